Source: an optimization exercise on an open RTL-to-GDS flow (aim: small area and a short achievable clock period). Production flows keep margins and buffers that such runs may drop. Where RTL was checked, it was by simulation tests only, not by an equivalence proof against the original. The runs stand in the order in which they began. Some may have run side by side, so a run need not build on the results above it, and the first need not be the original design. Not every run is shown, and edits may drop behaviour that the tests do not exercise. Function not checked in runs 2, 5 to 17, 25, 26, 38 and 39: the RTL went through the layout flow alone.

### design.v
module Cordic #(parameter MODE = 0, STAGES = 8, WIDTH = 16, PHASE_WIDTH = 19)(
input wire                        in_clk,
input wire                        in_rst,
input wire                        in_enable,
input wire    [WIDTH-1:0]         in_x,
input wire    [WIDTH-1:0]         in_y,
input wire    [PHASE_WIDTH-1:0]   in_phase,
output wire                       out_valid,
output wire   [PHASE_WIDTH-1:0]   out_phase,
output wire   [WIDTH-1:0]         out_x,
output wire   [WIDTH-1:0]         out_y
);
localparam	ROTATIONAL = 0, 
			VECTORING  = 1;
wire signed   [WIDTH:0]         xn [STAGES:0];
wire signed   [WIDTH:0]         yn [STAGES:0];
wire signed   [PHASE_WIDTH-1:0]   zn [STAGES:0];
reg signed  [WIDTH:0]         xn_reg [STAGES:0];
reg signed  [WIDTH:0]         yn_reg [STAGES:0];
reg signed  [PHASE_WIDTH-1:0]   zn_reg [STAGES:0];
reg start;
generate
	if(MODE == ROTATIONAL) begin
reg [WIDTH-1:0] temp_x, temp_y;
reg [PHASE_WIDTH-1:0] temp_z;
always @ (posedge in_clk or negedge in_rst) 
begin
 if(!in_rst) begin
	temp_x <= 'b0;
	temp_y <= 'b0;
	temp_z <= 'b0; 
 end else if (start) begin
	temp_x <= in_x;
	temp_y <= in_y;
	temp_z <= in_phase;
	end
end
wire [PHASE_WIDTH-1:0] half_pi = 19'h19220;
wire [PHASE_WIDTH-1:0] z_limit = 19'h1b333;
reg [WIDTH-1:0] adjusted_x, adjusted_y;
reg [PHASE_WIDTH-1:0] adjusted_z;
always @ (*) 
begin
	if(temp_z[PHASE_WIDTH-1] == 1'b0 && temp_z > z_limit) begin
		adjusted_x = ~temp_y + 'b1;
		adjusted_y = temp_x;
		adjusted_z = temp_z - half_pi;
	end 
	else if(temp_z[PHASE_WIDTH-1] == 1'b1 && (~temp_z+19'b1) > z_limit) begin
		adjusted_x = temp_y;
		adjusted_y = ~temp_x + 'b1;
		adjusted_z = temp_z + half_pi;
	end 
	else begin
		adjusted_x = temp_x;
		adjusted_y = temp_y;
		adjusted_z = temp_z;
	end
end
assign xn[0] = {adjusted_x[WIDTH-1], adjusted_x};
assign yn[0] = {adjusted_y[WIDTH-1], adjusted_y};
assign zn[0] = adjusted_z;
end else if(MODE == VECTORING) begin
assign xn[0] = {in_x[WIDTH-1], in_x};
assign yn[0] = {in_y[WIDTH-1], in_y};
assign zn[0] = 'b0;
end
endgenerate
generate 
genvar i;
	if(MODE == ROTATIONAL) begin
for(i=0; i<STAGES; i=i+1) begin
  assign xn[i+1] = (zn_reg[i][PHASE_WIDTH-1] == 1'b0) ? xn_reg[i]-(yn_reg[i]>>>i)   : xn_reg[i]+(yn_reg[i]>>>i);
  assign yn[i+1] = (zn_reg[i][PHASE_WIDTH-1] == 1'b0) ? yn_reg[i]+(xn_reg[i]>>>i)   : yn_reg[i]-(xn_reg[i]>>>i);
  assign zn[i+1] = (zn_reg[i][PHASE_WIDTH-1] == 1'b0) ? zn_reg[i]-arctangent(i) : zn_reg[i]+arctangent(i);
end
end else if(MODE == VECTORING) begin
for(i=0; i<STAGES; i=i+1) begin
  assign xn[i+1] = (yn_reg[i][WIDTH] == 1'b1) ? xn_reg[i]-(yn_reg[i]>>>i)   : xn_reg[i]+(yn_reg[i]>>>i);
  assign yn[i+1] = (yn_reg[i][WIDTH] == 1'b1) ? yn_reg[i]+(xn_reg[i]>>>i)   : yn_reg[i]-(xn_reg[i]>>>i);
  assign zn[i+1] = (yn_reg[i][WIDTH] == 1'b1) ? zn_reg[i]-arctangent(i) : zn_reg[i]+arctangent(i);
end
end
endgenerate
always @ (posedge in_clk or negedge in_rst)
	if(!in_rst)
		start <= 1'b0;
	else
		start <= in_enable;
reg [STAGES+2:0] valid_reg;	
for(i=0; i<=STAGES; i=i+1) begin
  always @ (posedge in_clk or negedge in_rst)
    if(!in_rst)begin
      xn_reg[i] <= 'b0;
      yn_reg[i] <= 'b0;
      zn_reg[i] <= 'b0;    
    end
    else if(valid_reg[i+1]) begin
      xn_reg[i] <= xn[i];
      yn_reg[i] <= yn[i];
      zn_reg[i] <= zn[i];
    end
end
wire signed [15:0] k = 18'h009B7;
wire signed [31:0] scaled_x = xn_reg[STAGES] * k;
wire signed [31:0] scaled_y = yn_reg[STAGES] * k;
assign out_x = scaled_x[27:12];
assign out_y = scaled_y[27:12];
assign out_phase = zn_reg[STAGES];
always@(posedge in_clk or negedge in_rst)
begin
  if(!in_rst)
    valid_reg <= 'b0;
  else
    valid_reg <= {valid_reg[STAGES+1:0], in_enable};
end
assign out_valid = valid_reg[STAGES+2];
function [18:0] arctangent;
  input [3:0] i;
  begin
    case (i)
    0 : arctangent = 19'b000_1100100100001111;  
    1 : arctangent = 19'b000_0111011010110001;  
    2 : arctangent = 19'b000_0011111010110110;  
    3 : arctangent = 19'b000_0001111111010101;  
    4 : arctangent = 19'b000_0000111111111010;  
    5 : arctangent = 19'b000_0000011111111111;  
    6 : arctangent = 19'b000_0000001111111111;  
    7 : arctangent = 19'b000_0000000111111111;  
    8 : arctangent = 19'b000_0000000011111111;  
    9 : arctangent = 19'b000_0000000001111111;  
    10: arctangent = 19'b000_0000000000111111;  
    11: arctangent = 19'b000_0000000000011111;  
    12: arctangent = 19'b000_0000000000001111;  
    13: arctangent = 19'b000_0000000000000111;  
    14: arctangent = 19'b000_0000000000000011;  
    15: arctangent = 19'b000_0000000000000001;  
    default: arctangent = 19'b000_0000000000000000;  
    endcase
  end
endfunction
endmodule
module CordicVectoring (
  input  wire        in_clk,
  input  wire        in_rst,
  input  wire        in_enable,
  input  wire [15:0] in_x,
  input  wire [15:0] in_y,
  output wire        out_valid,
  output wire [18:0] out_phase,
  output wire [15:0] out_x,
  output wire [15:0] out_y
);
  Cordic #(.MODE(1), .STAGES(8), .WIDTH(16), .PHASE_WIDTH(19)) u_cordic (
    .in_clk    (in_clk),
    .in_rst    (in_rst),
    .in_enable (in_enable),
    .in_x      (in_x),
    .in_y      (in_y),
    .in_phase  (19'd0),
    .out_valid (out_valid),
    .out_phase (out_phase),
    .out_x     (out_x),
    .out_y     (out_y)
  );
endmodule
### run.sh
#!/bin/bash
# synth_recipe.tcl (not shown) runs the flow's synth.tcl, then flattens the netlist and writes it again
# the make line also repeats each setting of config.mk as NAME=value (left out here)
make -C /OpenROAD-flow-scripts/flow DESIGN_CONFIG=/design/flow/config.mk WORK_HOME=/design/flow/orfs CLKGATE_MAP_FILE= SYNTH_SCRIPT=/design/flow/synth_recipe.tcl finish
### config.mk
export PLATFORM = sky130hd
export DESIGN_NAME = CordicVectoring
export DESIGN_NICKNAME = CordicVectoring
export VERILOG_FILES = /design/flow/design.v
export SDC_FILE = /design/flow/constraint.sdc
export NUM_CORES = 4
export LEC_CHECK = 0
export CAP_MARGIN = 20
export CORE_MARGIN = 2
export CORE_UTILIZATION = 40
export SLEW_MARGIN = 20
### constraint.sdc
create_clock -name core_clock -period 9.0 [get_ports {in_clk}]
set_input_delay 1.8000 -clock core_clock [delete_from_list [all_inputs] [get_ports {in_clk}]]
set_output_delay 1.8000 -clock core_clock [all_outputs]
set_load 0.01 [all_outputs]
==> run summary, run 1 <==
run status timing/DRC/antenna clean; minimum setup slack after placement about 1.2 ns; overall fraction of global-route tracks in use around 18%; proportion of synthesized area in mux cells 5.93%; tightest slew margin relative to the limit between 30% and 40%; metal3 WL 2320 um; H-Tree Depth 2; wire length on met1 45600 um; detailed-route wire length per cell 15.6 um; GRT Residual Overflow 0; Crit-path slowest cell sky130_fd_sc_hd__clkdlybuf4s50_1; total length of routed met2 wires 51400 um; count of final max-slew check failures 0; vias after detailed routing 34300; Finished Core Util 44.1%; first-pass GRT wire length 174000 um; number of primary I/O pins 87; Fmax achieved 117 MHz; Inserted Diodes 0; starting DRC count in detailed routing 1520; number of port buffers 86; post-synth net total around 6000; synthesized-area fraction occupied by xor and xnor cells about a tenth; via count of the first global-routing pass 34900; biggest fanout along the worst timing path 5; largest stage delay on the critical path between 0.5 and 0.6 ns; max reg flops 152; largest family of logic cells by synthesized area adder cells; basic-gate share of the synthesized area counting and, or, nand and nor cells 11.6%; cell-by-cell trace of the critical path ha_1, inv_1, fa_1, inv_1, fa_1, fa_1, inv_1, fa_1, inv_1, ha_1, a21o_1, a221oi_1, o22ai_1, a41oi_1, nor2b_1, o221ai_1, a21oi_1, xnor2_1, clkdlybuf4s50_1; Core Region 113000 um^2; share of final-layout standard cells stronger than drive strength 1 a little over 7%; initial core utilization 40.3%; width of the die 341 um; number of antenna violations at the first check in global routing 0; source-to-sink clock delay at the later pin of the worst-skew pair 0.67 ns; maximum count of clock buffers along a single path 3; count of filler cells inserted in the layout 11100; reported max-cap violation count 0; most frequently used flop master after synthesis sky130_fd_sc_hd__dfrtp_1; classification of the worst-slack hold path flop to flop; post-route setup slack 0.483 ns; Clock Sink Count 450; number of antenna-violating nets in the routed design 0; first drt pass iteration count 7; number of instances in the synthesized netlist 5054; clock transition at the register clock pins on the worst setup and hold paths after CTS 0.07 ns; final critical-path required period 8.52 ns; max layer used met4; hold bufs inserted after CTS 0; DRC viols 0; fraction of the mapped netlist area in compound gates 17.7%; category of the most critical setup path flop to primary output; clock tree root buffer cell sky130_fd_sc_hd__clkbuf_16; required time at the worst-slack endpoint 7.20 ns; adder-cell area share of the yosys netlist 24.3%; TritonCTS clock tree built; Cell variety after synth between 70 and 80; detailed placer's ending HPWL 82500 um; FF-to-FF setup slack about 4.7 ns; number of nets in the final layout 5854; total number of yosys warnings 4; final period utilization between 90% and 100%; routability congestion estimate from global placement roughly 0.9; kind of start point of the critical path flop; sequential element share of the synthesized area about 25%; area growth from synthesis to layout 9.43%; number of synthesized flops with an enable pin 0; DIE AREA 116000 um^2; mean number of vias per cell 5.19; synthesis-stage register bit count 450; number of setup violations in the final report 0; Mean Syn Cell Area 8.99 um^2; clock skew after layout 0.0497 ns; number of placement rows 123; maximum number of pins on one net before global-route repair 138; transition at the pin with the smallest max-transition slack 1.02 ns; cell area after synthesis 45400 um^2; Gates resized, CTS repair 0; number of instances in the placed design 6499; Synth async-reset ratio 100%; final non-filler cell total ~6600; capturing element type of the critical path primary output; Setup Buffers After CTS 0; unrepaired setup endpoints after global routing false; arrival time of data at the critical path endpoint 6.72 ns; sum of negative setup slack 0 ns; die height between 300 and 400 um; Post-Route WL 103000 um; number of endpoints with negative hold slack in the final report 0; number of buffers created by CTS 56
critical path: cells and delay by family, from the launching register on:
kind                       cells  cell delay, ns
AOI/OAI and AO/OA              6            1.68
xor gates and xnor gates       1            0.13
and+or+nand+nor                1            0.35
DFF                            1            0.45
adders and majority gates      6            2.66
buffers and inverters          5            0.79
cells in the mapped netlist, drive strengths merged (34+ instances only):
cell,number,area [um^2]
clkbuf,104,392
nand2,235,885
dfrtp,450,11300
nor2,394,1480
a21oi,408,2040
buf,60,345
o21a,76,571
a31oi,57,357
o21ai,271,1360
o21bai,50,375
nor3,108,541
a211oi,39,293
a21o,157,1180
mux2i,42,420
ha,559,6990
mux2,202,2270
xnor2,325,2850
inv,565,2120
and3,34,213
nand3,53,265
nor2b,55,344
fa,203,4060
nand2b,62,388
xor2,158,1380
final timing paths:
check                                         endpoint  cells past startpoint                   from
worst max-delay path                         out_y[10]                     19  u_cordic.yn_reg[8][8]
worst max register to register  u_cordic.yn_reg[6][15]                     14  u_cordic.xn_reg[5][5]
worst min register to register   u_cordic.valid_reg[1]                      0  u_cordic.valid_reg[0]
max in group asynchronous        u_cordic.valid_reg[3]                      3                 in_rst
worst min-delay path             u_cordic.valid_reg[1]                      0  u_cordic.valid_reg[0]
min in group asynchronous       u_cordic.xn_reg[8][16]                      1                 in_rst
layout by cell type (no fill, tap or decap), types with 12 or more instances in the layout:
master / count
sky130_fd_sc_hd__a21o_1: 157
sky130_fd_sc_hd__a41oi_1: 15
sky130_fd_sc_hd__mux2_2: 202
sky130_fd_sc_hd__a21oi_1: 408
sky130_fd_sc_hd__o21ai_0: 271
sky130_fd_sc_hd__clkdlybuf4s50_1: 85
sky130_fd_sc_hd__and3_1: 34
sky130_fd_sc_hd__or3_1: 23
sky130_fd_sc_hd__ha_1: 559
sky130_fd_sc_hd__nor2_1: 394
sky130_fd_sc_hd__dfrtp_1: 441
sky130_fd_sc_hd__a2111oi_0: 15
sky130_fd_sc_hd__nor3_1: 108
sky130_fd_sc_hd__o31ai_1: 25
sky130_fd_sc_hd__nand2b_1: 62
sky130_fd_sc_hd__nor3b_1: 17
sky130_fd_sc_hd__mux2i_1: 42
sky130_fd_sc_hd__nand4_1: 21
sky130_fd_sc_hd__a31oi_1: 57
sky130_fd_sc_hd__o21a_1: 76
sky130_fd_sc_hd__o22ai_1: 12
sky130_fd_sc_hd__o211ai_1: 22
sky130_fd_sc_hd__xnor2_1: 325
sky130_fd_sc_hd__a211oi_1: 39
sky130_fd_sc_hd__nand2_1: 234
sky130_fd_sc_hd__clkbuf_16: 56
sky130_fd_sc_hd__buf_4: 22
sky130_fd_sc_hd__and2_1: 13
sky130_fd_sc_hd__nor4_1: 28
sky130_fd_sc_hd__nor2b_1: 55
sky130_fd_sc_hd__fa_1: 203
sky130_fd_sc_hd__a211o_1: 16
sky130_fd_sc_hd__or2_2: 15
sky130_fd_sc_hd__o21bai_1: 50
sky130_fd_sc_hd__nand3_1: 53
sky130_fd_sc_hd__clkbuf_8: 16
sky130_fd_sc_hd__inv_1: 565
sky130_fd_sc_hd__xor2_1: 158
sky130_fd_sc_hd__a21boi_0: 12
per-layer routing:
metal  vias to the layer above  global-route usage (%)
met4                         0                    6.36
met3                       180                    1.81
met2                       386                    32.5
li1                      17600                       -
met5                         -                       0
met1                     16100                    21.5
area by class of cell:
class                           count  area (um^2)  area share (%)
Inverter                          567         2130            4.28
Sequential cell                   450        11300            22.7
Clock buffer                       82         1660            3.34
Clock inverter                     23          423           0.850
Timing Repair Buffer              109         1050            2.11
Tap cell                         1500         1880            3.77
Multi-Input combinational cell   3873        31300            63.0
logic make-up after synthesis:
| logic type | Yosys count |
|---|---|
| AO/OA/AOI/OAI | 1279 |
| XOR/XNOR | 483 |
| adder cells (fa/ha/maj) | 762 |
| buffers and inverters | 731 |
| flip-flops | 450 |
| multiplexers | 244 |
| AND/OR/NAND/NOR | 1105 |
metrics by stage:
step | hold slack, ns | instance area [um^2]
CTS | 0.342 | 49700
floorplan | 0.331 | 45400
detailed placement | 0.335 | 47600
global placement | 0.332 | 47600
finish | 0.340 | 49700
global route | 0.359 | 49700
Power of run 1 is not shown: default switching activity piles up to over one toggle a cycle in this logic, so the estimate is an artifact.
==> inputs of run 2 (changes only) <==
==> design.v (replaced) <==
module Cordic (
  input  wire        in_clk,
  input  wire        in_rst,
  input  wire        in_enable,
  input  wire [15:0] in_x,
  input  wire [15:0] in_y,
  output wire        out_valid,
  output wire [18:0] out_phase,
  output wire [15:0] out_x,
  output wire [15:0] out_y
);
  function [18:0] atan;
    input integer i;
    begin
      case (i)
        0: atan = 19'h0c90f;
        1: atan = 19'h076b1;
        2: atan = 19'h03eb6;
        3: atan = 19'h01fd5;
        4: atan = 19'h00ffa;
        5: atan = 19'h007ff;
        6: atan = 19'h003ff;
        default: atan = 19'h001ff;
      endcase
    end
  endfunction
  reg [11:0] vld;
  always @(posedge in_clk or negedge in_rst)
    if (!in_rst) vld <= 12'b0;
    else         vld <= {vld[10:0], in_enable};
  assign out_valid = vld[11];
  reg signed [16:0] xr [0:8];
  reg signed [16:0] yr [0:8];
  reg        [7:0]  dr [1:8];    
  always @(posedge in_clk) begin
    xr[0] <= {in_x[15], in_x};
    yr[0] <= {in_y[15], in_y};
  end
  genvar i;
  generate
    for (i = 0; i < 8; i = i + 1) begin : g_stage
      wire               d  = yr[i][16];
      wire signed [16:0] xs = xr[i] >>> i;
      wire signed [16:0] ys = yr[i] >>> i;
      wire signed [16:0] xn = xr[i] + (ys ^ {17{d}}) + d;
      wire signed [16:0] yn = yr[i] + (xs ^ {17{~d}}) + !d;
      always @(posedge in_clk) begin
        xr[i+1] <= xn;
        yr[i+1] <= yn;
      end
      if (i == 0) begin : g_d0
        always @(posedge in_clk) dr[1] <= {7'b0, d};
      end else begin : g_dn
        always @(posedge in_clk) dr[i+1] <= (dr[i] & ((8'd1 << i) - 8'd1)) | ({7'b0, d} << i);
      end
    end
  endgenerate
  wire signed [31:0] ex = xr[8];
  wire signed [31:0] ey = yr[8];
  wire signed [31:0] px = (ex <<< 11) + (ex <<< 9) - (ex <<< 6) - (ex <<< 3) - ex;
  wire signed [31:0] py = (ey <<< 11) + (ey <<< 9) - (ey <<< 6) - (ey <<< 3) - ey;
  function [18:0] zsum;
    input [3:0] dirs;
    input integer base;
    integer k;
    begin
      zsum = 19'd0;
      for (k = 0; k < 4; k = k + 1)
        zsum = dirs[k] ? zsum - atan(base + k) : zsum + atan(base + k);
    end
  endfunction
  wire [18:0] zlo [0:15];
  wire [18:0] zhi [0:15];
  genvar j;
  generate
    for (j = 0; j < 16; j = j + 1) begin : g_ztab
      assign zlo[j] = zsum(j, 0);
      assign zhi[j] = zsum(j, 4);
    end
  endgenerate
  wire [18:0] z = zlo[dr[8][3:0]] + zhi[dr[8][7:4]];
  reg [15:0] ox, oy;
  reg [18:0] oz;
  always @(posedge in_clk) begin
    ox <= px[27:12];
    oy <= py[27:12];
    oz <= z;
  end
  assign out_x = ox;
  assign out_y = oy;
  assign out_phase = oz;
endmodule
module CordicVectoring (
  input  wire        in_clk,
  input  wire        in_rst,
  input  wire        in_enable,
  input  wire [15:0] in_x,
  input  wire [15:0] in_y,
  output wire        out_valid,
  output wire [18:0] out_phase,
  output wire [15:0] out_x,
  output wire [15:0] out_y
);
  Cordic u_cordic (
    .in_clk    (in_clk),
    .in_rst    (in_rst),
    .in_enable (in_enable),
    .in_x      (in_x),
    .in_y      (in_y),
    .out_valid (out_valid),
    .out_phase (out_phase),
    .out_x     (out_x),
    .out_y     (out_y)
  );
endmodule
==> run summary, run 2 <==
run status timing/DRC/antenna clean; Clock Sink Count 401; Core Region 62700 um^2; detailed placer's ending HPWL between 40000 and 50000 um; crit-path most repeated cell sky130_fd_sc_hd__a21o_1; unrepaired setup endpoints after global routing false; first-pass GRT wire length 86400 um; mean number of vias per cell roughly 5; commonest non-fill, non-tap cells in the layout sky130_fd_sc_hd__dfxtp_1, sky130_fd_sc_hd__ha_1, sky130_fd_sc_hd__xnor2_1, sky130_fd_sc_hd__inv_1, sky130_fd_sc_hd__xor2_1; routability congestion estimate from global placement 0.853; GRT Residual Overflow 0; hold_sp u_cordic.dr[3][2]; Crit-path slowest cell sky130_fd_sc_hd__dfxtp_1; Synth async-reset ratio 2.99%; number of setup violations in the final report 0; hold bufs inserted after CTS 0; number of endpoints with negative hold slack in the final report 0; final period utilization 50.9%; overall fraction of global-route tracks in use 15.6%; TritonCTS clock tree built; clock tree root buffer cell sky130_fd_sc_hd__clkbuf_16; max reg flops 152; capturing element type of the critical path flop; kind of start point of the critical path flop; number of antenna violations at the first check in global routing 0; Mean Syn Cell Area slightly below 10 um^2; sum of negative setup slack 0 ns; synthesis-stage register bit count 401; family with the most delay on the worst path adder cells; number of antenna-violating nets in the routed design 0; reported max-cap violation count 0; via count of the first global-routing pass around 18000; arrival time of data at the critical path endpoint about 5.1 ns; clock transition at the register clock pins on the worst setup and hold paths after CTS 0.06 ns; sequential element share of the synthesized area 32.0%; number of port buffers 85; Fmax achieved 218 MHz; DIE AREA between 60000 and 70000 um^2; Reg2Reg Capture Point u_cordic.ox[15]; Setup Buffers After CTS 0; die height roughly 260 um; detailed-route wire length per cell approximately 14 um; worst min-delay path endpoint u_cordic.dr[4][2]; final critical-path required period 4.58 ns; cell area after synthesis 25300 um^2; share of the synthesized area in the top cell type a little under a third; Post-Route WL about 50000 um; maximum count of clock buffers along a single path 3; startpoint of the worst-slack reg-to-reg timing path u_cordic.xr[8][16]; transition at the pin with the smallest max-transition slack 0.946 ns; FF-to-FF setup slack roughly 4.4 ns; classification of the worst-slack hold path flop to flop; category of the most critical setup path flop to flop; width of the die 255 um; total number of yosys warnings 4; Inserted Diodes 0; share of final-layout standard cells stronger than drive strength 1 5.33%; post-synth net total around 3000; number of placement rows 92; leading post-synthesis cells by cell area sky130_fd_sc_hd__dfxtp_1, sky130_fd_sc_hd__ha_1, sky130_fd_sc_hd__xnor2_1, sky130_fd_sc_hd__fa_1, sky130_fd_sc_hd__xor2_1; R2R depth 13; initial core utilization approximately two fifths; maximum number of pins on one net before global-route repair 33; largest stage delay on the critical path 0.55 ns; source-to-sink clock delay at the later pin of the worst-skew pair 0.61 ns; number of synthesized flops with an enable pin 0; number of nets in the final layout ~3100; biggest fanout along the worst timing path 9; Area after DPL around 27000 um^2; first drt pass iteration count 5; worst hold path cell count 0; tightest slew margin relative to the limit 36.1%; post-route standard cell area excluding fillers 28800 um^2; area growth from synthesis to layout 14.0%; count of final max-slew check failures 0; most common library cell in the layout ignoring fill and taps sky130_fd_sc_hd__dfxtp_1; vias after detailed routing between 15000 and 20000; number of primary I/O pins 87; most numerous cell types in the synthesized netlist sky130_fd_sc_hd__dfxtp_1, sky130_fd_sc_hd__ha_1, sky130_fd_sc_hd__xnor2_1; number of buffers created by CTS 48; worst path buffer plus inverter count 1; most repeated cell in the gate-level netlist after synthesis sky130_fd_sc_hd__dfxtp_1; library cell with the largest summed area after synthesis sky130_fd_sc_hd__dfxtp_1; cell-by-cell trace of the critical path inv_1, fa_1, fa_1, fa_1, ha_1, a21o_1, a21o_1, a21o_1, a21o_1, a221oi_2, o2111ai_1, a21oi_1, xor2_1; most frequently used flop master after synthesis sky130_fd_sc_hd__dfxtp_1; H-Tree Depth 2; Gates resized, CTS repair 0; required time at the worst-slack endpoint 9.53 ns; number of instances in the synthesized netlist 2574; starting DRC count in detailed routing 731; Cell variety after synth 71; DRC viols 0; clock skew after layout ~0.05 ns
==> run 2: cell types whose count changed in the layout (fill, tap and decap cells not counted), sizes merged, moves of 236 or more <==
cell | before | now
inv | 567 | 207
nor2 | 394 | 116
dfrtp | 450 | 12
ha | 559 | 323
a21oi | 408 | 162
dfxtp | 0 | 389
==> run 2: cell families after synthesis <==
group	share of synthesized area, %
xor gates and xnor gates	16.7
AOI/OAI and AO/OA	13.9
other	0.0148
and+or+nand+nor	9.47
muxes	0.396
adders and majority gates	23.8
buffers and inverters	3.62
DFF	32.0
==> run 2: per-stage QoR <==
step / utilization, % / hold slack (ns) / setup slack, ns / cells
CTS: 45.9 / 0.321 / 4.40 / 3566
floorplan: - / 0.310 / 4.80 / 2574
global route: 45.9 / 0.328 / 4.12 / 3566
global placement: 43.2 / 0.310 / 4.50 / 3477
finish: 45.9 / 0.323 / 4.42 / 3566
detailed placement: 43.2 / 0.312 / 4.41 / 3477
==> run 2: how the worst max path moves through the flow <==
| stage | startpoint | endpoint | slack, ns | cells after the start |
|---|---|---|---|---|
| floorplan | u_cordic.xr[8][16] | u_cordic.ox[15] | 4.80 | 13 |
| global placement | u_cordic.xr[8][5] | u_cordic.ox[15] | 4.50 | 16 |
| detailed placement | u_cordic.xr[8][6] | u_cordic.ox[15] | 4.41 | 16 |
| CTS | u_cordic.xr[8][6] | u_cordic.ox[15] | 4.40 | 16 |
| global route | u_cordic.xr[8][5] | u_cordic.ox[15] | 4.12 | 16 |
| finish | u_cordic.xr[8][16] | u_cordic.ox[15] | 4.42 | 13 |
==> run 2: routing by layer <==
layer	part of all wire [%]	routed length, um	vias to the layer above	GRT usage (%)
li1	-	-	9033	-
met1	46	22900	8165	19.3
met3	2.8	1370	72	2.19
met5	0	0	-	0
met2	49	24200	188	28.3
met4	2.0	998	0	4.07
==> run 2: final cells by class <==
cell class / count / area [um^2]
flip-flops and latches: 401 / 8090
clock inverters: 25 / 322
clock buffers: 64 / 1380
inverters: 205 / 769
fillers: 5900 / 33900
multi-input cells: 1932 / 16300
well taps: 846 / 1060
repair buffers: 93 / 911
Power of run 2 is left out for the same reason.
==> inputs of run 3 (changes only) <==
--- a/design.v
+++ b/design.v
@@ -24,14 +24,14 @@
       endcase
     end
   endfunction
-  reg [11:0] vld;
+  reg [12:0] vld;
   always @(posedge in_clk or negedge in_rst)
-    if (!in_rst) vld <= 12'b0;
-    else         vld <= {vld[10:0], in_enable};
-  assign out_valid = vld[11];
+    if (!in_rst) vld <= 13'b0;
+    else         vld <= {vld[11:0], in_enable};
+  assign out_valid = vld[12];
   reg signed [16:0] xr [0:8];
   reg signed [16:0] yr [0:8];
-  reg        [7:0]  dr [1:8];    
+  reg        [7:0]  dr [1:9];    
   always @(posedge in_clk) begin
     xr[0] <= {in_x[15], in_x};
     yr[0] <= {in_y[15], in_y};
@@ -42,11 +42,9 @@
       wire               d  = yr[i][16];
       wire signed [16:0] xs = xr[i] >>> i;
       wire signed [16:0] ys = yr[i] >>> i;
-      wire signed [16:0] xn = xr[i] + (ys ^ {17{d}}) + d;
-      wire signed [16:0] yn = yr[i] + (xs ^ {17{~d}}) + !d;
       always @(posedge in_clk) begin
-        xr[i+1] <= xn;
-        yr[i+1] <= yn;
+        xr[i+1] <= xr[i] + (ys ^ {17{d}}) + d;
+        yr[i+1] <= yr[i] + (xs ^ {17{~d}}) + !d;
       end
       if (i == 0) begin : g_d0
         always @(posedge in_clk) dr[1] <= {7'b0, d};
@@ -55,10 +53,28 @@
       end
     end
   endgenerate
-  wire signed [31:0] ex = xr[8];
-  wire signed [31:0] ey = yr[8];
-  wire signed [31:0] px = (ex <<< 11) + (ex <<< 9) - (ex <<< 6) - (ex <<< 3) - ex;
-  wire signed [31:0] py = (ey <<< 11) + (ey <<< 9) - (ey <<< 6) - (ey <<< 3) - ey;
+  reg [15:0] xa, ya;      
+  reg [11:0] xb, yb;      
+  reg        xc, yc;      
+  function [28:0] gain1;   
+    input signed [16:0] v;
+    reg signed [18:0] a;
+    reg signed [23:0] b;
+    reg        [3:0]  lo;
+    begin
+      a  = (v <<< 2) + v;
+      b  = (v <<< 6) + (v <<< 3) + v;
+      lo = {1'b0, a[2:0]} - {1'b0, b[11:9]} - {3'b0, |v[8:0]};
+      gain1 = {lo[3], a[18:3], b[23:12]};
+    end
+  endfunction
+  wire [28:0] gx = gain1(xr[8]);
+  wire [28:0] gy = gain1(yr[8]);
+  always @(posedge in_clk) begin
+    {xc, xa, xb} <= gx;
+    {yc, ya, yb} <= gy;
+    dr[9]        <= dr[8];
+  end
   function [18:0] zsum;
     input [3:0] dirs;
     input integer base;
@@ -78,13 +94,12 @@
       assign zhi[j] = zsum(j, 4);
     end
   endgenerate
-  wire [18:0] z = zlo[dr[8][3:0]] + zhi[dr[8][7:4]];
   reg [15:0] ox, oy;
   reg [18:0] oz;
   always @(posedge in_clk) begin
-    ox <= px[27:12];
-    oy <= py[27:12];
-    oz <= z;
+    ox <= xa - {{4{xb[11]}}, xb} - xc;
+    oy <= ya - {{4{yb[11]}}, yb} - yc;
+    oz <= zlo[dr[9][3:0]] + zhi[dr[9][7:4]];
   end
   assign out_x = ox;
   assign out_y = oy;
==> run summary, run 3 <==
first-pass GRT wire length around 95000 um; routability congestion estimate from global placement 0.850; clock skew after layout 0.0306 ns; number of instances in the synthesized netlist 3051; vias after detailed routing 20600; die height 271 um; Crit-path slowest cell sky130_fd_sc_hd__a2111oi_0; fraction of the mapped netlist area in compound gates 15.5%; clock tree root buffer cell sky130_fd_sc_hd__clkbuf_16; post-route setup slack ~5.6 ns; cell-by-cell trace of the critical path buf_4, nand2b_1, and2_1, fa_1, a21o_1, a21oi_1, o21ai_0, a31oi_1, o21ai_0, a2111oi_0, nor3_1, xor2_1; unrepaired setup endpoints after global routing false; tightest slew margin relative to the limit between 30% and 40%; biggest fanout along the worst timing path 32; maximum count of clock buffers along a single path 3; sequential element share of the synthesized area approximately a third; final critical-path required period 3.42 ns; synthesis-stage register bit count 469; category of the most critical setup path flop to flop; R2R depth 12; total number of yosys warnings 4; Core Region 71100 um^2; detailed-route wire length per cell 13.5 um; maximum number of pins on one net before global-route repair 33; number of antenna-violating nets in the routed design 0; library cell with the largest summed area after synthesis sky130_fd_sc_hd__dfxtp_1; classification of the worst-slack hold path flop to flop; leading post-synthesis cells by cell area sky130_fd_sc_hd__dfxtp_1, sky130_fd_sc_hd__ha_1, sky130_fd_sc_hd__xnor2_1, sky130_fd_sc_hd__xor2_1, sky130_fd_sc_hd__fa_1; Inserted Diodes 0; total number of cells along the worst setup path 12; number of endpoints with negative hold slack in the final report 0; starting DRC count in detailed routing 861; sum of negative setup slack 0 ns; detailed placer's ending HPWL between 40000 and 50000 um; capturing element type of the critical path flop; largest stage delay on the critical path 0.47 ns; proportion of synthesized area in mux cells 0.670%; reported max-cap violation count 0; overall fraction of global-route tracks in use 15.1%; DIE AREA about 74000 um^2; count of final max-slew check failures 0; source-to-sink clock delay at the later pin of the worst-skew pair between 0.6 and 0.7 ns; Cell variety after synth 77; Post-Route WL between 50000 and 60000 um; first drt pass iteration count 5; mean number of vias per cell 4.97; number of placement rows 98; number of buffers created by CTS between 50 and 60; transition at the pin with the smallest max-transition slack 0.957 ns; number of nets in the final layout 3597; family with the most delay on the worst path compound AO/OA/AOI/OAI gates; number of antenna violations at the first check in global routing 0; most frequently used flop master after synthesis sky130_fd_sc_hd__dfxtp_1; required time at the worst-slack endpoint 9.50 ns; synthesized-area fraction occupied by xor and xnor cells 15.3%; kind of start point of the critical path flop; area growth from synthesis to layout 13.3%; Synth async-reset ratio 2.77%; number of synthesized flops with an enable pin 0; TritonCTS clock tree built; width of the die roughly 270 um; most repeated cell in the gate-level netlist after synthesis sky130_fd_sc_hd__dfxtp_1; number of primary I/O pins 87; basic-gate share of the synthesized area counting and, or, nand and nor cells 12.6%; Gates resized, CTS repair 0; worst hold slack ~0.32 ns; crit-path most repeated cell sky130_fd_sc_hd__o21ai_0; count of filler cells inserted in the layout 6882; DRC viols 0; most common library cell in the layout ignoring fill and taps sky130_fd_sc_hd__dfxtp_1; hold bufs inserted after CTS 0; arrival time of data at the critical path endpoint 3.92 ns; most numerous cell types in the synthesized netlist sky130_fd_sc_hd__dfxtp_1, sky130_fd_sc_hd__ha_1, sky130_fd_sc_hd__xnor2_1; via count of the first global-routing pass 19800; Mean Syn Cell Area ~9.4 um^2; share of final-layout standard cells stronger than drive strength 1 4.64%; clock transition at the register clock pins on the worst setup and hold paths after CTS 0.06 ns; GRT Residual Overflow 0; number of setup violations in the final report 0; run status timing/DRC/antenna clean; Fmax achieved 293 MHz; number of port buffers 85; H-Tree Depth 2; Clock Sink Count 469; worst hold path cell count 0; adder-cell area share of the yosys netlist 19.3%; initial core utilization 40.2%; largest family of logic cells by synthesized area adder cells; share of the synthesized area in the top cell type 31.9%; Setup Buffers After CTS 0; Finished Core Util 45.5%; worst path buffer plus inverter count 1; commonest non-fill, non-tap cells in the layout sky130_fd_sc_hd__dfxtp_1, sky130_fd_sc_hd__ha_1, sky130_fd_sc_hd__xnor2_1, sky130_fd_sc_hd__inv_1, sky130_fd_sc_hd__a21oi_1; minimum setup slack after placement 5.58 ns; post-synth net total 3496; final period utilization 38.0%; cell area after synthesis 28600 um^2
[run 3: cell types whose count changed in the layout (fill, tap and decap cells not counted), moves of 15 or more]
| cell | previous run | this run |
|---|---|---|
| sky130_fd_sc_hd__xnor2_1 | 287 | 304 |
| sky130_fd_sc_hd__nand2b_1 | 30 | 56 |
| sky130_fd_sc_hd__o21ai_0 | 76 | 110 |
| sky130_fd_sc_hd__a21oi_1 | 161 | 196 |
| sky130_fd_sc_hd__ha_1 | 323 | 359 |
| sky130_fd_sc_hd__a31oi_1 | 23 | 38 |
| sky130_fd_sc_hd__nand2_1 | 94 | 123 |
| sky130_fd_sc_hd__nor3_1 | 49 | 91 |
| sky130_fd_sc_hd__nor2_1 | 116 | 178 |
| sky130_fd_sc_hd__dfxtp_1 | 389 | 456 |
| sky130_fd_sc_hd__fa_1 | 99 | 51 |
[run 3: final timing paths]
kind                                         start            endpoint  slack (ns)
worst min-delay path             u_cordic.dr[3][0]   u_cordic.dr[4][0]        0.32
worst min register to register   u_cordic.dr[3][0]   u_cordic.dr[4][0]        0.32
worst max register to register  u_cordic.yr[1][16]  u_cordic.yr[2][12]        5.58
max in group asynchronous                   in_rst     u_cordic.vld[3]        7.07
worst max-delay path            u_cordic.yr[1][16]  u_cordic.yr[2][12]        5.58
min in group asynchronous                   in_rst     u_cordic.vld[5]        1.56
[run 3: final cells by class]
cell class / count / area [um^2] / area share (%)
multi-input combinational: 2314 / 18100 / 55.9
sequential: 469 / 9450 / 29.2
clock buffer: 73 / 1510 / 4.68
tap: 950 / 1190 / 3.67
timing repair buffer: 93 / 911 / 2.81
inverter: 219 / 822 / 2.54
clock inverter: 25 / 394 / 1.22
[run 3: cells by family after synthesis]
kind of cell,Yosys count
DFF,469
muxes,18
buffers and inverters,268
other,1
and+or+nand+nor,716
xor gates and xnor gates,498
AOI/OAI and AO/OA,671
adders and majority gates,410
[run 3: through the flow]
stage	instances	area, um^2
2_1_floorplan	3051	28600
3_3_place_gp	4045	30500
3_5_place_dp	4045	30500
4_1_cts	4143	32400
5_1_grt	4143	32400
6_report	4143	32400
[run 3: routing by layer]
metal | vias up | part of all wire [%] | track usage (%)
met1 | 9365 | 46 | 18.7
li1 | 10900 | - | -
met4 | 0 | 3.2 | 5.62
met2 | 237 | 48 | 26.8
met5 | - | 0 | 0
met3 | 99 | 2.5 | 1.87
Power of run 3 is left out for the same reason.
==> inputs of run 4 (changes only) <==
==> flow/run.sh (new file) <==
#!/bin/bash
set -euo pipefail
bash standard.sh \
  SETUP_SLACK_MARGIN=${MARGIN:-6.4} \
  "BUFFER_PORTS_ARGS=-buffer_cell sky130_fd_sc_hd__buf_2" \
  finish > standard.log 2>&1
==> standard.sh (new file) <==
#!/bin/bash
# synth_recipe.tcl (not shown) runs the flow's synth.tcl, then flattens the netlist and writes it again
# the make line also repeats each setting of config.mk as NAME=value (left out here)
make -C /OpenROAD-flow-scripts/flow DESIGN_CONFIG=/design/flow/config.mk WORK_HOME=/design/flow/orfs CLKGATE_MAP_FILE= SYNTH_SCRIPT=/design/flow/synth_recipe.tcl "${@:-finish}"
removed: run.sh
==> run summary, run 4 <==
source-to-sink clock delay at the later pin of the worst-skew pair 0.61 ns; first drt pass iteration count 5; run status timing/DRC/antenna clean; area growth from synthesis to layout 28.0%; Core Region 71100 um^2; H-Tree Depth 2; number of instances in the synthesized netlist 3051; leading post-synthesis cells by cell area sky130_fd_sc_hd__dfxtp_1, sky130_fd_sc_hd__ha_1, sky130_fd_sc_hd__xnor2_1, sky130_fd_sc_hd__xor2_1, sky130_fd_sc_hd__fa_1; Cell variety after synth between 70 and 80; clock skew after layout about 0.028 ns; most common library cell in the layout ignoring fill and taps sky130_fd_sc_hd__dfxtp_1; final period utilization between 30 and 40%; sum of negative setup slack 0 ns; GRT Residual Overflow 0; maximum count of clock buffers along a single path 3; overall fraction of global-route tracks in use between 15 and 20%; DIE AREA 73600 um^2; required time at the worst-slack endpoint 9.50 ns; vias after detailed routing roughly 22000; arrival time of data at the critical path endpoint 3.39 ns; number of port buffers 85; number of instances in the placed design 4045; detailed placer's ending HPWL 43900 um; Clock Sink Count around 470; number of endpoints with negative hold slack in the final report 0; die height 271 um; share of final-layout standard cells stronger than drive strength 1 26.0%; share of the synthesized area in the top cell type between 30% and 40%; first-pass GRT wire length roughly 100000 um; post-route setup slack approximately 6 ns; multi-input logic area 20300 um^2; most repeated cell in the gate-level netlist after synthesis sky130_fd_sc_hd__dfxtp_1; synthesis-stage register bit count between 400 and 500; final non-filler cell total 4371; number of setup violations in the final report 0; number of antenna-violating nets in the routed design 0; count of filler cells inserted in the layout 6452; initial core utilization 40.2%; post-synth net total 3496; reported max-cap violation count 0; DRC viols 0; category of the most critical setup path flop to flop; most numerous cell types in the synthesized netlist sky130_fd_sc_hd__dfxtp_1, sky130_fd_sc_hd__ha_1, sky130_fd_sc_hd__xnor2_1; Post-Route WL 64000 um; final critical-path required period between 2 and 3 ns; clock transition at the register clock pins on the worst setup and hold paths after CTS 0.06 ns; detailed-route wire length per cell 14.6 um; maximum number of pins on one net before global-route repair 17; number of placement rows between 90 and 100; transition at the pin with the smallest max-transition slack 0.528 ns; Fmax achieved 346 MHz; cell area after synthesis 28600 um^2; classification of the worst-slack hold path flop to flop; unrepaired setup endpoints after global routing true; clock tree root buffer cell sky130_fd_sc_hd__clkbuf_16; number of synthesized flops with an enable pin 0; minimum setup slack after placement 5.74 ns; mean number of vias per cell 5.05; kind of start point of the critical path flop; number of buffers created by CTS 53; number of primary I/O pins 87; total number of yosys warnings 4; via count of the first global-routing pass 21400; most frequently used flop master after synthesis sky130_fd_sc_hd__dfxtp_1; capturing element type of the critical path flop; number of antenna violations at the first check in global routing 0; sequential element share of the synthesized area between 30% and 40%; library cell with the largest summed area after synthesis sky130_fd_sc_hd__dfxtp_1; width of the die 271 um; starting DRC count in detailed routing 786; commonest non-fill, non-tap cells in the layout sky130_fd_sc_hd__dfxtp_1, sky130_fd_sc_hd__ha_1, sky130_fd_sc_hd__xnor2_1, sky130_fd_sc_hd__inv_1, sky130_fd_sc_hd__xor2_1; count of final max-slew check failures 0; tightest slew margin relative to the limit roughly 65%; number of nets in the final layout about 3800; Inserted Diodes 0; TritonCTS clock tree built; Mean Syn Cell Area 9.37 um^2; area taken by flip-flops and latches 9640 um^2; routability congestion estimate from global placement between 0.8 and 0.9; biggest fanout along the worst timing path 3; Synth async-reset ratio 2.77%
-- run 4: cell types whose count changed in the layout (fill, tap and decap cells not counted), moves of 28 or more --
cell and change:
sky130_fd_sc_hd__buf_4 +171, sky130_fd_sc_hd__clkdlybuf4s50_1 -85, sky130_fd_sc_hd__dfxtp_1 -72, sky130_fd_sc_hd__buf_2 +69, sky130_fd_sc_hd__a21oi_1 -68, sky130_fd_sc_hd__a21oi_2 +58
sky130_fd_sc_hd__o21ai_0 -54, sky130_fd_sc_hd__buf_6 +50, sky130_fd_sc_hd__dfxtp_4 +37, sky130_fd_sc_hd__o21ai_2 +37, sky130_fd_sc_hd__dfxtp_2 +35, sky130_fd_sc_hd__xnor2_1 -31
sky130_fd_sc_hd__ha_1 -29, sky130_fd_sc_hd__xnor2_2 +28
-- run 4: per-stage QoR --
stage	util [%]	area (um^2)	hold WS [ns]
floorplan	-	28800	0.310
global placement	42.4	30200	0.310
detailed placement	42.4	30200	0.312
CTS	48.2	34300	0.321
global route	51.4	36600	0.328
finish	51.4	36600	0.321
-- run 4: logic make-up (layout without fill, tap and decap cells) --
logic type	after synthesis	in the layout	share of synthesized area, %
buffers and inverters	268	638	3.58
AND/OR/NAND/NOR	716	716	12.6
AO/OA/AOI/OAI	671	671	15.5
XOR/XNOR	498	498	15.3
multiplexers	18	18	0.670
flip-flops	469	469	33.1
other	1	1	0.0131
adder cells (fa/ha/maj)	410	410	19.3
-- run 4: layer usage --
layer | global-route usage [%] | vias up | wire (um)
li1 | - | 11300 | -
met1 | 19.5 | 10300 | 27900
met2 | 29.9 | 246 | 32200
met3 | 2.19 | 132 | 1470
met4 | 6.35 | 0 | 2420
met5 | 0 | - | 0
-- run 4: final timing paths --
check | start | to | slack, ns | depth (start not counted)
max | u_cordic.yr[8][3] | u_cordic.yc | 6.11 | 12
min | u_cordic.dr[4][0] | u_cordic.dr[5][0] | 0.32 | 0
max reg2reg | u_cordic.yr[8][3] | u_cordic.yc | 6.11 | 12
min reg2reg | u_cordic.dr[4][0] | u_cordic.dr[5][0] | 0.32 | 0
max in group asynchronous | in_rst | u_cordic.vld[6] | 7.70 | 1
min in group asynchronous | in_rst | u_cordic.vld[5] | 1.08 | 1
-- run 4: cell type report --
cell class | count | share of cell area (%)
multi-input combinational | 2314 | 55.5
sequential | 469 | 26.3
timing repair buffer | 319 | 7.50
inverter | 219 | 2.25
clock inverter | 33 | 1.16
tap | 950 | 3.25
clock buffer | 67 | 4.04
-- run 4: timing repair --
| action | CTS | global route |
|---|---|---|
| setup buffers | 113 | 104 |
| endpoints found under the setup margin | 212 | 186 |
| gates cloned | 7 | 2 |
| pin swaps | 144 | 257 |
| resized for setup | 323 | 315 |
| hold buffers | 0 | 0 |
-- run 4: worst max-delay path, stage by stage, from the launching register on --
cell and delay [ns]:
sky130_fd_sc_hd__dfxtp_4 0.36, sky130_fd_sc_hd__fa_2 0.57, sky130_fd_sc_hd__ha_4 0.21, sky130_fd_sc_hd__nand4_1 0.15, sky130_fd_sc_hd__a21boi_1 0.09, sky130_fd_sc_hd__o21a_1 0.22
sky130_fd_sc_hd__o31ai_4 0.22, sky130_fd_sc_hd__ha_1 0.27, sky130_fd_sc_hd__a21o_1 0.16, sky130_fd_sc_hd__ha_1 0.26, sky130_fd_sc_hd__nand2_1 0.06, sky130_fd_sc_hd__nand3b_1 0.08
sky130_fd_sc_hd__xnor2_1 0.12
Power of run 4 is left out for the same reason.
==> inputs of run 5 (changes only) <==
--- a/design.v
+++ b/design.v
@@ -42,9 +42,12 @@
       wire               d  = yr[i][16];
       wire signed [16:0] xs = xr[i] >>> i;
       wire signed [16:0] ys = yr[i] >>> i;
+      wire        [16:0] xn, yn;
+      padd #(.N(17), .ARCH(1)) u_xadd (.a(xr[i]), .b(ys ^ {17{d}}),  .cin(d),  .s(xn));
+      padd #(.N(17), .ARCH(1)) u_yadd (.a(yr[i]), .b(xs ^ {17{~d}}), .cin(~d), .s(yn));
       always @(posedge in_clk) begin
-        xr[i+1] <= xr[i] + (ys ^ {17{d}}) + d;
-        yr[i+1] <= yr[i] + (xs ^ {17{~d}}) + !d;
+        xr[i+1] <= xn;
+        yr[i+1] <= yn;
       end
       if (i == 0) begin : g_d0
         always @(posedge in_clk) dr[1] <= {7'b0, d};
@@ -105,6 +108,40 @@
   assign out_y = oy;
   assign out_phase = oz;
 endmodule
+module padd #(parameter N = 17, ARCH = 0) (
+  input  wire [N-1:0] a,
+  input  wire [N-1:0] b,
+  input  wire         cin,
+  output wire [N-1:0] s
+);
+  localparam W = N + 1;              
+  localparam L = $clog2(W);
+  localparam D = 2 * L;              
+  wire [W*(D+1)-1:0] g, p;           
+  assign g[W-1:0] = {a & b, cin};
+  assign p[W-1:0] = {a ^ b, 1'b0};
+  genvar l, k;
+  generate
+    for (l = 0; l < D; l = l + 1) begin : lv
+      for (k = 0; k < W; k = k + 1) begin : bt
+        localparam integer J =
+          (ARCH == 0) ? ((l < L && ((k >> l) & 1)) ? ((k >> l) << l) - 1 : -1) :
+          (ARCH == 2) ? ((l < L && k >= (1 << l)) ? k - (1 << l) : -1) :
+          (l < L) ? ((((k + 1) % (2 << l)) == 0) ? k - (1 << l) : -1) :
+          (l < 2 * L - 1) ? (((((k + 1) % (2 << (2 * L - 2 - l))) == (1 << (2 * L - 2 - l))) &&
+                              k >= (2 << (2 * L - 2 - l))) ? k - (1 << (2 * L - 2 - l)) : -1) : -1;
+        if (J >= 0) begin : c
+          assign g[(l+1)*W+k] = g[l*W+k] | (p[l*W+k] & g[l*W+J]);
+          assign p[(l+1)*W+k] = p[l*W+k] & p[l*W+J];
+        end else begin : n
+          assign g[(l+1)*W+k] = g[l*W+k];
+          assign p[(l+1)*W+k] = p[l*W+k];
+        end
+      end
+    end
+  endgenerate
+  assign s = p[W-1:1] ^ g[D*W+N-1:D*W];
+endmodule
 module CordicVectoring (
   input  wire        in_clk,
   input  wire        in_rst,
==> run summary, run 5 <==
Inserted Diodes 0; DIE AREA 71700 um^2; detailed placer's ending HPWL 41400 um; category of the most critical setup path flop to flop; most repeated cell in the gate-level netlist after synthesis sky130_fd_sc_hd__dfxtp_1; sum of negative setup slack 0 ns; clock tree root buffer cell sky130_fd_sc_hd__clkbuf_16; share of final-layout standard cells stronger than drive strength 1 29.2%; library cell with the largest summed area after synthesis sky130_fd_sc_hd__dfxtp_1; count of filler cells inserted in the layout around 5700; commonest non-fill, non-tap cells in the layout sky130_fd_sc_hd__inv_1, sky130_fd_sc_hd__dfxtp_1, sky130_fd_sc_hd__ha_1, sky130_fd_sc_hd__xnor2_1, sky130_fd_sc_hd__buf_4; Synth async-reset ratio 2.77%; detailed-route wire length per cell 14.8 um; H-Tree Depth 2; post-synth net total 3328; starting DRC count in detailed routing 537; most frequently used flop master after synthesis sky130_fd_sc_hd__dfxtp_1; maximum number of pins on one net before global-route repair 17; number of synthesized flops with an enable pin 0; final critical-path required period between 2 and 3 ns; required time at the worst-slack endpoint 9.55 ns; number of instances in the synthesized netlist around 2800; overall fraction of global-route tracks in use 16.7%; count of final max-slew check failures 0; most numerous cell types in the synthesized netlist sky130_fd_sc_hd__dfxtp_1, sky130_fd_sc_hd__inv_1, sky130_fd_sc_hd__ha_1; clock transition at the register clock pins on the worst setup and hold paths after CTS 0.06 ns; synthesis-stage register bit count 469; area growth from synthesis to layout 34.0%; width of the die 268 um; cell area after synthesis 27800 um^2; kind of start point of the critical path flop; number of placement rows 96; sequential element share of the synthesized area 34.0%; maximum count of clock buffers along a single path 3; biggest fanout along the worst timing path 5; routability congestion estimate from global placement between 0.8 and 0.9; first-pass GRT wire length 98300 um; mean number of vias per cell 4.83; classification of the worst-slack hold path flop to flop; share of the synthesized area in the top cell type about a third; Core Region around 69000 um^2; number of setup violations in the final report 0; arrival time of data at the critical path endpoint about 3.5 ns; via count of the first global-routing pass 21200; Clock Sink Count ~470; die height 268 um; source-to-sink clock delay at the later pin of the worst-skew pair 0.61 ns; leading post-synthesis cells by cell area sky130_fd_sc_hd__dfxtp_1, sky130_fd_sc_hd__ha_1, sky130_fd_sc_hd__fa_1, sky130_fd_sc_hd__xnor2_1, sky130_fd_sc_hd__xor2_1; number of endpoints with negative hold slack in the final report 0; clock skew after layout between 0.02 and 0.03 ns; most common library cell in the layout ignoring fill and taps sky130_fd_sc_hd__inv_1; TritonCTS clock tree built; number of antenna-violating nets in the routed design 0; vias after detailed routing 20000; hold_sp u_cordic.dr[6][5]; Reg2Reg Capture Point u_cordic.yr[8][15]; Fmax achieved 336 MHz; R2R depth 11; Post-Route WL 61200 um; unrepaired setup endpoints after global routing true; FF-to-FF setup slack 6.02 ns; first drt pass iteration count 5; number of port buffers 85; worst hold path cell count 0; final period utilization about a third; initial core utilization 40.5%; total number of yosys warnings 7; startpoint of the worst-slack reg-to-reg timing path u_cordic.yr[7][16]; number of primary I/O pins between 80 and 90; number of nets in the final layout 3709; run status timing/DRC/antenna clean; number of antenna violations at the first check in global routing 0; number of buffers created by CTS 55; DRC viols 0; capturing element type of the critical path flop; worst min-delay path endpoint u_cordic.dr[7][5]; reported max-cap violation count 0; Cell variety after synth 73; Mean Syn Cell Area 10.0 um^2; GRT Residual Overflow 0
## run 5: cell count changes after synthesis, moves of 18 or more
cell / delta
sky130_fd_sc_hd__nor3_1: -62
sky130_fd_sc_hd__xnor2_1: -56
sky130_fd_sc_hd__fa_1: +94
sky130_fd_sc_hd__a21o_1: -21
sky130_fd_sc_hd__inv_1: +206
sky130_fd_sc_hd__nor2_1: -69
sky130_fd_sc_hd__o21ai_0: -37
sky130_fd_sc_hd__a21oi_1: -32
sky130_fd_sc_hd__nand3_1: -49
sky130_fd_sc_hd__nand2_1: -37
sky130_fd_sc_hd__nand2b_1: -18
## run 5: worst max path at each step
| stage | from | end | slack (ns) | depth (start not counted) |
|---|---|---|---|---|
| floorplan | u_cordic.yr[7][16] | u_cordic.yr[8][15] | 6.07 | 12 |
| CTS | u_cordic.yr[7][16] | u_cordic.yr[8][15] | 6.01 | 11 |
| finish | u_cordic.yr[7][16] | u_cordic.yr[8][15] | 6.02 | 11 |
| global route | u_cordic.yr[7][16] | u_cordic.yr[8][15] | 5.94 | 11 |
| detailed placement | u_cordic.yr[2][16] | u_cordic.yr[3][15] | 5.34 | 11 |
| global placement | u_cordic.yr[2][16] | u_cordic.yr[3][15] | 5.43 | 11 |
## run 5: per-stage QoR
step	setup WS [ns]	utilization, %	hold slack [ns]	instance area, um^2	std cells
floorplan	6.07	-	0.310	28600	2779
global placement	5.43	43.4	0.313	29800	3763
detailed placement	5.34	43.4	0.314	29800	3763
CTS	6.01	50.8	0.324	34900	4032
global route	5.94	54.3	0.327	37300	4132
finish	6.02	54.3	0.311	37300	4132
## run 5: repair_timing
action,CTS,global route
gates cloned,2,1
hold buffers,0,0
gates resized for setup,342,330
setup buffers,169,99
pin swaps,189,188
endpoints found under the setup margin,265,214
## run 5: worst max-delay path, stage by stage (launching register included)
cell and delay, ns:
sky130_fd_sc_hd__dfxtp_4 0.36, sky130_fd_sc_hd__buf_12 0.15, sky130_fd_sc_hd__xnor2_4 0.19, sky130_fd_sc_hd__ha_4 0.22, sky130_fd_sc_hd__and3_4 0.16, sky130_fd_sc_hd__a221o_1 0.33
sky130_fd_sc_hd__o31a_1 0.28, sky130_fd_sc_hd__o41a_1 0.35, sky130_fd_sc_hd__a41o_1 0.23, sky130_fd_sc_hd__o22ai_2 0.16, sky130_fd_sc_hd__fa_1 0.42, sky130_fd_sc_hd__inv_1 0.06
## run 5: routing by layer
layer,GRT usage [%],routed length [um]
met4,7.34,2440
met3,2.11,1410
met2,34.3,34700
met5,0,0
met1,16.4,22700
## run 5: area by class of cell
type / instances / area [um^2] / area share (%)
Clock inverter: 22 / 275 / 0.738
Multi-Input combinational cell: 1851 / 19800 / 53.2
Inverter: 425 / 1600 / 4.30
Clock buffer: 76 / 1640 / 4.39
Sequential cell: 469 / 9630 / 25.8
Tap cell: 931 / 1160 / 3.12
Timing Repair Buffer: 358 / 3150 / 8.46
## run 5: cell families (layout without fill, tap and decap cells)
| kind of cell | count (synthesis) | count (layout) | share of synthesized area [%] |
|---|---|---|---|
| AO/OA/AOI/OAI | 484 | 484 | 11.3 |
| flip-flops | 469 | 469 | 34.0 |
| adder cells (fa/ha/maj) | 514 | 514 | 27.0 |
| buffers and inverters | 459 | 881 | 6.25 |
| other | 1 | 1 | 0.0135 |
| multiplexers | 9 | 9 | 0.342 |
| AND/OR/NAND/NOR | 403 | 403 | 7.29 |
| XOR/XNOR | 440 | 440 | 13.8 |
Power of run 5 is left out for the same reason.
==> inputs of run 6 (changes only) <==
--- a/design.v
+++ b/design.v
@@ -43,8 +43,8 @@
       wire signed [16:0] xs = xr[i] >>> i;
       wire signed [16:0] ys = yr[i] >>> i;
       wire        [16:0] xn, yn;
-      padd #(.N(17), .ARCH(1)) u_xadd (.a(xr[i]), .b(ys ^ {17{d}}),  .cin(d),  .s(xn));
-      padd #(.N(17), .ARCH(1)) u_yadd (.a(yr[i]), .b(xs ^ {17{~d}}), .cin(~d), .s(yn));
+      padd #(.N(17), .ARCH(0)) u_xadd (.a(xr[i]), .b(ys ^ {17{d}}),  .cin(d),  .s(xn));
+      padd #(.N(17), .ARCH(0)) u_yadd (.a(yr[i]), .b(xs ^ {17{~d}}), .cin(~d), .s(yn));
       always @(posedge in_clk) begin
         xr[i+1] <= xn;
         yr[i+1] <= yn;
==> run summary, run 6 <==
worst path buffer plus inverter count 1; unrepaired setup endpoints after global routing true; required time at the worst-slack endpoint 7.20 ns; width of the die approximately 270 um; leading post-synthesis cells by cell area sky130_fd_sc_hd__dfxtp_1, sky130_fd_sc_hd__ha_1, sky130_fd_sc_hd__xnor2_1, sky130_fd_sc_hd__xor2_1, sky130_fd_sc_hd__fa_1; number of instances in the synthesized netlist 2837; synthesis-stage register bit count 469; DIE AREA 70700 um^2; sum of negative setup slack 0 ns; tightest slew margin relative to the limit 63.4%; library cell with the largest summed area after synthesis sky130_fd_sc_hd__dfxtp_1; post-synth net total 3322; number of antenna violations at the first check in global routing 0; overall fraction of global-route tracks in use 16.6%; final critical-path required period 2.89 ns; multi-input logic area 18800 um^2; first drt pass iteration count 5; kind of start point of the critical path flop; Cell variety after synth 76; family with the most delay on the worst path flip-flops; clock tree root buffer cell sky130_fd_sc_hd__clkbuf_16; vias after detailed routing 20300; run status timing/DRC/antenna clean; number of placement rows 96; TritonCTS clock tree built; detailed placer's ending HPWL 42700 um; transition at the pin with the smallest max-transition slack about 0.55 ns; minimum setup slack after placement 5.47 ns; biggest fanout along the worst timing path 1; Inserted Diodes 0; number of port buffers 85; area taken by flip-flops and latches 9610 um^2; source-to-sink clock delay at the later pin of the worst-skew pair 0.62 ns; cell-by-cell trace of the critical path buf_2; GRT Residual Overflow 0; starting DRC count in detailed routing between 600 and 700; number of primary I/O pins 87; initial core utilization 40.2%; detailed-route wire length per cell 14.7 um; maximum count of clock buffers along a single path 3; Core Region 68200 um^2; number of instances in the placed design ~3800; number of setup violations in the final report 0; Mean Syn Cell Area 9.67 um^2; area growth from synthesis to layout 30.1%; via count of the first global-routing pass 20900; post-route setup slack 6.11 ns; category of the most critical setup path flop to primary output; largest stage delay on the critical path 0.35 ns; most frequently used flop master after synthesis sky130_fd_sc_hd__dfxtp_1; Crit-path slowest cell sky130_fd_sc_hd__dfrtp_1; maximum number of pins on one net before global-route repair 17; sequential element share of the synthesized area 34.5%; count of filler cells inserted in the layout 5961; number of nets in the final layout 3688; most numerous cell types in the synthesized netlist sky130_fd_sc_hd__dfxtp_1, sky130_fd_sc_hd__inv_1, sky130_fd_sc_hd__ha_1; final non-filler cell total 4128; Synth async-reset ratio 2.77%; routability congestion estimate from global placement ~0.88; die height 266 um; hold bufs inserted after CTS 0; Fmax achieved 346 MHz; cell area after synthesis roughly 27000 um^2; share of final-layout standard cells stronger than drive strength 1 26.6%; reported max-cap violation count 0; H-Tree Depth 2; final period utilization 32.1%; total number of yosys warnings 7; most repeated cell in the gate-level netlist after synthesis sky130_fd_sc_hd__dfxtp_1; first-pass GRT wire length approximately 98000 um; commonest non-fill, non-tap cells in the layout sky130_fd_sc_hd__dfxtp_1, sky130_fd_sc_hd__inv_1, sky130_fd_sc_hd__ha_1, sky130_fd_sc_hd__xnor2_1, sky130_fd_sc_hd__buf_4; classification of the worst-slack hold path flop to flop; number of synthesized flops with an enable pin 0; clock skew after layout roughly 0.027 ns; capturing element type of the critical path primary output; share of the synthesized area in the top cell type 33.3%; DRC viols 0; clock transition at the register clock pins on the worst setup and hold paths after CTS ~0.060 ns; number of endpoints with negative hold slack in the final report 0; most common library cell in the layout ignoring fill and taps sky130_fd_sc_hd__dfxtp_1; number of antenna-violating nets in the routed design 0; count of final max-slew check failures 0; arrival time of data at the critical path endpoint between 1 and 1.5 ns; Clock Sink Count 469; number of buffers created by CTS 52; Post-Route WL 60900 um; mean number of vias per cell 4.93
## run 6: changes by cell type in the layout (fill, tap and decap cells not counted), moves of 22 or more
cell                      change
sky130_fd_sc_hd__o21ai_0     +22
sky130_fd_sc_hd__buf_4       +28
sky130_fd_sc_hd__nor2_1      +44
sky130_fd_sc_hd__fa_1        -36
sky130_fd_sc_hd__xnor2_1     +30
sky130_fd_sc_hd__xor2_1      +23
sky130_fd_sc_hd__inv_1       -48
sky130_fd_sc_hd__buf_6       -47
## run 6: per-layer routing
metal	vias to the layer above	global-route usage [%]	part of all wire (%)
li1	10300	-	-
met1	9683	19.1	42
met2	253	31.3	52
met4	0	5.98	3.3
met5	-	0	0
met3	130	2.13	2.7
## run 6: cell type report
type	instances	share of cell area, %
timing repair buffer	348	8.06
multi-input combinational	1959	52.7
sequential	469	26.9
tap	882	3.09
clock inverter	31	1.18
clock buffer	66	4.07
inverter	373	3.92
## run 6: metrics by stage
| step | hold WS, ns | area, um^2 | util, % |
|---|---|---|---|
| after CTS | 0.326 | 33400 | 49.0 |
| after global routing | 0.330 | 35700 | 52.3 |
| final | 0.314 | 35700 | 52.3 |
| after floorplan | 0.310 | 28000 | - |
| after global placement | 0.311 | 29100 | 42.7 |
| after detailed placement | 0.312 | 29100 | 42.7 |
## run 6: repair_timing
| action | 4_1_cts | 5_1_grt |
|---|---|---|
| pin swaps | 145 | 222 |
| setup endpoints to repair | 210 | 168 |
| buffers inserted | 142 | 109 |
| gates resized for setup | 235 | 289 |
| cloned | 7 | 1 |
## run 6: cells by family after synthesis
group,Yosys count,synth area share [%]
adder cells (fa/ha/maj),450,23.0
buffers and inverters,409,5.64
XOR/XNOR,472,15.1
AO/OA/AOI/OAI,538,12.8
AND/OR/NAND/NOR,487,8.64
flip-flops,469,34.5
multiplexers,11,0.438
other,1,0.0137
## run 6: final timing paths
check                                   from           endpoint  slack (ns)  cells after the start
max                         u_cordic.vld[12]          out_valid        6.11                      1
min                        u_cordic.dr[6][3]  u_cordic.dr[7][3]        0.31                      0
max reg2reg                u_cordic.xr[8][6]        u_cordic.xc        6.12                     12
min reg2reg                u_cordic.dr[6][3]  u_cordic.dr[7][3]        0.31                      0
max in group asynchronous             in_rst    u_cordic.vld[2]        7.73                      1
min in group asynchronous             in_rst   u_cordic.vld[12]        1.06                      1
Power of run 6 is left out for the same reason.
==> inputs of run 7 (changes only) <==
==> flow/run.sh (replaced) <==
#!/bin/bash
set -euo pipefail
bash standard.sh \
  SETUP_SLACK_MARGIN=${MARGIN:-6.1} \
  "BUFFER_PORTS_ARGS=-buffer_cell sky130_fd_sc_hd__buf_2" \
  finish > standard.log 2>&1
==> run summary, run 7 <==
launch point of the critical path u_cordic.yr[1][16]; number of instances in the synthesized netlist 2837; number of nets in the final layout 3526; category of the most critical setup path flop to flop; via count of the first global-routing pass 18800; number of setup violations in the final report 0; Synth async-reset ratio about 2.8%; Fmax achieved 338 MHz; total number of yosys warnings 7; number of synthesized flops with an enable pin 0; cell-by-cell trace of the critical path buf_8, xnor2_2, ha_1, nand3_1, o211ai_1, a211oi_2, o31a_1, a221oi_2, nor2_1, fa_1, xor2_1; detailed placer's ending HPWL 39500 um; starting DRC count in detailed routing 574; most numerous cell types in the synthesized netlist sky130_fd_sc_hd__dfxtp_1, sky130_fd_sc_hd__inv_1, sky130_fd_sc_hd__ha_1; clock tree root buffer cell sky130_fd_sc_hd__clkbuf_16; maximum number of pins on one net before global-route repair 31; count of filler cells inserted in the layout 6369; number of port buffers 85; Core Region 68200 um^2; initial core utilization 40.2%; sum of negative setup slack 0 ns; classification of the worst-slack hold path flop to flop; kind of start point of the critical path flop; multi-input logic area 17300 um^2; capturing element type of the critical path flop; number of antenna violations at the first check in global routing 0; Clock Sink Count approximately 470; Post-Route WL 53400 um; Crit-path slowest cell sky130_fd_sc_hd__fa_1; DIE AREA 70700 um^2; H-Tree Depth 2; most repeated cell in the gate-level netlist after synthesis sky130_fd_sc_hd__dfxtp_1; final critical-path required period 2.96 ns; clock transition at the register clock pins on the worst setup and hold paths after CTS 0.06 ns; width of the die 266 um; first-pass GRT wire length 86900 um; synthesis-stage register bit count 469; area taken by flip-flops and latches about 9600 um^2; number of placement rows between 90 and 100; TritonCTS clock tree built; largest stage delay on the critical path ~0.41 ns; count of final max-slew check failures 0; library cell with the largest summed area after synthesis sky130_fd_sc_hd__dfxtp_1; biggest fanout along the worst timing path 7; arrival time of data at the critical path endpoint 3.44 ns; family with the most delay on the worst path compound AO/OA/AOI/OAI gates; number of antenna-violating nets in the routed design 0; leading post-synthesis cells by cell area sky130_fd_sc_hd__dfxtp_1, sky130_fd_sc_hd__ha_1, sky130_fd_sc_hd__xnor2_1, sky130_fd_sc_hd__xor2_1, sky130_fd_sc_hd__fa_1; share of final-layout standard cells stronger than drive strength 1 14.9%; commonest non-fill, non-tap cells in the layout sky130_fd_sc_hd__dfxtp_1, sky130_fd_sc_hd__inv_1, sky130_fd_sc_hd__ha_1, sky130_fd_sc_hd__xnor2_1, sky130_fd_sc_hd__xor2_1; post-synth net total 3322; overall fraction of global-route tracks in use between 10% and 20%; mean number of vias per cell roughly 4.8; startpoint of the worst-slack reg-to-reg timing path u_cordic.yr[1][16]; number of primary I/O pins a little under 90; unrepaired setup endpoints after global routing true; first drt pass iteration count 5; Mean Syn Cell Area 9.67 um^2; Cell variety after synth 76; hold bufs inserted after CTS 0; worst hold slack 0.301 ns; required time at the worst-slack endpoint approximately 9.5 ns; final period utilization 32.9%; number of buffers created by CTS 55; routability congestion estimate from global placement 0.837; run status timing/DRC/antenna clean; vias after detailed routing around 19000; worst path buffer plus inverter count 1; cell area after synthesis 27400 um^2; Inserted Diodes 0; share of the synthesized area in the top cell type 33.3%; die height 266 um; number of endpoints with negative hold slack in the final report 0; detailed-route wire length per cell 13.5 um; source-to-sink clock delay at the later pin of the worst-skew pair 0.62 ns; DRC viols 0; Most Used Layer, Global Route met2; most frequently used flop master after synthesis sky130_fd_sc_hd__dfxtp_1; area growth from synthesis to layout 18.5%; clock skew after layout 0.0323 ns; most common library cell in the layout ignoring fill and taps sky130_fd_sc_hd__dfxtp_1; maximum count of clock buffers along a single path 3; reported max-cap violation count 0; GRT Residual Overflow 0; hold_sp u_cordic.dr[7][3]; global-route track usage on met1 15.9%; sequential element share of the synthesized area 34.5%; global routing usage on met3 2.35%; met2 track demand over resource in global routing 28.6%
## run 7: cell counts after synthesis
No cell type changed its count.
## run 7: final cells by class
type	count	share of cell area (%)
Clock buffer	80	5.08
Tap cell	882	3.39
Multi-Input combinational cell	1959	53.2
Sequential cell	469	29.4
Timing Repair Buffer	183	4.26
Clock inverter	12	0.331
Inverter	373	4.31
## run 7: timing repair
action,4_1_cts,5_1_grt
setup buffers,36,51
endpoints found under the setup margin,81,54
pin swaps,29,92
resized for setup,106,137
cloned,3,3
## run 7: final timing paths
kind / end / slack, ns / depth (start not counted)
max in group asynchronous: u_cordic.vld[0] / 7.71 / 1
max reg2reg: u_cordic.yr[2][16] / 6.04 / 11
min: u_cordic.dr[8][3] / 0.30 / 0
min in group asynchronous: u_cordic.vld[12] / 1.06 / 1
max: u_cordic.yr[2][16] / 6.04 / 11
min reg2reg: u_cordic.dr[8][3] / 0.30 / 0
## run 7: per-layer routing
layer  share of wire, %  wire length [um]
met5                  0                 0
met4                3.3              1770
met3                2.9              1570
met2                 53             28000
met1                 41             22000
## run 7: cell families after synthesis
kind of cell             after synthesis  synth area share (%)
AO/OA/AOI/OAI                        538                  12.8
XOR/XNOR                             472                  15.1
adder cells (fa/ha/maj)              450                  23.0
buffers and inverters                409                  5.64
flip-flops                           469                  34.5
multiplexers                          11                 0.438
other                                  1                0.0137
AND/OR/NAND/NOR                      487                  8.64
## run 7: stage by stage
stage          utilization, %  cells  instance area, um^2  setup WS [ns]
5_1_grt                  47.7   3958                32500           5.98
2_1_floorplan               -   2837                27600           6.06
6_report                 47.7   3958                32500           6.04
3_5_place_dp             42.4   3773                28900           5.38
4_1_cts                  46.1   3904                31500           6.05
3_3_place_gp             42.4   3773                28900           5.43
## run 7: worst register-to-register path, cell delays in order (launching register included)
cell,delay [ns]
sky130_fd_sc_hd__dfxtp_4,0.39
sky130_fd_sc_hd__buf_8,0.16
sky130_fd_sc_hd__xnor2_2,0.14
sky130_fd_sc_hd__ha_1,0.34
sky130_fd_sc_hd__nand3_1,0.09
sky130_fd_sc_hd__o211ai_1,0.32
sky130_fd_sc_hd__a211oi_2,0.15
sky130_fd_sc_hd__o31a_1,0.32
sky130_fd_sc_hd__a221oi_2,0.28
sky130_fd_sc_hd__nor2_1,0.11
sky130_fd_sc_hd__fa_1,0.41
sky130_fd_sc_hd__xor2_1,0.14
Power of run 7 is left out for the same reason.
==> inputs of run 8 (changes only) <==
--- a/design.v
+++ b/design.v
@@ -30,32 +30,38 @@
     else         vld <= {vld[11:0], in_enable};
   assign out_valid = vld[12];
   reg signed [16:0] xr [0:8];
-  reg signed [16:0] yr [0:8];
+  reg        [16:0] mr [0:8];
   reg        [7:0]  dr [1:9];    
   always @(posedge in_clk) begin
     xr[0] <= {in_x[15], in_x};
-    yr[0] <= {in_y[15], in_y};
+    mr[0] <= {in_y[15], in_y};
   end
   genvar i;
   generate
     for (i = 0; i < 8; i = i + 1) begin : g_stage
-      wire               d  = yr[i][16];
+      wire        e;             
+      wire        s  = mr[i][16];
+      wire        d  = s ^ e;
+      wire [16:0] ym = mr[i] ^ {17{s}};
       wire signed [16:0] xs = xr[i] >>> i;
-      wire signed [16:0] ys = yr[i] >>> i;
-      wire        [16:0] xn, yn;
-      padd #(.N(17), .ARCH(0)) u_xadd (.a(xr[i]), .b(ys ^ {17{d}}),  .cin(d),  .s(xn));
-      padd #(.N(17), .ARCH(0)) u_yadd (.a(yr[i]), .b(xs ^ {17{~d}}), .cin(~d), .s(yn));
+      wire [16:0] xn, mn;
+      padd #(.N(17), .ARCH(0)) u_xadd (.a(xr[i]), .b(ym >> i), .cin(d),    .s(xn));
+      padd #(.N(17), .ARCH(0)) u_madd (.a(ym),    .b(~xs),    .cin(1'b1), .s(mn));
       always @(posedge in_clk) begin
         xr[i+1] <= xn;
-        yr[i+1] <= yn;
+        mr[i+1] <= mn;
       end
       if (i == 0) begin : g_d0
+        assign e = 1'b0;
         always @(posedge in_clk) dr[1] <= {7'b0, d};
       end else begin : g_dn
+        assign e = dr[i][i-1];
         always @(posedge in_clk) dr[i+1] <= (dr[i] & ((8'd1 << i) - 8'd1)) | ({7'b0, d} << i);
       end
     end
   endgenerate
+  wire signed [16:0] x8 = xr[8];
+  wire signed [16:0] y8 = mr[8] ^ {17{dr[8][7]}};
   reg [15:0] xa, ya;      
   reg [11:0] xb, yb;      
   reg        xc, yc;      
@@ -71,8 +77,8 @@
       gain1 = {lo[3], a[18:3], b[23:12]};
     end
   endfunction
-  wire [28:0] gx = gain1(xr[8]);
-  wire [28:0] gy = gain1(yr[8]);
+  wire [28:0] gx = gain1(x8);
+  wire [28:0] gy = gain1(y8);
   always @(posedge in_clk) begin
     {xc, xa, xb} <= gx;
     {yc, ya, yb} <= gy;
@@ -116,31 +122,42 @@
 );
   localparam W = N + 1;              
   localparam L = $clog2(W);
-  localparam D = 2 * L;              
-  wire [W*(D+1)-1:0] g, p;           
-  assign g[W-1:0] = {a & b, cin};
-  assign p[W-1:0] = {a ^ b, 1'b0};
-  genvar l, k;
-  generate
-    for (l = 0; l < D; l = l + 1) begin : lv
-      for (k = 0; k < W; k = k + 1) begin : bt
-        localparam integer J =
-          (ARCH == 0) ? ((l < L && ((k >> l) & 1)) ? ((k >> l) << l) - 1 : -1) :
-          (ARCH == 2) ? ((l < L && k >= (1 << l)) ? k - (1 << l) : -1) :
-          (l < L) ? ((((k + 1) % (2 << l)) == 0) ? k - (1 << l) : -1) :
-          (l < 2 * L - 1) ? (((((k + 1) % (2 << (2 * L - 2 - l))) == (1 << (2 * L - 2 - l))) &&
-                              k >= (2 << (2 * L - 2 - l))) ? k - (1 << (2 * L - 2 - l)) : -1) : -1;
-        if (J >= 0) begin : c
-          assign g[(l+1)*W+k] = g[l*W+k] | (p[l*W+k] & g[l*W+J]);
-          assign p[(l+1)*W+k] = p[l*W+k] & p[l*W+J];
-        end else begin : n
-          assign g[(l+1)*W+k] = g[l*W+k];
-          assign p[(l+1)*W+k] = p[l*W+k];
-        end
+  localparam D = 2 * L - 1;          
+  function integer src;
+    input integer l, k;
+    integer m;
+    begin
+      src = -1;
+      if (ARCH == 0) begin
+        if (l < L && ((k >> l) & 1)) src = ((k >> l) << l) - 1;
+      end else if (ARCH == 2) begin
+        if (l < L && k >= (1 << l)) src = k - (1 << l);
+      end else if (l < L) begin
+        if (((k + 1) % (2 << l)) == 0) src = k - (1 << l);
+      end else begin
+        m = 2 * L - 2 - l;
+        if (((k + 1) % (2 << m)) == (1 << m) && k >= (2 << m)) src = k - (1 << m);
       end
     end
-  endgenerate
-  assign s = p[W-1:1] ^ g[D*W+N-1:D*W];
+  endfunction
+  reg [W-1:0] g, p, gn, pn;
+  integer l, k;
+  always @(*) begin
+    g = {a & b, cin};
+    p = {a ^ b, 1'b0};
+    for (l = 0; l < D; l = l + 1) begin
+      gn = g;
+      pn = p;
+      for (k = 0; k < W; k = k + 1)
+        if (src(l, k) >= 0) begin
+          gn[k] = g[k] | (p[k] & g[src(l, k)]);
+          pn[k] = p[k] & p[src(l, k)];
+        end
+      g = gn;
+      p = pn;
+    end
+  end
+  assign s = (a ^ b) ^ g[N-1:0];
 endmodule
 module CordicVectoring (
   input  wire        in_clk,
--- a/config.mk
+++ b/config.mk
@@ -8,4 +8,6 @@
 export CAP_MARGIN = 20
 export CORE_MARGIN = 2
 export CORE_UTILIZATION = 40
+export CTS_CLUSTER_DIAMETER = 100
+export CTS_CLUSTER_SIZE = 30
 export SLEW_MARGIN = 20
==> run summary, run 8 <==
leading post-synthesis cells by cell area sky130_fd_sc_hd__dfxtp_1, sky130_fd_sc_hd__ha_1, sky130_fd_sc_hd__xor2_1, sky130_fd_sc_hd__fa_1, sky130_fd_sc_hd__xnor2_1; arrival time of data at the critical path endpoint 3.76 ns; number of antenna violations at the first check in global routing 0; transition at the pin with the smallest max-transition slack 0.613 ns; clock transition at the register clock pins on the worst setup and hold paths after CTS about 0.11 ns; most repeated cell in the gate-level netlist after synthesis sky130_fd_sc_hd__dfxtp_1; biggest fanout along the worst timing path 12; source-to-sink clock delay at the later pin of the worst-skew pair 0.62 ns; tightest slew margin relative to the limit between 50% and 60%; Fmax achieved 310 MHz; area growth from synthesis to layout 29.4%; FF-to-FF setup slack 5.78 ns; detailed-route wire length per cell about 14 um; run status timing/DRC/antenna clean; sequential element share of the synthesized area 35.0%; post-route standard cell area excluding fillers 34900 um^2; detailed placer's ending HPWL 41000 um; DIE AREA 69500 um^2; worst min-delay path endpoint u_cordic.dr[9][0]; number of instances in the synthesized netlist ~2800; initial core utilization 40.3%; family with the most delay on the worst path simple AND/OR/NAND/NOR gates; die height around 260 um; final period utilization between 30% and 40%; worst hold slack 0.315 ns; R2R depth 14; share of the synthesized area in the top cell type about a third; number of port buffers between 80 and 90; required time at the worst-slack endpoint 9.54 ns; number of antenna-violating nets in the routed design 0; Mean Syn Cell Area 9.66 um^2; kind of start point of the critical path flop; maximum count of clock buffers along a single path 3; most frequently used flop master after synthesis sky130_fd_sc_hd__dfxtp_1; hold_sp u_cordic.dr[8][0]; most common library cell in the layout ignoring fill and taps sky130_fd_sc_hd__dfxtp_1; Synth async-reset ratio 2.77%; Reg2Reg Capture Point u_cordic.yc; vias after detailed routing roughly 19000; share of final-layout standard cells stronger than drive strength 1 27.4%; first-pass GRT wire length just over 90000 um; Cell variety after synth 73; category of the most critical setup path flop to flop; Inserted Diodes 0; clock tree root buffer cell sky130_fd_sc_hd__clkbuf_16; number of placement rows between 90 and 100; via count of the first global-routing pass 20000; first drt pass iteration count 5; DRC viols 0; largest stage delay on the critical path 0.42 ns; total number of yosys warnings 8; clock skew after layout ~0.036 ns; cell area after synthesis 27000 um^2; most numerous cell types in the synthesized netlist sky130_fd_sc_hd__dfxtp_1, sky130_fd_sc_hd__inv_1, sky130_fd_sc_hd__ha_1; Clock Sink Count 469; library cell with the largest summed area after synthesis sky130_fd_sc_hd__dfxtp_1; H-Tree Depth 1; commonest non-fill, non-tap cells in the layout sky130_fd_sc_hd__dfxtp_1, sky130_fd_sc_hd__inv_1, sky130_fd_sc_hd__ha_1, sky130_fd_sc_hd__buf_4, sky130_fd_sc_hd__xor2_1; Crit-path slowest cell sky130_fd_sc_hd__dfxtp_4; number of buffers created by CTS 26; post-route setup slack 5.78 ns; Post-Route WL 57600 um; synthesis-stage register bit count 469; Core Region 66900 um^2; unrepaired setup endpoints after global routing true; width of the die 264 um; cell-by-cell trace of the critical path bufbuf_16, and3b_1, or3_4, ha_4, a21boi_2, o21ai_1, nor2b_2, xor2_1, ha_1, a21o_1, ha_4, nand2b_4, a21oi_2, xor2_1; number of setup violations in the final report 0; sum of negative setup slack 0 ns; GRT Residual Overflow 0; Area after DPL approximately 29000 um^2; starting DRC count in detailed routing 513; maximum number of pins on one net before global-route repair 33; worst hold path cell count 0; post-synth net total 3285; number of endpoints with negative hold slack in the final report 0; hold bufs inserted after CTS 0; minimum setup slack after placement 4.94 ns; worst path buffer plus inverter count 1; number of primary I/O pins 87; number of nets in the final layout 3620; startpoint of the worst-slack reg-to-reg timing path u_cordic.dr[8][7]; classification of the worst-slack hold path flop to flop; final critical-path required period 3.22 ns; count of final max-slew check failures 0; overall fraction of global-route tracks in use 16.0%; mean number of vias per cell 4.78; TritonCTS clock tree built; number of synthesized flops with an enable pin 0; capturing element type of the critical path flop; routability congestion estimate from global placement about 0.85; reported max-cap violation count 0
[run 8: cell count changes in the layout (fill, tap and decap cells not counted), moves of 23 or more]
cell | before | now
sky130_fd_sc_hd__buf_4 | 82 | 195
sky130_fd_sc_hd__o21ai_0 | 80 | 44
sky130_fd_sc_hd__clkbuf_16 | 60 | 27
sky130_fd_sc_hd__a21oi_1 | 137 | 77
sky130_fd_sc_hd__buf_6 | 1 | 53
sky130_fd_sc_hd__ha_1 | 346 | 314
sky130_fd_sc_hd__xor2_4 | 0 | 37
sky130_fd_sc_hd__a21o_1 | 64 | 34
sky130_fd_sc_hd__o21ai_2 | 6 | 35
sky130_fd_sc_hd__xor2_2 | 5 | 30
sky130_fd_sc_hd__ha_2 | 2 | 25
sky130_fd_sc_hd__xnor2_1 | 247 | 165
[run 8: area by class of cell]
| type | count | area [um^2] |
|---|---|---|
| Clock buffer | 28 | 668 |
| Sequential cell | 469 | 9580 |
| Inverter | 392 | 1470 |
| Clock inverter | 19 | 320 |
| Multi-Input combinational cell | 1885 | 18700 |
| Fill cell | 5810 | 32000 |
| Timing Repair Buffer | 353 | 3050 |
| Tap cell | 873 | 1090 |
[run 8: timing repair]
action                                 CTS  global route
setup endpoints to repair              191           155
buffers inserted                       175            80
pin swaps                              201           189
cloned                                   4             1
endpoints found under the hold margin    0             0
gates resized for setup                325           281
[run 8: worst max path at each step]
stage,startpoint,cells past startpoint,slack [ns],endpoint
3_5_place_dp,u_cordic.mr[2][16],13,4.94,u_cordic.xr[3][16]
6_report,u_cordic.dr[8][7],14,5.78,u_cordic.yc
4_1_cts,u_cordic.dr[8][7],16,5.80,u_cordic.yc
3_3_place_gp,u_cordic.mr[2][16],13,5.00,u_cordic.xr[3][16]
2_1_floorplan,u_cordic.dr[8][7],18,5.61,u_cordic.yc
5_1_grt,u_cordic.dr[8][7],16,5.63,u_cordic.yb[11]
[run 8: kinds of logic after synthesis]
group	count (synthesis)	synth area share, %
other	1	0.0139
adders and majority gates	462	23.9
AOI/OAI and AO/OA	454	11.2
DFF	469	35.0
buffers and inverters	438	6.20
and+or+nand+nor	527	9.35
xor gates and xnor gates	438	14.2
muxes	3	0.116
[run 8: routing by layer]
metal	vias to the layer above	global-route usage [%]	share of wire [%]
met4	0	5.61	3.3
met1	9110	17.1	39
li1	9813	-	-
met3	107	1.57	2.2
met5	-	0	0
met2	198	32.1	56
[run 8: per-stage QoR]
| stage | std cells | util [%] |
|---|---|---|
| 3_5_place_dp | 3712 | 43.2 |
| 4_1_cts | 3938 | 49.1 |
| 2_1_floorplan | 2792 | - |
| 5_1_grt | 4019 | 52.2 |
| 6_report | 4019 | 52.2 |
| 3_3_place_gp | 3712 | 43.2 |
Power of run 8 is left out for the same reason.
==> inputs of run 9 (changes only) <==
==> flow/run.sh (replaced) <==
#!/bin/bash
set -euo pipefail
bash standard.sh \
  SETUP_SLACK_MARGIN=${MARGIN:-5.9} \
  "BUFFER_PORTS_ARGS=-buffer_cell sky130_fd_sc_hd__buf_2" \
  finish > standard.log 2>&1
==> run summary, run 9 <==
run status timing/DRC/antenna clean; first-pass GRT wire length roughly 91000 um; mean number of vias per cell 4.82; number of port buffers 85; Fmax achieved about 310 MHz; cell area after synthesis 27000 um^2; final period utilization 35.7%; sequential element share of the synthesized area 35.0%; number of placement rows 95; H-Tree Depth 1; most frequently used flop master after synthesis sky130_fd_sc_hd__dfxtp_1; required time at the worst-slack endpoint 9.53 ns; share of the synthesized area in the top cell type 33.8%; transition at the pin with the smallest max-transition slack 0.661 ns; Cell variety after synth 73; sum of negative setup slack 0 ns; leading post-synthesis cells by cell area sky130_fd_sc_hd__dfxtp_1, sky130_fd_sc_hd__ha_1, sky130_fd_sc_hd__xor2_1, sky130_fd_sc_hd__fa_1, sky130_fd_sc_hd__xnor2_1; startpoint of the worst-slack reg-to-reg timing path u_cordic.dr[8][7]; number of setup violations in the final report 0; die height 264 um; reported max-cap violation count 0; number of primary I/O pins between 80 and 90; final critical-path required period 3.21 ns; source-to-sink clock delay at the later pin of the worst-skew pair 0.59 ns; number of synthesized flops with an enable pin 0; Inserted Diodes 0; tightest slew margin relative to the limit 55.3%; capturing element type of the critical path flop; arrival time of data at the critical path endpoint 3.74 ns; DRC viols 0; Reg2Reg Capture Point u_cordic.yc; TritonCTS clock tree built; number of endpoints with negative hold slack in the final report 0; FF-to-FF setup slack 5.79 ns; number of nets in the final layout 3553; initial core utilization 40.3%; maximum number of pins on one net before global-route repair 33; Mean Syn Cell Area 9.66 um^2; kind of start point of the critical path flop; worst min-delay path endpoint u_cordic.dr[9][3]; count of final max-slew check failures 0; library cell with the largest summed area after synthesis sky130_fd_sc_hd__dfxtp_1; most numerous cell types in the synthesized netlist sky130_fd_sc_hd__dfxtp_1, sky130_fd_sc_hd__inv_1, sky130_fd_sc_hd__ha_1; number of instances in the synthesized netlist 2792; GRT Residual Overflow 0; maximum count of clock buffers along a single path 3; synthesis-stage register bit count 469; worst hold path cell count 0; Clock Sink Count 469; clock transition at the register clock pins on the worst setup and hold paths after CTS 0.11 ns; routability congestion estimate from global placement 0.850; R2R depth 16; DIE AREA between 60000 and 70000 um^2; launch point of the critical path u_cordic.dr[8][7]; width of the die 264 um; post-route standard cell area excluding fillers roughly 33000 um^2; clock skew after layout 0.0229 ns; most common library cell in the layout ignoring fill and taps sky130_fd_sc_hd__dfxtp_1; vias after detailed routing 19000; Post-Route WL 56700 um; starting DRC count in detailed routing 605; via count of the first global-routing pass 19300; number of buffers created by CTS 24; unrepaired setup endpoints after global routing true; Synth async-reset ratio 2.77%; number of antenna violations at the first check in global routing 0; classification of the worst-slack hold path flop to flop; Core Region 66900 um^2; overall fraction of global-route tracks in use 15.7%; detailed-route wire length per cell 14.3 um; most repeated cell in the gate-level netlist after synthesis sky130_fd_sc_hd__dfxtp_1; number of antenna-violating nets in the routed design 0; share of final-layout standard cells stronger than drive strength 1 21.3%; first drt pass iteration count 5; hold_sp u_cordic.dr[8][3]; commonest non-fill, non-tap cells in the layout sky130_fd_sc_hd__dfxtp_1, sky130_fd_sc_hd__inv_1, sky130_fd_sc_hd__ha_1, sky130_fd_sc_hd__xor2_1, sky130_fd_sc_hd__xnor2_1; total number of yosys warnings 8; biggest fanout along the worst timing path 6; post-synth net total 3285; clock tree root buffer cell sky130_fd_sc_hd__clkbuf_16; Area after DPL 28700 um^2; detailed placer's ending HPWL ~42000 um; area growth from synthesis to layout 22.7%; worst hold slack between 0.3 and 0.4 ns; category of the most critical setup path flop to flop
run 9: cell count changes in the layout (fill, tap and decap cells not counted), moves of 11 or more:
| cell | previous run | this run |
|---|---|---|
| sky130_fd_sc_hd__buf_12 | 20 | 9 |
| sky130_fd_sc_hd__a21oi_2 | 39 | 27 |
| sky130_fd_sc_hd__ha_4 | 29 | 17 |
| sky130_fd_sc_hd__o21ai_0 | 44 | 58 |
| sky130_fd_sc_hd__a21oi_1 | 77 | 94 |
| sky130_fd_sc_hd__ha_1 | 314 | 339 |
| sky130_fd_sc_hd__inv_2 | 25 | 13 |
| sky130_fd_sc_hd__buf_4 | 195 | 171 |
| sky130_fd_sc_hd__xnor2_1 | 165 | 176 |
| sky130_fd_sc_hd__inv_1 | 366 | 378 |
| sky130_fd_sc_hd__xnor2_2 | 21 | 10 |
| sky130_fd_sc_hd__xor2_1 | 180 | 191 |
| sky130_fd_sc_hd__ha_2 | 25 | 12 |
| sky130_fd_sc_hd__buf_6 | 53 | 14 |
run 9: cell type report:
type	count	area (um^2)
Multi-Input combinational cell	1885	17900
Fill cell	6046	33800
Inverter	392	1470
Clock buffer	28	626
Timing Repair Buffer	288	2240
Sequential cell	469	9560
Tap cell	873	1090
Clock inverter	16	243
run 9: cells by family (layout without fill, tap and decap cells):
group / Yosys count / in the layout / synth area share (%)
AOI/OAI and AO/OA: 454 / 454 / 11.2
xor gates and xnor gates: 438 / 438 / 14.2
adders and majority gates: 462 / 462 / 23.9
buffers and inverters: 438 / 724 / 6.20
DFF: 469 / 469 / 35.0
muxes: 3 / 3 / 0.116
other: 1 / 1 / 0.0139
and+or+nand+nor: 527 / 527 / 9.35
run 9: how the worst max path moves through the flow:
stage | slack, ns | to
floorplan | 5.61 | u_cordic.yc
global placement | 4.99 | u_cordic.xr[3][16]
detailed placement | 4.96 | u_cordic.xr[3][16]
CTS | 5.78 | u_cordic.yc
global route | 5.67 | u_cordic.yc
finish | 5.79 | u_cordic.yc
run 9: worst max-delay path, stage by stage, from the launching register on:
cell and delay [ns]:
sky130_fd_sc_hd__dfxtp_4 0.44, sky130_fd_sc_hd__buf_12 0.16, sky130_fd_sc_hd__xnor2_4 0.12, sky130_fd_sc_hd__inv_2 0.06, sky130_fd_sc_hd__ha_2 0.16, sky130_fd_sc_hd__or3_1 0.31, sky130_fd_sc_hd__ha_1 0.29, sky130_fd_sc_hd__a21boi_2 0.15
sky130_fd_sc_hd__o21ai_1 0.12, sky130_fd_sc_hd__nor2b_2 0.16, sky130_fd_sc_hd__xor2_1 0.17, sky130_fd_sc_hd__ha_1 0.25, sky130_fd_sc_hd__a21o_1 0.20, sky130_fd_sc_hd__ha_4 0.16, sky130_fd_sc_hd__nand2b_4 0.13, sky130_fd_sc_hd__a21oi_2 0.11
sky130_fd_sc_hd__xor2_1 0.15
run 9: layer usage:
layer | vias to the layer above | routed length [um] | GRT usage [%]
li1 | 9682 | - | -
met1 | 9011 | 22300 | 17.0
met2 | 228 | 30700 | 31.1
met3 | 112 | 1170 | 1.33
met4 | 0 | 2480 | 6.22
met5 | - | 0 | 0
run 9: metrics by stage:
stage                     std cells  setup WS, ns  util, %
final                          3951          5.79     49.5
after global routing           3951          5.67     49.5
after CTS                      3847          5.78     46.6
after detailed placement       3709          4.96     43.0
after global placement         3709          4.99     43.0
after floorplan                2792          5.61        -
run 9: what timing repair did:
item	CTS	global route
hold endpoints to repair	0	0
hold buffers	0	0
endpoints found under the setup margin	175	78
gates resized for setup	171	232
buffers inserted	91	103
pin swaps	86	147
cloned	3	1
Power of run 9 is left out for the same reason.
==> inputs of run 10 (changes only) <==
--- a/design.v
+++ b/design.v
@@ -45,8 +45,8 @@
       wire [16:0] ym = mr[i] ^ {17{s}};
       wire signed [16:0] xs = xr[i] >>> i;
       wire [16:0] xn, mn;
-      padd #(.N(17), .ARCH(0)) u_xadd (.a(xr[i]), .b(ym >> i), .cin(d),    .s(xn));
-      padd #(.N(17), .ARCH(0)) u_madd (.a(ym),    .b(~xs),    .cin(1'b1), .s(mn));
+      padd #(.N(17), .ARCH(0)) u_xadd (.a(xr[i]), .b(ym >> i), .cin(d),    .inv(1'b0),         .s(xn));
+      padd #(.N(17), .ARCH(0)) u_madd (.a(ym),    .b(~xs),    .cin(1'b1), .inv(i == 7 && d), .s(mn));
       always @(posedge in_clk) begin
         xr[i+1] <= xn;
         mr[i+1] <= mn;
@@ -61,7 +61,7 @@
     end
   endgenerate
   wire signed [16:0] x8 = xr[8];
-  wire signed [16:0] y8 = mr[8] ^ {17{dr[8][7]}};
+  wire signed [16:0] y8 = mr[8];
   reg [15:0] xa, ya;      
   reg [11:0] xb, yb;      
   reg        xc, yc;      
@@ -118,6 +118,7 @@
   input  wire [N-1:0] a,
   input  wire [N-1:0] b,
   input  wire         cin,
+  input  wire         inv,
   output wire [N-1:0] s
 );
   localparam W = N + 1;              
@@ -157,7 +158,7 @@
       p = pn;
     end
   end
-  assign s = (a ^ b) ^ g[N-1:0];
+  assign s = (a ^ b ^ {N{inv}}) ^ g[N-1:0];
 endmodule
 module CordicVectoring (
   input  wire        in_clk,
==> flow/run.sh (replaced) <==
#!/bin/bash
set -euo pipefail
bash standard.sh \
  SETUP_SLACK_MARGIN=${MARGIN:-6.1} \
  "BUFFER_PORTS_ARGS=-buffer_cell sky130_fd_sc_hd__buf_2" \
  finish > standard.log 2>&1
--- a/config.mk
+++ b/config.mk
@@ -8,6 +8,4 @@
 export CAP_MARGIN = 20
 export CORE_MARGIN = 2
 export CORE_UTILIZATION = 40
-export CTS_CLUSTER_DIAMETER = 100
-export CTS_CLUSTER_SIZE = 30
 export SLEW_MARGIN = 20
==> run summary, run 10 <==
leading post-synthesis cells by cell area sky130_fd_sc_hd__dfxtp_1, sky130_fd_sc_hd__ha_1, sky130_fd_sc_hd__fa_1, sky130_fd_sc_hd__xor2_1, sky130_fd_sc_hd__xnor2_1; initial core utilization 40.6%; Crit-path slowest cell sky130_fd_sc_hd__fa_1; number of antenna violations at the first check in global routing 0; arrival time of data at the critical path endpoint 3.46 ns; first drt pass iteration count 5; starting DRC count in detailed routing 763; clock tree root buffer cell sky130_fd_sc_hd__clkbuf_16; number of endpoints with negative hold slack in the final report 0; largest stage delay on the critical path 0.59 ns; termination of the worst setup path u_cordic.xc; biggest fanout along the worst timing path 3; number of placement rows 95; most repeated cell in the gate-level netlist after synthesis sky130_fd_sc_hd__dfxtp_1; run status timing/DRC/antenna clean; clock transition at the register clock pins on the worst setup and hold paths after CTS ~0.060 ns; most frequently used flop master after synthesis sky130_fd_sc_hd__dfxtp_1; category of the most critical setup path flop to flop; share of final-layout standard cells stronger than drive strength 1 20.1%; count of final max-slew check failures 0; DIE AREA 70600 um^2; area growth from synthesis to layout 23.9%; number of instances in the synthesized netlist 2827; number of nets in the final layout 3601; global-route track usage on met1 16.2%; vias after detailed routing 19900; library cell with the largest summed area after synthesis sky130_fd_sc_hd__dfxtp_1; reported max-cap violation count 0; unrepaired setup endpoints after global routing true; number of buffers created by CTS 54; routability congestion estimate from global placement between 0.8 and 0.9; maximum count of clock buffers along a single path 3; total number of yosys warnings 8; detailed placer's ending HPWL 42600 um; crit-path most repeated cell sky130_fd_sc_hd__ha_1; final period utilization 32.9%; Reg2Reg Capture Point u_cordic.xc; Core Region 67500 um^2; number of port buffers 85; clock skew after layout 0.0264 ns; Cell variety after synth 75; number of setup violations in the final report 0; overall fraction of global-route tracks in use 15.9%; most common library cell in the layout ignoring fill and taps sky130_fd_sc_hd__dfxtp_1; maximum number of pins on one net before global-route repair 19; kind of start point of the critical path flop; width of the die 266 um; DRC viols 0; share of the synthesized area in the top cell type between 30 and 40%; sum of negative setup slack 0 ns; number of primary I/O pins 87; Post-Route WL around 60000 um; H-Tree Depth 2; met2 track demand over resource in global routing 31.5%; source-to-sink clock delay at the later pin of the worst-skew pair 0.62 ns; number of antenna-violating nets in the routed design 0; Mean Syn Cell Area 9.69 um^2; global routing usage on met3 between 2 and 3%; commonest non-fill, non-tap cells in the layout sky130_fd_sc_hd__dfxtp_1, sky130_fd_sc_hd__inv_1, sky130_fd_sc_hd__ha_1, sky130_fd_sc_hd__xnor2_1, sky130_fd_sc_hd__xor2_1; GRT Residual Overflow 0; detailed-route wire length per cell 14.6 um; Fmax achieved 337 MHz; die height 266 um; Clock Sink Count 469; synthesis-stage register bit count 469; cell-by-cell trace of the critical path fa_1, ha_4, a21oi_4, a21oi_1, o21a_1, nor2_2, xor2_1, ha_1, a21o_1, ha_1, nand2_1, nand3b_1, xnor2_1; capturing element type of the critical path flop; most numerous cell types in the synthesized netlist sky130_fd_sc_hd__dfxtp_1, sky130_fd_sc_hd__inv_1, sky130_fd_sc_hd__ha_1; mean number of vias per cell between 4 and 5; via count of the first global-routing pass 20300; required time at the worst-slack endpoint 9.50 ns; Inserted Diodes 0; FF-to-FF setup slack between 6 and 7 ns; post-synth net total 3325; sequential element share of the synthesized area about 35%; Synth async-reset ratio 2.77%; launch point of the critical path u_cordic.xr[8][3]; first-pass GRT wire length 93600 um; cell area after synthesis approximately 27000 um^2; TritonCTS clock tree built; classification of the worst-slack hold path flop to flop; Most Used Layer, Global Route met2; number of synthesized flops with an enable pin 0; transition at the pin with the smallest max-transition slack 0.611 ns; tightest slew margin relative to the limit 58.9%; startpoint of the worst-slack reg-to-reg timing path u_cordic.xr[8][3]; R2R depth 13; final critical-path required period 2.96 ns
==> run 10: worst min path at each step <==
stage	slack, ns	startpoint	depth (start not counted)	to
after floorplan	0.31	u_cordic.dr[2][0]	0	u_cordic.dr[3][0]
after global placement	0.31	u_cordic.dr[6][1]	0	u_cordic.dr[7][1]
after detailed placement	0.31	u_cordic.dr[2][0]	0	u_cordic.dr[3][0]
after CTS	0.32	u_cordic.dr[6][4]	0	u_cordic.dr[7][4]
after global routing	0.33	u_cordic.dr[8][2]	0	u_cordic.dr[9][2]
final	0.32	u_cordic.dr[8][0]	0	u_cordic.dr[9][0]
==> run 10: routing by layer <==
metal / vias up / share of wire [%]
li1: 10000 / -
met1: 9380 / 38
met2: 311 / 55
met3: 148 / 3.1
met4: 0 / 4.5
met5: - / 0
==> run 10: timing repair <==
| item | 4_1_cts | 5_1_grt |
|---|---|---|
| setup endpoints to repair | 167 | 97 |
| gates cloned | 1 | 3 |
| setup buffers | 91 | 76 |
| pin swaps | 64 | 116 |
| gates resized for setup | 195 | 167 |
| hold buffers | 0 | 0 |
==> run 10: worst max-delay path: cells and delay by family (launching register included) <==
kind	cells	cell delay (ns)
xor+xnor	2	0.31
simple gates	3	0.29
compound gates	4	0.56
fa+ha+maj	4	1.35
flops	1	0.35
==> run 10: cells by family after synthesis <==
group | Yosys count | share of synthesized area (%)
XOR/XNOR | 402 | 12.9
AND/OR/NAND/NOR | 511 | 9.24
other | 1 | 0.0137
AO/OA/AOI/OAI | 549 | 13.5
flip-flops | 469 | 34.5
multiplexers | 9 | 0.343
buffers and inverters | 423 | 5.87
adder cells (fa/ha/maj) | 463 | 23.7
==> run 10: layout make-up <==
class,instances,area [um^2]
Tap cell,873,1090
Clock buffer,77,1530
Multi-Input combinational cell,1935,17900
Timing Repair Buffer,259,2040
Sequential cell,469,9580
Inverter,384,1440
Clock inverter,22,315
Fill cell,6027,33600
==> run 10: through the flow <==
stage	instances	setup WS, ns	utilization, %	hold slack [ns]	instance area [um^2]
after detailed placement	3749	5.17	42.9	0.312	29000
after global placement	3749	5.30	42.9	0.310	29000
after floorplan	2827	6.05	-	0.310	27700
final	4019	6.04	50.3	0.320	33900
after global routing	4019	5.88	50.3	0.328	33900
after CTS	3940	5.95	48.1	0.318	32500
Power of run 10 is left out for the same reason.
==> inputs of run 11 (changes only) <==
==> design.v: back to that of run 6 <==
==> flow/run.sh (replaced) <==
#!/bin/bash
set -euo pipefail
bash standard.sh \
  SETUP_SLACK_MARGIN=${MARGIN:-6.25} \
  "BUFFER_PORTS_ARGS=-buffer_cell sky130_fd_sc_hd__buf_2" \
  finish > standard.log 2>&1
==> run summary, run 11 <==
library cell with the largest summed area after synthesis sky130_fd_sc_hd__dfxtp_1; TritonCTS clock tree built; global-route track usage on met1 18.3%; Crit-path slowest cell sky130_fd_sc_hd__fa_1; total number of yosys warnings 7; number of primary I/O pins 87; routability congestion estimate from global placement 0.854; share of the synthesized area in the top cell type about 33%; DIE AREA 70700 um^2; number of port buffers 85; most numerous cell types in the synthesized netlist sky130_fd_sc_hd__dfxtp_1, sky130_fd_sc_hd__inv_1, sky130_fd_sc_hd__ha_1; Mean Syn Cell Area 9.67 um^2; maximum count of clock buffers along a single path 3; largest stage delay on the critical path 0.53 ns; count of filler cells inserted in the layout 6095; Most Used Layer, Global Route met2; source-to-sink clock delay at the later pin of the worst-skew pair 0.63 ns; category of the most critical setup path flop to flop; most frequently used flop master after synthesis sky130_fd_sc_hd__dfxtp_1; vias after detailed routing 19800; initial core utilization 40.2%; width of the die ~270 um; worst hold path cell count 0; run status timing/DRC/antenna clean; Cell variety after synth 76; GRT Residual Overflow 0; number of antenna-violating nets in the routed design 0; Fmax achieved approximately 350 MHz; share of final-layout standard cells stronger than drive strength 1 approximately a fifth; area taken by flip-flops and latches 9600 um^2; worst path buffer plus inverter count 2; Core Region 68200 um^2; clock transition at the register clock pins on the worst setup and hold paths after CTS 0.06 ns; Clock Sink Count 469; minimum setup slack after placement approximately 5.4 ns; DRC viols 0; most common library cell in the layout ignoring fill and taps sky130_fd_sc_hd__dfxtp_1; transition at the pin with the smallest max-transition slack roughly 0.54 ns; most repeated cell in the gate-level netlist after synthesis sky130_fd_sc_hd__dfxtp_1; number of nets in the final layout 3590; post-route setup slack 6.13 ns; overall fraction of global-route tracks in use 16.1%; required time at the worst-slack endpoint approximately 9.5 ns; final critical-path required period about 2.9 ns; number of antenna violations at the first check in global routing 0; cell-by-cell trace of the critical path inv_4, fa_1, inv_1, ha_1, nand3_2, a21oi_2, or2_4, a21o_1, ha_1, a21o_1, ha_1, nand2_1, nand3b_1, xnor2_1; number of instances in the synthesized netlist 2837; classification of the worst-slack hold path flop to flop; sum of negative setup slack 0 ns; count of final max-slew check failures 0; capturing element type of the critical path flop; via count of the first global-routing pass 20100; first-pass GRT wire length between 90000 and 100000 um; number of synthesized flops with an enable pin 0; Inserted Diodes 0; number of buffers created by CTS 54; area growth from synthesis to layout 24.0%; mean number of vias per cell 4.91; kind of start point of the critical path flop; detailed placer's ending HPWL 42300 um; sequential element share of the synthesized area 34.5%; biggest fanout along the worst timing path 4; arrival time of data at the critical path endpoint 3.36 ns; clock tree root buffer cell sky130_fd_sc_hd__clkbuf_16; crit-path most repeated cell sky130_fd_sc_hd__ha_1; number of setup violations in the final report 0; R2R depth 14; number of placement rows 96; multi-input logic area 18000 um^2; number of endpoints with negative hold slack in the final report 0; family with the most delay on the worst path adder cells; leading post-synthesis cells by cell area sky130_fd_sc_hd__dfxtp_1, sky130_fd_sc_hd__ha_1, sky130_fd_sc_hd__xnor2_1, sky130_fd_sc_hd__xor2_1, sky130_fd_sc_hd__fa_1; worst hold slack 0.325 ns; detailed-route wire length per cell between 10 and 15 um; synthesis-stage register bit count about 470; reported max-cap violation count 0; post-synth net total 3322; first drt pass iteration count 5; tightest slew margin relative to the limit 62.7%; Post-Route WL 58200 um; global routing usage on met3 2.46%; met2 track demand over resource in global routing 30.1%; maximum number of pins on one net before global-route repair 17; final period utilization 31.9%; Synth async-reset ratio 2.77%; commonest non-fill, non-tap cells in the layout sky130_fd_sc_hd__dfxtp_1, sky130_fd_sc_hd__inv_1, sky130_fd_sc_hd__ha_1, sky130_fd_sc_hd__xnor2_1, sky130_fd_sc_hd__xor2_1; unrepaired setup endpoints after global routing true; starting DRC count in detailed routing 693; clock skew after layout around 0.042 ns; cell area after synthesis around 27000 um^2; total number of cells along the worst setup path 14; die height 266 um; H-Tree Depth 2
## run 11: cell count changes after synthesis, sizes merged, moves of 16 or more
cell   delta
a21oi    +16
nand2    +21
nor2b    -26
o21a     -17
xnor2    +74
## run 11: worst register-to-register path, stage by stage, from the launching register on
cell	delay, ns
sky130_fd_sc_hd__dfxtp_4	0.36
sky130_fd_sc_hd__inv_4	0.04
sky130_fd_sc_hd__fa_1	0.53
sky130_fd_sc_hd__inv_1	0.05
sky130_fd_sc_hd__ha_1	0.29
sky130_fd_sc_hd__nand3_2	0.09
sky130_fd_sc_hd__a21oi_2	0.04
sky130_fd_sc_hd__or2_4	0.25
sky130_fd_sc_hd__a21o_1	0.16
sky130_fd_sc_hd__ha_1	0.27
sky130_fd_sc_hd__a21o_1	0.16
sky130_fd_sc_hd__ha_1	0.27
sky130_fd_sc_hd__nand2_1	0.06
sky130_fd_sc_hd__nand3b_1	0.08
sky130_fd_sc_hd__xnor2_1	0.13
## run 11: cells by family (layout without fill, tap and decap cells)
logic type	count (synthesis)	count (layout)	synth area share, %
compound gates	538	538	12.8
simple gates	487	487	8.64
xor+xnor	472	472	15.1
flops	469	469	34.5
fa+ha+maj	450	450	23.0
buf+inv	409	717	5.64
mux	11	11	0.438
other cells	1	1	0.0137
## run 11: final timing paths
kind	startpoint	end	slack (ns)
worst min register to register	u_cordic.dr[7][2]	u_cordic.dr[8][2]	0.33
max in group asynchronous	in_rst	u_cordic.vld[10]	7.70
min in group asynchronous	in_rst	u_cordic.vld[7]	1.07
worst max register to register	u_cordic.xr[8][1]	u_cordic.xc	6.13
worst max-delay path	u_cordic.xr[8][1]	u_cordic.xc	6.13
worst min-delay path	u_cordic.dr[7][2]	u_cordic.dr[8][2]	0.33
## run 11: cell type report
cell class | count | share of cell area (%)
clock inverter | 19 | 0.952
multi-input combinational | 1959 | 53.0
inverter | 373 | 4.12
timing repair buffer | 248 | 6.02
sequential | 469 | 28.2
clock buffer | 77 | 4.46
tap | 882 | 3.24
## run 11: what timing repair did
item                       CTS  global route
gates resized for setup    160           226
hold buffers                 0             0
setup endpoints to repair  175           120
pin swaps                   82           138
gates cloned                 4             3
buffers inserted            80            72
## run 11: metal layers
layer	share of wire, %	up-vias
met2	52	223
li1	-	10100
met4	3.3	0
met5	0	-
met3	2.8	128
met1	42	9324
## run 11: per-stage QoR
| stage | utilization (%) | cells | instance area [um^2] |
|---|---|---|---|
| 3_3_place_gp | 42.6 | 3772 | 29100 |
| 4_1_cts | 47.4 | 3952 | 32300 |
| 2_1_floorplan | - | 2837 | 27800 |
| 3_5_place_dp | 42.6 | 3772 | 29100 |
| 5_1_grt | 49.9 | 4027 | 34000 |
| 6_report | 49.9 | 4027 | 34000 |
Power of run 11 is left out for the same reason.
==> inputs of run 12 (changes only) <==
==> flow/run.sh (replaced) <==
#!/bin/bash
set -euo pipefail
bash standard.sh \
  SETUP_SLACK_MARGIN=${MARGIN:-6.1} \
  "BUFFER_PORTS_ARGS=-buffer_cell sky130_fd_sc_hd__buf_2" \
  finish > standard.log 2>&1
--- a/config.mk
+++ b/config.mk
@@ -7,5 +7,6 @@
 export LEC_CHECK = 0
 export CAP_MARGIN = 20
 export CORE_MARGIN = 2
-export CORE_UTILIZATION = 40
+export CORE_UTILIZATION = 65
+export PLACE_DENSITY = 0.75
 export SLEW_MARGIN = 20
==> run summary, run 12 <==
number of antenna violations at the first check in global routing 0; Inserted Diodes 0; number of port buffers 85; number of setup violations in the final report 0; TritonCTS clock tree built; family with the most delay on the worst path compound AO/OA/AOI/OAI gates; total length of routed met2 wires 29800 um; wire length on met1 24200 um; kind of start point of the critical path flop; number of instances in the synthesized netlist 2837; most common library cell in the layout ignoring fill and taps sky130_fd_sc_hd__dfxtp_1; sum of negative setup slack 0 ns; leading post-synthesis cells by cell area sky130_fd_sc_hd__dfxtp_1, sky130_fd_sc_hd__ha_1, sky130_fd_sc_hd__xnor2_1, sky130_fd_sc_hd__xor2_1, sky130_fd_sc_hd__fa_1; routability congestion estimate from global placement 0.870; maximum count of clock buffers along a single path 3; width of the die 209 um; mean number of vias per cell between 5 and 6; sequential element share of the synthesized area between 30% and 40%; H-Tree Depth 2; metal3 WL 1700 um; Core Region 41900 um^2; post-route standard cell area excluding fillers 32300 um^2; count of final max-slew check failures 0; classification of the worst-slack hold path flop to flop; Reg2Reg Capture Point u_cordic.yr[4][15]; most numerous cell types in the synthesized netlist sky130_fd_sc_hd__dfxtp_1, sky130_fd_sc_hd__inv_1, sky130_fd_sc_hd__ha_1; starting DRC count in detailed routing 961; Clock Sink Count about 470; final non-filler cell total 3631; clock skew after layout ~0.02 ns; final period utilization 32.4%; synthesis-stage register bit count 469; cell-by-cell trace of the critical path buf_12, xnor2_2, ha_1, nand3_2, o211ai_1, a211oi_2, o31a_1, a221oi_2, nor2_1, fa_2, inv_2; Mean Syn Cell Area 9.67 um^2; first drt pass iteration count 5; capturing element type of the critical path flop; DIE AREA 43900 um^2; library cell with the largest summed area after synthesis sky130_fd_sc_hd__dfxtp_1; reported max-cap violation count 0; arrival time of data at the critical path endpoint 3.40 ns; clock transition at the register clock pins on the worst setup and hold paths after CTS 0.06 ns; clock tree root buffer cell sky130_fd_sc_hd__clkbuf_16; most repeated cell in the gate-level netlist after synthesis sky130_fd_sc_hd__dfxtp_1; worst path buffer plus inverter count 2; count of filler cells inserted in the layout 2856; Cell variety after synth 76; total number of yosys warnings 7; source-to-sink clock delay at the later pin of the worst-skew pair 0.60 ns; total number of cells along the worst setup path 11; Synth async-reset ratio approximately 2.8%; required time at the worst-slack endpoint approximately 9.5 ns; die height 209 um; DRC viols 0; via count of the first global-routing pass between 20000 and 25000; share of final-layout standard cells stronger than drive strength 1 approximately 16%; termination of the worst setup path u_cordic.yr[4][15]; maximum number of pins on one net before global-route repair 17; initial core utilization 65.6%; GRT Residual Overflow 0; number of placement rows 75; detailed placer's ending HPWL around 40000 um; unrepaired setup endpoints after global routing true; startpoint of the worst-slack reg-to-reg timing path u_cordic.yr[3][16]; number of nets in the final layout 3540; Fmax achieved 343 MHz; number of antenna-violating nets in the routed design 0; run status timing/DRC/antenna clean; overall fraction of global-route tracks in use 25.7%; FF-to-FF setup slack just over 6 ns; cell area after synthesis approximately 27000 um^2; area taken by flip-flops and latches 9590 um^2; tightest slew margin relative to the limit 57.3%; number of primary I/O pins 87; number of instances in the placed design 3431; multi-input logic area 17400 um^2; R2R depth 11; vias after detailed routing 19900; number of buffers created by CTS 49; biggest fanout along the worst timing path 8; commonest non-fill, non-tap cells in the layout sky130_fd_sc_hd__dfxtp_1, sky130_fd_sc_hd__inv_1, sky130_fd_sc_hd__ha_1, sky130_fd_sc_hd__xnor2_1, sky130_fd_sc_hd__xor2_1; transition at the pin with the smallest max-transition slack 0.637 ns; number of synthesized flops with an enable pin 0; first-pass GRT wire length 93400 um; largest stage delay on the critical path 0.53 ns; Crit-path slowest cell sky130_fd_sc_hd__fa_2; Area after DPL 28500 um^2; area growth from synthesis to layout 17.6%; hold bufs inserted after CTS 0; max layer used met4; post-synth net total 3322; Post-Route WL about 57000 um; detailed-route wire length per cell about 16 um; number of endpoints with negative hold slack in the final report 0; launch point of the critical path u_cordic.yr[3][16]; most frequently used flop master after synthesis sky130_fd_sc_hd__dfxtp_1; final critical-path required period 2.91 ns; share of the synthesized area in the top cell type 33.3%; category of the most critical setup path flop to flop
## run 12: cell counts after synthesis
Identical to the previous run, type by type.
## run 12: worst min path at each step
| stage | depth (start not counted) | startpoint | endpoint |
|---|---|---|---|
| 2_1_floorplan | 0 | u_cordic.dr[1][0] | u_cordic.dr[2][0] |
| 3_3_place_gp | 0 | u_cordic.dr[5][0] | u_cordic.dr[6][0] |
| 3_5_place_dp | 0 | u_cordic.dr[4][3] | u_cordic.dr[5][3] |
| 4_1_cts | 0 | u_cordic.dr[5][3] | u_cordic.dr[6][3] |
| 5_1_grt | 0 | u_cordic.dr[5][3] | u_cordic.dr[6][3] |
| 6_report | 0 | u_cordic.dr[5][3] | u_cordic.dr[6][3] |
## run 12: per-stage QoR
step                      util [%]  hold slack (ns)  worst slack, ns
after CTS                     74.4            0.323             6.07
after global routing          77.1            0.330             5.99
after global placement        68.1            0.310             5.45
after detailed placement      68.1            0.312             5.41
after floorplan                  -            0.310             6.06
final                         77.1            0.318             6.09
## run 12: timing repair
action	4_1_cts	5_1_grt
setup endpoints to repair	76	51
pin swaps	42	114
setup buffers	45	59
gates cloned	7	1
gates resized for setup	123	158
## run 12: cell families (layout without fill, tap and decap cells)
kind of cell / Yosys count / count (layout) / share of synthesized area, %
flops: 469 / 469 / 34.5
compound gates: 538 / 538 / 12.8
simple gates: 487 / 487 / 8.64
fa+ha+maj: 450 / 450 / 23.0
other cells: 1 / 1 / 0.0137
xor+xnor: 472 / 472 / 15.1
buf+inv: 409 / 664 / 5.64
mux: 11 / 11 / 0.438
## run 12: cell type report
type / instances / area share, %
tap: 539 / 2.09
multi-input combinational: 1959 / 53.8
inverter: 373 / 4.34
clock buffer: 66 / 4.41
sequential: 469 / 29.7
clock inverter: 22 / 0.671
timing repair buffer: 203 / 4.98
## run 12: worst reg2reg max path: stages (launching register included)
cell                       delay [ns]
sky130_fd_sc_hd__dfxtp_4         0.36
sky130_fd_sc_hd__buf_12          0.14
sky130_fd_sc_hd__xnor2_2         0.14
sky130_fd_sc_hd__ha_1            0.34
sky130_fd_sc_hd__nand3_2         0.08
sky130_fd_sc_hd__o211ai_1        0.30
sky130_fd_sc_hd__a211oi_2        0.17
sky130_fd_sc_hd__o31a_1          0.36
sky130_fd_sc_hd__a221oi_2        0.26
sky130_fd_sc_hd__nor2_1          0.10
sky130_fd_sc_hd__fa_2            0.53
sky130_fd_sc_hd__inv_2           0.03
## run 12: layer usage
metal | global-route usage [%] | vias up
met3 | 3.01 | 118
li1 | - | 9976
met1 | 30.4 | 9475
met5 | 0 | -
met4 | 8.39 | 0
met2 | 48.4 | 337
Power of run 12 is left out for the same reason.
==> inputs of run 13 (changes only) <==
==> flow/run.sh (replaced) <==
#!/bin/bash
set -euo pipefail
bash standard.sh \
  SETUP_SLACK_MARGIN=${MARGIN:-6.0} \
  "BUFFER_PORTS_ARGS=-buffer_cell sky130_fd_sc_hd__buf_2" \
  finish > standard.log 2>&1
--- a/config.mk
+++ b/config.mk
@@ -7,6 +7,5 @@
 export LEC_CHECK = 0
 export CAP_MARGIN = 20
 export CORE_MARGIN = 2
-export CORE_UTILIZATION = 65
-export PLACE_DENSITY = 0.75
+export CORE_UTILIZATION = 40
 export SLEW_MARGIN = 20
==> run summary, run 13 <==
post-route standard cell area excluding fillers 32200 um^2; run status timing/DRC/antenna clean; total number of cells along the worst setup path 13; Clock Sink Count about 470; count of final max-slew check failures 0; number of endpoints with negative hold slack in the final report 0; share of final-layout standard cells stronger than drive strength 1 13.0%; largest family of logic cells by synthesized area adder cells; cell-by-cell trace of the critical path buf_6, buf_4, xor2_1, ha_1, nand3_1, o2111ai_1, nand2_1, nand4b_1, a21oi_1, a21oi_2, o21bai_1, ha_1, xor2_1; wire length on met1 between 20000 and 25000 um; Synth async-reset ratio 2.77%; cell area after synthesis between 20000 and 30000 um^2; source-to-sink clock delay at the later pin of the worst-skew pair 0.60 ns; TritonCTS clock tree built; routability congestion estimate from global placement between 0.8 and 0.9; basic-gate share of the synthesized area counting and, or, nand and nor cells 8.64%; number of primary I/O pins 87; number of setup violations in the final report 0; arrival time of data at the critical path endpoint between 3 and 4 ns; library cell with the largest summed area after synthesis sky130_fd_sc_hd__dfxtp_1; synthesis-stage register bit count 469; classification of the worst-slack hold path flop to flop; kind of start point of the critical path flop; leading post-synthesis cells by cell area sky130_fd_sc_hd__dfxtp_1, sky130_fd_sc_hd__ha_1, sky130_fd_sc_hd__xnor2_1, sky130_fd_sc_hd__xor2_1, sky130_fd_sc_hd__fa_1; clock transition at the register clock pins on the worst setup and hold paths after CTS 0.06 ns; category of the most critical setup path flop to flop; share of the synthesized area in the top cell type 33.3%; proportion of synthesized area in mux cells less than 1%; most frequently used flop master after synthesis sky130_fd_sc_hd__dfxtp_1; most numerous cell types in the synthesized netlist sky130_fd_sc_hd__dfxtp_1, sky130_fd_sc_hd__inv_1, sky130_fd_sc_hd__ha_1; via count of the first global-routing pass 18500; Inserted Diodes 0; most repeated cell in the gate-level netlist after synthesis sky130_fd_sc_hd__dfxtp_1; overall fraction of global-route tracks in use 14.6%; FF-to-FF setup slack slightly above 6 ns; clock skew after layout 0.0142 ns; area growth from synthesis to layout 17.4%; family with the most delay on the worst path compound AO/OA/AOI/OAI gates; worst path buffer plus inverter count 2; mean number of vias per cell 4.77; GRT Residual Overflow 0; tightest slew margin relative to the limit 60.8%; number of placement rows between 90 and 100; termination of the worst setup path u_cordic.xr[2][16]; Cell variety after synth between 70 and 80; multi-input logic area 16900 um^2; final critical-path required period 2.96 ns; number of buffers created by CTS 54; unrepaired setup endpoints after global routing true; sequential element share of the synthesized area 34.5%; DRC viols 0; post-synth net total 3322; Mean Syn Cell Area between 9 and 10 um^2; detailed-route wire length per cell between 10 and 15 um; total length of routed met2 wires 27300 um; sum of negative setup slack 0 ns; first drt pass iteration count 5; total number of yosys warnings 7; Core Region around 68000 um^2; most common library cell in the layout ignoring fill and taps sky130_fd_sc_hd__dfxtp_1; metal3 WL 1650 um; capturing element type of the critical path flop; Fmax achieved 338 MHz; area taken by flip-flops and latches between 9000 and 10000 um^2; number of synthesized flops with an enable pin 0; R2R depth 13; number of antenna violations at the first check in global routing 2; starting DRC count in detailed routing 662; count of filler cells inserted in the layout roughly 6400; DIE AREA 70700 um^2; required time at the worst-slack endpoint between 9 and 10 ns; Reg2Reg Capture Point u_cordic.xr[2][16]; initial core utilization 40.2%; number of instances in the synthesized netlist between 2000 and 3000; Post-Route WL around 52000 um; max layer used met4; final period utilization 32.9%; hold bufs inserted after CTS 0; number of port buffers 85; biggest fanout along the worst timing path 7; fraction of the mapped netlist area in compound gates 12.8%; startpoint of the worst-slack reg-to-reg timing path u_cordic.yr[1][16]; clock tree root buffer cell sky130_fd_sc_hd__clkbuf_16; maximum number of pins on one net before global-route repair 31; detailed placer's ending HPWL 39400 um; first-pass GRT wire length about 86000 um; Finished Core Util 47.2%; Area after DPL 28900 um^2; launch point of the critical path u_cordic.yr[1][16]; commonest non-fill, non-tap cells in the layout sky130_fd_sc_hd__dfxtp_1, sky130_fd_sc_hd__inv_1, sky130_fd_sc_hd__ha_1, sky130_fd_sc_hd__xnor2_1, sky130_fd_sc_hd__xor2_1; synthesized-area fraction occupied by xor and xnor cells 15.1%; reported max-cap violation count 0; H-Tree Depth 2; transition at the pin with the smallest max-transition slack ~0.6 ns; adder-cell area share of the yosys netlist 23.0%; width of the die 266 um; maximum count of clock buffers along a single path 3; number of antenna-violating nets in the routed design 0; Crit-path slowest cell sky130_fd_sc_hd__dfxtp_4; die height 266 um; largest stage delay on the critical path 0.38 ns; number of nets in the final layout ~3500; vias after detailed routing 18800
-- run 13: layout make-up --
type                       instances  share of cell area [%]
clock buffer                      70                    4.83
timing repair buffer             156                    3.65
multi-input combinational       1959                    52.5
sequential                       469                    29.7
inverter                         373                    4.34
tap                              882                    3.42
clock inverter                    32                    1.52
-- run 13: worst min-delay path by stage --
stage                      startpoint           endpoint  slack (ns)  cells past startpoint
floorplan           u_cordic.dr[1][0]  u_cordic.dr[2][0]        0.31                      0
global placement    u_cordic.dr[4][0]  u_cordic.dr[5][0]        0.31                      0
detailed placement  u_cordic.dr[5][2]  u_cordic.dr[6][2]        0.31                      0
CTS                 u_cordic.dr[5][2]  u_cordic.dr[6][2]        0.33                      0
global route        u_cordic.dr[5][2]  u_cordic.dr[6][2]        0.33                      0
finish              u_cordic.dr[4][1]  u_cordic.dr[5][1]        0.32                      0
-- run 13: kinds of logic (layout without fill, tap and decap cells) --
kind of cell | count (synthesis) | count (layout)
AO/OA/AOI/OAI | 538 | 538
AND/OR/NAND/NOR | 487 | 487
XOR/XNOR | 472 | 472
flip-flops | 469 | 469
adder cells (fa/ha/maj) | 450 | 450
buffers and inverters | 409 | 631
multiplexers | 11 | 11
other | 1 | 1
-- run 13: layer usage --
metal / up-vias / global-route usage, %
met4: 0 / 5.47
met1: 8534 / 16.1
li1: 9929 / -
met2: 234 / 28.0
met3: 117 / 2.27
met5: - / 0
-- run 13: metrics by stage --
step                hold slack [ns]  cells  setup WS (ns)
floorplan                     0.310   2837           6.01
global placement              0.311   3773           5.39
detailed placement            0.312   3773           5.36
CTS                           0.326   3895           5.98
global route                  0.331   3941           5.90
finish                        0.323   3941           6.04
-- run 13: timing repair --
action	4_1_cts	5_1_grt
gates cloned	2	3
pin swaps	3	50
resized for setup	82	105
setup buffers	18	43
endpoints found under the setup margin	76	46
Power of run 13 is left out for the same reason.
==> inputs of run 14 (changes only) <==
--- a/config.mk
+++ b/config.mk
@@ -8,4 +8,5 @@
 export CAP_MARGIN = 20
 export CORE_MARGIN = 2
 export CORE_UTILIZATION = 40
+export CTS_BUF_LIST = sky130_fd_sc_hd__clkbuf_4 sky130_fd_sc_hd__clkbuf_8
 export SLEW_MARGIN = 20
==> run summary, run 14 <==
clock transition at the register clock pins on the worst setup and hold paths after CTS 0.06 ns; clock tree root buffer cell sky130_fd_sc_hd__clkbuf_8; total number of cells along the worst setup path 1; vias after detailed routing 18900; reported max-cap violation count 0; number of endpoints with negative hold slack in the final report 0; share of the synthesized area in the top cell type 33.3%; arrival time of data at the critical path endpoint 1.14 ns; cell area after synthesis 27400 um^2; most repeated cell in the gate-level netlist after synthesis sky130_fd_sc_hd__dfxtp_1; number of buffers created by CTS 83; first drt pass iteration count 5; clock skew after layout 0.0493 ns; source-to-sink clock delay at the later pin of the worst-skew pair slightly below 0.7 ns; number of instances in the synthesized netlist 2837; mean number of vias per cell ~4.7; via count of the first global-routing pass 18800; count of filler cells inserted in the layout 6494; maximum number of pins on one net before global-route repair 31; number of setup violations in the final report 0; GRT Residual Overflow 0; number of port buffers 85; largest stage delay on the critical path roughly 0.35 ns; sequential element share of the synthesized area around 34%; die height 266 um; library cell with the largest summed area after synthesis sky130_fd_sc_hd__dfxtp_1; final period utilization roughly a third; maximum count of clock buffers along a single path 3; transition at the pin with the smallest max-transition slack just over 0.6 ns; count of final max-slew check failures 0; classification of the worst-slack hold path flop to flop; R2R depth 10; category of the most critical setup path flop to primary output; tightest slew margin relative to the limit 59.6%; proportion of synthesized area in mux cells less than 1%; Fmax achieved ~340 MHz; first-pass GRT wire length 87500 um; adder-cell area share of the yosys netlist 23.0%; share of final-layout standard cells stronger than drive strength 1 14.8%; worst hold path cell count 0; Crit-path slowest cell sky130_fd_sc_hd__dfrtp_1; starting DRC count in detailed routing about 660; synthesis-stage register bit count 469; number of antenna-violating nets in the routed design 0; number of primary I/O pins 87; width of the die 266 um; most frequently used flop master after synthesis sky130_fd_sc_hd__dfxtp_1; sum of negative setup slack 0 ns; most common library cell in the layout ignoring fill and taps sky130_fd_sc_hd__dfxtp_1; number of synthesized flops with an enable pin 0; final critical-path required period 2.94 ns; basic-gate share of the synthesized area counting and, or, nand and nor cells about 8.6%; required time at the worst-slack endpoint 7.20 ns; Cell variety after synth 76; Core Region 68200 um^2; overall fraction of global-route tracks in use 15.0%; total number of yosys warnings 7; DIE AREA 70700 um^2; TritonCTS clock tree built; kind of start point of the critical path flop; largest family of logic cells by synthesized area adder cells; number of nets in the final layout 3525; Synth async-reset ratio between 2 and 3%; number of antenna violations at the first check in global routing 3; area growth from synthesis to layout 16.8%; commonest non-fill, non-tap cells in the layout sky130_fd_sc_hd__dfxtp_1, sky130_fd_sc_hd__inv_1, sky130_fd_sc_hd__ha_1, sky130_fd_sc_hd__xnor2_1, sky130_fd_sc_hd__xor2_1; synthesized-area fraction occupied by xor and xnor cells about 15%; family with the most delay on the worst path flip-flops; post-synth net total 3322; worst path buffer plus inverter count 1; most numerous cell types in the synthesized netlist sky130_fd_sc_hd__dfxtp_1, sky130_fd_sc_hd__inv_1, sky130_fd_sc_hd__ha_1; DRC viols 0; run status timing/DRC/antenna clean; Clock Sink Count 469; Mean Syn Cell Area 9.67 um^2; unrepaired setup endpoints after global routing true; capturing element type of the critical path primary output; cell-by-cell trace of the critical path buf_2; initial core utilization between 40% and 50%; Post-Route WL 53200 um; H-Tree Depth 3; fraction of the mapped netlist area in compound gates 12.8%; routability congestion estimate from global placement 0.834; detailed-route wire length per cell 13.3 um; biggest fanout along the worst timing path 1; hold bufs inserted after CTS 0; leading post-synthesis cells by cell area sky130_fd_sc_hd__dfxtp_1, sky130_fd_sc_hd__ha_1, sky130_fd_sc_hd__xnor2_1, sky130_fd_sc_hd__xor2_1, sky130_fd_sc_hd__fa_1; detailed placer's ending HPWL 39400 um; number of placement rows 96
-- run 14: layout make-up --
type | count | area [um^2] | area share, %
Antenna cell | 1 | 2.50 | 0.00780
Clock buffer | 130 | 1640 | 5.11
Clock inverter | 21 | 224 | 0.699
Inverter | 373 | 1400 | 4.37
Multi-Input combinational cell | 1959 | 17000 | 52.9
Sequential cell | 469 | 9570 | 29.8
Tap cell | 882 | 1100 | 3.44
Timing Repair Buffer | 154 | 1160 | 3.63
-- run 14: worst paths after layout --
check	start	end	slack (ns)
setup / recovery	u_cordic.vld[12]	out_valid	6.06
hold / removal	u_cordic.dr[3][1]	u_cordic.dr[4][1]	0.29
setup reg to reg	u_cordic.yr[1][16]	u_cordic.yr[2][15]	6.06
hold reg to reg	u_cordic.dr[3][1]	u_cordic.dr[4][1]	0.29
max in group asynchronous	in_rst	u_cordic.vld[6]	7.78
min in group asynchronous	in_rst	u_cordic.vld[4]	1.00
-- run 14: cells by family (layout without fill, tap and decap cells) --
| group | after synthesis | count (layout) |
|---|---|---|
| adder cells (fa/ha/maj) | 450 | 450 |
| AND/OR/NAND/NOR | 487 | 487 |
| other | 1 | 2 |
| buffers and inverters | 409 | 678 |
| XOR/XNOR | 472 | 472 |
| flip-flops | 469 | 469 |
| multiplexers | 11 | 11 |
| AO/OA/AOI/OAI | 538 | 538 |
-- run 14: stage by stage --
step,cell area [um^2],hold slack (ns),util [%],cells,worst slack [ns]
6_report,32100,0.289,47.0,3989,6.06
2_1_floorplan,27500,0.310,-,2837,6.01
3_5_place_dp,28900,0.312,42.3,3773,5.36
4_1_cts,31200,0.279,45.7,3943,5.97
5_1_grt,32100,0.286,47.0,3989,5.93
3_3_place_gp,28900,0.311,42.3,3773,5.39
-- run 14: routing by layer --
metal  global-route usage [%]  up-vias  wire, um  part of all wire (%)
met1                     16.2     8594     21900                    41
li1                         -     9981         -                     -
met4                     6.06        0      1900                   3.6
met5                        0        -         0                     0
met3                     3.00      124      1620                   3.0
met2                     28.2      236     27700                    52
-- run 14: repair_timing --
action                                  4_1_cts  5_1_grt
gates cloned                                  2        3
endpoints found under the setup margin       81       53
buffers inserted                             17       42
pin swaps                                     3       69
gates resized for setup                      86      114
Power of run 14 is left out for the same reason.
==> inputs of run 15 (changes only) <==
==> flow/run.sh (replaced) <==
#!/bin/bash
set -euo pipefail
bash standard.sh \
  SETUP_SLACK_MARGIN=${MARGIN:-5.8} \
  "BUFFER_PORTS_ARGS=-buffer_cell sky130_fd_sc_hd__buf_2" \
  finish > standard.log 2>&1
--- a/config.mk
+++ b/config.mk
@@ -8,5 +8,4 @@
 export CAP_MARGIN = 20
 export CORE_MARGIN = 2
 export CORE_UTILIZATION = 40
-export CTS_BUF_LIST = sky130_fd_sc_hd__clkbuf_4 sky130_fd_sc_hd__clkbuf_8
 export SLEW_MARGIN = 20
==> run summary, run 15 <==
TritonCTS clock tree built; leading post-synthesis cells by cell area sky130_fd_sc_hd__dfxtp_1, sky130_fd_sc_hd__ha_1, sky130_fd_sc_hd__xnor2_1, sky130_fd_sc_hd__xor2_1, sky130_fd_sc_hd__fa_1; fraction of the mapped netlist area in compound gates between 10% and 20%; total number of yosys warnings 7; most common library cell in the layout ignoring fill and taps sky130_fd_sc_hd__dfxtp_1; DIE AREA around 71000 um^2; hold bufs inserted after CTS 0; Core Region 68200 um^2; number of buffers created by CTS 55; clock transition at the register clock pins on the worst setup and hold paths after CTS approximately 0.050 ns; H-Tree Depth 2; cell-by-cell trace of the critical path buf_12, xnor2_1, ha_1, nand3_1, o211ai_1, a211oi_1, o31a_1, a221oi_2, nor2_1, fa_1, xor2_1; most frequently used flop master after synthesis sky130_fd_sc_hd__dfxtp_1; share of final-layout standard cells stronger than drive strength 1 9.06%; number of placement rows 96; vias after detailed routing around 18000; Fmax achieved 329 MHz; Inserted Diodes 0; number of nets in the final layout 3452; arrival time of data at the critical path endpoint 3.51 ns; first drt pass iteration count 5; source-to-sink clock delay at the later pin of the worst-skew pair 0.60 ns; GRT Residual Overflow 0; classification of the worst-slack hold path flop to flop; number of instances in the synthesized netlist 2837; synthesis-stage register bit count approximately 470; run status timing/DRC/antenna clean; Clock Sink Count 469; post-synth net total 3322; die height ~270 um; library cell with the largest summed area after synthesis sky130_fd_sc_hd__dfxtp_1; overall fraction of global-route tracks in use about 14%; Synth async-reset ratio approximately 2.8%; first-pass GRT wire length 84300 um; kind of start point of the critical path flop; reported max-cap violation count 0; most repeated cell in the gate-level netlist after synthesis sky130_fd_sc_hd__dfxtp_1; via count of the first global-routing pass 18200; capturing element type of the critical path flop; Post-Route WL 50200 um; category of the most critical setup path flop to flop; Area after DPL 28900 um^2; tightest slew margin relative to the limit 59.2%; commonest non-fill, non-tap cells in the layout sky130_fd_sc_hd__dfxtp_1, sky130_fd_sc_hd__inv_1, sky130_fd_sc_hd__ha_1, sky130_fd_sc_hd__xnor2_1, sky130_fd_sc_hd__xor2_1; initial core utilization just over 40%; clock tree root buffer cell sky130_fd_sc_hd__clkbuf_16; maximum count of clock buffers along a single path 3; count of final max-slew check failures 0; most numerous cell types in the synthesized netlist sky130_fd_sc_hd__dfxtp_1, sky130_fd_sc_hd__inv_1, sky130_fd_sc_hd__ha_1; routability congestion estimate from global placement approximately 0.86; required time at the worst-slack endpoint 9.47 ns; number of antenna-violating nets in the routed design 0; number of synthesized flops with an enable pin 0; sum of negative setup slack 0 ns; unrepaired setup endpoints after global routing false; number of instances in the placed design 3773; number of antenna violations at the first check in global routing 2; clock skew after layout 0.0207 ns; cell area after synthesis roughly 27000 um^2; detailed placer's ending HPWL a little under 40000 um; mean number of vias per cell 4.73; number of primary I/O pins 87; number of port buffers 85; final non-filler cell total 3894; sequential element share of the synthesized area 34.5%; family with the most delay on the worst path compound AO/OA/AOI/OAI gates; biggest fanout along the worst timing path 28; transition at the pin with the smallest max-transition slack 0.608 ns; post-route standard cell area excluding fillers 31100 um^2; DRC viols 0; Crit-path slowest cell sky130_fd_sc_hd__o31a_1; synthesized-area fraction occupied by xor and xnor cells about 15%; final period utilization ~34%; number of endpoints with negative hold slack in the final report 0; adder-cell area share of the yosys netlist 23.0%; basic-gate share of the synthesized area counting and, or, nand and nor cells 8.64%; largest stage delay on the critical path ~0.40 ns; Cell variety after synth between 70 and 80; area growth from synthesis to layout 13.5%; detailed-route wire length per cell between 10 and 15 um; width of the die 266 um; share of the synthesized area in the top cell type 33.3%; worst path buffer plus inverter count 1; number of setup violations in the final report 0; largest family of logic cells by synthesized area adder cells; Mean Syn Cell Area 9.67 um^2; final critical-path required period 3.04 ns; starting DRC count in detailed routing 645; maximum number of pins on one net before global-route repair 33; proportion of synthesized area in mux cells 0.438%; Finished Core Util a little under half
-- run 15: cell counts after synthesis --
No cell type changed its count.
-- run 15: layer usage --
metal	up-vias	GRT usage [%]	part of all wire (%)
met4	0	4.84	2.6
met2	197	27.1	51
met3	81	2.30	3.1
li1	9802	-	-
met1	8354	16.1	43
met5	-	0	0
-- run 15: kinds of logic after synthesis --
| group | count (synthesis) |
|---|---|
| DFF | 469 |
| buffers and inverters | 409 |
| xor gates and xnor gates | 472 |
| and+or+nand+nor | 487 |
| other | 1 |
| adders and majority gates | 450 |
| muxes | 11 |
| AOI/OAI and AO/OA | 538 |
-- run 15: final cells by class --
class,count,area [um^2]
fillers,6575,37100
multi-input cells,1959,16600
flip-flops and latches,469,9530
clock buffers,82,1650
inverters,373,1400
well taps,882,1100
repair buffers,109,691
clock inverters,20,195
-- run 15: what timing repair did --
item,4_1_cts,5_1_grt
pin swaps,1,4
gates resized for setup,26,64
gates cloned,0,0
buffers inserted,7,12
endpoints found under the setup margin,36,36
-- run 15: path summary, 6_finish.rpt --
| kind | start | to | slack [ns] | cells past startpoint |
|---|---|---|---|---|
| min | u_cordic.dr[6][0] | u_cordic.dr[7][0] | 0.32 | 0 |
| max reg2reg | u_cordic.yr[3][16] | u_cordic.yr[4][16] | 5.96 | 11 |
| max in group asynchronous | in_rst | u_cordic.vld[11] | 7.70 | 1 |
| max | u_cordic.yr[3][16] | u_cordic.yr[4][16] | 5.96 | 11 |
| min in group asynchronous | in_rst | u_cordic.vld[7] | 1.08 | 1 |
| min reg2reg | u_cordic.dr[6][0] | u_cordic.dr[7][0] | 0.32 | 0 |
-- run 15: stage by stage --
stage | hold slack (ns) | setup slack [ns]
2_1_floorplan | 0.310 | 5.82
3_3_place_gp | 0.311 | 5.36
4_1_cts | 0.325 | 5.80
3_5_place_dp | 0.312 | 5.32
5_1_grt | 0.329 | 5.79
6_report | 0.325 | 5.96
Power of run 15 is left out for the same reason.
==> inputs of run 16 (changes only) <==
--- a/design.v
+++ b/design.v
@@ -24,14 +24,14 @@
       endcase
     end
   endfunction
-  reg [12:0] vld;
+  reg [11:0] vld;
   always @(posedge in_clk or negedge in_rst)
-    if (!in_rst) vld <= 13'b0;
-    else         vld <= {vld[11:0], in_enable};
-  assign out_valid = vld[12];
+    if (!in_rst) vld <= 12'b0;
+    else         vld <= {vld[10:0], in_enable};
+  assign out_valid = vld[11];
   reg signed [16:0] xr [0:8];
   reg signed [16:0] yr [0:8];
-  reg        [7:0]  dr [1:9];    
+  reg        [7:0]  dr [1:8];    
   always @(posedge in_clk) begin
     xr[0] <= {in_x[15], in_x};
     yr[0] <= {in_y[15], in_y};
@@ -56,28 +56,18 @@
       end
     end
   endgenerate
-  reg [15:0] xa, ya;      
-  reg [11:0] xb, yb;      
-  reg        xc, yc;      
-  function [28:0] gain1;   
-    input signed [16:0] v;
-    reg signed [18:0] a;
-    reg signed [23:0] b;
-    reg        [3:0]  lo;
+  localparam [27:0] GAINC = 28'h5b70049;
+  function [15:0] gain;
+    input [16:0] v;
+    reg   [16:0] u;
+    reg   [27:0] p;
     begin
-      a  = (v <<< 2) + v;
-      b  = (v <<< 6) + (v <<< 3) + v;
-      lo = {1'b0, a[2:0]} - {1'b0, b[11:9]} - {3'b0, |v[8:0]};
-      gain1 = {lo[3], a[18:3], b[23:12]};
+      u = {~v[16], v[15:0]};
+      p = ({11'b0, u} << 11) + ({11'b0, u} << 9) + ({11'b0, ~u} << 6) +
+          ({11'b0, ~u} << 3) + {11'b0, ~u} + GAINC;
+      gain = p[27:12];
     end
   endfunction
-  wire [28:0] gx = gain1(xr[8]);
-  wire [28:0] gy = gain1(yr[8]);
-  always @(posedge in_clk) begin
-    {xc, xa, xb} <= gx;
-    {yc, ya, yb} <= gy;
-    dr[9]        <= dr[8];
-  end
   function [18:0] zsum;
     input [3:0] dirs;
     input integer base;
@@ -100,9 +90,9 @@
   reg [15:0] ox, oy;
   reg [18:0] oz;
   always @(posedge in_clk) begin
-    ox <= xa - {{4{xb[11]}}, xb} - xc;
-    oy <= ya - {{4{yb[11]}}, yb} - yc;
-    oz <= zlo[dr[9][3:0]] + zhi[dr[9][7:4]];
+    ox <= gain(xr[8]);
+    oy <= gain(yr[8]);
+    oz <= zlo[dr[8][3:0]] + zhi[dr[8][7:4]];
   end
   assign out_x = ox;
   assign out_y = oy;
==> flow/run.sh (replaced) <==
#!/bin/bash
set -euo pipefail
bash standard.sh \
  SETUP_SLACK_MARGIN=${MARGIN:-6.0} \
  "BUFFER_PORTS_ARGS=-buffer_cell sky130_fd_sc_hd__buf_2" \
  finish > standard.log 2>&1
==> run summary, run 16 <==
run status timing/DRC/antenna clean; arrival time of data at the critical path endpoint between 4 and 5 ns; maximum number of pins on one net before global-route repair 17; leading post-synthesis cells by cell area sky130_fd_sc_hd__dfxtp_1, sky130_fd_sc_hd__ha_1, sky130_fd_sc_hd__fa_1, sky130_fd_sc_hd__xnor2_1, sky130_fd_sc_hd__xor2_1; number of nets in the final layout 3235; number of primary I/O pins slightly below 90; area growth from synthesis to layout 26.9%; unrepaired setup endpoints after global routing true; final critical-path required period ~3.9 ns; DRC viols 0; overall fraction of global-route tracks in use 15.8%; number of instances in the synthesized netlist 2420; number of setup violations in the final report 0; launch point of the critical path u_cordic.yr[8][11]; clock skew after layout between 0.03 and 0.04 ns; detailed placer's ending HPWL 36100 um; hold bufs inserted after CTS 0; vias after detailed routing 16900; required time at the worst-slack endpoint approximately 9.5 ns; number of port buffers 85; initial core utilization 40.5%; commonest non-fill, non-tap cells in the layout sky130_fd_sc_hd__inv_1, sky130_fd_sc_hd__dfxtp_1, sky130_fd_sc_hd__ha_1, sky130_fd_sc_hd__xnor2_1, sky130_fd_sc_hd__xor2_1; Core Region 60500 um^2; cell area after synthesis 24500 um^2; routability congestion estimate from global placement 0.840; hold_sp u_cordic.dr[7][0]; first drt pass iteration count 5; mean number of vias per cell 4.76; classification of the worst-slack hold path flop to flop; TritonCTS clock tree built; number of antenna violations at the first check in global routing 0; starting DRC count in detailed routing about 370; first-pass GRT wire length between 80000 and 90000 um; number of synthesized flops with an enable pin 0; Post-Route WL 51100 um; Cell variety after synth between 60 and 70; number of antenna-violating nets in the routed design 0; detailed-route wire length per cell 14.4 um; Mean Syn Cell Area 10.1 um^2; Fmax achieved 258 MHz; most frequently used flop master after synthesis sky130_fd_sc_hd__dfxtp_1; number of buffers created by CTS 49; sequential element share of the synthesized area 33.1%; share of the synthesized area in the top cell type 31.9%; via count of the first global-routing pass about 18000; total number of yosys warnings 7; kind of start point of the critical path flop; maximum count of clock buffers along a single path 3; post-synth net total 2931; number of placement rows 90; GRT Residual Overflow 0; H-Tree Depth 2; Clock Sink Count 402; library cell with the largest summed area after synthesis sky130_fd_sc_hd__dfxtp_1; category of the most critical setup path flop to flop; Synth async-reset ratio 2.99%; width of the die 251 um; clock transition at the register clock pins on the worst setup and hold paths after CTS around 0.06 ns; source-to-sink clock delay at the later pin of the worst-skew pair 0.61 ns; reported max-cap violation count 0; startpoint of the worst-slack reg-to-reg timing path u_cordic.yr[8][11]; capturing element type of the critical path flop; final period utilization between 40 and 50%; DIE AREA 63200 um^2; biggest fanout along the worst timing path 4; clock tree root buffer cell sky130_fd_sc_hd__clkbuf_16; most common library cell in the layout ignoring fill and taps sky130_fd_sc_hd__inv_1; die height 251 um; number of endpoints with negative hold slack in the final report 0; most repeated cell in the gate-level netlist after synthesis sky130_fd_sc_hd__dfxtp_1; count of final max-slew check failures 0; most numerous cell types in the synthesized netlist sky130_fd_sc_hd__dfxtp_1, sky130_fd_sc_hd__inv_1, sky130_fd_sc_hd__ha_1; tightest slew margin relative to the limit 58.9%; share of final-layout standard cells stronger than drive strength 1 24.3%; synthesis-stage register bit count around 400; transition at the pin with the smallest max-transition slack 0.612 ns; sum of negative setup slack 0 ns
[run 16: cell count changes in the layout (fill, tap and decap cells not counted), moves of 48 or more]
cell,before,now
sky130_fd_sc_hd__a21oi_1,155,70
sky130_fd_sc_hd__buf_4,16,151
sky130_fd_sc_hd__dfxtp_1,429,343
sky130_fd_sc_hd__nand2_1,98,37
sky130_fd_sc_hd__nor2_1,143,95
sky130_fd_sc_hd__o21ai_0,92,27
[run 16: final timing paths]
kind / end / slack (ns) / depth (start not counted)
worst max-delay path: u_cordic.oy[13] / 5.13 / 17
worst min-delay path: u_cordic.dr[8][0] / 0.32 / 0
worst max register to register: u_cordic.oy[13] / 5.13 / 17
worst min register to register: u_cordic.dr[8][0] / 0.32 / 0
max in group asynchronous: u_cordic.vld[10] / 7.72 / 1
min in group asynchronous: u_cordic.vld[0] / 1.08 / 1
[run 16: layer usage]
layer,vias up,share of wire [%],GRT usage (%)
li1,8528,-,-
met1,7995,40,17.2
met2,224,53,30.8
met3,108,2.9,2.38
met4,0,3.3,5.32
met5,-,0,0
[run 16: cell families after synthesis]
kind of cell / Yosys count / share of synthesized area [%]
muxes: 10 / 0.414
xor gates and xnor gates: 435 / 15.6
and+or+nand+nor: 328 / 6.46
DFF: 402 / 33.1
buffers and inverters: 410 / 6.36
other: 1 / 0.0153
adders and majority gates: 476 / 28.1
AOI/OAI and AO/OA: 358 / 9.91
[run 16: stage by stage]
step | instances | cell area (um^2) | util [%] | hold WS (ns) | setup slack [ns]
floorplan | 2420 | 24700 | - | 0.310 | 5.34
finish | 3542 | 31100 | 51.4 | 0.321 | 5.13
CTS | 3466 | 29700 | 49.0 | 0.321 | 5.21
global placement | 3263 | 26000 | 43.0 | 0.309 | 5.03
global route | 3541 | 31100 | 51.4 | 0.329 | 5.02
detailed placement | 3263 | 26000 | 43.0 | 0.312 | 5.02
[run 16: timing repair]
action / 4_1_cts / 5_1_grt
gates resized for setup: 207 / 172
cloned: 7 / 2
buffers inserted: 110 / 73
pin swaps: 98 / 131
endpoints found under the setup margin: 104 / 75
[run 16: layout make-up]
type / instances / area, um^2
inverter: 379 / 1450
multi-input combinational: 1608 / 16300
clock buffer: 64 / 1400
fill: 5376 / 29400
tap: 782 / 978
antenna: 1 / 2.50
sequential: 402 / 8230
clock inverter: 22 / 339
timing repair buffer: 284 / 2370
[run 16: critical path: stages (launching register included)]
cell and delay (ns):
sky130_fd_sc_hd__dfxtp_4 0.35, sky130_fd_sc_hd__inv_4 0.07, sky130_fd_sc_hd__fa_2 0.44, sky130_fd_sc_hd__fa_1 0.50
sky130_fd_sc_hd__inv_1 0.05, sky130_fd_sc_hd__fa_1 0.49, sky130_fd_sc_hd__inv_2 0.05, sky130_fd_sc_hd__ha_4 0.22
sky130_fd_sc_hd__and3_4 0.19, sky130_fd_sc_hd__a22oi_2 0.20, sky130_fd_sc_hd__nand2b_1 0.11, sky130_fd_sc_hd__a2111oi_2 0.24
sky130_fd_sc_hd__a21o_1 0.25, sky130_fd_sc_hd__o221ai_4 0.15, sky130_fd_sc_hd__nand3_2 0.13, sky130_fd_sc_hd__buf_6 0.10
sky130_fd_sc_hd__nand2_1 0.05, sky130_fd_sc_hd__xor2_1 0.16
Power of run 16 is left out for the same reason.
==> inputs of run 17 (changes only) <==
==> flow/run.sh (replaced) <==
#!/bin/bash
set -euo pipefail
bash standard.sh \
  SETUP_SLACK_MARGIN=${MARGIN:-5.8} \
  "BUFFER_PORTS_ARGS=-buffer_cell sky130_fd_sc_hd__buf_2" \
  finish > standard.log 2>&1
==> run summary, run 17 <==
post-synth net total 2931; capturing element type of the critical path flop; most numerous cell types in the synthesized netlist sky130_fd_sc_hd__dfxtp_1, sky130_fd_sc_hd__inv_1, sky130_fd_sc_hd__ha_1; biggest fanout along the worst timing path 3; number of primary I/O pins 87; leading post-synthesis cells by cell area sky130_fd_sc_hd__dfxtp_1, sky130_fd_sc_hd__ha_1, sky130_fd_sc_hd__fa_1, sky130_fd_sc_hd__xnor2_1, sky130_fd_sc_hd__xor2_1; DIE AREA 63200 um^2; number of synthesized flops with an enable pin 0; run status timing/DRC/antenna clean; number of antenna-violating nets in the routed design 0; category of the most critical setup path flop to flop; Post-Route WL 47000 um; vias after detailed routing 16200; Synth async-reset ratio 2.99%; TritonCTS clock tree built; starting DRC count in detailed routing 411; cell-by-cell trace of the critical path inv_4, fa_1, fa_1, fa_1, ha_4, a21o_1, a21o_1, a21o_1, o2bb2ai_2, a21oi_2, a31oi_4, and4_4, a2111oi_4, xnor2_1; unrepaired setup endpoints after global routing true; hold bufs inserted after CTS 0; GRT Residual Overflow 0; maximum count of clock buffers along a single path 3; share of the synthesized area in the top cell type 31.9%; DRC viols 0; routability congestion estimate from global placement 0.846; commonest non-fill, non-tap cells in the layout sky130_fd_sc_hd__inv_1, sky130_fd_sc_hd__dfxtp_1, sky130_fd_sc_hd__ha_1, sky130_fd_sc_hd__xnor2_1, sky130_fd_sc_hd__xor2_1; maximum number of pins on one net before global-route repair 25; R2R depth 14; Reg2Reg Capture Point u_cordic.ox[15]; transition at the pin with the smallest max-transition slack 0.569 ns; width of the die around 250 um; via count of the first global-routing pass between 15000 and 20000; Clock Sink Count around 400; count of final max-slew check failures 0; number of endpoints with negative hold slack in the final report 0; clock skew after layout between 0.03 and 0.04 ns; H-Tree Depth 2; source-to-sink clock delay at the later pin of the worst-skew pair 0.61 ns; first drt pass iteration count 4; number of antenna violations at the first check in global routing 1; number of buffers created by CTS 48; initial core utilization 40.5%; die height 251 um; most frequently used flop master after synthesis sky130_fd_sc_hd__dfxtp_1; Inserted Diodes 0; Mean Syn Cell Area 10.1 um^2; sequential element share of the synthesized area 33.1%; required time at the worst-slack endpoint 9.49 ns; startpoint of the worst-slack reg-to-reg timing path u_cordic.xr[8][12]; area growth from synthesis to layout 20.8%; mean number of vias per cell between 4 and 5; library cell with the largest summed area after synthesis sky130_fd_sc_hd__dfxtp_1; most common library cell in the layout ignoring fill and taps sky130_fd_sc_hd__inv_1; family with the most delay on the worst path adder cells; Cell variety after synth 65; total number of yosys warnings 7; detailed placer's ending HPWL around 36000 um; reported max-cap violation count 0; number of placement rows 90; detailed-route wire length per cell 13.6 um; clock transition at the register clock pins on the worst setup and hold paths after CTS 0.06 ns; most repeated cell in the gate-level netlist after synthesis sky130_fd_sc_hd__dfxtp_1; termination of the worst setup path u_cordic.ox[15]; synthesis-stage register bit count 402; number of port buffers 85; Fmax achieved ~270 MHz; overall fraction of global-route tracks in use between 10% and 20%; total number of cells along the worst setup path 14; share of final-layout standard cells stronger than drive strength 1 18.6%; arrival time of data at the critical path endpoint 4.23 ns; worst path buffer plus inverter count 1; number of instances in the synthesized netlist 2420; first-pass GRT wire length 79300 um; launch point of the critical path u_cordic.xr[8][12]; number of nets in the final layout 3146; final period utilization a little over 40%; clock tree root buffer cell sky130_fd_sc_hd__clkbuf_16; final critical-path required period 3.74 ns; number of setup violations in the final report 0; FF-to-FF setup slack 5.26 ns; count of filler cells inserted in the layout 5402; sum of negative setup slack 0 ns; Crit-path slowest cell sky130_fd_sc_hd__fa_1; kind of start point of the critical path flop; cell area after synthesis 24500 um^2; tightest slew margin relative to the limit between 60% and 70%; classification of the worst-slack hold path flop to flop; Core Region 60500 um^2; largest stage delay on the critical path 0.55 ns
==> run 17: through the flow <==
stage	instance area (um^2)	hold slack, ns	utilization [%]	setup WS, ns	instances
6_report	29600	0.323	48.9	5.26	3456
5_1_grt	29600	0.327	48.9	5.11	3456
4_1_cts	28800	0.325	47.6	5.27	3406
3_5_place_dp	26000	0.312	42.9	4.98	3263
3_3_place_gp	26000	0.310	42.9	5.02	3263
2_1_floorplan	24700	0.310	-	5.34	2420
==> run 17: worst min-delay path by stage <==
| stage | endpoint | startpoint | depth (start not counted) |
|---|---|---|---|
| floorplan | u_cordic.dr[2][0] | u_cordic.dr[1][0] | 0 |
| global placement | u_cordic.dr[5][2] | u_cordic.dr[4][2] | 0 |
| detailed placement | u_cordic.dr[7][4] | u_cordic.dr[6][4] | 0 |
| CTS | u_cordic.dr[8][0] | u_cordic.dr[7][0] | 0 |
| global route | u_cordic.dr[8][2] | u_cordic.dr[7][2] | 0 |
| finish | u_cordic.dr[8][0] | u_cordic.dr[7][0] | 0 |
==> run 17: cell type report <==
| class | instances | area [um^2] | area share, % |
|---|---|---|---|
| clock inverters | 26 | 377 | 1.27 |
| well taps | 782 | 978 | 3.31 |
| repair buffers | 196 | 1530 | 5.18 |
| clock buffers | 63 | 1310 | 4.42 |
| flip-flops and latches | 402 | 8220 | 27.8 |
| multi-input cells | 1608 | 15700 | 53.1 |
| inverters | 379 | 1440 | 4.86 |
==> run 17: logic make-up after synthesis <==
logic type / synth area share [%]
fa+ha+maj: 28.1
xor+xnor: 15.6
buf+inv: 6.36
flops: 33.1
compound gates: 9.91
simple gates: 6.46
mux: 0.414
other cells: 0.0153
==> run 17: what timing repair did <==
item                                    CTS  global route
endpoints found under the setup margin   75            66
setup buffers                            50            48
gates cloned                              4             2
pin swaps                                57            53
gates resized for setup                 146            95
==> run 17: per-layer routing <==
layer / vias to the layer above / global-route usage [%] / wire, um
met5: - / 0 / 0
met4: 0 / 5.32 / 1410
met3: 90 / 2.39 / 1520
met2: 205 / 28.7 / 24400
met1: 7555 / 16.9 / 19700
li1: 8343 / - / -
Power of run 17 is left out for the same reason.
==> inputs of run 18 (changes only) <==
==> design.v (replaced) <==
module Cordic (
  input  wire        in_clk,
  input  wire        in_rst,
  input  wire        in_enable,
  input  wire [15:0] in_x,
  input  wire [15:0] in_y,
  output wire        out_valid,
  output wire [18:0] out_phase,
  output wire [15:0] out_x,
  output wire [15:0] out_y
);
  function [18:0] atan;
    input integer i;
    begin
      case (i)
        0: atan = 19'h0c90f;
        1: atan = 19'h076b1;
        2: atan = 19'h03eb6;
        3: atan = 19'h01fd5;
        4: atan = 19'h00ffa;
        5: atan = 19'h007ff;
        6: atan = 19'h003ff;
        default: atan = 19'h001ff;
      endcase
    end
  endfunction
  reg [12:0] vld;
  always @(posedge in_clk or negedge in_rst)
    if (!in_rst) vld <= 13'b0;
    else         vld <= {vld[11:0], in_enable};
  assign out_valid = vld[12];
  reg signed [16:0] xr [0:8];
  reg signed [16:0] yr [0:8];
  reg        [7:0]  dr [1:9];    
  always @(posedge in_clk) begin
    xr[0] <= {in_x[15], in_x};
    yr[0] <= {in_y[15], in_y};
  end
  genvar i;
  generate
    for (i = 0; i < 8; i = i + 1) begin : g_stage
      wire               d  = yr[i][16];
      wire signed [16:0] xs = xr[i] >>> i;
      wire signed [16:0] ys = yr[i] >>> i;
      wire        [16:0] xn, yn;
      sk17 u_xadd (.a(xr[i]), .b(ys ^ {17{d}}),  .cin(d),  .s(xn));
      sk17 u_yadd (.a(yr[i]), .b(xs ^ {17{~d}}), .cin(~d), .s(yn));
      always @(posedge in_clk) begin
        xr[i+1] <= xn;
        yr[i+1] <= yn;
      end
      if (i == 0) begin : g_d0
        always @(posedge in_clk) dr[1] <= {7'b0, d};
      end else begin : g_dn
        always @(posedge in_clk) dr[i+1] <= (dr[i] & ((8'd1 << i) - 8'd1)) | ({7'b0, d} << i);
      end
    end
  endgenerate
  reg [15:0] xa, ya;      
  reg [11:0] xb, yb;      
  reg        xc, yc;      
  function [28:0] gain1;   
    input signed [16:0] v;
    reg signed [18:0] a;
    reg signed [23:0] b;
    reg        [3:0]  lo;
    begin
      a  = (v <<< 2) + v;
      b  = (v <<< 6) + (v <<< 3) + v;
      lo = {1'b0, a[2:0]} - {1'b0, b[11:9]} - {3'b0, |v[8:0]};
      gain1 = {lo[3], a[18:3], b[23:12]};
    end
  endfunction
  wire [28:0] gx = gain1(xr[8]);
  wire [28:0] gy = gain1(yr[8]);
  always @(posedge in_clk) begin
    {xc, xa, xb} <= gx;
    {yc, ya, yb} <= gy;
    dr[9]        <= dr[8];
  end
  function [18:0] zsum;
    input [3:0] dirs;
    input integer base;
    integer k;
    begin
      zsum = 19'd0;
      for (k = 0; k < 4; k = k + 1)
        zsum = dirs[k] ? zsum - atan(base + k) : zsum + atan(base + k);
    end
  endfunction
  wire [18:0] zlo [0:15];
  wire [18:0] zhi [0:15];
  genvar j;
  generate
    for (j = 0; j < 16; j = j + 1) begin : g_ztab
      assign zlo[j] = zsum(j, 0);
      assign zhi[j] = zsum(j, 4);
    end
  endgenerate
  reg [15:0] ox, oy;
  reg [18:0] oz;
  always @(posedge in_clk) begin
    ox <= xa - {{4{xb[11]}}, xb} - xc;
    oy <= ya - {{4{yb[11]}}, yb} - yc;
    oz <= zlo[dr[9][3:0]] + zhi[dr[9][7:4]];
  end
  assign out_x = ox;
  assign out_y = oy;
  assign out_phase = oz;
endmodule
module sk17 (
  input  wire [16:0] a,
  input  wire [16:0] b,
  input  wire        cin,
  output wire [16:0] s
);
  wire g0_0 = cin;
  wire g0_1 = a[0] & b[0];
  wire p0_1 = a[0] ^ b[0];
  wire g0_2 = a[1] & b[1];
  wire p0_2 = a[1] ^ b[1];
  wire g0_3 = a[2] & b[2];
  wire p0_3 = a[2] ^ b[2];
  wire g0_4 = a[3] & b[3];
  wire p0_4 = a[3] ^ b[3];
  wire g0_5 = a[4] & b[4];
  wire p0_5 = a[4] ^ b[4];
  wire g0_6 = a[5] & b[5];
  wire p0_6 = a[5] ^ b[5];
  wire g0_7 = a[6] & b[6];
  wire p0_7 = a[6] ^ b[6];
  wire g0_8 = a[7] & b[7];
  wire p0_8 = a[7] ^ b[7];
  wire g0_9 = a[8] & b[8];
  wire p0_9 = a[8] ^ b[8];
  wire g0_10 = a[9] & b[9];
  wire p0_10 = a[9] ^ b[9];
  wire g0_11 = a[10] & b[10];
  wire p0_11 = a[10] ^ b[10];
  wire g0_12 = a[11] & b[11];
  wire p0_12 = a[11] ^ b[11];
  wire g0_13 = a[12] & b[12];
  wire p0_13 = a[12] ^ b[12];
  wire g0_14 = a[13] & b[13];
  wire p0_14 = a[13] ^ b[13];
  wire g0_15 = a[14] & b[14];
  wire p0_15 = a[14] ^ b[14];
  wire g0_16 = a[15] & b[15];
  wire p0_16 = a[15] ^ b[15];
  wire g0_17 = a[16] & b[16];
  wire p0_17 = a[16] ^ b[16];
  wire g1_1 = g0_1 | (p0_1 & g0_0);
  wire g1_3 = g0_3 | (p0_3 & g0_2);
  wire p1_3 = p0_3 & p0_2;
  wire g1_5 = g0_5 | (p0_5 & g0_4);
  wire p1_5 = p0_5 & p0_4;
  wire g1_7 = g0_7 | (p0_7 & g0_6);
  wire p1_7 = p0_7 & p0_6;
  wire g1_9 = g0_9 | (p0_9 & g0_8);
  wire p1_9 = p0_9 & p0_8;
  wire g1_11 = g0_11 | (p0_11 & g0_10);
  wire p1_11 = p0_11 & p0_10;
  wire g1_13 = g0_13 | (p0_13 & g0_12);
  wire p1_13 = p0_13 & p0_12;
  wire g1_15 = g0_15 | (p0_15 & g0_14);
  wire p1_15 = p0_15 & p0_14;
  wire g1_17 = g0_17 | (p0_17 & g0_16);
  wire p1_17 = p0_17 & p0_16;
  wire g2_2 = g0_2 | (p0_2 & g1_1);
  wire g2_3 = g1_3 | (p1_3 & g1_1);
  wire g2_6 = g0_6 | (p0_6 & g1_5);
  wire p2_6 = p0_6 & p1_5;
  wire g2_7 = g1_7 | (p1_7 & g1_5);
  wire p2_7 = p1_7 & p1_5;
  wire g2_10 = g0_10 | (p0_10 & g1_9);
  wire p2_10 = p0_10 & p1_9;
  wire g2_11 = g1_11 | (p1_11 & g1_9);
  wire p2_11 = p1_11 & p1_9;
  wire g2_14 = g0_14 | (p0_14 & g1_13);
  wire p2_14 = p0_14 & p1_13;
  wire g2_15 = g1_15 | (p1_15 & g1_13);
  wire p2_15 = p1_15 & p1_13;
  wire g3_4 = g0_4 | (p0_4 & g2_3);
  wire g3_5 = g1_5 | (p1_5 & g2_3);
  wire g3_6 = g2_6 | (p2_6 & g2_3);
  wire g3_7 = g2_7 | (p2_7 & g2_3);
  wire g3_12 = g0_12 | (p0_12 & g2_11);
  wire p3_12 = p0_12 & p2_11;
  wire g3_13 = g1_13 | (p1_13 & g2_11);
  wire p3_13 = p1_13 & p2_11;
  wire g3_14 = g2_14 | (p2_14 & g2_11);
  wire p3_14 = p2_14 & p2_11;
  wire g3_15 = g2_15 | (p2_15 & g2_11);
  wire p3_15 = p2_15 & p2_11;
  wire g4_8 = g0_8 | (p0_8 & g3_7);
  wire g4_9 = g1_9 | (p1_9 & g3_7);
  wire g4_10 = g2_10 | (p2_10 & g3_7);
  wire g4_11 = g2_11 | (p2_11 & g3_7);
  wire g4_12 = g3_12 | (p3_12 & g3_7);
  wire g4_13 = g3_13 | (p3_13 & g3_7);
  wire g4_14 = g3_14 | (p3_14 & g3_7);
  wire g4_15 = g3_15 | (p3_15 & g3_7);
  wire g5_16 = g0_16 | (p0_16 & g4_15);
  wire g5_17 = g1_17 | (p1_17 & g4_15);
  assign s[0] = a[0] ^ b[0] ^ g0_0;
  assign s[1] = a[1] ^ b[1] ^ g1_1;
  assign s[2] = a[2] ^ b[2] ^ g2_2;
  assign s[3] = a[3] ^ b[3] ^ g2_3;
  assign s[4] = a[4] ^ b[4] ^ g3_4;
  assign s[5] = a[5] ^ b[5] ^ g3_5;
  assign s[6] = a[6] ^ b[6] ^ g3_6;
  assign s[7] = a[7] ^ b[7] ^ g3_7;
  assign s[8] = a[8] ^ b[8] ^ g4_8;
  assign s[9] = a[9] ^ b[9] ^ g4_9;
  assign s[10] = a[10] ^ b[10] ^ g4_10;
  assign s[11] = a[11] ^ b[11] ^ g4_11;
  assign s[12] = a[12] ^ b[12] ^ g4_12;
  assign s[13] = a[13] ^ b[13] ^ g4_13;
  assign s[14] = a[14] ^ b[14] ^ g4_14;
  assign s[15] = a[15] ^ b[15] ^ g4_15;
  assign s[16] = a[16] ^ b[16] ^ g5_16;
endmodule
module CordicVectoring (
  input  wire        in_clk,
  input  wire        in_rst,
  input  wire        in_enable,
  input  wire [15:0] in_x,
  input  wire [15:0] in_y,
  output wire        out_valid,
  output wire [18:0] out_phase,
  output wire [15:0] out_x,
  output wire [15:0] out_y
);
  Cordic u_cordic (
    .in_clk    (in_clk),
    .in_rst    (in_rst),
    .in_enable (in_enable),
    .in_x      (in_x),
    .in_y      (in_y),
    .out_valid (out_valid),
    .out_phase (out_phase),
    .out_x     (out_x),
    .out_y     (out_y)
  );
endmodule
==> flow/run.sh (replaced) <==
#!/bin/bash
set -euo pipefail
bash standard.sh \
  SETUP_SLACK_MARGIN=${MARGIN:-6.0} \
  "BUFFER_PORTS_ARGS=-buffer_cell sky130_fd_sc_hd__buf_2" \
  finish > standard.log 2>&1
==> run summary, run 18 <==
run status timing/DRC/antenna clean; Inserted Diodes 0; TritonCTS clock tree built; clock tree root buffer cell sky130_fd_sc_hd__clkbuf_16; number of antenna violations at the first check in global routing 0; number of port buffers 85; Synth async-reset ratio 2.77%; number of instances in the synthesized netlist roughly 2700; area taken by flip-flops and latches 9540 um^2; starting DRC count in detailed routing 528; vias after detailed routing 18700; DIE AREA 69300 um^2; sum of negative setup slack 0 ns; first drt pass iteration count 5; GRT Residual Overflow 0; detailed placer's ending HPWL 40600 um; Post-Route WL between 50000 and 60000 um; arrival time of data at the critical path endpoint 3.47 ns; initial core utilization 40.2%; worst hold path cell count 0; cell-by-cell trace of the critical path buf_12, xor2_1, ha_1, a21o_1, a221o_1, a21o_1, a21o_1, a41o_1, and3_1, and2_1, ha_1, xor2_1; R2R depth 12; capturing element type of the critical path flop; via count of the first global-routing pass 19100; Mean Syn Cell Area 10.1 um^2; share of the synthesized area in the top cell type 34.0%; cell area after synthesis 26900 um^2; classification of the worst-slack hold path flop to flop; final period utilization 33.2%; synthesis-stage register bit count 469; sequential element share of the synthesized area 35.2%; source-to-sink clock delay at the later pin of the worst-skew pair 0.63 ns; maximum number of pins on one net before global-route repair 29; total number of yosys warnings 7; Core Region ~67000 um^2; hold bufs inserted after CTS 0; hold_sp u_cordic.dr[5][2]; worst min-delay path endpoint u_cordic.dr[6][2]; mean number of vias per cell 4.93; commonest non-fill, non-tap cells in the layout sky130_fd_sc_hd__dfxtp_1, sky130_fd_sc_hd__ha_1, sky130_fd_sc_hd__inv_1, sky130_fd_sc_hd__xnor2_1, sky130_fd_sc_hd__xor2_1; largest stage delay on the critical path 0.36 ns; Fmax achieved between 300 and 400 MHz; most numerous cell types in the synthesized netlist sky130_fd_sc_hd__dfxtp_1, sky130_fd_sc_hd__ha_1, sky130_fd_sc_hd__inv_1; Clock Sink Count 469; tightest slew margin relative to the limit between 50% and 60%; number of placement rows 95; family with the most delay on the worst path compound AO/OA/AOI/OAI gates; library cell with the largest summed area after synthesis sky130_fd_sc_hd__dfxtp_1; area growth from synthesis to layout 20.5%; total number of cells along the worst setup path 12; first-pass GRT wire length 88500 um; most common library cell in the layout ignoring fill and taps sky130_fd_sc_hd__dfxtp_1; final critical-path required period ~3 ns; clock transition at the register clock pins on the worst setup and hold paths after CTS ~0.060 ns; required time at the worst-slack endpoint 9.48 ns; unrepaired setup endpoints after global routing true; most frequently used flop master after synthesis sky130_fd_sc_hd__dfxtp_1; count of final max-slew check failures 0; number of setup violations in the final report 0; most repeated cell in the gate-level netlist after synthesis sky130_fd_sc_hd__dfxtp_1; crit-path most repeated cell sky130_fd_sc_hd__a21o_1; category of the most critical setup path flop to flop; post-synth net total roughly 3100; number of synthesized flops with an enable pin 0; number of endpoints with negative hold slack in the final report 0; H-Tree Depth 2; width of the die 263 um; worst path buffer plus inverter count 1; die height around 260 um; biggest fanout along the worst timing path 11; multi-input logic area 17200 um^2; overall fraction of global-route tracks in use 15.3%; share of final-layout standard cells stronger than drive strength 1 16.0%; DRC viols 0; detailed-route wire length per cell 14.4 um; Cell variety after synth 76; Crit-path slowest cell sky130_fd_sc_hd__dfxtp_4; number of primary I/O pins 87; Reg2Reg Capture Point u_cordic.xr[5][16]; number of nets in the final layout between 3000 and 4000; number of antenna-violating nets in the routed design 0; clock skew after layout 0.0444 ns; number of buffers created by CTS 55; count of filler cells inserted in the layout 6060; maximum count of clock buffers along a single path 3; FF-to-FF setup slack 6.01 ns; routability congestion estimate from global placement 0.862; startpoint of the worst-slack reg-to-reg timing path u_cordic.yr[4][16]; transition at the pin with the smallest max-transition slack 0.644 ns; leading post-synthesis cells by cell area sky130_fd_sc_hd__dfxtp_1, sky130_fd_sc_hd__ha_1, sky130_fd_sc_hd__xnor2_1, sky130_fd_sc_hd__xor2_1, sky130_fd_sc_hd__fa_1; kind of start point of the critical path flop; reported max-cap violation count 0
-- run 18: cell type report --
class / instances / area share, %
tap: 873 / 3.37
multi-input combinational: 1900 / 53.2
timing repair buffer: 190 / 4.58
sequential: 469 / 29.5
clock buffer: 83 / 5.07
clock inverter: 21 / 1.26
inverter: 260 / 3.02
-- run 18: worst max path at each step --
stage	from	to
6_report	u_cordic.yr[4][16]	u_cordic.xr[5][16]
5_1_grt	u_cordic.yr[8][1]	u_cordic.yc
4_1_cts	u_cordic.yr[6][16]	u_cordic.xr[7][16]
3_5_place_dp	u_cordic.yr[6][16]	u_cordic.xr[7][16]
3_3_place_gp	u_cordic.yr[6][16]	u_cordic.xr[7][16]
2_1_floorplan	u_cordic.yr[6][16]	u_cordic.yr[7][16]
-- run 18: layer usage --
| metal | GRT usage [%] | part of all wire, % | up-vias |
|---|---|---|---|
| met4 | 6.67 | 3.9 | 0 |
| met2 | 31.2 | 56 | 265 |
| met3 | 2.63 | 2.9 | 134 |
| met5 | 0 | 0 | - |
| li1 | - | - | 9531 |
| met1 | 14.8 | 38 | 8780 |
-- run 18: cells by family (layout without fill, tap and decap cells) --
family	count (synthesis)	count (layout)	share of synthesized area, %
multiplexers	10	10	0.424
AND/OR/NAND/NOR	458	458	8.38
flip-flops	469	469	35.2
buffers and inverters	294	554	4.18
XOR/XNOR	474	474	15.4
AO/OA/AOI/OAI	507	507	12.9
other	1	1	0.0140
adder cells (fa/ha/maj)	450	450	23.5
-- run 18: timing repair --
item	in CTS	in global routing
pin swaps	42	83
buffers inserted	35	57
gates resized for setup	107	101
setup endpoints to repair	90	48
cloned	5	1
-- run 18: stage by stage --
stage               worst slack (ns)  util, %  cells  hold WS (ns)  area, um^2
finish                          6.01     48.5   3796         0.324       32400
floorplan                       5.99        -   2663         0.310       27100
CTS                             5.92     47.0   3738         0.325       31400
global placement                5.37     42.6   3594         0.311       28400
global route                    5.89     48.5   3796         0.327       32400
detailed placement              5.34     42.6   3594         0.312       28400
Power of run 18 is left out for the same reason.
==> inputs of run 19 (changes only) <==
--- a/config.mk
+++ b/config.mk
@@ -8,4 +8,5 @@
 export CAP_MARGIN = 20
 export CORE_MARGIN = 2
 export CORE_UTILIZATION = 40
+export GPL_TIMING_DRIVEN = 1
 export SLEW_MARGIN = 20
==> run summary, run 19 <==
run status timing/DRC/antenna clean; tightest slew margin relative to the limit approximately 57%; number of port buffers 85; number of buffers created by CTS between 50 and 60; GRT Residual Overflow 0; DIE AREA 69300 um^2; synthesis-stage register bit count 469; Inserted Diodes 0; biggest fanout along the worst timing path 11; TritonCTS clock tree built; category of the most critical setup path flop to flop; H-Tree Depth 2; arrival time of data at the critical path endpoint between 3 and 4 ns; post-synth net total 3148; kind of start point of the critical path flop; count of filler cells inserted in the layout 6060; most frequently used flop master after synthesis sky130_fd_sc_hd__dfxtp_1; transition at the pin with the smallest max-transition slack between 0.6 and 0.7 ns; Cell variety after synth 76; most numerous cell types in the synthesized netlist sky130_fd_sc_hd__dfxtp_1, sky130_fd_sc_hd__ha_1, sky130_fd_sc_hd__inv_1; commonest non-fill, non-tap cells in the layout sky130_fd_sc_hd__dfxtp_1, sky130_fd_sc_hd__ha_1, sky130_fd_sc_hd__inv_1, sky130_fd_sc_hd__xnor2_1, sky130_fd_sc_hd__xor2_1; sequential element share of the synthesized area 35.2%; classification of the worst-slack hold path flop to flop; clock transition at the register clock pins on the worst setup and hold paths after CTS 0.06 ns; overall fraction of global-route tracks in use between 10% and 20%; most repeated cell in the gate-level netlist after synthesis sky130_fd_sc_hd__dfxtp_1; detailed placer's ending HPWL 40600 um; die height roughly 260 um; starting DRC count in detailed routing 528; FF-to-FF setup slack about 6 ns; share of final-layout standard cells stronger than drive strength 1 between 10% and 20%; most common library cell in the layout ignoring fill and taps sky130_fd_sc_hd__dfxtp_1; multi-input logic area 17200 um^2; mean number of vias per cell 4.93; number of antenna-violating nets in the routed design 0; source-to-sink clock delay at the later pin of the worst-skew pair ~0.63 ns; maximum count of clock buffers along a single path 3; Synth async-reset ratio under 10%; Post-Route WL around 55000 um; initial core utilization 40.2%; number of nets in the final layout 3361; Fmax achieved between 300 and 400 MHz; clock skew after layout 0.0444 ns; required time at the worst-slack endpoint 9.48 ns; Mean Syn Cell Area 10.1 um^2; share of the synthesized area in the top cell type 34.0%; number of setup violations in the final report 0; Core Region 66800 um^2; Clock Sink Count between 400 and 500; final critical-path required period approximately 3.0 ns; detailed-route wire length per cell 14.4 um; count of final max-slew check failures 0; leading post-synthesis cells by cell area sky130_fd_sc_hd__dfxtp_1, sky130_fd_sc_hd__ha_1, sky130_fd_sc_hd__xnor2_1, sky130_fd_sc_hd__xor2_1, sky130_fd_sc_hd__fa_1; maximum number of pins on one net before global-route repair 29; final period utilization 33.2%; DRC viols 0; number of synthesized flops with an enable pin 0; cell area after synthesis 26900 um^2; area taken by flip-flops and latches 9540 um^2; clock tree root buffer cell sky130_fd_sc_hd__clkbuf_16; sum of negative setup slack 0 ns; area growth from synthesis to layout 20.5%; via count of the first global-routing pass 19100; capturing element type of the critical path flop; library cell with the largest summed area after synthesis sky130_fd_sc_hd__dfxtp_1; routability congestion estimate from global placement 0.862; first drt pass iteration count 5; number of placement rows 95; number of instances in the synthesized netlist 2663; hold bufs inserted after CTS 0; number of antenna violations at the first check in global routing 0; unrepaired setup endpoints after global routing true; first-pass GRT wire length 88500 um; width of the die 263 um; reported max-cap violation count 0; number of primary I/O pins 87; number of endpoints with negative hold slack in the final report 0; vias after detailed routing 18700; total number of yosys warnings 7
[run 19: cell counts in the layout (fill, tap and decap cells not counted)]
Identical to the previous run, type by type.
[run 19: repair_timing]
| action | 4_1_cts | 5_1_grt |
|---|---|---|
| buffers inserted | 35 | 57 |
| endpoints found under the setup margin | 90 | 48 |
| pin swaps | 42 | 83 |
| cloned | 5 | 1 |
| gates resized for setup | 107 | 101 |
[run 19: worst max-delay path, stage by stage (launching register included)]
cell and delay (ns):
sky130_fd_sc_hd__dfxtp_4 0.36, sky130_fd_sc_hd__buf_12 0.15, sky130_fd_sc_hd__xor2_1 0.17, sky130_fd_sc_hd__ha_1 0.36, sky130_fd_sc_hd__a21o_1 0.19, sky130_fd_sc_hd__a221o_1 0.33
sky130_fd_sc_hd__a21o_1 0.20, sky130_fd_sc_hd__a21o_1 0.17, sky130_fd_sc_hd__a41o_1 0.23, sky130_fd_sc_hd__and3_1 0.21, sky130_fd_sc_hd__and2_1 0.16, sky130_fd_sc_hd__ha_1 0.18
sky130_fd_sc_hd__xor2_1 0.15
[run 19: through the flow]
stage	cell area [um^2]	std cells	util, %	hold slack [ns]	setup WS [ns]
2_1_floorplan	27100	2663	-	0.310	5.99
3_3_place_gp	28400	3594	42.6	0.311	5.37
3_5_place_dp	28400	3594	42.6	0.312	5.34
4_1_cts	31400	3738	47.0	0.325	5.92
5_1_grt	32400	3796	48.5	0.327	5.89
6_report	32400	3796	48.5	0.324	6.01
[run 19: area by class of cell]
cell class                 instances  share of cell area, %
multi-input combinational       1900                   53.2
sequential                       469                   29.5
clock buffer                      83                   5.07
timing repair buffer             190                   4.58
tap                              873                   3.37
inverter                         260                   3.02
clock inverter                    21                   1.26
[run 19: kinds of logic after synthesis]
| group | share of synthesized area, % |
|---|---|
| adder cells (fa/ha/maj) | 23.5 |
| buffers and inverters | 4.18 |
| multiplexers | 0.424 |
| AO/OA/AOI/OAI | 12.9 |
| other | 0.0140 |
| XOR/XNOR | 15.4 |
| AND/OR/NAND/NOR | 8.38 |
| flip-flops | 35.2 |
[run 19: worst paths after layout]
| check | endpoint | startpoint | depth (start not counted) |
|---|---|---|---|
| worst max-delay path | u_cordic.xr[5][16] | u_cordic.yr[4][16] | 12 |
| worst min-delay path | u_cordic.dr[6][2] | u_cordic.dr[5][2] | 0 |
| worst max register to register | u_cordic.xr[5][16] | u_cordic.yr[4][16] | 12 |
| worst min register to register | u_cordic.dr[6][2] | u_cordic.dr[5][2] | 0 |
| max in group asynchronous | u_cordic.vld[2] | in_rst | 1 |
| min in group asynchronous | u_cordic.vld[5] | in_rst | 1 |
[run 19: layer usage]
metal / routed length, um / GRT usage, % / vias to the layer above
met1: 20500 / 14.8 / 8780
met5: 0 / 0 / -
met2: 30300 / 31.2 / 265
met3: 1580 / 2.63 / 134
met4: 2140 / 6.67 / 0
li1: - / - / 9531
Power of run 19 is left out for the same reason.
==> inputs of run 20 (changes only) <==
--- a/design.v
+++ b/design.v
@@ -56,27 +56,45 @@
       end
     end
   endgenerate
-  reg [15:0] xa, ya;      
-  reg [11:0] xb, yb;      
-  reg        xc, yc;      
-  function [28:0] gain1;   
-    input signed [16:0] v;
-    reg signed [18:0] a;
-    reg signed [23:0] b;
-    reg        [3:0]  lo;
+  localparam [27:0] GAINC = 28'h5b70049;
+  function [27:0] csa_s;
+    input [27:0] a, b, c;
+    csa_s = a ^ b ^ c;
+  endfunction
+  function [27:0] csa_c;
+    input [27:0] a, b, c;
+    csa_c = {(a[26:0] & b[26:0]) | (a[26:0] & c[26:0]) | (b[26:0] & c[26:0]), 1'b0};
+  endfunction
+  function [32:0] gain1;   
+    input [16:0] v;
+    reg   [16:0] u;
+    reg   [27:0] r1, r2, r3, r4, r5, s1, c1, t1, e1, s2, c2, s3, c3;
+    reg   [12:0] lo;
     begin
-      a  = (v <<< 2) + v;
-      b  = (v <<< 6) + (v <<< 3) + v;
-      lo = {1'b0, a[2:0]} - {1'b0, b[11:9]} - {3'b0, |v[8:0]};
-      gain1 = {lo[3], a[18:3], b[23:12]};
-    end
-  endfunction
-  wire [28:0] gx = gain1(xr[8]);
-  wire [28:0] gy = gain1(yr[8]);
+      u  = {~v[16], v[15:0]};
+      r1 = {u, 11'b0};
+      r2 = {2'b0, u, 9'b0};
+      r3 = {5'b0, ~u, 6'b0};
+      r4 = {8'b0, ~u, 3'b0};
+      r5 = {11'b0, ~u};
+      s1 = csa_s(r1, r2, r3);
+      c1 = csa_c(r1, r2, r3);
+      t1 = csa_s(r4, r5, GAINC);
+      e1 = csa_c(r4, r5, GAINC);
+      s2 = csa_s(s1, c1, t1);
+      c2 = csa_c(s1, c1, t1);
+      s3 = csa_s(s2, c2, e1);
+      c3 = csa_c(s2, c2, e1);
+      lo = {1'b0, s3[11:0]} + {1'b0, c3[11:0]};
+      gain1 = {lo[12], s3[27:12], c3[27:12]};
+    end
+  endfunction
+  reg [15:0] xs_, ys_, xc_, yc_;   
+  reg        xl_, yl_;              
   always @(posedge in_clk) begin
-    {xc, xa, xb} <= gx;
-    {yc, ya, yb} <= gy;
-    dr[9]        <= dr[8];
+    {xl_, xs_, xc_} <= gain1(xr[8]);
+    {yl_, ys_, yc_} <= gain1(yr[8]);
+    dr[9]           <= dr[8];
   end
   function [18:0] zsum;
     input [3:0] dirs;
@@ -100,8 +118,8 @@
   reg [15:0] ox, oy;
   reg [18:0] oz;
   always @(posedge in_clk) begin
-    ox <= xa - {{4{xb[11]}}, xb} - xc;
-    oy <= ya - {{4{yb[11]}}, yb} - yc;
+    ox <= xs_ + xc_ + xl_;
+    oy <= ys_ + yc_ + yl_;
     oz <= zlo[dr[9][3:0]] + zhi[dr[9][7:4]];
   end
   assign out_x = ox;
--- a/config.mk
+++ b/config.mk
@@ -8,5 +8,4 @@
 export CAP_MARGIN = 20
 export CORE_MARGIN = 2
 export CORE_UTILIZATION = 40
-export GPL_TIMING_DRIVEN = 1
 export SLEW_MARGIN = 20
==> run summary, run 20 <==
number of instances in the synthesized netlist 2448; kind of start point of the critical path flop; Inserted Diodes 0; source-to-sink clock delay at the later pin of the worst-skew pair 0.58 ns; run status timing/DRC/antenna clean; most frequently used flop master after synthesis sky130_fd_sc_hd__dfxtp_1; category of the most critical setup path flop to flop; share of the synthesized area in the top cell type a little over a third; share of final-layout standard cells stronger than drive strength 1 13.6%; width of the die 259 um; via count of the first global-routing pass 17500; hold_sp u_cordic.dr[1][0]; Crit-path slowest cell sky130_fd_sc_hd__fa_1; met2 track demand over resource in global routing between 20 and 30%; Core Region 64500 um^2; unrepaired setup endpoints after global routing true; first drt pass iteration count 4; final period utilization roughly a third; overall fraction of global-route tracks in use 14.3%; number of primary I/O pins between 80 and 90; Clock Sink Count 477; largest stage delay on the critical path 0.43 ns; mean number of vias per cell 4.71; Cell variety after synth 72; clock transition at the register clock pins on the worst setup and hold paths after CTS 0.06 ns; number of placement rows 93; worst hold path cell count 0; required time at the worst-slack endpoint 9.52 ns; number of endpoints with negative hold slack in the final report 0; detailed-route wire length per cell 13.9 um; leading post-synthesis cells by cell area sky130_fd_sc_hd__dfxtp_1, sky130_fd_sc_hd__ha_1, sky130_fd_sc_hd__fa_1, sky130_fd_sc_hd__xnor2_1, sky130_fd_sc_hd__xor2_1; H-Tree Depth 2; initial core utilization between 40 and 50%; routability congestion estimate from global placement 0.846; classification of the worst-slack hold path flop to flop; FF-to-FF setup slack 6.07 ns; global-route track usage on met1 14.2%; most numerous cell types in the synthesized netlist sky130_fd_sc_hd__dfxtp_1, sky130_fd_sc_hd__ha_1, sky130_fd_sc_hd__inv_1; number of nets in the final layout 3143; count of final max-slew check failures 0; Post-Route WL 49000 um; Synth async-reset ratio 2.73%; clock tree root buffer cell sky130_fd_sc_hd__clkbuf_16; Fmax achieved 341 MHz; vias after detailed routing around 17000; total number of yosys warnings 7; global routing usage on met3 2.19%; first-pass GRT wire length 79800 um; minimum setup slack after placement ~5.5 ns; biggest fanout along the worst timing path 7; number of setup violations in the final report 0; area growth from synthesis to layout 17.5%; maximum number of pins on one net before global-route repair 31; capturing element type of the critical path flop; detailed placer's ending HPWL around 38000 um; commonest non-fill, non-tap cells in the layout sky130_fd_sc_hd__dfxtp_1, sky130_fd_sc_hd__ha_1, sky130_fd_sc_hd__inv_1, sky130_fd_sc_hd__xnor2_1, sky130_fd_sc_hd__xor2_1; post-route setup slack 6.07 ns; number of buffers created by CTS 51; arrival time of data at the critical path endpoint between 3 and 4 ns; tightest slew margin relative to the limit between 40 and 50%; Most Used Layer, Global Route met2; sequential element share of the synthesized area 36.9%; cell-by-cell trace of the critical path buf_12, xnor2_4, ha_4, o21a_1, buf_4, o221ai_2, o21ai_2, a41oi_2, o21bai_1, a21o_1, a21oi_2, fa_1, inv_1; startpoint of the worst-slack reg-to-reg timing path u_cordic.yr[3][16]; final critical-path required period 2.93 ns; most common library cell in the layout ignoring fill and taps sky130_fd_sc_hd__dfxtp_1; hold bufs inserted after CTS 0; GRT Residual Overflow 0; DIE AREA 67200 um^2; die height 259 um; number of antenna violations at the first check in global routing 0; number of synthesized flops with an enable pin 0; library cell with the largest summed area after synthesis sky130_fd_sc_hd__dfxtp_1; reported max-cap violation count 0; post-synth net total 2965; sum of negative setup slack 0 ns; R2R depth 13; synthesis-stage register bit count 477; transition at the pin with the smallest max-transition slack between 0.7 and 0.8 ns; cell area after synthesis 26000 um^2; Reg2Reg Capture Point u_cordic.yr[4][15]; DRC viols 0; worst min-delay path endpoint u_cordic.dr[2][0]; starting DRC count in detailed routing 559; maximum count of clock buffers along a single path 3; number of antenna-violating nets in the routed design 0; clock skew after layout 0.0137 ns; TritonCTS clock tree built; most repeated cell in the gate-level netlist after synthesis sky130_fd_sc_hd__dfxtp_1; Mean Syn Cell Area 10.6 um^2; number of port buffers 85; launch point of the critical path u_cordic.yr[3][16]
run 20: critical path, delay by kind of cell, from the launching register on:
kind | cells | cell delay (ns)
buffers and inverters | 3 | 0.37
xor gates and xnor gates | 1 | 0.18
DFF | 1 | 0.37
adders and majority gates | 2 | 0.66
AOI/OAI and AO/OA | 7 | 1.30
run 20: logic make-up (layout without fill, tap and decap cells):
logic type | Yosys count | in the layout | synth area share, %
compound gates | 413 | 413 | 10.6
flops | 477 | 477 | 36.9
buf+inv | 310 | 529 | 4.51
fa+ha+maj | 482 | 482 | 26.9
simple gates | 330 | 330 | 6.27
other cells | 1 | 1 | 0.0144
mux | 12 | 12 | 0.514
xor+xnor | 423 | 423 | 14.2
run 20: worst max-delay path by stage:
stage	to	slack [ns]	depth (start not counted)
after global routing	u_cordic.yr[4][16]	5.94	12
after detailed placement	u_cordic.yr[8][16]	5.46	11
after floorplan	u_cordic.xr[5][16]	5.99	13
after global placement	u_cordic.yr[8][16]	5.52	11
final	u_cordic.yr[4][15]	6.07	13
after CTS	u_cordic.yr[3][16]	5.96	12
run 20: cell type report:
cell class	count	area (um^2)
repair buffers	155	1210
well taps	855	1070
fillers	5864	33900
multi-input cells	1661	15800
inverters	280	1050
flip-flops and latches	477	9660
clock inverters	28	350
clock buffers	66	1460
run 20: repair_timing:
| item | CTS | global route |
|---|---|---|
| setup buffers | 8 | 48 |
| endpoints found under the setup margin | 40 | 30 |
| pin swaps | 5 | 44 |
| resized for setup | 53 | 74 |
| cloned | 3 | 5 |
run 20: through the flow:
step / hold WS [ns] / cell area [um^2] / std cells / utilization, %
floorplan: 0.310 / 26100 / 2448 / -
global placement: 0.311 / 27500 / 3364 / 42.6
detailed placement: 0.312 / 27500 / 3364 / 42.6
CTS: 0.325 / 29700 / 3469 / 46.0
global route: 0.330 / 30600 / 3522 / 47.5
finish: 0.325 / 30600 / 3522 / 47.5
run 20: routing by layer:
metal	vias up	routed length (um)	part of all wire, %
li1	8553	-	-
met3	116	1390	2.8
met4	0	2090	4.3
met2	219	26900	55
met1	7699	18700	38
met5	-	0	0
Power of run 20 is left out for the same reason.
==> inputs of run 21 (changes only) <==
==> flow/run.sh (replaced) <==
#!/bin/bash
set -euo pipefail
bash standard.sh \
  SETUP_SLACK_MARGIN=${MARGIN:-6.2} \
  "BUFFER_PORTS_ARGS=-buffer_cell sky130_fd_sc_hd__buf_2" \
  finish > standard.log 2>&1
==> run summary, run 21 <==
Fmax achieved 339 MHz; capturing element type of the critical path flop; via count of the first global-routing pass 17900; number of port buffers 85; total number of yosys warnings 7; clock skew after layout 0.0311 ns; most repeated cell in the gate-level netlist after synthesis sky130_fd_sc_hd__dfxtp_1; first drt pass iteration count 5; cell area after synthesis 26000 um^2; post-synth net total 2965; classification of the worst-slack hold path flop to flop; final period utilization 32.8%; final critical-path required period between 2 and 3 ns; Core Region 64500 um^2; clock tree root buffer cell sky130_fd_sc_hd__clkbuf_16; number of antenna-violating nets in the routed design 0; width of the die approximately 260 um; Inserted Diodes 0; Synth async-reset ratio 2.73%; mean number of vias per cell 4.77; commonest non-fill, non-tap cells in the layout sky130_fd_sc_hd__dfxtp_1, sky130_fd_sc_hd__ha_1, sky130_fd_sc_hd__inv_1, sky130_fd_sc_hd__xor2_1, sky130_fd_sc_hd__xnor2_1; number of antenna violations at the first check in global routing 0; number of setup violations in the final report 0; number of synthesized flops with an enable pin 0; source-to-sink clock delay at the later pin of the worst-skew pair 0.62 ns; starting DRC count in detailed routing 687; maximum number of pins on one net before global-route repair 17; startpoint of the worst-slack reg-to-reg timing path u_cordic.yr[3][16]; launch point of the critical path u_cordic.yr[3][16]; category of the most critical setup path flop to flop; most frequently used flop master after synthesis sky130_fd_sc_hd__dfxtp_1; reported max-cap violation count 0; Cell variety after synth a little over 70; maximum count of clock buffers along a single path 3; kind of start point of the critical path flop; Clock Sink Count 477; number of primary I/O pins 87; unrepaired setup endpoints after global routing true; Post-Route WL between 50000 and 60000 um; number of nets in the final layout 3238; vias after detailed routing 17300; FF-to-FF setup slack 6.05 ns; number of endpoints with negative hold slack in the final report 0; initial core utilization between 40% and 50%; synthesis-stage register bit count 477; clock transition at the register clock pins on the worst setup and hold paths after CTS roughly 0.060 ns; overall fraction of global-route tracks in use 15.0%; transition at the pin with the smallest max-transition slack 0.779 ns; detailed placer's ending HPWL 37700 um; H-Tree Depth 2; area growth from synthesis to layout 24.6%; share of the synthesized area in the top cell type 35.7%; routability congestion estimate from global placement 0.862; count of final max-slew check failures 0; number of buffers created by CTS 53; run status timing/DRC/antenna clean; Reg2Reg Capture Point u_cordic.yr[4][15]; R2R depth 12; library cell with the largest summed area after synthesis sky130_fd_sc_hd__dfxtp_1; TritonCTS clock tree built; tightest slew margin relative to the limit 46.7%; DIE AREA 67200 um^2; termination of the worst setup path u_cordic.yr[4][15]; sum of negative setup slack 0 ns; hold bufs inserted after CTS 0; first-pass GRT wire length 83200 um; biggest fanout along the worst timing path 7; die height 259 um; most common library cell in the layout ignoring fill and taps sky130_fd_sc_hd__dfxtp_1; most numerous cell types in the synthesized netlist sky130_fd_sc_hd__dfxtp_1, sky130_fd_sc_hd__ha_1, sky130_fd_sc_hd__inv_1; DRC viols 0; leading post-synthesis cells by cell area sky130_fd_sc_hd__dfxtp_1, sky130_fd_sc_hd__ha_1, sky130_fd_sc_hd__fa_1, sky130_fd_sc_hd__xnor2_1, sky130_fd_sc_hd__xor2_1; Mean Syn Cell Area 10.6 um^2; GRT Residual Overflow 0; number of placement rows 93; number of instances in the synthesized netlist 2448; arrival time of data at the critical path endpoint about 3.5 ns; required time at the worst-slack endpoint 9.54 ns; sequential element share of the synthesized area 36.9%; detailed-route wire length per cell 14.4 um; share of final-layout standard cells stronger than drive strength 1 20.8%
==> run 21: cell counts after synthesis <==
No cell type changed its count.
==> run 21: how the worst min path moves through the flow <==
stage	from	slack, ns	cells after the start	end
2_1_floorplan	u_cordic.dr[1][0]	0.31	0	u_cordic.dr[2][0]
3_3_place_gp	u_cordic.dr[7][4]	0.31	0	u_cordic.dr[8][4]
3_5_place_dp	u_cordic.dr[4][1]	0.31	0	u_cordic.dr[5][1]
4_1_cts	u_cordic.dr[4][1]	0.32	0	u_cordic.dr[5][1]
5_1_grt	u_cordic.dr[8][3]	0.32	0	u_cordic.dr[9][3]
6_report	u_cordic.dr[3][0]	0.32	0	u_cordic.dr[4][0]
==> run 21: critical path, cell delays in order (launching register included) <==
cell	delay [ns]
sky130_fd_sc_hd__dfxtp_4	0.35
sky130_fd_sc_hd__buf_12	0.15
sky130_fd_sc_hd__xnor2_2	0.13
sky130_fd_sc_hd__ha_1	0.34
sky130_fd_sc_hd__a21o_1	0.22
sky130_fd_sc_hd__a221oi_4	0.33
sky130_fd_sc_hd__o21ai_2	0.11
sky130_fd_sc_hd__a41oi_2	0.25
sky130_fd_sc_hd__o21bai_1	0.13
sky130_fd_sc_hd__a21o_1	0.22
sky130_fd_sc_hd__a21oi_2	0.16
sky130_fd_sc_hd__fa_2	0.45
sky130_fd_sc_hd__inv_1	0.06
==> run 21: kinds of logic after synthesis <==
family	synth area share, %
xor gates and xnor gates	14.2
muxes	0.514
other	0.0144
DFF	36.9
adders and majority gates	26.9
AOI/OAI and AO/OA	10.6
buffers and inverters	4.51
and+or+nand+nor	6.27
==> run 21: per-stage QoR <==
| step | setup WS [ns] | cells | utilization [%] | hold WS, ns | instance area (um^2) |
|---|---|---|---|---|---|
| after detailed placement | 5.53 | 3361 | 42.9 | 0.312 | 27600 |
| after floorplan | 6.18 | 2448 | - | 0.310 | 26400 |
| after global placement | 5.65 | 3361 | 42.9 | 0.310 | 27600 |
| after global routing | 5.97 | 3620 | 50.3 | 0.324 | 32400 |
| final | 6.05 | 3620 | 50.3 | 0.322 | 32400 |
| after CTS | 6.07 | 3537 | 47.7 | 0.322 | 30800 |
==> run 21: layer usage <==
| layer | vias to the layer above | GRT usage [%] | routed length [um] |
|---|---|---|---|
| li1 | 8720 | - | - |
| met1 | 8123 | 15.5 | 19700 |
| met2 | 285 | 28.9 | 28200 |
| met3 | 152 | 2.54 | 1590 |
| met4 | 0 | 7.84 | 2710 |
| met5 | - | 0 | 0 |
==> run 21: repair_timing <==
action                                  in CTS  in global routing
cloned                                       5                  0
endpoints found under the setup margin     147                100
setup buffers                               72                 83
resized for setup                           93                187
pin swaps                                   58                121
==> run 21: layout make-up <==
cell class,instances,area [um^2]
Tap cell,855,1070
Sequential cell,477,9700
Multi-Input combinational cell,1661,16600
Fill cell,5643,32000
Timing Repair Buffer,248,2060
Clock inverter,31,445
Clock buffer,68,1470
Inverter,280,1050
Power of run 21 is left out for the same reason.
==> inputs of run 22 (changes only) <==
==> flow/run.sh (replaced) <==
#!/bin/bash
set -euo pipefail
bash standard.sh \
  SETUP_SLACK_MARGIN=${MARGIN:-5.9} \
  "BUFFER_PORTS_ARGS=-buffer_cell sky130_fd_sc_hd__buf_2" \
  finish > standard.log 2>&1
==> run summary, run 22 <==
number of buffers created by CTS 52; die height 259 um; R2R depth 12; Crit-path slowest cell sky130_fd_sc_hd__dfxtp_4; library cell with the largest summed area after synthesis sky130_fd_sc_hd__dfxtp_1; commonest non-fill, non-tap cells in the layout sky130_fd_sc_hd__dfxtp_1, sky130_fd_sc_hd__ha_1, sky130_fd_sc_hd__inv_1, sky130_fd_sc_hd__xnor2_1, sky130_fd_sc_hd__xor2_1; sequential element share of the synthesized area 36.9%; hold_sp u_cordic.dr[6][2]; clock tree root buffer cell sky130_fd_sc_hd__clkbuf_16; starting DRC count in detailed routing 575; number of placement rows 93; unrepaired setup endpoints after global routing true; cell area after synthesis around 26000 um^2; launch point of the critical path u_cordic.yr[4][16]; minimum setup slack after placement 5.43 ns; number of synthesized flops with an enable pin 0; Synth async-reset ratio 2.73%; share of the synthesized area in the top cell type between 30% and 40%; mean number of vias per cell roughly 4.7; number of antenna-violating nets in the routed design 0; number of endpoints with negative hold slack in the final report 0; width of the die 259 um; vias after detailed routing ~16000; Inserted Diodes 0; final period utilization between 30 and 40%; number of instances in the synthesized netlist 2448; classification of the worst-slack hold path flop to flop; leading post-synthesis cells by cell area sky130_fd_sc_hd__dfxtp_1, sky130_fd_sc_hd__ha_1, sky130_fd_sc_hd__fa_1, sky130_fd_sc_hd__xnor2_1, sky130_fd_sc_hd__xor2_1; tightest slew margin relative to the limit 45.2%; count of filler cells inserted in the layout 6014; total number of yosys warnings 7; post-route setup slack 6.01 ns; largest stage delay on the critical path between 0.3 and 0.4 ns; number of antenna violations at the first check in global routing 0; FF-to-FF setup slack 6.01 ns; clock transition at the register clock pins on the worst setup and hold paths after CTS 0.06 ns; GRT Residual Overflow 0; synthesis-stage register bit count 477; cell-by-cell trace of the critical path buf_12, xor2_1, ha_1, a21o_1, a31oi_4, o31ai_4, a221o_1, and2_4, o21a_1, and3_1, ha_1, xor2_1; required time at the worst-slack endpoint 9.46 ns; capturing element type of the critical path flop; post-synth net total 2965; biggest fanout along the worst timing path 7; detailed placer's ending HPWL 37200 um; clock skew after layout 0.0243 ns; number of primary I/O pins 87; number of nets in the final layout between 3000 and 4000; overall fraction of global-route tracks in use 13.9%; Post-Route WL 47800 um; reported max-cap violation count 0; number of port buffers 85; kind of start point of the critical path flop; DRC viols 0; count of final max-slew check failures 0; Mean Syn Cell Area 10.6 um^2; initial core utilization between 40% and 50%; routability congestion estimate from global placement around 0.85; Cell variety after synth 72; termination of the worst setup path u_cordic.xr[5][16]; first drt pass iteration count 4; share of final-layout standard cells stronger than drive strength 1 10.3%; most numerous cell types in the synthesized netlist sky130_fd_sc_hd__dfxtp_1, sky130_fd_sc_hd__ha_1, sky130_fd_sc_hd__inv_1; Core Region 64500 um^2; most frequently used flop master after synthesis sky130_fd_sc_hd__dfxtp_1; maximum number of pins on one net before global-route repair 33; H-Tree Depth 2; most common library cell in the layout ignoring fill and taps sky130_fd_sc_hd__dfxtp_1; startpoint of the worst-slack reg-to-reg timing path u_cordic.yr[4][16]; category of the most critical setup path flop to flop; source-to-sink clock delay at the later pin of the worst-skew pair 0.59 ns; final critical-path required period 2.99 ns; most repeated cell in the gate-level netlist after synthesis sky130_fd_sc_hd__dfxtp_1; TritonCTS clock tree built; Fmax achieved between 300 and 400 MHz; Clock Sink Count 477; DIE AREA around 67000 um^2; arrival time of data at the critical path endpoint between 3 and 4 ns; Reg2Reg Capture Point u_cordic.xr[5][16]; run status timing/DRC/antenna clean; Finished Core Util 46.3%; detailed-route wire length per cell 13.8 um; maximum count of clock buffers along a single path 3; via count of the first global-routing pass 17300; sum of negative setup slack 0 ns; first-pass GRT wire length 78100 um; area growth from synthesis to layout 14.6%; number of setup violations in the final report 0; transition at the pin with the smallest max-transition slack 0.801 ns
[run 22: cell types whose count changed in the layout (fill, tap and decap cells not counted), sizes merged]
cell	change
clkinv	-9
buf	-142
bufbuf	-1
clkbuf	+15
bufinv	-5
[run 22: critical path: cells and delay by family, from the launching register on]
family          cells  cell delay (ns)
simple gates        2             0.38
flops               1             0.37
buf+inv             1             0.15
compound gates      5             1.09
fa+ha+maj           2             0.55
xor+xnor            2             0.32
[run 22: how the worst min path moves through the flow]
| stage | endpoint | slack, ns | cells past startpoint |
|---|---|---|---|
| after detailed placement | u_cordic.dr[7][0] | 0.31 | 0 |
| after CTS | u_cordic.dr[7][2] | 0.32 | 0 |
| after floorplan | u_cordic.dr[2][0] | 0.31 | 0 |
| final | u_cordic.dr[7][2] | 0.32 | 0 |
| after global placement | u_cordic.dr[6][2] | 0.31 | 0 |
| after global routing | u_cordic.dr[4][2] | 0.33 | 0 |
[run 22: logic make-up after synthesis]
kind of cell / after synthesis / synth area share (%)
adder cells (fa/ha/maj): 482 / 26.9
multiplexers: 12 / 0.514
XOR/XNOR: 423 / 14.2
flip-flops: 477 / 36.9
AND/OR/NAND/NOR: 330 / 6.27
AO/OA/AOI/OAI: 413 / 10.6
other: 1 / 0.0144
buffers and inverters: 310 / 4.51
[run 22: metal layers]
| metal | track usage, % | vias up | wire, um |
|---|---|---|---|
| met5 | 0 | - | 0 |
| met2 | 27.5 | 221 | 25900 |
| met3 | 1.98 | 137 | 1170 |
| met4 | 6.86 | 0 | 2240 |
| li1 | - | 8447 | - |
| met1 | 14.2 | 7612 | 18500 |
[run 22: what timing repair did]
action / 4_1_cts / 5_1_grt
setup endpoints to repair: 31 / 33
pin swaps: 3 / 5
hold buffers: 0 / 0
setup buffers: 3 / 10
gates resized for setup: 28 / 46
cloned: 1 / 5
[run 22: area by class of cell]
cell class	instances	area (um^2)	area share [%]
Tap cell	855	1070	3.58
Sequential cell	477	9640	32.3
Timing Repair Buffer	110	821	2.75
Clock buffer	78	1540	5.16
Multi-Input combinational cell	1661	15500	52.0
Inverter	280	1050	3.52
Clock inverter	17	215	0.721
[run 22: stage by stage]
stage / hold WS [ns] / cell area [um^2] / instances
2_1_floorplan: 0.310 / 26100 / 2448
3_3_place_gp: 0.310 / 27500 / 3364
3_5_place_dp: 0.312 / 27500 / 3364
4_1_cts: 0.324 / 29400 / 3463
5_1_grt: 0.330 / 29800 / 3478
6_report: 0.323 / 29800 / 3478
Power of run 22 is left out for the same reason.
==> inputs of run 23 (changes only) <==
==> flow/run.sh (replaced) <==
#!/bin/bash
set -euo pipefail
bash standard.sh \
  SETUP_SLACK_MARGIN=${MARGIN:-5.7} \
  "BUFFER_PORTS_ARGS=-buffer_cell sky130_fd_sc_hd__buf_2" \
  finish > standard.log 2>&1
==> run summary, run 23 <==
Crit-path slowest cell sky130_fd_sc_hd__fa_1; Finished Core Util 45.7%; sum of negative setup slack 0 ns; most common library cell in the layout ignoring fill and taps sky130_fd_sc_hd__dfxtp_1; number of placement rows 93; biggest fanout along the worst timing path 32; number of antenna-violating nets in the routed design 0; FF-to-FF setup slack 5.87 ns; vias after detailed routing 16300; starting DRC count in detailed routing 519; Cell variety after synth 72; number of instances in the placed design about 3400; Clock Sink Count 477; DRC viols 0; Core Region 64500 um^2; post-synth net total a little under 3000; clock transition at the register clock pins on the worst setup and hold paths after CTS ~0.050 ns; Post-Route WL 46500 um; number of endpoints with negative hold slack in the final report 0; TritonCTS clock tree built; number of nets in the final layout slightly above 3000; mean number of vias per cell 4.70; category of the most critical setup path flop to flop; share of final-layout standard cells stronger than drive strength 1 just under 9%; hold bufs inserted after CTS 0; commonest non-fill, non-tap cells in the layout sky130_fd_sc_hd__dfxtp_1, sky130_fd_sc_hd__ha_1, sky130_fd_sc_hd__inv_1, sky130_fd_sc_hd__xnor2_1, sky130_fd_sc_hd__xor2_1; width of the die between 200 and 300 um; number of setup violations in the final report 0; cell-by-cell trace of the critical path buf_12, xnor2_1, ha_1, and3_1, a32oi_1, o2bb2ai_1, o31a_1, o22ai_2, o21a_1, nor2_1, fa_1, inv_1; final non-filler cell total 3465; H-Tree Depth 2; sequential element share of the synthesized area 36.9%; tightest slew margin relative to the limit between 30% and 40%; number of synthesized flops with an enable pin 0; capturing element type of the critical path flop; synthesis-stage register bit count 477; number of antenna violations at the first check in global routing 0; classification of the worst-slack hold path flop to flop; first drt pass iteration count 5; die height 259 um; leading post-synthesis cells by cell area sky130_fd_sc_hd__dfxtp_1, sky130_fd_sc_hd__ha_1, sky130_fd_sc_hd__fa_1, sky130_fd_sc_hd__xnor2_1, sky130_fd_sc_hd__xor2_1; maximum count of clock buffers along a single path 3; arrival time of data at the critical path endpoint 3.67 ns; number of port buffers 85; first-pass GRT wire length 78700 um; Inserted Diodes 0; detailed-route wire length per cell 13.4 um; source-to-sink clock delay at the later pin of the worst-skew pair 0.62 ns; worst hold slack 0.324 ns; kind of start point of the critical path flop; most repeated cell in the gate-level netlist after synthesis sky130_fd_sc_hd__dfxtp_1; required time at the worst-slack endpoint around 9.5 ns; library cell with the largest summed area after synthesis sky130_fd_sc_hd__dfxtp_1; most frequently used flop master after synthesis sky130_fd_sc_hd__dfxtp_1; cell area after synthesis 26000 um^2; total number of yosys warnings 7; maximum number of pins on one net before global-route repair 33; detailed placer's ending HPWL 37700 um; via count of the first global-routing pass 17400; final critical-path required period 3.13 ns; transition at the pin with the smallest max-transition slack 0.892 ns; Fmax achieved between 300 and 400 MHz; overall fraction of global-route tracks in use between 10% and 20%; number of primary I/O pins 87; routability congestion estimate from global placement 0.849; run status timing/DRC/antenna clean; largest stage delay on the critical path 0.43 ns; count of final max-slew check failures 0; number of instances in the synthesized netlist 2448; area growth from synthesis to layout 13.2%; Synth async-reset ratio roughly 2.7%; final period utilization between 30% and 40%; most numerous cell types in the synthesized netlist sky130_fd_sc_hd__dfxtp_1, sky130_fd_sc_hd__ha_1, sky130_fd_sc_hd__inv_1; DIE AREA 67200 um^2; Mean Syn Cell Area 10.6 um^2; GRT Residual Overflow 0; clock tree root buffer cell sky130_fd_sc_hd__clkbuf_16; initial core utilization 40.4%; clock skew after layout 0.0444 ns; reported max-cap violation count 0; number of buffers created by CTS 54; share of the synthesized area in the top cell type a little over a third; unrepaired setup endpoints after global routing true
-- run 23: cell counts after synthesis --
No cell type changed its count.
-- run 23: path summary, 6_finish.rpt --
check                                        start                  to  cells after the start
worst max-delay path            u_cordic.yr[1][16]  u_cordic.yr[2][15]                     12
worst min-delay path             u_cordic.dr[5][1]   u_cordic.dr[6][1]                      0
worst max register to register  u_cordic.yr[1][16]  u_cordic.yr[2][15]                     12
worst min register to register   u_cordic.dr[5][1]   u_cordic.dr[6][1]                      0
max in group asynchronous                   in_rst    u_cordic.vld[12]                      1
min in group asynchronous                   in_rst     u_cordic.vld[1]                      1
-- run 23: final cells by class --
| type | count | area, um^2 |
|---|---|---|
| fillers | 6023 | 35000 |
| clock inverters | 24 | 352 |
| inverters | 280 | 1050 |
| repair buffers | 94 | 557 |
| clock buffers | 74 | 1520 |
| well taps | 855 | 1070 |
| flip-flops and latches | 477 | 9630 |
| multi-input cells | 1661 | 15300 |
-- run 23: logic make-up after synthesis --
kind of cell             share of synthesized area, %
AO/OA/AOI/OAI                                    10.6
multiplexers                                    0.514
buffers and inverters                            4.51
XOR/XNOR                                         14.2
AND/OR/NAND/NOR                                  6.27
other                                          0.0144
flip-flops                                       36.9
adder cells (fa/ha/maj)                          26.9
-- run 23: through the flow --
| step | setup WS (ns) | instance area (um^2) |
|---|---|---|
| after floorplan | 5.72 | 26100 |
| after global placement | 5.52 | 27500 |
| after detailed placement | 5.46 | 27500 |
| after CTS | 5.72 | 29400 |
| after global routing | 5.61 | 29500 |
| final | 5.87 | 29500 |
-- run 23: routing by layer --
layer  wire length [um]  global-route usage (%)  vias up
met3               1350                    2.42      117
met5                  0                       0        -
met2              24900                    27.6      217
met4               2010                    6.35        0
met1              18200                    14.4     7534
li1                   -                       -     8433
-- run 23: worst max-delay path: cells and delay by family (launching register included) --
family / cells / cell delay [ns]
AOI/OAI and AO/OA: 5 / 1.22
and+or+nand+nor: 2 / 0.32
buffers and inverters: 2 / 0.29
xor gates and xnor gates: 1 / 0.16
adders and majority gates: 2 / 0.73
DFF: 1 / 0.35
-- run 23: repair_timing --
action | 4_1_cts | 5_1_grt
resized for setup | 8 | 22
pin swaps | 0 | 2
setup endpoints to repair | 11 | 24
setup buffers | 0 | 3
Power of run 23 is left out for the same reason.
==> inputs of run 24 (changes only) <==
==> flow/run.sh (replaced) <==
#!/bin/bash
set -euo pipefail
bash standard.sh \
  SETUP_SLACK_MARGIN=${MARGIN:-5.9} \
  "BUFFER_PORTS_ARGS=-buffer_cell sky130_fd_sc_hd__buf_2" \
  finish > standard.log 2>&1
--- a/config.mk
+++ b/config.mk
@@ -8,4 +8,5 @@
 export CAP_MARGIN = 20
 export CORE_MARGIN = 2
 export CORE_UTILIZATION = 40
+export CTS_BUF_LIST = sky130_fd_sc_hd__clkbuf_8
 export SLEW_MARGIN = 20
==> run summary, run 24 <==
FF-to-FF setup slack 6.00 ns; largest stage delay on the critical path 0.37 ns; final critical-path required period 3.00 ns; number of instances in the synthesized netlist 2448; cell-by-cell trace of the critical path buf_12, xor2_1, ha_1, a21o_1, a31oi_4, o31ai_4, a221o_1, and2_4, o21a_1, and3_1, ha_1, xor2_1; count of final max-slew check failures 0; Core Region approximately 64000 um^2; commonest non-fill, non-tap cells in the layout sky130_fd_sc_hd__dfxtp_1, sky130_fd_sc_hd__ha_1, sky130_fd_sc_hd__inv_1, sky130_fd_sc_hd__xnor2_1, sky130_fd_sc_hd__xor2_1; DRC viols 0; hold_sp u_cordic.dr[6][3]; overall fraction of global-route tracks in use 14.2%; via count of the first global-routing pass approximately 18000; Synth async-reset ratio 2.73%; number of primary I/O pins 87; unrepaired setup endpoints after global routing true; transition at the pin with the smallest max-transition slack 0.809 ns; kind of start point of the critical path flop; number of buffers created by CTS 85; share of final-layout standard cells stronger than drive strength 1 11.7%; number of antenna violations at the first check in global routing 1; biggest fanout along the worst timing path 7; leading post-synthesis cells by cell area sky130_fd_sc_hd__dfxtp_1, sky130_fd_sc_hd__ha_1, sky130_fd_sc_hd__fa_1, sky130_fd_sc_hd__xnor2_1, sky130_fd_sc_hd__xor2_1; arrival time of data at the critical path endpoint between 3 and 4 ns; cell area after synthesis approximately 26000 um^2; library cell with the largest summed area after synthesis sky130_fd_sc_hd__dfxtp_1; total number of cells along the worst setup path 12; DIE AREA ~67000 um^2; Clock Sink Count about 480; required time at the worst-slack endpoint 9.51 ns; R2R depth 12; most numerous cell types in the synthesized netlist sky130_fd_sc_hd__dfxtp_1, sky130_fd_sc_hd__ha_1, sky130_fd_sc_hd__inv_1; source-to-sink clock delay at the later pin of the worst-skew pair 0.67 ns; number of port buffers 85; maximum number of pins on one net before global-route repair 33; initial core utilization 40.4%; clock tree root buffer cell sky130_fd_sc_hd__clkbuf_8; family with the most delay on the worst path compound AO/OA/AOI/OAI gates; category of the most critical setup path flop to flop; classification of the worst-slack hold path flop to flop; H-Tree Depth 3; starting DRC count in detailed routing between 500 and 600; number of nets in the final layout between 3000 and 4000; sequential element share of the synthesized area 36.9%; Mean Syn Cell Area approximately 11 um^2; area growth from synthesis to layout 14.6%; first drt pass iteration count 6; total number of yosys warnings 7; Fmax achieved 333 MHz; most repeated cell in the gate-level netlist after synthesis sky130_fd_sc_hd__dfxtp_1; number of placement rows 93; Cell variety after synth 72; Post-Route WL 48100 um; run status timing/DRC/antenna clean; hold bufs inserted after CTS 0; most frequently used flop master after synthesis sky130_fd_sc_hd__dfxtp_1; clock skew after layout 0.0369 ns; detailed-route wire length per cell approximately 14 um; TritonCTS clock tree built; clock transition at the register clock pins on the worst setup and hold paths after CTS roughly 0.05 ns; tightest slew margin relative to the limit 44.7%; GRT Residual Overflow 0; number of antenna-violating nets in the routed design 0; number of synthesized flops with an enable pin 0; maximum count of clock buffers along a single path 3; post-synth net total 2965; worst path buffer plus inverter count 1; most common library cell in the layout ignoring fill and taps sky130_fd_sc_hd__dfxtp_1; reported max-cap violation count 0; number of setup violations in the final report 0; vias after detailed routing 16600; Crit-path slowest cell sky130_fd_sc_hd__dfxtp_4; routability congestion estimate from global placement 0.845; startpoint of the worst-slack reg-to-reg timing path u_cordic.yr[4][16]; Area after DPL 27500 um^2; detailed placer's ending HPWL between 30000 and 40000 um; first-pass GRT wire length 78500 um; number of endpoints with negative hold slack in the final report 0; width of the die 259 um; die height between 200 and 300 um; worst hold path cell count 0; post-route standard cell area excluding fillers approximately 30000 um^2; worst hold slack 0.318 ns; sum of negative setup slack 0 ns; mean number of vias per cell 4.70; Reg2Reg Capture Point u_cordic.xr[5][16]; final period utilization 33.3%; share of the synthesized area in the top cell type 35.7%; worst min-delay path endpoint u_cordic.dr[7][3]; synthesis-stage register bit count 477; capturing element type of the critical path flop
run 24: cell counts after synthesis:
No cell type changed its count.
run 24: cell type report:
type | count | area (um^2)
Clock buffer | 108 | 1490
Inverter | 280 | 1050
Sequential cell | 477 | 9640
Clock inverter | 43 | 292
Timing Repair Buffer | 109 | 801
Multi-Input combinational cell | 1661 | 15500
Tap cell | 855 | 1070
Antenna cell | 2 | 5.00
Fill cell | 6049 | 34600
run 24: worst max-delay path by stage:
stage	from	endpoint	slack [ns]
2_1_floorplan	u_cordic.yr[1][16]	u_cordic.yr[2][16]	5.93
3_3_place_gp	u_cordic.yr[7][16]	u_cordic.yr[8][16]	5.51
3_5_place_dp	u_cordic.yr[7][16]	u_cordic.yr[8][16]	5.43
4_1_cts	u_cordic.yr[5][16]	u_cordic.yr[6][15]	5.91
5_1_grt	u_cordic.dr[9][4]	u_cordic.oz[18]	5.83
6_report	u_cordic.yr[4][16]	u_cordic.xr[5][16]	6.00
run 24: logic make-up (layout without fill, tap and decap cells):
kind of cell             Yosys count  count (layout)  synth area share (%)
multiplexers                      12              12                 0.514
AO/OA/AOI/OAI                    413             413                  10.6
AND/OR/NAND/NOR                  330             330                  6.27
buffers and inverters            310             540                  4.51
adder cells (fa/ha/maj)          482             482                  26.9
XOR/XNOR                         423             423                  14.2
other                              1               3                0.0144
flip-flops                       477             477                  36.9
run 24: routing by layer:
metal	up-vias	track usage (%)	wire (um)
met4	0	7.93	2420
met1	7671	14.0	18400
met3	144	3.03	1580
li1	8532	-	-
met5	-	0	0
met2	271	27.2	25600
run 24: worst reg2reg max path, delay by kind of cell, from the launching register on:
family,cells,cell delay (ns)
fa+ha+maj,2,0.55
flops,1,0.37
compound gates,5,1.10
xor+xnor,2,0.32
simple gates,2,0.38
buf+inv,1,0.15
run 24: per-stage QoR:
stage / std cells / worst slack (ns) / util (%)
6_report: 3535 / 6.00 / 46.3
5_1_grt: 3535 / 5.83 / 46.3
3_3_place_gp: 3364 / 5.51 / 42.6
4_1_cts: 3520 / 5.91 / 45.7
3_5_place_dp: 3364 / 5.43 / 42.6
2_1_floorplan: 2448 / 5.93 / -
run 24: repair_timing:
item	4_1_cts	5_1_grt
pin swaps	3	5
setup endpoints to repair	31	26
resized for setup	30	44
buffers inserted	4	8
gates cloned	1	5
Power of run 24 is left out for the same reason.
==> inputs of run 25 (changes only) <==
--- a/design.v
+++ b/design.v
@@ -115,12 +115,19 @@
       assign zhi[j] = zsum(j, 4);
     end
   endgenerate
+  wire [15:0] oxn, oyn;
+  wire [17:0] ozn;
+  wire [18:0] zl = zlo[dr[9][3:0]];
+  wire [18:0] zh = zhi[dr[9][7:4]];
+  sk16 u_xout (.a(xs_), .b(xc_), .cin(xl_), .s(oxn));
+  sk16 u_yout (.a(ys_), .b(yc_), .cin(yl_), .s(oyn));
+  sk18 u_zout (.a(zl[18:1]), .b(zh[18:1]), .cin(1'b1), .s(ozn));
   reg [15:0] ox, oy;
   reg [18:0] oz;
   always @(posedge in_clk) begin
-    ox <= xs_ + xc_ + xl_;
-    oy <= ys_ + yc_ + yl_;
-    oz <= zlo[dr[9][3:0]] + zhi[dr[9][7:4]];
+    ox <= oxn;
+    oy <= oyn;
+    oz <= {ozn, 1'b0};
   end
   assign out_x = ox;
   assign out_y = oy;
@@ -238,6 +245,230 @@
   assign s[15] = a[15] ^ b[15] ^ g4_15;
   assign s[16] = a[16] ^ b[16] ^ g5_16;
 endmodule
+module sk16 (
+  input  wire [15:0] a,
+  input  wire [15:0] b,
+  input  wire        cin,
+  output wire [15:0] s
+);
+  wire g0_0 = cin;
+  wire g0_1 = a[0] & b[0];
+  wire p0_1 = a[0] ^ b[0];
+  wire g0_2 = a[1] & b[1];
+  wire p0_2 = a[1] ^ b[1];
+  wire g0_3 = a[2] & b[2];
+  wire p0_3 = a[2] ^ b[2];
+  wire g0_4 = a[3] & b[3];
+  wire p0_4 = a[3] ^ b[3];
+  wire g0_5 = a[4] & b[4];
+  wire p0_5 = a[4] ^ b[4];
+  wire g0_6 = a[5] & b[5];
+  wire p0_6 = a[5] ^ b[5];
+  wire g0_7 = a[6] & b[6];
+  wire p0_7 = a[6] ^ b[6];
+  wire g0_8 = a[7] & b[7];
+  wire p0_8 = a[7] ^ b[7];
+  wire g0_9 = a[8] & b[8];
+  wire p0_9 = a[8] ^ b[8];
+  wire g0_10 = a[9] & b[9];
+  wire p0_10 = a[9] ^ b[9];
+  wire g0_11 = a[10] & b[10];
+  wire p0_11 = a[10] ^ b[10];
+  wire g0_12 = a[11] & b[11];
+  wire p0_12 = a[11] ^ b[11];
+  wire g0_13 = a[12] & b[12];
+  wire p0_13 = a[12] ^ b[12];
+  wire g0_14 = a[13] & b[13];
+  wire p0_14 = a[13] ^ b[13];
+  wire g0_15 = a[14] & b[14];
+  wire p0_15 = a[14] ^ b[14];
+  wire g0_16 = a[15] & b[15];
+  wire p0_16 = a[15] ^ b[15];
+  wire g1_1 = g0_1 | (p0_1 & g0_0);
+  wire g1_3 = g0_3 | (p0_3 & g0_2);
+  wire p1_3 = p0_3 & p0_2;
+  wire g1_5 = g0_5 | (p0_5 & g0_4);
+  wire p1_5 = p0_5 & p0_4;
+  wire g1_7 = g0_7 | (p0_7 & g0_6);
+  wire p1_7 = p0_7 & p0_6;
+  wire g1_9 = g0_9 | (p0_9 & g0_8);
+  wire p1_9 = p0_9 & p0_8;
+  wire g1_11 = g0_11 | (p0_11 & g0_10);
+  wire p1_11 = p0_11 & p0_10;
+  wire g1_13 = g0_13 | (p0_13 & g0_12);
+  wire p1_13 = p0_13 & p0_12;
+  wire g1_15 = g0_15 | (p0_15 & g0_14);
+  wire p1_15 = p0_15 & p0_14;
+  wire g2_2 = g0_2 | (p0_2 & g1_1);
+  wire g2_3 = g1_3 | (p1_3 & g1_1);
+  wire g2_6 = g0_6 | (p0_6 & g1_5);
+  wire p2_6 = p0_6 & p1_5;
+  wire g2_7 = g1_7 | (p1_7 & g1_5);
+  wire p2_7 = p1_7 & p1_5;
+  wire g2_10 = g0_10 | (p0_10 & g1_9);
+  wire p2_10 = p0_10 & p1_9;
+  wire g2_11 = g1_11 | (p1_11 & g1_9);
+  wire p2_11 = p1_11 & p1_9;
+  wire g2_14 = g0_14 | (p0_14 & g1_13);
+  wire p2_14 = p0_14 & p1_13;
+  wire g2_15 = g1_15 | (p1_15 & g1_13);
+  wire p2_15 = p1_15 & p1_13;
+  wire g3_4 = g0_4 | (p0_4 & g2_3);
+  wire g3_5 = g1_5 | (p1_5 & g2_3);
+  wire g3_6 = g2_6 | (p2_6 & g2_3);
+  wire g3_7 = g2_7 | (p2_7 & g2_3);
+  wire g3_12 = g0_12 | (p0_12 & g2_11);
+  wire p3_12 = p0_12 & p2_11;
+  wire g3_13 = g1_13 | (p1_13 & g2_11);
+  wire p3_13 = p1_13 & p2_11;
+  wire g3_14 = g2_14 | (p2_14 & g2_11);
+  wire p3_14 = p2_14 & p2_11;
+  wire g3_15 = g2_15 | (p2_15 & g2_11);
+  wire p3_15 = p2_15 & p2_11;
+  wire g4_8 = g0_8 | (p0_8 & g3_7);
+  wire g4_9 = g1_9 | (p1_9 & g3_7);
+  wire g4_10 = g2_10 | (p2_10 & g3_7);
+  wire g4_11 = g2_11 | (p2_11 & g3_7);
+  wire g4_12 = g3_12 | (p3_12 & g3_7);
+  wire g4_13 = g3_13 | (p3_13 & g3_7);
+  wire g4_14 = g3_14 | (p3_14 & g3_7);
+  wire g4_15 = g3_15 | (p3_15 & g3_7);
+  wire g5_16 = g0_16 | (p0_16 & g4_15);
+  assign s[0] = a[0] ^ b[0] ^ g0_0;
+  assign s[1] = a[1] ^ b[1] ^ g1_1;
+  assign s[2] = a[2] ^ b[2] ^ g2_2;
+  assign s[3] = a[3] ^ b[3] ^ g2_3;
+  assign s[4] = a[4] ^ b[4] ^ g3_4;
+  assign s[5] = a[5] ^ b[5] ^ g3_5;
+  assign s[6] = a[6] ^ b[6] ^ g3_6;
+  assign s[7] = a[7] ^ b[7] ^ g3_7;
+  assign s[8] = a[8] ^ b[8] ^ g4_8;
+  assign s[9] = a[9] ^ b[9] ^ g4_9;
+  assign s[10] = a[10] ^ b[10] ^ g4_10;
+  assign s[11] = a[11] ^ b[11] ^ g4_11;
+  assign s[12] = a[12] ^ b[12] ^ g4_12;
+  assign s[13] = a[13] ^ b[13] ^ g4_13;
+  assign s[14] = a[14] ^ b[14] ^ g4_14;
+  assign s[15] = a[15] ^ b[15] ^ g4_15;
+endmodule
+module sk18 (
+  input  wire [17:0] a,
+  input  wire [17:0] b,
+  input  wire        cin,
+  output wire [17:0] s
+);
+  wire g0_0 = cin;
+  wire g0_1 = a[0] & b[0];
+  wire p0_1 = a[0] ^ b[0];
+  wire g0_2 = a[1] & b[1];
+  wire p0_2 = a[1] ^ b[1];
+  wire g0_3 = a[2] & b[2];
+  wire p0_3 = a[2] ^ b[2];
+  wire g0_4 = a[3] & b[3];
+  wire p0_4 = a[3] ^ b[3];
+  wire g0_5 = a[4] & b[4];
+  wire p0_5 = a[4] ^ b[4];
+  wire g0_6 = a[5] & b[5];
+  wire p0_6 = a[5] ^ b[5];
+  wire g0_7 = a[6] & b[6];
+  wire p0_7 = a[6] ^ b[6];
+  wire g0_8 = a[7] & b[7];
+  wire p0_8 = a[7] ^ b[7];
+  wire g0_9 = a[8] & b[8];
+  wire p0_9 = a[8] ^ b[8];
+  wire g0_10 = a[9] & b[9];
+  wire p0_10 = a[9] ^ b[9];
+  wire g0_11 = a[10] & b[10];
+  wire p0_11 = a[10] ^ b[10];
+  wire g0_12 = a[11] & b[11];
+  wire p0_12 = a[11] ^ b[11];
+  wire g0_13 = a[12] & b[12];
+  wire p0_13 = a[12] ^ b[12];
+  wire g0_14 = a[13] & b[13];
+  wire p0_14 = a[13] ^ b[13];
+  wire g0_15 = a[14] & b[14];
+  wire p0_15 = a[14] ^ b[14];
+  wire g0_16 = a[15] & b[15];
+  wire p0_16 = a[15] ^ b[15];
+  wire g0_17 = a[16] & b[16];
+  wire p0_17 = a[16] ^ b[16];
+  wire g0_18 = a[17] & b[17];
+  wire p0_18 = a[17] ^ b[17];
+  wire g1_1 = g0_1 | (p0_1 & g0_0);
+  wire g1_3 = g0_3 | (p0_3 & g0_2);
+  wire p1_3 = p0_3 & p0_2;
+  wire g1_5 = g0_5 | (p0_5 & g0_4);
+  wire p1_5 = p0_5 & p0_4;
+  wire g1_7 = g0_7 | (p0_7 & g0_6);
+  wire p1_7 = p0_7 & p0_6;
+  wire g1_9 = g0_9 | (p0_9 & g0_8);
+  wire p1_9 = p0_9 & p0_8;
+  wire g1_11 = g0_11 | (p0_11 & g0_10);
+  wire p1_11 = p0_11 & p0_10;
+  wire g1_13 = g0_13 | (p0_13 & g0_12);
+  wire p1_13 = p0_13 & p0_12;
+  wire g1_15 = g0_15 | (p0_15 & g0_14);
+  wire p1_15 = p0_15 & p0_14;
+  wire g1_17 = g0_17 | (p0_17 & g0_16);
+  wire p1_17 = p0_17 & p0_16;
+  wire g2_2 = g0_2 | (p0_2 & g1_1);
+  wire g2_3 = g1_3 | (p1_3 & g1_1);
+  wire g2_6 = g0_6 | (p0_6 & g1_5);
+  wire p2_6 = p0_6 & p1_5;
+  wire g2_7 = g1_7 | (p1_7 & g1_5);
+  wire p2_7 = p1_7 & p1_5;
+  wire g2_10 = g0_10 | (p0_10 & g1_9);
+  wire p2_10 = p0_10 & p1_9;
+  wire g2_11 = g1_11 | (p1_11 & g1_9);
+  wire p2_11 = p1_11 & p1_9;
+  wire g2_14 = g0_14 | (p0_14 & g1_13);
+  wire p2_14 = p0_14 & p1_13;
+  wire g2_15 = g1_15 | (p1_15 & g1_13);
+  wire p2_15 = p1_15 & p1_13;
+  wire g2_18 = g0_18 | (p0_18 & g1_17);
+  wire p2_18 = p0_18 & p1_17;
+  wire g3_4 = g0_4 | (p0_4 & g2_3);
+  wire g3_5 = g1_5 | (p1_5 & g2_3);
+  wire g3_6 = g2_6 | (p2_6 & g2_3);
+  wire g3_7 = g2_7 | (p2_7 & g2_3);
+  wire g3_12 = g0_12 | (p0_12 & g2_11);
+  wire p3_12 = p0_12 & p2_11;
+  wire g3_13 = g1_13 | (p1_13 & g2_11);
+  wire p3_13 = p1_13 & p2_11;
+  wire g3_14 = g2_14 | (p2_14 & g2_11);
+  wire p3_14 = p2_14 & p2_11;
+  wire g3_15 = g2_15 | (p2_15 & g2_11);
+  wire p3_15 = p2_15 & p2_11;
+  wire g4_8 = g0_8 | (p0_8 & g3_7);
+  wire g4_9 = g1_9 | (p1_9 & g3_7);
+  wire g4_10 = g2_10 | (p2_10 & g3_7);
+  wire g4_11 = g2_11 | (p2_11 & g3_7);
+  wire g4_12 = g3_12 | (p3_12 & g3_7);
+  wire g4_13 = g3_13 | (p3_13 & g3_7);
+  wire g4_14 = g3_14 | (p3_14 & g3_7);
+  wire g4_15 = g3_15 | (p3_15 & g3_7);
+  wire g5_16 = g0_16 | (p0_16 & g4_15);
+  wire g5_17 = g1_17 | (p1_17 & g4_15);
+  wire g5_18 = g2_18 | (p2_18 & g4_15);
+  assign s[0] = a[0] ^ b[0] ^ g0_0;
+  assign s[1] = a[1] ^ b[1] ^ g1_1;
+  assign s[2] = a[2] ^ b[2] ^ g2_2;
+  assign s[3] = a[3] ^ b[3] ^ g2_3;
+  assign s[4] = a[4] ^ b[4] ^ g3_4;
+  assign s[5] = a[5] ^ b[5] ^ g3_5;
+  assign s[6] = a[6] ^ b[6] ^ g3_6;
+  assign s[7] = a[7] ^ b[7] ^ g3_7;
+  assign s[8] = a[8] ^ b[8] ^ g4_8;
+  assign s[9] = a[9] ^ b[9] ^ g4_9;
+  assign s[10] = a[10] ^ b[10] ^ g4_10;
+  assign s[11] = a[11] ^ b[11] ^ g4_11;
+  assign s[12] = a[12] ^ b[12] ^ g4_12;
+  assign s[13] = a[13] ^ b[13] ^ g4_13;
+  assign s[14] = a[14] ^ b[14] ^ g4_14;
+  assign s[15] = a[15] ^ b[15] ^ g4_15;
+  assign s[16] = a[16] ^ b[16] ^ g5_16;
+  assign s[17] = a[17] ^ b[17] ^ g5_17;
+endmodule
 module CordicVectoring (
   input  wire        in_clk,
   input  wire        in_rst,
--- a/config.mk
+++ b/config.mk
@@ -8,5 +8,4 @@
 export CAP_MARGIN = 20
 export CORE_MARGIN = 2
 export CORE_UTILIZATION = 40
-export CTS_BUF_LIST = sky130_fd_sc_hd__clkbuf_8
 export SLEW_MARGIN = 20
==> run summary, run 25 <==
Post-Route WL between 40000 and 50000 um; unrepaired setup endpoints after global routing true; H-Tree Depth 2; TritonCTS clock tree built; number of endpoints with negative hold slack in the final report 0; sum of negative setup slack 0 ns; DIE AREA 66600 um^2; proportion of synthesized area in mux cells 0.349%; share of final-layout standard cells stronger than drive strength 1 between 10% and 20%; adder-cell area share of the yosys netlist 27.7%; reported max-cap violation count 0; worst path buffer plus inverter count 2; number of instances in the placed design 3288; arrival time of data at the critical path endpoint 3.59 ns; Fmax achieved 326 MHz; first-pass GRT wire length around 80000 um; tightest slew margin relative to the limit between 50% and 60%; number of primary I/O pins 87; via count of the first global-routing pass 16800; overall fraction of global-route tracks in use 14.2%; source-to-sink clock delay at the later pin of the worst-skew pair 0.61 ns; clock skew after layout between 0.03 and 0.04 ns; required time at the worst-slack endpoint 9.53 ns; most repeated cell in the gate-level netlist after synthesis sky130_fd_sc_hd__dfxtp_1; number of antenna violations at the first check in global routing 0; detailed placer's ending HPWL 36800 um; final period utilization 34.1%; cell-by-cell trace of the critical path buf_12, xnor2_4, ha_4, or4_4, o21ai_4, a31oi_4, a221o_1, a31o_4, a31oi_4, o21ba_4, fa_1, inv_1; transition at the pin with the smallest max-transition slack 0.590 ns; largest stage delay on the critical path 0.53 ns; capturing element type of the critical path flop; final non-filler cell total roughly 3400; kind of start point of the critical path flop; worst hold slack 0.318 ns; multi-input logic area between 15000 and 20000 um^2; clock tree root buffer cell sky130_fd_sc_hd__clkbuf_16; share of the synthesized area in the top cell type a little over a third; largest family of logic cells by synthesized area adder cells; number of synthesized flops with an enable pin 0; classification of the worst-slack hold path flop to flop; Synth async-reset ratio 2.73%; vias after detailed routing 16100; maximum number of pins on one net before global-route repair 25; width of the die roughly 260 um; DRC viols 0; commonest non-fill, non-tap cells in the layout sky130_fd_sc_hd__dfxtp_1, sky130_fd_sc_hd__ha_1, sky130_fd_sc_hd__inv_1, sky130_fd_sc_hd__xnor2_1, sky130_fd_sc_hd__xor2_1; crit-path most repeated cell sky130_fd_sc_hd__a31oi_4; basic-gate share of the synthesized area counting and, or, nand and nor cells 5.61%; number of setup violations in the final report 0; count of final max-slew check failures 0; number of buffers created by CTS 53; mean number of vias per cell approximately 4.7; routability congestion estimate from global placement 0.854; area growth from synthesis to layout 18.7%; leading post-synthesis cells by cell area sky130_fd_sc_hd__dfxtp_1, sky130_fd_sc_hd__ha_1, sky130_fd_sc_hd__fa_1, sky130_fd_sc_hd__xnor2_1, sky130_fd_sc_hd__xor2_1; starting DRC count in detailed routing about 430; area taken by flip-flops and latches 9680 um^2; Crit-path slowest cell sky130_fd_sc_hd__or4_4; most common library cell in the layout ignoring fill and taps sky130_fd_sc_hd__dfxtp_1; fraction of the mapped netlist area in compound gates about 10%; hold bufs inserted after CTS 0; Finished Core Util 47.8%; final critical-path required period 3.07 ns; Clock Sink Count 477; category of the most critical setup path flop to flop; Mean Syn Cell Area 10.9 um^2; Core Region 64100 um^2; number of instances in the synthesized netlist 2374; sequential element share of the synthesized area 37.2%; number of nets in the final layout 3077; maximum count of clock buffers along a single path 3; family with the most delay on the worst path compound AO/OA/AOI/OAI gates; number of antenna-violating nets in the routed design 0; detailed-route wire length per cell 14.1 um; synthesis-stage register bit count 477; total number of yosys warnings 7; most frequently used flop master after synthesis sky130_fd_sc_hd__dfxtp_1; count of filler cells inserted in the layout 5827; first drt pass iteration count 4; GRT Residual Overflow 0; synthesized-area fraction occupied by xor and xnor cells 14.8%; post-synth net total slightly below 3000; most numerous cell types in the synthesized netlist sky130_fd_sc_hd__dfxtp_1, sky130_fd_sc_hd__ha_1, sky130_fd_sc_hd__inv_1; run status timing/DRC/antenna clean; Cell variety after synth 68; number of placement rows 93; Inserted Diodes 0; initial core utilization 40.3%; cell area after synthesis 25800 um^2; biggest fanout along the worst timing path 5; number of port buffers 85; library cell with the largest summed area after synthesis sky130_fd_sc_hd__dfxtp_1; clock transition at the register clock pins on the worst setup and hold paths after CTS about 0.06 ns; die height 258 um
==> run 25: cell count changes in the layout (fill, tap and decap cells not counted), moves of 25 or more <==
cell | previous run | this run
sky130_fd_sc_hd__clkbuf_16 | 5 | 57
sky130_fd_sc_hd__inv_1 | 305 | 270
sky130_fd_sc_hd__nor2_1 | 88 | 63
sky130_fd_sc_hd__clkbuf_8 | 108 | 16
sky130_fd_sc_hd__buf_4 | 11 | 53
==> run 25: worst paths after layout <==
path                               startpoint                 end  slack (ns)  cells past startpoint
max                        u_cordic.yr[4][16]  u_cordic.yr[5][15]        5.93                     12
min                         u_cordic.dr[8][3]   u_cordic.dr[9][3]        0.32                      0
max reg2reg                u_cordic.yr[4][16]  u_cordic.yr[5][15]        5.93                     12
min reg2reg                 u_cordic.dr[8][3]   u_cordic.dr[9][3]        0.32                      0
max in group asynchronous              in_rst     u_cordic.vld[1]        7.71                      1
min in group asynchronous              in_rst    u_cordic.vld[12]        1.07                      1
==> run 25: metal layers <==
layer	routed length, um	global-route usage [%]	vias up
met5	0	0	-
met4	2110	6.60	0
met3	1460	2.41	111
met2	27100	28.4	230
met1	18000	14.1	7532
li1	-	-	8253
==> run 25: final cells by class <==
type                            instances  share of cell area [%]
Clock inverter                         18                   0.955
Timing Repair Buffer                  155                    3.97
Tap cell                              855                    3.49
Inverter                              274                    3.38
Multi-Input combinational cell       1592                    51.5
Clock buffer                           78                    5.16
Sequential cell                       477                    31.6
==> run 25: cell families (layout without fill, tap and decap cells) <==
family | count (synthesis) | in the layout
fa+ha+maj | 489 | 489
buf+inv | 305 | 525
xor+xnor | 436 | 436
mux | 8 | 8
other cells | 1 | 1
simple gates | 284 | 284
flops | 477 | 477
compound gates | 374 | 374
==> run 25: timing repair <==
action                     4_1_cts  5_1_grt
pin swaps                       22       43
cloned                           4        4
setup endpoints to repair       48       26
gates resized for setup         71      103
buffers inserted                23       34
==> run 25: per-stage QoR <==
stage | cell area, um^2 | setup slack [ns]
global route | 30700 | 5.84
global placement | 27200 | 5.19
floorplan | 25900 | 5.78
CTS | 29700 | 5.79
finish | 30700 | 5.93
detailed placement | 27200 | 5.12
Power of run 25 is left out for the same reason.
==> inputs of run 26 (changes only) <==
--- a/config.mk
+++ b/config.mk
@@ -8,4 +8,6 @@
 export CAP_MARGIN = 20
 export CORE_MARGIN = 2
 export CORE_UTILIZATION = 40
+export CTS_CLUSTER_DIAMETER = 100
+export CTS_CLUSTER_SIZE = 30
 export SLEW_MARGIN = 20
==> run summary, run 26 <==
maximum count of clock buffers along a single path 3; Synth async-reset ratio between 2 and 3%; number of antenna violations at the first check in global routing 0; H-Tree Depth 1; number of placement rows 93; number of antenna-violating nets in the routed design 0; Inserted Diodes 0; sequential element share of the synthesized area 37.2%; transition at the pin with the smallest max-transition slack 0.585 ns; worst hold slack 0.304 ns; Core Region 64100 um^2; source-to-sink clock delay at the later pin of the worst-skew pair slightly below 0.6 ns; worst path buffer plus inverter count 1; classification of the worst-slack hold path flop to flop; synthesis-stage register bit count 477; vias after detailed routing between 15000 and 20000; Post-Route WL 47400 um; largest stage delay on the critical path 0.38 ns; most numerous cell types in the synthesized netlist sky130_fd_sc_hd__dfxtp_1, sky130_fd_sc_hd__ha_1, sky130_fd_sc_hd__inv_1; Mean Syn Cell Area around 11 um^2; kind of start point of the critical path flop; first drt pass iteration count 4; clock tree root buffer cell sky130_fd_sc_hd__clkbuf_16; share of the synthesized area in the top cell type 36.0%; hold bufs inserted after CTS 0; number of endpoints with negative hold slack in the final report 0; detailed-route wire length per cell 14.0 um; cell-by-cell trace of the critical path buf_4, nor2b_1, nor2_1, or2_2, ha_1, a21oi_1, nor2b_1, a311o_1, a221o_1, a21o_1, fa_2, xor2_1; commonest non-fill, non-tap cells in the layout sky130_fd_sc_hd__dfxtp_1, sky130_fd_sc_hd__ha_1, sky130_fd_sc_hd__inv_1, sky130_fd_sc_hd__xnor2_1, sky130_fd_sc_hd__xor2_1; reported max-cap violation count 0; arrival time of data at the critical path endpoint 3.58 ns; number of primary I/O pins 87; count of final max-slew check failures 0; capturing element type of the critical path flop; initial core utilization between 40 and 50%; detailed placer's ending HPWL approximately 37000 um; run status timing/DRC/antenna clean; first-pass GRT wire length 77300 um; maximum number of pins on one net before global-route repair 32; unrepaired setup endpoints after global routing true; share of final-layout standard cells stronger than drive strength 1 13.3%; via count of the first global-routing pass 16600; crit-path most repeated cell sky130_fd_sc_hd__nor2b_1; most frequently used flop master after synthesis sky130_fd_sc_hd__dfxtp_1; Crit-path slowest cell sky130_fd_sc_hd__dfxtp_4; number of nets in the final layout roughly 3000; leading post-synthesis cells by cell area sky130_fd_sc_hd__dfxtp_1, sky130_fd_sc_hd__ha_1, sky130_fd_sc_hd__fa_1, sky130_fd_sc_hd__xnor2_1, sky130_fd_sc_hd__xor2_1; area growth from synthesis to layout 13.9%; total number of yosys warnings 7; width of the die roughly 260 um; Cell variety after synth 68; DRC viols 0; area taken by flip-flops and latches 9680 um^2; tightest slew margin relative to the limit 60.5%; DIE AREA between 60000 and 70000 um^2; clock skew after layout 0.0352 ns; count of filler cells inserted in the layout between 5000 and 6000; final period utilization between 30% and 40%; mean number of vias per cell approximately 4.7; GRT Residual Overflow 0; starting DRC count in detailed routing around 450; number of setup violations in the final report 0; required time at the worst-slack endpoint 9.50 ns; post-synth net total 2898; number of port buffers 85; cell area after synthesis 25800 um^2; die height 258 um; number of synthesized flops with an enable pin 0; biggest fanout along the worst timing path 10; most repeated cell in the gate-level netlist after synthesis sky130_fd_sc_hd__dfxtp_1; number of instances in the synthesized netlist around 2400; clock transition at the register clock pins on the worst setup and hold paths after CTS 0.11 ns; most common library cell in the layout ignoring fill and taps sky130_fd_sc_hd__dfxtp_1; multi-input logic area 15700 um^2; overall fraction of global-route tracks in use 13.9%; final critical-path required period 3.08 ns; routability congestion estimate from global placement 0.854; category of the most critical setup path flop to flop; number of buffers created by CTS 23; Clock Sink Count 477; family with the most delay on the worst path compound AO/OA/AOI/OAI gates; TritonCTS clock tree built; Fmax achieved 324 MHz; library cell with the largest summed area after synthesis sky130_fd_sc_hd__dfxtp_1; sum of negative setup slack 0 ns
==> run 26: cell counts after synthesis <==
No cell type changed its count.
==> run 26: cell type report <==
class                   instances  share of cell area, %
clock buffers                  25                   1.98
flip-flops and latches        477                   32.9
clock inverters                13                  0.561
inverters                     274                   3.51
well taps                     855                   3.63
repair buffers                154                   3.96
multi-input cells            1592                   53.5
==> run 26: what timing repair did <==
item,in CTS,in global routing
endpoints found under the setup margin,46,26
buffers inserted,33,25
cloned,4,2
gates resized for setup,83,86
pin swaps,32,31
==> run 26: final timing paths <==
path	from	end	slack, ns	cells past startpoint
max	u_cordic.dr[9][0]	u_cordic.oz[17]	5.92	12
min	u_cordic.dr[8][3]	u_cordic.dr[9][3]	0.30	0
max reg2reg	u_cordic.dr[9][0]	u_cordic.oz[17]	5.92	12
min reg2reg	u_cordic.dr[8][3]	u_cordic.dr[9][3]	0.30	0
max in group asynchronous	in_rst	u_cordic.vld[3]	7.69	1
min in group asynchronous	in_rst	u_cordic.vld[12]	1.06	1
==> run 26: logic make-up after synthesis <==
| logic type | count (synthesis) | share of synthesized area, % |
|---|---|---|
| adder cells (fa/ha/maj) | 489 | 27.7 |
| flip-flops | 477 | 37.2 |
| XOR/XNOR | 436 | 14.8 |
| AO/OA/AOI/OAI | 374 | 9.87 |
| buffers and inverters | 305 | 4.50 |
| AND/OR/NAND/NOR | 284 | 5.61 |
| multiplexers | 8 | 0.349 |
| other | 1 | 0.0145 |
==> run 26: through the flow <==
stage | setup WS, ns | util [%] | instances | instance area (um^2)
6_report | 5.92 | 45.9 | 3390 | 29400
3_3_place_gp | 5.19 | 42.5 | 3288 | 27200
2_1_floorplan | 5.78 | - | 2374 | 25900
5_1_grt | 5.82 | 45.9 | 3390 | 29400
3_5_place_dp | 5.12 | 42.5 | 3288 | 27200
4_1_cts | 5.77 | 44.8 | 3363 | 28700
==> run 26: layer usage <==
metal / GRT usage [%] / up-vias / routed length (um)
li1: - / 8146 / -
met1: 14.0 / 7445 / 17800
met2: 28.4 / 212 / 26400
met3: 1.57 / 118 / 1010
met4: 5.97 / 0 / 2220
met5: 0 / - / 0
Power of run 26 is left out for the same reason.
==> inputs of run 27 (changes only) <==
==> design.v: back to that of run 20 <==
--- a/config.mk
+++ b/config.mk
@@ -5,9 +5,8 @@
 export SDC_FILE = /design/flow/constraint.sdc
 export NUM_CORES = 4
 export LEC_CHECK = 0
+export ABC_AREA = 1
 export CAP_MARGIN = 20
 export CORE_MARGIN = 2
 export CORE_UTILIZATION = 40
-export CTS_CLUSTER_DIAMETER = 100
-export CTS_CLUSTER_SIZE = 30
 export SLEW_MARGIN = 20
==> run summary, run 27 <==
run status timing/DRC/antenna clean; worst path buffer plus inverter count 1; routability congestion estimate from global placement between 0.8 and 0.9; biggest fanout along the worst timing path 1; tightest slew margin relative to the limit 36.5%; sequential element share of the synthesized area 33.4%; area growth from synthesis to layout 11.9%; initial core utilization 40.4%; transition at the pin with the smallest max-transition slack between 0.9 and 1 ns; mean number of vias per cell 4.41; required time at the worst-slack endpoint 7.20 ns; Core Region 71400 um^2; post-synth net total 4041; launch point of the critical path u_cordic.oz[1]; classification of the worst-slack hold path flop to flop; source-to-sink clock delay at the later pin of the worst-skew pair a little over 0.6 ns; overall fraction of global-route tracks in use 14.7%; most numerous cell types in the synthesized netlist sky130_fd_sc_hd__nand2_1, sky130_fd_sc_hd__inv_1, sky130_fd_sc_hd__dfxtp_1; Mean Syn Cell Area ~8 um^2; leading post-synthesis cells by cell area sky130_fd_sc_hd__dfxtp_1, sky130_fd_sc_hd__ha_1, sky130_fd_sc_hd__nand2_1, sky130_fd_sc_hd__fa_1, sky130_fd_sc_hd__inv_1; number of synthesized flops with an enable pin 0; Fmax achieved between 300 and 400 MHz; H-Tree Depth 2; sum of negative setup slack 0 ns; starting DRC count in detailed routing 572; Setup Buffers After CTS 0; Cell variety after synth 38; detailed-route wire length per cell between 10 and 15 um; most repeated cell in the gate-level netlist after synthesis sky130_fd_sc_hd__nand2_1; unrepaired setup endpoints after global routing false; number of setup violations in the final report 0; share of the synthesized area in the top cell type 32.2%; vias after detailed routing just over 20000; count of final max-slew check failures 0; GRT Residual Overflow 0; final critical-path required period between 2 and 3 ns; largest stage delay on the critical path 0.35 ns; die height 272 um; Crit-path slowest cell sky130_fd_sc_hd__dfxtp_1; total number of cells along the worst setup path 1; commonest non-fill, non-tap cells in the layout sky130_fd_sc_hd__nand2_1, sky130_fd_sc_hd__inv_1, sky130_fd_sc_hd__dfxtp_1, sky130_fd_sc_hd__ha_1, sky130_fd_sc_hd__nor2_1; Post-Route WL around 53000 um; multi-input logic area 16700 um^2; number of primary I/O pins 87; total number of yosys warnings 7; cell-by-cell trace of the critical path buf_2; Reg2Reg Capture Point u_cordic.yl_; Clock Sink Count about 480; number of instances in the synthesized netlist 3524; clock tree root buffer cell sky130_fd_sc_hd__clkbuf_16; clock skew after layout approximately 0.013 ns; reported max-cap violation count 0; first-pass GRT wire length between 90000 and 100000 um; number of placement rows 98; cell area after synthesis 28800 um^2; final period utilization 32.4%; synthesis-stage register bit count about 480; area taken by flip-flops and latches slightly below 10000 um^2; DRC viols 0; FF-to-FF setup slack 6.12 ns; maximum number of pins on one net before global-route repair 35; capturing element type of the critical path primary output; number of endpoints with negative hold slack in the final report 0; TritonCTS clock tree built; kind of start point of the critical path flop; library cell with the largest summed area after synthesis sky130_fd_sc_hd__dfxtp_1; most frequently used flop master after synthesis sky130_fd_sc_hd__dfxtp_1; detailed placer's ending HPWL about 43000 um; worst hold path cell count 0; R2R depth 10; number of buffers created by CTS 57; most common library cell in the layout ignoring fill and taps sky130_fd_sc_hd__nand2_1; termination of the worst setup path out_phase[1]; number of antenna violations at the first check in global routing 0; Synth async-reset ratio between 2 and 3%; first drt pass iteration count 5; hold bufs inserted after CTS 0; family with the most delay on the worst path flip-flops; number of antenna-violating nets in the routed design 0; startpoint of the worst-slack reg-to-reg timing path u_cordic.yr[8][0]; arrival time of data at the critical path endpoint 1.11 ns; number of port buffers 85; number of nets in the final layout 4161; DIE AREA around 74000 um^2; count of filler cells inserted in the layout 7087; share of final-layout standard cells stronger than drive strength 1 6.67%; via count of the first global-routing pass 20100; clock transition at the register clock pins on the worst setup and hold paths after CTS 0.06 ns; Inserted Diodes 0; category of the most critical setup path flop to primary output; width of the die between 200 and 300 um; maximum count of clock buffers along a single path 3
run 27: cell types whose count changed after synthesis, moves of 82 or more:
cell                      previous run  this run
sky130_fd_sc_hd__nand2_1            61       865
sky130_fd_sc_hd__nor2_1             66       204
sky130_fd_sc_hd__nand3_1             6       167
sky130_fd_sc_hd__xnor2_1           231       120
sky130_fd_sc_hd__a21oi_1           110       192
sky130_fd_sc_hd__inv_1             274       608
run 27: what timing repair did:
action	4_1_cts	5_1_grt
resized for setup	1	2
pin swaps	0	0
endpoints found under the setup margin	2	2
run 27: cell families (layout without fill, tap and decap cells):
| kind of cell | after synthesis | count (layout) | share of synthesized area [%] |
|---|---|---|---|
| compound gates | 284 | 284 | 5.44 |
| xor+xnor | 305 | 305 | 9.27 |
| fa+ha+maj | 482 | 482 | 24.3 |
| buf+inv | 641 | 807 | 8.61 |
| flops | 477 | 477 | 33.4 |
| other cells | 1 | 1 | 0.0130 |
| simple gates | 1334 | 1334 | 19.0 |
run 27: cell type report:
cell class | instances | share of cell area (%)
sequential | 477 | 29.8
timing repair buffer | 89 | 1.41
inverter | 613 | 7.13
tap | 950 | 3.68
clock buffer | 79 | 5.05
multi-input combinational | 2406 | 51.8
clock inverter | 26 | 1.04
run 27: worst min-delay path by stage:
stage | from | endpoint
6_report | u_cordic.dr[6][3] | u_cordic.dr[7][3]
3_5_place_dp | u_cordic.dr[3][0] | u_cordic.dr[4][0]
3_3_place_gp | u_cordic.dr[1][0] | u_cordic.dr[2][0]
4_1_cts | u_cordic.dr[6][3] | u_cordic.dr[7][3]
5_1_grt | u_cordic.dr[6][3] | u_cordic.dr[7][3]
2_1_floorplan | u_cordic.dr[1][0] | u_cordic.dr[2][0]
run 27: per-stage QoR:
stage	setup slack (ns)	hold slack, ns	std cells	cell area [um^2]	utilization (%)
after floorplan	6.31	0.310	3524	28800	-
after global placement	5.82	0.311	4535	30300	42.4
final	6.09	0.317	4640	32300	45.2
after global routing	5.91	0.330	4640	32300	45.2
after CTS	6.02	0.321	4640	32300	45.2
after detailed placement	5.78	0.312	4535	30300	42.4
run 27: worst reg2reg max path, stage by stage (launching register included):
cell                        delay, ns
sky130_fd_sc_hd__dfxtp_1         0.39
sky130_fd_sc_hd__inv_1           0.10
sky130_fd_sc_hd__fa_1            0.51
sky130_fd_sc_hd__fa_1            0.55
sky130_fd_sc_hd__inv_1           0.06
sky130_fd_sc_hd__fa_1            0.48
sky130_fd_sc_hd__ha_1            0.30
sky130_fd_sc_hd__nand2_1         0.07
sky130_fd_sc_hd__nor2_1          0.14
sky130_fd_sc_hd__nand4_1         0.10
sky130_fd_sc_hd__o2111ai_1       0.09
run 27: layer usage:
| metal | share of wire (%) | global-route usage, % | vias to the layer above |
|---|---|---|---|
| met5 | 0 | 0 | - |
| met4 | 2.6 | 4.51 | 0 |
| met3 | 2.9 | 2.27 | 92 |
| met2 | 51 | 28.3 | 205 |
| met1 | 43 | 16.4 | 9042 |
| li1 | - | - | 11100 |
Power of run 27 is left out for the same reason.
==> inputs of run 28 (changes only) <==
--- a/config.mk
+++ b/config.mk
@@ -5,8 +5,9 @@
 export SDC_FILE = /design/flow/constraint.sdc
 export NUM_CORES = 4
 export LEC_CHECK = 0
-export ABC_AREA = 1
 export CAP_MARGIN = 20
 export CORE_MARGIN = 2
 export CORE_UTILIZATION = 40
+export CTS_CLUSTER_DIAMETER = 100
+export CTS_CLUSTER_SIZE = 30
 export SLEW_MARGIN = 20
==> run summary, run 28 <==
overall fraction of global-route tracks in use 13.6%; Mean Syn Cell Area 10.6 um^2; classification of the worst-slack hold path flop to flop; arrival time of data at the critical path endpoint 3.45 ns; GRT Residual Overflow 0; initial core utilization 40.4%; Crit-path slowest cell sky130_fd_sc_hd__dfxtp_4; transition at the pin with the smallest max-transition slack between 0.8 and 0.9 ns; post-synth net total 2965; metal3 WL 1030 um; share of the synthesized area in the top cell type 35.7%; number of setup violations in the final report 0; TritonCTS clock tree built; clock transition at the register clock pins on the worst setup and hold paths after CTS between 0.1 and 0.15 ns; capturing element type of the critical path flop; total number of yosys warnings 7; DIE AREA about 67000 um^2; sequential element share of the synthesized area 36.9%; total length of routed met2 wires 25300 um; leading post-synthesis cells by cell area sky130_fd_sc_hd__dfxtp_1, sky130_fd_sc_hd__ha_1, sky130_fd_sc_hd__fa_1, sky130_fd_sc_hd__xnor2_1, sky130_fd_sc_hd__xor2_1; sum of negative setup slack 0 ns; maximum number of pins on one net before global-route repair 33; startpoint of the worst-slack reg-to-reg timing path u_cordic.yr[4][16]; die height 259 um; cell area after synthesis 26000 um^2; max layer used met4; wire length on met1 18200 um; count of final max-slew check failures 0; number of instances in the synthesized netlist 2448; H-Tree Depth 1; run status timing/DRC/antenna clean; first-pass GRT wire length between 70000 and 80000 um; clock skew after layout just under 0.03 ns; hold_sp u_cordic.dr[7][5]; tightest slew margin relative to the limit 45.2%; post-route setup slack approximately 6 ns; vias after detailed routing about 16000; cell-by-cell trace of the critical path buf_12, xor2_2, ha_1, o21ai_2, a22o_1, o31ai_4, a221o_1, and2_4, o21a_1, and3_1, ha_2, xor2_1; most numerous cell types in the synthesized netlist sky130_fd_sc_hd__dfxtp_1, sky130_fd_sc_hd__ha_1, sky130_fd_sc_hd__inv_1; library cell with the largest summed area after synthesis sky130_fd_sc_hd__dfxtp_1; detailed placer's ending HPWL 37200 um; number of primary I/O pins 87; source-to-sink clock delay at the later pin of the worst-skew pair 0.58 ns; first drt pass iteration count 6; area growth from synthesis to layout 11.1%; number of buffers created by CTS 23; share of final-layout standard cells stronger than drive strength 1 under 10%; most repeated cell in the gate-level netlist after synthesis sky130_fd_sc_hd__dfxtp_1; number of synthesized flops with an enable pin 0; final period utilization 33.5%; via count of the first global-routing pass between 15000 and 20000; Fmax achieved ~330 MHz; Cell variety after synth 72; kind of start point of the critical path flop; most frequently used flop master after synthesis sky130_fd_sc_hd__dfxtp_1; biggest fanout along the worst timing path 13; Post-Route WL 46600 um; FF-to-FF setup slack 5.99 ns; largest stage delay on the critical path 0.39 ns; final critical-path required period 3.01 ns; worst hold slack around 0.33 ns; DRC viols 0; synthesis-stage register bit count about 480; number of nets in the final layout 3075; count of filler cells inserted in the layout 6091; number of port buffers 85; number of antenna violations at the first check in global routing 0; most common library cell in the layout ignoring fill and taps sky130_fd_sc_hd__dfxtp_1; Inserted Diodes 0; clock tree root buffer cell sky130_fd_sc_hd__clkbuf_16; routability congestion estimate from global placement 0.845; number of placement rows 93; number of endpoints with negative hold slack in the final report 0; total number of cells along the worst setup path 12; Synth async-reset ratio 2.73%; worst hold path cell count 0; number of antenna-violating nets in the routed design 0; required time at the worst-slack endpoint 9.44 ns; Clock Sink Count about 480; worst path buffer plus inverter count 1; R2R depth 12; detailed-route wire length per cell 13.6 um; Reg2Reg Capture Point u_cordic.xr[5][16]; reported max-cap violation count 0; worst min-delay path endpoint u_cordic.dr[8][5]; commonest non-fill, non-tap cells in the layout sky130_fd_sc_hd__dfxtp_1, sky130_fd_sc_hd__ha_1, sky130_fd_sc_hd__inv_1, sky130_fd_sc_hd__xnor2_1, sky130_fd_sc_hd__xor2_1; minimum setup slack after placement 5.43 ns; width of the die 259 um; maximum count of clock buffers along a single path 3; Core Region 64500 um^2; mean number of vias per cell 4.72; category of the most critical setup path flop to flop; starting DRC count in detailed routing about 580; family with the most delay on the worst path compound AO/OA/AOI/OAI gates; unrepaired setup endpoints after global routing true
## run 28: cell types whose count changed in the layout (fill, tap and decap cells not counted), sizes merged, moves of 30 or more
cell / delta
o21a: +30
xnor2: +100
nand2: -832
inv: -334
a21o: +51
nor2: -119
nand3: -147
a21oi: -68
clkbuf: -48
## run 28: worst max-delay path by stage
stage	end	slack, ns	from
after CTS	u_cordic.yr[6][15]	5.90	u_cordic.yr[5][16]
after global placement	u_cordic.yr[8][16]	5.51	u_cordic.yr[7][16]
final	u_cordic.xr[5][16]	5.99	u_cordic.yr[4][16]
after floorplan	u_cordic.yr[2][16]	5.93	u_cordic.yr[1][16]
after global routing	u_cordic.oz[18]	5.84	u_cordic.dr[9][4]
after detailed placement	u_cordic.yr[8][16]	5.43	u_cordic.yr[7][16]
## run 28: final cells by class
class	instances	area, um^2	share of cell area, %
Multi-Input combinational cell	1661	15500	53.7
Clock inverter	11	180	0.623
Timing Repair Buffer	115	841	2.91
Clock buffer	27	611	2.11
Tap cell	855	1070	3.70
Sequential cell	477	9650	33.3
Inverter	280	1050	3.63
## run 28: per-stage QoR
step | instances | utilization [%] | instance area [um^2]
5_1_grt | 3426 | 44.9 | 28900
2_1_floorplan | 2448 | - | 26100
6_report | 3426 | 44.9 | 28900
3_3_place_gp | 3364 | 42.6 | 27500
3_5_place_dp | 3364 | 42.6 | 27500
4_1_cts | 3409 | 44.2 | 28500
## run 28: cells by family after synthesis
group	count (synthesis)	share of synthesized area, %
multiplexers	12	0.514
flip-flops	477	36.9
AND/OR/NAND/NOR	330	6.27
AO/OA/AOI/OAI	413	10.6
adder cells (fa/ha/maj)	482	26.9
other	1	0.0144
XOR/XNOR	423	14.2
buffers and inverters	310	4.51
## run 28: routing by layer
metal	up-vias	global-route usage, %
met5	-	0
met4	0	5.97
met3	103	1.46
met2	196	27.3
met1	7502	14.0
li1	8361	-
## run 28: repair_timing
action | CTS | global route
pin swaps | 5 | 10
buffers inserted | 6 | 13
setup endpoints to repair | 31 | 26
gates resized for setup | 31 | 50
cloned | 1 | 4
hold buffers | 0 | 0
Power of run 28 is left out for the same reason.
==> inputs of run 29 (changes only) <==
--- a/config.mk
+++ b/config.mk
@@ -9,5 +9,5 @@
 export CORE_MARGIN = 2
 export CORE_UTILIZATION = 40
 export CTS_CLUSTER_DIAMETER = 100
-export CTS_CLUSTER_SIZE = 30
+export CTS_CLUSTER_SIZE = 35
 export SLEW_MARGIN = 20
==> run summary, run 29 <==
run status timing/DRC/antenna clean; library cell with the largest summed area after synthesis sky130_fd_sc_hd__dfxtp_1; Cell variety after synth 72; most numerous cell types in the synthesized netlist sky130_fd_sc_hd__dfxtp_1, sky130_fd_sc_hd__ha_1, sky130_fd_sc_hd__inv_1; GRT Residual Overflow 0; count of final max-slew check failures 0; leading post-synthesis cells by cell area sky130_fd_sc_hd__dfxtp_1, sky130_fd_sc_hd__ha_1, sky130_fd_sc_hd__fa_1, sky130_fd_sc_hd__xnor2_1, sky130_fd_sc_hd__xor2_1; final period utilization 33.5%; cell area after synthesis 26000 um^2; worst hold slack ~0.33 ns; number of synthesized flops with an enable pin 0; post-synth net total 2965; share of the synthesized area in the top cell type 35.7%; commonest non-fill, non-tap cells in the layout sky130_fd_sc_hd__dfxtp_1, sky130_fd_sc_hd__ha_1, sky130_fd_sc_hd__inv_1, sky130_fd_sc_hd__xnor2_1, sky130_fd_sc_hd__xor2_1; number of port buffers 85; most repeated cell in the gate-level netlist after synthesis sky130_fd_sc_hd__dfxtp_1; unrepaired setup endpoints after global routing true; overall fraction of global-route tracks in use 13.6%; cell-by-cell trace of the critical path buf_12, xor2_2, ha_1, o21ai_2, a22o_1, o31ai_4, a221o_1, and2_4, o21a_1, and3_1, ha_2, xor2_1; detailed-route wire length per cell between 10 and 15 um; DRC viols 0; worst path buffer plus inverter count 1; Inserted Diodes 0; die height around 260 um; clock skew after layout 0.0440 ns; tightest slew margin relative to the limit 46.1%; clock tree root buffer cell sky130_fd_sc_hd__clkbuf_16; transition at the pin with the smallest max-transition slack between 0.7 and 0.8 ns; Synth async-reset ratio 2.73%; first drt pass iteration count 7; Post-Route WL 46100 um; required time at the worst-slack endpoint about 9.4 ns; routability congestion estimate from global placement about 0.85; number of endpoints with negative hold slack in the final report 0; mean number of vias per cell 4.73; clock transition at the register clock pins on the worst setup and hold paths after CTS 0.12 ns; Clock Sink Count between 400 and 500; number of nets in the final layout 3072; share of final-layout standard cells stronger than drive strength 1 9.06%; Mean Syn Cell Area 10.6 um^2; classification of the worst-slack hold path flop to flop; initial core utilization 40.4%; sum of negative setup slack 0 ns; number of instances in the synthesized netlist 2448; vias after detailed routing 16200; total number of yosys warnings 7; number of setup violations in the final report 0; via count of the first global-routing pass 17000; biggest fanout along the worst timing path 13; maximum number of pins on one net before global-route repair 36; Fmax achieved 331 MHz; most common library cell in the layout ignoring fill and taps sky130_fd_sc_hd__dfxtp_1; category of the most critical setup path flop to flop; first-pass GRT wire length between 70000 and 80000 um; width of the die 259 um; largest stage delay on the critical path 0.39 ns; capturing element type of the critical path flop; maximum count of clock buffers along a single path 3; reported max-cap violation count 0; count of filler cells inserted in the layout 6084; number of buffers created by CTS 23; number of antenna violations at the first check in global routing 0; synthesis-stage register bit count 477; kind of start point of the critical path flop; Core Region 64500 um^2; starting DRC count in detailed routing 575; TritonCTS clock tree built; number of antenna-violating nets in the routed design 0; family with the most delay on the worst path compound AO/OA/AOI/OAI gates; final critical-path required period 3.02 ns; most frequently used flop master after synthesis sky130_fd_sc_hd__dfxtp_1; Crit-path slowest cell sky130_fd_sc_hd__dfxtp_4; number of primary I/O pins 87; DIE AREA ~67000 um^2; source-to-sink clock delay at the later pin of the worst-skew pair between 0.5 and 0.6 ns; arrival time of data at the critical path endpoint 3.45 ns; sequential element share of the synthesized area 36.9%; H-Tree Depth 1; number of placement rows 93; detailed placer's ending HPWL 37200 um; area growth from synthesis to layout 11.1%
run 29: routing by layer:
metal	vias up	GRT usage, %	wire [um]
met2	223	27.3	25100
met5	-	0	0
li1	8360	-	-
met4	0	6.00	2120
met3	116	1.46	1040
met1	7503	13.9	17900
run 29: cells by family (layout without fill, tap and decap cells):
kind of cell / count (synthesis) / after routing / synth area share, %
AND/OR/NAND/NOR: 330 / 330 / 6.27
other: 1 / 1 / 0.0144
XOR/XNOR: 423 / 423 / 14.2
flip-flops: 477 / 477 / 36.9
adder cells (fa/ha/maj): 482 / 482 / 26.9
buffers and inverters: 310 / 433 / 4.51
AO/OA/AOI/OAI: 413 / 413 / 10.6
multiplexers: 12 / 12 / 0.514
run 29: final timing paths:
| path | from | endpoint | slack [ns] | cells after the start |
|---|---|---|---|---|
| min in group asynchronous | in_rst | u_cordic.vld[12] | 1.07 | 1 |
| max in group asynchronous | in_rst | u_cordic.vld[0] | 7.71 | 1 |
| setup reg to reg | u_cordic.yr[4][16] | u_cordic.xr[5][16] | 5.98 | 12 |
| hold reg to reg | u_cordic.dr[7][5] | u_cordic.dr[8][5] | 0.33 | 0 |
| hold / removal | u_cordic.dr[7][5] | u_cordic.dr[8][5] | 0.33 | 0 |
| setup / recovery | u_cordic.yr[4][16] | u_cordic.xr[5][16] | 5.98 | 12 |
run 29: stage by stage:
| stage | area [um^2] | std cells | setup slack, ns | utilization, % |
|---|---|---|---|---|
| 2_1_floorplan | 26100 | 2448 | 5.93 | - |
| 3_3_place_gp | 27500 | 3364 | 5.51 | 42.6 |
| 3_5_place_dp | 27500 | 3364 | 5.43 | 42.6 |
| 4_1_cts | 28500 | 3412 | 5.91 | 44.3 |
| 5_1_grt | 28900 | 3426 | 5.85 | 44.9 |
| 6_report | 28900 | 3426 | 5.98 | 44.9 |
run 29: final cells by class:
cell class                 count  area (um^2)  share of cell area [%]
sequential                   477         9640                    33.3
timing repair buffer         112          801                    2.77
multi-input combinational   1661        15500                    53.6
tap                          855         1070                    3.70
clock inverter                16          255                   0.882
inverter                     280         1050                    3.63
clock buffer                  25          593                    2.05
run 29: what timing repair did:
item | CTS | global route
cloned | 1 | 3
pin swaps | 5 | 9
endpoints found under the setup margin | 32 | 29
buffers inserted | 6 | 11
resized for setup | 31 | 48
hold buffers | 0 | 0
Power of run 29 is left out for the same reason.
==> inputs of run 30 (changes only) <==
==> flow/run.sh (replaced) <==
#!/bin/bash
set -euo pipefail
bash standard.sh \
  SETUP_SLACK_MARGIN=${MARGIN:-6.0} \
  "BUFFER_PORTS_ARGS=-buffer_cell sky130_fd_sc_hd__buf_2" \
  finish > standard.log 2>&1
--- a/config.mk
+++ b/config.mk
@@ -9,5 +9,5 @@
 export CORE_MARGIN = 2
 export CORE_UTILIZATION = 40
 export CTS_CLUSTER_DIAMETER = 100
-export CTS_CLUSTER_SIZE = 35
+export CTS_CLUSTER_SIZE = 30
 export SLEW_MARGIN = 20
==> run summary, run 30 <==
library cell with the largest summed area after synthesis sky130_fd_sc_hd__dfxtp_1; required time at the worst-slack endpoint approximately 9.5 ns; reported max-cap violation count 0; TritonCTS clock tree built; startpoint of the worst-slack reg-to-reg timing path u_cordic.yr[2][16]; most common library cell in the layout ignoring fill and taps sky130_fd_sc_hd__dfxtp_1; number of port buffers 85; starting DRC count in detailed routing 553; R2R depth 12; Crit-path slowest cell sky130_fd_sc_hd__fa_2; number of instances in the synthesized netlist 2448; first drt pass iteration count 5; commonest non-fill, non-tap cells in the layout sky130_fd_sc_hd__dfxtp_1, sky130_fd_sc_hd__ha_1, sky130_fd_sc_hd__inv_1, sky130_fd_sc_hd__xnor2_1, sky130_fd_sc_hd__xor2_1; total number of yosys warnings 7; worst path buffer plus inverter count 2; via count of the first global-routing pass 17100; share of final-layout standard cells stronger than drive strength 1 11.7%; synthesis-stage register bit count 477; category of the most critical setup path flop to flop; initial core utilization 40.4%; run status timing/DRC/antenna clean; overall fraction of global-route tracks in use 13.9%; GRT Residual Overflow 0; clock transition at the register clock pins on the worst setup and hold paths after CTS 0.11 ns; DRC viols 0; Cell variety after synth 72; vias after detailed routing 16400; worst hold path cell count 0; number of buffers created by CTS 23; Mean Syn Cell Area 10.6 um^2; first-pass GRT wire length 78200 um; FF-to-FF setup slack 6.07 ns; area growth from synthesis to layout 13.4%; detailed placer's ending HPWL approximately 38000 um; number of primary I/O pins 87; DIE AREA 67200 um^2; tightest slew margin relative to the limit 44.6%; count of filler cells inserted in the layout 5973; unrepaired setup endpoints after global routing true; die height ~260 um; number of placement rows 93; hold_sp u_cordic.dr[5][4]; number of setup violations in the final report 0; clock skew after layout 0.0300 ns; final critical-path required period slightly below 3 ns; classification of the worst-slack hold path flop to flop; number of endpoints with negative hold slack in the final report 0; Synth async-reset ratio 2.73%; number of antenna violations at the first check in global routing 0; count of final max-slew check failures 0; Post-Route WL slightly below 50000 um; family with the most delay on the worst path compound AO/OA/AOI/OAI gates; source-to-sink clock delay at the later pin of the worst-skew pair 0.57 ns; largest stage delay on the critical path 0.52 ns; sequential element share of the synthesized area 36.9%; cell area after synthesis approximately 26000 um^2; number of nets in the final layout 3116; Inserted Diodes 0; Clock Sink Count 477; most repeated cell in the gate-level netlist after synthesis sky130_fd_sc_hd__dfxtp_1; share of the synthesized area in the top cell type 35.7%; H-Tree Depth 1; number of antenna-violating nets in the routed design 0; biggest fanout along the worst timing path 8; area taken by flip-flops and latches 9660 um^2; Reg2Reg Capture Point u_cordic.yr[3][15]; worst hold slack 0.326 ns; arrival time of data at the critical path endpoint 3.41 ns; routability congestion estimate from global placement 0.846; detailed-route wire length per cell 13.9 um; mean number of vias per cell between 4 and 5; sum of negative setup slack 0 ns; capturing element type of the critical path flop; most frequently used flop master after synthesis sky130_fd_sc_hd__dfxtp_1; maximum number of pins on one net before global-route repair 32; cell-by-cell trace of the critical path buf_12, xnor2_4, ha_4, and3_4, a32oi_4, o2bb2ai_4, o31a_1, o22ai_2, o21a_1, nor2_2, fa_2, inv_1; maximum count of clock buffers along a single path 3; multi-input logic area 15800 um^2; launch point of the critical path u_cordic.yr[2][16]; Core Region 64500 um^2; kind of start point of the critical path flop; width of the die 259 um; transition at the pin with the smallest max-transition slack 0.810 ns; post-synth net total slightly below 3000; number of synthesized flops with an enable pin 0; clock tree root buffer cell sky130_fd_sc_hd__clkbuf_16; final period utilization about 33%; Fmax achieved between 300 and 400 MHz; leading post-synthesis cells by cell area sky130_fd_sc_hd__dfxtp_1, sky130_fd_sc_hd__ha_1, sky130_fd_sc_hd__fa_1, sky130_fd_sc_hd__xnor2_1, sky130_fd_sc_hd__xor2_1; worst min-delay path endpoint u_cordic.dr[6][4]; most numerous cell types in the synthesized netlist sky130_fd_sc_hd__dfxtp_1, sky130_fd_sc_hd__ha_1, sky130_fd_sc_hd__inv_1
-- run 30: worst max path at each step --
stage	slack (ns)	end	cells past startpoint
2_1_floorplan	5.99	u_cordic.xr[5][16]	13
3_3_place_gp	5.52	u_cordic.yr[8][16]	11
3_5_place_dp	5.46	u_cordic.yr[8][16]	11
4_1_cts	5.99	u_cordic.yr[3][16]	12
5_1_grt	5.90	u_cordic.xr[3][16]	13
6_report	6.07	u_cordic.yr[3][15]	12
-- run 30: worst reg2reg max path, delay by kind of cell (launching register included) --
family | cells | cell delay, ns
compound gates | 5 | 1.04
simple gates | 2 | 0.25
fa+ha+maj | 2 | 0.80
xor+xnor | 1 | 0.17
flops | 1 | 0.39
buf+inv | 2 | 0.19
-- run 30: logic make-up (layout without fill, tap and decap cells) --
family	count (synthesis)	after routing	synth area share [%]
adders and majority gates	482	482	26.9
DFF	477	477	36.9
muxes	12	12	0.514
other	1	1	0.0144
and+or+nand+nor	330	330	6.27
xor gates and xnor gates	423	423	14.2
buffers and inverters	310	474	4.51
AOI/OAI and AO/OA	413	413	10.6
-- run 30: through the flow --
stage,util (%),setup WS [ns],cell area [um^2],std cells
floorplan,-,5.99,26100,2448
global placement,42.6,5.52,27500,3364
detailed placement,42.6,5.46,27500,3364
CTS,44.4,5.99,28600,3412
global route,45.8,5.90,29500,3467
finish,45.8,6.07,29500,3467
-- run 30: what timing repair did --
| action | in CTS | in global routing |
|---|---|---|
| gates resized for setup | 53 | 74 |
| buffers inserted | 7 | 51 |
| hold buffers | 0 | 0 |
| gates cloned | 3 | 4 |
| endpoints found under the setup margin | 39 | 31 |
| pin swaps | 6 | 48 |
-- run 30: layout make-up --
type                            instances  area share [%]
Inverter                              280            3.56
Timing Repair Buffer                  156            4.10
Sequential cell                       477            32.7
Multi-Input combinational cell       1661            53.5
Tap cell                              855            3.62
Clock inverter                         10           0.500
Clock buffer                           28            2.05
-- run 30: metal layers --
layer / global-route usage [%] / part of all wire [%]
met5: 0 / 0
met4: 4.57 / 3.3
met3: 1.53 / 2.2
met2: 28.7 / 56
met1: 14.3 / 39
Power of run 30 is left out for the same reason.
==> inputs of run 31 (changes only) <==
==> flow/run.sh (replaced) <==
#!/bin/bash
set -euo pipefail
bash standard.sh \
  SETUP_SLACK_MARGIN=${MARGIN:-6.1} \
  "BUFFER_PORTS_ARGS=-buffer_cell sky130_fd_sc_hd__buf_2" \
  finish > standard.log 2>&1
==> run summary, run 31 <==
number of antenna-violating nets in the routed design 0; count of final max-slew check failures 0; largest stage delay on the critical path 0.39 ns; wire length on met1 19300 um; number of endpoints with negative hold slack in the final report 0; unrepaired setup endpoints after global routing true; GRT Residual Overflow 0; most common library cell in the layout ignoring fill and taps sky130_fd_sc_hd__dfxtp_1; final non-filler cell total 3492; number of antenna violations at the first check in global routing 0; DIE AREA about 67000 um^2; width of the die roughly 260 um; routability congestion estimate from global placement between 0.8 and 0.9; capturing element type of the critical path flop; clock transition at the register clock pins on the worst setup and hold paths after CTS approximately 0.11 ns; number of buffers created by CTS 24; category of the most critical setup path flop to flop; most repeated cell in the gate-level netlist after synthesis sky130_fd_sc_hd__dfxtp_1; detailed placer's ending HPWL 37900 um; leading post-synthesis cells by cell area sky130_fd_sc_hd__dfxtp_1, sky130_fd_sc_hd__ha_1, sky130_fd_sc_hd__fa_1, sky130_fd_sc_hd__xnor2_1, sky130_fd_sc_hd__xor2_1; tightest slew margin relative to the limit 44.6%; hold bufs inserted after CTS 0; clock skew after layout approximately 0.032 ns; cell area after synthesis 26000 um^2; cell-by-cell trace of the critical path bufbuf_16, xor2_2, ha_2, a21oi_2, a22o_1, o31ai_4, a221o_1, and2_4, o21a_1, and3_4, ha_4, xor2_1; biggest fanout along the worst timing path 13; Synth async-reset ratio 2.73%; most numerous cell types in the synthesized netlist sky130_fd_sc_hd__dfxtp_1, sky130_fd_sc_hd__ha_1, sky130_fd_sc_hd__inv_1; sequential element share of the synthesized area 36.9%; arrival time of data at the critical path endpoint 3.32 ns; total number of yosys warnings 7; launch point of the critical path u_cordic.yr[4][16]; FF-to-FF setup slack 6.12 ns; Core Region 64500 um^2; Inserted Diodes 0; share of the synthesized area in the top cell type 35.7%; maximum count of clock buffers along a single path 3; sum of negative setup slack 0 ns; post-synth net total 2965; library cell with the largest summed area after synthesis sky130_fd_sc_hd__dfxtp_1; number of setup violations in the final report 0; Cell variety after synth 72; R2R depth 12; Post-Route WL 50100 um; clock tree root buffer cell sky130_fd_sc_hd__clkbuf_16; first-pass GRT wire length 80700 um; number of instances in the synthesized netlist 2448; number of placement rows 93; number of port buffers 85; Mean Syn Cell Area 10.6 um^2; classification of the worst-slack hold path flop to flop; H-Tree Depth 1; Fmax achieved 347 MHz; number of primary I/O pins 87; max layer used met4; Clock Sink Count 477; TritonCTS clock tree built; die height 259 um; kind of start point of the critical path flop; Reg2Reg Capture Point u_cordic.xr[5][16]; area growth from synthesis to layout 16.8%; startpoint of the worst-slack reg-to-reg timing path u_cordic.yr[4][16]; final period utilization between 30% and 40%; detailed-route wire length per cell 14.3 um; post-route standard cell area excluding fillers around 30000 um^2; via count of the first global-routing pass 17500; required time at the worst-slack endpoint 9.44 ns; source-to-sink clock delay at the later pin of the worst-skew pair between 0.5 and 0.6 ns; Finished Core Util 47.2%; overall fraction of global-route tracks in use between 10% and 20%; initial core utilization roughly 40%; Area after DPL 27500 um^2; commonest non-fill, non-tap cells in the layout sky130_fd_sc_hd__dfxtp_1, sky130_fd_sc_hd__ha_1, sky130_fd_sc_hd__inv_1, sky130_fd_sc_hd__xnor2_1, sky130_fd_sc_hd__xor2_1; Crit-path slowest cell sky130_fd_sc_hd__dfxtp_4; DRC viols 0; most frequently used flop master after synthesis sky130_fd_sc_hd__dfxtp_1; final critical-path required period 2.88 ns; share of final-layout standard cells stronger than drive strength 1 14.7%; metal3 WL around 1100 um; mean number of vias per cell 4.77; reported max-cap violation count 0; number of nets in the final layout 3140; first drt pass iteration count 5; transition at the pin with the smallest max-transition slack approximately 0.81 ns; synthesis-stage register bit count between 400 and 500; vias after detailed routing 16600; number of synthesized flops with an enable pin 0; total length of routed met2 wires 27400 um; number of instances in the placed design 3362; starting DRC count in detailed routing 579; run status timing/DRC/antenna clean; termination of the worst setup path u_cordic.xr[5][16]; maximum number of pins on one net before global-route repair 32
[run 31: changes by cell type in the layout (fill, tap and decap cells not counted), sizes merged]
cell	delta
inv	+4
buf	+22
clkinv	-1
bufbuf	+1
clkbuf	-1
clkinvlp	-2
bufinv	+2
[run 31: worst max-delay path: cells and delay by family (launching register included)]
kind                     cells  cell delay (ns)
AO/OA/AOI/OAI                5             0.98
flip-flops                   1             0.39
AND/OR/NAND/NOR              2             0.34
XOR/XNOR                     2             0.34
buffers and inverters        1             0.30
adder cells (fa/ha/maj)      2             0.35
[run 31: worst min-delay path by stage]
stage                 startpoint  cells after the start           endpoint  slack [ns]
6_report       u_cordic.dr[2][0]                      0  u_cordic.dr[3][0]        0.32
5_1_grt        u_cordic.dr[2][0]                      0  u_cordic.dr[3][0]        0.33
4_1_cts        u_cordic.dr[2][0]                      0  u_cordic.dr[3][0]        0.32
3_5_place_dp   u_cordic.dr[8][5]                      0  u_cordic.dr[9][5]        0.31
3_3_place_gp   u_cordic.dr[5][3]                      0  u_cordic.dr[6][3]        0.31
2_1_floorplan  u_cordic.dr[1][0]                      0  u_cordic.dr[2][0]        0.31
[run 31: per-stage QoR]
| stage | worst slack (ns) | hold WS (ns) |
|---|---|---|
| floorplan | 6.10 | 0.310 |
| global placement | 5.46 | 0.311 |
| detailed placement | 5.37 | 0.312 |
| CTS | 6.02 | 0.325 |
| global route | 6.00 | 0.328 |
| finish | 6.12 | 0.324 |
[run 31: what timing repair did]
item                       CTS  global route
setup endpoints to repair   87            40
resized for setup           78           129
setup buffers               29            53
cloned                       4             4
pin swaps                   26            90
[run 31: cell type report]
class                   instances  area [um^2]
fillers                      5894        34100
multi-input cells            1661        16300
flip-flops and latches        477         9660
repair buffers                179         1430
well taps                     855         1070
inverters                     280         1050
clock buffers                  27          643
clock inverters                13          226
[run 31: cells by family after synthesis]
kind of cell / share of synthesized area [%]
adders and majority gates: 26.9
DFF: 36.9
xor gates and xnor gates: 14.2
AOI/OAI and AO/OA: 10.6
and+or+nand+nor: 6.27
buffers and inverters: 4.51
muxes: 0.514
other: 0.0144
[run 31: per-layer routing]
metal	up-vias	global-route usage [%]
li1	8501	-
met3	123	1.50
met2	211	29.0
met4	0	6.23
met1	7813	14.8
met5	-	0
Power of run 31 is left out for the same reason.
==> inputs of run 32 (changes only) <==
==> flow/run.sh (replaced) <==
#!/bin/bash
set -euo pipefail
bash standard.sh \
  SETUP_SLACK_MARGIN=${MARGIN:-6.0} \
  "BUFFER_PORTS_ARGS=-buffer_cell sky130_fd_sc_hd__buf_2" \
  finish > standard.log 2>&1
--- a/config.mk
+++ b/config.mk
@@ -11,3 +11,4 @@
 export CTS_CLUSTER_DIAMETER = 100
 export CTS_CLUSTER_SIZE = 30
 export SLEW_MARGIN = 20
+export TNS_END_PERCENT = 30
==> run summary, run 32 <==
classification of the worst-slack hold path flop to flop; number of primary I/O pins 87; number of antenna-violating nets in the routed design 0; number of synthesized flops with an enable pin 0; via count of the first global-routing pass 17100; Core Region 64500 um^2; library cell with the largest summed area after synthesis sky130_fd_sc_hd__dfxtp_1; Reg2Reg Capture Point u_cordic.yr[4][15]; global routing usage on met3 1.46%; hold bufs inserted after CTS 0; vias after detailed routing 16300; DRC viols 0; final period utilization 33.4%; count of final max-slew check failures 0; number of antenna violations at the first check in global routing 0; die height between 200 and 300 um; FF-to-FF setup slack roughly 6.0 ns; Fmax achieved between 300 and 400 MHz; transition at the pin with the smallest max-transition slack roughly 0.9 ns; number of endpoints with negative hold slack in the final report 0; startpoint of the worst-slack reg-to-reg timing path u_cordic.yr[3][16]; mean number of vias per cell 4.74; category of the most critical setup path flop to flop; synthesis-stage register bit count around 480; starting DRC count in detailed routing 473; Post-Route WL ~47000 um; Mean Syn Cell Area 10.6 um^2; maximum number of pins on one net before global-route repair 32; number of instances in the synthesized netlist around 2400; TritonCTS clock tree built; reported max-cap violation count 0; clock skew after layout 0.0270 ns; DIE AREA 67200 um^2; first drt pass iteration count 5; Finished Core Util 45.1%; share of final-layout standard cells stronger than drive strength 1 9.55%; tightest slew margin relative to the limit 37.7%; first-pass GRT wire length 78700 um; share of the synthesized area in the top cell type between 30% and 40%; sum of negative setup slack 0 ns; most common library cell in the layout ignoring fill and taps sky130_fd_sc_hd__dfxtp_1; initial core utilization 40.4%; detailed-route wire length per cell 13.7 um; overall fraction of global-route tracks in use around 14%; sequential element share of the synthesized area a little under two fifths; Clock Sink Count 477; Inserted Diodes 0; Synth async-reset ratio 2.73%; clock tree root buffer cell sky130_fd_sc_hd__clkbuf_16; post-synth net total roughly 3000; routability congestion estimate from global placement 0.881; detailed placer's ending HPWL 37500 um; most frequently used flop master after synthesis sky130_fd_sc_hd__dfxtp_1; clock transition at the register clock pins on the worst setup and hold paths after CTS 0.11 ns; source-to-sink clock delay at the later pin of the worst-skew pair 0.59 ns; most repeated cell in the gate-level netlist after synthesis sky130_fd_sc_hd__dfxtp_1; number of buffers created by CTS 24; unrepaired setup endpoints after global routing true; GRT Residual Overflow 0; worst min-delay path endpoint u_cordic.dr[4][0]; capturing element type of the critical path flop; cell area after synthesis 26000 um^2; maximum count of clock buffers along a single path 3; number of placement rows between 90 and 100; most numerous cell types in the synthesized netlist sky130_fd_sc_hd__dfxtp_1, sky130_fd_sc_hd__ha_1, sky130_fd_sc_hd__inv_1; width of the die about 260 um; R2R depth 12; total number of yosys warnings 7; Cell variety after synth 72; area growth from synthesis to layout 11.7%; met2 track demand over resource in global routing 28.3%; number of setup violations in the final report 0; final critical-path required period 3.00 ns; number of nets in the final layout 3078; hold_sp u_cordic.dr[3][0]; commonest non-fill, non-tap cells in the layout sky130_fd_sc_hd__dfxtp_1, sky130_fd_sc_hd__ha_1, sky130_fd_sc_hd__inv_1, sky130_fd_sc_hd__xnor2_1, sky130_fd_sc_hd__xor2_1; run status timing/DRC/antenna clean; biggest fanout along the worst timing path 14; required time at the worst-slack endpoint roughly 9.6 ns; leading post-synthesis cells by cell area sky130_fd_sc_hd__dfxtp_1, sky130_fd_sc_hd__ha_1, sky130_fd_sc_hd__fa_1, sky130_fd_sc_hd__xnor2_1, sky130_fd_sc_hd__xor2_1; worst hold path cell count 0; H-Tree Depth 1; arrival time of data at the critical path endpoint 3.55 ns; global-route track usage on met1 14.4%; Most Used Layer, Global Route met2; kind of start point of the critical path flop; number of port buffers 85
run 32: routing by layer:
layer / wire [um] / share of wire [%] / vias to the layer above
met5: 0 / 0 / -
met4: 2080 / 4.4 / 0
met3: 1040 / 2.2 / 96
met2: 25600 / 54 / 202
met1: 18300 / 39 / 7584
li1: - / - / 8387
run 32: worst max-delay path: stages, from the launching register on:
cell and delay (ns):
sky130_fd_sc_hd__dfxtp_2 0.41, sky130_fd_sc_hd__buf_12 0.18, sky130_fd_sc_hd__xnor2_1 0.09, sky130_fd_sc_hd__ha_1 0.36
sky130_fd_sc_hd__a21o_1 0.24, sky130_fd_sc_hd__a221oi_2 0.31, sky130_fd_sc_hd__o21ai_0 0.13, sky130_fd_sc_hd__a41oi_2 0.24
sky130_fd_sc_hd__o21bai_1 0.12, sky130_fd_sc_hd__a21o_1 0.22, sky130_fd_sc_hd__a21oi_2 0.16, sky130_fd_sc_hd__fa_1 0.42
sky130_fd_sc_hd__inv_1 0.06
run 32: how the worst max path moves through the flow:
stage / cells past startpoint / start / to
after global routing: 12 / u_cordic.dr[9][2] / u_cordic.oz[18]
final: 12 / u_cordic.yr[3][16] / u_cordic.yr[4][15]
after floorplan: 12 / u_cordic.yr[4][16] / u_cordic.yr[5][15]
after CTS: 12 / u_cordic.yr[6][16] / u_cordic.xr[7][16]
after global placement: 11 / u_cordic.yr[7][16] / u_cordic.yr[8][16]
after detailed placement: 11 / u_cordic.yr[7][16] / u_cordic.yr[8][16]
run 32: cell families (layout without fill, tap and decap cells):
group	Yosys count	count (layout)	share of synthesized area (%)
AO/OA/AOI/OAI	413	413	10.6
XOR/XNOR	423	423	14.2
other	1	1	0.0144
adder cells (fa/ha/maj)	482	482	26.9
buffers and inverters	310	437	4.51
flip-flops	477	477	36.9
AND/OR/NAND/NOR	330	330	6.27
multiplexers	12	12	0.514
run 32: final cells by class:
cell class,count,area (um^2)
tap,855,1070
clock buffer,28,647
inverter,280,1050
timing repair buffer,117,883
sequential,477,9650
fill,6043,35400
multi-input combinational,1661,15600
clock inverter,12,218
run 32: metrics by stage:
stage	area (um^2)	hold slack (ns)	cells	worst slack, ns
after floorplan	26100	0.310	2448	5.84
after global placement	27500	0.311	3364	5.53
after detailed placement	27500	0.312	3364	5.44
after CTS	28700	0.328	3416	5.87
after global routing	29100	0.337	3430	5.85
final	29100	0.329	3430	6.00
run 32: what timing repair did:
item | 4_1_cts | 5_1_grt
setup buffers | 8 | 12
setup endpoints to repair | 42 | 35
endpoints found under the hold margin | 0 | 0
cloned | 4 | 2
pin swaps | 11 | 10
gates resized for setup | 47 | 45
Power of run 32 is left out for the same reason.
==> inputs of run 33 (changes only) <==
--- a/config.mk
+++ b/config.mk
@@ -7,8 +7,7 @@
 export LEC_CHECK = 0
 export CAP_MARGIN = 20
 export CORE_MARGIN = 2
-export CORE_UTILIZATION = 40
+export CORE_UTILIZATION = 55
 export CTS_CLUSTER_DIAMETER = 100
 export CTS_CLUSTER_SIZE = 30
 export SLEW_MARGIN = 20
-export TNS_END_PERCENT = 30
==> run summary, run 33 <==
sum of negative setup slack 0 ns; hold bufs inserted after CTS 0; share of the synthesized area in the top cell type 35.7%; synthesis-stage register bit count 477; Clock Sink Count 477; final period utilization 32.7%; TritonCTS clock tree built; arrival time of data at the critical path endpoint 3.40 ns; commonest non-fill, non-tap cells in the layout sky130_fd_sc_hd__dfxtp_1, sky130_fd_sc_hd__ha_1, sky130_fd_sc_hd__inv_1, sky130_fd_sc_hd__xnor2_1, sky130_fd_sc_hd__xor2_1; Post-Route WL 48800 um; initial core utilization 55.8%; reported max-cap violation count 0; Fmax achieved ~340 MHz; most common library cell in the layout ignoring fill and taps sky130_fd_sc_hd__dfxtp_1; detailed-route wire length per cell 15.3 um; count of filler cells inserted in the layout 3886; Area after DPL 27200 um^2; area taken by flip-flops and latches 9660 um^2; routability congestion estimate from global placement between 0.8 and 0.9; run status timing/DRC/antenna clean; area growth from synthesis to layout 10.9%; via count of the first global-routing pass approximately 17000; capturing element type of the critical path flop; number of port buffers 85; cell area after synthesis 26000 um^2; required time at the worst-slack endpoint 9.46 ns; die height 222 um; number of synthesized flops with an enable pin 0; number of instances in the synthesized netlist between 2000 and 2500; clock tree root buffer cell sky130_fd_sc_hd__clkbuf_16; largest family of logic cells by synthesized area adder cells; post-route setup slack slightly above 6 ns; final critical-path required period 2.94 ns; mean number of vias per cell roughly 5.2; source-to-sink clock delay at the later pin of the worst-skew pair approximately 0.56 ns; transition at the pin with the smallest max-transition slack around 1.0 ns; post-route standard cell area excluding fillers 28900 um^2; first drt pass iteration count 15; number of antenna violations at the first check in global routing 0; Mean Syn Cell Area 10.6 um^2; number of primary I/O pins 87; worst hold path cell count 0; number of endpoints with negative hold slack in the final report 0; tightest slew margin relative to the limit a little under 30%; count of final max-slew check failures 0; Cell variety after synth 72; most numerous cell types in the synthesized netlist sky130_fd_sc_hd__dfxtp_1, sky130_fd_sc_hd__ha_1, sky130_fd_sc_hd__inv_1; number of buffers created by CTS 20; overall fraction of global-route tracks in use 19.9%; clock transition at the register clock pins on the worst setup and hold paths after CTS 0.11 ns; proportion of synthesized area in mux cells 0.514%; hold_sp u_cordic.dr[8][2]; total number of yosys warnings 7; minimum setup slack after placement about 5.4 ns; synthesized-area fraction occupied by xor and xnor cells around 14%; kind of start point of the critical path flop; vias after detailed routing roughly 17000; adder-cell area share of the yosys netlist between 20% and 30%; unrepaired setup endpoints after global routing true; most repeated cell in the gate-level netlist after synthesis sky130_fd_sc_hd__dfxtp_1; Inserted Diodes 0; sequential element share of the synthesized area 36.9%; DRC viols 0; starting DRC count in detailed routing 447; GRT Residual Overflow 0; H-Tree Depth 1; leading post-synthesis cells by cell area sky130_fd_sc_hd__dfxtp_1, sky130_fd_sc_hd__ha_1, sky130_fd_sc_hd__fa_1, sky130_fd_sc_hd__xnor2_1, sky130_fd_sc_hd__xor2_1; R2R depth 12; Finished Core Util 61.9%; biggest fanout along the worst timing path 16; launch point of the critical path u_cordic.yr[1][16]; number of antenna-violating nets in the routed design 0; startpoint of the worst-slack reg-to-reg timing path u_cordic.yr[1][16]; number of placement rows between 70 and 80; share of final-layout standard cells stronger than drive strength 1 10.6%; basic-gate share of the synthesized area counting and, or, nand and nor cells 6.27%; first-pass GRT wire length about 81000 um; clock skew after layout slightly below 0.02 ns; DIE AREA 49100 um^2; width of the die 222 um; library cell with the largest summed area after synthesis sky130_fd_sc_hd__dfxtp_1; detailed placer's ending HPWL around 39000 um; maximum count of clock buffers along a single path 3; Synth async-reset ratio between 2 and 3%; classification of the worst-slack hold path flop to flop; category of the most critical setup path flop to flop; multi-input logic area 15700 um^2; Core Region 46700 um^2; fraction of the mapped netlist area in compound gates 10.6%; post-synth net total 2965; number of nets in the final layout 3100; most frequently used flop master after synthesis sky130_fd_sc_hd__dfxtp_1; number of setup violations in the final report 0; maximum number of pins on one net before global-route repair 33
[run 33: cell count changes in the layout (fill, tap and decap cells not counted), moves of 3 or more]
cell,delta
sky130_fd_sc_hd__buf_4,+25
sky130_fd_sc_hd__a21oi_2,+3
sky130_fd_sc_hd__a31oi_4,+3
sky130_fd_sc_hd__dfxtp_2,-3
sky130_fd_sc_hd__dfxtp_4,+3
sky130_fd_sc_hd__clkinv_8,-4
sky130_fd_sc_hd__clkbuf_16,-4
sky130_fd_sc_hd__a31oi_2,-4
[run 33: critical path, cell delays in order, from the launching register on]
cell and delay [ns]:
sky130_fd_sc_hd__dfxtp_4 0.37, sky130_fd_sc_hd__buf_12 0.16, sky130_fd_sc_hd__xnor2_2 0.15, sky130_fd_sc_hd__ha_1 0.35, sky130_fd_sc_hd__and3_4 0.21, sky130_fd_sc_hd__a32oi_4 0.13
sky130_fd_sc_hd__o2bb2ai_4 0.15, sky130_fd_sc_hd__o31a_1 0.33, sky130_fd_sc_hd__o22ai_2 0.19, sky130_fd_sc_hd__o21a_1 0.18, sky130_fd_sc_hd__nor2_2 0.06, sky130_fd_sc_hd__fa_2 0.54
sky130_fd_sc_hd__inv_1 0.04
[run 33: final timing paths]
kind	to	slack (ns)
max	u_cordic.yr[2][15]	6.06
min	u_cordic.dr[9][2]	0.33
max reg2reg	u_cordic.yr[2][15]	6.06
min reg2reg	u_cordic.dr[9][2]	0.33
max in group asynchronous	u_cordic.vld[7]	7.69
min in group asynchronous	u_cordic.vld[10]	1.10
[run 33: cell families (layout without fill, tap and decap cells)]
| logic type | count (synthesis) | count (layout) |
|---|---|---|
| AOI/OAI and AO/OA | 413 | 413 |
| xor gates and xnor gates | 423 | 423 |
| adders and majority gates | 482 | 482 |
| buffers and inverters | 310 | 451 |
| DFF | 477 | 477 |
| muxes | 12 | 12 |
| other | 1 | 1 |
| and+or+nand+nor | 330 | 330 |
[run 33: what timing repair did]
item                                    4_1_cts  5_1_grt
cloned                                        5        2
endpoints found under the setup margin       36       34
buffers inserted                              4       40
pin swaps                                     4       36
endpoints found under the hold margin         0        0
resized for setup                            52       70
[run 33: area by class of cell]
cell class	count	share of cell area, %
sequential	477	33.5
timing repair buffer	143	3.84
multi-input combinational	1661	54.4
clock inverter	4	0.221
inverter	280	3.64
clock buffer	24	1.86
tap	607	2.63
[run 33: metal layers]
layer	track usage (%)	vias up	share of wire (%)
met4	4.25	0	2.0
li1	-	8414	-
met5	0	-	0
met3	2.09	53	2.1
met2	37.4	154	51
met1	24.4	7891	45
[run 33: through the flow]
stage               hold slack (ns)  std cells
floorplan                     0.310       2448
global placement              0.311       3117
detailed placement            0.312       3117
CTS                           0.330       3154
global route                  0.332       3196
finish                        0.325       3196
Power of run 33 is left out for the same reason.
==> inputs of run 34 (changes only) <==
--- a/config.mk
+++ b/config.mk
@@ -7,7 +7,7 @@
 export LEC_CHECK = 0
 export CAP_MARGIN = 20
 export CORE_MARGIN = 2
-export CORE_UTILIZATION = 55
-export CTS_CLUSTER_DIAMETER = 100
+export CORE_UTILIZATION = 40
+export CTS_CLUSTER_DIAMETER = 60
 export CTS_CLUSTER_SIZE = 30
 export SLEW_MARGIN = 20
==> run summary, run 34 <==
run status timing/DRC/antenna clean; Mean Syn Cell Area ~11 um^2; Synth async-reset ratio 2.73%; first drt pass iteration count 5; routability congestion estimate from global placement approximately 0.85; number of instances in the synthesized netlist 2448; DRC viols 0; Post-Route WL about 50000 um; number of buffers created by CTS 42; biggest fanout along the worst timing path 13; largest stage delay on the critical path 0.52 ns; overall fraction of global-route tracks in use 14.4%; share of final-layout standard cells stronger than drive strength 1 12.7%; H-Tree Depth 2; synthesized-area fraction occupied by xor and xnor cells between 10 and 15%; share of the synthesized area in the top cell type 35.7%; fraction of the mapped netlist area in compound gates 10.6%; sequential element share of the synthesized area 36.9%; arrival time of data at the critical path endpoint 3.41 ns; commonest non-fill, non-tap cells in the layout sky130_fd_sc_hd__dfxtp_1, sky130_fd_sc_hd__ha_1, sky130_fd_sc_hd__inv_1, sky130_fd_sc_hd__xnor2_1, sky130_fd_sc_hd__xor2_1; maximum number of pins on one net before global-route repair 25; total number of yosys warnings 7; starting DRC count in detailed routing around 590; final non-filler cell total 3500; initial core utilization 40.4%; Area after DPL 27500 um^2; required time at the worst-slack endpoint 9.46 ns; detailed placer's ending HPWL 37600 um; number of setup violations in the final report 0; number of antenna-violating nets in the routed design 0; area taken by flip-flops and latches 9660 um^2; proportion of synthesized area in mux cells 0.514%; width of the die 259 um; cell area after synthesis 26000 um^2; worst path buffer plus inverter count 2; number of synthesized flops with an enable pin 0; Clock Sink Count 477; final period utilization about 33%; Fmax achieved 339 MHz; sum of negative setup slack 0 ns; mean number of vias per cell 4.75; count of final max-slew check failures 0; tightest slew margin relative to the limit approximately 44%; clock transition at the register clock pins on the worst setup and hold paths after CTS 0.08 ns; vias after detailed routing 16600; number of port buffers 85; GRT Residual Overflow 0; number of endpoints with negative hold slack in the final report 0; number of instances in the placed design 3364; multi-input logic area approximately 16000 um^2; unrepaired setup endpoints after global routing true; Crit-path slowest cell sky130_fd_sc_hd__fa_2; adder-cell area share of the yosys netlist 26.9%; Cell variety after synth 72; leading post-synthesis cells by cell area sky130_fd_sc_hd__dfxtp_1, sky130_fd_sc_hd__ha_1, sky130_fd_sc_hd__fa_1, sky130_fd_sc_hd__xnor2_1, sky130_fd_sc_hd__xor2_1; largest family of logic cells by synthesized area adder cells; synthesis-stage register bit count 477; number of antenna violations at the first check in global routing 1; most numerous cell types in the synthesized netlist sky130_fd_sc_hd__dfxtp_1, sky130_fd_sc_hd__ha_1, sky130_fd_sc_hd__inv_1; kind of start point of the critical path flop; Core Region roughly 64000 um^2; cell-by-cell trace of the critical path buf_12, xnor2_1, ha_1, and3_4, a32oi_2, o2bb2ai_4, o31a_1, o22ai_2, o21a_1, nor2_1, fa_2, inv_1; clock skew after layout 0.0339 ns; classification of the worst-slack hold path flop to flop; most repeated cell in the gate-level netlist after synthesis sky130_fd_sc_hd__dfxtp_1; first-pass GRT wire length 80300 um; library cell with the largest summed area after synthesis sky130_fd_sc_hd__dfxtp_1; post-synth net total 2965; count of filler cells inserted in the layout 5899; most frequently used flop master after synthesis sky130_fd_sc_hd__dfxtp_1; final critical-path required period 2.95 ns; family with the most delay on the worst path compound AO/OA/AOI/OAI gates; via count of the first global-routing pass 17400; most common library cell in the layout ignoring fill and taps sky130_fd_sc_hd__dfxtp_1; area growth from synthesis to layout 16.1%; basic-gate share of the synthesized area counting and, or, nand and nor cells 6.27%; DIE AREA 67200 um^2; die height 259 um; TritonCTS clock tree built; transition at the pin with the smallest max-transition slack 0.814 ns; detailed-route wire length per cell 14.1 um; maximum count of clock buffers along a single path 3; Inserted Diodes 0; clock tree root buffer cell sky130_fd_sc_hd__clkbuf_16; post-route standard cell area excluding fillers roughly 30000 um^2; number of placement rows 93; capturing element type of the critical path flop; reported max-cap violation count 0; worst hold slack ~0.32 ns; hold bufs inserted after CTS 0; category of the most critical setup path flop to flop; number of nets in the final layout 3131; number of primary I/O pins 87; source-to-sink clock delay at the later pin of the worst-skew pair approximately 0.58 ns
[run 34: cells by family after synthesis]
| family | Yosys count |
|---|---|
| compound gates | 413 |
| xor+xnor | 423 |
| fa+ha+maj | 482 |
| buf+inv | 310 |
| flops | 477 |
| mux | 12 |
| other cells | 1 |
| simple gates | 330 |
[run 34: stage by stage]
stage / util [%] / setup slack, ns
6_report: 46.9 / 6.05
5_1_grt: 46.9 / 5.92
4_1_cts: 45.6 / 6.01
3_5_place_dp: 42.6 / 5.46
3_3_place_gp: 42.6 / 5.52
2_1_floorplan: - / 5.99
[run 34: what timing repair did]
| action | in CTS | in global routing |
|---|---|---|
| cloned | 4 | 4 |
| setup buffers | 8 | 45 |
| pin swaps | 6 | 36 |
| hold endpoints to repair | 0 | 0 |
| setup endpoints to repair | 40 | 30 |
| gates resized for setup | 56 | 69 |
[run 34: final timing paths]
kind	from	cells after the start	to	slack, ns
max in group asynchronous	in_rst	1	u_cordic.vld[12]	7.69
min in group asynchronous	in_rst	1	u_cordic.vld[0]	1.08
setup reg to reg	u_cordic.yr[1][16]	12	u_cordic.yr[2][15]	6.05
hold reg to reg	u_cordic.dr[3][0]	0	u_cordic.dr[4][0]	0.32
setup / recovery	u_cordic.yr[1][16]	12	u_cordic.yr[2][15]	6.05
hold / removal	u_cordic.dr[3][0]	0	u_cordic.dr[4][0]	0.32
[run 34: per-layer routing]
layer	vias up	GRT usage (%)	share of wire, %
li1	8533	-	-
met1	7753	14.5	38
met2	214	29.2	55
met3	114	2.32	2.8
met4	0	5.60	3.7
met5	-	0	0
[run 34: area by class of cell]
| class | count | area share (%) |
|---|---|---|
| multi-input combinational | 1661 | 52.2 |
| inverter | 280 | 3.48 |
| clock buffer | 49 | 3.73 |
| clock inverter | 26 | 1.19 |
| timing repair buffer | 152 | 3.91 |
| tap | 855 | 3.54 |
| sequential | 477 | 31.9 |
Power of run 34 is left out for the same reason.
==> inputs of run 35 (changes only) <==
--- a/config.mk
+++ b/config.mk
@@ -8,6 +8,6 @@
 export CAP_MARGIN = 20
 export CORE_MARGIN = 2
 export CORE_UTILIZATION = 40
-export CTS_CLUSTER_DIAMETER = 60
-export CTS_CLUSTER_SIZE = 30
+export CTS_CLUSTER_DIAMETER = 100
+export CTS_CLUSTER_SIZE = 24
 export SLEW_MARGIN = 20
==> run summary, run 35 <==
proportion of synthesized area in mux cells 0.514%; category of the most critical setup path flop to flop; starting DRC count in detailed routing 555; library cell with the largest summed area after synthesis sky130_fd_sc_hd__dfxtp_1; biggest fanout along the worst timing path 7; adder-cell area share of the yosys netlist 26.9%; number of instances in the synthesized netlist 2448; Inserted Diodes 0; Clock Sink Count ~480; Synth async-reset ratio between 2 and 3%; H-Tree Depth 1; Fmax achieved about 340 MHz; count of final max-slew check failures 0; maximum number of pins on one net before global-route repair 26; hold bufs inserted after CTS 0; Core Region 64500 um^2; largest family of logic cells by synthesized area adder cells; unrepaired setup endpoints after global routing true; number of buffers created by CTS 25; clock skew after layout approximately 0.023 ns; detailed-route wire length per cell 14.0 um; overall fraction of global-route tracks in use 14.1%; synthesis-stage register bit count 477; kind of start point of the critical path flop; maximum count of clock buffers along a single path 3; number of synthesized flops with an enable pin 0; run status timing/DRC/antenna clean; capturing element type of the critical path flop; Cell variety after synth 72; tightest slew margin relative to the limit 44.5%; Post-Route WL between 40000 and 50000 um; most repeated cell in the gate-level netlist after synthesis sky130_fd_sc_hd__dfxtp_1; first drt pass iteration count 4; number of primary I/O pins 87; die height around 260 um; number of endpoints with negative hold slack in the final report 0; detailed placer's ending HPWL between 30000 and 40000 um; commonest non-fill, non-tap cells in the layout sky130_fd_sc_hd__dfxtp_1, sky130_fd_sc_hd__ha_1, sky130_fd_sc_hd__inv_1, sky130_fd_sc_hd__xnor2_1, sky130_fd_sc_hd__xor2_1; DRC viols 0; vias after detailed routing 16500; number of antenna violations at the first check in global routing 0; reported max-cap violation count 0; post-synth net total just under 3000; most numerous cell types in the synthesized netlist sky130_fd_sc_hd__dfxtp_1, sky130_fd_sc_hd__ha_1, sky130_fd_sc_hd__inv_1; TritonCTS clock tree built; launch point of the critical path u_cordic.yr[2][16]; share of the synthesized area in the top cell type 35.7%; first-pass GRT wire length 78800 um; share of final-layout standard cells stronger than drive strength 1 12.4%; initial core utilization around two fifths; required time at the worst-slack endpoint between 9 and 10 ns; final critical-path required period 2.95 ns; via count of the first global-routing pass 17100; Mean Syn Cell Area 10.6 um^2; fraction of the mapped netlist area in compound gates between 10% and 20%; source-to-sink clock delay at the later pin of the worst-skew pair 0.58 ns; number of nets in the final layout 3127; synthesized-area fraction occupied by xor and xnor cells 14.2%; clock transition at the register clock pins on the worst setup and hold paths after CTS 0.09 ns; total number of yosys warnings 7; most common library cell in the layout ignoring fill and taps sky130_fd_sc_hd__dfxtp_1; final period utilization 32.8%; transition at the pin with the smallest max-transition slack 0.812 ns; basic-gate share of the synthesized area counting and, or, nand and nor cells 6.27%; area growth from synthesis to layout 13.9%; number of setup violations in the final report 0; sum of negative setup slack 0 ns; width of the die 259 um; number of port buffers 85; hold_sp u_cordic.dr[8][3]; arrival time of data at the critical path endpoint 3.44 ns; classification of the worst-slack hold path flop to flop; number of antenna-violating nets in the routed design 0; routability congestion estimate from global placement 0.846; cell area after synthesis 26000 um^2; leading post-synthesis cells by cell area sky130_fd_sc_hd__dfxtp_1, sky130_fd_sc_hd__ha_1, sky130_fd_sc_hd__fa_1, sky130_fd_sc_hd__xnor2_1, sky130_fd_sc_hd__xor2_1; number of placement rows 93; GRT Residual Overflow 0; most frequently used flop master after synthesis sky130_fd_sc_hd__dfxtp_1; startpoint of the worst-slack reg-to-reg timing path u_cordic.yr[2][16]; mean number of vias per cell about 4.8; sequential element share of the synthesized area 36.9%; DIE AREA 67200 um^2; clock tree root buffer cell sky130_fd_sc_hd__clkbuf_16
run 35: area by class of cell:
cell class | count | area, um^2
Inverter | 280 | 1050
Multi-Input combinational cell | 1661 | 15900
Fill cell | 5949 | 34800
Timing Repair Buffer | 165 | 1260
Tap cell | 855 | 1070
Clock inverter | 8 | 93.8
Clock buffer | 29 | 651
Sequential cell | 477 | 9660
run 35: worst paths after layout:
check | end | slack [ns] | cells after the start
min in group asynchronous | u_cordic.vld[11] | 1.07 | 1
min | u_cordic.dr[9][3] | 0.33 | 0
max in group asynchronous | u_cordic.vld[0] | 7.71 | 1
max reg2reg | u_cordic.yr[3][15] | 6.05 | 13
max | u_cordic.yr[3][15] | 6.05 | 13
min reg2reg | u_cordic.dr[9][3] | 0.33 | 0
run 35: cell families (layout without fill, tap and decap cells):
family          Yosys count  after routing
buf+inv                 310            482
simple gates            330            330
other cells               1              1
xor+xnor                423            423
fa+ha+maj               482            482
compound gates          413            413
mux                      12             12
flops                   477            477
run 35: worst max-delay path: stages (launching register included):
cell	delay [ns]
sky130_fd_sc_hd__dfxtp_4	0.36
sky130_fd_sc_hd__buf_12	0.14
sky130_fd_sc_hd__buf_8	0.13
sky130_fd_sc_hd__buf_4	0.13
sky130_fd_sc_hd__xnor2_2	0.14
sky130_fd_sc_hd__ha_4	0.29
sky130_fd_sc_hd__o21a_1	0.18
sky130_fd_sc_hd__o2bb2ai_4	0.10
sky130_fd_sc_hd__o31a_1	0.34
sky130_fd_sc_hd__o22ai_2	0.24
sky130_fd_sc_hd__o21a_1	0.20
sky130_fd_sc_hd__nor2_2	0.06
sky130_fd_sc_hd__fa_2	0.51
sky130_fd_sc_hd__inv_1	0.03
run 35: per-stage QoR:
step / util (%) / hold slack (ns) / cell area, um^2 / cells / worst slack, ns
final: 46.0 / 0.332 / 29700 / 3475 / 6.05
after global routing: 46.0 / 0.338 / 29700 / 3475 / 5.92
after CTS: 44.4 / 0.334 / 28600 / 3413 / 5.98
after detailed placement: 42.6 / 0.312 / 27500 / 3364 / 5.46
after global placement: 42.6 / 0.311 / 27500 / 3364 / 5.52
after floorplan: - / 0.310 / 26100 / 2448 / 5.99
run 35: what timing repair did:
action                                  in CTS  in global routing
buffers inserted                             8                 60
gates cloned                                 4                  2
endpoints found under the setup margin      40                 32
resized for setup                           52                 91
pin swaps                                    6                 57
run 35: metal layers:
metal	global-route usage (%)	vias to the layer above	wire (um)
met5	0	-	0
met4	5.16	0	1780
met3	1.51	92	1080
met2	29.0	206	27000
met1	14.3	7748	18700
li1	-	8475	-
Power of run 35 is left out for the same reason.
==> inputs of run 36 (changes only) <==
==> flow/run.sh (replaced) <==
#!/bin/bash
set -euo pipefail
bash standard.sh \
  SETUP_SLACK_MARGIN=6.0 \
  "BUFFER_PORTS_ARGS=-buffer_cell sky130_fd_sc_hd__buf_2" \
  finish > standard.log 2>&1
--- a/config.mk
+++ b/config.mk
@@ -7,7 +7,7 @@
 export LEC_CHECK = 0
 export CAP_MARGIN = 20
 export CORE_MARGIN = 2
-export CORE_UTILIZATION = 40
+export CORE_UTILIZATION = 55
 export CTS_CLUSTER_DIAMETER = 100
-export CTS_CLUSTER_SIZE = 24
+export CTS_CLUSTER_SIZE = 30
 export SLEW_MARGIN = 20
==> run summary, run 36 <==
number of port buffers 85; sequential element share of the synthesized area 36.9%; share of final-layout standard cells stronger than drive strength 1 10.6%; final critical-path required period 2.94 ns; number of synthesized flops with an enable pin 0; clock transition at the register clock pins on the worst setup and hold paths after CTS between 0.1 and 0.15 ns; category of the most critical setup path flop to flop; cell area after synthesis 26000 um^2; H-Tree Depth 1; number of buffers created by CTS 20; sum of negative setup slack 0 ns; Mean Syn Cell Area 10.6 um^2; number of nets in the final layout between 3000 and 4000; number of endpoints with negative hold slack in the final report 0; synthesis-stage register bit count 477; cell-by-cell trace of the critical path buf_12, xnor2_2, ha_1, and3_4, a32oi_4, o2bb2ai_4, o31a_1, o22ai_2, o21a_1, nor2_2, fa_2, inv_1; most numerous cell types in the synthesized netlist sky130_fd_sc_hd__dfxtp_1, sky130_fd_sc_hd__ha_1, sky130_fd_sc_hd__inv_1; detailed-route wire length per cell 15.3 um; TritonCTS clock tree built; number of antenna-violating nets in the routed design 0; total number of yosys warnings 7; detailed placer's ending HPWL 38800 um; arrival time of data at the critical path endpoint 3.40 ns; Cell variety after synth 72; unrepaired setup endpoints after global routing true; overall fraction of global-route tracks in use 19.9%; library cell with the largest summed area after synthesis sky130_fd_sc_hd__dfxtp_1; first drt pass iteration count 15; reported max-cap violation count 0; number of placement rows 79; Post-Route WL ~49000 um; number of primary I/O pins 87; Synth async-reset ratio under 10%; Crit-path slowest cell sky130_fd_sc_hd__fa_2; post-synth net total 2965; via count of the first global-routing pass 16900; mean number of vias per cell 5.17; count of final max-slew check failures 0; Fmax achieved 340 MHz; initial core utilization 55.8%; DRC viols 0; most frequently used flop master after synthesis sky130_fd_sc_hd__dfxtp_1; run status timing/DRC/antenna clean; Inserted Diodes 0; Core Region 46700 um^2; largest stage delay on the critical path roughly 0.54 ns; maximum number of pins on one net before global-route repair 33; Clock Sink Count about 480; width of the die 222 um; capturing element type of the critical path flop; biggest fanout along the worst timing path 16; required time at the worst-slack endpoint 9.46 ns; source-to-sink clock delay at the later pin of the worst-skew pair 0.56 ns; number of instances in the synthesized netlist roughly 2400; tightest slew margin relative to the limit 29.2%; maximum count of clock buffers along a single path 3; transition at the pin with the smallest max-transition slack 1.03 ns; area growth from synthesis to layout 10.9%; number of setup violations in the final report 0; Finished Core Util between 60% and 70%; routability congestion estimate from global placement between 0.8 and 0.9; most repeated cell in the gate-level netlist after synthesis sky130_fd_sc_hd__dfxtp_1; most common library cell in the layout ignoring fill and taps sky130_fd_sc_hd__dfxtp_1; clock skew after layout 0.0193 ns; leading post-synthesis cells by cell area sky130_fd_sc_hd__dfxtp_1, sky130_fd_sc_hd__ha_1, sky130_fd_sc_hd__fa_1, sky130_fd_sc_hd__xnor2_1, sky130_fd_sc_hd__xor2_1; classification of the worst-slack hold path flop to flop; hold bufs inserted after CTS 0; DIE AREA around 50000 um^2; first-pass GRT wire length roughly 81000 um; die height 222 um; starting DRC count in detailed routing 447; final period utilization ~33%; commonest non-fill, non-tap cells in the layout sky130_fd_sc_hd__dfxtp_1, sky130_fd_sc_hd__ha_1, sky130_fd_sc_hd__inv_1, sky130_fd_sc_hd__xnor2_1, sky130_fd_sc_hd__xor2_1; share of the synthesized area in the top cell type 35.7%; GRT Residual Overflow 0; number of antenna violations at the first check in global routing 0; kind of start point of the critical path flop; clock tree root buffer cell sky130_fd_sc_hd__clkbuf_16; vias after detailed routing about 17000
## run 36: cell counts after synthesis
Identical to the previous run, type by type.
## run 36: per-stage QoR
stage	area [um^2]	hold WS, ns	std cells	setup slack (ns)
final	28900	0.325	3196	6.06
after global routing	28900	0.332	3196	5.95
after CTS	28200	0.330	3154	5.99
after detailed placement	27200	0.312	3117	5.40
after global placement	27200	0.311	3117	5.52
after floorplan	26100	0.310	2448	5.99
## run 36: routing by layer
layer	global-route usage, %	part of all wire, %	wire (um)
met5	0	0	0
met4	4.25	2.0	995
met3	2.09	2.1	1010
met2	37.4	51	25100
met1	24.4	45	21700
## run 36: area by class of cell
cell class / count / area, um^2
multi-input combinational: 1661 / 15700
clock inverter: 4 / 63.8
sequential: 477 / 9660
inverter: 280 / 1050
timing repair buffer: 143 / 1110
fill: 3886 / 17800
clock buffer: 24 / 537
tap: 607 / 759
## run 36: critical path, delay by kind of cell (launching register included)
family          cells  cell delay (ns)
buf+inv             2             0.20
fa+ha+maj           2             0.89
xor+xnor            1             0.15
compound gates      5             0.98
flops               1             0.37
simple gates        2             0.27
## run 36: cells by family after synthesis
group	share of synthesized area, %
adder cells (fa/ha/maj)	26.9
flip-flops	36.9
XOR/XNOR	14.2
AO/OA/AOI/OAI	10.6
AND/OR/NAND/NOR	6.27
buffers and inverters	4.51
multiplexers	0.514
other	0.0144
## run 36: what timing repair did
item                                    CTS  global route
gates resized for setup                  52            70
buffers inserted                          4            40
endpoints found under the setup margin   36            34
gates cloned                              5             2
pin swaps                                 4            36
## run 36: path summary, 6_finish.rpt
kind                                     from            endpoint  slack [ns]  depth (start not counted)
max                        u_cordic.yr[1][16]  u_cordic.yr[2][15]        6.06                         12
min                         u_cordic.dr[8][2]   u_cordic.dr[9][2]        0.33                          0
max in group asynchronous              in_rst     u_cordic.vld[7]        7.69                          1
min in group asynchronous              in_rst    u_cordic.vld[10]        1.10                          1
max reg2reg                u_cordic.yr[1][16]  u_cordic.yr[2][15]        6.06                         12
min reg2reg                 u_cordic.dr[8][2]   u_cordic.dr[9][2]        0.33                          0
Power of run 36 is left out for the same reason.
==> inputs of run 37 (changes only) <==
--- a/config.mk
+++ b/config.mk
@@ -7,7 +7,7 @@
 export LEC_CHECK = 0
 export CAP_MARGIN = 20
 export CORE_MARGIN = 2
-export CORE_UTILIZATION = 55
+export CORE_UTILIZATION = 65
 export CTS_CLUSTER_DIAMETER = 100
 export CTS_CLUSTER_SIZE = 30
 export SLEW_MARGIN = 20
==> run summary, run 37 <==
worst min-delay path endpoint u_cordic.dr[9][0]; leading post-synthesis cells by cell area sky130_fd_sc_hd__dfxtp_1, sky130_fd_sc_hd__ha_1, sky130_fd_sc_hd__fa_1, sky130_fd_sc_hd__xnor2_1, sky130_fd_sc_hd__xor2_1; number of instances in the synthesized netlist around 2400; capturing element type of the critical path flop; Core Region 39600 um^2; initial core utilization between 60% and 70%; tightest slew margin relative to the limit 40.3%; sum of negative setup slack 0 ns; post-synth net total just under 3000; most numerous cell types in the synthesized netlist sky130_fd_sc_hd__dfxtp_1, sky130_fd_sc_hd__ha_1, sky130_fd_sc_hd__inv_1; Fmax achieved between 300 and 400 MHz; mean number of vias per cell 5.34; library cell with the largest summed area after synthesis sky130_fd_sc_hd__dfxtp_1; number of antenna-violating nets in the routed design 0; synthesis-stage register bit count 477; Reg2Reg Capture Point u_cordic.yr[3][16]; reported max-cap violation count 0; detailed-route wire length per cell 15.7 um; startpoint of the worst-slack reg-to-reg timing path u_cordic.yr[2][16]; category of the most critical setup path flop to flop; required time at the worst-slack endpoint 9.45 ns; Cell variety after synth 72; R2R depth 12; unrepaired setup endpoints after global routing true; number of endpoints with negative hold slack in the final report 0; proportion of synthesized area in mux cells 0.514%; adder-cell area share of the yosys netlist 26.9%; vias after detailed routing 16600; run status timing/DRC/antenna clean; final period utilization around a third; share of final-layout standard cells stronger than drive strength 1 10.5%; largest family of logic cells by synthesized area adder cells; detailed placer's ending HPWL ~38000 um; biggest fanout along the worst timing path 14; starting DRC count in detailed routing around 630; number of nets in the final layout 3100; via count of the first global-routing pass 17000; width of the die 204 um; first drt pass iteration count 5; number of primary I/O pins 87; Finished Core Util between 70% and 80%; DRC viols 0; clock transition at the register clock pins on the worst setup and hold paths after CTS 0.11 ns; routability congestion estimate from global placement 0.856; Post-Route WL 49000 um; number of setup violations in the final report 0; most common library cell in the layout ignoring fill and taps sky130_fd_sc_hd__dfxtp_1; Synth async-reset ratio 2.73%; clock skew after layout 0.0166 ns; first-pass GRT wire length 79900 um; Mean Syn Cell Area 10.6 um^2; maximum number of pins on one net before global-route repair 33; classification of the worst-slack hold path flop to flop; number of placement rows 73; TritonCTS clock tree built; final critical-path required period 2.96 ns; area growth from synthesis to layout 10.0%; die height ~200 um; total number of yosys warnings 7; H-Tree Depth 1; hold_sp u_cordic.dr[8][0]; arrival time of data at the critical path endpoint around 3.4 ns; basic-gate share of the synthesized area counting and, or, nand and nor cells 6.27%; share of the synthesized area in the top cell type 35.7%; most frequently used flop master after synthesis sky130_fd_sc_hd__dfxtp_1; count of filler cells inserted in the layout ~2900; Clock Sink Count 477; synthesized-area fraction occupied by xor and xnor cells between 10 and 15%; clock tree root buffer cell sky130_fd_sc_hd__clkbuf_16; kind of start point of the critical path flop; number of synthesized flops with an enable pin 0; FF-to-FF setup slack 6.04 ns; fraction of the mapped netlist area in compound gates 10.6%; maximum count of clock buffers along a single path 3; source-to-sink clock delay at the later pin of the worst-skew pair 0.55 ns; DIE AREA 41700 um^2; number of antenna violations at the first check in global routing 0; Inserted Diodes 0; cell area after synthesis roughly 26000 um^2; sequential element share of the synthesized area 36.9%; overall fraction of global-route tracks in use approximately a quarter; worst hold path cell count 0; number of buffers created by CTS 19; most repeated cell in the gate-level netlist after synthesis sky130_fd_sc_hd__dfxtp_1; number of port buffers 85; transition at the pin with the smallest max-transition slack 0.872 ns; GRT Residual Overflow 0; count of final max-slew check failures 0; commonest non-fill, non-tap cells in the layout sky130_fd_sc_hd__dfxtp_1, sky130_fd_sc_hd__ha_1, sky130_fd_sc_hd__inv_1, sky130_fd_sc_hd__xnor2_1, sky130_fd_sc_hd__xor2_1
-- run 37: critical path: stages, from the launching register on --
cell,delay (ns)
sky130_fd_sc_hd__dfxtp_2,0.36
sky130_fd_sc_hd__buf_12,0.16
sky130_fd_sc_hd__xnor2_2,0.15
sky130_fd_sc_hd__ha_1,0.33
sky130_fd_sc_hd__and3_1,0.20
sky130_fd_sc_hd__a32oi_2,0.15
sky130_fd_sc_hd__o2bb2ai_4,0.18
sky130_fd_sc_hd__o31a_1,0.35
sky130_fd_sc_hd__o22ai_2,0.19
sky130_fd_sc_hd__o21a_1,0.16
sky130_fd_sc_hd__nor2_1,0.06
sky130_fd_sc_hd__fa_1,0.39
sky130_fd_sc_hd__xor2_1,0.16
-- run 37: per-layer routing --
layer | track usage (%) | share of wire (%)
met4 | 6.34 | 2.7
met3 | 2.17 | 1.8
met1 | 28.8 | 44
met2 | 43.6 | 52
met5 | 0 | 0
-- run 37: worst max-delay path by stage --
stage	start	to	cells past startpoint
floorplan	u_cordic.yr[4][16]	u_cordic.xr[5][16]	13
CTS	u_cordic.yr[6][16]	u_cordic.yr[7][15]	11
global route	u_cordic.yr[2][16]	u_cordic.yr[3][16]	12
finish	u_cordic.yr[2][16]	u_cordic.yr[3][16]	12
global placement	u_cordic.yr[6][16]	u_cordic.yr[7][15]	11
detailed placement	u_cordic.yr[6][16]	u_cordic.yr[7][15]	11
-- run 37: repair_timing --
| item | CTS | global route |
|---|---|---|
| setup buffers | 5 | 41 |
| hold buffers | 0 | 0 |
| hold endpoints to repair | 0 | 0 |
| pin swaps | 3 | 34 |
| cloned | 4 | 3 |
| setup endpoints to repair | 52 | 33 |
| gates resized for setup | 40 | 79 |
-- run 37: metrics by stage --
step                      hold WS (ns)  instances  worst slack, ns  cell area (um^2)
after floorplan                  0.310       2448             5.99             26100
after global placement           0.310       3034             5.39             27100
after detailed placement         0.312       3034             5.28             27100
after CTS                        0.333       3066             5.97             27900
after global routing             0.336       3110             5.90             28700
final                            0.331       3110             6.04             28700
-- run 37: cell families after synthesis --
group                      count (synthesis)
AOI/OAI and AO/OA                        413
adders and majority gates                482
buffers and inverters                    310
DFF                                      477
muxes                                     12
xor gates and xnor gates                 423
and+or+nand+nor                          330
other                                      1
-- run 37: area by class of cell --
type | count | area (um^2) | share of cell area, %
inverters | 280 | 1050 | 3.67
clock buffers | 22 | 487 | 1.70
flip-flops and latches | 477 | 9650 | 33.7
well taps | 525 | 657 | 2.29
repair buffers | 144 | 1110 | 3.88
multi-input cells | 1661 | 15700 | 54.8
clock inverters | 1 | 5.00 | 0.0175
Power of run 37 is left out for the same reason.
==> inputs of run 38 (changes only) <==
--- a/design.v
+++ b/design.v
@@ -43,8 +43,8 @@
       wire signed [16:0] xs = xr[i] >>> i;
       wire signed [16:0] ys = yr[i] >>> i;
       wire        [16:0] xn, yn;
-      sk17 u_xadd (.a(xr[i]), .b(ys ^ {17{d}}),  .cin(d),  .s(xn));
-      sk17 u_yadd (.a(yr[i]), .b(xs ^ {17{~d}}), .cin(~d), .s(yn));
+      ks17 u_xadd (.a(xr[i]), .b(ys ^ {17{d}}),  .cin(d),  .s(xn));
+      ks17 u_yadd (.a(yr[i]), .b(xs ^ {17{~d}}), .cin(~d), .s(yn));
       always @(posedge in_clk) begin
         xr[i+1] <= xn;
         yr[i+1] <= yn;
@@ -126,7 +126,7 @@
   assign out_y = oy;
   assign out_phase = oz;
 endmodule
-module sk17 (
+module ks17 (
   input  wire [16:0] a,
   input  wire [16:0] b,
   input  wire        cin,
@@ -168,58 +168,106 @@
   wire g0_17 = a[16] & b[16];
   wire p0_17 = a[16] ^ b[16];
   wire g1_1 = g0_1 | (p0_1 & g0_0);
+  wire g1_2 = g0_2 | (p0_2 & g0_1);
+  wire p1_2 = p0_2 & p0_1;
   wire g1_3 = g0_3 | (p0_3 & g0_2);
   wire p1_3 = p0_3 & p0_2;
+  wire g1_4 = g0_4 | (p0_4 & g0_3);
+  wire p1_4 = p0_4 & p0_3;
   wire g1_5 = g0_5 | (p0_5 & g0_4);
   wire p1_5 = p0_5 & p0_4;
+  wire g1_6 = g0_6 | (p0_6 & g0_5);
+  wire p1_6 = p0_6 & p0_5;
   wire g1_7 = g0_7 | (p0_7 & g0_6);
   wire p1_7 = p0_7 & p0_6;
+  wire g1_8 = g0_8 | (p0_8 & g0_7);
+  wire p1_8 = p0_8 & p0_7;
   wire g1_9 = g0_9 | (p0_9 & g0_8);
   wire p1_9 = p0_9 & p0_8;
+  wire g1_10 = g0_10 | (p0_10 & g0_9);
+  wire p1_10 = p0_10 & p0_9;
   wire g1_11 = g0_11 | (p0_11 & g0_10);
   wire p1_11 = p0_11 & p0_10;
+  wire g1_12 = g0_12 | (p0_12 & g0_11);
+  wire p1_12 = p0_12 & p0_11;
   wire g1_13 = g0_13 | (p0_13 & g0_12);
   wire p1_13 = p0_13 & p0_12;
+  wire g1_14 = g0_14 | (p0_14 & g0_13);
+  wire p1_14 = p0_14 & p0_13;
   wire g1_15 = g0_15 | (p0_15 & g0_14);
   wire p1_15 = p0_15 & p0_14;
+  wire g1_16 = g0_16 | (p0_16 & g0_15);
+  wire p1_16 = p0_16 & p0_15;
   wire g1_17 = g0_17 | (p0_17 & g0_16);
   wire p1_17 = p0_17 & p0_16;
-  wire g2_2 = g0_2 | (p0_2 & g1_1);
+  wire g2_2 = g1_2 | (p1_2 & g0_0);
   wire g2_3 = g1_3 | (p1_3 & g1_1);
-  wire g2_6 = g0_6 | (p0_6 & g1_5);
-  wire p2_6 = p0_6 & p1_5;
+  wire g2_4 = g1_4 | (p1_4 & g1_2);
+  wire p2_4 = p1_4 & p1_2;
+  wire g2_5 = g1_5 | (p1_5 & g1_3);
+  wire p2_5 = p1_5 & p1_3;
+  wire g2_6 = g1_6 | (p1_6 & g1_4);
+  wire p2_6 = p1_6 & p1_4;
   wire g2_7 = g1_7 | (p1_7 & g1_5);
   wire p2_7 = p1_7 & p1_5;
-  wire g2_10 = g0_10 | (p0_10 & g1_9);
-  wire p2_10 = p0_10 & p1_9;
+  wire g2_8 = g1_8 | (p1_8 & g1_6);
+  wire p2_8 = p1_8 & p1_6;
+  wire g2_9 = g1_9 | (p1_9 & g1_7);
+  wire p2_9 = p1_9 & p1_7;
+  wire g2_10 = g1_10 | (p1_10 & g1_8);
+  wire p2_10 = p1_10 & p1_8;
   wire g2_11 = g1_11 | (p1_11 & g1_9);
   wire p2_11 = p1_11 & p1_9;
-  wire g2_14 = g0_14 | (p0_14 & g1_13);
-  wire p2_14 = p0_14 & p1_13;
+  wire g2_12 = g1_12 | (p1_12 & g1_10);
+  wire p2_12 = p1_12 & p1_10;
+  wire g2_13 = g1_13 | (p1_13 & g1_11);
+  wire p2_13 = p1_13 & p1_11;
+  wire g2_14 = g1_14 | (p1_14 & g1_12);
+  wire p2_14 = p1_14 & p1_12;
   wire g2_15 = g1_15 | (p1_15 & g1_13);
   wire p2_15 = p1_15 & p1_13;
-  wire g3_4 = g0_4 | (p0_4 & g2_3);
-  wire g3_5 = g1_5 | (p1_5 & g2_3);
-  wire g3_6 = g2_6 | (p2_6 & g2_3);
+  wire g2_16 = g1_16 | (p1_16 & g1_14);
+  wire p2_16 = p1_16 & p1_14;
+  wire g2_17 = g1_17 | (p1_17 & g1_15);
+  wire p2_17 = p1_17 & p1_15;
+  wire g3_4 = g2_4 | (p2_4 & g0_0);
+  wire g3_5 = g2_5 | (p2_5 & g1_1);
+  wire g3_6 = g2_6 | (p2_6 & g2_2);
   wire g3_7 = g2_7 | (p2_7 & g2_3);
-  wire g3_12 = g0_12 | (p0_12 & g2_11);
-  wire p3_12 = p0_12 & p2_11;
-  wire g3_13 = g1_13 | (p1_13 & g2_11);
-  wire p3_13 = p1_13 & p2_11;
-  wire g3_14 = g2_14 | (p2_14 & g2_11);
-  wire p3_14 = p2_14 & p2_11;
+  wire g3_8 = g2_8 | (p2_8 & g2_4);
+  wire p3_8 = p2_8 & p2_4;
+  wire g3_9 = g2_9 | (p2_9 & g2_5);
+  wire p3_9 = p2_9 & p2_5;
+  wire g3_10 = g2_10 | (p2_10 & g2_6);
+  wire p3_10 = p2_10 & p2_6;
+  wire g3_11 = g2_11 | (p2_11 & g2_7);
+  wire p3_11 = p2_11 & p2_7;
+  wire g3_12 = g2_12 | (p2_12 & g2_8);
+  wire p3_12 = p2_12 & p2_8;
+  wire g3_13 = g2_13 | (p2_13 & g2_9);
+  wire p3_13 = p2_13 & p2_9;
+  wire g3_14 = g2_14 | (p2_14 & g2_10);
+  wire p3_14 = p2_14 & p2_10;
   wire g3_15 = g2_15 | (p2_15 & g2_11);
   wire p3_15 = p2_15 & p2_11;
-  wire g4_8 = g0_8 | (p0_8 & g3_7);
-  wire g4_9 = g1_9 | (p1_9 & g3_7);
-  wire g4_10 = g2_10 | (p2_10 & g3_7);
-  wire g4_11 = g2_11 | (p2_11 & g3_7);
-  wire g4_12 = g3_12 | (p3_12 & g3_7);
-  wire g4_13 = g3_13 | (p3_13 & g3_7);
-  wire g4_14 = g3_14 | (p3_14 & g3_7);
+  wire g3_16 = g2_16 | (p2_16 & g2_12);
+  wire p3_16 = p2_16 & p2_12;
+  wire g3_17 = g2_17 | (p2_17 & g2_13);
+  wire p3_17 = p2_17 & p2_13;
+  wire g4_8 = g3_8 | (p3_8 & g0_0);
+  wire g4_9 = g3_9 | (p3_9 & g1_1);
+  wire g4_10 = g3_10 | (p3_10 & g2_2);
+  wire g4_11 = g3_11 | (p3_11 & g2_3);
+  wire g4_12 = g3_12 | (p3_12 & g3_4);
+  wire g4_13 = g3_13 | (p3_13 & g3_5);
+  wire g4_14 = g3_14 | (p3_14 & g3_6);
   wire g4_15 = g3_15 | (p3_15 & g3_7);
-  wire g5_16 = g0_16 | (p0_16 & g4_15);
-  wire g5_17 = g1_17 | (p1_17 & g4_15);
+  wire g4_16 = g3_16 | (p3_16 & g3_8);
+  wire p4_16 = p3_16 & p3_8;
+  wire g4_17 = g3_17 | (p3_17 & g3_9);
+  wire p4_17 = p3_17 & p3_9;
+  wire g5_16 = g4_16 | (p4_16 & g0_0);
+  wire g5_17 = g4_17 | (p4_17 & g1_1);
   assign s[0] = a[0] ^ b[0] ^ g0_0;
   assign s[1] = a[1] ^ b[1] ^ g1_1;
   assign s[2] = a[2] ^ b[2] ^ g2_2;
--- a/config.mk
+++ b/config.mk
@@ -7,7 +7,7 @@
 export LEC_CHECK = 0
 export CAP_MARGIN = 20
 export CORE_MARGIN = 2
-export CORE_UTILIZATION = 65
+export CORE_UTILIZATION = 55
 export CTS_CLUSTER_DIAMETER = 100
 export CTS_CLUSTER_SIZE = 30
 export SLEW_MARGIN = 20
==> run summary, run 38 <==
most common library cell in the layout ignoring fill and taps sky130_fd_sc_hd__dfxtp_1; reported max-cap violation count 0; post-synth net total 3494; number of nets in the final layout 3566; final period utilization a little over a third; first-pass GRT wire length 97500 um; vias after detailed routing 20700; kind of start point of the critical path flop; width of the die ~230 um; Most Used Layer, Global Route met2; Inserted Diodes 0; TritonCTS clock tree built; initial core utilization between 50 and 60%; source-to-sink clock delay at the later pin of the worst-skew pair 0.59 ns; share of final-layout standard cells stronger than drive strength 1 roughly 7%; clock transition at the register clock pins on the worst setup and hold paths after CTS 0.11 ns; cell area after synthesis 28700 um^2; number of synthesized flops with an enable pin 0; classification of the worst-slack hold path flop to flop; Cell variety after synth 73; leading post-synthesis cells by cell area sky130_fd_sc_hd__dfxtp_1, sky130_fd_sc_hd__ha_1, sky130_fd_sc_hd__xnor2_1, sky130_fd_sc_hd__xor2_1, sky130_fd_sc_hd__fa_1; H-Tree Depth 1; maximum count of clock buffers along a single path 3; most frequently used flop master after synthesis sky130_fd_sc_hd__dfxtp_1; DIE AREA about 54000 um^2; Post-Route WL 59800 um; die height 232 um; total number of yosys warnings 7; area growth from synthesis to layout 7.91%; Fmax achieved 311 MHz; clock tree root buffer cell sky130_fd_sc_hd__clkbuf_16; first drt pass iteration count 5; number of instances in the synthesized netlist 3017; number of endpoints with negative hold slack in the final report 0; commonest non-fill, non-tap cells in the layout sky130_fd_sc_hd__dfxtp_1, sky130_fd_sc_hd__ha_1, sky130_fd_sc_hd__xnor2_1, sky130_fd_sc_hd__inv_1, sky130_fd_sc_hd__a21oi_1; Mean Syn Cell Area roughly 9.5 um^2; run status timing/DRC/antenna clean; global-route track usage on met1 28.7%; DRC viols 0; hold bufs inserted after CTS 0; required time at the worst-slack endpoint 9.54 ns; detailed-route wire length per cell 15.8 um; met2 track demand over resource in global routing approximately two fifths; via count of the first global-routing pass 20000; most repeated cell in the gate-level netlist after synthesis sky130_fd_sc_hd__dfxtp_1; number of primary I/O pins 87; sequential element share of the synthesized area 33.5%; library cell with the largest summed area after synthesis sky130_fd_sc_hd__dfxtp_1; biggest fanout along the worst timing path 2; Area after DPL 29800 um^2; overall fraction of global-route tracks in use 21.8%; number of antenna-violating nets in the routed design 0; number of port buffers 85; count of filler cells inserted in the layout 4452; most numerous cell types in the synthesized netlist sky130_fd_sc_hd__dfxtp_1, sky130_fd_sc_hd__ha_1, sky130_fd_sc_hd__xnor2_1; share of the synthesized area in the top cell type between 30% and 40%; number of antenna violations at the first check in global routing 0; number of buffers created by CTS 22; transition at the pin with the smallest max-transition slack ~1 ns; tightest slew margin relative to the limit 30.0%; R2R depth 12; GRT Residual Overflow 0; sum of negative setup slack 0 ns; global routing usage on met3 2.22%; worst hold path cell count 0; count of final max-slew check failures 0; routability congestion estimate from global placement around 0.86; number of placement rows 83; unrepaired setup endpoints after global routing true; post-route standard cell area excluding fillers 31000 um^2; Clock Sink Count about 480; mean number of vias per cell 5.47; category of the most critical setup path flop to flop; Core Region 51400 um^2; arrival time of data at the critical path endpoint 3.76 ns; number of setup violations in the final report 0; capturing element type of the critical path flop; Synth async-reset ratio 2.73%; final critical-path required period 3.22 ns; starting DRC count in detailed routing 940; detailed placer's ending HPWL 47500 um; maximum number of pins on one net before global-route repair 39; synthesis-stage register bit count roughly 480; clock skew after layout between 0.03 and 0.04 ns
[run 38: cell count changes after synthesis, moves of 21 or more]
| cell | previous run | this run |
|---|---|---|
| sky130_fd_sc_hd__nand3_1 | 20 | 46 |
| sky130_fd_sc_hd__clkbuf_1 | 8 | 40 |
| sky130_fd_sc_hd__nor2b_1 | 20 | 48 |
| sky130_fd_sc_hd__nor3_1 | 31 | 52 |
| sky130_fd_sc_hd__inv_1 | 280 | 232 |
| sky130_fd_sc_hd__o21a_1 | 31 | 54 |
| sky130_fd_sc_hd__xnor2_1 | 220 | 285 |
| sky130_fd_sc_hd__fa_1 | 130 | 75 |
| sky130_fd_sc_hd__o21ai_0 | 45 | 151 |
| sky130_fd_sc_hd__nor2_1 | 88 | 170 |
| sky130_fd_sc_hd__a21oi_1 | 125 | 212 |
| sky130_fd_sc_hd__nand2_1 | 70 | 126 |
[run 38: timing repair]
item,4_1_cts,5_1_grt
buffers inserted,14,3
gates resized for setup,31,63
setup endpoints to repair,39,59
endpoints found under the hold margin,0,0
pin swaps,7,10
[run 38: final cells by class]
cell class / instances / area, um^2 / share of cell area, %
clock buffer: 24 / 568 / 1.83
multi-input combinational: 2247 / 18200 / 58.7
clock inverter: 10 / 125 / 0.404
inverter: 232 / 871 / 2.81
sequential: 477 / 9670 / 31.2
timing repair buffer: 109 / 707 / 2.28
tap: 680 / 851 / 2.75
[run 38: worst paths after layout]
kind	startpoint	to	slack (ns)
worst max-delay path	u_cordic.dr[9][0]	u_cordic.oz[17]	5.78
worst min-delay path	u_cordic.dr[8][2]	u_cordic.dr[9][2]	0.32
worst max register to register	u_cordic.dr[9][0]	u_cordic.oz[17]	5.78
worst min register to register	u_cordic.dr[8][2]	u_cordic.dr[9][2]	0.32
max in group asynchronous	in_rst	u_cordic.vld[6]	7.71
min in group asynchronous	in_rst	u_cordic.vld[9]	1.07
[run 38: per-stage QoR]
step                utilization (%)  setup slack [ns]  hold slack [ns]  cells
floorplan                         -              5.84            0.310   3017
global placement               58.0              5.44            0.311   3728
detailed placement             58.0              5.39            0.312   3728
CTS                            59.8              5.73            0.323   3776
global route                   60.2              5.67            0.328   3779
finish                         60.2              5.78            0.324   3779
[run 38: logic make-up after synthesis]
group | share of synthesized area [%]
flip-flops | 33.5
adder cells (fa/ha/maj) | 21.2
XOR/XNOR | 14.5
other | 0.0131
AND/OR/NAND/NOR | 10.1
AO/OA/AOI/OAI | 16.3
multiplexers | 0.501
buffers and inverters | 3.85
[run 38: worst max-delay path: stages, from the launching register on]
cell and delay [ns]:
sky130_fd_sc_hd__dfxtp_4 0.39, sky130_fd_sc_hd__xnor2_4 0.20, sky130_fd_sc_hd__xnor2_2 0.13, sky130_fd_sc_hd__ha_2 0.20, sky130_fd_sc_hd__inv_2 0.04, sky130_fd_sc_hd__fa_2 0.35, sky130_fd_sc_hd__a21o_1 0.19, sky130_fd_sc_hd__a311o_1 0.29
sky130_fd_sc_hd__a2111o_1 0.41, sky130_fd_sc_hd__a211oi_2 0.31, sky130_fd_sc_hd__a21oi_2 0.10, sky130_fd_sc_hd__or4b_1 0.47, sky130_fd_sc_hd__nand3_1 0.09
[run 38: layer usage]
metal  vias to the layer above  wire, um
met5                         -         0
met4                         0      1100
met3                        67      1960
met2                       310     28900
met1                      9689     27900
li1                      10600         -
Power of run 38 is left out for the same reason.
==> inputs of run 39 (changes only) <==
--- a/design.v
+++ b/design.v
@@ -43,8 +43,8 @@
       wire signed [16:0] xs = xr[i] >>> i;
       wire signed [16:0] ys = yr[i] >>> i;
       wire        [16:0] xn, yn;
-      ks17 u_xadd (.a(xr[i]), .b(ys ^ {17{d}}),  .cin(d),  .s(xn));
-      ks17 u_yadd (.a(yr[i]), .b(xs ^ {17{~d}}), .cin(~d), .s(yn));
+      hc17 u_xadd (.a(xr[i]), .b(ys ^ {17{d}}),  .cin(d),  .s(xn));
+      hc17 u_yadd (.a(yr[i]), .b(xs ^ {17{~d}}), .cin(~d), .s(yn));
       always @(posedge in_clk) begin
         xr[i+1] <= xn;
         yr[i+1] <= yn;
@@ -126,7 +126,7 @@
   assign out_y = oy;
   assign out_phase = oz;
 endmodule
-module ks17 (
+module hc17 (
   input  wire [16:0] a,
   input  wire [16:0] b,
   input  wire        cin,
@@ -168,123 +168,81 @@
   wire g0_17 = a[16] & b[16];
   wire p0_17 = a[16] ^ b[16];
   wire g1_1 = g0_1 | (p0_1 & g0_0);
-  wire g1_2 = g0_2 | (p0_2 & g0_1);
-  wire p1_2 = p0_2 & p0_1;
   wire g1_3 = g0_3 | (p0_3 & g0_2);
   wire p1_3 = p0_3 & p0_2;
-  wire g1_4 = g0_4 | (p0_4 & g0_3);
-  wire p1_4 = p0_4 & p0_3;
   wire g1_5 = g0_5 | (p0_5 & g0_4);
   wire p1_5 = p0_5 & p0_4;
-  wire g1_6 = g0_6 | (p0_6 & g0_5);
-  wire p1_6 = p0_6 & p0_5;
   wire g1_7 = g0_7 | (p0_7 & g0_6);
   wire p1_7 = p0_7 & p0_6;
-  wire g1_8 = g0_8 | (p0_8 & g0_7);
-  wire p1_8 = p0_8 & p0_7;
   wire g1_9 = g0_9 | (p0_9 & g0_8);
   wire p1_9 = p0_9 & p0_8;
-  wire g1_10 = g0_10 | (p0_10 & g0_9);
-  wire p1_10 = p0_10 & p0_9;
   wire g1_11 = g0_11 | (p0_11 & g0_10);
   wire p1_11 = p0_11 & p0_10;
-  wire g1_12 = g0_12 | (p0_12 & g0_11);
-  wire p1_12 = p0_12 & p0_11;
   wire g1_13 = g0_13 | (p0_13 & g0_12);
   wire p1_13 = p0_13 & p0_12;
-  wire g1_14 = g0_14 | (p0_14 & g0_13);
-  wire p1_14 = p0_14 & p0_13;
   wire g1_15 = g0_15 | (p0_15 & g0_14);
   wire p1_15 = p0_15 & p0_14;
-  wire g1_16 = g0_16 | (p0_16 & g0_15);
-  wire p1_16 = p0_16 & p0_15;
   wire g1_17 = g0_17 | (p0_17 & g0_16);
   wire p1_17 = p0_17 & p0_16;
-  wire g2_2 = g1_2 | (p1_2 & g0_0);
   wire g2_3 = g1_3 | (p1_3 & g1_1);
-  wire g2_4 = g1_4 | (p1_4 & g1_2);
-  wire p2_4 = p1_4 & p1_2;
   wire g2_5 = g1_5 | (p1_5 & g1_3);
   wire p2_5 = p1_5 & p1_3;
-  wire g2_6 = g1_6 | (p1_6 & g1_4);
-  wire p2_6 = p1_6 & p1_4;
   wire g2_7 = g1_7 | (p1_7 & g1_5);
   wire p2_7 = p1_7 & p1_5;
-  wire g2_8 = g1_8 | (p1_8 & g1_6);
-  wire p2_8 = p1_8 & p1_6;
   wire g2_9 = g1_9 | (p1_9 & g1_7);
   wire p2_9 = p1_9 & p1_7;
-  wire g2_10 = g1_10 | (p1_10 & g1_8);
-  wire p2_10 = p1_10 & p1_8;
   wire g2_11 = g1_11 | (p1_11 & g1_9);
   wire p2_11 = p1_11 & p1_9;
-  wire g2_12 = g1_12 | (p1_12 & g1_10);
-  wire p2_12 = p1_12 & p1_10;
   wire g2_13 = g1_13 | (p1_13 & g1_11);
   wire p2_13 = p1_13 & p1_11;
-  wire g2_14 = g1_14 | (p1_14 & g1_12);
-  wire p2_14 = p1_14 & p1_12;
   wire g2_15 = g1_15 | (p1_15 & g1_13);
   wire p2_15 = p1_15 & p1_13;
-  wire g2_16 = g1_16 | (p1_16 & g1_14);
-  wire p2_16 = p1_16 & p1_14;
   wire g2_17 = g1_17 | (p1_17 & g1_15);
   wire p2_17 = p1_17 & p1_15;
-  wire g3_4 = g2_4 | (p2_4 & g0_0);
   wire g3_5 = g2_5 | (p2_5 & g1_1);
-  wire g3_6 = g2_6 | (p2_6 & g2_2);
   wire g3_7 = g2_7 | (p2_7 & g2_3);
-  wire g3_8 = g2_8 | (p2_8 & g2_4);
-  wire p3_8 = p2_8 & p2_4;
   wire g3_9 = g2_9 | (p2_9 & g2_5);
   wire p3_9 = p2_9 & p2_5;
-  wire g3_10 = g2_10 | (p2_10 & g2_6);
-  wire p3_10 = p2_10 & p2_6;
   wire g3_11 = g2_11 | (p2_11 & g2_7);
   wire p3_11 = p2_11 & p2_7;
-  wire g3_12 = g2_12 | (p2_12 & g2_8);
-  wire p3_12 = p2_12 & p2_8;
   wire g3_13 = g2_13 | (p2_13 & g2_9);
   wire p3_13 = p2_13 & p2_9;
-  wire g3_14 = g2_14 | (p2_14 & g2_10);
-  wire p3_14 = p2_14 & p2_10;
   wire g3_15 = g2_15 | (p2_15 & g2_11);
   wire p3_15 = p2_15 & p2_11;
-  wire g3_16 = g2_16 | (p2_16 & g2_12);
-  wire p3_16 = p2_16 & p2_12;
   wire g3_17 = g2_17 | (p2_17 & g2_13);
   wire p3_17 = p2_17 & p2_13;
-  wire g4_8 = g3_8 | (p3_8 & g0_0);
   wire g4_9 = g3_9 | (p3_9 & g1_1);
-  wire g4_10 = g3_10 | (p3_10 & g2_2);
   wire g4_11 = g3_11 | (p3_11 & g2_3);
-  wire g4_12 = g3_12 | (p3_12 & g3_4);
   wire g4_13 = g3_13 | (p3_13 & g3_5);
-  wire g4_14 = g3_14 | (p3_14 & g3_6);
   wire g4_15 = g3_15 | (p3_15 & g3_7);
-  wire g4_16 = g3_16 | (p3_16 & g3_8);
-  wire p4_16 = p3_16 & p3_8;
   wire g4_17 = g3_17 | (p3_17 & g3_9);
   wire p4_17 = p3_17 & p3_9;
-  wire g5_16 = g4_16 | (p4_16 & g0_0);
   wire g5_17 = g4_17 | (p4_17 & g1_1);
+  wire g6_2 = g0_2 | (p0_2 & g1_1);
+  wire g6_4 = g0_4 | (p0_4 & g2_3);
+  wire g6_6 = g0_6 | (p0_6 & g3_5);
+  wire g6_8 = g0_8 | (p0_8 & g3_7);
+  wire g6_10 = g0_10 | (p0_10 & g4_9);
+  wire g6_12 = g0_12 | (p0_12 & g4_11);
+  wire g6_14 = g0_14 | (p0_14 & g4_13);
+  wire g6_16 = g0_16 | (p0_16 & g4_15);
   assign s[0] = a[0] ^ b[0] ^ g0_0;
   assign s[1] = a[1] ^ b[1] ^ g1_1;
-  assign s[2] = a[2] ^ b[2] ^ g2_2;
+  assign s[2] = a[2] ^ b[2] ^ g6_2;
   assign s[3] = a[3] ^ b[3] ^ g2_3;
-  assign s[4] = a[4] ^ b[4] ^ g3_4;
+  assign s[4] = a[4] ^ b[4] ^ g6_4;
   assign s[5] = a[5] ^ b[5] ^ g3_5;
-  assign s[6] = a[6] ^ b[6] ^ g3_6;
+  assign s[6] = a[6] ^ b[6] ^ g6_6;
   assign s[7] = a[7] ^ b[7] ^ g3_7;
-  assign s[8] = a[8] ^ b[8] ^ g4_8;
+  assign s[8] = a[8] ^ b[8] ^ g6_8;
   assign s[9] = a[9] ^ b[9] ^ g4_9;
-  assign s[10] = a[10] ^ b[10] ^ g4_10;
+  assign s[10] = a[10] ^ b[10] ^ g6_10;
   assign s[11] = a[11] ^ b[11] ^ g4_11;
-  assign s[12] = a[12] ^ b[12] ^ g4_12;
+  assign s[12] = a[12] ^ b[12] ^ g6_12;
   assign s[13] = a[13] ^ b[13] ^ g4_13;
-  assign s[14] = a[14] ^ b[14] ^ g4_14;
+  assign s[14] = a[14] ^ b[14] ^ g6_14;
   assign s[15] = a[15] ^ b[15] ^ g4_15;
-  assign s[16] = a[16] ^ b[16] ^ g5_16;
+  assign s[16] = a[16] ^ b[16] ^ g6_16;
 endmodule
 module CordicVectoring (
   input  wire        in_clk,
==> run summary, run 39 <==
Crit-path slowest cell sky130_fd_sc_hd__fa_2; Synth async-reset ratio between 2 and 3%; routability congestion estimate from global placement 0.877; most numerous cell types in the synthesized netlist sky130_fd_sc_hd__inv_1, sky130_fd_sc_hd__dfxtp_1, sky130_fd_sc_hd__ha_1; most repeated cell in the gate-level netlist after synthesis sky130_fd_sc_hd__inv_1; unrepaired setup endpoints after global routing true; family with the most delay on the worst path compound AO/OA/AOI/OAI gates; GRT Residual Overflow 0; post-route setup slack 6.06 ns; run status timing/DRC/antenna clean; total number of yosys warnings 7; leading post-synthesis cells by cell area sky130_fd_sc_hd__dfxtp_1, sky130_fd_sc_hd__ha_1, sky130_fd_sc_hd__fa_1, sky130_fd_sc_hd__xnor2_1, sky130_fd_sc_hd__inv_1; Inserted Diodes 0; number of buffers created by CTS 20; detailed-route wire length per cell 14.7 um; minimum setup slack after placement 5.39 ns; proportion of synthesized area in mux cells 0.402%; overall fraction of global-route tracks in use about 20%; final critical-path required period 2.94 ns; post-synth net total 3162; Clock Sink Count 477; adder-cell area share of the yosys netlist 30.3%; via count of the first global-routing pass between 15000 and 20000; crit-path most repeated cell sky130_fd_sc_hd__o21a_1; Post-Route WL 49800 um; vias after detailed routing 16800; share of final-layout standard cells stronger than drive strength 1 9.89%; DRC viols 0; commonest non-fill, non-tap cells in the layout sky130_fd_sc_hd__inv_1, sky130_fd_sc_hd__dfxtp_1, sky130_fd_sc_hd__ha_1, sky130_fd_sc_hd__xnor2_1, sky130_fd_sc_hd__fa_1; clock transition at the register clock pins on the worst setup and hold paths after CTS ~0.11 ns; arrival time of data at the critical path endpoint 3.41 ns; mean number of vias per cell 4.96; number of antenna violations at the first check in global routing 0; number of port buffers 85; area taken by flip-flops and latches 9650 um^2; sequential element share of the synthesized area 35.5%; number of primary I/O pins 87; source-to-sink clock delay at the later pin of the worst-skew pair 0.57 ns; area growth from synthesis to layout 10.9%; capturing element type of the critical path flop; Area after DPL 28300 um^2; Cell variety after synth 73; share of the synthesized area in the top cell type 34.3%; Fmax achieved between 300 and 400 MHz; most common library cell in the layout ignoring fill and taps sky130_fd_sc_hd__inv_1; H-Tree Depth 1; number of placement rows between 80 and 90; tightest slew margin relative to the limit a little over half; number of instances in the synthesized netlist 2581; post-route standard cell area excluding fillers 30100 um^2; largest family of logic cells by synthesized area adder cells; first-pass GRT wire length 81400 um; count of filler cells inserted in the layout 4114; final period utilization 32.6%; transition at the pin with the smallest max-transition slack ~0.70 ns; most frequently used flop master after synthesis sky130_fd_sc_hd__dfxtp_1; count of final max-slew check failures 0; first drt pass iteration count 5; DIE AREA 51100 um^2; sum of negative setup slack 0 ns; TritonCTS clock tree built; required time at the worst-slack endpoint approximately 9.5 ns; category of the most critical setup path flop to flop; Core Region 48700 um^2; width of the die between 200 and 250 um; largest stage delay on the critical path 0.52 ns; die height 226 um; worst path buffer plus inverter count 2; cell area after synthesis 27100 um^2; initial core utilization 55.6%; synthesis-stage register bit count 477; reported max-cap violation count 0; starting DRC count in detailed routing roughly 500; detailed placer's ending HPWL 39500 um; cell-by-cell trace of the critical path buf_12, xnor2_4, ha_4, a21o_1, a41oi_4, o211a_1, o31ai_4, o22ai_4, o21a_1, o21a_1, fa_2, inv_1; number of nets in the final layout 3301; library cell with the largest summed area after synthesis sky130_fd_sc_hd__dfxtp_1; number of antenna-violating nets in the routed design 0; maximum count of clock buffers along a single path 3; kind of start point of the critical path flop; number of setup violations in the final report 0; classification of the worst-slack hold path flop to flop; fraction of the mapped netlist area in compound gates 9.51%; basic-gate share of the synthesized area counting and, or, nand and nor cells 4.72%; synthesized-area fraction occupied by xor and xnor cells 12.3%; clock tree root buffer cell sky130_fd_sc_hd__clkbuf_16; number of endpoints with negative hold slack in the final report 0; Mean Syn Cell Area 10.5 um^2; multi-input logic area 16000 um^2; maximum number of pins on one net before global-route repair 32; number of synthesized flops with an enable pin 0; clock skew after layout 0.0245 ns; biggest fanout along the worst timing path 6
==> run 39: cell types whose count changed in the layout (fill, tap and decap cells not counted), moves of 33 or more <==
cell / before / now
sky130_fd_sc_hd__inv_1: 230 / 486
sky130_fd_sc_hd__nor2_1: 170 / 54
sky130_fd_sc_hd__fa_1: 74 / 181
sky130_fd_sc_hd__o21ai_0: 143 / 42
sky130_fd_sc_hd__a21oi_1: 212 / 124
sky130_fd_sc_hd__xnor2_1: 279 / 207
sky130_fd_sc_hd__nand2_1: 126 / 64
sky130_fd_sc_hd__buf_4: 14 / 47
==> run 39: cell type report <==
type | instances | share of cell area [%]
multi-input cells | 1587 | 53.1
clock inverters | 3 | 0.183
well taps | 664 | 2.76
inverters | 486 | 6.07
flip-flops and latches | 477 | 32.1
repair buffers | 148 | 3.94
clock buffers | 28 | 1.90
==> run 39: worst register-to-register path, stage by stage, from the launching register on <==
cell	delay (ns)
sky130_fd_sc_hd__dfxtp_4	0.37
sky130_fd_sc_hd__buf_12	0.14
sky130_fd_sc_hd__xnor2_4	0.14
sky130_fd_sc_hd__ha_4	0.29
sky130_fd_sc_hd__a21o_1	0.15
sky130_fd_sc_hd__a41oi_4	0.05
sky130_fd_sc_hd__o211a_1	0.29
sky130_fd_sc_hd__o31ai_4	0.33
sky130_fd_sc_hd__o22ai_4	0.13
sky130_fd_sc_hd__o21a_1	0.20
sky130_fd_sc_hd__o21a_1	0.19
sky130_fd_sc_hd__fa_2	0.52
sky130_fd_sc_hd__inv_1	0.04
==> run 39: per-layer routing <==
| layer | vias up | wire [um] | GRT usage [%] |
|---|---|---|---|
| met5 | - | 0 | 0 |
| met3 | 82 | 938 | 1.69 |
| met4 | 0 | 1560 | 6.15 |
| met2 | 157 | 27300 | 39.1 |
| met1 | 8056 | 20000 | 22.0 |
| li1 | 8551 | - | - |
==> run 39: per-stage QoR <==
| step | std cells | utilization (%) | hold slack, ns |
|---|---|---|---|
| 2_1_floorplan | 2581 | - | 0.310 |
| 3_3_place_gp | 3305 | 58.0 | 0.310 |
| 3_5_place_dp | 3305 | 58.0 | 0.312 |
| 4_1_cts | 3354 | 60.5 | 0.331 |
| 5_1_grt | 3393 | 61.7 | 0.336 |
| 6_report | 3393 | 61.7 | 0.323 |
==> run 39: timing repair <==
item                       4_1_cts  5_1_grt
setup endpoints to repair       87       42
hold buffers                     0        0
resized for setup               59       46
buffers inserted                12       36
pin swaps                       10       35
cloned                           6        3
==> run 39: path summary, 6_finish.rpt <==
path                                         start            endpoint  slack [ns]  depth (start not counted)
worst max-delay path            u_cordic.yr[4][16]  u_cordic.yr[5][15]        6.06                         12
worst min-delay path             u_cordic.dr[8][6]   u_cordic.dr[9][6]        0.32                          0
worst max register to register  u_cordic.yr[4][16]  u_cordic.yr[5][15]        6.06                         12
worst min register to register   u_cordic.dr[8][6]   u_cordic.dr[9][6]        0.32                          0
max in group asynchronous                   in_rst     u_cordic.vld[9]        7.69                          1
min in group asynchronous                   in_rst    u_cordic.vld[12]        1.09                          1
==> run 39: kinds of logic after synthesis <==
| group | Yosys count |
|---|---|
| adder cells (fa/ha/maj) | 546 |
| other | 1 |
| XOR/XNOR | 382 |
| buffers and inverters | 517 |
| flip-flops | 477 |
| multiplexers | 10 |
| AND/OR/NAND/NOR | 257 |
| AO/OA/AOI/OAI | 391 |
Power of run 39 is left out for the same reason.
==> inputs of run 40 (changes only) <==
==> design.v: back to that of run 20 <==
==> flow/run.sh (replaced) <==
#!/bin/bash
set -euo pipefail
bash standard.sh \
  SETUP_SLACK_MARGIN=5.9 \
  "BUFFER_PORTS_ARGS=-buffer_cell sky130_fd_sc_hd__buf_2" \
  finish > standard.log 2>&1
==> run summary, run 40 <==
source-to-sink clock delay at the later pin of the worst-skew pair 0.57 ns; width of the die about 220 um; Synth async-reset ratio 2.73%; category of the most critical setup path flop to flop; most numerous cell types in the synthesized netlist sky130_fd_sc_hd__dfxtp_1, sky130_fd_sc_hd__ha_1, sky130_fd_sc_hd__inv_1; largest stage delay on the critical path 0.38 ns; TritonCTS clock tree built; number of instances in the synthesized netlist 2448; global routing usage on met3 1.82%; clock tree root buffer cell sky130_fd_sc_hd__clkbuf_16; unrepaired setup endpoints after global routing true; commonest non-fill, non-tap cells in the layout sky130_fd_sc_hd__dfxtp_1, sky130_fd_sc_hd__ha_1, sky130_fd_sc_hd__inv_1, sky130_fd_sc_hd__xnor2_1, sky130_fd_sc_hd__xor2_1; final period utilization 33.1%; sequential element share of the synthesized area 36.9%; number of nets in the final layout 3069; GRT Residual Overflow 0; sum of negative setup slack 0 ns; detailed-route wire length per cell 15.2 um; most repeated cell in the gate-level netlist after synthesis sky130_fd_sc_hd__dfxtp_1; via count of the first global-routing pass 16600; number of antenna violations at the first check in global routing 0; classification of the worst-slack hold path flop to flop; tightest slew margin relative to the limit 40.0%; family with the most delay on the worst path compound AO/OA/AOI/OAI gates; Crit-path slowest cell sky130_fd_sc_hd__dfxtp_4; Inserted Diodes 0; most common library cell in the layout ignoring fill and taps sky130_fd_sc_hd__dfxtp_1; kind of start point of the critical path flop; DIE AREA 49100 um^2; count of final max-slew check failures 0; library cell with the largest summed area after synthesis sky130_fd_sc_hd__dfxtp_1; routability congestion estimate from global placement ~0.84; global-route track usage on met1 23.7%; arrival time of data at the critical path endpoint around 3.4 ns; FF-to-FF setup slack 6.02 ns; area growth from synthesis to layout 9.07%; number of port buffers 85; clock transition at the register clock pins on the worst setup and hold paths after CTS about 0.11 ns; mean number of vias per cell roughly 5; transition at the pin with the smallest max-transition slack 0.877 ns; maximum count of clock buffers along a single path 3; share of final-layout standard cells stronger than drive strength 1 8.60%; number of primary I/O pins 87; number of placement rows 79; initial core utilization 55.8%; required time at the worst-slack endpoint around 9.5 ns; met2 track demand over resource in global routing 36.1%; final critical-path required period between 2 and 3 ns; capturing element type of the critical path flop; biggest fanout along the worst timing path 12; share of the synthesized area in the top cell type between 30% and 40%; DRC viols 0; post-synth net total 2965; count of filler cells inserted in the layout between 3000 and 4000; leading post-synthesis cells by cell area sky130_fd_sc_hd__dfxtp_1, sky130_fd_sc_hd__ha_1, sky130_fd_sc_hd__fa_1, sky130_fd_sc_hd__xnor2_1, sky130_fd_sc_hd__xor2_1; worst path buffer plus inverter count 1; die height 222 um; Most Used Layer, Global Route met2; cell area after synthesis 26000 um^2; Mean Syn Cell Area 10.6 um^2; hold bufs inserted after CTS 0; reported max-cap violation count 0; number of endpoints with negative hold slack in the final report 0; clock skew after layout 0.0235 ns; vias after detailed routing 16300; most frequently used flop master after synthesis sky130_fd_sc_hd__dfxtp_1; number of buffers created by CTS 20; run status timing/DRC/antenna clean; number of synthesized flops with an enable pin 0; maximum number of pins on one net before global-route repair 33; Fmax achieved 335 MHz; number of setup violations in the final report 0; cell-by-cell trace of the critical path buf_12, xor2_1, ha_1, a21o_1, a31o_4, a21oi_4, a211oi_1, o31a_1, o2111ai_1, nor2_1, ha_1, xor2_1; overall fraction of global-route tracks in use 19.3%; Clock Sink Count 477; Post-Route WL 48100 um; starting DRC count in detailed routing around 450; detailed placer's ending HPWL 38500 um; number of antenna-violating nets in the routed design 0; synthesis-stage register bit count 477; Core Region 46700 um^2; first drt pass iteration count 18; total number of yosys warnings 7; Cell variety after synth 72; first-pass GRT wire length 78900 um; H-Tree Depth 1
## run 40: cell count changes after synthesis, moves of 11 or more
cell                       change
sky130_fd_sc_hd__o21a_1       -14
sky130_fd_sc_hd__inv_1       -206
sky130_fd_sc_hd__and2_1       +11
sky130_fd_sc_hd__a31oi_1      +12
sky130_fd_sc_hd__o21bai_1     +13
sky130_fd_sc_hd__xor2_1       +41
sky130_fd_sc_hd__fa_1         -55
sky130_fd_sc_hd__a21o_1       +15
sky130_fd_sc_hd__nor2_1       +33
## run 40: cell type report
type / instances / area, um^2 / area share (%)
clock inverter: 6 / 46.3 / 0.163
sequential: 477 / 9640 / 34.0
multi-input combinational: 1661 / 15600 / 54.7
tap: 607 / 759 / 2.67
clock buffer: 23 / 533 / 1.88
timing repair buffer: 112 / 820 / 2.89
inverter: 280 / 1050 / 3.70
## run 40: metal layers
metal	vias to the layer above	wire length (um)
li1	8352	-
met3	57	955
met5	-	0
met1	7769	21600
met2	124	24400
met4	0	1160
## run 40: path summary, 6_finish.rpt
check                                         from                 end  cells after the start
max in group asynchronous                   in_rst    u_cordic.vld[12]                      1
worst max register to register  u_cordic.yr[5][16]  u_cordic.xr[6][16]                     12
worst max-delay path            u_cordic.yr[5][16]  u_cordic.xr[6][16]                     12
min in group asynchronous                   in_rst     u_cordic.vld[1]                      1
worst min-delay path             u_cordic.dr[8][0]   u_cordic.dr[9][0]                      0
worst min register to register   u_cordic.dr[8][0]   u_cordic.dr[9][0]                      0
## run 40: cells by family after synthesis
group | count (synthesis) | synth area share, %
simple gates | 330 | 6.27
compound gates | 413 | 10.6
xor+xnor | 423 | 14.2
mux | 12 | 0.514
fa+ha+maj | 482 | 26.9
buf+inv | 310 | 4.51
other cells | 1 | 0.0144
flops | 477 | 36.9
## run 40: stage by stage
stage | std cells | hold WS (ns) | area (um^2) | utilization (%) | worst slack, ns
6_report | 3166 | 0.331 | 28400 | 60.9 | 6.02
5_1_grt | 3166 | 0.343 | 28400 | 60.9 | 5.87
4_1_cts | 3149 | 0.335 | 27900 | 59.9 | 5.89
3_5_place_dp | 3116 | 0.312 | 27100 | 58.2 | 5.16
3_3_place_gp | 3116 | 0.310 | 27100 | 58.2 | 5.27
2_1_floorplan | 2448 | 0.310 | 26100 | - | 5.93
## run 40: timing repair
action,in CTS,in global routing
pin swaps,1,7
endpoints found under the setup margin,38,29
gates resized for setup,30,54
buffers inserted,2,14
gates cloned,2,3
Power of run 40 is left out for the same reason.
==> inputs of run 41 (changes only) <==
==> flow/run.sh (replaced) <==
#!/bin/bash
set -euo pipefail
bash standard.sh \
  SETUP_SLACK_MARGIN=6.0 \
  "BUFFER_PORTS_ARGS=-buffer_cell sky130_fd_sc_hd__buf_2" \
  finish > standard.log 2>&1
--- a/config.mk
+++ b/config.mk
@@ -10,4 +10,5 @@
 export CORE_UTILIZATION = 55
 export CTS_CLUSTER_DIAMETER = 100
 export CTS_CLUSTER_SIZE = 30
+export PLACE_DENSITY = 0.7
 export SLEW_MARGIN = 20
==> run summary, run 41 <==
cell-by-cell trace of the critical path buf_12, xnor2_1, ha_1, and3_1, a32oi_2, o2bb2ai_4, o31a_1, o22ai_2, o21a_1, nor2_1, fa_1, xor2_1; count of final max-slew check failures 0; most common library cell in the layout ignoring fill and taps sky130_fd_sc_hd__dfxtp_1; number of endpoints with negative hold slack in the final report 0; number of antenna violations at the first check in global routing 0; family with the most delay on the worst path compound AO/OA/AOI/OAI gates; first-pass GRT wire length 79500 um; detailed placer's ending HPWL between 30000 and 40000 um; Mean Syn Cell Area roughly 11 um^2; most repeated cell in the gate-level netlist after synthesis sky130_fd_sc_hd__dfxtp_1; maximum number of pins on one net before global-route repair 32; classification of the worst-slack hold path flop to flop; number of instances in the synthesized netlist approximately 2400; share of final-layout standard cells stronger than drive strength 1 ~11%; post-synth net total 2965; share of the synthesized area in the top cell type 35.7%; number of placement rows between 70 and 80; leading post-synthesis cells by cell area sky130_fd_sc_hd__dfxtp_1, sky130_fd_sc_hd__ha_1, sky130_fd_sc_hd__fa_1, sky130_fd_sc_hd__xnor2_1, sky130_fd_sc_hd__xor2_1; number of setup violations in the final report 0; routability congestion estimate from global placement between 0.8 and 0.9; starting DRC count in detailed routing 541; area growth from synthesis to layout 11.0%; run status timing/DRC/antenna clean; number of antenna-violating nets in the routed design 0; initial core utilization 55.8%; H-Tree Depth 1; overall fraction of global-route tracks in use 19.2%; TritonCTS clock tree built; total number of yosys warnings 7; Inserted Diodes 0; area taken by flip-flops and latches a little under 10000 um^2; kind of start point of the critical path flop; clock skew after layout 0.0212 ns; hold bufs inserted after CTS 0; clock transition at the register clock pins on the worst setup and hold paths after CTS 0.11 ns; number of primary I/O pins 87; number of nets in the final layout 3099; post-route setup slack 6.07 ns; Crit-path slowest cell sky130_fd_sc_hd__fa_1; largest stage delay on the critical path 0.40 ns; synthesis-stage register bit count 477; Synth async-reset ratio 2.73%; number of synthesized flops with an enable pin 0; DRC viols 0; arrival time of data at the critical path endpoint 3.40 ns; commonest non-fill, non-tap cells in the layout sky130_fd_sc_hd__dfxtp_1, sky130_fd_sc_hd__ha_1, sky130_fd_sc_hd__inv_1, sky130_fd_sc_hd__xnor2_1, sky130_fd_sc_hd__xor2_1; cell area after synthesis 26000 um^2; count of filler cells inserted in the layout 3762; biggest fanout along the worst timing path 16; most numerous cell types in the synthesized netlist sky130_fd_sc_hd__dfxtp_1, sky130_fd_sc_hd__ha_1, sky130_fd_sc_hd__inv_1; vias after detailed routing ~17000; number of port buffers 85; source-to-sink clock delay at the later pin of the worst-skew pair 0.57 ns; final period utilization 32.6%; Clock Sink Count 477; capturing element type of the critical path flop; number of buffers created by CTS 20; reported max-cap violation count 0; die height 222 um; DIE AREA 49100 um^2; GRT Residual Overflow 0; tightest slew margin relative to the limit 45.3%; clock tree root buffer cell sky130_fd_sc_hd__clkbuf_16; library cell with the largest summed area after synthesis sky130_fd_sc_hd__dfxtp_1; Core Region 46700 um^2; Cell variety after synth 72; maximum count of clock buffers along a single path 3; first drt pass iteration count 24; multi-input logic area 15800 um^2; sequential element share of the synthesized area 36.9%; final critical-path required period 2.93 ns; minimum setup slack after placement 5.30 ns; worst path buffer plus inverter count 1; via count of the first global-routing pass 16900; unrepaired setup endpoints after global routing true; most frequently used flop master after synthesis sky130_fd_sc_hd__dfxtp_1; required time at the worst-slack endpoint 9.46 ns; Fmax achieved ~340 MHz; transition at the pin with the smallest max-transition slack roughly 0.80 ns; detailed-route wire length per cell 15.1 um; category of the most critical setup path flop to flop; width of the die 222 um; sum of negative setup slack 0 ns; Post-Route WL 48200 um; mean number of vias per cell about 5.2; FF-to-FF setup slack 6.07 ns
run 41: cell counts after synthesis:
Identical to the previous run, type by type.
run 41: kinds of logic (layout without fill, tap and decap cells):
kind of cell	after synthesis	after routing	share of synthesized area, %
compound gates	413	413	10.6
xor+xnor	423	423	14.2
fa+ha+maj	482	482	26.9
buf+inv	310	448	4.51
flops	477	477	36.9
mux	12	12	0.514
other cells	1	1	0.0144
simple gates	330	330	6.27
run 41: metrics by stage:
stage	instance area [um^2]	hold WS, ns	cells	utilization, %
global placement	27200	0.310	3115	58.2
detailed placement	27200	0.312	3115	58.2
global route	28900	0.332	3193	61.9
finish	28900	0.318	3193	61.9
floorplan	26100	0.310	2448	-
CTS	28100	0.323	3153	60.2
run 41: what timing repair did:
action                                  4_1_cts  5_1_grt
pin swaps                                     5       40
buffers inserted                              8       38
endpoints found under the setup margin       52       35
gates resized for setup                      45       77
cloned                                        4        2
run 41: worst paths after layout:
path | from | endpoint | cells past startpoint
worst max register to register | u_cordic.yr[1][16] | u_cordic.yr[2][16] | 12
max in group asynchronous | in_rst | u_cordic.vld[5] | 1
worst min register to register | u_cordic.dr[7][5] | u_cordic.dr[8][5] | 0
worst max-delay path | u_cordic.yr[1][16] | u_cordic.yr[2][16] | 12
worst min-delay path | u_cordic.dr[7][5] | u_cordic.dr[8][5] | 0
min in group asynchronous | in_rst | u_cordic.vld[1] | 1
run 41: worst reg2reg max path, stage by stage, from the launching register on:
cell and delay (ns):
sky130_fd_sc_hd__dfxtp_2 0.35, sky130_fd_sc_hd__buf_12 0.15, sky130_fd_sc_hd__xnor2_1 0.14, sky130_fd_sc_hd__ha_1 0.34, sky130_fd_sc_hd__and3_1 0.18, sky130_fd_sc_hd__a32oi_2 0.14
sky130_fd_sc_hd__o2bb2ai_4 0.17, sky130_fd_sc_hd__o31a_1 0.34, sky130_fd_sc_hd__o22ai_2 0.23, sky130_fd_sc_hd__o21a_1 0.18, sky130_fd_sc_hd__nor2_1 0.06, sky130_fd_sc_hd__fa_1 0.40
sky130_fd_sc_hd__xor2_1 0.15
run 41: layout make-up:
| cell class | count | share of cell area [%] |
|---|---|---|
| tap | 607 | 2.63 |
| sequential | 477 | 33.4 |
| timing repair buffer | 142 | 3.76 |
| inverter | 280 | 3.64 |
| clock buffer | 24 | 1.86 |
| clock inverter | 2 | 0.126 |
| multi-input combinational | 1661 | 54.6 |
run 41: per-layer routing:
metal	vias up	global-route usage (%)	share of wire, %
met1	7893	24.4	45
met3	70	1.88	2.4
li1	8407	-	-
met5	-	0	0
met2	194	35.1	50
met4	0	4.75	2.3
Power of run 41 is left out for the same reason.

-- separate check: timing with driven ports --
Ports are ideal in the flow. The routed layouts listed here were re-timed in OpenROAD.
Step 1 (the two cells are an assumption about what drives the block):
set clk [get_ports {in_clk}]
set_driving_cell -lib_cell sky130_fd_sc_hd__clkbuf_16 $clk
set_driving_cell -lib_cell sky130_fd_sc_hd__buf_2 [delete_from_list [all_inputs] $clk]
Step 2 times the ports against the registers' clock, not the clock port: input delays grow and output delays shrink by t, the midpoint of the rising clock arrivals with the driver on.
Three values: no drivers, after step 1, after step 2; two values: the first two.
run | shift t [ns] | setup WS [ns] | hold WS [ns] | clock arrival spread, ns
run 1 | 0.711 | 0.483 / 0.421 / 1.132 | 0.340 / 0.340 / 0.340 | 0.052 / 0.052
run 2 | 0.643 | 4.421 / 4.421 / 4.421 | 0.323 / 0.323 / 0.323 | 0.051 / 0.051
run 3 | 0.671 | 5.583 / 5.536 / 5.583 | 0.324 / 0.324 / 0.324 | 0.031 / 0.031
run 4 | 0.659 | 6.107 / 6.060 / 6.107 | 0.321 / 0.321 / 0.321 | 0.035 / 0.035
run 5 | 0.657 | 6.020 / 6.020 / 6.020 | 0.311 / 0.311 / 0.311 | 0.033 / 0.033
run 6 | 0.671 | 6.111 / 6.049 / 6.120 | 0.314 / 0.314 / 0.314 | 0.030 / 0.029
run 7 | 0.659 | 6.040 / 6.040 / 6.040 | 0.301 / 0.301 / 0.301 | 0.033 / 0.032
run 8 | 0.657 | 5.779 / 5.779 / 5.779 | 0.315 / 0.315 / 0.315 | 0.039 / 0.040
run 9 | 0.641 | 5.791 / 5.791 / 5.791 | 0.331 / 0.331 / 0.331 | 0.025 / 0.024
run 10 | 0.667 | 6.035 / 6.035 / 6.035 | 0.320 / 0.320 / 0.320 | 0.027 / 0.027
run 11 | 0.669 | 6.126 / 6.071 / 6.126 | 0.325 / 0.325 / 0.325 | 0.042 / 0.042
run 12 | 0.643 | 6.088 / 6.084 / 6.088 | 0.318 / 0.318 / 0.318 | 0.023 / 0.023
run 13 | 0.652 | 6.043 / 6.043 / 6.043 | 0.323 / 0.323 / 0.323 | 0.016 / 0.016
run 14 | 0.718 | 6.056 / 6.000 / 6.062 | 0.289 / 0.289 / 0.289 | 0.057 / 0.057
run 15 | 0.653 | 5.958 / 5.958 / 5.958 | 0.325 / 0.325 / 0.325 | 0.024 / 0.024
run 16 | 0.647 | 5.131 / 5.131 / 5.131 | 0.321 / 0.321 / 0.321 | 0.034 / 0.035
run 17 | 0.647 | 5.259 / 5.259 / 5.259 | 0.323 / 0.323 / 0.323 | 0.036 / 0.035
run 18 | 0.671 | 6.012 / 6.012 / 6.012 | 0.324 / 0.324 / 0.324 | 0.045 / 0.044
run 19 | 0.671 | 6.012 / 6.012 / 6.012 | 0.324 / 0.324 / 0.324 | 0.045 / 0.044
run 20 | 0.637 | 6.066 / 6.066 / 6.066 | 0.325 / 0.325 / 0.325 | 0.020 / 0.020
run 21 | 0.667 | 6.049 / 6.049 / 6.049 | 0.322 / 0.322 / 0.322 | 0.032 / 0.032
run 22 | 0.641 | 6.005 / 6.005 / 6.005 | 0.323 / 0.323 / 0.323 | 0.028 / 0.029
run 23 | 0.659 | 5.865 / 5.865 / 5.865 | 0.324 / 0.324 / 0.324 | 0.046 / 0.046
run 24 | 0.708 | 5.999 / 5.999 / 5.999 | 0.318 / 0.318 / 0.318 | 0.038 / 0.038
run 25 | 0.645 | 5.933 / 5.933 / 5.933 | 0.318 / 0.318 / 0.318 | 0.036 / 0.037
run 26 | 0.633 | 5.918 / 5.918 / 5.918 | 0.304 / 0.304 / 0.304 | 0.039 / 0.038
run 27 | 0.671 | 6.087 / 6.024 / 6.119 | 0.317 / 0.317 / 0.317 | 0.021 / 0.021
run 28 | 0.625 | 5.988 / 5.988 / 5.988 | 0.333 / 0.333 / 0.333 | 0.030 / 0.030
run 29 | 0.619 | 5.981 / 5.981 / 5.981 | 0.329 / 0.329 / 0.329 | 0.049 / 0.050
run 30 | 0.615 | 6.072 / 6.072 / 6.072 | 0.326 / 0.326 / 0.326 | 0.031 / 0.031
run 31 | 0.624 | 6.119 / 6.082 / 6.119 | 0.324 / 0.324 / 0.324 | 0.032 / 0.032
run 32 | 0.637 | 5.998 / 5.999 / 5.999 | 0.329 / 0.329 / 0.329 | 0.027 / 0.027
run 33 | 0.605 | 6.061 / 6.061 / 6.061 | 0.325 / 0.325 / 0.325 | 0.021 / 0.021
run 34 | 0.621 | 6.051 / 6.051 / 6.051 | 0.323 / 0.323 / 0.323 | 0.035 / 0.035
run 35 | 0.637 | 6.050 / 6.050 / 6.050 | 0.332 / 0.332 / 0.332 | 0.026 / 0.026
run 36 | 0.605 | 6.061 / 6.061 / 6.061 | 0.325 / 0.325 / 0.325 | 0.021 / 0.021
run 37 | 0.605 | 6.040 / 6.040 / 6.040 | 0.331 / 0.331 / 0.331 | 0.020 / 0.020
run 38 | 0.635 | 5.784 / 5.784 / 5.784 | 0.324 / 0.324 / 0.324 | 0.035 / 0.035
run 39 | 0.613 | 6.063 / 6.063 / 6.063 | 0.323 / 0.323 / 0.323 | 0.026 / 0.026
run 40 | 0.614 | 6.017 / 6.017 / 6.017 | 0.331 / 0.331 / 0.331 | 0.026 / 0.026
run 41 | 0.614 | 6.066 / 6.066 / 6.066 | 0.318 / 0.318 / 0.318 | 0.028 / 0.028
After both steps every run listed still meets setup and hold.
